Source: an optimization exercise on an open RTL-to-GDS flow (aim: small area). Production flows keep margins and buffers that such runs may drop. In this exercise RTL edits were held to simulation tests only and were not proved equivalent to the original. The runs stand in the order in which they began. Some may have run side by side, so a run need not build on the results above it, and the first need not be the original design. Some runs may be left out. An edit can pass the tests and still lose a function that they never use.

[flow/config.mk]
export PLATFORM = sky130hd
export DESIGN_NAME = algorithm_top
export DESIGN_NICKNAME = algorithm_top
export VERILOG_FILES = /design/flow/design.v
export SDC_FILE = /design/flow/constraint.sdc
export NUM_CORES = 4
export LEC_CHECK = 0
export CAP_MARGIN = 20
export CORE_MARGIN = 2
export CORE_UTILIZATION = 40
export SLEW_MARGIN = 20
[flow/constraint.sdc]
create_clock -name core_clock -period 11.0 [get_ports {clk}]
set_input_delay 2.2000 -clock core_clock [delete_from_list [all_inputs] [get_ports {clk}]]
set_output_delay 2.2000 -clock core_clock [all_outputs]
set_load 0.01 [all_outputs]
[flow/design.v]
parameter int COEFF_WIDTH      = 16;  
parameter int COEFF_FRAC      = 13;  
parameter int DATA_WIDTH       = 16;  
parameter int DATA_FRAC       = 12;  
parameter int OUTPUT_WIDTH    = 18;  
parameter int OUTPUT_FRAC     = 14;  
parameter int ACC_WIDTH       = 32;  
parameter int PIPELINE_DEPTH  = 16;  
parameter int COEFF_COUNT = 8;  
typedef logic                    logic_t;
typedef logic [DATA_WIDTH-1:0]  data_t;
typedef logic [COEFF_WIDTH-1:0] coeff_t;
typedef logic [OUTPUT_WIDTH-1:0] out_t;
typedef struct packed {
  coeff_t re;
  coeff_t im;
} coeff_complex_t;
localparam logic [COEFF_COUNT*2*COEFF_WIDTH-1:0] TWIDDLE_ROM = {
  16'sd8173, -16'sd604,    
  16'sd8182, -16'sd402,    
  16'sd8190, -16'sd202,    
  16'sd8192, 16'sd0,    
  16'sd8173, -16'sd604,    
  16'sd8182, -16'sd402,    
  16'sd8190, -16'sd202,    
  16'sd8192, 16'sd0    
};
`timescale 1ns/1ps
module algorithm_core (
  input  logic            clk,
  input  logic            rst_n,
  input  logic            in_valid,
  output logic            in_ready,
  input  logic signed [DATA_WIDTH*2-1:0] in_data,  
  output logic            out_valid,
  input  logic            out_ready,
  output logic signed [OUTPUT_WIDTH*2-1:0] out_data
);
  localparam int DEPTH = PIPELINE_DEPTH;
  localparam int PTR_BITS = $clog2(DEPTH);
  logic [PTR_BITS-1:0] wr_ptr, rd_ptr;
  logic [PTR_BITS:0]   count;  
  logic signed [OUTPUT_WIDTH-1:0] fifo_real [0:DEPTH-1];
  logic signed [OUTPUT_WIDTH-1:0] fifo_imag [0:DEPTH-1];
  logic [PTR_BITS-1:0] sample_counter;
  logic signed [DATA_WIDTH-1:0] in_real_s, in_imag_s;
  assign in_real_s = in_data[DATA_WIDTH*2-1 -: DATA_WIDTH];
  assign in_imag_s = in_data[DATA_WIDTH-1 -: DATA_WIDTH];
  coeff_complex_t current_twiddle;
  always_comb begin
    current_twiddle = TWIDDLE_ROM[(sample_counter % COEFF_COUNT)*2*COEFF_WIDTH +: 2*COEFF_WIDTH];
  end
  logic signed [ACC_WIDTH-1:0] mul_ar;  
  logic signed [ACC_WIDTH-1:0] mul_bi;  
  logic signed [ACC_WIDTH-1:0] mul_ai;  
  logic signed [ACC_WIDTH-1:0] mul_br;  
  logic signed [ACC_WIDTH-1:0] prod_real_aligned;
  logic signed [ACC_WIDTH-1:0] prod_imag_aligned;
  always_comb begin
    mul_ar = $signed(in_real_s) * $signed(current_twiddle.re);
    mul_bi = $signed(in_imag_s) * $signed(current_twiddle.im);
    mul_ai = $signed(in_real_s) * $signed(current_twiddle.im);
    mul_br = $signed(in_imag_s) * $signed(current_twiddle.re);
    prod_real_aligned = (mul_ar - mul_bi) >>> COEFF_FRAC;
    prod_imag_aligned = (mul_ai + mul_br) >>> COEFF_FRAC;
  end
  localparam int FRAC_DIFF = OUTPUT_FRAC - DATA_FRAC;
  logic signed [ACC_WIDTH-1:0] prod_real_out_scaled;
  logic signed [ACC_WIDTH-1:0] prod_imag_out_scaled;
  always_comb begin
    if (FRAC_DIFF >= 0) begin
      prod_real_out_scaled = prod_real_aligned <<< FRAC_DIFF;
      prod_imag_out_scaled = prod_imag_aligned <<< FRAC_DIFF;
    end else begin
      prod_real_out_scaled = prod_real_aligned >>> (-FRAC_DIFF);
      prod_imag_out_scaled = prod_imag_aligned >>> (-FRAC_DIFF);
    end
  end
  function automatic logic signed [OUTPUT_WIDTH-1:0] saturate_out(input logic signed [ACC_WIDTH-1:0] val);
    logic signed [OUTPUT_WIDTH-1:0] max_v;
    logic signed [OUTPUT_WIDTH-1:0] min_v;
    max_v = $signed({1'b0, {(OUTPUT_WIDTH-1){1'b1}}});
    min_v = $signed({1'b1, {(OUTPUT_WIDTH-1){1'b0}}});
    if (val > $signed({{(ACC_WIDTH-OUTPUT_WIDTH){max_v[OUTPUT_WIDTH-1]}}, max_v}))
      saturate_out = max_v;
    else if (val < $signed({{(ACC_WIDTH-OUTPUT_WIDTH){min_v[OUTPUT_WIDTH-1]}}, min_v}))
      saturate_out = min_v;
    else
      saturate_out = val[OUTPUT_WIDTH-1:0];
  endfunction
  logic push, pop;
  assign push = in_valid && in_ready;
  assign pop  = out_valid && out_ready;
  assign in_ready  = (count < DEPTH);
  assign out_valid = (count > 0);
  always_comb begin
    if (count > 0) begin
      out_data = { fifo_real[rd_ptr], fifo_imag[rd_ptr] };
    end else begin
      out_data = '0;
    end
  end
  integer i;
  always_ff @(posedge clk or negedge rst_n) begin
    if (!rst_n) begin
      wr_ptr <= '0;
      rd_ptr <= '0;
      count  <= '0;
      sample_counter <= '0;
      for (i=0;i<DEPTH;i=i+1) begin
        fifo_real[i] <= '0;
        fifo_imag[i] <= '0;
      end
    end else begin
      if (push) begin
        sample_counter <= sample_counter + 1;
      end
      if (push && (count < DEPTH)) begin
        fifo_real[wr_ptr] <= saturate_out(prod_real_out_scaled);
        fifo_imag[wr_ptr] <= saturate_out(prod_imag_out_scaled);
        wr_ptr <= wr_ptr + 1;
      end
      if (pop && (count > 0)) begin
        rd_ptr <= rd_ptr + 1;
      end
      if ((push && (count < DEPTH)) && !(pop && (count > 0)))
        count <= count + 1;
      else if (!(push && (count < DEPTH)) && (pop && (count > 0)))
        count <= count - 1;
    end
  end
endmodule
`timescale 1ns/1ps
module algorithm_top (
  input  logic            clk,
  input  logic            rst_n,
  input  logic            s_axis_valid,
  output logic            s_axis_ready,
  input  logic signed [DATA_WIDTH*2-1:0] s_axis_data,  
  output logic            m_axis_valid,
  input  logic            m_axis_ready,
  output logic signed [OUTPUT_WIDTH*2-1:0] m_axis_data
);
  algorithm_core core_i (
    .clk      (clk),
    .rst_n    (rst_n),
    .in_valid (s_axis_valid),
    .in_ready (s_axis_ready),
    .in_data  (s_axis_data),
    .out_valid(m_axis_valid),
    .out_ready(m_axis_ready),
    .out_data (m_axis_data)
  );
endmodule
[flow/run.sh]
#!/bin/bash
# synth_recipe.tcl (not shown) runs the flow's synth.tcl, then flattens the netlist and writes it again
# the make line also repeats each setting of config.mk as NAME=value (left out here)
make -C /OpenROAD-flow-scripts/flow DESIGN_CONFIG=/design/flow/config.mk WORK_HOME=/design/flow/orfs CLKGATE_MAP_FILE= SYNTH_SCRIPT=/design/flow/synth_recipe.tcl finish
==> results of run 1 <==
[final timing paths]
kind,startpoint,to,slack [ns],cells after the start
setup reg to reg,core_i.sample_counter[0]$_DFFE_PN0P_,core_i.fifo_imag[15][16]$_DFFE_PN0P_,1.03,30
max in group asynchronous,rst_n,core_i.fifo_real[14][2]$_DFFE_PN0P_,7.17,3
min in group asynchronous,rst_n,core_i.rd_ptr[1]$_DFFE_PN0P_,1.61,1
setup / recovery,s_axis_data[11],core_i.fifo_imag[15][16]$_DFFE_PN0P_,0.37,27
hold reg to reg,core_i.fifo_imag[0][1]$_DFFE_PN0P_,core_i.fifo_imag[0][1]$_DFFE_PN0P_,0.48,2
hold / removal,core_i.fifo_imag[0][1]$_DFFE_PN0P_,core_i.fifo_imag[0][1]$_DFFE_PN0P_,0.48,2
[per-stage QoR]
step	setup slack (ns)	instance area (µm²)
CTS	0.363	61300
finish	0.374	61300
global placement	-0.251	59300
global route	0.0178	61300
detailed placement	-0.266	59300
floorplan	0.668	55300
[layout make-up]
class | count | area [µm²]
clock buffer | 92 | 1720
fill | 13200 | 76000
tap | 1794 | 2240
clock inverter | 13 | 198
inverter | 1208 | 4530
multi-input combinational | 3711 | 35700
timing repair buffer | 301 | 2890
sequential | 560 | 14000
[critical path: stages]
cell and delay (ns):
clkdlybuf4s50_1 0.68, nand2_1 0.38, inv_1 0.28, fa_1 0.58, inv_1 0.07, fa_1 0.54, inv_1 0.05, fa_1 0.49
fa_1 0.59, fa_1 0.46, fa_1 0.47, fa_1 0.50, inv_1 0.05, fa_1 0.48, inv_1 0.05, ha_1 0.35
and4_1 0.22, and2_1 0.17, a221o_1 0.45, nor3_1 0.29, o21ai_1 0.16, a2111oi_0 0.67, o21ai_2 0.15, buf_12 0.19
a21oi_1 0.16, buf_4 0.30, a21oi_1 0.12
[state kept, by name, summed over array words and instances, names as in the netlist]
name,count
core_i.count,5
core_i.fifo_imag,272
core_i.fifo_real,272
core_i.rd_ptr,4
core_i.sample_counter,3
core_i.wr_ptr,4
[routing by layer]
metal / up-vias / routed length [µm] / global-route usage
met1: 21300 / 75400 / 0.354
met3: 483 / 15700 / 0.0506
li1: 18200 / - / -
met5: - / 60 / 0
met2: 1824 / 85900 / 0.432
met4: 8 / 8880 / 0.109
[Yosys cell counts (all sizes together) (2+ instances only)]
master	n	area, µm²
a22oi	185	1390
o21ai	211	1100
nor2b	18	113
nand3	37	185
xnor2	91	797
ha	368	4600
o21bai	11	82.6
or3	4	25.0
xor2	30	263
nand4	55	344
nand2	300	1130
nor3	20	110
a31oi	4	25.0
or2	9	56.3
and3b	3	26.3
mux2	2	22.5
buf	77	392
a221o	2	20.0
a21o	33	248
inv	1208	4530
clkbuf	210	788
fa	898	18000
nor4	2	18.8
dfrtp	560	14000
o2111ai	6	52.6
a31o	3	26.3
and3	7	43.8
a221oi	29	260
o211ai	4	30.0
and4	4	35.0
a2111oi	3	45.1
mux2i	4	40.0
a211oi	8	60.1
nand2b	4	25.0
a21boi	5	37.5
nor3b	3	22.5
a22o	27	236
o21a	13	97.6
a21oi	583	2960
nor2	591	2220
and2	121	757
[cell usage in the layout (no fill, tap or decap), drive strengths merged, types with 13 or more instances in the layout]
cell type,Yosys,layout
a22oi,185,185
fa,898,898
a21o,33,33
inv,1208,1210
dfrtp,560,560
nor2b,18,18
nand2,300,300
a21oi,583,583
a22o,27,27
clkdlybuf4s50,0,72
clkbuf,210,92
nand3,37,37
o21a,13,13
a221oi,29,29
nor3,20,20
and2,121,121
o21ai,211,211
xor2,30,30
xnor2,91,91
nor2,591,591
ha,368,368
nand4,55,55
buf,77,229
[logic make-up (layout without fill, tap and decap cells)]
kind of cell	count (synthesis)	after routing	share of synthesized area
buf+inv	1495	1614	0.103
fa+ha+maj	1266	1266	0.408
simple gates	1181	1181	0.0928
flops	560	560	0.253
xor+xnor	121	121	0.0192
mux	6	6	0.00113
compound gates	1137	1137	0.122
[what timing repair did]
action / CTS / global route
hold buffers: 0 / 0
endpoints found under the hold margin: 0 / 0
setup endpoints to repair: 0 / 16
resized for setup: 0 / 1
==> impl_results.md, run 1 <==
- Status: complete, no violations
- Post-synth ARST share: 1.00
- Layout cells sized above 1: 0.0659
- Core area: 137000 µm²
- Synth Cell Area: 55300 µm²
- Max frequency: 94.1 MHz
- Post-synth cell types: 67
- CTS clk-pin slew, worst paths: 0.06 ns
- Non-filler cells, final: 7679
- Final Skew: 0.0278 ns
- Endpoints failing setup: 0
- Syn Inst Count: 5766
- CP Max Fanout: 17
- First-pass detailed-route iteration total: 6
- Via-per-instance ratio: 5.44
- EDFF count, synth: 0
- Die width: 376 µm
- Minimum clock period after layout: 10.63 ns
- Pins Over Slew Limit: 0
- Die Ht: 376 µm
- First-pass GRT wire length: 282000 µm
- Drt total wl: 186000 µm
- Ant diodes: 0
- Starting Density: 0.403
- CTS Buf Count: 57
- Synth Register Bits: 560
- # DRC: 0
- Initial drt markers: 3945
- Largest net degree at the start of global routing: 102
- Root Buffer: clkbuf_16
- Placer congestion estimate: 0.964
- Slew margin rel.: 0.256
- Via Count: 41800
- Final hold violation count: 0
- GRT Resource Usage Total: 0.267
- Min Hold Slack: 0.477 ns
- Mean area per synthesized cell: 9.60 µm²
- Layout area overhead: 10.7%
- CP endpoint kind: register
- Sequential fraction of the synthesis area: 0.253
- Syn nets: 7068
- Gr ovfl total: 0
- Vias in the first global route: 44400
- # nets final: 7141
- Crit path launch type: input pin
- Dominant synthesized flop cell: dfrtp_1
- Routed WL per cell: 24.2 µm
- Total setup buffers inserted after CTS: 0
- Placed Cells: 7574
- Layout Utilization: 0.446
- Final ANT Viol Nets: 0
- Critical path class: input pin to register
- Max clock buf depth: 3
- Port Buf Inserts: 73
- Row cnt: 136
- Clk sink count: 560
- Worst Tran Pin Value: 1.12 ns
- CP arrival: 11.13 ns
- CTS H-tree depth: 2
- Post-DP HPWL: 137000 µm
- Max-cap violations: 0
- # IOs: 74
- RSZ-0062 raised after global routing: no
- Synth warn: 3
- CTS tree: built
- Initial antenna violation count: 4
- Die area: 141000 µm²
- Hold Crit Class: register to register
- Post-route clock period utilization: 0.966
- CP required: 11.50 ns
- Sum of negative setup slack: 0 ns
- Worst-Skew Late Latency: 0.65 ns
Power of run 1 is not shown: default switching activity piles up to over one toggle a cycle in this logic, so the estimate is an artifact.
==> inputs of run 2 (changes only) <==
==> flow/design.v (replaced) <==
parameter int DATA_WIDTH     = 16;  
parameter int OUTPUT_WIDTH   = 18;  
parameter int PIPELINE_DEPTH = 16;  
`timescale 1ns/1ps
module algorithm_core (
  input  logic            clk,
  input  logic            rst_n,
  input  logic            in_valid,
  output logic            in_ready,
  input  logic signed [DATA_WIDTH*2-1:0] in_data,  
  output logic            out_valid,
  input  logic            out_ready,
  output logic signed [OUTPUT_WIDTH*2-1:0] out_data
);
  localparam int DEPTH = PIPELINE_DEPTH;
  localparam int PTR_BITS = $clog2(DEPTH);
  logic [PTR_BITS:0] wr_ptr, rd_ptr;
  logic [DATA_WIDTH*2-1:0] mem [0:DEPTH-1];
  logic empty, full, push, pop;
  assign empty = (wr_ptr == rd_ptr);
  assign full  = (wr_ptr[PTR_BITS] != rd_ptr[PTR_BITS]) &&
                 (wr_ptr[PTR_BITS-1:0] == rd_ptr[PTR_BITS-1:0]);
  assign in_ready  = !full;
  assign out_valid = !empty;
  assign push = in_valid && !full;
  assign pop  = out_ready && !empty;
  always_ff @(posedge clk or negedge rst_n) begin
    if (!rst_n) begin
      wr_ptr <= '0;
      rd_ptr <= '0;
    end else begin
      if (push) wr_ptr <= wr_ptr + 1'b1;
      if (pop)  rd_ptr <= rd_ptr + 1'b1;
    end
  end
  always_ff @(posedge clk) begin
    if (push) mem[wr_ptr[PTR_BITS-1:0]] <= in_data;
  end
  logic [DATA_WIDTH*2-1:0] head;
  logic [1:0] k;
  assign head = mem[rd_ptr[PTR_BITS-1:0]];
  assign k = rd_ptr[1:0];
  logic signed [DATA_WIDTH-1:0] a, b;
  assign a = head[DATA_WIDTH*2-1 -: DATA_WIDTH];
  assign b = head[DATA_WIDTH-1 -: DATA_WIDTH];
  function automatic logic signed [29:0] dd_mul(input logic signed [15:0] x, input logic [1:0] kk);
    logic signed [29:0] r1, r2, r3, r4, xs;
    xs = 30'(x);
    case (kk)
      2'd1: begin r1 = xs <<< 8; r2 = -(xs <<< 6); r3 = xs <<< 3;    r4 = xs <<< 1; end
      2'd2: begin r1 = xs <<< 9; r2 = -(xs <<< 7); r3 = xs <<< 4;    r4 = xs <<< 1; end
      2'd3: begin r1 = xs <<< 9; r2 = xs <<< 7;    r3 = -(xs <<< 5); r4 = -(xs <<< 2); end
      default: begin r1 = '0; r2 = '0; r3 = '0; r4 = '0; end
    endcase
    dd_mul = r1 + r2 + r3 + r4;
  endfunction
  function automatic logic signed [29:0] dc_mul(input logic signed [15:0] x, input logic [1:0] kk);
    logic signed [29:0] r1, r2, r3, xs;
    xs = 30'(x);
    case (kk)
      2'd1: begin r1 = xs <<< 1; r2 = '0;       r3 = '0; end
      2'd2: begin r1 = xs <<< 3; r2 = xs <<< 1; r3 = '0; end
      2'd3: begin r1 = xs <<< 4; r2 = xs <<< 1; r3 = xs; end
      default: begin r1 = '0; r2 = '0; r3 = '0; end
    endcase
    dc_mul = r1 + r2 + r3;
  endfunction
  logic signed [29:0] re, im;
  assign re = (30'(a) <<< 13) + dd_mul(b, k) - dc_mul(a, k);
  assign im = (30'(b) <<< 13) - dd_mul(a, k) - dc_mul(b, k);
  function automatic logic [OUTPUT_WIDTH-1:0] scale_sat(input logic signed [29:0] x);
    logic [16:0] q;
    q = x[29:13];
    if (!q[16] && q[15])      scale_sat = 18'h1ffff;
    else if (q[16] && !q[15]) scale_sat = 18'h20000;
    else                      scale_sat = {q[15:0], 2'b00};
  endfunction
  assign out_data = {scale_sat(re), scale_sat(im)};
endmodule
`timescale 1ns/1ps
module algorithm_top (
  input  logic            clk,
  input  logic            rst_n,
  input  logic            s_axis_valid,
  output logic            s_axis_ready,
  input  logic signed [DATA_WIDTH*2-1:0] s_axis_data,  
  output logic            m_axis_valid,
  input  logic            m_axis_ready,
  output logic signed [OUTPUT_WIDTH*2-1:0] m_axis_data
);
  algorithm_core core_i (
    .clk      (clk),
    .rst_n    (rst_n),
    .in_valid (s_axis_valid),
    .in_ready (s_axis_ready),
    .in_data  (s_axis_data),
    .out_valid(m_axis_valid),
    .out_ready(m_axis_ready),
    .out_data (m_axis_data)
  );
endmodule
==> impl_results.md, run 2 <==
- Via-per-instance ratio: 5.55 (was 5.44)
- CP Max Fanout: 4 (was 17)
- # DRC: 0 (unchanged)
- Most frequent cells in the layout: edfxtp_1, inv_1, nand2_1 (was inv_1, fa_1, nor2_1)
- GRT Resource Usage Total: 0.232 (was 0.267)
- Design area: 39200 µm² (was 61300 µm²)
- Crit path launch type: register (was input pin)
- Post-DP HPWL: 71100 µm (was 137000 µm)
- Min-delay src: core_i.rd_ptr[4]$_DFFE_PN0P_ (was core_i.fifo_imag[0][1]$_DFFE_PN0P_)
- Initial antenna violation count: 3 (was 4)
- Final ANT Viol Nets: 0 (unchanged)
- Synth Register Bits: 522 (was 560)
- EDFF count, synth: 512 (was 0)
- CTS Buf Count: 43 (was 57)
- R2R setup slack: 7.58 ns (was 1.03 ns)
- Post-synth top cells: edfxtp_1, inv_1, nand2_1, fa_1, mux4_2 (was inv_1, fa_1, nor2_1, a21oi_1, dfrtp_1)
- Most frequent cell on the critical path: buf_4 (was fa_1)
- CTS tree: built (unchanged)
- Sequential fraction of the synthesis area: 0.471 (was 0.253)
- CP max stage delay: 0.56 ns (was 0.68 ns)
- Initial drt markers: 1886 (was 3945)
- Largest net degree at the start of global routing: 66 (was 102)
- Endpoints failing setup: 0 (unchanged)
- Post-synth ARST share: 0.0192 (was 1.00)
- Routed WL per cell: 24.8 µm (was 24.2 µm)
- Most common cell in the netlist: edfxtp_1 (was inv_1)
- Dominant synthesized flop cell: edfxtp_1 (was dfrtp_1)
- Minimum clock period after layout: 10.72 ns (was 10.63 ns)
- CP arrival: 8.52 ns (was 11.13 ns)
- Reg2Reg Depth: 9 (was 30)
- Post-synth cell types: 82 (was 67)
- Worst-Skew Late Latency: 0.57 ns (was 0.65 ns)
- First-pass detailed-route iteration total: 6 (unchanged)
- Hold Crit Class: register to register (unchanged)
- Post-route clock period utilization: 0.975 (was 0.966)
- Worst Tran Pin Value: 0.875 ns (was 1.12 ns)
- Die Ht: 292 µm (was 376 µm)
- Syn Inst Count: 2599 (was 5766)
- Synth Cell Area: 33200 µm² (was 55300 µm²)
- Hold Path Stages: 1 (was 2)
- Min-Delay Endpoint: core_i.rd_ptr[4]$_DFFE_PN0P_ (was core_i.fifo_imag[0][1]$_DFFE_PN0P_)
- R2r startpoint: core_i.rd_ptr[3]$_DFFE_PN0P_ (was core_i.sample_counter[0]$_DFFE_PN0P_)
- Max-cap violations: 0 (unchanged)
- Row cnt: 105 (was 136)
- Yosys top cell by area: edfxtp_1 (was fa_1)
- Gr ovfl total: 0 (unchanged)
- First-pass GRT wire length: 147000 µm (was 282000 µm)
- Via Count: 22100 (was 41800)
- Cell family with most CP delay: adder cells (unchanged)
- Mean area per synthesized cell: 12.8 µm² (was 9.60 µm²)
- Synth warn: 1 (was 3)
- Clk sink count: 522 (was 560)
- Slowest-stage cell, CP: fa_1 (was clkdlybuf4s50_1)
- Share of the synthesized area in the top cell type: 0.464 (was 0.325)
- Die width: 292 µm (was 376 µm)
- Starting Density: 0.404 (was 0.403)
- Port Buf Inserts: 73 (unchanged)
- Dpl cell area: 36600 µm² (was 59300 µm²)
- CTS clk-pin slew, worst paths: 0.07 ns (was 0.06 ns)
- Max frequency: 93.3 MHz (was 94.1 MHz)
- Placed Cells: 3850 (was 7574)
- Vias in the first global route: 23500 (was 44400)
- Die area: 85200 µm² (was 141000 µm²)
- Cts hold-fix bufs: 0 (unchanged)
- Final Skew: 0.0210 ns (was 0.0278 ns)
- RR Endpoint: core_i.mem[8][22]$_DFFE_PP_ (was core_i.fifo_imag[15][16]$_DFFE_PN0P_)
- CP Buf/Inv Count: 10 (was 8)
- Largest register FFs: 512
- Final hold violation count: 0 (unchanged)
- Critical path class: register to output port (was input pin to register)
- Slew margin rel.: 0.414 (was 0.256)
- Status: complete, no violations (unchanged)
- # nets final: 3280 (was 7141)
- Commonest non-fill, non-tap cell in the layout: edfxtp_1 (was inv_1)
- Root Buffer: clkbuf_16 (unchanged)
- Syn nets: 3003 (was 7068)
- # IOs: 74 (unchanged)
- Non-filler cells, final: 3982 (was 7679)
- Max clock buf depth: 3 (unchanged)
- Core area: 82100 µm² (was 137000 µm²)
- Synth area leaders: edfxtp_1, fa_1, mux4_2 (was fa_1, dfrtp_1, ha_1)
- Placer congestion estimate: 1.02 (was 0.964)
- Crit path depth: 35 (was 27)
- CP required: 8.80 ns (was 11.50 ns)
- CP endpoint kind: output port (was register)
- Layout cells sized above 1: 0.231 (was 0.0659)
- Drt total wl: 98900 µm (was 186000 µm)
- Pins Over Slew Limit: 0 (unchanged)
- Layout area overhead: 18.2% (was 10.7%)
- CTS H-tree depth: 2 (unchanged)
## run 2: what timing repair did
action                                  in CTS  in global routing
cloned                                       5                  2
pin swaps                                   21                 87
setup buffers                               27                 19
resized for setup                          114                169
endpoints found under the setup margin      36                 36
## run 2: area by class of cell
| type | instances | area [µm²] |
|---|---|---|
| diodes | 1 | 2.50 |
| fillers | 7225 | 42900 |
| clock buffers | 56 | 1190 |
| repair buffers | 343 | 2980 |
| clock inverters | 24 | 224 |
| flip-flops and latches | 522 | 15600 |
| inverters | 397 | 1490 |
| well taps | 1070 | 1340 |
| multi-input cells | 1569 | 16300 |
## run 2: worst max path at each step
| stage | slack (ns) | endpoint | from |
|---|---|---|---|
| 6_report | 0.28 | m_axis_data[16] | core_i.rd_ptr[2]$_DFFE_PN0P_ |
| 5_1_grt | -0.07 | m_axis_data[5] | core_i.rd_ptr[2]$_DFFE_PN0P_ |
| 4_1_cts | -0.03 | m_axis_data[18] | core_i.rd_ptr[1]$_DFFE_PN0P_ |
| 3_5_place_dp | -0.54 | m_axis_data[32] | core_i.rd_ptr[1]$_DFFE_PN0P_ |
| 3_3_place_gp | -0.43 | m_axis_data[18] | core_i.rd_ptr[1]$_DFFE_PN0P_ |
| 2_1_floorplan | 0.64 | m_axis_data[10] | core_i.rd_ptr[1]$_DFFE_PN0P_ |
## run 2: cell families after synthesis
logic type	share of synthesized area
AO/OA/AOI/OAI	0.0691
XOR/XNOR	0.0234
adder cells (fa/ha/maj)	0.199
buffers and inverters	0.0616
flip-flops	0.471
multiplexers	0.0937
AND/OR/NAND/NOR	0.0821
## run 2: metal layers
metal	global-route usage	vias up	wire length [µm]
met4	0.0925	6	4170
li1	-	9654	-
met3	0.0283	183	6210
met5	0	-	38
met1	0.302	11400	40000
met2	0.395	875	48500
## run 2: per-stage QoR
step / util / setup WS [ns] / hold slack [ns] / setup TNS (ns)
2_1_floorplan: - / 0.635 / 0.462 / 0
3_3_place_gp: 0.446 / -0.430 / 0.476 / -7.53
3_5_place_dp: 0.446 / -0.543 / 0.487 / -11.09
4_1_cts: 0.471 / -0.0326 / 0.500 / -0.0632
5_1_grt: 0.477 / -0.0741 / 0.515 / -0.519
6_report: 0.477 / 0.277 / 0.501 / 0
## run 2: worst register-to-register path, cell delays in order (launching register included)
cell      delay, ns
dfrtp_1        0.41
buf_4          0.24
buf_6          0.26
xor2_1         0.17
nor4_1         0.10
nand2b_1       0.10
and2_1         0.31
nand2_1        0.29
nor2_4         0.65
buf_4          0.51
Power of run 2 is left out for the same reason.
==> inputs of run 3 (changes only) <==
==> flow/design.v (replaced) <==
parameter int DATA_WIDTH     = 16;  
parameter int OUTPUT_WIDTH   = 18;  
parameter int PIPELINE_DEPTH = 16;  
`timescale 1ns/1ps
module algorithm_core (
  input  logic            clk,
  input  logic            rst_n,
  input  logic            in_valid,
  output logic            in_ready,
  input  logic signed [DATA_WIDTH*2-1:0] in_data,  
  output logic            out_valid,
  input  logic            out_ready,
  output logic signed [OUTPUT_WIDTH*2-1:0] out_data
);
  localparam int DEPTH = PIPELINE_DEPTH;
  localparam int PTR_BITS = $clog2(DEPTH);
  logic [PTR_BITS:0] wr_ptr, rd_ptr;
  logic [DATA_WIDTH*2-1:0] mem [0:DEPTH-1];
  logic empty, full, push, pop;
  assign empty = (wr_ptr == rd_ptr);
  assign full  = (wr_ptr[PTR_BITS] != rd_ptr[PTR_BITS]) &&
                 (wr_ptr[PTR_BITS-1:0] == rd_ptr[PTR_BITS-1:0]);
  assign in_ready  = !full;
  assign out_valid = !empty;
  assign push = in_valid && !full;
  assign pop  = out_ready && !empty;
  always_ff @(posedge clk or negedge rst_n) begin
    if (!rst_n) begin
      wr_ptr <= '0;
      rd_ptr <= '0;
    end else begin
      if (push) wr_ptr <= wr_ptr + 1'b1;
      if (pop)  rd_ptr <= rd_ptr + 1'b1;
    end
  end
  always_ff @(posedge clk) begin
    if (push) mem[wr_ptr[PTR_BITS-1:0]] <= in_data;
  end
  logic [DATA_WIDTH*2-1:0] head;
  logic [1:0] k;
  assign head = mem[rd_ptr[PTR_BITS-1:0]];
  assign k = rd_ptr[1:0];
  logic [DATA_WIDTH-1:0] a, b;
  assign a = head[DATA_WIDTH*2-1 -: DATA_WIDTH];
  assign b = head[DATA_WIDTH-1 -: DATA_WIDTH];
  logic [16:0] q_r, q_i;
  wire r_0 = (k == 2'd0) ? 1'b0 : (k == 2'd1) ? b[0] : (k == 2'd2) ? 1'b0 : 1'b0;
  wire r_1 = (k == 2'd0) ? 1'b0 : (k == 2'd1) ? b[1] : (k == 2'd2) ? b[0] : 1'b0;
  wire r_2 = (k == 2'd0) ? 1'b0 : (k == 2'd1) ? b[2] : (k == 2'd2) ? b[1] : b[0];
  wire r_3 = (k == 2'd0) ? 1'b0 : (k == 2'd1) ? b[3] : (k == 2'd2) ? b[2] : b[1];
  wire r_4 = (k == 2'd0) ? 1'b0 : (k == 2'd1) ? b[4] : (k == 2'd2) ? b[3] : b[2];
  wire r_5 = (k == 2'd0) ? 1'b0 : (k == 2'd1) ? b[5] : (k == 2'd2) ? b[4] : b[3];
  wire r_6 = (k == 2'd0) ? 1'b0 : (k == 2'd1) ? b[6] : (k == 2'd2) ? b[5] : b[4];
  wire r_7 = (k == 2'd0) ? 1'b0 : (k == 2'd1) ? b[7] : (k == 2'd2) ? b[6] : b[5];
  wire r_8 = (k == 2'd0) ? 1'b0 : (k == 2'd1) ? b[8] : (k == 2'd2) ? b[7] : b[6];
  wire r_9 = (k == 2'd0) ? 1'b0 : (k == 2'd1) ? b[9] : (k == 2'd2) ? b[8] : b[7];
  wire r_10 = (k == 2'd0) ? 1'b0 : (k == 2'd1) ? b[10] : (k == 2'd2) ? b[9] : b[8];
  wire r_11 = (k == 2'd0) ? 1'b0 : (k == 2'd1) ? b[11] : (k == 2'd2) ? b[10] : b[9];
  wire r_12 = (k == 2'd0) ? 1'b0 : (k == 2'd1) ? b[12] : (k == 2'd2) ? b[11] : b[10];
  wire r_13 = (k == 2'd0) ? 1'b0 : (k == 2'd1) ? b[13] : (k == 2'd2) ? b[12] : b[11];
  wire r_14 = (k == 2'd0) ? 1'b0 : (k == 2'd1) ? b[14] : (k == 2'd2) ? b[13] : b[12];
  wire r_15 = (k == 2'd0) ? 1'b0 : (k == 2'd1) ? b[15] : (k == 2'd2) ? b[14] : b[13];
  wire r_16 = (k == 2'd0) ? 1'b0 : (k == 2'd1) ? b[15] : (k == 2'd2) ? b[15] : b[14];
  wire r_17 = (k == 2'd0) ? 1'b1 : (k == 2'd1) ? ~b[15] : (k == 2'd2) ? ~b[15] : ~b[15];
  wire r_18 = (k == 2'd0) ? 1'b0 : (k == 2'd1) ? b[0] : (k == 2'd2) ? 1'b0 : b[0];
  wire r_19 = (k == 2'd0) ? 1'b0 : (k == 2'd1) ? b[1] : (k == 2'd2) ? b[0] : b[1];
  wire r_20 = (k == 2'd0) ? 1'b0 : (k == 2'd1) ? b[2] : (k == 2'd2) ? b[1] : b[2];
  wire r_21 = (k == 2'd0) ? 1'b0 : (k == 2'd1) ? b[3] : (k == 2'd2) ? b[2] : b[3];
  wire r_22 = (k == 2'd0) ? 1'b0 : (k == 2'd1) ? b[4] : (k == 2'd2) ? b[3] : b[4];
  wire r_23 = (k == 2'd0) ? 1'b0 : (k == 2'd1) ? b[5] : (k == 2'd2) ? b[4] : b[5];
  wire r_24 = (k == 2'd0) ? 1'b0 : (k == 2'd1) ? b[6] : (k == 2'd2) ? b[5] : b[6];
  wire r_25 = (k == 2'd0) ? 1'b0 : (k == 2'd1) ? b[7] : (k == 2'd2) ? b[6] : b[7];
  wire r_26 = (k == 2'd0) ? 1'b0 : (k == 2'd1) ? b[8] : (k == 2'd2) ? b[7] : b[8];
  wire r_27 = (k == 2'd0) ? 1'b0 : (k == 2'd1) ? b[9] : (k == 2'd2) ? b[8] : b[9];
  wire r_28 = (k == 2'd0) ? 1'b0 : (k == 2'd1) ? b[10] : (k == 2'd2) ? b[9] : b[10];
  wire r_29 = (k == 2'd0) ? 1'b0 : (k == 2'd1) ? b[11] : (k == 2'd2) ? b[10] : b[11];
  wire r_30 = (k == 2'd0) ? 1'b0 : (k == 2'd1) ? b[12] : (k == 2'd2) ? b[11] : b[12];
  wire r_31 = (k == 2'd0) ? 1'b0 : (k == 2'd1) ? b[13] : (k == 2'd2) ? b[12] : b[13];
  wire r_32 = (k == 2'd0) ? 1'b0 : (k == 2'd1) ? b[14] : (k == 2'd2) ? b[13] : b[14];
  wire r_33 = (k == 2'd0) ? 1'b0 : (k == 2'd1) ? b[15] : (k == 2'd2) ? b[14] : b[15];
  wire r_34 = (k == 2'd0) ? 1'b1 : (k == 2'd1) ? ~b[15] : (k == 2'd2) ? ~b[15] : ~b[15];
  wire r_35 = (k == 2'd0) ? 1'b0 : (k == 2'd1) ? b[0] : (k == 2'd2) ? 1'b0 : 1'b0;
  wire r_36 = (k == 2'd0) ? 1'b0 : (k == 2'd1) ? b[1] : (k == 2'd2) ? b[0] : 1'b0;
  wire r_37 = (k == 2'd0) ? 1'b0 : (k == 2'd1) ? b[2] : (k == 2'd2) ? b[1] : b[0];
  wire r_38 = (k == 2'd0) ? 1'b0 : (k == 2'd1) ? b[3] : (k == 2'd2) ? b[2] : b[1];
  wire r_39 = (k == 2'd0) ? 1'b0 : (k == 2'd1) ? b[4] : (k == 2'd2) ? b[3] : b[2];
  wire r_40 = (k == 2'd0) ? 1'b0 : (k == 2'd1) ? b[5] : (k == 2'd2) ? b[4] : b[3];
  wire r_41 = (k == 2'd0) ? 1'b0 : (k == 2'd1) ? b[6] : (k == 2'd2) ? b[5] : b[4];
  wire r_42 = (k == 2'd0) ? 1'b0 : (k == 2'd1) ? b[7] : (k == 2'd2) ? b[6] : b[5];
  wire r_43 = (k == 2'd0) ? 1'b0 : (k == 2'd1) ? b[8] : (k == 2'd2) ? b[7] : b[6];
  wire r_44 = (k == 2'd0) ? 1'b0 : (k == 2'd1) ? b[9] : (k == 2'd2) ? b[8] : b[7];
  wire r_45 = (k == 2'd0) ? 1'b0 : (k == 2'd1) ? b[10] : (k == 2'd2) ? b[9] : b[8];
  wire r_46 = (k == 2'd0) ? 1'b0 : (k == 2'd1) ? b[11] : (k == 2'd2) ? b[10] : b[9];
  wire r_47 = (k == 2'd0) ? 1'b0 : (k == 2'd1) ? b[12] : (k == 2'd2) ? b[11] : b[10];
  wire r_48 = (k == 2'd0) ? 1'b0 : (k == 2'd1) ? b[13] : (k == 2'd2) ? b[12] : b[11];
  wire r_49 = (k == 2'd0) ? 1'b0 : (k == 2'd1) ? b[14] : (k == 2'd2) ? b[13] : b[12];
  wire r_50 = (k == 2'd0) ? 1'b0 : (k == 2'd1) ? b[15] : (k == 2'd2) ? b[14] : b[13];
  wire r_51 = (k == 2'd0) ? 1'b0 : (k == 2'd1) ? b[15] : (k == 2'd2) ? b[15] : b[14];
  wire r_52 = (k == 2'd0) ? 1'b1 : (k == 2'd1) ? ~b[15] : (k == 2'd2) ? ~b[15] : ~b[15];
  wire r_53 = (k == 2'd0) ? 1'b0 : (k == 2'd1) ? b[0] : (k == 2'd2) ? b[0] : 1'b0;
  wire r_54 = (k == 2'd0) ? 1'b0 : (k == 2'd1) ? b[1] : (k == 2'd2) ? b[1] : ~b[0];
  wire r_55 = (k == 2'd0) ? 1'b0 : (k == 2'd1) ? b[2] : (k == 2'd2) ? b[2] : ~b[1];
  wire r_56 = (k == 2'd0) ? 1'b0 : (k == 2'd1) ? b[3] : (k == 2'd2) ? b[3] : ~b[2];
  wire r_57 = (k == 2'd0) ? 1'b0 : (k == 2'd1) ? b[4] : (k == 2'd2) ? b[4] : ~b[3];
  wire r_58 = (k == 2'd0) ? 1'b0 : (k == 2'd1) ? b[5] : (k == 2'd2) ? b[5] : ~b[4];
  wire r_59 = (k == 2'd0) ? 1'b0 : (k == 2'd1) ? b[6] : (k == 2'd2) ? b[6] : ~b[5];
  wire r_60 = (k == 2'd0) ? 1'b0 : (k == 2'd1) ? b[7] : (k == 2'd2) ? b[7] : ~b[6];
  wire r_61 = (k == 2'd0) ? 1'b0 : (k == 2'd1) ? b[8] : (k == 2'd2) ? b[8] : ~b[7];
  wire r_62 = (k == 2'd0) ? 1'b0 : (k == 2'd1) ? b[9] : (k == 2'd2) ? b[9] : ~b[8];
  wire r_63 = (k == 2'd0) ? 1'b0 : (k == 2'd1) ? b[10] : (k == 2'd2) ? b[10] : ~b[9];
  wire r_64 = (k == 2'd0) ? 1'b0 : (k == 2'd1) ? b[11] : (k == 2'd2) ? b[11] : ~b[10];
  wire r_65 = (k == 2'd0) ? 1'b0 : (k == 2'd1) ? b[12] : (k == 2'd2) ? b[12] : ~b[11];
  wire r_66 = (k == 2'd0) ? 1'b0 : (k == 2'd1) ? b[13] : (k == 2'd2) ? b[13] : ~b[12];
  wire r_67 = (k == 2'd0) ? 1'b0 : (k == 2'd1) ? b[14] : (k == 2'd2) ? b[14] : ~b[13];
  wire r_68 = (k == 2'd0) ? 1'b0 : (k == 2'd1) ? b[15] : (k == 2'd2) ? b[15] : ~b[14];
  wire r_69 = (k == 2'd0) ? 1'b1 : (k == 2'd1) ? ~b[15] : (k == 2'd2) ? ~b[15] : b[15];
  wire r_70 = (k == 2'd0) ? 1'b0 : (k == 2'd1) ? ~a[0] : (k == 2'd2) ? 1'b0 : 1'b0;
  wire r_71 = (k == 2'd0) ? 1'b0 : (k == 2'd1) ? ~a[1] : (k == 2'd2) ? 1'b0 : 1'b0;
  wire r_72 = (k == 2'd0) ? 1'b0 : (k == 2'd1) ? ~a[2] : (k == 2'd2) ? ~a[0] : 1'b0;
  wire r_73 = (k == 2'd0) ? 1'b0 : (k == 2'd1) ? ~a[3] : (k == 2'd2) ? ~a[1] : ~a[0];
  wire r_74 = (k == 2'd0) ? 1'b0 : (k == 2'd1) ? ~a[4] : (k == 2'd2) ? ~a[2] : ~a[1];
  wire r_75 = (k == 2'd0) ? 1'b0 : (k == 2'd1) ? ~a[5] : (k == 2'd2) ? ~a[3] : ~a[2];
  wire r_76 = (k == 2'd0) ? 1'b0 : (k == 2'd1) ? ~a[6] : (k == 2'd2) ? ~a[4] : ~a[3];
  wire r_77 = (k == 2'd0) ? 1'b0 : (k == 2'd1) ? ~a[7] : (k == 2'd2) ? ~a[5] : ~a[4];
  wire r_78 = (k == 2'd0) ? 1'b0 : (k == 2'd1) ? ~a[8] : (k == 2'd2) ? ~a[6] : ~a[5];
  wire r_79 = (k == 2'd0) ? 1'b0 : (k == 2'd1) ? ~a[9] : (k == 2'd2) ? ~a[7] : ~a[6];
  wire r_80 = (k == 2'd0) ? 1'b0 : (k == 2'd1) ? ~a[10] : (k == 2'd2) ? ~a[8] : ~a[7];
  wire r_81 = (k == 2'd0) ? 1'b0 : (k == 2'd1) ? ~a[11] : (k == 2'd2) ? ~a[9] : ~a[8];
  wire r_82 = (k == 2'd0) ? 1'b0 : (k == 2'd1) ? ~a[12] : (k == 2'd2) ? ~a[10] : ~a[9];
  wire r_83 = (k == 2'd0) ? 1'b0 : (k == 2'd1) ? ~a[13] : (k == 2'd2) ? ~a[11] : ~a[10];
  wire r_84 = (k == 2'd0) ? 1'b0 : (k == 2'd1) ? ~a[14] : (k == 2'd2) ? ~a[12] : ~a[11];
  wire r_85 = (k == 2'd0) ? 1'b0 : (k == 2'd1) ? ~a[15] : (k == 2'd2) ? ~a[13] : ~a[12];
  wire r_86 = (k == 2'd0) ? 1'b0 : (k == 2'd1) ? ~a[15] : (k == 2'd2) ? ~a[14] : ~a[13];
  wire r_87 = (k == 2'd0) ? 1'b0 : (k == 2'd1) ? ~a[15] : (k == 2'd2) ? ~a[15] : ~a[14];
  wire r_88 = (k == 2'd0) ? 1'b1 : (k == 2'd1) ? a[15] : (k == 2'd2) ? a[15] : a[15];
  wire r_89 = (k == 2'd0) ? 1'b0 : (k == 2'd1) ? 1'b0 : (k == 2'd2) ? ~a[0] : ~a[0];
  wire r_90 = (k == 2'd0) ? 1'b0 : (k == 2'd1) ? 1'b0 : (k == 2'd2) ? ~a[1] : ~a[1];
  wire r_91 = (k == 2'd0) ? 1'b0 : (k == 2'd1) ? 1'b0 : (k == 2'd2) ? ~a[2] : ~a[2];
  wire r_92 = (k == 2'd0) ? 1'b0 : (k == 2'd1) ? 1'b0 : (k == 2'd2) ? ~a[3] : ~a[3];
  wire r_93 = (k == 2'd0) ? 1'b0 : (k == 2'd1) ? 1'b0 : (k == 2'd2) ? ~a[4] : ~a[4];
  wire r_94 = (k == 2'd0) ? 1'b0 : (k == 2'd1) ? 1'b0 : (k == 2'd2) ? ~a[5] : ~a[5];
  wire r_95 = (k == 2'd0) ? 1'b0 : (k == 2'd1) ? 1'b0 : (k == 2'd2) ? ~a[6] : ~a[6];
  wire r_96 = (k == 2'd0) ? 1'b0 : (k == 2'd1) ? 1'b0 : (k == 2'd2) ? ~a[7] : ~a[7];
  wire r_97 = (k == 2'd0) ? 1'b0 : (k == 2'd1) ? 1'b0 : (k == 2'd2) ? ~a[8] : ~a[8];
  wire r_98 = (k == 2'd0) ? 1'b0 : (k == 2'd1) ? 1'b0 : (k == 2'd2) ? ~a[9] : ~a[9];
  wire r_99 = (k == 2'd0) ? 1'b0 : (k == 2'd1) ? 1'b0 : (k == 2'd2) ? ~a[10] : ~a[10];
  wire r_100 = (k == 2'd0) ? 1'b0 : (k == 2'd1) ? 1'b0 : (k == 2'd2) ? ~a[11] : ~a[11];
  wire r_101 = (k == 2'd0) ? 1'b0 : (k == 2'd1) ? 1'b0 : (k == 2'd2) ? ~a[12] : ~a[12];
  wire r_102 = (k == 2'd0) ? 1'b0 : (k == 2'd1) ? 1'b0 : (k == 2'd2) ? ~a[13] : ~a[13];
  wire r_103 = (k == 2'd0) ? 1'b0 : (k == 2'd1) ? 1'b0 : (k == 2'd2) ? ~a[14] : ~a[14];
  wire r_104 = (k == 2'd0) ? 1'b1 : (k == 2'd1) ? 1'b1 : (k == 2'd2) ? a[15] : a[15];
  wire r_105 = (k == 2'd0) ? 1'b0 : (k == 2'd1) ? 1'b0 : (k == 2'd2) ? 1'b0 : ~a[0];
  wire r_106 = (k == 2'd0) ? 1'b0 : (k == 2'd1) ? 1'b0 : (k == 2'd2) ? 1'b0 : ~a[1];
  wire r_107 = (k == 2'd0) ? 1'b0 : (k == 2'd1) ? 1'b0 : (k == 2'd2) ? 1'b0 : ~a[2];
  wire r_108 = (k == 2'd0) ? 1'b0 : (k == 2'd1) ? 1'b0 : (k == 2'd2) ? 1'b0 : ~a[3];
  wire r_109 = (k == 2'd0) ? 1'b0 : (k == 2'd1) ? 1'b0 : (k == 2'd2) ? 1'b0 : ~a[4];
  wire r_110 = (k == 2'd0) ? 1'b0 : (k == 2'd1) ? 1'b0 : (k == 2'd2) ? 1'b0 : ~a[5];
  wire r_111 = (k == 2'd0) ? 1'b0 : (k == 2'd1) ? 1'b0 : (k == 2'd2) ? 1'b0 : ~a[6];
  wire r_112 = (k == 2'd0) ? 1'b0 : (k == 2'd1) ? 1'b0 : (k == 2'd2) ? 1'b0 : ~a[7];
  wire r_113 = (k == 2'd0) ? 1'b0 : (k == 2'd1) ? 1'b0 : (k == 2'd2) ? 1'b0 : ~a[8];
  wire r_114 = (k == 2'd0) ? 1'b0 : (k == 2'd1) ? 1'b0 : (k == 2'd2) ? 1'b0 : ~a[9];
  wire r_115 = (k == 2'd0) ? 1'b0 : (k == 2'd1) ? 1'b0 : (k == 2'd2) ? 1'b0 : ~a[10];
  wire r_116 = (k == 2'd0) ? 1'b0 : (k == 2'd1) ? 1'b0 : (k == 2'd2) ? 1'b0 : ~a[11];
  wire r_117 = (k == 2'd0) ? 1'b0 : (k == 2'd1) ? 1'b0 : (k == 2'd2) ? 1'b0 : ~a[12];
  wire r_118 = (k == 2'd0) ? 1'b0 : (k == 2'd1) ? 1'b0 : (k == 2'd2) ? 1'b0 : ~a[13];
  wire r_119 = (k == 2'd0) ? 1'b0 : (k == 2'd1) ? 1'b0 : (k == 2'd2) ? 1'b0 : ~a[14];
  wire r_120 = (k == 2'd0) ? 1'b1 : (k == 2'd1) ? 1'b1 : (k == 2'd2) ? 1'b1 : a[15];
  wire r_121 = (k == 2'd3);
  wire r_122 = (k == 2'd1) | (k == 2'd2) | (k == 2'd3);
  wire r_123 = (k == 2'd3);
  wire r_124 = (k == 2'd2);
  wire r_125 = (k == 2'd3);
  wire r_126, r_127;
  assign {r_127, r_126} = r_112 + r_95;
  wire r_128, r_129;
  assign {r_129, r_128} = r_113 + r_96 + r_77;
  wire r_130, r_131;
  assign {r_131, r_130} = r_114 + r_97 + r_78;
  wire r_132, r_133;
  assign {r_133, r_132} = r_115 + r_98 + r_79;
  wire r_134, r_135;
  assign {r_135, r_134} = r_116 + r_99 + r_80;
  wire r_136, r_137;
  assign {r_137, r_136} = r_117 + r_100 + r_81;
  wire r_138, r_139;
  assign {r_139, r_138} = r_118 + r_101 + r_82;
  wire r_140, r_141;
  assign {r_141, r_140} = r_65 + r_45;
  wire r_142, r_143;
  assign {r_143, r_142} = r_119 + r_102 + r_83;
  wire r_144, r_145;
  assign {r_145, r_144} = r_66 + r_46 + r_26;
  wire r_146, r_147;
  assign {r_147, r_146} = 1'b1 + r_120 + r_103;
  wire r_148, r_149;
  assign {r_149, r_148} = r_84 + r_67 + r_47;
  wire r_150, r_151;
  assign {r_151, r_150} = r_27 + r_8;
  wire r_152, r_153;
  assign {r_153, r_152} = r_104 + r_85 + r_68;
  wire r_154, r_155;
  assign {r_155, r_154} = r_48 + r_28 + r_9;
  wire r_156, r_157;
  assign {r_157, r_156} = r_86 + r_69 + r_49;
  wire r_158, r_159;
  assign {r_159, r_158} = 1'b1 + r_87;
  wire r_160, r_161;
  assign {r_161, r_160} = r_122 + r_106;
  wire r_162, r_163;
  assign {r_163, r_162} = r_123 + r_107 + r_90;
  wire r_164, r_165;
  assign {r_165, r_164} = r_124 + r_108 + r_91;
  wire r_166, r_167;
  assign {r_167, r_166} = r_72 + r_55;
  wire r_168, r_169;
  assign {r_169, r_168} = r_125 + r_109 + r_92;
  wire r_170, r_171;
  assign {r_171, r_170} = r_73 + r_56 + r_36;
  wire r_172, r_173;
  assign {r_173, r_172} = r_110 + r_93 + r_74;
  wire r_174, r_175;
  assign {r_175, r_174} = r_57 + r_37;
  wire r_176, r_177;
  assign {r_177, r_176} = r_111 + r_94 + r_75;
  wire r_178, r_179;
  assign {r_179, r_178} = r_58 + r_38 + r_18;
  wire r_180, r_181;
  assign {r_181, r_180} = r_76 + r_59 + r_39;
  wire r_182, r_183;
  assign {r_183, r_182} = r_19 + r_0 + r_126;
  wire r_184, r_185;
  assign {r_185, r_184} = r_60 + r_40 + r_20;
  wire r_186, r_187;
  assign {r_187, r_186} = r_1 + r_128 + r_127;
  wire r_188, r_189;
  assign {r_189, r_188} = r_61 + r_41 + r_21;
  wire r_190, r_191;
  assign {r_191, r_190} = r_2 + r_130 + r_129;
  wire r_192, r_193;
  assign {r_193, r_192} = r_62 + r_42 + r_22;
  wire r_194, r_195;
  assign {r_195, r_194} = r_3 + r_132 + r_131;
  wire r_196, r_197;
  assign {r_197, r_196} = r_63 + r_43 + r_23;
  wire r_198, r_199;
  assign {r_199, r_198} = r_4 + r_134 + r_133;
  wire r_200, r_201;
  assign {r_201, r_200} = r_64 + r_44 + r_24;
  wire r_202, r_203;
  assign {r_203, r_202} = r_5 + r_136 + r_135;
  wire r_204, r_205;
  assign {r_205, r_204} = r_25 + r_6 + a[0];
  wire r_206, r_207;
  assign {r_207, r_206} = r_140 + r_138 + r_137;
  wire r_208, r_209;
  assign {r_209, r_208} = r_7 + a[1] + r_144;
  wire r_210, r_211;
  assign {r_211, r_210} = r_142 + r_141 + r_139;
  wire r_212, r_213;
  assign {r_213, r_212} = a[2] + r_150 + r_148;
  wire r_214, r_215;
  assign {r_215, r_214} = r_146 + r_145 + r_143;
  wire r_216, r_217;
  assign {r_217, r_216} = a[3] + r_154 + r_152;
  wire r_218, r_219;
  assign {r_219, r_218} = r_151 + r_149 + r_147;
  wire r_220, r_221;
  assign {r_221, r_220} = r_29 + r_10 + a[4];
  wire r_222, r_223;
  assign {r_223, r_222} = r_156 + r_155 + r_153;
  wire r_224, r_225;
  assign {r_225, r_224} = r_50 + r_30 + r_11;
  wire r_226, r_227;
  assign {r_227, r_226} = a[5] + r_158 + r_157;
  wire r_228, r_229;
  assign {r_229, r_228} = r_88 + r_51 + r_31;
  wire r_230, r_231;
  assign {r_231, r_230} = r_12 + a[6] + r_159;
  wire r_232, r_233;
  assign {r_233, r_232} = r_52 + r_32 + r_13;
  wire r_234, r_235;
  assign {r_235, r_234} = 1'b1 + r_33;
  wire r_236, r_237;
  assign {r_237, r_236} = r_89 + r_70;
  wire r_238, r_239;
  assign {r_239, r_238} = r_71 + r_54 + r_162;
  wire r_240, r_241;
  assign {r_241, r_240} = r_35 + r_166 + r_164;
  wire r_242, r_243;
  assign {r_243, r_242} = r_170 + r_168 + r_167;
  wire r_244, r_245;
  assign {r_245, r_244} = r_174 + r_172 + r_171;
  wire r_246, r_247;
  assign {r_247, r_246} = r_178 + r_176 + r_175;
  wire r_248, r_249;
  assign {r_249, r_248} = r_182 + r_180 + r_179;
  wire r_250, r_251;
  assign {r_251, r_250} = r_186 + r_184 + r_183;
  wire r_252, r_253;
  assign {r_253, r_252} = r_190 + r_188 + r_187;
  wire r_254, r_255;
  assign {r_255, r_254} = r_194 + r_192 + r_191;
  wire r_256, r_257;
  assign {r_257, r_256} = r_198 + r_196 + r_195;
  wire r_258, r_259;
  assign {r_259, r_258} = r_202 + r_200 + r_199;
  wire r_260, r_261;
  assign {r_261, r_260} = r_206 + r_204 + r_203;
  wire r_262, r_263;
  assign {r_263, r_262} = r_210 + r_208 + r_207;
  wire r_264, r_265;
  assign {r_265, r_264} = r_214 + r_212 + r_211;
  wire r_266, r_267;
  assign {r_267, r_266} = r_218 + r_216 + r_215;
  wire r_268, r_269;
  assign {r_269, r_268} = r_222 + r_220 + r_219;
  wire r_270, r_271;
  assign {r_271, r_270} = r_226 + r_224 + r_223;
  wire r_272, r_273;
  assign {r_273, r_272} = r_230 + r_228 + r_227;
  wire r_274, r_275;
  assign {r_275, r_274} = a[7] + r_232 + r_231;
  wire r_276, r_277;
  assign {r_277, r_276} = r_14 + a[8] + r_234;
  wire r_278, r_279;
  assign {r_279, r_278} = r_34 + r_15 + a[9];
  wire r_280, r_281;
  assign {r_281, r_280} = 1'b1 + r_16;
  wire r_282, r_283;
  assign {r_283, r_282} = r_53 + r_160;
  wire r_284, r_285;
  assign {r_285, r_284} = r_161 + r_238 + r_237;
  wire r_286, r_287;
  assign {r_287, r_286} = r_163 + r_240 + r_239;
  wire r_288, r_289;
  assign {r_289, r_288} = r_165 + r_242 + r_241;
  wire r_290, r_291;
  assign {r_291, r_290} = r_169 + r_244 + r_243;
  wire r_292, r_293;
  assign {r_293, r_292} = r_173 + r_246 + r_245;
  wire r_294, r_295;
  assign {r_295, r_294} = r_177 + r_248 + r_247;
  wire r_296, r_297;
  assign {r_297, r_296} = r_181 + r_250 + r_249;
  wire r_298, r_299;
  assign {r_299, r_298} = r_185 + r_252 + r_251;
  wire r_300, r_301;
  assign {r_301, r_300} = r_189 + r_254 + r_253;
  wire r_302, r_303;
  assign {r_303, r_302} = r_193 + r_256 + r_255;
  wire r_304, r_305;
  assign {r_305, r_304} = r_197 + r_258 + r_257;
  wire r_306, r_307;
  assign {r_307, r_306} = r_201 + r_260 + r_259;
  wire r_308, r_309;
  assign {r_309, r_308} = r_205 + r_262 + r_261;
  wire r_310, r_311;
  assign {r_311, r_310} = r_209 + r_264 + r_263;
  wire r_312, r_313;
  assign {r_313, r_312} = r_213 + r_266 + r_265;
  wire r_314, r_315;
  assign {r_315, r_314} = r_217 + r_268 + r_267;
  wire r_316, r_317;
  assign {r_317, r_316} = r_221 + r_270 + r_269;
  wire r_318, r_319;
  assign {r_319, r_318} = r_225 + r_272 + r_271;
  wire r_320, r_321;
  assign {r_321, r_320} = r_229 + r_274 + r_273;
  wire r_322, r_323;
  assign {r_323, r_322} = r_233 + r_276 + r_275;
  wire r_324, r_325;
  assign {r_325, r_324} = r_235 + r_278 + r_277;
  wire r_326, r_327;
  assign {r_327, r_326} = a[10] + r_280 + r_279;
  wire r_328, r_329;
  assign {r_329, r_328} = r_17 + a[11] + r_281;
  wire r_330, r_331;
  assign {r_331, r_330} = 1'b1 + a[12];
  wire r_332, r_333;
  assign {r_333, r_332} = 1'b1 + a[13];
  wire r_334, r_335;
  assign {r_335, r_334} = 1'b1 + a[14];
  wire [29:0] r_x = {1'b1, r_335, r_333, r_331, r_329, r_327, r_325, r_323, r_321, r_319, r_317, r_315, r_313, r_311, r_309, r_307, r_305, r_303, r_301, r_299, r_297, r_295, r_293, r_291, r_289, r_287, r_285, r_283, r_282, r_105};
  wire [29:0] r_y = {1'b0, ~a[15], r_334, r_332, r_330, r_328, r_326, r_324, r_322, r_320, r_318, r_316, r_314, r_312, r_310, r_308, r_306, r_304, r_302, r_300, r_298, r_296, r_294, r_292, r_290, r_288, r_286, r_284, r_236, r_121};
  wire [29:0] r_v = r_x + r_y;
  assign q_r = r_v[29:13];
  wire i_0 = (k == 2'd0) ? 1'b0 : (k == 2'd1) ? ~a[0] : (k == 2'd2) ? 1'b0 : 1'b0;
  wire i_1 = (k == 2'd0) ? 1'b0 : (k == 2'd1) ? ~a[1] : (k == 2'd2) ? ~a[0] : 1'b0;
  wire i_2 = (k == 2'd0) ? 1'b0 : (k == 2'd1) ? ~a[2] : (k == 2'd2) ? ~a[1] : ~a[0];
  wire i_3 = (k == 2'd0) ? 1'b0 : (k == 2'd1) ? ~a[3] : (k == 2'd2) ? ~a[2] : ~a[1];
  wire i_4 = (k == 2'd0) ? 1'b0 : (k == 2'd1) ? ~a[4] : (k == 2'd2) ? ~a[3] : ~a[2];
  wire i_5 = (k == 2'd0) ? 1'b0 : (k == 2'd1) ? ~a[5] : (k == 2'd2) ? ~a[4] : ~a[3];
  wire i_6 = (k == 2'd0) ? 1'b0 : (k == 2'd1) ? ~a[6] : (k == 2'd2) ? ~a[5] : ~a[4];
  wire i_7 = (k == 2'd0) ? 1'b0 : (k == 2'd1) ? ~a[7] : (k == 2'd2) ? ~a[6] : ~a[5];
  wire i_8 = (k == 2'd0) ? 1'b0 : (k == 2'd1) ? ~a[8] : (k == 2'd2) ? ~a[7] : ~a[6];
  wire i_9 = (k == 2'd0) ? 1'b0 : (k == 2'd1) ? ~a[9] : (k == 2'd2) ? ~a[8] : ~a[7];
  wire i_10 = (k == 2'd0) ? 1'b0 : (k == 2'd1) ? ~a[10] : (k == 2'd2) ? ~a[9] : ~a[8];
  wire i_11 = (k == 2'd0) ? 1'b0 : (k == 2'd1) ? ~a[11] : (k == 2'd2) ? ~a[10] : ~a[9];
  wire i_12 = (k == 2'd0) ? 1'b0 : (k == 2'd1) ? ~a[12] : (k == 2'd2) ? ~a[11] : ~a[10];
  wire i_13 = (k == 2'd0) ? 1'b0 : (k == 2'd1) ? ~a[13] : (k == 2'd2) ? ~a[12] : ~a[11];
  wire i_14 = (k == 2'd0) ? 1'b0 : (k == 2'd1) ? ~a[14] : (k == 2'd2) ? ~a[13] : ~a[12];
  wire i_15 = (k == 2'd0) ? 1'b0 : (k == 2'd1) ? ~a[15] : (k == 2'd2) ? ~a[14] : ~a[13];
  wire i_16 = (k == 2'd0) ? 1'b0 : (k == 2'd1) ? ~a[15] : (k == 2'd2) ? ~a[15] : ~a[14];
  wire i_17 = (k == 2'd0) ? 1'b1 : (k == 2'd1) ? a[15] : (k == 2'd2) ? a[15] : a[15];
  wire i_18 = (k == 2'd0) ? 1'b0 : (k == 2'd1) ? ~a[0] : (k == 2'd2) ? 1'b0 : ~a[0];
  wire i_19 = (k == 2'd0) ? 1'b0 : (k == 2'd1) ? ~a[1] : (k == 2'd2) ? ~a[0] : ~a[1];
  wire i_20 = (k == 2'd0) ? 1'b0 : (k == 2'd1) ? ~a[2] : (k == 2'd2) ? ~a[1] : ~a[2];
  wire i_21 = (k == 2'd0) ? 1'b0 : (k == 2'd1) ? ~a[3] : (k == 2'd2) ? ~a[2] : ~a[3];
  wire i_22 = (k == 2'd0) ? 1'b0 : (k == 2'd1) ? ~a[4] : (k == 2'd2) ? ~a[3] : ~a[4];
  wire i_23 = (k == 2'd0) ? 1'b0 : (k == 2'd1) ? ~a[5] : (k == 2'd2) ? ~a[4] : ~a[5];
  wire i_24 = (k == 2'd0) ? 1'b0 : (k == 2'd1) ? ~a[6] : (k == 2'd2) ? ~a[5] : ~a[6];
  wire i_25 = (k == 2'd0) ? 1'b0 : (k == 2'd1) ? ~a[7] : (k == 2'd2) ? ~a[6] : ~a[7];
  wire i_26 = (k == 2'd0) ? 1'b0 : (k == 2'd1) ? ~a[8] : (k == 2'd2) ? ~a[7] : ~a[8];
  wire i_27 = (k == 2'd0) ? 1'b0 : (k == 2'd1) ? ~a[9] : (k == 2'd2) ? ~a[8] : ~a[9];
  wire i_28 = (k == 2'd0) ? 1'b0 : (k == 2'd1) ? ~a[10] : (k == 2'd2) ? ~a[9] : ~a[10];
  wire i_29 = (k == 2'd0) ? 1'b0 : (k == 2'd1) ? ~a[11] : (k == 2'd2) ? ~a[10] : ~a[11];
  wire i_30 = (k == 2'd0) ? 1'b0 : (k == 2'd1) ? ~a[12] : (k == 2'd2) ? ~a[11] : ~a[12];
  wire i_31 = (k == 2'd0) ? 1'b0 : (k == 2'd1) ? ~a[13] : (k == 2'd2) ? ~a[12] : ~a[13];
  wire i_32 = (k == 2'd0) ? 1'b0 : (k == 2'd1) ? ~a[14] : (k == 2'd2) ? ~a[13] : ~a[14];
  wire i_33 = (k == 2'd0) ? 1'b0 : (k == 2'd1) ? ~a[15] : (k == 2'd2) ? ~a[14] : ~a[15];
  wire i_34 = (k == 2'd0) ? 1'b1 : (k == 2'd1) ? a[15] : (k == 2'd2) ? a[15] : a[15];
  wire i_35 = (k == 2'd0) ? 1'b0 : (k == 2'd1) ? ~a[0] : (k == 2'd2) ? 1'b0 : 1'b0;
  wire i_36 = (k == 2'd0) ? 1'b0 : (k == 2'd1) ? ~a[1] : (k == 2'd2) ? ~a[0] : 1'b0;
  wire i_37 = (k == 2'd0) ? 1'b0 : (k == 2'd1) ? ~a[2] : (k == 2'd2) ? ~a[1] : ~a[0];
  wire i_38 = (k == 2'd0) ? 1'b0 : (k == 2'd1) ? ~a[3] : (k == 2'd2) ? ~a[2] : ~a[1];
  wire i_39 = (k == 2'd0) ? 1'b0 : (k == 2'd1) ? ~a[4] : (k == 2'd2) ? ~a[3] : ~a[2];
  wire i_40 = (k == 2'd0) ? 1'b0 : (k == 2'd1) ? ~a[5] : (k == 2'd2) ? ~a[4] : ~a[3];
  wire i_41 = (k == 2'd0) ? 1'b0 : (k == 2'd1) ? ~a[6] : (k == 2'd2) ? ~a[5] : ~a[4];
  wire i_42 = (k == 2'd0) ? 1'b0 : (k == 2'd1) ? ~a[7] : (k == 2'd2) ? ~a[6] : ~a[5];
  wire i_43 = (k == 2'd0) ? 1'b0 : (k == 2'd1) ? ~a[8] : (k == 2'd2) ? ~a[7] : ~a[6];
  wire i_44 = (k == 2'd0) ? 1'b0 : (k == 2'd1) ? ~a[9] : (k == 2'd2) ? ~a[8] : ~a[7];
  wire i_45 = (k == 2'd0) ? 1'b0 : (k == 2'd1) ? ~a[10] : (k == 2'd2) ? ~a[9] : ~a[8];
  wire i_46 = (k == 2'd0) ? 1'b0 : (k == 2'd1) ? ~a[11] : (k == 2'd2) ? ~a[10] : ~a[9];
  wire i_47 = (k == 2'd0) ? 1'b0 : (k == 2'd1) ? ~a[12] : (k == 2'd2) ? ~a[11] : ~a[10];
  wire i_48 = (k == 2'd0) ? 1'b0 : (k == 2'd1) ? ~a[13] : (k == 2'd2) ? ~a[12] : ~a[11];
  wire i_49 = (k == 2'd0) ? 1'b0 : (k == 2'd1) ? ~a[14] : (k == 2'd2) ? ~a[13] : ~a[12];
  wire i_50 = (k == 2'd0) ? 1'b0 : (k == 2'd1) ? ~a[15] : (k == 2'd2) ? ~a[14] : ~a[13];
  wire i_51 = (k == 2'd0) ? 1'b0 : (k == 2'd1) ? ~a[15] : (k == 2'd2) ? ~a[15] : ~a[14];
  wire i_52 = (k == 2'd0) ? 1'b1 : (k == 2'd1) ? a[15] : (k == 2'd2) ? a[15] : a[15];
  wire i_53 = (k == 2'd0) ? 1'b0 : (k == 2'd1) ? ~a[0] : (k == 2'd2) ? ~a[0] : 1'b0;
  wire i_54 = (k == 2'd0) ? 1'b0 : (k == 2'd1) ? ~a[1] : (k == 2'd2) ? ~a[1] : a[0];
  wire i_55 = (k == 2'd0) ? 1'b0 : (k == 2'd1) ? ~a[2] : (k == 2'd2) ? ~a[2] : a[1];
  wire i_56 = (k == 2'd0) ? 1'b0 : (k == 2'd1) ? ~a[3] : (k == 2'd2) ? ~a[3] : a[2];
  wire i_57 = (k == 2'd0) ? 1'b0 : (k == 2'd1) ? ~a[4] : (k == 2'd2) ? ~a[4] : a[3];
  wire i_58 = (k == 2'd0) ? 1'b0 : (k == 2'd1) ? ~a[5] : (k == 2'd2) ? ~a[5] : a[4];
  wire i_59 = (k == 2'd0) ? 1'b0 : (k == 2'd1) ? ~a[6] : (k == 2'd2) ? ~a[6] : a[5];
  wire i_60 = (k == 2'd0) ? 1'b0 : (k == 2'd1) ? ~a[7] : (k == 2'd2) ? ~a[7] : a[6];
  wire i_61 = (k == 2'd0) ? 1'b0 : (k == 2'd1) ? ~a[8] : (k == 2'd2) ? ~a[8] : a[7];
  wire i_62 = (k == 2'd0) ? 1'b0 : (k == 2'd1) ? ~a[9] : (k == 2'd2) ? ~a[9] : a[8];
  wire i_63 = (k == 2'd0) ? 1'b0 : (k == 2'd1) ? ~a[10] : (k == 2'd2) ? ~a[10] : a[9];
  wire i_64 = (k == 2'd0) ? 1'b0 : (k == 2'd1) ? ~a[11] : (k == 2'd2) ? ~a[11] : a[10];
  wire i_65 = (k == 2'd0) ? 1'b0 : (k == 2'd1) ? ~a[12] : (k == 2'd2) ? ~a[12] : a[11];
  wire i_66 = (k == 2'd0) ? 1'b0 : (k == 2'd1) ? ~a[13] : (k == 2'd2) ? ~a[13] : a[12];
  wire i_67 = (k == 2'd0) ? 1'b0 : (k == 2'd1) ? ~a[14] : (k == 2'd2) ? ~a[14] : a[13];
  wire i_68 = (k == 2'd0) ? 1'b0 : (k == 2'd1) ? ~a[15] : (k == 2'd2) ? ~a[15] : a[14];
  wire i_69 = (k == 2'd0) ? 1'b1 : (k == 2'd1) ? a[15] : (k == 2'd2) ? a[15] : ~a[15];
  wire i_70 = (k == 2'd0) ? 1'b0 : (k == 2'd1) ? ~b[0] : (k == 2'd2) ? 1'b0 : 1'b0;
  wire i_71 = (k == 2'd0) ? 1'b0 : (k == 2'd1) ? ~b[1] : (k == 2'd2) ? 1'b0 : 1'b0;
  wire i_72 = (k == 2'd0) ? 1'b0 : (k == 2'd1) ? ~b[2] : (k == 2'd2) ? ~b[0] : 1'b0;
  wire i_73 = (k == 2'd0) ? 1'b0 : (k == 2'd1) ? ~b[3] : (k == 2'd2) ? ~b[1] : ~b[0];
  wire i_74 = (k == 2'd0) ? 1'b0 : (k == 2'd1) ? ~b[4] : (k == 2'd2) ? ~b[2] : ~b[1];
  wire i_75 = (k == 2'd0) ? 1'b0 : (k == 2'd1) ? ~b[5] : (k == 2'd2) ? ~b[3] : ~b[2];
  wire i_76 = (k == 2'd0) ? 1'b0 : (k == 2'd1) ? ~b[6] : (k == 2'd2) ? ~b[4] : ~b[3];
  wire i_77 = (k == 2'd0) ? 1'b0 : (k == 2'd1) ? ~b[7] : (k == 2'd2) ? ~b[5] : ~b[4];
  wire i_78 = (k == 2'd0) ? 1'b0 : (k == 2'd1) ? ~b[8] : (k == 2'd2) ? ~b[6] : ~b[5];
  wire i_79 = (k == 2'd0) ? 1'b0 : (k == 2'd1) ? ~b[9] : (k == 2'd2) ? ~b[7] : ~b[6];
  wire i_80 = (k == 2'd0) ? 1'b0 : (k == 2'd1) ? ~b[10] : (k == 2'd2) ? ~b[8] : ~b[7];
  wire i_81 = (k == 2'd0) ? 1'b0 : (k == 2'd1) ? ~b[11] : (k == 2'd2) ? ~b[9] : ~b[8];
  wire i_82 = (k == 2'd0) ? 1'b0 : (k == 2'd1) ? ~b[12] : (k == 2'd2) ? ~b[10] : ~b[9];
  wire i_83 = (k == 2'd0) ? 1'b0 : (k == 2'd1) ? ~b[13] : (k == 2'd2) ? ~b[11] : ~b[10];
  wire i_84 = (k == 2'd0) ? 1'b0 : (k == 2'd1) ? ~b[14] : (k == 2'd2) ? ~b[12] : ~b[11];
  wire i_85 = (k == 2'd0) ? 1'b0 : (k == 2'd1) ? ~b[15] : (k == 2'd2) ? ~b[13] : ~b[12];
  wire i_86 = (k == 2'd0) ? 1'b0 : (k == 2'd1) ? ~b[15] : (k == 2'd2) ? ~b[14] : ~b[13];
  wire i_87 = (k == 2'd0) ? 1'b0 : (k == 2'd1) ? ~b[15] : (k == 2'd2) ? ~b[15] : ~b[14];
  wire i_88 = (k == 2'd0) ? 1'b1 : (k == 2'd1) ? b[15] : (k == 2'd2) ? b[15] : b[15];
  wire i_89 = (k == 2'd0) ? 1'b0 : (k == 2'd1) ? 1'b0 : (k == 2'd2) ? ~b[0] : ~b[0];
  wire i_90 = (k == 2'd0) ? 1'b0 : (k == 2'd1) ? 1'b0 : (k == 2'd2) ? ~b[1] : ~b[1];
  wire i_91 = (k == 2'd0) ? 1'b0 : (k == 2'd1) ? 1'b0 : (k == 2'd2) ? ~b[2] : ~b[2];
  wire i_92 = (k == 2'd0) ? 1'b0 : (k == 2'd1) ? 1'b0 : (k == 2'd2) ? ~b[3] : ~b[3];
  wire i_93 = (k == 2'd0) ? 1'b0 : (k == 2'd1) ? 1'b0 : (k == 2'd2) ? ~b[4] : ~b[4];
  wire i_94 = (k == 2'd0) ? 1'b0 : (k == 2'd1) ? 1'b0 : (k == 2'd2) ? ~b[5] : ~b[5];
  wire i_95 = (k == 2'd0) ? 1'b0 : (k == 2'd1) ? 1'b0 : (k == 2'd2) ? ~b[6] : ~b[6];
  wire i_96 = (k == 2'd0) ? 1'b0 : (k == 2'd1) ? 1'b0 : (k == 2'd2) ? ~b[7] : ~b[7];
  wire i_97 = (k == 2'd0) ? 1'b0 : (k == 2'd1) ? 1'b0 : (k == 2'd2) ? ~b[8] : ~b[8];
  wire i_98 = (k == 2'd0) ? 1'b0 : (k == 2'd1) ? 1'b0 : (k == 2'd2) ? ~b[9] : ~b[9];
  wire i_99 = (k == 2'd0) ? 1'b0 : (k == 2'd1) ? 1'b0 : (k == 2'd2) ? ~b[10] : ~b[10];
  wire i_100 = (k == 2'd0) ? 1'b0 : (k == 2'd1) ? 1'b0 : (k == 2'd2) ? ~b[11] : ~b[11];
  wire i_101 = (k == 2'd0) ? 1'b0 : (k == 2'd1) ? 1'b0 : (k == 2'd2) ? ~b[12] : ~b[12];
  wire i_102 = (k == 2'd0) ? 1'b0 : (k == 2'd1) ? 1'b0 : (k == 2'd2) ? ~b[13] : ~b[13];
  wire i_103 = (k == 2'd0) ? 1'b0 : (k == 2'd1) ? 1'b0 : (k == 2'd2) ? ~b[14] : ~b[14];
  wire i_104 = (k == 2'd0) ? 1'b1 : (k == 2'd1) ? 1'b1 : (k == 2'd2) ? b[15] : b[15];
  wire i_105 = (k == 2'd0) ? 1'b0 : (k == 2'd1) ? 1'b0 : (k == 2'd2) ? 1'b0 : ~b[0];
  wire i_106 = (k == 2'd0) ? 1'b0 : (k == 2'd1) ? 1'b0 : (k == 2'd2) ? 1'b0 : ~b[1];
  wire i_107 = (k == 2'd0) ? 1'b0 : (k == 2'd1) ? 1'b0 : (k == 2'd2) ? 1'b0 : ~b[2];
  wire i_108 = (k == 2'd0) ? 1'b0 : (k == 2'd1) ? 1'b0 : (k == 2'd2) ? 1'b0 : ~b[3];
  wire i_109 = (k == 2'd0) ? 1'b0 : (k == 2'd1) ? 1'b0 : (k == 2'd2) ? 1'b0 : ~b[4];
  wire i_110 = (k == 2'd0) ? 1'b0 : (k == 2'd1) ? 1'b0 : (k == 2'd2) ? 1'b0 : ~b[5];
  wire i_111 = (k == 2'd0) ? 1'b0 : (k == 2'd1) ? 1'b0 : (k == 2'd2) ? 1'b0 : ~b[6];
  wire i_112 = (k == 2'd0) ? 1'b0 : (k == 2'd1) ? 1'b0 : (k == 2'd2) ? 1'b0 : ~b[7];
  wire i_113 = (k == 2'd0) ? 1'b0 : (k == 2'd1) ? 1'b0 : (k == 2'd2) ? 1'b0 : ~b[8];
  wire i_114 = (k == 2'd0) ? 1'b0 : (k == 2'd1) ? 1'b0 : (k == 2'd2) ? 1'b0 : ~b[9];
  wire i_115 = (k == 2'd0) ? 1'b0 : (k == 2'd1) ? 1'b0 : (k == 2'd2) ? 1'b0 : ~b[10];
  wire i_116 = (k == 2'd0) ? 1'b0 : (k == 2'd1) ? 1'b0 : (k == 2'd2) ? 1'b0 : ~b[11];
  wire i_117 = (k == 2'd0) ? 1'b0 : (k == 2'd1) ? 1'b0 : (k == 2'd2) ? 1'b0 : ~b[12];
  wire i_118 = (k == 2'd0) ? 1'b0 : (k == 2'd1) ? 1'b0 : (k == 2'd2) ? 1'b0 : ~b[13];
  wire i_119 = (k == 2'd0) ? 1'b0 : (k == 2'd1) ? 1'b0 : (k == 2'd2) ? 1'b0 : ~b[14];
  wire i_120 = (k == 2'd0) ? 1'b1 : (k == 2'd1) ? 1'b1 : (k == 2'd2) ? 1'b1 : b[15];
  wire i_121 = (k == 2'd3);
  wire i_122 = (k == 2'd3);
  wire i_123 = (k == 2'd1) | (k == 2'd2);
  wire i_124 = (k == 2'd1) | (k == 2'd2);
  wire i_125 = (k == 2'd2) | (k == 2'd3);
  wire i_126 = (k == 2'd3);
  wire i_127 = (k == 2'd1) | (k == 2'd3);
  wire i_128 = (k == 2'd1) | (k == 2'd2);
  wire i_129 = (k == 2'd2);
  wire i_130 = (k == 2'd3);
  wire i_131, i_132;
  assign {i_132, i_131} = i_127 + i_111;
  wire i_133, i_134;
  assign {i_134, i_133} = i_128 + i_112 + i_95;
  wire i_135, i_136;
  assign {i_136, i_135} = i_76 + i_59;
  wire i_137, i_138;
  assign {i_138, i_137} = i_129 + i_113 + i_96;
  wire i_139, i_140;
  assign {i_140, i_139} = i_77 + i_60 + i_40;
  wire i_141, i_142;
  assign {i_142, i_141} = i_130 + i_114 + i_97;
  wire i_143, i_144;
  assign {i_144, i_143} = i_78 + i_61 + i_41;
  wire i_145, i_146;
  assign {i_146, i_145} = i_115 + i_98 + i_79;
  wire i_147, i_148;
  assign {i_148, i_147} = i_62 + i_42;
  wire i_149, i_150;
  assign {i_150, i_149} = i_116 + i_99 + i_80;
  wire i_151, i_152;
  assign {i_152, i_151} = i_63 + i_43;
  wire i_153, i_154;
  assign {i_154, i_153} = i_117 + i_100 + i_81;
  wire i_155, i_156;
  assign {i_156, i_155} = i_64 + i_44;
  wire i_157, i_158;
  assign {i_158, i_157} = i_118 + i_101 + i_82;
  wire i_159, i_160;
  assign {i_160, i_159} = i_65 + i_45 + i_25;
  wire i_161, i_162;
  assign {i_162, i_161} = i_119 + i_102 + i_83;
  wire i_163, i_164;
  assign {i_164, i_163} = i_66 + i_46 + i_26;
  wire i_165, i_166;
  assign {i_166, i_165} = 1'b1 + i_120 + i_103;
  wire i_167, i_168;
  assign {i_168, i_167} = i_84 + i_67 + i_47;
  wire i_169, i_170;
  assign {i_170, i_169} = i_27 + i_8;
  wire i_171, i_172;
  assign {i_172, i_171} = i_104 + i_85 + i_68;
  wire i_173, i_174;
  assign {i_174, i_173} = i_48 + i_28 + i_9;
  wire i_175, i_176;
  assign {i_176, i_175} = i_86 + i_69 + i_49;
  wire i_177, i_178;
  assign {i_178, i_177} = 1'b1 + i_87;
  wire i_179, i_180;
  assign {i_180, i_179} = i_122 + i_106;
  wire i_181, i_182;
  assign {i_182, i_181} = i_123 + i_107 + i_90;
  wire i_183, i_184;
  assign {i_184, i_183} = i_124 + i_108 + i_91;
  wire i_185, i_186;
  assign {i_186, i_185} = i_72 + i_55;
  wire i_187, i_188;
  assign {i_188, i_187} = i_125 + i_109 + i_92;
  wire i_189, i_190;
  assign {i_190, i_189} = i_73 + i_56 + i_36;
  wire i_191, i_192;
  assign {i_192, i_191} = i_126 + i_110 + i_93;
  wire i_193, i_194;
  assign {i_194, i_193} = i_74 + i_57 + i_37;
  wire i_195, i_196;
  assign {i_196, i_195} = i_94 + i_75 + i_58;
  wire i_197, i_198;
  assign {i_198, i_197} = i_38 + i_18 + i_131;
  wire i_199, i_200;
  assign {i_200, i_199} = i_39 + i_19 + i_0;
  wire i_201, i_202;
  assign {i_202, i_201} = i_135 + i_133 + i_132;
  wire i_203, i_204;
  assign {i_204, i_203} = i_20 + i_1 + i_139;
  wire i_205, i_206;
  assign {i_206, i_205} = i_137 + i_136 + i_134;
  wire i_207, i_208;
  assign {i_208, i_207} = i_21 + i_2 + i_143;
  wire i_209, i_210;
  assign {i_210, i_209} = i_141 + i_140 + i_138;
  wire i_211, i_212;
  assign {i_212, i_211} = i_22 + i_3 + i_147;
  wire i_213, i_214;
  assign {i_214, i_213} = i_145 + i_144 + i_142;
  wire i_215, i_216;
  assign {i_216, i_215} = i_23 + i_4 + i_151;
  wire i_217, i_218;
  assign {i_218, i_217} = i_149 + i_148 + i_146;
  wire i_219, i_220;
  assign {i_220, i_219} = i_24 + i_5 + i_155;
  wire i_221, i_222;
  assign {i_222, i_221} = i_153 + i_152 + i_150;
  wire i_223, i_224;
  assign {i_224, i_223} = i_6 + b[0] + i_159;
  wire i_225, i_226;
  assign {i_226, i_225} = i_157 + i_156 + i_154;
  wire i_227, i_228;
  assign {i_228, i_227} = i_7 + b[1] + i_163;
  wire i_229, i_230;
  assign {i_230, i_229} = i_161 + i_160 + i_158;
  wire i_231, i_232;
  assign {i_232, i_231} = b[2] + i_169 + i_167;
  wire i_233, i_234;
  assign {i_234, i_233} = i_165 + i_164 + i_162;
  wire i_235, i_236;
  assign {i_236, i_235} = b[3] + i_173 + i_171;
  wire i_237, i_238;
  assign {i_238, i_237} = i_170 + i_168 + i_166;
  wire i_239, i_240;
  assign {i_240, i_239} = i_29 + i_10 + b[4];
  wire i_241, i_242;
  assign {i_242, i_241} = i_175 + i_174 + i_172;
  wire i_243, i_244;
  assign {i_244, i_243} = i_50 + i_30 + i_11;
  wire i_245, i_246;
  assign {i_246, i_245} = b[5] + i_177 + i_176;
  wire i_247, i_248;
  assign {i_248, i_247} = i_88 + i_51 + i_31;
  wire i_249, i_250;
  assign {i_250, i_249} = i_12 + b[6] + i_178;
  wire i_251, i_252;
  assign {i_252, i_251} = i_52 + i_32 + i_13;
  wire i_253, i_254;
  assign {i_254, i_253} = 1'b1 + i_33;
  wire i_255, i_256;
  assign {i_256, i_255} = i_89 + i_70;
  wire i_257, i_258;
  assign {i_258, i_257} = i_71 + i_54 + i_181;
  wire i_259, i_260;
  assign {i_260, i_259} = i_35 + i_185 + i_183;
  wire i_261, i_262;
  assign {i_262, i_261} = i_189 + i_187 + i_186;
  wire i_263, i_264;
  assign {i_264, i_263} = i_193 + i_191 + i_190;
  wire i_265, i_266;
  assign {i_266, i_265} = i_197 + i_195 + i_194;
  wire i_267, i_268;
  assign {i_268, i_267} = i_201 + i_199 + i_198;
  wire i_269, i_270;
  assign {i_270, i_269} = i_205 + i_203 + i_202;
  wire i_271, i_272;
  assign {i_272, i_271} = i_209 + i_207 + i_206;
  wire i_273, i_274;
  assign {i_274, i_273} = i_213 + i_211 + i_210;
  wire i_275, i_276;
  assign {i_276, i_275} = i_217 + i_215 + i_214;
  wire i_277, i_278;
  assign {i_278, i_277} = i_221 + i_219 + i_218;
  wire i_279, i_280;
  assign {i_280, i_279} = i_225 + i_223 + i_222;
  wire i_281, i_282;
  assign {i_282, i_281} = i_229 + i_227 + i_226;
  wire i_283, i_284;
  assign {i_284, i_283} = i_233 + i_231 + i_230;
  wire i_285, i_286;
  assign {i_286, i_285} = i_237 + i_235 + i_234;
  wire i_287, i_288;
  assign {i_288, i_287} = i_241 + i_239 + i_238;
  wire i_289, i_290;
  assign {i_290, i_289} = i_245 + i_243 + i_242;
  wire i_291, i_292;
  assign {i_292, i_291} = i_249 + i_247 + i_246;
  wire i_293, i_294;
  assign {i_294, i_293} = b[7] + i_251 + i_250;
  wire i_295, i_296;
  assign {i_296, i_295} = i_14 + b[8] + i_253;
  wire i_297, i_298;
  assign {i_298, i_297} = i_34 + i_15 + b[9];
  wire i_299, i_300;
  assign {i_300, i_299} = 1'b1 + i_16;
  wire i_301, i_302;
  assign {i_302, i_301} = i_53 + i_179;
  wire i_303, i_304;
  assign {i_304, i_303} = i_180 + i_257 + i_256;
  wire i_305, i_306;
  assign {i_306, i_305} = i_182 + i_259 + i_258;
  wire i_307, i_308;
  assign {i_308, i_307} = i_184 + i_261 + i_260;
  wire i_309, i_310;
  assign {i_310, i_309} = i_188 + i_263 + i_262;
  wire i_311, i_312;
  assign {i_312, i_311} = i_192 + i_265 + i_264;
  wire i_313, i_314;
  assign {i_314, i_313} = i_196 + i_267 + i_266;
  wire i_315, i_316;
  assign {i_316, i_315} = i_200 + i_269 + i_268;
  wire i_317, i_318;
  assign {i_318, i_317} = i_204 + i_271 + i_270;
  wire i_319, i_320;
  assign {i_320, i_319} = i_208 + i_273 + i_272;
  wire i_321, i_322;
  assign {i_322, i_321} = i_212 + i_275 + i_274;
  wire i_323, i_324;
  assign {i_324, i_323} = i_216 + i_277 + i_276;
  wire i_325, i_326;
  assign {i_326, i_325} = i_220 + i_279 + i_278;
  wire i_327, i_328;
  assign {i_328, i_327} = i_224 + i_281 + i_280;
  wire i_329, i_330;
  assign {i_330, i_329} = i_228 + i_283 + i_282;
  wire i_331, i_332;
  assign {i_332, i_331} = i_232 + i_285 + i_284;
  wire i_333, i_334;
  assign {i_334, i_333} = i_236 + i_287 + i_286;
  wire i_335, i_336;
  assign {i_336, i_335} = i_240 + i_289 + i_288;
  wire i_337, i_338;
  assign {i_338, i_337} = i_244 + i_291 + i_290;
  wire i_339, i_340;
  assign {i_340, i_339} = i_248 + i_293 + i_292;
  wire i_341, i_342;
  assign {i_342, i_341} = i_252 + i_295 + i_294;
  wire i_343, i_344;
  assign {i_344, i_343} = i_254 + i_297 + i_296;
  wire i_345, i_346;
  assign {i_346, i_345} = b[10] + i_299 + i_298;
  wire i_347, i_348;
  assign {i_348, i_347} = i_17 + b[11] + i_300;
  wire i_349, i_350;
  assign {i_350, i_349} = 1'b1 + b[12];
  wire i_351, i_352;
  assign {i_352, i_351} = 1'b1 + b[13];
  wire i_353, i_354;
  assign {i_354, i_353} = 1'b1 + b[14];
  wire [29:0] i_x = {1'b1, i_354, i_352, i_350, i_348, i_346, i_344, i_342, i_340, i_338, i_336, i_334, i_332, i_330, i_328, i_326, i_324, i_322, i_320, i_318, i_316, i_314, i_312, i_310, i_308, i_306, i_304, i_302, i_301, i_105};
  wire [29:0] i_y = {1'b0, ~b[15], i_353, i_351, i_349, i_347, i_345, i_343, i_341, i_339, i_337, i_335, i_333, i_331, i_329, i_327, i_325, i_323, i_321, i_319, i_317, i_315, i_313, i_311, i_309, i_307, i_305, i_303, i_255, i_121};
  wire [29:0] i_v = i_x + i_y;
  assign q_i = i_v[29:13];
  function automatic logic [OUTPUT_WIDTH-1:0] scale_sat(input logic [16:0] q);
    if (!q[16] && q[15])      scale_sat = 18'h1ffff;
    else if (q[16] && !q[15]) scale_sat = 18'h20000;
    else                      scale_sat = {q[15:0], 2'b00};
  endfunction
  assign out_data = {scale_sat(q_r), scale_sat(q_i)};
endmodule
`timescale 1ns/1ps
module algorithm_top (
  input  logic            clk,
  input  logic            rst_n,
  input  logic            s_axis_valid,
  output logic            s_axis_ready,
  input  logic signed [DATA_WIDTH*2-1:0] s_axis_data,  
  output logic            m_axis_valid,
  input  logic            m_axis_ready,
  output logic signed [OUTPUT_WIDTH*2-1:0] m_axis_data
);
  algorithm_core core_i (
    .clk      (clk),
    .rst_n    (rst_n),
    .in_valid (s_axis_valid),
    .in_ready (s_axis_ready),
    .in_data  (s_axis_data),
    .out_valid(m_axis_valid),
    .out_ready(m_axis_ready),
    .out_data (m_axis_data)
  );
endmodule
==> impl_results.md, run 3 <==
- Syn nets: 2479 (was 3003)
- Root Buffer: clkbuf_16 (unchanged)
- EDFF count, synth: 512 (unchanged)
- Worst-Skew Late Latency: 0.56 ns (was 0.57 ns)
- Gr ovfl total: 0 (unchanged)
- # DRC: 0 (unchanged)
- Starting Density: 0.404 (about the same)
- Most frequent cells in the layout: edfxtp_1, inv_1, fa_1 (was edfxtp_1, inv_1, nand2_1)
- Slew margin rel.: 0.361 (was 0.414)
- GRT Resource Usage Total: 0.200 (was 0.232)
- Slowest-stage cell, CP: mux4_2 (was fa_1)
- Largest net degree at the start of global routing: 47 (was 66)
- Mean area per synthesized cell: 13.8 µm² (was 12.8 µm²)
- Die Ht: 278 µm (was 292 µm)
- Die width: 278 µm (was 292 µm)
- Synth area leaders: edfxtp_1, fa_1, mux4_2 (unchanged)
- Pins Over Slew Limit: 0 (unchanged)
- First-pass detailed-route iteration total: 6 (unchanged)
- Initial drt markers: 1610 (was 1886)
- Critical path class: register to output port (unchanged)
- First-pass GRT wire length: 117000 µm (was 147000 µm)
- Initial antenna violation count: 7 (was 3)
- Layout area overhead: 11.9% (was 18.2%)
- Row cnt: 100 (was 105)
- Placed Cells: 3151 (was 3850)
- CP required: 8.80 ns (about the same)
- Layout Utilization: 0.452 (was 0.477)
- Layout cells sized above 1: 0.142 (was 0.231)
- CTS Buf Count: 46 (was 43)
- # IOs: 74 (unchanged)
- Max-cap violations: 0 (unchanged)
- Die area: 77400 µm² (was 85200 µm²)
- Synth warn: 1 (unchanged)
- Synth Register Bits: 522 (unchanged)
- Vias in the first global route: 19100 (was 23500)
- Most frequent cell on the critical path: fa_1 (was buf_4)
- Clk sink count: 522 (unchanged)
- Minimum clock period after layout: 10.64 ns (was 10.72 ns)
- Ant diodes: 0 (was 1)
- Sequential fraction of the synthesis area: 0.520 (was 0.471)
- Final ANT Viol Nets: 0 (unchanged)
- Syn Inst Count: 2172 (was 2599)
- Dominant synthesized flop cell: edfxtp_1 (unchanged)
- Min Hold Slack: 0.500 ns (was 0.501 ns)
- Cell family with most CP delay: adder cells (unchanged)
- CP arrival: 8.44 ns (was 8.52 ns)
- CTS tree: built (unchanged)
- Endpoints failing setup: 0 (unchanged)
- Non-filler cells, final: 3241 (was 3982)
- Hold Crit Class: register to register (unchanged)
- CP Max Fanout: 30 (was 4)
- Commonest non-fill, non-tap cell in the layout: edfxtp_1 (unchanged)
- CP endpoint kind: output port (unchanged)
- Post-synth cell types: 63 (was 82)
- Worst Tran Pin Value: 0.958 ns (was 0.875 ns)
- Via-per-instance ratio: 5.58 (was 5.55)
- CP max stage delay: 0.68 ns (was 0.56 ns)
- Final hold violation count: 0 (unchanged)
- R2R setup slack: 7.62 ns (was 7.58 ns)
- # nets final: 2544 (was 3280)
- Max frequency: 94.0 MHz (was 93.3 MHz)
- Post-synth top cells: edfxtp_1, inv_1, fa_1, nand2_1, mux4_2 (was edfxtp_1, inv_1, nand2_1, fa_1, mux4_2)
- CTS H-tree depth: 2 (unchanged)
- Post-route clock period utilization: 0.967 (was 0.975)
- Placer congestion estimate: 0.914 (was 1.02)
- Port Buf Inserts: 73 (unchanged)
- Via Count: 18100 (was 22100)
- Routed WL per cell: 23.6 µm (was 24.8 µm)
- Yosys top cell by area: edfxtp_1 (unchanged)
- Crit path launch type: register (unchanged)
- Final Skew: 0.0221 ns (was 0.0210 ns)
- Largest register FFs: 512 (unchanged)
- Drt total wl: 76600 µm (was 98900 µm)
- Synth Cell Area: 30100 µm² (was 33200 µm²)
- Core area: 74400 µm² (was 82100 µm²)
- CP Buf/Inv Count: 4 (was 10)
- CTS clk-pin slew, worst paths: 0.06 ns (was 0.07 ns)
- Post-DP HPWL: 51700 µm (was 71100 µm)
- Post-synth ARST share: 0.0192 (unchanged)
- Max clock buf depth: 3 (unchanged)
- Most common cell in the netlist: edfxtp_1 (unchanged)
- Share of the synthesized area in the top cell type: 0.511 (was 0.464)
- Status: complete, no violations (unchanged)
- CP Cell Sequence: buf_12, mux4_2, mux4_2, nor2_1, a21oi_1, mux2i_1, nor2b_1, fa_1, inv_1, fa_1, fa_1, fa_1, inv_1, ha_1, a21o_1, a21o_1, a21oi_1, o221ai_1, a21o_1, a41oi_2, nor2_2, o22ai_2, a2bb2oi_1, clkdlybuf4s50_1
run 3: cell types whose count changed after synthesis, moves of 30 or more:
cell	change
nand2_1	-167
nor2_1	+55
a211oi_1	+30
a22oi_1	-33
inv_1	-117
fa_1	-80
xnor2_1	-34
nand3_1	-39
run 3: per-layer routing:
metal / part of all wire / routed length [µm] / vias up / track usage
met3: 0.057 / 4350 / 120 / 0.0228
li1: - / - / 7925 / -
met5: 0.00078 / 60 / - / 0
met1: 0.42 / 32000 / 9441 / 0.268
met2: 0.50 / 38600 / 595 / 0.347
met4: 0.021 / 1600 / 10 / 0.0500
run 3: area by class of cell:
type                       instances  area (µm²)
multi-input combinational       1257       13100
clock buffer                      64        1250
fill                            6564       40800
tap                              969        1210
timing repair buffer             131        1310
sequential                       522       15600
clock inverter                    19        90.1
inverter                         279        1050
run 3: worst paths after layout:
check,to,cells past startpoint,from
setup / recovery,m_axis_data[26],24,core_i.rd_ptr[0]$_DFFE_PN0P_
hold / removal,core_i.wr_ptr[4]$_DFFE_PN0P_,1,core_i.wr_ptr[4]$_DFFE_PN0P_
setup reg to reg,core_i.mem[7][22]$_DFFE_PP_,8,core_i.rd_ptr[1]$_DFFE_PN0P_
hold reg to reg,core_i.wr_ptr[4]$_DFFE_PN0P_,1,core_i.wr_ptr[4]$_DFFE_PN0P_
max in group asynchronous,core_i.rd_ptr[1]$_DFFE_PN0P_,1,rst_n
min in group asynchronous,core_i.wr_ptr[4]$_DFFE_PN0P_,1,rst_n
run 3: worst reg2reg max path: cells and delay by family (launching register included):
family                 cells  cell delay [ns]
buffers and inverters      2             0.81
XOR/XNOR                   1             0.21
flip-flops                 1             0.61
AND/OR/NAND/NOR            5             1.36
run 3: logic make-up after synthesis:
kind of cell,synth area share
AND/OR/NAND/NOR,0.0695
AO/OA/AOI/OAI,0.0682
XOR/XNOR,0.0119
multiplexers,0.121
flip-flops,0.520
adder cells (fa/ha/maj),0.159
buffers and inverters,0.0509
run 3: what timing repair did:
| item | CTS | global route |
|---|---|---|
| gates resized for setup | 0 | 20 |
| hold endpoints to repair | 0 | 0 |
| setup endpoints to repair | 0 | 35 |
| buffers inserted | 0 | 6 |
| hold buffers | 0 | 0 |
run 3: metrics by stage:
| stage | instance area (µm²) | setup WS, ns | setup TNS [ns] |
|---|---|---|---|
| finish | 33700 | 0.360 | 0 |
| global route | 33700 | -0.000433 | -0.000433 |
| CTS | 33500 | 0.0206 | 0 |
| detailed placement | 32100 | 0.649 | 0 |
| global placement | 32100 | 0.673 | 0 |
| floorplan | 30100 | 1.49 | 0 |
Power of run 3 is left out for the same reason.
==> inputs of run 4 (changes only) <==
--- a/flow/design.v
+++ b/flow/design.v
@@ -38,7 +38,14 @@
   end
   logic [DATA_WIDTH*2-1:0] head;
   logic [1:0] k;
-  assign head = mem[rd_ptr[PTR_BITS-1:0]];
+  logic [DEPTH-1:0] rd_sel;
+  always_comb begin
+    head = '0;
+    for (int j = 0; j < DEPTH; j++) begin
+      rd_sel[j] = (rd_ptr[PTR_BITS-1:0] == j);
+      head = head | ({(DATA_WIDTH*2){rd_sel[j]}} & mem[j]);
+    end
+  end
   assign k = rd_ptr[1:0];
   logic [DATA_WIDTH-1:0] a, b;
   assign a = head[DATA_WIDTH*2-1 -: DATA_WIDTH];
--- a/flow/config.mk
+++ b/flow/config.mk
@@ -8,4 +8,5 @@
 export CAP_MARGIN = 20
 export CORE_MARGIN = 2
 export CORE_UTILIZATION = 40
+export CTS_BUF_LIST = sky130_fd_sc_hd__clkbuf_4 sky130_fd_sc_hd__clkbuf_8
 export SLEW_MARGIN = 20
==> impl_results.md, run 4 <==
- R2r startpoint: core_i.rd_ptr[2]$_DFFE_PN0P_ (was core_i.rd_ptr[1]$_DFFE_PN0P_)
- Placer congestion estimate: 0.946 (was 0.914)
- Worst setup path start: core_i.rd_ptr[0]$_DFFE_PN0P_ (unchanged)
- Layout area overhead: 14.7% (was 11.9%)
- Max clock buf depth: 3 (unchanged)
- First-pass detailed-route iteration total: 8 (was 6)
- GRT Resource Usage Total: 0.242 (was 0.200)
- Min-delay src: core_i.wr_ptr[4]$_DFFE_PN0P_ (unchanged)
- CP endpoint kind: output port (unchanged)
- Synth area leaders: edfxtp_1, fa_1, a22oi_1 (was edfxtp_1, fa_1, mux4_2)
- # DRC: 0 (unchanged)
- Endpoints failing setup: 0 (unchanged)
- Crit path launch type: register (unchanged)
- Gr ovfl total: 0 (unchanged)
- Post-synth ARST share: 0.0192 (unchanged)
- Synth Register Bits: 522 (unchanged)
- Cts hold-fix bufs: 0 (unchanged)
- CTS clk-pin slew, worst paths: 0.06 ns (about the same)
- CP max stage delay: 0.56 ns (was 0.68 ns)
- Final Skew: 0.0300 ns (was 0.0221 ns)
- Slowest-stage cell, CP: clkdlybuf4s50_1 (was mux4_2)
- Final ANT Viol Nets: 0 (unchanged)
- Max frequency: 93.6 MHz (was 94.0 MHz)
- Post-synth cell types: 74 (was 63)
- Slew margin rel.: 0.404 (was 0.361)
- CP Max Fanout: 21 (was 30)
- CTS Buf Count: 74 (was 46)
- Port Buf Inserts: 73 (unchanged)
- Hold Crit Class: register to register (unchanged)
- Ant diodes: 0 (unchanged)
- Commonest non-fill, non-tap cell in the layout: edfxtp_1 (unchanged)
- Post-route clock period utilization: 0.971 (was 0.967)
- Cell family with most CP delay: adder cells (unchanged)
- Layout Utilization: 0.466 (was 0.452)
- Core area: 71700 µm² (was 74400 µm²)
- Starting Density: 0.406 (was 0.404)
- Synth warn: 1 (unchanged)
- CP Buf/Inv Count: 7 (was 4)
- Die Ht: 274 µm (was 278 µm)
- Via-per-instance ratio: 5.83 (was 5.58)
- Syn nets: 2655 (was 2479)
- Most frequent cells in the layout: edfxtp_1, inv_1, nand2_1 (was edfxtp_1, inv_1, fa_1)
- Row cnt: 98 (was 100)
- Root Buffer: clkbuf_8 (was clkbuf_16)
- CTS tree: built (unchanged)
- Mean area per synthesized cell: 12.4 µm² (was 13.8 µm²)
- Max-cap violations: 0 (unchanged)
- Critical path class: register to output port (unchanged)
- Status: complete, no violations (unchanged)
- Largest net degree at the start of global routing: 61 (was 47)
- Dominant synthesized flop cell: edfxtp_1 (unchanged)
- Sum of negative setup slack: 0 ns (unchanged)
- First-pass GRT wire length: 135000 µm (was 117000 µm)
- Vias in the first global route: 21100 (was 19100)
- Initial antenna violation count: 2 (was 7)
- Die width: 274 µm (was 278 µm)
- Min Hold Slack: 0.487 ns (was 0.500 ns)
- Clk sink count: 522 (unchanged)
- Worst Tran Pin Value: 0.883 ns (was 0.958 ns)
- Via Count: 20500 (was 18100)
- Post-synth top cells: edfxtp_1, inv_1, nand2_1, fa_1, a22oi_1 (was edfxtp_1, inv_1, fa_1, nand2_1, mux4_2)
- Routed WL per cell: 25.6 µm (was 23.6 µm)
- Drt total wl: 90300 µm (was 76600 µm)
- RSZ-0062 raised after global routing: no
- CTS H-tree depth: 3 (was 2)
- Final hold violation count: 0 (unchanged)
- Most frequent cell on the critical path: fa_1 (unchanged)
- Share of the synthesized area in the top cell type: 0.528 (was 0.511)
- Minimum clock period after layout: 10.68 ns (was 10.64 ns)
- Die area: 75000 µm² (was 77400 µm²)
- # IOs: 74 (unchanged)
- Pins Over Slew Limit: 0 (unchanged)
- Largest register FFs: 512 (unchanged)
- Syn Inst Count: 2349 (was 2172)
- Layout cells sized above 1: 0.140 (was 0.142)
- EDFF count, synth: 512 (unchanged)
- # nets final: 2830 (was 2544)
- CP arrival: 8.48 ns (was 8.44 ns)
- Synth Cell Area: 29100 µm² (was 30100 µm²)
- Most common cell in the netlist: edfxtp_1 (unchanged)
- CP required: 8.80 ns (about the same)
- Yosys top cell by area: edfxtp_1 (unchanged)
- Post-DP HPWL: 60100 µm (was 51700 µm)
- Sequential fraction of the synthesis area: 0.536 (was 0.520)
- Initial drt markers: 2302 (was 1610)
- Worst-Skew Late Latency: 0.63 ns (was 0.56 ns)
## run 4: per-stage QoR
stage               area, µm²  setup WS (ns)  cells
floorplan               29100           1.72   2349
global placement        31600          0.282   3374
detailed placement      31600          0.311   3375
CTS                     33100         0.0161   3498
global route            33400        0.00274   3520
finish                  33400          0.321   3520
## run 4: kinds of logic after synthesis
family	after synthesis	share of synthesized area
compound gates	574	0.139
xor+xnor	41	0.0123
fa+ha+maj	270	0.163
buf+inv	380	0.0535
flops	522	0.536
mux	7	0.00258
simple gates	555	0.0926
## run 4: what timing repair did
item                                    4_1_cts  5_1_grt
endpoints found under the setup margin       34       34
setup buffers                                 1       22
gates resized for setup                      21       52
pin swaps                                     2       15
## run 4: routing by layer
layer,up-vias,routed length (µm),track usage
met2,971,44000,0.408
met3,205,6850,0.0320
li1,8916,-,-
met4,4,3620,0.0975
met1,10400,35800,0.316
met5,-,27,0
## run 4: layout make-up
class                   instances  area [µm²]
well taps                     950        1190
clock buffers                 105        1270
clock inverters                17        93.8
fillers                      6396       38300
repair buffers                225        2050
inverters                     254         958
flip-flops and latches        522       15600
multi-input cells            1447       12200
## run 4: path summary, 6_finish.rpt
path,depth (start not counted),to,slack [ns]
max,28,m_axis_data[29],0.32
min,1,core_i.wr_ptr[4]$_DFFE_PN0P_,0.49
max reg2reg,8,core_i.mem[15][20]$_DFFE_PP_,8.02
min reg2reg,1,core_i.wr_ptr[4]$_DFFE_PN0P_,0.49
max in group asynchronous,1,core_i.rd_ptr[3]$_DFFE_PN0P_,8.73
min in group asynchronous,1,core_i.rd_ptr[2]$_DFFE_PN0P_,1.90
Power of run 4 is left out for the same reason.
==> inputs of run 5 (changes only) <==
--- a/flow/config.mk
+++ b/flow/config.mk
@@ -5,8 +5,8 @@
 export SDC_FILE = /design/flow/constraint.sdc
 export NUM_CORES = 4
 export LEC_CHECK = 0
-export CAP_MARGIN = 20
+export CAP_MARGIN = 10
 export CORE_MARGIN = 2
-export CORE_UTILIZATION = 40
+export CORE_UTILIZATION = 65
 export CTS_BUF_LIST = sky130_fd_sc_hd__clkbuf_4 sky130_fd_sc_hd__clkbuf_8
-export SLEW_MARGIN = 20
+export SLEW_MARGIN = 10
==> impl_results.md, run 5 <==
- Drt total wl: 85800 µm (was 90300 µm)
- Final setup margin: 0.209 ns (was 0.321 ns)
- Most frequent cell on the critical path: fa_1 (unchanged)
- First-pass GRT wire length: 127000 µm (was 135000 µm)
- Layout cells sized above 1: 0.138 (was 0.140)
- Placer congestion estimate: 0.993 (was 0.946)
- Max clock buf depth: 3 (unchanged)
- Cell family with most CP delay: adder cells (unchanged)
- Worst Tran Pin Value: 1.13 ns (was 0.883 ns)
- Yosys top cell by area: edfxtp_1 (unchanged)
- Most common cell in the netlist: edfxtp_1 (unchanged)
- R2r startpoint: core_i.rd_ptr[3]$_DFFE_PN0P_ (was core_i.rd_ptr[2]$_DFFE_PN0P_)
- CTS clk-pin slew, worst paths: 0.08 ns (was 0.06 ns)
- Hold Path Stages: 1 (unchanged)
- Die Ht: 216 µm (was 274 µm)
- Minimum clock period after layout: 10.79 ns (was 10.68 ns)
- DP Worst Slack: 0.229 ns (was 0.311 ns)
- # nets final: 2816 (was 2830)
- Synth area leaders: edfxtp_1, fa_1, a22oi_1 (unchanged)
- Commonest non-fill, non-tap cell in the layout: edfxtp_1 (unchanged)
- Pins Over Slew Limit: 0 (unchanged)
- Final Skew: 0.0321 ns (was 0.0300 ns)
- Min-delay src: core_i.wr_ptr[4]$_DFFE_PN0P_ (unchanged)
- CTS tree: built (unchanged)
- GRT Resource Usage Total: 0.371 (was 0.242)
- First-pass detailed-route iteration total: 8 (unchanged)
- Syn nets: 2655 (unchanged)
- Critical path class: register to output port (unchanged)
- Via Count: 20900 (was 20500)
- Gr ovfl total: 0 (unchanged)
- CTS Buf Count: 75 (was 74)
- Worst-Skew Late Latency: 0.63 ns (about the same)
- Status: complete, no violations (unchanged)
- Endpoints failing setup: 0 (unchanged)
- Initial drt markers: 2213 (was 2302)
- R2R setup slack: 7.91 ns (was 8.02 ns)
- Port Buf Inserts: 73 (unchanged)
- Post-route clock period utilization: 0.981 (was 0.971)
- CP max stage delay: 0.56 ns (about the same)
- Synth Cell Area: 29100 µm² (unchanged)
- # DRC: 0 (unchanged)
- Layout area overhead: 13.0% (was 14.7%)
- Die width: 216 µm (was 274 µm)
- Largest net degree at the start of global routing: 65 (was 61)
- Slew margin rel.: 0.248 (was 0.404)
- Cts hold-fix bufs: 0 (unchanged)
- Syn Inst Count: 2349 (unchanged)
- CP arrival: 8.59 ns (was 8.48 ns)
- Root Buffer: clkbuf_8 (unchanged)
- Post-DP HPWL: 56100 µm (was 60100 µm)
- Reg2Reg Depth: 8 (unchanged)
- Dominant synthesized flop cell: edfxtp_1 (unchanged)
- Mean area per synthesized cell: 12.4 µm² (unchanged)
- Initial antenna violation count: 2 (unchanged)
- Largest register FFs: 512 (unchanged)
- Die area: 46500 µm² (was 75000 µm²)
- CTS H-tree depth: 3 (unchanged)
- Final ANT Viol Nets: 0 (unchanged)
- Final hold violation count: 0 (unchanged)
- Starting Density: 0.659 (was 0.406)
- Sequential fraction of the synthesis area: 0.536 (unchanged)
- Hold Crit Class: register to register (unchanged)
- Core area: 44200 µm² (was 71700 µm²)
- Min-Delay Endpoint: core_i.wr_ptr[4]$_DFFE_PN0P_ (unchanged)
- CP endpoint kind: output port (unchanged)
- RR Endpoint: core_i.mem[15][17]$_DFFE_PP_ (was core_i.mem[15][20]$_DFFE_PP_)
- Via-per-instance ratio: 6.62 (was 5.83)
- Row cnt: 77 (was 98)
- Crit path launch type: register (unchanged)
- Max frequency: 92.7 MHz (was 93.6 MHz)
- Share of the synthesized area in the top cell type: 0.528 (unchanged)
- Fill cells: 2886 (was 6396)
- Post-synth top cells: edfxtp_1, inv_1, nand2_1, fa_1, a22oi_1 (unchanged)
- Clk sink count: 522 (unchanged)
- Synth warn: 1 (unchanged)
- Most frequent cells in the layout: edfxtp_1, inv_1, nand2_1 (unchanged)
- EDFF count, synth: 512 (unchanged)
- CP required: 8.80 ns (about the same)
- # IOs: 74 (unchanged)
- Routed WL per cell: 27.1 µm (was 25.6 µm)
- CP Buf/Inv Count: 9 (was 7)
- Slowest-stage cell, CP: fa_1 (was clkdlybuf4s50_1)
- Vias in the first global route: 20800 (was 21100)
- Post-synth ARST share: 0.0192 (unchanged)
- Max-cap violations: 0 (unchanged)
- Post-synth cell types: 74 (unchanged)
- CP Max Fanout: 13 (was 21)
- Synth Register Bits: 522 (unchanged)
## run 5: cell types whose count changed in the layout (fill, tap and decap cells not counted), sizes merged, moves of 2 or more
cell	delta
buf	-17
clkbuf	-12
clkdlybuf4s50	+11
clkinv	+23
clkinvlp	+5
diode	+2
dlymetal6s2s	-11
inv	-4
## run 5: kinds of logic (layout without fill, tap and decap cells)
family	Yosys count	count (layout)	synth area share
other	0	2	0
multiplexers	7	7	0.00258
buffers and inverters	380	597	0.0535
adder cells (fa/ha/maj)	270	270	0.163
AO/OA/AOI/OAI	574	574	0.139
XOR/XNOR	41	41	0.0123
AND/OR/NAND/NOR	555	556	0.0926
flip-flops	522	522	0.536
## run 5: area by class of cell
| class | count | area, µm² | share of cell area |
|---|---|---|---|
| sequential | 522 | 15600 | 0.475 |
| multi-input combinational | 1448 | 12300 | 0.372 |
| timing repair buffer | 209 | 1910 | 0.0582 |
| clock buffer | 92 | 1160 | 0.0352 |
| inverter | 254 | 971 | 0.0295 |
| tap | 592 | 741 | 0.0225 |
| clock inverter | 42 | 238 | 0.00722 |
| antenna | 2 | 5.00 | 0.000152 |
## run 5: layer usage
layer / vias to the layer above / part of all wire / global-route usage
li1: 8915 / - / -
met1: 10400 / 0.36 / 0.479
met2: 1389 / 0.49 / 0.608
met3: 283 / 0.11 / 0.0698
met4: 0 / 0.052 / 0.185
met5: - / 0 / 0
## run 5: through the flow
| step | utilization | setup TNS, ns | instance area (µm²) | instances | hold slack (ns) |
|---|---|---|---|---|---|
| CTS | 0.734 | 0 | 32400 | 3129 | 0.502 |
| finish | 0.744 | 0 | 32900 | 3161 | 0.499 |
| global route | 0.744 | -0.239 | 32900 | 3160 | 0.521 |
| global placement | 0.701 | 0 | 31000 | 2994 | 0.475 |
| floorplan | - | 0 | 29100 | 2349 | 0.462 |
| detailed placement | 0.701 | 0 | 31000 | 2994 | 0.483 |
## run 5: how the worst max path moves through the flow
| stage | startpoint | depth (start not counted) | slack (ns) | to |
|---|---|---|---|---|
| final | core_i.rd_ptr[0]$_DFFE_PN0P_ | 30 | 0.21 | m_axis_data[15] |
| after global routing | core_i.rd_ptr[1]$_DFFE_PN0P_ | 30 | -0.03 | m_axis_data[5] |
| after CTS | core_i.rd_ptr[1]$_DFFE_PN0P_ | 30 | 0.01 | m_axis_data[5] |
| after detailed placement | core_i.rd_ptr[0]$_DFFE_PN0P_ | 28 | 0.23 | m_axis_data[5] |
| after global placement | core_i.rd_ptr[0]$_DFFE_PN0P_ | 28 | 0.33 | m_axis_data[2] |
| after floorplan | core_i.rd_ptr[0]$_DFFE_PN0P_ | 31 | 1.72 | m_axis_data[19] |
## run 5: what timing repair did
action / 4_1_cts / 5_1_grt
endpoints found under the hold margin: 0 / 0
gates cloned: 0 / 1
pin swaps: 1 / 15
resized for setup: 17 / 58
setup buffers: 1 / 29
setup endpoints to repair: 34 / 35
Power of run 5 is left out for the same reason.
==> inputs of run 6 (changes only) <==
==> flow/design.v (replaced) <==
parameter int DATA_WIDTH     = 16;  
parameter int OUTPUT_WIDTH   = 18;  
parameter int PIPELINE_DEPTH = 16;  
`timescale 1ns/1ps
module algorithm_core (
  input  logic            clk,
  input  logic            rst_n,
  input  logic            in_valid,
  output logic            in_ready,
  input  logic signed [DATA_WIDTH*2-1:0] in_data,  
  output logic            out_valid,
  input  logic            out_ready,
  output logic signed [OUTPUT_WIDTH*2-1:0] out_data
);
  localparam int DEPTH = PIPELINE_DEPTH;
  localparam int PTR_BITS = $clog2(DEPTH);
  logic [PTR_BITS:0] wr_ptr, rd_ptr;
  logic [DATA_WIDTH*2-1:0] mem [0:DEPTH-1];
  logic empty, full, push, pop;
  assign empty = (wr_ptr == rd_ptr);
  assign full  = (wr_ptr[PTR_BITS] != rd_ptr[PTR_BITS]) &&
                 (wr_ptr[PTR_BITS-1:0] == rd_ptr[PTR_BITS-1:0]);
  assign in_ready  = !full;
  assign out_valid = !empty;
  assign push = in_valid && !full;
  assign pop  = out_ready && !empty;
  always_ff @(posedge clk or negedge rst_n) begin
    if (!rst_n) begin
      wr_ptr <= '0;
      rd_ptr <= '0;
    end else begin
      if (push) wr_ptr <= wr_ptr + 1'b1;
      if (pop)  rd_ptr <= rd_ptr + 1'b1;
    end
  end
  always_ff @(posedge clk) begin
    if (push) mem[wr_ptr[PTR_BITS-1:0]] <= in_data;
  end
  logic [DATA_WIDTH*2-1:0] head;
  logic [1:0] k;
  logic [DEPTH-1:0] rd_sel;
  always_comb begin
    head = '0;
    for (int j = 0; j < DEPTH; j++) begin
      rd_sel[j] = (rd_ptr[PTR_BITS-1:0] == j);
      head = head | ({(DATA_WIDTH*2){rd_sel[j]}} & mem[j]);
    end
  end
  assign k = rd_ptr[1:0];
  logic [DATA_WIDTH-1:0] a, b;
  assign a = head[DATA_WIDTH*2-1 -: DATA_WIDTH];
  assign b = head[DATA_WIDTH-1 -: DATA_WIDTH];
  logic [16:0] q_r, q_i;
  wire r_0 = (k == 2'd0) ? 1'b0 : (k == 2'd1) ? b[0] : (k == 2'd2) ? 1'b0 : 1'b0;
  wire r_1 = (k == 2'd0) ? 1'b0 : (k == 2'd1) ? b[1] : (k == 2'd2) ? b[0] : 1'b0;
  wire r_2 = (k == 2'd0) ? 1'b0 : (k == 2'd1) ? b[2] : (k == 2'd2) ? b[1] : b[0];
  wire r_3 = (k == 2'd0) ? 1'b0 : (k == 2'd1) ? b[3] : (k == 2'd2) ? b[2] : b[1];
  wire r_4 = (k == 2'd0) ? 1'b0 : (k == 2'd1) ? b[4] : (k == 2'd2) ? b[3] : b[2];
  wire r_5 = (k == 2'd0) ? 1'b0 : (k == 2'd1) ? b[5] : (k == 2'd2) ? b[4] : b[3];
  wire r_6 = (k == 2'd0) ? 1'b0 : (k == 2'd1) ? b[6] : (k == 2'd2) ? b[5] : b[4];
  wire r_7 = (k == 2'd0) ? 1'b0 : (k == 2'd1) ? b[7] : (k == 2'd2) ? b[6] : b[5];
  wire r_8 = (k == 2'd0) ? 1'b1 : (k == 2'd1) ? b[8] : (k == 2'd2) ? b[7] : b[6];
  wire r_9 = (k == 2'd0) ? 1'b0 : (k == 2'd1) ? b[9] : (k == 2'd2) ? b[8] : b[7];
  wire r_10 = (k == 2'd0) ? 1'b0 : (k == 2'd1) ? b[10] : (k == 2'd2) ? b[9] : b[8];
  wire r_11 = (k == 2'd0) ? 1'b1 : (k == 2'd1) ? b[11] : (k == 2'd2) ? b[10] : b[9];
  wire r_12 = (k == 2'd0) ? 1'b0 : (k == 2'd1) ? b[12] : (k == 2'd2) ? b[11] : b[10];
  wire r_13 = (k == 2'd0) ? 1'b0 : (k == 2'd1) ? b[13] : (k == 2'd2) ? b[12] : b[11];
  wire r_14 = (k == 2'd0) ? 1'b1 : (k == 2'd1) ? b[14] : (k == 2'd2) ? b[13] : b[12];
  wire r_15 = (k == 2'd0) ? 1'b0 : (k == 2'd1) ? b[15] : (k == 2'd2) ? b[14] : b[13];
  wire r_16 = (k == 2'd0) ? 1'b1 : (k == 2'd1) ? b[15] : (k == 2'd2) ? b[15] : b[14];
  wire r_17 = (k == 2'd0) ? 1'b1 : (k == 2'd1) ? ~b[15] : (k == 2'd2) ? ~b[15] : ~b[15];
  wire r_18 = (k == 2'd0) ? 1'b0 : (k == 2'd1) ? b[0] : (k == 2'd2) ? 1'b0 : b[0];
  wire r_19 = (k == 2'd0) ? 1'b0 : (k == 2'd1) ? b[1] : (k == 2'd2) ? b[0] : b[1];
  wire r_20 = (k == 2'd0) ? 1'b0 : (k == 2'd1) ? b[2] : (k == 2'd2) ? b[1] : b[2];
  wire r_21 = (k == 2'd0) ? 1'b0 : (k == 2'd1) ? b[3] : (k == 2'd2) ? b[2] : b[3];
  wire r_22 = (k == 2'd0) ? 1'b0 : (k == 2'd1) ? b[4] : (k == 2'd2) ? b[3] : b[4];
  wire r_23 = (k == 2'd0) ? 1'b0 : (k == 2'd1) ? b[5] : (k == 2'd2) ? b[4] : b[5];
  wire r_24 = (k == 2'd0) ? 1'b0 : (k == 2'd1) ? b[6] : (k == 2'd2) ? b[5] : b[6];
  wire r_25 = (k == 2'd0) ? 1'b0 : (k == 2'd1) ? b[7] : (k == 2'd2) ? b[6] : b[7];
  wire r_26 = (k == 2'd0) ? 1'b0 : (k == 2'd1) ? b[8] : (k == 2'd2) ? b[7] : b[8];
  wire r_27 = (k == 2'd0) ? 1'b0 : (k == 2'd1) ? b[9] : (k == 2'd2) ? b[8] : b[9];
  wire r_28 = (k == 2'd0) ? 1'b0 : (k == 2'd1) ? b[10] : (k == 2'd2) ? b[9] : b[10];
  wire r_29 = (k == 2'd0) ? 1'b0 : (k == 2'd1) ? b[11] : (k == 2'd2) ? b[10] : b[11];
  wire r_30 = (k == 2'd0) ? 1'b0 : (k == 2'd1) ? b[12] : (k == 2'd2) ? b[11] : b[12];
  wire r_31 = (k == 2'd0) ? 1'b0 : (k == 2'd1) ? b[13] : (k == 2'd2) ? b[12] : b[13];
  wire r_32 = (k == 2'd0) ? 1'b0 : (k == 2'd1) ? b[14] : (k == 2'd2) ? b[13] : b[14];
  wire r_33 = (k == 2'd0) ? 1'b0 : (k == 2'd1) ? b[15] : (k == 2'd2) ? b[14] : b[15];
  wire r_34 = (k == 2'd0) ? 1'b1 : (k == 2'd1) ? ~b[15] : (k == 2'd2) ? ~b[15] : ~b[15];
  wire r_35 = (k == 2'd0) ? 1'b0 : (k == 2'd1) ? b[0] : (k == 2'd2) ? 1'b1 : 1'b0;
  wire r_36 = (k == 2'd0) ? 1'b0 : (k == 2'd1) ? b[1] : (k == 2'd2) ? b[0] : 1'b1;
  wire r_37 = (k == 2'd0) ? 1'b0 : (k == 2'd1) ? b[2] : (k == 2'd2) ? b[1] : b[0];
  wire r_38 = (k == 2'd0) ? 1'b0 : (k == 2'd1) ? b[3] : (k == 2'd2) ? b[2] : b[1];
  wire r_39 = (k == 2'd0) ? 1'b0 : (k == 2'd1) ? b[4] : (k == 2'd2) ? b[3] : b[2];
  wire r_40 = (k == 2'd0) ? 1'b0 : (k == 2'd1) ? b[5] : (k == 2'd2) ? b[4] : b[3];
  wire r_41 = (k == 2'd0) ? 1'b0 : (k == 2'd1) ? b[6] : (k == 2'd2) ? b[5] : b[4];
  wire r_42 = (k == 2'd0) ? 1'b0 : (k == 2'd1) ? b[7] : (k == 2'd2) ? b[6] : b[5];
  wire r_43 = (k == 2'd0) ? 1'b0 : (k == 2'd1) ? b[8] : (k == 2'd2) ? b[7] : b[6];
  wire r_44 = (k == 2'd0) ? 1'b0 : (k == 2'd1) ? b[9] : (k == 2'd2) ? b[8] : b[7];
  wire r_45 = (k == 2'd0) ? 1'b0 : (k == 2'd1) ? b[10] : (k == 2'd2) ? b[9] : b[8];
  wire r_46 = (k == 2'd0) ? 1'b0 : (k == 2'd1) ? b[11] : (k == 2'd2) ? b[10] : b[9];
  wire r_47 = (k == 2'd0) ? 1'b0 : (k == 2'd1) ? b[12] : (k == 2'd2) ? b[11] : b[10];
  wire r_48 = (k == 2'd0) ? 1'b0 : (k == 2'd1) ? b[13] : (k == 2'd2) ? b[12] : b[11];
  wire r_49 = (k == 2'd0) ? 1'b0 : (k == 2'd1) ? b[14] : (k == 2'd2) ? b[13] : b[12];
  wire r_50 = (k == 2'd0) ? 1'b0 : (k == 2'd1) ? b[15] : (k == 2'd2) ? b[14] : b[13];
  wire r_51 = (k == 2'd0) ? 1'b0 : (k == 2'd1) ? b[15] : (k == 2'd2) ? b[15] : b[14];
  wire r_52 = (k == 2'd0) ? 1'b1 : (k == 2'd1) ? ~b[15] : (k == 2'd2) ? ~b[15] : ~b[15];
  wire r_53 = (k == 2'd0) ? 1'b0 : (k == 2'd1) ? b[0] : (k == 2'd2) ? b[0] : 1'b1;
  wire r_54 = (k == 2'd0) ? 1'b0 : (k == 2'd1) ? b[1] : (k == 2'd2) ? b[1] : ~b[0];
  wire r_55 = (k == 2'd0) ? 1'b0 : (k == 2'd1) ? b[2] : (k == 2'd2) ? b[2] : ~b[1];
  wire r_56 = (k == 2'd0) ? 1'b0 : (k == 2'd1) ? b[3] : (k == 2'd2) ? b[3] : ~b[2];
  wire r_57 = (k == 2'd0) ? 1'b0 : (k == 2'd1) ? b[4] : (k == 2'd2) ? b[4] : ~b[3];
  wire r_58 = (k == 2'd0) ? 1'b0 : (k == 2'd1) ? b[5] : (k == 2'd2) ? b[5] : ~b[4];
  wire r_59 = (k == 2'd0) ? 1'b0 : (k == 2'd1) ? b[6] : (k == 2'd2) ? b[6] : ~b[5];
  wire r_60 = (k == 2'd0) ? 1'b0 : (k == 2'd1) ? b[7] : (k == 2'd2) ? b[7] : ~b[6];
  wire r_61 = (k == 2'd0) ? 1'b0 : (k == 2'd1) ? b[8] : (k == 2'd2) ? b[8] : ~b[7];
  wire r_62 = (k == 2'd0) ? 1'b0 : (k == 2'd1) ? b[9] : (k == 2'd2) ? b[9] : ~b[8];
  wire r_63 = (k == 2'd0) ? 1'b0 : (k == 2'd1) ? b[10] : (k == 2'd2) ? b[10] : ~b[9];
  wire r_64 = (k == 2'd0) ? 1'b0 : (k == 2'd1) ? b[11] : (k == 2'd2) ? b[11] : ~b[10];
  wire r_65 = (k == 2'd0) ? 1'b0 : (k == 2'd1) ? b[12] : (k == 2'd2) ? b[12] : ~b[11];
  wire r_66 = (k == 2'd0) ? 1'b0 : (k == 2'd1) ? b[13] : (k == 2'd2) ? b[13] : ~b[12];
  wire r_67 = (k == 2'd0) ? 1'b0 : (k == 2'd1) ? b[14] : (k == 2'd2) ? b[14] : ~b[13];
  wire r_68 = (k == 2'd0) ? 1'b0 : (k == 2'd1) ? b[15] : (k == 2'd2) ? b[15] : ~b[14];
  wire r_69 = (k == 2'd0) ? 1'b1 : (k == 2'd1) ? ~b[15] : (k == 2'd2) ? ~b[15] : b[15];
  wire r_70 = (k == 2'd0) ? 1'b0 : (k == 2'd1) ? ~a[0] : (k == 2'd2) ? 1'b1 : 1'b0;
  wire r_71 = (k == 2'd0) ? 1'b0 : (k == 2'd1) ? ~a[1] : (k == 2'd2) ? 1'b0 : 1'b1;
  wire r_72 = (k == 2'd0) ? 1'b0 : (k == 2'd1) ? ~a[2] : (k == 2'd2) ? ~a[0] : 1'b0;
  wire r_73 = (k == 2'd0) ? 1'b0 : (k == 2'd1) ? ~a[3] : (k == 2'd2) ? ~a[1] : ~a[0];
  wire r_74 = (k == 2'd0) ? 1'b0 : (k == 2'd1) ? ~a[4] : (k == 2'd2) ? ~a[2] : ~a[1];
  wire r_75 = (k == 2'd0) ? 1'b0 : (k == 2'd1) ? ~a[5] : (k == 2'd2) ? ~a[3] : ~a[2];
  wire r_76 = (k == 2'd0) ? 1'b0 : (k == 2'd1) ? ~a[6] : (k == 2'd2) ? ~a[4] : ~a[3];
  wire r_77 = (k == 2'd0) ? 1'b0 : (k == 2'd1) ? ~a[7] : (k == 2'd2) ? ~a[5] : ~a[4];
  wire r_78 = (k == 2'd0) ? 1'b0 : (k == 2'd1) ? ~a[8] : (k == 2'd2) ? ~a[6] : ~a[5];
  wire r_79 = (k == 2'd0) ? 1'b0 : (k == 2'd1) ? ~a[9] : (k == 2'd2) ? ~a[7] : ~a[6];
  wire r_80 = (k == 2'd0) ? 1'b0 : (k == 2'd1) ? ~a[10] : (k == 2'd2) ? ~a[8] : ~a[7];
  wire r_81 = (k == 2'd0) ? 1'b0 : (k == 2'd1) ? ~a[11] : (k == 2'd2) ? ~a[9] : ~a[8];
  wire r_82 = (k == 2'd0) ? 1'b0 : (k == 2'd1) ? ~a[12] : (k == 2'd2) ? ~a[10] : ~a[9];
  wire r_83 = (k == 2'd0) ? 1'b0 : (k == 2'd1) ? ~a[13] : (k == 2'd2) ? ~a[11] : ~a[10];
  wire r_84 = (k == 2'd0) ? 1'b0 : (k == 2'd1) ? ~a[14] : (k == 2'd2) ? ~a[12] : ~a[11];
  wire r_85 = (k == 2'd0) ? 1'b0 : (k == 2'd1) ? ~a[15] : (k == 2'd2) ? ~a[13] : ~a[12];
  wire r_86 = (k == 2'd0) ? 1'b0 : (k == 2'd1) ? ~a[15] : (k == 2'd2) ? ~a[14] : ~a[13];
  wire r_87 = (k == 2'd0) ? 1'b0 : (k == 2'd1) ? ~a[15] : (k == 2'd2) ? ~a[15] : ~a[14];
  wire r_88 = (k == 2'd0) ? 1'b1 : (k == 2'd1) ? a[15] : (k == 2'd2) ? a[15] : a[15];
  wire r_89 = (k == 2'd0) ? 1'b0 : (k == 2'd1) ? 1'b1 : (k == 2'd2) ? ~a[0] : ~a[0];
  wire r_90 = (k == 2'd0) ? 1'b0 : (k == 2'd1) ? 1'b0 : (k == 2'd2) ? ~a[1] : ~a[1];
  wire r_91 = (k == 2'd0) ? 1'b0 : (k == 2'd1) ? 1'b0 : (k == 2'd2) ? ~a[2] : ~a[2];
  wire r_92 = (k == 2'd0) ? 1'b0 : (k == 2'd1) ? 1'b0 : (k == 2'd2) ? ~a[3] : ~a[3];
  wire r_93 = (k == 2'd0) ? 1'b0 : (k == 2'd1) ? 1'b0 : (k == 2'd2) ? ~a[4] : ~a[4];
  wire r_94 = (k == 2'd0) ? 1'b0 : (k == 2'd1) ? 1'b0 : (k == 2'd2) ? ~a[5] : ~a[5];
  wire r_95 = (k == 2'd0) ? 1'b0 : (k == 2'd1) ? 1'b0 : (k == 2'd2) ? ~a[6] : ~a[6];
  wire r_96 = (k == 2'd0) ? 1'b0 : (k == 2'd1) ? 1'b0 : (k == 2'd2) ? ~a[7] : ~a[7];
  wire r_97 = (k == 2'd0) ? 1'b0 : (k == 2'd1) ? 1'b0 : (k == 2'd2) ? ~a[8] : ~a[8];
  wire r_98 = (k == 2'd0) ? 1'b0 : (k == 2'd1) ? 1'b0 : (k == 2'd2) ? ~a[9] : ~a[9];
  wire r_99 = (k == 2'd0) ? 1'b0 : (k == 2'd1) ? 1'b0 : (k == 2'd2) ? ~a[10] : ~a[10];
  wire r_100 = (k == 2'd0) ? 1'b0 : (k == 2'd1) ? 1'b0 : (k == 2'd2) ? ~a[11] : ~a[11];
  wire r_101 = (k == 2'd0) ? 1'b0 : (k == 2'd1) ? 1'b0 : (k == 2'd2) ? ~a[12] : ~a[12];
  wire r_102 = (k == 2'd0) ? 1'b0 : (k == 2'd1) ? 1'b0 : (k == 2'd2) ? ~a[13] : ~a[13];
  wire r_103 = (k == 2'd0) ? 1'b0 : (k == 2'd1) ? 1'b1 : (k == 2'd2) ? ~a[14] : ~a[14];
  wire r_104 = (k == 2'd0) ? 1'b1 : (k == 2'd1) ? 1'b1 : (k == 2'd2) ? a[15] : a[15];
  wire r_105 = (k == 2'd0) ? 1'b0 : (k == 2'd1) ? 1'b0 : (k == 2'd2) ? 1'b0 : ~a[0];
  wire r_106 = (k == 2'd0) ? 1'b0 : (k == 2'd1) ? 1'b0 : (k == 2'd2) ? 1'b0 : ~a[1];
  wire r_107 = (k == 2'd0) ? 1'b0 : (k == 2'd1) ? 1'b0 : (k == 2'd2) ? 1'b0 : ~a[2];
  wire r_108 = (k == 2'd0) ? 1'b0 : (k == 2'd1) ? 1'b0 : (k == 2'd2) ? 1'b0 : ~a[3];
  wire r_109 = (k == 2'd0) ? 1'b0 : (k == 2'd1) ? 1'b0 : (k == 2'd2) ? 1'b0 : ~a[4];
  wire r_110 = (k == 2'd0) ? 1'b0 : (k == 2'd1) ? 1'b0 : (k == 2'd2) ? 1'b0 : ~a[5];
  wire r_111 = (k == 2'd0) ? 1'b0 : (k == 2'd1) ? 1'b0 : (k == 2'd2) ? 1'b0 : ~a[6];
  wire r_112 = (k == 2'd0) ? 1'b0 : (k == 2'd1) ? 1'b0 : (k == 2'd2) ? 1'b0 : ~a[7];
  wire r_113 = (k == 2'd0) ? 1'b0 : (k == 2'd1) ? 1'b0 : (k == 2'd2) ? 1'b0 : ~a[8];
  wire r_114 = (k == 2'd0) ? 1'b0 : (k == 2'd1) ? 1'b0 : (k == 2'd2) ? 1'b0 : ~a[9];
  wire r_115 = (k == 2'd0) ? 1'b0 : (k == 2'd1) ? 1'b0 : (k == 2'd2) ? 1'b0 : ~a[10];
  wire r_116 = (k == 2'd0) ? 1'b0 : (k == 2'd1) ? 1'b0 : (k == 2'd2) ? 1'b0 : ~a[11];
  wire r_117 = (k == 2'd0) ? 1'b0 : (k == 2'd1) ? 1'b0 : (k == 2'd2) ? 1'b0 : ~a[12];
  wire r_118 = (k == 2'd0) ? 1'b0 : (k == 2'd1) ? 1'b0 : (k == 2'd2) ? 1'b0 : ~a[13];
  wire r_119 = (k == 2'd0) ? 1'b0 : (k == 2'd1) ? 1'b0 : (k == 2'd2) ? 1'b0 : ~a[14];
  wire r_120 = (k == 2'd0) ? 1'b1 : (k == 2'd1) ? 1'b1 : (k == 2'd2) ? 1'b1 : a[15];
  wire r_121 = (k == 2'd3);
  wire r_122 = (k == 2'd2) | (k == 2'd3);
  wire r_123 = (k == 2'd1) | (k == 2'd2) | (k == 2'd3);
  wire r_124 = (k == 2'd1) | (k == 2'd2) | (k == 2'd3);
  wire r_125 = (k == 2'd1) | (k == 2'd2) | (k == 2'd3);
  wire r_126, r_127;
  assign {r_127, r_126} = r_112 + r_95;
  wire r_128, r_129;
  assign {r_129, r_128} = r_113 + r_96 + r_77;
  wire r_130, r_131;
  assign {r_131, r_130} = r_114 + r_97 + r_78;
  wire r_132, r_133;
  assign {r_133, r_132} = r_115 + r_98 + r_79;
  wire r_134, r_135;
  assign {r_135, r_134} = r_116 + r_99 + r_80;
  wire r_136, r_137;
  assign {r_137, r_136} = r_117 + r_100 + r_81;
  wire r_138, r_139;
  assign {r_139, r_138} = r_118 + r_101 + r_82;
  wire r_140, r_141;
  assign {r_141, r_140} = r_65 + r_45;
  wire r_142, r_143;
  assign {r_143, r_142} = r_119 + r_102 + r_83;
  wire r_144, r_145;
  assign {r_145, r_144} = r_66 + r_46 + r_26;
  wire r_146, r_147;
  assign {r_147, r_146} = r_122 + r_120 + r_103;
  wire r_148, r_149;
  assign {r_149, r_148} = r_84 + r_67 + r_47;
  wire r_150, r_151;
  assign {r_151, r_150} = r_27 + r_8;
  wire r_152, r_153;
  assign {r_153, r_152} = r_104 + r_85 + r_68;
  wire r_154, r_155;
  assign {r_155, r_154} = r_48 + r_28 + r_9;
  wire r_156, r_157;
  assign {r_157, r_156} = r_86 + r_69 + r_49;
  wire r_158, r_159;
  assign {r_159, r_158} = r_123 + r_87;
  wire r_160, r_161;
  assign {r_161, r_160} = r_108 + r_91;
  wire r_162, r_163;
  assign {r_163, r_162} = r_109 + r_92 + r_73;
  wire r_164, r_165;
  assign {r_165, r_164} = r_110 + r_93 + r_74;
  wire r_166, r_167;
  assign {r_167, r_166} = r_111 + r_94 + r_75;
  wire r_168, r_169;
  assign {r_169, r_168} = r_58 + r_38;
  wire r_170, r_171;
  assign {r_171, r_170} = r_76 + r_59 + r_39;
  wire r_172, r_173;
  assign {r_173, r_172} = r_19 + r_0 + r_126;
  wire r_174, r_175;
  assign {r_175, r_174} = r_60 + r_40 + r_20;
  wire r_176, r_177;
  assign {r_177, r_176} = r_1 + r_128 + r_127;
  wire r_178, r_179;
  assign {r_179, r_178} = r_61 + r_41 + r_21;
  wire r_180, r_181;
  assign {r_181, r_180} = r_2 + r_130 + r_129;
  wire r_182, r_183;
  assign {r_183, r_182} = r_62 + r_42 + r_22;
  wire r_184, r_185;
  assign {r_185, r_184} = r_3 + r_132 + r_131;
  wire r_186, r_187;
  assign {r_187, r_186} = r_63 + r_43 + r_23;
  wire r_188, r_189;
  assign {r_189, r_188} = r_4 + r_134 + r_133;
  wire r_190, r_191;
  assign {r_191, r_190} = r_64 + r_44 + r_24;
  wire r_192, r_193;
  assign {r_193, r_192} = r_5 + r_136 + r_135;
  wire r_194, r_195;
  assign {r_195, r_194} = r_25 + r_6 + a[0];
  wire r_196, r_197;
  assign {r_197, r_196} = r_140 + r_138 + r_137;
  wire r_198, r_199;
  assign {r_199, r_198} = r_7 + a[1] + r_144;
  wire r_200, r_201;
  assign {r_201, r_200} = r_142 + r_141 + r_139;
  wire r_202, r_203;
  assign {r_203, r_202} = a[2] + r_150 + r_148;
  wire r_204, r_205;
  assign {r_205, r_204} = r_146 + r_145 + r_143;
  wire r_206, r_207;
  assign {r_207, r_206} = a[3] + r_154 + r_152;
  wire r_208, r_209;
  assign {r_209, r_208} = r_151 + r_149 + r_147;
  wire r_210, r_211;
  assign {r_211, r_210} = r_29 + r_10 + a[4];
  wire r_212, r_213;
  assign {r_213, r_212} = r_156 + r_155 + r_153;
  wire r_214, r_215;
  assign {r_215, r_214} = r_50 + r_30 + r_11;
  wire r_216, r_217;
  assign {r_217, r_216} = a[5] + r_158 + r_157;
  wire r_218, r_219;
  assign {r_219, r_218} = r_88 + r_51 + r_31;
  wire r_220, r_221;
  assign {r_221, r_220} = r_12 + a[6] + r_159;
  wire r_222, r_223;
  assign {r_223, r_222} = r_52 + r_32 + r_13;
  wire r_224, r_225;
  assign {r_225, r_224} = r_124 + r_33;
  wire r_226, r_227;
  assign {r_227, r_226} = r_106 + r_89;
  wire r_228, r_229;
  assign {r_229, r_228} = r_107 + r_90 + r_71;
  wire r_230, r_231;
  assign {r_231, r_230} = r_72 + r_55 + r_35;
  wire r_232, r_233;
  assign {r_233, r_232} = r_56 + r_36 + r_162;
  wire r_234, r_235;
  assign {r_235, r_234} = r_57 + r_37 + r_164;
  wire r_236, r_237;
  assign {r_237, r_236} = r_18 + r_168 + r_166;
  wire r_238, r_239;
  assign {r_239, r_238} = r_172 + r_170 + r_169;
  wire r_240, r_241;
  assign {r_241, r_240} = r_176 + r_174 + r_173;
  wire r_242, r_243;
  assign {r_243, r_242} = r_180 + r_178 + r_177;
  wire r_244, r_245;
  assign {r_245, r_244} = r_184 + r_182 + r_181;
  wire r_246, r_247;
  assign {r_247, r_246} = r_188 + r_186 + r_185;
  wire r_248, r_249;
  assign {r_249, r_248} = r_192 + r_190 + r_189;
  wire r_250, r_251;
  assign {r_251, r_250} = r_196 + r_194 + r_193;
  wire r_252, r_253;
  assign {r_253, r_252} = r_200 + r_198 + r_197;
  wire r_254, r_255;
  assign {r_255, r_254} = r_204 + r_202 + r_201;
  wire r_256, r_257;
  assign {r_257, r_256} = r_208 + r_206 + r_205;
  wire r_258, r_259;
  assign {r_259, r_258} = r_212 + r_210 + r_209;
  wire r_260, r_261;
  assign {r_261, r_260} = r_216 + r_214 + r_213;
  wire r_262, r_263;
  assign {r_263, r_262} = r_220 + r_218 + r_217;
  wire r_264, r_265;
  assign {r_265, r_264} = a[7] + r_222 + r_221;
  wire r_266, r_267;
  assign {r_267, r_266} = r_14 + a[8] + r_224;
  wire r_268, r_269;
  assign {r_269, r_268} = r_34 + r_15 + a[9];
  wire r_270, r_271;
  assign {r_271, r_270} = r_125 + r_16;
  wire r_272, r_273;
  assign {r_273, r_272} = r_70 + r_53;
  wire r_274, r_275;
  assign {r_275, r_274} = r_54 + r_228 + r_227;
  wire r_276, r_277;
  assign {r_277, r_276} = r_160 + r_230 + r_229;
  wire r_278, r_279;
  assign {r_279, r_278} = r_161 + r_232 + r_231;
  wire r_280, r_281;
  assign {r_281, r_280} = r_163 + r_234 + r_233;
  wire r_282, r_283;
  assign {r_283, r_282} = r_165 + r_236 + r_235;
  wire r_284, r_285;
  assign {r_285, r_284} = r_167 + r_238 + r_237;
  wire r_286, r_287;
  assign {r_287, r_286} = r_171 + r_240 + r_239;
  wire r_288, r_289;
  assign {r_289, r_288} = r_175 + r_242 + r_241;
  wire r_290, r_291;
  assign {r_291, r_290} = r_179 + r_244 + r_243;
  wire r_292, r_293;
  assign {r_293, r_292} = r_183 + r_246 + r_245;
  wire r_294, r_295;
  assign {r_295, r_294} = r_187 + r_248 + r_247;
  wire r_296, r_297;
  assign {r_297, r_296} = r_191 + r_250 + r_249;
  wire r_298, r_299;
  assign {r_299, r_298} = r_195 + r_252 + r_251;
  wire r_300, r_301;
  assign {r_301, r_300} = r_199 + r_254 + r_253;
  wire r_302, r_303;
  assign {r_303, r_302} = r_203 + r_256 + r_255;
  wire r_304, r_305;
  assign {r_305, r_304} = r_207 + r_258 + r_257;
  wire r_306, r_307;
  assign {r_307, r_306} = r_211 + r_260 + r_259;
  wire r_308, r_309;
  assign {r_309, r_308} = r_215 + r_262 + r_261;
  wire r_310, r_311;
  assign {r_311, r_310} = r_219 + r_264 + r_263;
  wire r_312, r_313;
  assign {r_313, r_312} = r_223 + r_266 + r_265;
  wire r_314, r_315;
  assign {r_315, r_314} = r_225 + r_268 + r_267;
  wire r_316, r_317;
  assign {r_317, r_316} = a[10] + r_270 + r_269;
  wire r_318, r_319;
  assign {r_319, r_318} = r_17 + a[11] + r_271;
  wire r_320, r_321;
  assign {r_321, r_320} = 1'b1 + a[12];
  wire r_322, r_323;
  assign {r_323, r_322} = 1'b1 + a[13];
  wire r_324, r_325;
  assign {r_325, r_324} = 1'b1 + a[14];
  wire [29:0] r_x = {1'b1, r_325, r_323, r_321, r_319, r_317, r_315, r_313, r_311, r_309, r_307, r_305, r_303, r_301, r_299, r_297, r_295, r_293, r_291, r_289, r_287, r_285, r_283, r_281, r_279, r_277, r_275, r_273, r_272, r_105};
  wire [29:0] r_y = {1'b0, ~a[15], r_324, r_322, r_320, r_318, r_316, r_314, r_312, r_310, r_308, r_306, r_304, r_302, r_300, r_298, r_296, r_294, r_292, r_290, r_288, r_286, r_284, r_282, r_280, r_278, r_276, r_274, r_226, r_121};
  wire r_326 = r_105 ^ r_121;
  wire r_327 = r_272 ^ r_226;
  wire r_328 = r_273 ^ r_274;
  wire r_329 = r_275 ^ r_276;
  wire r_330 = r_277 ^ r_278;
  wire r_331 = r_279 ^ r_280;
  wire r_332 = r_281 ^ r_282;
  wire r_333 = r_283 ^ r_284;
  wire r_334 = r_285 ^ r_286;
  wire r_335 = r_287 ^ r_288;
  wire r_336 = r_289 ^ r_290;
  wire r_337 = r_291 ^ r_292;
  wire r_338 = r_293 ^ r_294;
  wire r_339 = r_295 ^ r_296;
  wire r_340 = r_297 ^ r_298;
  wire r_341 = r_299 ^ r_300;
  wire r_342 = r_301 ^ r_302;
  wire r_343 = r_303 ^ r_304;
  wire r_344 = r_305 ^ r_306;
  wire r_345 = r_307 ^ r_308;
  wire r_346 = r_309 ^ r_310;
  wire r_347 = r_311 ^ r_312;
  wire r_348 = r_313 ^ r_314;
  wire r_349 = r_315 ^ r_316;
  wire r_350 = r_317 ^ r_318;
  wire r_351 = r_319 ^ r_320;
  wire r_352 = r_321 ^ r_322;
  wire r_353 = r_323 ^ r_324;
  wire r_354 = r_325 ^ ~a[15];
  wire r_355 = 1'b1 ^ 1'b0;
  wire r_356 = r_105 & r_121;
  wire r_357 = r_272 & r_226;
  wire r_358 = r_273 & r_274;
  wire r_359 = r_275 & r_276;
  wire r_360 = r_277 & r_278;
  wire r_361 = r_279 & r_280;
  wire r_362 = r_281 & r_282;
  wire r_363 = r_283 & r_284;
  wire r_364 = r_285 & r_286;
  wire r_365 = r_287 & r_288;
  wire r_366 = r_289 & r_290;
  wire r_367 = r_291 & r_292;
  wire r_368 = r_293 & r_294;
  wire r_369 = r_295 & r_296;
  wire r_370 = r_297 & r_298;
  wire r_371 = r_299 & r_300;
  wire r_372 = r_301 & r_302;
  wire r_373 = r_303 & r_304;
  wire r_374 = r_305 & r_306;
  wire r_375 = r_307 & r_308;
  wire r_376 = r_309 & r_310;
  wire r_377 = r_311 & r_312;
  wire r_378 = r_313 & r_314;
  wire r_379 = r_315 & r_316;
  wire r_380 = r_317 & r_318;
  wire r_381 = r_319 & r_320;
  wire r_382 = r_321 & r_322;
  wire r_383 = r_323 & r_324;
  wire r_384 = r_325 & ~a[15];
  wire r_385 = 1'b1 & 1'b0;
  wire r_386 = r_357 | (r_327 & r_356);
  wire r_387 = r_327 & r_326;
  wire r_388 = r_359 | (r_329 & r_358);
  wire r_389 = r_329 & r_328;
  wire r_390 = r_361 | (r_331 & r_360);
  wire r_391 = r_331 & r_330;
  wire r_392 = r_363 | (r_333 & r_362);
  wire r_393 = r_333 & r_332;
  wire r_394 = r_365 | (r_335 & r_364);
  wire r_395 = r_335 & r_334;
  wire r_396 = r_367 | (r_337 & r_366);
  wire r_397 = r_337 & r_336;
  wire r_398 = r_369 | (r_339 & r_368);
  wire r_399 = r_339 & r_338;
  wire r_400 = r_371 | (r_341 & r_370);
  wire r_401 = r_341 & r_340;
  wire r_402 = r_373 | (r_343 & r_372);
  wire r_403 = r_343 & r_342;
  wire r_404 = r_375 | (r_345 & r_374);
  wire r_405 = r_345 & r_344;
  wire r_406 = r_377 | (r_347 & r_376);
  wire r_407 = r_347 & r_346;
  wire r_408 = r_379 | (r_349 & r_378);
  wire r_409 = r_349 & r_348;
  wire r_410 = r_381 | (r_351 & r_380);
  wire r_411 = r_351 & r_350;
  wire r_412 = r_383 | (r_353 & r_382);
  wire r_413 = r_353 & r_352;
  wire r_414 = r_385 | (r_355 & r_384);
  wire r_415 = r_355 & r_354;
  wire r_416 = r_388 | (r_389 & r_386);
  wire r_417 = r_389 & r_387;
  wire r_418 = r_392 | (r_393 & r_390);
  wire r_419 = r_393 & r_391;
  wire r_420 = r_396 | (r_397 & r_394);
  wire r_421 = r_397 & r_395;
  wire r_422 = r_400 | (r_401 & r_398);
  wire r_423 = r_401 & r_399;
  wire r_424 = r_404 | (r_405 & r_402);
  wire r_425 = r_405 & r_403;
  wire r_426 = r_408 | (r_409 & r_406);
  wire r_427 = r_409 & r_407;
  wire r_428 = r_412 | (r_413 & r_410);
  wire r_429 = r_413 & r_411;
  wire r_430 = r_418 | (r_419 & r_416);
  wire r_431 = r_419 & r_417;
  wire r_432 = r_422 | (r_423 & r_420);
  wire r_433 = r_423 & r_421;
  wire r_434 = r_426 | (r_427 & r_424);
  wire r_435 = r_427 & r_425;
  wire r_436 = r_432 | (r_433 & r_430);
  wire r_437 = r_433 & r_431;
  wire r_438 = r_434 | (r_435 & r_436);
  wire r_439 = r_435 & r_437;
  wire r_440 = r_420 | (r_421 & r_430);
  wire r_441 = r_421 & r_431;
  wire r_442 = r_424 | (r_425 & r_436);
  wire r_443 = r_425 & r_437;
  wire r_444 = r_428 | (r_429 & r_438);
  wire r_445 = r_429 & r_439;
  wire r_446 = r_390 | (r_391 & r_416);
  wire r_447 = r_391 & r_417;
  wire r_448 = r_394 | (r_395 & r_430);
  wire r_449 = r_395 & r_431;
  wire r_450 = r_398 | (r_399 & r_440);
  wire r_451 = r_399 & r_441;
  wire r_452 = r_402 | (r_403 & r_436);
  wire r_453 = r_403 & r_437;
  wire r_454 = r_406 | (r_407 & r_442);
  wire r_455 = r_407 & r_443;
  wire r_456 = r_410 | (r_411 & r_438);
  wire r_457 = r_411 & r_439;
  wire r_458 = r_414 | (r_415 & r_444);
  wire r_459 = r_415 & r_445;
  wire r_460 = r_358 | (r_328 & r_386);
  wire r_461 = r_328 & r_387;
  wire r_462 = r_360 | (r_330 & r_416);
  wire r_463 = r_330 & r_417;
  wire r_464 = r_362 | (r_332 & r_446);
  wire r_465 = r_332 & r_447;
  wire r_466 = r_364 | (r_334 & r_430);
  wire r_467 = r_334 & r_431;
  wire r_468 = r_366 | (r_336 & r_448);
  wire r_469 = r_336 & r_449;
  wire r_470 = r_368 | (r_338 & r_440);
  wire r_471 = r_338 & r_441;
  wire r_472 = r_370 | (r_340 & r_450);
  wire r_473 = r_340 & r_451;
  wire r_474 = r_372 | (r_342 & r_436);
  wire r_475 = r_342 & r_437;
  wire r_476 = r_374 | (r_344 & r_452);
  wire r_477 = r_344 & r_453;
  wire r_478 = r_376 | (r_346 & r_442);
  wire r_479 = r_346 & r_443;
  wire r_480 = r_378 | (r_348 & r_454);
  wire r_481 = r_348 & r_455;
  wire r_482 = r_380 | (r_350 & r_438);
  wire r_483 = r_350 & r_439;
  wire r_484 = r_382 | (r_352 & r_456);
  wire r_485 = r_352 & r_457;
  wire r_486 = r_384 | (r_354 & r_444);
  wire r_487 = r_354 & r_445;
  wire r_488 = r_339 ^ r_470;
  wire r_489 = r_340 ^ r_450;
  wire r_490 = r_341 ^ r_472;
  wire r_491 = r_342 ^ r_436;
  wire r_492 = r_343 ^ r_474;
  wire r_493 = r_344 ^ r_452;
  wire r_494 = r_345 ^ r_476;
  wire r_495 = r_346 ^ r_442;
  wire r_496 = r_347 ^ r_478;
  wire r_497 = r_348 ^ r_454;
  wire r_498 = r_349 ^ r_480;
  wire r_499 = r_350 ^ r_438;
  wire r_500 = r_351 ^ r_482;
  wire r_501 = r_352 ^ r_456;
  wire r_502 = r_353 ^ r_484;
  wire r_503 = r_354 ^ r_444;
  wire r_504 = r_355 ^ r_486;
  assign q_r = {r_504, r_503, r_502, r_501, r_500, r_499, r_498, r_497, r_496, r_495, r_494, r_493, r_492, r_491, r_490, r_489, r_488};
  wire i_0 = (k == 2'd0) ? 1'b0 : (k == 2'd1) ? ~a[0] : (k == 2'd2) ? 1'b1 : 1'b0;
  wire i_1 = (k == 2'd0) ? 1'b0 : (k == 2'd1) ? ~a[1] : (k == 2'd2) ? ~a[0] : 1'b0;
  wire i_2 = (k == 2'd0) ? 1'b0 : (k == 2'd1) ? ~a[2] : (k == 2'd2) ? ~a[1] : ~a[0];
  wire i_3 = (k == 2'd0) ? 1'b0 : (k == 2'd1) ? ~a[3] : (k == 2'd2) ? ~a[2] : ~a[1];
  wire i_4 = (k == 2'd0) ? 1'b0 : (k == 2'd1) ? ~a[4] : (k == 2'd2) ? ~a[3] : ~a[2];
  wire i_5 = (k == 2'd0) ? 1'b0 : (k == 2'd1) ? ~a[5] : (k == 2'd2) ? ~a[4] : ~a[3];
  wire i_6 = (k == 2'd0) ? 1'b0 : (k == 2'd1) ? ~a[6] : (k == 2'd2) ? ~a[5] : ~a[4];
  wire i_7 = (k == 2'd0) ? 1'b0 : (k == 2'd1) ? ~a[7] : (k == 2'd2) ? ~a[6] : ~a[5];
  wire i_8 = (k == 2'd0) ? 1'b1 : (k == 2'd1) ? ~a[8] : (k == 2'd2) ? ~a[7] : ~a[6];
  wire i_9 = (k == 2'd0) ? 1'b0 : (k == 2'd1) ? ~a[9] : (k == 2'd2) ? ~a[8] : ~a[7];
  wire i_10 = (k == 2'd0) ? 1'b0 : (k == 2'd1) ? ~a[10] : (k == 2'd2) ? ~a[9] : ~a[8];
  wire i_11 = (k == 2'd0) ? 1'b1 : (k == 2'd1) ? ~a[11] : (k == 2'd2) ? ~a[10] : ~a[9];
  wire i_12 = (k == 2'd0) ? 1'b0 : (k == 2'd1) ? ~a[12] : (k == 2'd2) ? ~a[11] : ~a[10];
  wire i_13 = (k == 2'd0) ? 1'b0 : (k == 2'd1) ? ~a[13] : (k == 2'd2) ? ~a[12] : ~a[11];
  wire i_14 = (k == 2'd0) ? 1'b1 : (k == 2'd1) ? ~a[14] : (k == 2'd2) ? ~a[13] : ~a[12];
  wire i_15 = (k == 2'd0) ? 1'b0 : (k == 2'd1) ? ~a[15] : (k == 2'd2) ? ~a[14] : ~a[13];
  wire i_16 = (k == 2'd0) ? 1'b1 : (k == 2'd1) ? ~a[15] : (k == 2'd2) ? ~a[15] : ~a[14];
  wire i_17 = (k == 2'd0) ? 1'b1 : (k == 2'd1) ? a[15] : (k == 2'd2) ? a[15] : a[15];
  wire i_18 = (k == 2'd0) ? 1'b0 : (k == 2'd1) ? ~a[0] : (k == 2'd2) ? 1'b0 : ~a[0];
  wire i_19 = (k == 2'd0) ? 1'b0 : (k == 2'd1) ? ~a[1] : (k == 2'd2) ? ~a[0] : ~a[1];
  wire i_20 = (k == 2'd0) ? 1'b0 : (k == 2'd1) ? ~a[2] : (k == 2'd2) ? ~a[1] : ~a[2];
  wire i_21 = (k == 2'd0) ? 1'b0 : (k == 2'd1) ? ~a[3] : (k == 2'd2) ? ~a[2] : ~a[3];
  wire i_22 = (k == 2'd0) ? 1'b0 : (k == 2'd1) ? ~a[4] : (k == 2'd2) ? ~a[3] : ~a[4];
  wire i_23 = (k == 2'd0) ? 1'b0 : (k == 2'd1) ? ~a[5] : (k == 2'd2) ? ~a[4] : ~a[5];
  wire i_24 = (k == 2'd0) ? 1'b0 : (k == 2'd1) ? ~a[6] : (k == 2'd2) ? ~a[5] : ~a[6];
  wire i_25 = (k == 2'd0) ? 1'b0 : (k == 2'd1) ? ~a[7] : (k == 2'd2) ? ~a[6] : ~a[7];
  wire i_26 = (k == 2'd0) ? 1'b0 : (k == 2'd1) ? ~a[8] : (k == 2'd2) ? ~a[7] : ~a[8];
  wire i_27 = (k == 2'd0) ? 1'b0 : (k == 2'd1) ? ~a[9] : (k == 2'd2) ? ~a[8] : ~a[9];
  wire i_28 = (k == 2'd0) ? 1'b0 : (k == 2'd1) ? ~a[10] : (k == 2'd2) ? ~a[9] : ~a[10];
  wire i_29 = (k == 2'd0) ? 1'b0 : (k == 2'd1) ? ~a[11] : (k == 2'd2) ? ~a[10] : ~a[11];
  wire i_30 = (k == 2'd0) ? 1'b0 : (k == 2'd1) ? ~a[12] : (k == 2'd2) ? ~a[11] : ~a[12];
  wire i_31 = (k == 2'd0) ? 1'b0 : (k == 2'd1) ? ~a[13] : (k == 2'd2) ? ~a[12] : ~a[13];
  wire i_32 = (k == 2'd0) ? 1'b0 : (k == 2'd1) ? ~a[14] : (k == 2'd2) ? ~a[13] : ~a[14];
  wire i_33 = (k == 2'd0) ? 1'b0 : (k == 2'd1) ? ~a[15] : (k == 2'd2) ? ~a[14] : ~a[15];
  wire i_34 = (k == 2'd0) ? 1'b1 : (k == 2'd1) ? a[15] : (k == 2'd2) ? a[15] : a[15];
  wire i_35 = (k == 2'd0) ? 1'b0 : (k == 2'd1) ? ~a[0] : (k == 2'd2) ? 1'b1 : 1'b0;
  wire i_36 = (k == 2'd0) ? 1'b0 : (k == 2'd1) ? ~a[1] : (k == 2'd2) ? ~a[0] : 1'b1;
  wire i_37 = (k == 2'd0) ? 1'b0 : (k == 2'd1) ? ~a[2] : (k == 2'd2) ? ~a[1] : ~a[0];
  wire i_38 = (k == 2'd0) ? 1'b0 : (k == 2'd1) ? ~a[3] : (k == 2'd2) ? ~a[2] : ~a[1];
  wire i_39 = (k == 2'd0) ? 1'b0 : (k == 2'd1) ? ~a[4] : (k == 2'd2) ? ~a[3] : ~a[2];
  wire i_40 = (k == 2'd0) ? 1'b0 : (k == 2'd1) ? ~a[5] : (k == 2'd2) ? ~a[4] : ~a[3];
  wire i_41 = (k == 2'd0) ? 1'b0 : (k == 2'd1) ? ~a[6] : (k == 2'd2) ? ~a[5] : ~a[4];
  wire i_42 = (k == 2'd0) ? 1'b0 : (k == 2'd1) ? ~a[7] : (k == 2'd2) ? ~a[6] : ~a[5];
  wire i_43 = (k == 2'd0) ? 1'b0 : (k == 2'd1) ? ~a[8] : (k == 2'd2) ? ~a[7] : ~a[6];
  wire i_44 = (k == 2'd0) ? 1'b0 : (k == 2'd1) ? ~a[9] : (k == 2'd2) ? ~a[8] : ~a[7];
  wire i_45 = (k == 2'd0) ? 1'b0 : (k == 2'd1) ? ~a[10] : (k == 2'd2) ? ~a[9] : ~a[8];
  wire i_46 = (k == 2'd0) ? 1'b0 : (k == 2'd1) ? ~a[11] : (k == 2'd2) ? ~a[10] : ~a[9];
  wire i_47 = (k == 2'd0) ? 1'b0 : (k == 2'd1) ? ~a[12] : (k == 2'd2) ? ~a[11] : ~a[10];
  wire i_48 = (k == 2'd0) ? 1'b0 : (k == 2'd1) ? ~a[13] : (k == 2'd2) ? ~a[12] : ~a[11];
  wire i_49 = (k == 2'd0) ? 1'b0 : (k == 2'd1) ? ~a[14] : (k == 2'd2) ? ~a[13] : ~a[12];
  wire i_50 = (k == 2'd0) ? 1'b0 : (k == 2'd1) ? ~a[15] : (k == 2'd2) ? ~a[14] : ~a[13];
  wire i_51 = (k == 2'd0) ? 1'b0 : (k == 2'd1) ? ~a[15] : (k == 2'd2) ? ~a[15] : ~a[14];
  wire i_52 = (k == 2'd0) ? 1'b1 : (k == 2'd1) ? a[15] : (k == 2'd2) ? a[15] : a[15];
  wire i_53 = (k == 2'd0) ? 1'b0 : (k == 2'd1) ? ~a[0] : (k == 2'd2) ? ~a[0] : 1'b1;
  wire i_54 = (k == 2'd0) ? 1'b0 : (k == 2'd1) ? ~a[1] : (k == 2'd2) ? ~a[1] : a[0];
  wire i_55 = (k == 2'd0) ? 1'b0 : (k == 2'd1) ? ~a[2] : (k == 2'd2) ? ~a[2] : a[1];
  wire i_56 = (k == 2'd0) ? 1'b0 : (k == 2'd1) ? ~a[3] : (k == 2'd2) ? ~a[3] : a[2];
  wire i_57 = (k == 2'd0) ? 1'b0 : (k == 2'd1) ? ~a[4] : (k == 2'd2) ? ~a[4] : a[3];
  wire i_58 = (k == 2'd0) ? 1'b0 : (k == 2'd1) ? ~a[5] : (k == 2'd2) ? ~a[5] : a[4];
  wire i_59 = (k == 2'd0) ? 1'b0 : (k == 2'd1) ? ~a[6] : (k == 2'd2) ? ~a[6] : a[5];
  wire i_60 = (k == 2'd0) ? 1'b0 : (k == 2'd1) ? ~a[7] : (k == 2'd2) ? ~a[7] : a[6];
  wire i_61 = (k == 2'd0) ? 1'b0 : (k == 2'd1) ? ~a[8] : (k == 2'd2) ? ~a[8] : a[7];
  wire i_62 = (k == 2'd0) ? 1'b0 : (k == 2'd1) ? ~a[9] : (k == 2'd2) ? ~a[9] : a[8];
  wire i_63 = (k == 2'd0) ? 1'b0 : (k == 2'd1) ? ~a[10] : (k == 2'd2) ? ~a[10] : a[9];
  wire i_64 = (k == 2'd0) ? 1'b0 : (k == 2'd1) ? ~a[11] : (k == 2'd2) ? ~a[11] : a[10];
  wire i_65 = (k == 2'd0) ? 1'b0 : (k == 2'd1) ? ~a[12] : (k == 2'd2) ? ~a[12] : a[11];
  wire i_66 = (k == 2'd0) ? 1'b0 : (k == 2'd1) ? ~a[13] : (k == 2'd2) ? ~a[13] : a[12];
  wire i_67 = (k == 2'd0) ? 1'b0 : (k == 2'd1) ? ~a[14] : (k == 2'd2) ? ~a[14] : a[13];
  wire i_68 = (k == 2'd0) ? 1'b0 : (k == 2'd1) ? ~a[15] : (k == 2'd2) ? ~a[15] : a[14];
  wire i_69 = (k == 2'd0) ? 1'b1 : (k == 2'd1) ? a[15] : (k == 2'd2) ? a[15] : ~a[15];
  wire i_70 = (k == 2'd0) ? 1'b0 : (k == 2'd1) ? ~b[0] : (k == 2'd2) ? 1'b0 : 1'b0;
  wire i_71 = (k == 2'd0) ? 1'b0 : (k == 2'd1) ? ~b[1] : (k == 2'd2) ? 1'b1 : 1'b0;
  wire i_72 = (k == 2'd0) ? 1'b0 : (k == 2'd1) ? ~b[2] : (k == 2'd2) ? ~b[0] : 1'b0;
  wire i_73 = (k == 2'd0) ? 1'b0 : (k == 2'd1) ? ~b[3] : (k == 2'd2) ? ~b[1] : ~b[0];
  wire i_74 = (k == 2'd0) ? 1'b0 : (k == 2'd1) ? ~b[4] : (k == 2'd2) ? ~b[2] : ~b[1];
  wire i_75 = (k == 2'd0) ? 1'b0 : (k == 2'd1) ? ~b[5] : (k == 2'd2) ? ~b[3] : ~b[2];
  wire i_76 = (k == 2'd0) ? 1'b0 : (k == 2'd1) ? ~b[6] : (k == 2'd2) ? ~b[4] : ~b[3];
  wire i_77 = (k == 2'd0) ? 1'b0 : (k == 2'd1) ? ~b[7] : (k == 2'd2) ? ~b[5] : ~b[4];
  wire i_78 = (k == 2'd0) ? 1'b0 : (k == 2'd1) ? ~b[8] : (k == 2'd2) ? ~b[6] : ~b[5];
  wire i_79 = (k == 2'd0) ? 1'b0 : (k == 2'd1) ? ~b[9] : (k == 2'd2) ? ~b[7] : ~b[6];
  wire i_80 = (k == 2'd0) ? 1'b0 : (k == 2'd1) ? ~b[10] : (k == 2'd2) ? ~b[8] : ~b[7];
  wire i_81 = (k == 2'd0) ? 1'b0 : (k == 2'd1) ? ~b[11] : (k == 2'd2) ? ~b[9] : ~b[8];
  wire i_82 = (k == 2'd0) ? 1'b0 : (k == 2'd1) ? ~b[12] : (k == 2'd2) ? ~b[10] : ~b[9];
  wire i_83 = (k == 2'd0) ? 1'b0 : (k == 2'd1) ? ~b[13] : (k == 2'd2) ? ~b[11] : ~b[10];
  wire i_84 = (k == 2'd0) ? 1'b0 : (k == 2'd1) ? ~b[14] : (k == 2'd2) ? ~b[12] : ~b[11];
  wire i_85 = (k == 2'd0) ? 1'b0 : (k == 2'd1) ? ~b[15] : (k == 2'd2) ? ~b[13] : ~b[12];
  wire i_86 = (k == 2'd0) ? 1'b0 : (k == 2'd1) ? ~b[15] : (k == 2'd2) ? ~b[14] : ~b[13];
  wire i_87 = (k == 2'd0) ? 1'b0 : (k == 2'd1) ? ~b[15] : (k == 2'd2) ? ~b[15] : ~b[14];
  wire i_88 = (k == 2'd0) ? 1'b1 : (k == 2'd1) ? b[15] : (k == 2'd2) ? b[15] : b[15];
  wire i_89 = (k == 2'd0) ? 1'b0 : (k == 2'd1) ? 1'b0 : (k == 2'd2) ? ~b[0] : ~b[0];
  wire i_90 = (k == 2'd0) ? 1'b0 : (k == 2'd1) ? 1'b1 : (k == 2'd2) ? ~b[1] : ~b[1];
  wire i_91 = (k == 2'd0) ? 1'b0 : (k == 2'd1) ? 1'b1 : (k == 2'd2) ? ~b[2] : ~b[2];
  wire i_92 = (k == 2'd0) ? 1'b0 : (k == 2'd1) ? 1'b0 : (k == 2'd2) ? ~b[3] : ~b[3];
  wire i_93 = (k == 2'd0) ? 1'b0 : (k == 2'd1) ? 1'b0 : (k == 2'd2) ? ~b[4] : ~b[4];
  wire i_94 = (k == 2'd0) ? 1'b0 : (k == 2'd1) ? 1'b1 : (k == 2'd2) ? ~b[5] : ~b[5];
  wire i_95 = (k == 2'd0) ? 1'b0 : (k == 2'd1) ? 1'b1 : (k == 2'd2) ? ~b[6] : ~b[6];
  wire i_96 = (k == 2'd0) ? 1'b0 : (k == 2'd1) ? 1'b0 : (k == 2'd2) ? ~b[7] : ~b[7];
  wire i_97 = (k == 2'd0) ? 1'b0 : (k == 2'd1) ? 1'b0 : (k == 2'd2) ? ~b[8] : ~b[8];
  wire i_98 = (k == 2'd0) ? 1'b0 : (k == 2'd1) ? 1'b0 : (k == 2'd2) ? ~b[9] : ~b[9];
  wire i_99 = (k == 2'd0) ? 1'b0 : (k == 2'd1) ? 1'b0 : (k == 2'd2) ? ~b[10] : ~b[10];
  wire i_100 = (k == 2'd0) ? 1'b0 : (k == 2'd1) ? 1'b0 : (k == 2'd2) ? ~b[11] : ~b[11];
  wire i_101 = (k == 2'd0) ? 1'b0 : (k == 2'd1) ? 1'b0 : (k == 2'd2) ? ~b[12] : ~b[12];
  wire i_102 = (k == 2'd0) ? 1'b0 : (k == 2'd1) ? 1'b0 : (k == 2'd2) ? ~b[13] : ~b[13];
  wire i_103 = (k == 2'd0) ? 1'b0 : (k == 2'd1) ? 1'b1 : (k == 2'd2) ? ~b[14] : ~b[14];
  wire i_104 = (k == 2'd0) ? 1'b1 : (k == 2'd1) ? 1'b1 : (k == 2'd2) ? b[15] : b[15];
  wire i_105 = (k == 2'd0) ? 1'b0 : (k == 2'd1) ? 1'b0 : (k == 2'd2) ? 1'b0 : ~b[0];
  wire i_106 = (k == 2'd0) ? 1'b0 : (k == 2'd1) ? 1'b0 : (k == 2'd2) ? 1'b0 : ~b[1];
  wire i_107 = (k == 2'd0) ? 1'b0 : (k == 2'd1) ? 1'b0 : (k == 2'd2) ? 1'b0 : ~b[2];
  wire i_108 = (k == 2'd0) ? 1'b0 : (k == 2'd1) ? 1'b0 : (k == 2'd2) ? 1'b0 : ~b[3];
  wire i_109 = (k == 2'd0) ? 1'b0 : (k == 2'd1) ? 1'b0 : (k == 2'd2) ? 1'b1 : ~b[4];
  wire i_110 = (k == 2'd0) ? 1'b0 : (k == 2'd1) ? 1'b0 : (k == 2'd2) ? 1'b0 : ~b[5];
  wire i_111 = (k == 2'd0) ? 1'b0 : (k == 2'd1) ? 1'b0 : (k == 2'd2) ? 1'b0 : ~b[6];
  wire i_112 = (k == 2'd0) ? 1'b0 : (k == 2'd1) ? 1'b0 : (k == 2'd2) ? 1'b0 : ~b[7];
  wire i_113 = (k == 2'd0) ? 1'b0 : (k == 2'd1) ? 1'b0 : (k == 2'd2) ? 1'b1 : ~b[8];
  wire i_114 = (k == 2'd0) ? 1'b0 : (k == 2'd1) ? 1'b0 : (k == 2'd2) ? 1'b0 : ~b[9];
  wire i_115 = (k == 2'd0) ? 1'b0 : (k == 2'd1) ? 1'b0 : (k == 2'd2) ? 1'b0 : ~b[10];
  wire i_116 = (k == 2'd0) ? 1'b0 : (k == 2'd1) ? 1'b0 : (k == 2'd2) ? 1'b0 : ~b[11];
  wire i_117 = (k == 2'd0) ? 1'b0 : (k == 2'd1) ? 1'b0 : (k == 2'd2) ? 1'b0 : ~b[12];
  wire i_118 = (k == 2'd0) ? 1'b0 : (k == 2'd1) ? 1'b0 : (k == 2'd2) ? 1'b0 : ~b[13];
  wire i_119 = (k == 2'd0) ? 1'b0 : (k == 2'd1) ? 1'b0 : (k == 2'd2) ? 1'b0 : ~b[14];
  wire i_120 = (k == 2'd0) ? 1'b1 : (k == 2'd1) ? 1'b1 : (k == 2'd2) ? 1'b1 : b[15];
  wire i_121 = (k == 2'd3);
  wire i_122 = (k == 2'd3);
  wire i_123 = (k == 2'd3);
  wire i_124 = (k == 2'd3);
  wire i_125 = (k == 2'd2) | (k == 2'd3);
  wire i_126 = (k == 2'd1) | (k == 2'd2) | (k == 2'd3);
  wire i_127 = (k == 2'd1) | (k == 2'd2) | (k == 2'd3);
  wire i_128 = (k == 2'd1) | (k == 2'd2) | (k == 2'd3);
  wire i_129, i_130;
  assign {i_130, i_129} = i_123 + i_111;
  wire i_131, i_132;
  assign {i_132, i_131} = i_112 + i_95 + i_76;
  wire i_133, i_134;
  assign {i_134, i_133} = i_113 + i_96 + i_77;
  wire i_135, i_136;
  assign {i_136, i_135} = i_124 + i_114 + i_97;
  wire i_137, i_138;
  assign {i_138, i_137} = i_78 + i_61;
  wire i_139, i_140;
  assign {i_140, i_139} = i_115 + i_98 + i_79;
  wire i_141, i_142;
  assign {i_142, i_141} = i_62 + i_42;
  wire i_143, i_144;
  assign {i_144, i_143} = i_116 + i_99 + i_80;
  wire i_145, i_146;
  assign {i_146, i_145} = i_63 + i_43;
  wire i_147, i_148;
  assign {i_148, i_147} = i_117 + i_100 + i_81;
  wire i_149, i_150;
  assign {i_150, i_149} = i_64 + i_44;
  wire i_151, i_152;
  assign {i_152, i_151} = i_118 + i_101 + i_82;
  wire i_153, i_154;
  assign {i_154, i_153} = i_65 + i_45 + i_25;
  wire i_155, i_156;
  assign {i_156, i_155} = i_119 + i_102 + i_83;
  wire i_157, i_158;
  assign {i_158, i_157} = i_66 + i_46 + i_26;
  wire i_159, i_160;
  assign {i_160, i_159} = i_125 + i_120 + i_103;
  wire i_161, i_162;
  assign {i_162, i_161} = i_84 + i_67 + i_47;
  wire i_163, i_164;
  assign {i_164, i_163} = i_27 + i_8;
  wire i_165, i_166;
  assign {i_166, i_165} = i_104 + i_85 + i_68;
  wire i_167, i_168;
  assign {i_168, i_167} = i_48 + i_28 + i_9;
  wire i_169, i_170;
  assign {i_170, i_169} = i_86 + i_69 + i_49;
  wire i_171, i_172;
  assign {i_172, i_171} = i_126 + i_87;
  wire i_173, i_174;
  assign {i_174, i_173} = i_108 + i_91;
  wire i_175, i_176;
  assign {i_176, i_175} = i_109 + i_92 + i_73;
  wire i_177, i_178;
  assign {i_178, i_177} = i_122 + i_110 + i_93;
  wire i_179, i_180;
  assign {i_180, i_179} = i_74 + i_57;
  wire i_181, i_182;
  assign {i_182, i_181} = i_94 + i_75 + i_58;
  wire i_183, i_184;
  assign {i_184, i_183} = i_38 + i_18 + i_129;
  wire i_185, i_186;
  assign {i_186, i_185} = i_59 + i_39 + i_19;
  wire i_187, i_188;
  assign {i_188, i_187} = i_0 + i_131 + i_130;
  wire i_189, i_190;
  assign {i_190, i_189} = i_60 + i_40 + i_20;
  wire i_191, i_192;
  assign {i_192, i_191} = i_1 + i_133 + i_132;
  wire i_193, i_194;
  assign {i_194, i_193} = i_41 + i_21 + i_2;
  wire i_195, i_196;
  assign {i_196, i_195} = i_137 + i_135 + i_134;
  wire i_197, i_198;
  assign {i_198, i_197} = i_22 + i_3 + i_141;
  wire i_199, i_200;
  assign {i_200, i_199} = i_139 + i_138 + i_136;
  wire i_201, i_202;
  assign {i_202, i_201} = i_23 + i_4 + i_145;
  wire i_203, i_204;
  assign {i_204, i_203} = i_143 + i_142 + i_140;
  wire i_205, i_206;
  assign {i_206, i_205} = i_24 + i_5 + i_149;
  wire i_207, i_208;
  assign {i_208, i_207} = i_147 + i_146 + i_144;
  wire i_209, i_210;
  assign {i_210, i_209} = i_6 + b[0] + i_153;
  wire i_211, i_212;
  assign {i_212, i_211} = i_151 + i_150 + i_148;
  wire i_213, i_214;
  assign {i_214, i_213} = i_7 + b[1] + i_157;
  wire i_215, i_216;
  assign {i_216, i_215} = i_155 + i_154 + i_152;
  wire i_217, i_218;
  assign {i_218, i_217} = b[2] + i_163 + i_161;
  wire i_219, i_220;
  assign {i_220, i_219} = i_159 + i_158 + i_156;
  wire i_221, i_222;
  assign {i_222, i_221} = b[3] + i_167 + i_165;
  wire i_223, i_224;
  assign {i_224, i_223} = i_164 + i_162 + i_160;
  wire i_225, i_226;
  assign {i_226, i_225} = i_29 + i_10 + b[4];
  wire i_227, i_228;
  assign {i_228, i_227} = i_169 + i_168 + i_166;
  wire i_229, i_230;
  assign {i_230, i_229} = i_50 + i_30 + i_11;
  wire i_231, i_232;
  assign {i_232, i_231} = b[5] + i_171 + i_170;
  wire i_233, i_234;
  assign {i_234, i_233} = i_88 + i_51 + i_31;
  wire i_235, i_236;
  assign {i_236, i_235} = i_12 + b[6] + i_172;
  wire i_237, i_238;
  assign {i_238, i_237} = i_52 + i_32 + i_13;
  wire i_239, i_240;
  assign {i_240, i_239} = i_127 + i_33;
  wire i_241, i_242;
  assign {i_242, i_241} = i_106 + i_89;
  wire i_243, i_244;
  assign {i_244, i_243} = i_107 + i_90 + i_71;
  wire i_245, i_246;
  assign {i_246, i_245} = i_72 + i_55 + i_35;
  wire i_247, i_248;
  assign {i_248, i_247} = i_56 + i_36 + i_175;
  wire i_249, i_250;
  assign {i_250, i_249} = i_37 + i_179 + i_177;
  wire i_251, i_252;
  assign {i_252, i_251} = i_183 + i_181 + i_180;
  wire i_253, i_254;
  assign {i_254, i_253} = i_187 + i_185 + i_184;
  wire i_255, i_256;
  assign {i_256, i_255} = i_191 + i_189 + i_188;
  wire i_257, i_258;
  assign {i_258, i_257} = i_195 + i_193 + i_192;
  wire i_259, i_260;
  assign {i_260, i_259} = i_199 + i_197 + i_196;
  wire i_261, i_262;
  assign {i_262, i_261} = i_203 + i_201 + i_200;
  wire i_263, i_264;
  assign {i_264, i_263} = i_207 + i_205 + i_204;
  wire i_265, i_266;
  assign {i_266, i_265} = i_211 + i_209 + i_208;
  wire i_267, i_268;
  assign {i_268, i_267} = i_215 + i_213 + i_212;
  wire i_269, i_270;
  assign {i_270, i_269} = i_219 + i_217 + i_216;
  wire i_271, i_272;
  assign {i_272, i_271} = i_223 + i_221 + i_220;
  wire i_273, i_274;
  assign {i_274, i_273} = i_227 + i_225 + i_224;
  wire i_275, i_276;
  assign {i_276, i_275} = i_231 + i_229 + i_228;
  wire i_277, i_278;
  assign {i_278, i_277} = i_235 + i_233 + i_232;
  wire i_279, i_280;
  assign {i_280, i_279} = b[7] + i_237 + i_236;
  wire i_281, i_282;
  assign {i_282, i_281} = i_14 + b[8] + i_239;
  wire i_283, i_284;
  assign {i_284, i_283} = i_34 + i_15 + b[9];
  wire i_285, i_286;
  assign {i_286, i_285} = i_128 + i_16;
  wire i_287, i_288;
  assign {i_288, i_287} = i_70 + i_53;
  wire i_289, i_290;
  assign {i_290, i_289} = i_54 + i_243 + i_242;
  wire i_291, i_292;
  assign {i_292, i_291} = i_173 + i_245 + i_244;
  wire i_293, i_294;
  assign {i_294, i_293} = i_174 + i_247 + i_246;
  wire i_295, i_296;
  assign {i_296, i_295} = i_176 + i_249 + i_248;
  wire i_297, i_298;
  assign {i_298, i_297} = i_178 + i_251 + i_250;
  wire i_299, i_300;
  assign {i_300, i_299} = i_182 + i_253 + i_252;
  wire i_301, i_302;
  assign {i_302, i_301} = i_186 + i_255 + i_254;
  wire i_303, i_304;
  assign {i_304, i_303} = i_190 + i_257 + i_256;
  wire i_305, i_306;
  assign {i_306, i_305} = i_194 + i_259 + i_258;
  wire i_307, i_308;
  assign {i_308, i_307} = i_198 + i_261 + i_260;
  wire i_309, i_310;
  assign {i_310, i_309} = i_202 + i_263 + i_262;
  wire i_311, i_312;
  assign {i_312, i_311} = i_206 + i_265 + i_264;
  wire i_313, i_314;
  assign {i_314, i_313} = i_210 + i_267 + i_266;
  wire i_315, i_316;
  assign {i_316, i_315} = i_214 + i_269 + i_268;
  wire i_317, i_318;
  assign {i_318, i_317} = i_218 + i_271 + i_270;
  wire i_319, i_320;
  assign {i_320, i_319} = i_222 + i_273 + i_272;
  wire i_321, i_322;
  assign {i_322, i_321} = i_226 + i_275 + i_274;
  wire i_323, i_324;
  assign {i_324, i_323} = i_230 + i_277 + i_276;
  wire i_325, i_326;
  assign {i_326, i_325} = i_234 + i_279 + i_278;
  wire i_327, i_328;
  assign {i_328, i_327} = i_238 + i_281 + i_280;
  wire i_329, i_330;
  assign {i_330, i_329} = i_240 + i_283 + i_282;
  wire i_331, i_332;
  assign {i_332, i_331} = b[10] + i_285 + i_284;
  wire i_333, i_334;
  assign {i_334, i_333} = i_17 + b[11] + i_286;
  wire i_335, i_336;
  assign {i_336, i_335} = 1'b1 + b[12];
  wire i_337, i_338;
  assign {i_338, i_337} = 1'b1 + b[13];
  wire i_339, i_340;
  assign {i_340, i_339} = 1'b1 + b[14];
  wire [29:0] i_x = {1'b1, i_340, i_338, i_336, i_334, i_332, i_330, i_328, i_326, i_324, i_322, i_320, i_318, i_316, i_314, i_312, i_310, i_308, i_306, i_304, i_302, i_300, i_298, i_296, i_294, i_292, i_290, i_288, i_287, i_105};
  wire [29:0] i_y = {1'b0, ~b[15], i_339, i_337, i_335, i_333, i_331, i_329, i_327, i_325, i_323, i_321, i_319, i_317, i_315, i_313, i_311, i_309, i_307, i_305, i_303, i_301, i_299, i_297, i_295, i_293, i_291, i_289, i_241, i_121};
  wire i_341 = i_105 ^ i_121;
  wire i_342 = i_287 ^ i_241;
  wire i_343 = i_288 ^ i_289;
  wire i_344 = i_290 ^ i_291;
  wire i_345 = i_292 ^ i_293;
  wire i_346 = i_294 ^ i_295;
  wire i_347 = i_296 ^ i_297;
  wire i_348 = i_298 ^ i_299;
  wire i_349 = i_300 ^ i_301;
  wire i_350 = i_302 ^ i_303;
  wire i_351 = i_304 ^ i_305;
  wire i_352 = i_306 ^ i_307;
  wire i_353 = i_308 ^ i_309;
  wire i_354 = i_310 ^ i_311;
  wire i_355 = i_312 ^ i_313;
  wire i_356 = i_314 ^ i_315;
  wire i_357 = i_316 ^ i_317;
  wire i_358 = i_318 ^ i_319;
  wire i_359 = i_320 ^ i_321;
  wire i_360 = i_322 ^ i_323;
  wire i_361 = i_324 ^ i_325;
  wire i_362 = i_326 ^ i_327;
  wire i_363 = i_328 ^ i_329;
  wire i_364 = i_330 ^ i_331;
  wire i_365 = i_332 ^ i_333;
  wire i_366 = i_334 ^ i_335;
  wire i_367 = i_336 ^ i_337;
  wire i_368 = i_338 ^ i_339;
  wire i_369 = i_340 ^ ~b[15];
  wire i_370 = 1'b1 ^ 1'b0;
  wire i_371 = i_105 & i_121;
  wire i_372 = i_287 & i_241;
  wire i_373 = i_288 & i_289;
  wire i_374 = i_290 & i_291;
  wire i_375 = i_292 & i_293;
  wire i_376 = i_294 & i_295;
  wire i_377 = i_296 & i_297;
  wire i_378 = i_298 & i_299;
  wire i_379 = i_300 & i_301;
  wire i_380 = i_302 & i_303;
  wire i_381 = i_304 & i_305;
  wire i_382 = i_306 & i_307;
  wire i_383 = i_308 & i_309;
  wire i_384 = i_310 & i_311;
  wire i_385 = i_312 & i_313;
  wire i_386 = i_314 & i_315;
  wire i_387 = i_316 & i_317;
  wire i_388 = i_318 & i_319;
  wire i_389 = i_320 & i_321;
  wire i_390 = i_322 & i_323;
  wire i_391 = i_324 & i_325;
  wire i_392 = i_326 & i_327;
  wire i_393 = i_328 & i_329;
  wire i_394 = i_330 & i_331;
  wire i_395 = i_332 & i_333;
  wire i_396 = i_334 & i_335;
  wire i_397 = i_336 & i_337;
  wire i_398 = i_338 & i_339;
  wire i_399 = i_340 & ~b[15];
  wire i_400 = 1'b1 & 1'b0;
  wire i_401 = i_372 | (i_342 & i_371);
  wire i_402 = i_342 & i_341;
  wire i_403 = i_374 | (i_344 & i_373);
  wire i_404 = i_344 & i_343;
  wire i_405 = i_376 | (i_346 & i_375);
  wire i_406 = i_346 & i_345;
  wire i_407 = i_378 | (i_348 & i_377);
  wire i_408 = i_348 & i_347;
  wire i_409 = i_380 | (i_350 & i_379);
  wire i_410 = i_350 & i_349;
  wire i_411 = i_382 | (i_352 & i_381);
  wire i_412 = i_352 & i_351;
  wire i_413 = i_384 | (i_354 & i_383);
  wire i_414 = i_354 & i_353;
  wire i_415 = i_386 | (i_356 & i_385);
  wire i_416 = i_356 & i_355;
  wire i_417 = i_388 | (i_358 & i_387);
  wire i_418 = i_358 & i_357;
  wire i_419 = i_390 | (i_360 & i_389);
  wire i_420 = i_360 & i_359;
  wire i_421 = i_392 | (i_362 & i_391);
  wire i_422 = i_362 & i_361;
  wire i_423 = i_394 | (i_364 & i_393);
  wire i_424 = i_364 & i_363;
  wire i_425 = i_396 | (i_366 & i_395);
  wire i_426 = i_366 & i_365;
  wire i_427 = i_398 | (i_368 & i_397);
  wire i_428 = i_368 & i_367;
  wire i_429 = i_400 | (i_370 & i_399);
  wire i_430 = i_370 & i_369;
  wire i_431 = i_403 | (i_404 & i_401);
  wire i_432 = i_404 & i_402;
  wire i_433 = i_407 | (i_408 & i_405);
  wire i_434 = i_408 & i_406;
  wire i_435 = i_411 | (i_412 & i_409);
  wire i_436 = i_412 & i_410;
  wire i_437 = i_415 | (i_416 & i_413);
  wire i_438 = i_416 & i_414;
  wire i_439 = i_419 | (i_420 & i_417);
  wire i_440 = i_420 & i_418;
  wire i_441 = i_423 | (i_424 & i_421);
  wire i_442 = i_424 & i_422;
  wire i_443 = i_427 | (i_428 & i_425);
  wire i_444 = i_428 & i_426;
  wire i_445 = i_433 | (i_434 & i_431);
  wire i_446 = i_434 & i_432;
  wire i_447 = i_437 | (i_438 & i_435);
  wire i_448 = i_438 & i_436;
  wire i_449 = i_441 | (i_442 & i_439);
  wire i_450 = i_442 & i_440;
  wire i_451 = i_447 | (i_448 & i_445);
  wire i_452 = i_448 & i_446;
  wire i_453 = i_449 | (i_450 & i_451);
  wire i_454 = i_450 & i_452;
  wire i_455 = i_435 | (i_436 & i_445);
  wire i_456 = i_436 & i_446;
  wire i_457 = i_439 | (i_440 & i_451);
  wire i_458 = i_440 & i_452;
  wire i_459 = i_443 | (i_444 & i_453);
  wire i_460 = i_444 & i_454;
  wire i_461 = i_405 | (i_406 & i_431);
  wire i_462 = i_406 & i_432;
  wire i_463 = i_409 | (i_410 & i_445);
  wire i_464 = i_410 & i_446;
  wire i_465 = i_413 | (i_414 & i_455);
  wire i_466 = i_414 & i_456;
  wire i_467 = i_417 | (i_418 & i_451);
  wire i_468 = i_418 & i_452;
  wire i_469 = i_421 | (i_422 & i_457);
  wire i_470 = i_422 & i_458;
  wire i_471 = i_425 | (i_426 & i_453);
  wire i_472 = i_426 & i_454;
  wire i_473 = i_429 | (i_430 & i_459);
  wire i_474 = i_430 & i_460;
  wire i_475 = i_373 | (i_343 & i_401);
  wire i_476 = i_343 & i_402;
  wire i_477 = i_375 | (i_345 & i_431);
  wire i_478 = i_345 & i_432;
  wire i_479 = i_377 | (i_347 & i_461);
  wire i_480 = i_347 & i_462;
  wire i_481 = i_379 | (i_349 & i_445);
  wire i_482 = i_349 & i_446;
  wire i_483 = i_381 | (i_351 & i_463);
  wire i_484 = i_351 & i_464;
  wire i_485 = i_383 | (i_353 & i_455);
  wire i_486 = i_353 & i_456;
  wire i_487 = i_385 | (i_355 & i_465);
  wire i_488 = i_355 & i_466;
  wire i_489 = i_387 | (i_357 & i_451);
  wire i_490 = i_357 & i_452;
  wire i_491 = i_389 | (i_359 & i_467);
  wire i_492 = i_359 & i_468;
  wire i_493 = i_391 | (i_361 & i_457);
  wire i_494 = i_361 & i_458;
  wire i_495 = i_393 | (i_363 & i_469);
  wire i_496 = i_363 & i_470;
  wire i_497 = i_395 | (i_365 & i_453);
  wire i_498 = i_365 & i_454;
  wire i_499 = i_397 | (i_367 & i_471);
  wire i_500 = i_367 & i_472;
  wire i_501 = i_399 | (i_369 & i_459);
  wire i_502 = i_369 & i_460;
  wire i_503 = i_354 ^ i_485;
  wire i_504 = i_355 ^ i_465;
  wire i_505 = i_356 ^ i_487;
  wire i_506 = i_357 ^ i_451;
  wire i_507 = i_358 ^ i_489;
  wire i_508 = i_359 ^ i_467;
  wire i_509 = i_360 ^ i_491;
  wire i_510 = i_361 ^ i_457;
  wire i_511 = i_362 ^ i_493;
  wire i_512 = i_363 ^ i_469;
  wire i_513 = i_364 ^ i_495;
  wire i_514 = i_365 ^ i_453;
  wire i_515 = i_366 ^ i_497;
  wire i_516 = i_367 ^ i_471;
  wire i_517 = i_368 ^ i_499;
  wire i_518 = i_369 ^ i_459;
  wire i_519 = i_370 ^ i_501;
  assign q_i = {i_519, i_518, i_517, i_516, i_515, i_514, i_513, i_512, i_511, i_510, i_509, i_508, i_507, i_506, i_505, i_504, i_503};
  function automatic logic [OUTPUT_WIDTH-1:0] scale_sat(input logic [16:0] q);
    if (!q[16] && q[15])      scale_sat = 18'h1ffff;
    else if (q[16] && !q[15]) scale_sat = 18'h20000;
    else                      scale_sat = {q[15:0], 2'b00};
  endfunction
  assign out_data = {scale_sat(q_r), scale_sat(q_i)};
endmodule
`timescale 1ns/1ps
module algorithm_top (
  input  logic            clk,
  input  logic            rst_n,
  input  logic            s_axis_valid,
  output logic            s_axis_ready,
  input  logic signed [DATA_WIDTH*2-1:0] s_axis_data,  
  output logic            m_axis_valid,
  input  logic            m_axis_ready,
  output logic signed [OUTPUT_WIDTH*2-1:0] m_axis_data
);
  algorithm_core core_i (
    .clk      (clk),
    .rst_n    (rst_n),
    .in_valid (s_axis_valid),
    .in_ready (s_axis_ready),
    .in_data  (s_axis_data),
    .out_valid(m_axis_valid),
    .out_ready(m_axis_ready),
    .out_data (m_axis_data)
  );
endmodule
==> flow/flow/run.sh (new file) <==
#!/bin/bash
# Own layout flow: the standard ORFS flow (standard.sh) with a few make settings changed:
#  - SYNTH_ARGS=-noabc: skip the quick ABC pass inside Yosys's synth so that the full-adder
#    extraction sees the adder logic as written (registers are unaffected)
#  - port buffers are buf_1 instead of the default choice
#  - clock tree synthesis without dummy loads, larger sink clusters
set -o pipefail
bash standard.sh \
  SYNTH_ARGS=-noabc \
  BUFFER_PORTS_ARGS="-buffer_cell sky130_fd_sc_hd__buf_1" \
  CTS_ARGS="-sink_clustering_enable -repair_clock_nets -dont_use_dummy_load -sink_clustering_size 25 -sink_clustering_max_diameter 80 -buf_list sky130_fd_sc_hd__clkbuf_16" \
  finish > standard_flow.log 2>&1
==> flow/standard.sh (new file) <==
#!/bin/bash
# synth_recipe.tcl (not shown) runs the flow's synth.tcl, then flattens the netlist and writes it again
# the make line also repeats each setting of config.mk as NAME=value (left out here)
make -C /OpenROAD-flow-scripts/flow DESIGN_CONFIG=/design/flow/config.mk WORK_HOME=/design/flow/orfs CLKGATE_MAP_FILE= SYNTH_SCRIPT=/design/flow/synth_recipe.tcl "${@:-finish}"
==> flow/config.mk (replaced) <==
export PLATFORM = sky130hd
export DESIGN_NAME = algorithm_top
export DESIGN_NICKNAME = algorithm_top
export VERILOG_FILES = /design/flow/design.v
export SDC_FILE = /design/flow/constraint.sdc
export NUM_CORES = 4
export LEC_CHECK = 0
export CAP_MARGIN = 20
export CORE_MARGIN = 2
export CORE_UTILIZATION = 40
export SLEW_MARGIN = 20
removed: flow/run.sh
==> impl_results.md, run 6 <==
- Status: complete, no violations (unchanged)
- Crit path launch type: register (unchanged)
- Placer congestion estimate: 0.933 (was 0.993)
- CP Buf/Inv Count: 7 (was 9)
- Syn nets: 2278 (was 2655)
- EDFF count, synth: 512 (unchanged)
- Pins Over Slew Limit: 0 (unchanged)
- GRT Resource Usage Total: 0.234 (was 0.371)
- # IOs: 74 (unchanged)
- Via Count: 18000 (was 20900)
- Cell family with most CP delay: adder cells (unchanged)
- CTS tree: built (unchanged)
- Post-synth top cells: edfxtp_1, nor2_1, fa_1, a22oi_1, nand2_1 (was edfxtp_1, inv_1, nand2_1, fa_1, a22oi_1)
- Slowest-stage cell, CP: fa_1 (unchanged)
- Share of the synthesized area in the top cell type: 0.558 (was 0.528)
- Largest register FFs: 512 (unchanged)
- Met3 GRT Util: 0.0209 (was 0.0698)
- First-pass detailed-route iteration total: 6 (was 8)
- CTS Buf Count: 24 (was 75)
- # DRC: 0 (unchanged)
- Post-route clock period utilization: 0.975 (was 0.981)
- CP Max Fanout: 20 (was 13)
- Final setup margin: 0.276 ns (was 0.209 ns)
- Final Skew: 0.0153 ns (was 0.0321 ns)
- Max-cap violations: 0 (unchanged)
- Port Buf Inserts: 73 (unchanged)
- Reg2Reg Depth: 8 (unchanged)
- Vias in the first global route: 17900 (was 20800)
- Final ANT Viol Nets: 0 (unchanged)
- Layout area overhead: 12.5% (was 13.0%)
- Critical path class: register to output port (unchanged)
- Synth warn: 1 (unchanged)
- Clk sink count: 522 (unchanged)
- Synth Cell Area: 27500 µm² (was 29100 µm²)
- # nets final: 2422 (was 2816)
- Gr ovfl total: 0 (unchanged)
- Fill cells: 6043 (was 2886)
- Min Hold Slack: 0.491 ns (was 0.499 ns)
- Die width: 266 µm (was 216 µm)
- Mean area per synthesized cell: 14.0 µm² (was 12.4 µm²)
- Yosys top cell by area: edfxtp_1 (unchanged)
- CTS clk-pin slew, worst paths: 0.10 ns (was 0.08 ns)
- Met2 Track Usage GR: 0.395 (was 0.608)
- Synth area leaders: edfxtp_1, fa_1, ha_1 (was edfxtp_1, fa_1, a22oi_1)
- Drt total wl: 84100 µm (was 85800 µm)
- Sequential fraction of the synthesis area: 0.568 (was 0.536)
- Routed WL per cell: 28.1 µm (was 27.1 µm)
- Initial drt markers: 2100 (was 2213)
- Layout cells sized above 1: 0.154 (was 0.138)
- Hold Crit Class: register to register (unchanged)
- Via-per-instance ratio: 6.01 (was 6.62)
- Synth Register Bits: 522 (unchanged)
- Crit path depth: 30 (unchanged)
- Die Ht: 266 µm (was 216 µm)
- Worst Tran Pin Value: 0.821 ns (was 1.13 ns)
- Endpoints failing setup: 0 (unchanged)
- Initial antenna violation count: 2 (unchanged)
- Largest net degree at the start of global routing: 71 (was 65)
- Most frequent cells in the layout: edfxtp_1, fa_1, nor2_1 (was edfxtp_1, inv_1, nand2_1)
- Dominant synthesized flop cell: edfxtp_1 (unchanged)
- Hold Path Stages: 1 (unchanged)
- CP endpoint kind: output port (unchanged)
- Grt met1 use: 0.328 (was 0.479)
- Most common cell in the netlist: edfxtp_1 (unchanged)
- Max frequency: 93.2 MHz (was 92.7 MHz)
- DP Worst Slack: 0.0153 ns (was 0.229 ns)
- CP arrival: 8.52 ns (was 8.59 ns)
- Final hold violation count: 0 (unchanged)
- Row cnt: 96 (was 77)
- Worst-Skew Late Latency: 0.57 ns (was 0.63 ns)
- Slew margin rel.: 0.453 (was 0.248)
- Max clock buf depth: 3 (unchanged)
- Die area: 70900 µm² (was 46500 µm²)
- Starting Density: 0.403 (was 0.659)
- Post-synth cell types: 70 (was 74)
- CP max stage delay: 0.53 ns (was 0.56 ns)
- Busiest layer in global routing: met2 (unchanged)
- Syn Inst Count: 1963 (was 2349)
- Core area: 68300 µm² (was 44200 µm²)
- CP required: 8.80 ns (about the same)
- First-pass GRT wire length: 122000 µm (was 127000 µm)
- Commonest non-fill, non-tap cell in the layout: edfxtp_1 (unchanged)
- Post-DP HPWL: 53300 µm (was 56100 µm)
- Layout Utilization: 0.453 (was 0.744)
- Minimum clock period after layout: 10.72 ns (was 10.79 ns)
- Sum of negative setup slack: 0 ns (unchanged)
- CTS H-tree depth: 1 (was 3)
- Root Buffer: clkbuf_16 (was clkbuf_8)
- Post-synth ARST share: 0.0192 (unchanged)
- Most frequent cell on the critical path: fa_1 (unchanged)
## run 6: cell types whose count changed after synthesis, moves of 26 or more
cell	before	now
a22oi_1	166	115
a21oi_1	106	80
a221oi_1	34	60
nand3_1	56	21
nor2_1	105	195
inv_1	247	36
a22o_1	39	68
nand2_1	210	100
o21ai_0	55	21
## run 6: what timing repair did
action                     CTS  global route
resized for setup           23            70
pin swaps                    7            47
hold endpoints to repair     0             0
buffers inserted             9            38
hold buffers                 0             0
cloned                       0             2
setup endpoints to repair   35            35
## run 6: cell families after synthesis
group	synth area share
buf+inv	0.0266
mux	0.00332
xor+xnor	0.00954
fa+ha+maj	0.188
compound gates	0.124
flops	0.568
simple gates	0.0813
## run 6: metal layers
layer,vias up,routed length (µm)
met5,-,0
met4,0,1840
met3,102,6110
met2,834,41300
met1,9309,34800
li1,7706,-
## run 6: stage by stage
step	instances	area, µm²
floorplan	1963	27500
global placement	2914	29600
detailed placement	2914	29600
CTS	2947	30300
global route	2989	31000
finish	2989	31000
## run 6: path summary, 6_finish.rpt
kind	end	slack, ns	start
worst max-delay path	m_axis_data[21]	0.28	core_i.rd_ptr[0]$_DFFE_PN0P_
worst min-delay path	core_i.rd_ptr[4]$_DFFE_PN0P_	0.49	core_i.rd_ptr[4]$_DFFE_PN0P_
worst max register to register	core_i.mem[15][17]$_DFFE_PP_	7.95	core_i.rd_ptr[3]$_DFFE_PN0P_
worst min register to register	core_i.rd_ptr[4]$_DFFE_PN0P_	0.49	core_i.rd_ptr[4]$_DFFE_PN0P_
max in group asynchronous	core_i.rd_ptr[2]$_DFFE_PN0P_	8.97	rst_n
min in group asynchronous	core_i.wr_ptr[0]$_DFFE_PN0P_	1.61	rst_n
## run 6: final cells by class
type,instances,area [µm²],share of cell area
inverter,45,169,0.00545
tap,882,1100,0.0356
multi-input combinational,1269,11700,0.377
sequential,522,15600,0.505
antenna,2,5.00,0.000162
clock buffer,24,601,0.0194
timing repair buffer,245,1790,0.0577
Power of run 6 is left out for the same reason.
==> inputs of run 7 (changes only) <==
--- a/flow/flow/run.sh
+++ b/flow/flow/run.sh
@@ -8,5 +8,5 @@
 bash standard.sh \
   SYNTH_ARGS=-noabc \
   BUFFER_PORTS_ARGS="-buffer_cell sky130_fd_sc_hd__buf_1" \
-  CTS_ARGS="-sink_clustering_enable -repair_clock_nets -dont_use_dummy_load -sink_clustering_size 25 -sink_clustering_max_diameter 80 -buf_list sky130_fd_sc_hd__clkbuf_16" \
+  CTS_ARGS="-sink_clustering_enable -repair_clock_nets -dont_use_dummy_load -sink_clustering_size 18 -sink_clustering_max_diameter 60 -buf_list sky130_fd_sc_hd__clkbuf_16" \
   finish > standard_flow.log 2>&1
==> impl_results.md, run 7 <==
- Minimum clock period after layout: 10.74 ns (was 10.72 ns)
- CTS clk-pin slew, worst paths: 0.08 ns (was 0.10 ns)
- Fill cells: 6008 (was 6043)
- Initial drt markers: 1965 (was 2100)
- Initial antenna violation count: 3 (was 2)
- CTS H-tree depth: 2 (was 1)
- Non-filler cells, final: 2984 (was 2989)
- Core area: 68300 µm² (unchanged)
- Post-synth top cells: edfxtp_1, nor2_1, fa_1, a22oi_1, nand2_1 (unchanged)
- First-pass GRT wire length: 122000 µm (about the same)
- Share of the synthesized area in the top cell type: 0.558 (unchanged)
- Largest register FFs: 512 (unchanged)
- Routed WL per cell: 28.3 µm (was 28.1 µm)
- Port Buf Inserts: 73 (unchanged)
- Synth warn: 1 (unchanged)
- Layout Utilization: 0.455 (was 0.453)
- Layout cells sized above 1: 0.149 (was 0.154)
- Worst-Skew Late Latency: 0.54 ns (was 0.57 ns)
- Synth Cell Area: 27500 µm² (unchanged)
- Vias in the first global route: 18100 (was 17900)
- Post-route clock period utilization: 0.977 (was 0.975)
- Die area: 70900 µm² (unchanged)
- CP endpoint kind: output port (unchanged)
- Syn Inst Count: 1963 (unchanged)
- Final ANT Viol Nets: 0 (unchanged)
- Post-DP HPWL: 53300 µm (unchanged)
- Most frequent cells in the layout: edfxtp_1, fa_1, nor2_1 (unchanged)
- Gr ovfl total: 0 (unchanged)
- Critical path class: register to output port (unchanged)
- Die width: 266 µm (unchanged)
- Dominant synthesized flop cell: edfxtp_1 (unchanged)
- CP arrival: 8.54 ns (was 8.52 ns)
- Mean area per synthesized cell: 14.0 µm² (unchanged)
- Starting Density: 0.403 (unchanged)
- Crit path launch type: register (unchanged)
- Largest net degree at the start of global routing: 71 (unchanged)
- Die Ht: 266 µm (unchanged)
- Most common cell in the netlist: edfxtp_1 (unchanged)
- Layout area overhead: 12.9% (was 12.5%)
- Via-per-instance ratio: 6.07 (was 6.01)
- CP Max Fanout: 70 (was 20)
- CTS Buf Count: 35 (was 24)
- Post-synth ARST share: 0.0192 (unchanged)
- Via Count: 18100 (was 18000)
- Synth area leaders: edfxtp_1, fa_1, ha_1 (unchanged)
- Synth Register Bits: 522 (unchanged)
- Slew margin rel.: 0.415 (was 0.453)
- Clk sink count: 522 (unchanged)
- Drt total wl: 84600 µm (was 84100 µm)
- Row cnt: 96 (unchanged)
- EDFF count, synth: 512 (unchanged)
- Max clock buf depth: 3 (unchanged)
- # DRC: 0 (unchanged)
- Hold Crit Class: register to register (unchanged)
- # nets final: 2416 (was 2422)
- # IOs: 74 (unchanged)
- Yosys top cell by area: edfxtp_1 (unchanged)
- Placed Cells: 2914 (unchanged)
- Root Buffer: clkbuf_16 (unchanged)
- Syn nets: 2278 (unchanged)
- CP required: 8.80 ns (about the same)
- Sum of negative setup slack: 0 ns (unchanged)
- Commonest non-fill, non-tap cell in the layout: edfxtp_1 (unchanged)
- Worst Tran Pin Value: 0.878 ns (was 0.821 ns)
- Final hold violation count: 0 (unchanged)
- First-pass detailed-route iteration total: 5 (was 6)
- Pins Over Slew Limit: 0 (unchanged)
- Endpoints failing setup: 0 (unchanged)
- Post-synth cell types: 70 (unchanged)
- Sequential fraction of the synthesis area: 0.568 (unchanged)
- GRT Resource Usage Total: 0.236 (was 0.234)
- Final Skew: 0.0281 ns (was 0.0153 ns)
- CTS tree: built (unchanged)
- Status: complete, no violations (unchanged)
- Max-cap violations: 0 (unchanged)
- Placer congestion estimate: 0.933 (unchanged)
- Max frequency: 93.1 MHz (was 93.2 MHz)
-- run 7: cell counts after synthesis --
No cell type changed its count.
-- run 7: kinds of logic after synthesis --
| kind of cell | after synthesis | synth area share |
|---|---|---|
| AO/OA/AOI/OAI | 460 | 0.124 |
| XOR/XNOR | 30 | 0.00954 |
| adder cells (fa/ha/maj) | 302 | 0.188 |
| buffers and inverters | 172 | 0.0266 |
| flip-flops | 522 | 0.568 |
| multiplexers | 9 | 0.00332 |
| AND/OR/NAND/NOR | 468 | 0.0813 |
-- run 7: area by class of cell --
type                       count  area, µm²  share of cell area
sequential                   522      15600               0.503
antenna                        3       7.51            0.000241
clock buffer                  35        876              0.0282
timing repair buffer         228       1660              0.0532
multi-input combinational   1269      11700               0.375
tap                          882       1100              0.0355
inverter                      45        169             0.00543
-- run 7: worst max-delay path, cell delays in order, from the launching register on --
cell      delay [ns]
dfrtp_2         0.44
inv_1           0.16
ha_4            0.19
buf_4           0.52
buf_4           0.77
nor2_1          0.31
nand2b_1        0.25
fa_1            0.45
inv_1           0.09
fa_1            0.46
fa_1            0.52
fa_1            0.50
ha_1            0.32
a21o_1          0.16
a21oi_1         0.24
o22ai_1         0.25
nor3b_4         0.24
o21ai_2         0.08
a211o_1         0.28
a21o_1          0.21
a21oi_4         0.16
o21ai_2         0.08
fa_2            0.59
buf_4           0.16
nor2_1          0.04
buf_4           0.16
nor2_1          0.10
buf_1           0.16
-- run 7: path summary, 6_finish.rpt --
path / slack, ns / to / depth (start not counted) / from
max in group asynchronous: 8.94 / core_i.rd_ptr[2]$_DFFE_PN0P_ / 1 / rst_n
max reg2reg: 7.86 / core_i.mem[6][29]$_DFFE_PP_ / 8 / core_i.rd_ptr[3]$_DFFE_PN0P_
min in group asynchronous: 1.63 / core_i.rd_ptr[4]$_DFFE_PN0P_ / 1 / rst_n
max: 0.26 / m_axis_data[5] / 27 / core_i.rd_ptr[0]$_DFFE_PN0P_
min: 0.49 / core_i.rd_ptr[4]$_DFFE_PN0P_ / 1 / core_i.rd_ptr[4]$_DFFE_PN0P_
min reg2reg: 0.49 / core_i.rd_ptr[4]$_DFFE_PN0P_ / 1 / core_i.rd_ptr[4]$_DFFE_PN0P_
-- run 7: routing by layer --
| layer | share of wire | GRT usage |
|---|---|---|
| met4 | 0.028 | 0.0679 |
| met2 | 0.49 | 0.394 |
| met1 | 0.41 | 0.327 |
| met5 | 0 | 0 |
| met3 | 0.077 | 0.0258 |
-- run 7: what timing repair did --
item | CTS | global route
buffers inserted | 8 | 22
pin swaps | 6 | 39
cloned | 0 | 2
hold buffers | 0 | 0
setup endpoints to repair | 35 | 35
resized for setup | 20 | 63
-- run 7: stage by stage --
stage / setup slack, ns / hold WS, ns / cell area, µm²
floorplan: 0.694 / 0.462 / 27500
global placement: 0.0904 / 0.480 / 29600
detailed placement: 0.0153 / 0.487 / 29600
CTS: -0.0162 / 0.497 / 30600
global route: -0.0236 / 0.513 / 31100
finish: 0.256 / 0.489 / 31100
Power of run 7 is left out for the same reason.
==> inputs of run 8 (changes only) <==
--- a/flow/design.v
+++ b/flow/design.v
@@ -13,40 +13,44 @@
   output logic signed [OUTPUT_WIDTH*2-1:0] out_data
 );
   localparam int DEPTH = PIPELINE_DEPTH;
-  localparam int PTR_BITS = $clog2(DEPTH);
-  logic [PTR_BITS:0] wr_ptr, rd_ptr;
+  localparam int CNT_BITS = $clog2(DEPTH) + 1;
+  logic [CNT_BITS-1:0] count;    
+  logic [1:0] rd_k;              
   logic [DATA_WIDTH*2-1:0] mem [0:DEPTH-1];
   logic empty, full, push, pop;
-  assign empty = (wr_ptr == rd_ptr);
-  assign full  = (wr_ptr[PTR_BITS] != rd_ptr[PTR_BITS]) &&
-                 (wr_ptr[PTR_BITS-1:0] == rd_ptr[PTR_BITS-1:0]);
+  assign empty = (count == 0);
+  assign full  = (count == DEPTH);
   assign in_ready  = !full;
   assign out_valid = !empty;
   assign push = in_valid && !full;
   assign pop  = out_ready && !empty;
   always_ff @(posedge clk or negedge rst_n) begin
     if (!rst_n) begin
-      wr_ptr <= '0;
-      rd_ptr <= '0;
+      count <= '0;
+      rd_k  <= '0;
     end else begin
-      if (push) wr_ptr <= wr_ptr + 1'b1;
-      if (pop)  rd_ptr <= rd_ptr + 1'b1;
+      if (push && !pop) count <= count + 1'b1;
+      else if (pop && !push) count <= count - 1'b1;
+      if (pop) rd_k <= rd_k + 1'b1;
     end
   end
   always_ff @(posedge clk) begin
-    if (push) mem[wr_ptr[PTR_BITS-1:0]] <= in_data;
+    if (push) begin
+      mem[0] <= in_data;
+      for (int j = 1; j < DEPTH; j++) mem[j] <= mem[j-1];
+    end
   end
   logic [DATA_WIDTH*2-1:0] head;
   logic [1:0] k;
+  assign k = rd_k;
   logic [DEPTH-1:0] rd_sel;
   always_comb begin
     head = '0;
     for (int j = 0; j < DEPTH; j++) begin
-      rd_sel[j] = (rd_ptr[PTR_BITS-1:0] == j);
+      rd_sel[j] = (count == j + 1);
       head = head | ({(DATA_WIDTH*2){rd_sel[j]}} & mem[j]);
     end
   end
-  assign k = rd_ptr[1:0];
   logic [DATA_WIDTH-1:0] a, b;
   assign a = head[DATA_WIDTH*2-1 -: DATA_WIDTH];
   assign b = head[DATA_WIDTH-1 -: DATA_WIDTH];
==> flow/flow/run.sh (replaced) <==
#!/bin/bash
# Own layout flow: the standard ORFS flow (standard.sh) with a few make settings changed:
#  - SYNTH_ARGS=-noabc: skip the quick ABC pass inside Yosys's synth so that the full-adder
#    extraction sees the adder logic as written (registers are unaffected)
#  - port buffers are buf_1 instead of the default choice
#  - clock tree synthesis without dummy loads, with larger sink clusters of clkbuf_16
set -o pipefail
bash standard.sh \
  SYNTH_ARGS=-noabc \
  BUFFER_PORTS_ARGS="-buffer_cell sky130_fd_sc_hd__buf_1" \
  CTS_ARGS="-sink_clustering_enable -repair_clock_nets -dont_use_dummy_load -sink_clustering_size 25 -sink_clustering_max_diameter 80 -buf_list sky130_fd_sc_hd__clkbuf_16" \
   finish > standard_flow.log 2>&1
==> impl_results.md, run 8 <==
- Initial drt markers: 1924 (was 1965)
- Worst-Skew Late Latency: 0.57 ns (was 0.54 ns)
- Sequential fraction of the synthesis area: 0.558 (was 0.568)
- Design area: 31400 µm² (was 31100 µm²)
- Non-filler cells, final: 3015 (was 2984)
- CP endpoint kind: output port (unchanged)
- CTS H-tree depth: 1 (was 2)
- Drt total wl: 78600 µm (was 84600 µm)
- Post-route clock period utilization: 0.979 (was 0.977)
- Row cnt: 96 (unchanged)
- Synth Cell Area: 27900 µm² (was 27500 µm²)
- CP Max Fanout: 16 (was 70)
- Grt met1 use: 0.311 (was 0.327)
- Largest net degree at the start of global routing: 215 (was 71)
- Vias in the first global route: 18100 (about the same)
- CP max stage delay: 0.56 ns (was 0.77 ns)
- Cts hold-fix bufs: 0 (unchanged)
- Met2 Track Usage GR: 0.355 (was 0.394)
- Dominant synthesized flop cell: edfxtp_1 (unchanged)
- Busiest layer in global routing: met2 (unchanged)
- CTS tree: built (unchanged)
- Commonest non-fill, non-tap cell in the layout: edfxtp_1 (unchanged)
- Pins Over Slew Limit: 0 (unchanged)
- Post-DP HPWL: 53900 µm (was 53300 µm)
- Share of the synthesized area in the top cell type: 0.552 (was 0.558)
- Max frequency: 92.8 MHz (was 93.1 MHz)
- Die width: 268 µm (was 266 µm)
- Final Skew: 0.0351 ns (was 0.0281 ns)
- CTS Buf Count: 24 (was 35)
- Placer congestion estimate: 0.987 (was 0.933)
- Worst setup path start: core_i.count[0]$_DFFE_PN0P_ (was core_i.rd_ptr[0]$_DFFE_PN0P_)
- Placed Cells: 2923 (was 2914)
- Syn Inst Count: 1947 (was 1963)
- CP Buf/Inv Count: 7 (unchanged)
- Synth Register Bits: 519 (was 522)
- Gr ovfl total: 0 (unchanged)
- Final hold violation count: 0 (unchanged)
- Synth warn: 2 (was 1)
- R2r startpoint: core_i.count[1]$_DFFE_PN0P_ (was core_i.rd_ptr[3]$_DFFE_PN0P_)
- Layout area overhead: 12.6% (was 12.9%)
- CTS clk-pin slew, worst paths: 0.11 ns (was 0.08 ns)
- Most frequent cell on the critical path: fa_1
- Critical path class: register to output port (unchanged)
- Fill cells: 6100 (was 6008)
- Die Ht: 268 µm (was 266 µm)
- Dpl cell area: 29700 µm² (was 29600 µm²)
- Hold Path Stages: 0 (was 1)
- GRT Resource Usage Total: 0.217 (was 0.236)
- Mean area per synthesized cell: 14.3 µm² (was 14.0 µm²)
- Status: complete, no violations (unchanged)
- Reg2Reg Depth: 8 (unchanged)
- First-pass detailed-route iteration total: 6 (was 5)
- Post-synth cell types: 91 (was 70)
- R2R setup slack: 7.19 ns (was 7.86 ns)
- Core area: 68800 µm² (was 68300 µm²)
- Max-cap violations: 0 (unchanged)
- Slew margin rel.: 0.341 (was 0.415)
- # nets final: 2403 (was 2416)
- Syn nets: 2264 (was 2278)
- Port Buf Inserts: 73 (unchanged)
- Min Hold Slack: 0.439 ns (was 0.489 ns)
- Synth area leaders: edfxtp_1, fa_1, ha_1 (unchanged)
- Die area: 71800 µm² (was 70900 µm²)
- Max clock buf depth: 3 (unchanged)
- Routed WL per cell: 26.1 µm (was 28.3 µm)
- Post-synth top cells: edfxtp_1, fa_1, nor2_1, a22oi_1, nand2_1 (was edfxtp_1, nor2_1, fa_1, a22oi_1, nand2_1)
- Slowest-stage cell, CP: fa_2 (was buf_4)
- Post-synth ARST share: 0.0135 (was 0.0192)
- Most frequent cells in the layout: edfxtp_1, fa_1, nor2_1 (unchanged)
- # DRC: 0 (unchanged)
- Crit path launch type: register (unchanged)
- Layout cells sized above 1: 0.171 (was 0.149)
- Cell family with most CP delay: adder cells (unchanged)
- Ant diodes: 0 (was 3)
- Minimum clock period after layout: 10.77 ns (was 10.74 ns)
- Initial antenna violation count: 0 (was 3)
- CP arrival: 8.57 ns (was 8.54 ns)
- Crit path depth: 28 (was 27)
- Sum of negative setup slack: 0 ns (unchanged)
- First-pass GRT wire length: 117000 µm (was 122000 µm)
- Endpoints failing setup: 0 (unchanged)
- # IOs: 74 (unchanged)
- Root Buffer: clkbuf_16 (unchanged)
- Largest register FFs: 512 (unchanged)
- Via Count: 17900 (was 18100)
- CP required: 8.80 ns (about the same)
- EDFF count, synth: 512 (unchanged)
- Yosys top cell by area: edfxtp_1 (unchanged)
- Starting Density: 0.405 (was 0.403)
- Worst Tran Pin Value: 0.989 ns (was 0.878 ns)
- Via-per-instance ratio: 5.92 (was 6.07)
- RR Endpoint: core_i.mem[0][18]$_DFFE_PP_ (was core_i.mem[6][29]$_DFFE_PP_)
- Most common cell in the netlist: edfxtp_1 (unchanged)
- CP endpoint: m_axis_data[3] (was m_axis_data[5])
- Met3 GRT Util: 0.0196 (was 0.0258)
- Final ANT Viol Nets: 0 (unchanged)
- Hold Crit Class: register to register (unchanged)
- Clk sink count: 519 (was 522)
[run 8: through the flow]
stage / setup slack, ns / utilization
global route: -0.0186 / 0.456
detailed placement: -0.636 / 0.431
global placement: -0.601 / 0.431
floorplan: -0.189 / -
finish: 0.229 / 0.456
CTS: 0.00679 / 0.446
[run 8: logic make-up after synthesis]
logic type	synth area share
and+or+nand+nor	0.0851
AOI/OAI and AO/OA	0.117
muxes	0.0174
xor gates and xnor gates	0.00691
adders and majority gates	0.188
buffers and inverters	0.0277
DFF	0.558
[run 8: final cells by class]
cell class	instances	area, µm²	share of cell area
clock buffers	24	601	0.0191
inverters	37	141	0.00451
multi-input cells	1262	12100	0.384
flip-flops and latches	519	15600	0.496
well taps	931	1160	0.0371
repair buffers	242	1840	0.0587
[run 8: how the worst min path moves through the flow]
stage | startpoint | endpoint | slack, ns
2_1_floorplan | core_i.mem[11][0]$_DFFE_PP_ | core_i.mem[12][0]$_DFFE_PP_ | 0.42
4_1_cts | core_i.mem[13][6]$_DFFE_PP_ | core_i.mem[14][6]$_DFFE_PP_ | 0.44
5_1_grt | core_i.mem[13][6]$_DFFE_PP_ | core_i.mem[14][6]$_DFFE_PP_ | 0.45
3_5_place_dp | core_i.mem[10][12]$_DFFE_PP_ | core_i.mem[11][12]$_DFFE_PP_ | 0.43
3_3_place_gp | core_i.mem[11][7]$_DFFE_PP_ | core_i.mem[12][7]$_DFFE_PP_ | 0.42
6_report | core_i.mem[13][6]$_DFFE_PP_ | core_i.mem[14][6]$_DFFE_PP_ | 0.44
[run 8: layer usage]
metal  part of all wire  routed length (µm)
met1               0.43               33900
met2               0.47               37200
met3              0.067                5230
met4              0.029                2290
met5                  0                   0
[run 8: timing repair]
item / CTS / global route
setup endpoints to repair: 35 / 34
cloned: 1 / 2
resized for setup: 48 / 81
hold endpoints to repair: 0 / 0
pin swaps: 18 / 46
setup buffers: 27 / 38
Power of run 8 is left out for the same reason.
==> inputs of run 9 (changes only) <==
--- a/flow/config.mk
+++ b/flow/config.mk
@@ -5,7 +5,8 @@
 export SDC_FILE = /design/flow/constraint.sdc
 export NUM_CORES = 4
 export LEC_CHECK = 0
-export CAP_MARGIN = 20
+export CAP_MARGIN = 5
 export CORE_MARGIN = 2
 export CORE_UTILIZATION = 40
-export SLEW_MARGIN = 20
+export GPL_TIMING_DRIVEN = 0
+export SLEW_MARGIN = 5
==> impl_results.md, run 9 <==
- Synth Register Bits: 519 (unchanged)
- Slowest-stage cell, CP: fa_1 (was fa_2)
- Drt total wl: 86900 µm (was 78600 µm)
- First-pass detailed-route iteration total: 6 (unchanged)
- Max frequency: 93.3 MHz (was 92.8 MHz)
- Ant diodes: 0 (unchanged)
- CP endpoint kind: output port (unchanged)
- Yosys top cell by area: edfxtp_1 (unchanged)
- Critical path class: register to output port (unchanged)
- Initial antenna violation count: 1 (was 0)
- Initial drt markers: 2271 (was 1924)
- Post-synth cell types: 91 (unchanged)
- Via Count: 18600 (was 17900)
- Via-per-instance ratio: 6.01 (was 5.92)
- Hold Crit Class: register to register (unchanged)
- Routed WL per cell: 28.1 µm (was 26.1 µm)
- Placer congestion estimate: 0.982 (was 0.987)
- Worst setup path start: core_i.count[3]$_DFFE_PN0P_ (was core_i.count[0]$_DFFE_PN0P_)
- CTS H-tree depth: 1 (unchanged)
- Die Ht: 268 µm (unchanged)
- Minimum clock period after layout: 10.71 ns (was 10.77 ns)
- Post-route clock period utilization: 0.974 (was 0.979)
- Sum of negative setup slack: 0 ns (unchanged)
- Worst-Skew Late Latency: 0.59 ns (was 0.57 ns)
- Row cnt: 96 (unchanged)
- Non-filler cells, final: 3089 (was 3015)
- Worst Tran Pin Value: 1.05 ns (was 0.989 ns)
- Cell family with most CP delay: adder cells (unchanged)
- Largest register FFs: 512 (unchanged)
- Die width: 268 µm (unchanged)
- # IOs: 74 (unchanged)
- Clk sink count: 519 (unchanged)
- Max clock buf depth: 3 (unchanged)
- Dpl cell area: 29700 µm² (about the same)
- Mean area per synthesized cell: 14.3 µm² (unchanged)
- CP Buf/Inv Count: 8 (was 7)
- CP required: 8.80 ns (about the same)
- Post-synth ARST share: 0.0135 (unchanged)
- Min-delay src: core_i.mem[14][12]$_DFFE_PP_ (was core_i.mem[13][6]$_DFFE_PP_)
- Syn Inst Count: 1947 (unchanged)
- Core area: 68800 µm² (unchanged)
- CP max stage delay: 0.58 ns (was 0.56 ns)
- Final ANT Viol Nets: 0 (unchanged)
- Dominant synthesized flop cell: edfxtp_1 (unchanged)
- R2r startpoint: core_i.count[0]$_DFFE_PN0P_ (was core_i.count[1]$_DFFE_PN0P_)
- Design area: 32200 µm² (was 31400 µm²)
- Final hold violation count: 0 (unchanged)
- First-pass GRT wire length: 126000 µm (was 117000 µm)
- Post-DP HPWL: 61300 µm (was 53900 µm)
- Synth warn: 2 (unchanged)
- Port Buf Inserts: 73 (unchanged)
- CTS clk-pin slew, worst paths: 0.10 ns (was 0.11 ns)
- Root Buffer: clkbuf_16 (unchanged)
- # DRC: 0 (unchanged)
- Gr ovfl total: 0 (unchanged)
- CP Max Fanout: 10 (was 16)
- Starting Density: 0.405 (unchanged)
- EDFF count, synth: 512 (unchanged)
- Endpoints failing setup: 0 (unchanged)
- Most common cell in the netlist: edfxtp_1 (unchanged)
- Commonest non-fill, non-tap cell in the layout: edfxtp_1 (unchanged)
- Final Skew: 0.0475 ns (was 0.0351 ns)
- Crit path launch type: register (unchanged)
- Die area: 71800 µm² (unchanged)
- Synth Cell Area: 27900 µm² (unchanged)
- Layout cells sized above 1: 0.192 (was 0.171)
- Synth area leaders: edfxtp_1, fa_1, ha_1 (unchanged)
- Syn nets: 2264 (unchanged)
- Share of the synthesized area in the top cell type: 0.552 (unchanged)
- Placed Cells: 2969 (was 2923)
- Layout area overhead: 15.7% (was 12.6%)
- # nets final: 2477 (was 2403)
- CTS Buf Count: 24 (unchanged)
- Largest net degree at the start of global routing: 36 (was 215)
- Status: complete, no violations (unchanged)
- Sequential fraction of the synthesis area: 0.558 (unchanged)
- Post-synth top cells: edfxtp_1, fa_1, nor2_1, a22oi_1, nand2_1 (unchanged)
- Vias in the first global route: 18600 (was 18100)
- Max-cap violations: 0 (unchanged)
- Cts hold-fix bufs: 0 (unchanged)
- Most frequent cells in the layout: edfxtp_1, fa_1, nor2_1 (unchanged)
- CP arrival: 8.51 ns (was 8.57 ns)
- Slew margin rel.: 0.298 (was 0.341)
- Pins Over Slew Limit: 0 (unchanged)
- CTS tree: built (unchanged)
- GRT Resource Usage Total: 0.241 (was 0.217)
run 9: cell counts after synthesis:
Identical to the previous run, type by type.
run 9: timing repair:
item                                    CTS  global route
endpoints found under the setup margin   36            36
resized for setup                       180           120
gates cloned                              0             3
buffers inserted                         51            52
hold endpoints to repair                  0             0
pin swaps                                36            59
run 9: per-layer routing:
metal	wire length, µm	GRT usage
met5	0	0
met4	2880	0.0740
met3	6810	0.0286
met2	41100	0.391
met1	36100	0.340
run 9: logic make-up after synthesis:
logic type	Yosys count	share of synthesized area
compound gates	439	0.117
xor+xnor	22	0.00691
fa+ha+maj	308	0.188
buf+inv	167	0.0277
flops	519	0.558
mux	44	0.0174
simple gates	448	0.0851
run 9: layout make-up:
class                           instances  area, µm²
Fill cell                            6066      36600
Sequential cell                       519      15600
Multi-Input combinational cell       1261      12200
Timing Repair Buffer                  197       1570
Tap cell                              931       1160
Buffer                                120        975
Clock buffer                           24        601
Inverter                               37        143
run 9: per-stage QoR:
step                hold WS, ns  worst slack, ns   util
finish                    0.437            0.286  0.468
CTS                       0.424          -0.0203  0.456
global route              0.426          -0.0222  0.468
floorplan                 0.419           -0.189      -
global placement          0.425            -2.98  0.426
detailed placement        0.434            -2.12  0.432
run 9: worst paths after layout:
check	to	slack, ns	cells after the start
worst max-delay path	m_axis_data[27]	0.29	28
worst min-delay path	core_i.mem[15][12]$_DFFE_PP_	0.44	0
worst max register to register	core_i.count[4]$_DFFE_PN0P_	6.80	16
worst min register to register	core_i.mem[15][12]$_DFFE_PP_	0.44	0
max in group asynchronous	core_i.count[0]$_DFFE_PN0P_	9.14	1
min in group asynchronous	core_i.count[4]$_DFFE_PN0P_	1.51	1
Power of run 9 is left out for the same reason.
==> inputs of run 10 (changes only) <==
==> flow/design.v (replaced) <==
parameter int DATA_WIDTH     = 16;  
parameter int OUTPUT_WIDTH   = 18;  
parameter int PIPELINE_DEPTH = 16;  
`timescale 1ns/1ps
module algorithm_core (
  input  logic            clk,
  input  logic            rst_n,
  input  logic            in_valid,
  output logic            in_ready,
  input  logic signed [DATA_WIDTH*2-1:0] in_data,  
  output logic            out_valid,
  input  logic            out_ready,
  output logic signed [OUTPUT_WIDTH*2-1:0] out_data
);
  localparam int DEPTH = PIPELINE_DEPTH;
  localparam int CNT_BITS = $clog2(DEPTH) + 1;
  logic [CNT_BITS-1:0] count;    
  logic [1:0] rd_k;              
  logic [DATA_WIDTH*2-1:0] mem [0:DEPTH-1];
  logic empty, full, push, pop;
  assign empty = (count == 0);
  assign full  = (count == DEPTH);
  assign in_ready  = !full;
  assign out_valid = !empty;
  assign push = in_valid && !full;
  assign pop  = out_ready && !empty;
  always_ff @(posedge clk or negedge rst_n) begin
    if (!rst_n) begin
      count <= '0;
      rd_k  <= '0;
    end else begin
      if (push && !pop) count <= count + 1'b1;
      else if (pop && !push) count <= count - 1'b1;
      if (pop) rd_k <= rd_k + 1'b1;
    end
  end
  always_ff @(posedge clk) begin
    if (push) begin
      mem[0] <= in_data;
      for (int j = 1; j < DEPTH; j++) mem[j] <= mem[j-1];
    end
  end
  logic [DATA_WIDTH*2-1:0] head;
  logic [1:0] k;
  assign k = rd_k;
  logic [DEPTH-1:0] rd_sel;
  always_comb begin
    head = '0;
    for (int j = 0; j < DEPTH; j++) begin
      rd_sel[j] = (count == j + 1);
      head = head | ({(DATA_WIDTH*2){rd_sel[j]}} & mem[j]);
    end
  end
  logic [DATA_WIDTH-1:0] a, b;
  assign a = head[DATA_WIDTH*2-1 -: DATA_WIDTH];
  assign b = head[DATA_WIDTH-1 -: DATA_WIDTH];
  logic [16:0] q_r, q_i;
  wire r_0 = (k == 2'd0) ? 1'b0 : (k == 2'd1) ? b[0] : (k == 2'd2) ? 1'b0 : 1'b0;
  wire r_1 = (k == 2'd0) ? 1'b0 : (k == 2'd1) ? b[1] : (k == 2'd2) ? b[0] : 1'b0;
  wire r_2 = (k == 2'd0) ? 1'b0 : (k == 2'd1) ? b[2] : (k == 2'd2) ? b[1] : b[0];
  wire r_3 = (k == 2'd0) ? 1'b0 : (k == 2'd1) ? b[3] : (k == 2'd2) ? b[2] : b[1];
  wire r_4 = (k == 2'd0) ? 1'b0 : (k == 2'd1) ? b[4] : (k == 2'd2) ? b[3] : b[2];
  wire r_5 = (k == 2'd0) ? 1'b0 : (k == 2'd1) ? b[5] : (k == 2'd2) ? b[4] : b[3];
  wire r_6 = (k == 2'd0) ? 1'b0 : (k == 2'd1) ? b[6] : (k == 2'd2) ? b[5] : b[4];
  wire r_7 = (k == 2'd0) ? 1'b0 : (k == 2'd1) ? b[7] : (k == 2'd2) ? b[6] : b[5];
  wire r_8 = (k == 2'd0) ? 1'b0 : (k == 2'd1) ? b[8] : (k == 2'd2) ? b[7] : b[6];
  wire r_9 = (k == 2'd0) ? 1'b0 : (k == 2'd1) ? b[9] : (k == 2'd2) ? b[8] : b[7];
  wire r_10 = (k == 2'd0) ? 1'b0 : (k == 2'd1) ? b[10] : (k == 2'd2) ? b[9] : b[8];
  wire r_11 = (k == 2'd0) ? 1'b0 : (k == 2'd1) ? b[11] : (k == 2'd2) ? b[10] : b[9];
  wire r_12 = (k == 2'd0) ? 1'b0 : (k == 2'd1) ? b[12] : (k == 2'd2) ? b[11] : b[10];
  wire r_13 = (k == 2'd0) ? 1'b0 : (k == 2'd1) ? b[13] : (k == 2'd2) ? b[12] : b[11];
  wire r_14 = (k == 2'd0) ? 1'b0 : (k == 2'd1) ? b[14] : (k == 2'd2) ? b[13] : b[12];
  wire r_15 = (k == 2'd0) ? 1'b0 : (k == 2'd1) ? b[15] : (k == 2'd2) ? b[14] : b[13];
  wire r_16 = (k == 2'd0) ? 1'b0 : (k == 2'd1) ? b[15] : (k == 2'd2) ? b[15] : b[14];
  wire r_17 = (k == 2'd0) ? 1'b1 : (k == 2'd1) ? ~b[15] : (k == 2'd2) ? ~b[15] : ~b[15];
  wire r_18 = (k == 2'd0) ? 1'b0 : (k == 2'd1) ? b[0] : (k == 2'd2) ? 1'b0 : b[0];
  wire r_19 = (k == 2'd0) ? 1'b0 : (k == 2'd1) ? b[1] : (k == 2'd2) ? b[0] : b[1];
  wire r_20 = (k == 2'd0) ? 1'b0 : (k == 2'd1) ? b[2] : (k == 2'd2) ? b[1] : b[2];
  wire r_21 = (k == 2'd0) ? 1'b0 : (k == 2'd1) ? b[3] : (k == 2'd2) ? b[2] : b[3];
  wire r_22 = (k == 2'd0) ? 1'b0 : (k == 2'd1) ? b[4] : (k == 2'd2) ? b[3] : b[4];
  wire r_23 = (k == 2'd0) ? 1'b0 : (k == 2'd1) ? b[5] : (k == 2'd2) ? b[4] : b[5];
  wire r_24 = (k == 2'd0) ? 1'b0 : (k == 2'd1) ? b[6] : (k == 2'd2) ? b[5] : b[6];
  wire r_25 = (k == 2'd0) ? 1'b0 : (k == 2'd1) ? b[7] : (k == 2'd2) ? b[6] : b[7];
  wire r_26 = (k == 2'd0) ? 1'b0 : (k == 2'd1) ? b[8] : (k == 2'd2) ? b[7] : b[8];
  wire r_27 = (k == 2'd0) ? 1'b0 : (k == 2'd1) ? b[9] : (k == 2'd2) ? b[8] : b[9];
  wire r_28 = (k == 2'd0) ? 1'b0 : (k == 2'd1) ? b[10] : (k == 2'd2) ? b[9] : b[10];
  wire r_29 = (k == 2'd0) ? 1'b0 : (k == 2'd1) ? b[11] : (k == 2'd2) ? b[10] : b[11];
  wire r_30 = (k == 2'd0) ? 1'b0 : (k == 2'd1) ? b[12] : (k == 2'd2) ? b[11] : b[12];
  wire r_31 = (k == 2'd0) ? 1'b0 : (k == 2'd1) ? b[13] : (k == 2'd2) ? b[12] : b[13];
  wire r_32 = (k == 2'd0) ? 1'b0 : (k == 2'd1) ? b[14] : (k == 2'd2) ? b[13] : b[14];
  wire r_33 = (k == 2'd0) ? 1'b0 : (k == 2'd1) ? b[15] : (k == 2'd2) ? b[14] : b[15];
  wire r_34 = (k == 2'd0) ? 1'b1 : (k == 2'd1) ? ~b[15] : (k == 2'd2) ? ~b[15] : ~b[15];
  wire r_35 = (k == 2'd0) ? 1'b0 : (k == 2'd1) ? b[0] : (k == 2'd2) ? 1'b0 : 1'b0;
  wire r_36 = (k == 2'd0) ? 1'b0 : (k == 2'd1) ? b[1] : (k == 2'd2) ? b[0] : 1'b0;
  wire r_37 = (k == 2'd0) ? 1'b0 : (k == 2'd1) ? b[2] : (k == 2'd2) ? b[1] : b[0];
  wire r_38 = (k == 2'd0) ? 1'b0 : (k == 2'd1) ? b[3] : (k == 2'd2) ? b[2] : b[1];
  wire r_39 = (k == 2'd0) ? 1'b0 : (k == 2'd1) ? b[4] : (k == 2'd2) ? b[3] : b[2];
  wire r_40 = (k == 2'd0) ? 1'b0 : (k == 2'd1) ? b[5] : (k == 2'd2) ? b[4] : b[3];
  wire r_41 = (k == 2'd0) ? 1'b0 : (k == 2'd1) ? b[6] : (k == 2'd2) ? b[5] : b[4];
  wire r_42 = (k == 2'd0) ? 1'b0 : (k == 2'd1) ? b[7] : (k == 2'd2) ? b[6] : b[5];
  wire r_43 = (k == 2'd0) ? 1'b0 : (k == 2'd1) ? b[8] : (k == 2'd2) ? b[7] : b[6];
  wire r_44 = (k == 2'd0) ? 1'b0 : (k == 2'd1) ? b[9] : (k == 2'd2) ? b[8] : b[7];
  wire r_45 = (k == 2'd0) ? 1'b0 : (k == 2'd1) ? b[10] : (k == 2'd2) ? b[9] : b[8];
  wire r_46 = (k == 2'd0) ? 1'b0 : (k == 2'd1) ? b[11] : (k == 2'd2) ? b[10] : b[9];
  wire r_47 = (k == 2'd0) ? 1'b0 : (k == 2'd1) ? b[12] : (k == 2'd2) ? b[11] : b[10];
  wire r_48 = (k == 2'd0) ? 1'b0 : (k == 2'd1) ? b[13] : (k == 2'd2) ? b[12] : b[11];
  wire r_49 = (k == 2'd0) ? 1'b0 : (k == 2'd1) ? b[14] : (k == 2'd2) ? b[13] : b[12];
  wire r_50 = (k == 2'd0) ? 1'b0 : (k == 2'd1) ? b[15] : (k == 2'd2) ? b[14] : b[13];
  wire r_51 = (k == 2'd0) ? 1'b0 : (k == 2'd1) ? b[15] : (k == 2'd2) ? b[15] : b[14];
  wire r_52 = (k == 2'd0) ? 1'b1 : (k == 2'd1) ? ~b[15] : (k == 2'd2) ? ~b[15] : ~b[15];
  wire r_53 = (k == 2'd0) ? 1'b0 : (k == 2'd1) ? b[0] : (k == 2'd2) ? b[0] : 1'b0;
  wire r_54 = (k == 2'd0) ? 1'b0 : (k == 2'd1) ? b[1] : (k == 2'd2) ? b[1] : ~b[0];
  wire r_55 = (k == 2'd0) ? 1'b0 : (k == 2'd1) ? b[2] : (k == 2'd2) ? b[2] : ~b[1];
  wire r_56 = (k == 2'd0) ? 1'b0 : (k == 2'd1) ? b[3] : (k == 2'd2) ? b[3] : ~b[2];
  wire r_57 = (k == 2'd0) ? 1'b0 : (k == 2'd1) ? b[4] : (k == 2'd2) ? b[4] : ~b[3];
  wire r_58 = (k == 2'd0) ? 1'b0 : (k == 2'd1) ? b[5] : (k == 2'd2) ? b[5] : ~b[4];
  wire r_59 = (k == 2'd0) ? 1'b0 : (k == 2'd1) ? b[6] : (k == 2'd2) ? b[6] : ~b[5];
  wire r_60 = (k == 2'd0) ? 1'b0 : (k == 2'd1) ? b[7] : (k == 2'd2) ? b[7] : ~b[6];
  wire r_61 = (k == 2'd0) ? 1'b0 : (k == 2'd1) ? b[8] : (k == 2'd2) ? b[8] : ~b[7];
  wire r_62 = (k == 2'd0) ? 1'b0 : (k == 2'd1) ? b[9] : (k == 2'd2) ? b[9] : ~b[8];
  wire r_63 = (k == 2'd0) ? 1'b0 : (k == 2'd1) ? b[10] : (k == 2'd2) ? b[10] : ~b[9];
  wire r_64 = (k == 2'd0) ? 1'b0 : (k == 2'd1) ? b[11] : (k == 2'd2) ? b[11] : ~b[10];
  wire r_65 = (k == 2'd0) ? 1'b0 : (k == 2'd1) ? b[12] : (k == 2'd2) ? b[12] : ~b[11];
  wire r_66 = (k == 2'd0) ? 1'b0 : (k == 2'd1) ? b[13] : (k == 2'd2) ? b[13] : ~b[12];
  wire r_67 = (k == 2'd0) ? 1'b0 : (k == 2'd1) ? b[14] : (k == 2'd2) ? b[14] : ~b[13];
  wire r_68 = (k == 2'd0) ? 1'b0 : (k == 2'd1) ? b[15] : (k == 2'd2) ? b[15] : ~b[14];
  wire r_69 = (k == 2'd0) ? 1'b1 : (k == 2'd1) ? ~b[15] : (k == 2'd2) ? ~b[15] : b[15];
  wire r_70 = (k == 2'd0) ? 1'b0 : (k == 2'd1) ? ~a[0] : (k == 2'd2) ? 1'b0 : 1'b0;
  wire r_71 = (k == 2'd0) ? 1'b0 : (k == 2'd1) ? ~a[1] : (k == 2'd2) ? 1'b0 : 1'b0;
  wire r_72 = (k == 2'd0) ? 1'b0 : (k == 2'd1) ? ~a[2] : (k == 2'd2) ? ~a[0] : 1'b0;
  wire r_73 = (k == 2'd0) ? 1'b0 : (k == 2'd1) ? ~a[3] : (k == 2'd2) ? ~a[1] : ~a[0];
  wire r_74 = (k == 2'd0) ? 1'b0 : (k == 2'd1) ? ~a[4] : (k == 2'd2) ? ~a[2] : ~a[1];
  wire r_75 = (k == 2'd0) ? 1'b0 : (k == 2'd1) ? ~a[5] : (k == 2'd2) ? ~a[3] : ~a[2];
  wire r_76 = (k == 2'd0) ? 1'b0 : (k == 2'd1) ? ~a[6] : (k == 2'd2) ? ~a[4] : ~a[3];
  wire r_77 = (k == 2'd0) ? 1'b0 : (k == 2'd1) ? ~a[7] : (k == 2'd2) ? ~a[5] : ~a[4];
  wire r_78 = (k == 2'd0) ? 1'b0 : (k == 2'd1) ? ~a[8] : (k == 2'd2) ? ~a[6] : ~a[5];
  wire r_79 = (k == 2'd0) ? 1'b0 : (k == 2'd1) ? ~a[9] : (k == 2'd2) ? ~a[7] : ~a[6];
  wire r_80 = (k == 2'd0) ? 1'b0 : (k == 2'd1) ? ~a[10] : (k == 2'd2) ? ~a[8] : ~a[7];
  wire r_81 = (k == 2'd0) ? 1'b0 : (k == 2'd1) ? ~a[11] : (k == 2'd2) ? ~a[9] : ~a[8];
  wire r_82 = (k == 2'd0) ? 1'b0 : (k == 2'd1) ? ~a[12] : (k == 2'd2) ? ~a[10] : ~a[9];
  wire r_83 = (k == 2'd0) ? 1'b0 : (k == 2'd1) ? ~a[13] : (k == 2'd2) ? ~a[11] : ~a[10];
  wire r_84 = (k == 2'd0) ? 1'b0 : (k == 2'd1) ? ~a[14] : (k == 2'd2) ? ~a[12] : ~a[11];
  wire r_85 = (k == 2'd0) ? 1'b0 : (k == 2'd1) ? ~a[15] : (k == 2'd2) ? ~a[13] : ~a[12];
  wire r_86 = (k == 2'd0) ? 1'b0 : (k == 2'd1) ? ~a[15] : (k == 2'd2) ? ~a[14] : ~a[13];
  wire r_87 = (k == 2'd0) ? 1'b0 : (k == 2'd1) ? ~a[15] : (k == 2'd2) ? ~a[15] : ~a[14];
  wire r_88 = (k == 2'd0) ? 1'b1 : (k == 2'd1) ? a[15] : (k == 2'd2) ? a[15] : a[15];
  wire r_89 = (k == 2'd0) ? 1'b0 : (k == 2'd1) ? 1'b0 : (k == 2'd2) ? ~a[0] : ~a[0];
  wire r_90 = (k == 2'd0) ? 1'b0 : (k == 2'd1) ? 1'b0 : (k == 2'd2) ? ~a[1] : ~a[1];
  wire r_91 = (k == 2'd0) ? 1'b0 : (k == 2'd1) ? 1'b0 : (k == 2'd2) ? ~a[2] : ~a[2];
  wire r_92 = (k == 2'd0) ? 1'b0 : (k == 2'd1) ? 1'b0 : (k == 2'd2) ? ~a[3] : ~a[3];
  wire r_93 = (k == 2'd0) ? 1'b0 : (k == 2'd1) ? 1'b0 : (k == 2'd2) ? ~a[4] : ~a[4];
  wire r_94 = (k == 2'd0) ? 1'b0 : (k == 2'd1) ? 1'b0 : (k == 2'd2) ? ~a[5] : ~a[5];
  wire r_95 = (k == 2'd0) ? 1'b0 : (k == 2'd1) ? 1'b0 : (k == 2'd2) ? ~a[6] : ~a[6];
  wire r_96 = (k == 2'd0) ? 1'b0 : (k == 2'd1) ? 1'b0 : (k == 2'd2) ? ~a[7] : ~a[7];
  wire r_97 = (k == 2'd0) ? 1'b0 : (k == 2'd1) ? 1'b0 : (k == 2'd2) ? ~a[8] : ~a[8];
  wire r_98 = (k == 2'd0) ? 1'b0 : (k == 2'd1) ? 1'b0 : (k == 2'd2) ? ~a[9] : ~a[9];
  wire r_99 = (k == 2'd0) ? 1'b0 : (k == 2'd1) ? 1'b0 : (k == 2'd2) ? ~a[10] : ~a[10];
  wire r_100 = (k == 2'd0) ? 1'b0 : (k == 2'd1) ? 1'b0 : (k == 2'd2) ? ~a[11] : ~a[11];
  wire r_101 = (k == 2'd0) ? 1'b0 : (k == 2'd1) ? 1'b0 : (k == 2'd2) ? ~a[12] : ~a[12];
  wire r_102 = (k == 2'd0) ? 1'b0 : (k == 2'd1) ? 1'b0 : (k == 2'd2) ? ~a[13] : ~a[13];
  wire r_103 = (k == 2'd0) ? 1'b0 : (k == 2'd1) ? 1'b0 : (k == 2'd2) ? ~a[14] : ~a[14];
  wire r_104 = (k == 2'd0) ? 1'b1 : (k == 2'd1) ? 1'b1 : (k == 2'd2) ? a[15] : a[15];
  wire r_105 = (k == 2'd0) ? 1'b0 : (k == 2'd1) ? 1'b0 : (k == 2'd2) ? 1'b0 : ~a[0];
  wire r_106 = (k == 2'd0) ? 1'b0 : (k == 2'd1) ? 1'b0 : (k == 2'd2) ? 1'b0 : ~a[1];
  wire r_107 = (k == 2'd0) ? 1'b0 : (k == 2'd1) ? 1'b0 : (k == 2'd2) ? 1'b0 : ~a[2];
  wire r_108 = (k == 2'd0) ? 1'b0 : (k == 2'd1) ? 1'b0 : (k == 2'd2) ? 1'b0 : ~a[3];
  wire r_109 = (k == 2'd0) ? 1'b0 : (k == 2'd1) ? 1'b0 : (k == 2'd2) ? 1'b0 : ~a[4];
  wire r_110 = (k == 2'd0) ? 1'b0 : (k == 2'd1) ? 1'b0 : (k == 2'd2) ? 1'b0 : ~a[5];
  wire r_111 = (k == 2'd0) ? 1'b0 : (k == 2'd1) ? 1'b0 : (k == 2'd2) ? 1'b0 : ~a[6];
  wire r_112 = (k == 2'd0) ? 1'b0 : (k == 2'd1) ? 1'b0 : (k == 2'd2) ? 1'b0 : ~a[7];
  wire r_113 = (k == 2'd0) ? 1'b0 : (k == 2'd1) ? 1'b0 : (k == 2'd2) ? 1'b0 : ~a[8];
  wire r_114 = (k == 2'd0) ? 1'b0 : (k == 2'd1) ? 1'b0 : (k == 2'd2) ? 1'b0 : ~a[9];
  wire r_115 = (k == 2'd0) ? 1'b0 : (k == 2'd1) ? 1'b0 : (k == 2'd2) ? 1'b0 : ~a[10];
  wire r_116 = (k == 2'd0) ? 1'b0 : (k == 2'd1) ? 1'b0 : (k == 2'd2) ? 1'b0 : ~a[11];
  wire r_117 = (k == 2'd0) ? 1'b0 : (k == 2'd1) ? 1'b0 : (k == 2'd2) ? 1'b0 : ~a[12];
  wire r_118 = (k == 2'd0) ? 1'b0 : (k == 2'd1) ? 1'b0 : (k == 2'd2) ? 1'b0 : ~a[13];
  wire r_119 = (k == 2'd0) ? 1'b0 : (k == 2'd1) ? 1'b0 : (k == 2'd2) ? 1'b0 : ~a[14];
  wire r_120 = (k == 2'd0) ? 1'b1 : (k == 2'd1) ? 1'b1 : (k == 2'd2) ? 1'b1 : a[15];
  wire r_121 = (k == 2'd3);
  wire r_122 = (k == 2'd1) | (k == 2'd2) | (k == 2'd3);
  wire r_123 = (k == 2'd3);
  wire r_124 = (k == 2'd2);
  wire r_125 = (k == 2'd3);
  wire r_126, r_127;
  assign {r_127, r_126} = r_112 + r_95;
  wire r_128, r_129;
  assign {r_129, r_128} = r_113 + r_96 + r_77;
  wire r_130, r_131;
  assign {r_131, r_130} = r_114 + r_97 + r_78;
  wire r_132, r_133;
  assign {r_133, r_132} = r_115 + r_98 + r_79;
  wire r_134, r_135;
  assign {r_135, r_134} = r_116 + r_99 + r_80;
  wire r_136, r_137;
  assign {r_137, r_136} = r_117 + r_100 + r_81;
  wire r_138, r_139;
  assign {r_139, r_138} = r_118 + r_101 + r_82;
  wire r_140, r_141;
  assign {r_141, r_140} = r_65 + r_45;
  wire r_142, r_143;
  assign {r_143, r_142} = r_119 + r_102 + r_83;
  wire r_144, r_145;
  assign {r_145, r_144} = r_66 + r_46 + r_26;
  wire r_146, r_147;
  assign {r_147, r_146} = 1'b1 + r_120 + r_103;
  wire r_148, r_149;
  assign {r_149, r_148} = r_84 + r_67 + r_47;
  wire r_150, r_151;
  assign {r_151, r_150} = r_27 + r_8;
  wire r_152, r_153;
  assign {r_153, r_152} = r_104 + r_85 + r_68;
  wire r_154, r_155;
  assign {r_155, r_154} = r_48 + r_28 + r_9;
  wire r_156, r_157;
  assign {r_157, r_156} = r_86 + r_69 + r_49;
  wire r_158, r_159;
  assign {r_159, r_158} = 1'b1 + r_87;
  wire r_160, r_161;
  assign {r_161, r_160} = r_122 + r_106;
  wire r_162, r_163;
  assign {r_163, r_162} = r_123 + r_107 + r_90;
  wire r_164, r_165;
  assign {r_165, r_164} = r_124 + r_108 + r_91;
  wire r_166, r_167;
  assign {r_167, r_166} = r_72 + r_55;
  wire r_168, r_169;
  assign {r_169, r_168} = r_125 + r_109 + r_92;
  wire r_170, r_171;
  assign {r_171, r_170} = r_73 + r_56 + r_36;
  wire r_172, r_173;
  assign {r_173, r_172} = r_110 + r_93 + r_74;
  wire r_174, r_175;
  assign {r_175, r_174} = r_57 + r_37;
  wire r_176, r_177;
  assign {r_177, r_176} = r_111 + r_94 + r_75;
  wire r_178, r_179;
  assign {r_179, r_178} = r_58 + r_38 + r_18;
  wire r_180, r_181;
  assign {r_181, r_180} = r_76 + r_59 + r_39;
  wire r_182, r_183;
  assign {r_183, r_182} = r_19 + r_0 + r_126;
  wire r_184, r_185;
  assign {r_185, r_184} = r_60 + r_40 + r_20;
  wire r_186, r_187;
  assign {r_187, r_186} = r_1 + r_128 + r_127;
  wire r_188, r_189;
  assign {r_189, r_188} = r_61 + r_41 + r_21;
  wire r_190, r_191;
  assign {r_191, r_190} = r_2 + r_130 + r_129;
  wire r_192, r_193;
  assign {r_193, r_192} = r_62 + r_42 + r_22;
  wire r_194, r_195;
  assign {r_195, r_194} = r_3 + r_132 + r_131;
  wire r_196, r_197;
  assign {r_197, r_196} = r_63 + r_43 + r_23;
  wire r_198, r_199;
  assign {r_199, r_198} = r_4 + r_134 + r_133;
  wire r_200, r_201;
  assign {r_201, r_200} = r_64 + r_44 + r_24;
  wire r_202, r_203;
  assign {r_203, r_202} = r_5 + r_136 + r_135;
  wire r_204, r_205;
  assign {r_205, r_204} = r_25 + r_6 + a[0];
  wire r_206, r_207;
  assign {r_207, r_206} = r_140 + r_138 + r_137;
  wire r_208, r_209;
  assign {r_209, r_208} = r_7 + a[1] + r_144;
  wire r_210, r_211;
  assign {r_211, r_210} = r_142 + r_141 + r_139;
  wire r_212, r_213;
  assign {r_213, r_212} = a[2] + r_150 + r_148;
  wire r_214, r_215;
  assign {r_215, r_214} = r_146 + r_145 + r_143;
  wire r_216, r_217;
  assign {r_217, r_216} = a[3] + r_154 + r_152;
  wire r_218, r_219;
  assign {r_219, r_218} = r_151 + r_149 + r_147;
  wire r_220, r_221;
  assign {r_221, r_220} = r_29 + r_10 + a[4];
  wire r_222, r_223;
  assign {r_223, r_222} = r_156 + r_155 + r_153;
  wire r_224, r_225;
  assign {r_225, r_224} = r_50 + r_30 + r_11;
  wire r_226, r_227;
  assign {r_227, r_226} = a[5] + r_158 + r_157;
  wire r_228, r_229;
  assign {r_229, r_228} = r_88 + r_51 + r_31;
  wire r_230, r_231;
  assign {r_231, r_230} = r_12 + a[6] + r_159;
  wire r_232, r_233;
  assign {r_233, r_232} = r_52 + r_32 + r_13;
  wire r_234, r_235;
  assign {r_235, r_234} = 1'b1 + r_33;
  wire r_236, r_237;
  assign {r_237, r_236} = r_89 + r_70;
  wire r_238, r_239;
  assign {r_239, r_238} = r_71 + r_54 + r_162;
  wire r_240, r_241;
  assign {r_241, r_240} = r_35 + r_166 + r_164;
  wire r_242, r_243;
  assign {r_243, r_242} = r_170 + r_168 + r_167;
  wire r_244, r_245;
  assign {r_245, r_244} = r_174 + r_172 + r_171;
  wire r_246, r_247;
  assign {r_247, r_246} = r_178 + r_176 + r_175;
  wire r_248, r_249;
  assign {r_249, r_248} = r_182 + r_180 + r_179;
  wire r_250, r_251;
  assign {r_251, r_250} = r_186 + r_184 + r_183;
  wire r_252, r_253;
  assign {r_253, r_252} = r_190 + r_188 + r_187;
  wire r_254, r_255;
  assign {r_255, r_254} = r_194 + r_192 + r_191;
  wire r_256, r_257;
  assign {r_257, r_256} = r_198 + r_196 + r_195;
  wire r_258, r_259;
  assign {r_259, r_258} = r_202 + r_200 + r_199;
  wire r_260, r_261;
  assign {r_261, r_260} = r_206 + r_204 + r_203;
  wire r_262, r_263;
  assign {r_263, r_262} = r_210 + r_208 + r_207;
  wire r_264, r_265;
  assign {r_265, r_264} = r_214 + r_212 + r_211;
  wire r_266, r_267;
  assign {r_267, r_266} = r_218 + r_216 + r_215;
  wire r_268, r_269;
  assign {r_269, r_268} = r_222 + r_220 + r_219;
  wire r_270, r_271;
  assign {r_271, r_270} = r_226 + r_224 + r_223;
  wire r_272, r_273;
  assign {r_273, r_272} = r_230 + r_228 + r_227;
  wire r_274, r_275;
  assign {r_275, r_274} = a[7] + r_232 + r_231;
  wire r_276, r_277;
  assign {r_277, r_276} = r_14 + a[8] + r_234;
  wire r_278, r_279;
  assign {r_279, r_278} = r_34 + r_15 + a[9];
  wire r_280, r_281;
  assign {r_281, r_280} = 1'b1 + r_16;
  wire r_282, r_283;
  assign {r_283, r_282} = r_53 + r_160;
  wire r_284, r_285;
  assign {r_285, r_284} = r_161 + r_238 + r_237;
  wire r_286, r_287;
  assign {r_287, r_286} = r_163 + r_240 + r_239;
  wire r_288, r_289;
  assign {r_289, r_288} = r_165 + r_242 + r_241;
  wire r_290, r_291;
  assign {r_291, r_290} = r_169 + r_244 + r_243;
  wire r_292, r_293;
  assign {r_293, r_292} = r_173 + r_246 + r_245;
  wire r_294, r_295;
  assign {r_295, r_294} = r_177 + r_248 + r_247;
  wire r_296, r_297;
  assign {r_297, r_296} = r_181 + r_250 + r_249;
  wire r_298, r_299;
  assign {r_299, r_298} = r_185 + r_252 + r_251;
  wire r_300, r_301;
  assign {r_301, r_300} = r_189 + r_254 + r_253;
  wire r_302, r_303;
  assign {r_303, r_302} = r_193 + r_256 + r_255;
  wire r_304, r_305;
  assign {r_305, r_304} = r_197 + r_258 + r_257;
  wire r_306, r_307;
  assign {r_307, r_306} = r_201 + r_260 + r_259;
  wire r_308, r_309;
  assign {r_309, r_308} = r_205 + r_262 + r_261;
  wire r_310, r_311;
  assign {r_311, r_310} = r_209 + r_264 + r_263;
  wire r_312, r_313;
  assign {r_313, r_312} = r_213 + r_266 + r_265;
  wire r_314, r_315;
  assign {r_315, r_314} = r_217 + r_268 + r_267;
  wire r_316, r_317;
  assign {r_317, r_316} = r_221 + r_270 + r_269;
  wire r_318, r_319;
  assign {r_319, r_318} = r_225 + r_272 + r_271;
  wire r_320, r_321;
  assign {r_321, r_320} = r_229 + r_274 + r_273;
  wire r_322, r_323;
  assign {r_323, r_322} = r_233 + r_276 + r_275;
  wire r_324, r_325;
  assign {r_325, r_324} = r_235 + r_278 + r_277;
  wire r_326, r_327;
  assign {r_327, r_326} = a[10] + r_280 + r_279;
  wire r_328, r_329;
  assign {r_329, r_328} = r_17 + a[11] + r_281;
  wire r_330, r_331;
  assign {r_331, r_330} = 1'b1 + a[12];
  wire r_332, r_333;
  assign {r_333, r_332} = 1'b1 + a[13];
  wire r_334, r_335;
  assign {r_335, r_334} = 1'b1 + a[14];
  wire [29:0] r_x = {1'b1, r_335, r_333, r_331, r_329, r_327, r_325, r_323, r_321, r_319, r_317, r_315, r_313, r_311, r_309, r_307, r_305, r_303, r_301, r_299, r_297, r_295, r_293, r_291, r_289, r_287, r_285, r_283, r_282, r_105};
  wire [29:0] r_y = {1'b0, ~a[15], r_334, r_332, r_330, r_328, r_326, r_324, r_322, r_320, r_318, r_316, r_314, r_312, r_310, r_308, r_306, r_304, r_302, r_300, r_298, r_296, r_294, r_292, r_290, r_288, r_286, r_284, r_236, r_121};
  wire r_336 = r_105 ^ r_121;
  wire r_337 = r_282 ^ r_236;
  wire r_338 = r_283 ^ r_284;
  wire r_339 = r_285 ^ r_286;
  wire r_340 = r_287 ^ r_288;
  wire r_341 = r_289 ^ r_290;
  wire r_342 = r_291 ^ r_292;
  wire r_343 = r_293 ^ r_294;
  wire r_344 = r_295 ^ r_296;
  wire r_345 = r_297 ^ r_298;
  wire r_346 = r_299 ^ r_300;
  wire r_347 = r_301 ^ r_302;
  wire r_348 = r_303 ^ r_304;
  wire r_349 = r_305 ^ r_306;
  wire r_350 = r_307 ^ r_308;
  wire r_351 = r_309 ^ r_310;
  wire r_352 = r_311 ^ r_312;
  wire r_353 = r_313 ^ r_314;
  wire r_354 = r_315 ^ r_316;
  wire r_355 = r_317 ^ r_318;
  wire r_356 = r_319 ^ r_320;
  wire r_357 = r_321 ^ r_322;
  wire r_358 = r_323 ^ r_324;
  wire r_359 = r_325 ^ r_326;
  wire r_360 = r_327 ^ r_328;
  wire r_361 = r_329 ^ r_330;
  wire r_362 = r_331 ^ r_332;
  wire r_363 = r_333 ^ r_334;
  wire r_364 = r_335 ^ ~a[15];
  wire r_365 = 1'b1 ^ 1'b0;
  wire r_366 = r_105 & r_121;
  wire r_367 = r_282 & r_236;
  wire r_368 = r_283 & r_284;
  wire r_369 = r_285 & r_286;
  wire r_370 = r_287 & r_288;
  wire r_371 = r_289 & r_290;
  wire r_372 = r_291 & r_292;
  wire r_373 = r_293 & r_294;
  wire r_374 = r_295 & r_296;
  wire r_375 = r_297 & r_298;
  wire r_376 = r_299 & r_300;
  wire r_377 = r_301 & r_302;
  wire r_378 = r_303 & r_304;
  wire r_379 = r_305 & r_306;
  wire r_380 = r_307 & r_308;
  wire r_381 = r_309 & r_310;
  wire r_382 = r_311 & r_312;
  wire r_383 = r_313 & r_314;
  wire r_384 = r_315 & r_316;
  wire r_385 = r_317 & r_318;
  wire r_386 = r_319 & r_320;
  wire r_387 = r_321 & r_322;
  wire r_388 = r_323 & r_324;
  wire r_389 = r_325 & r_326;
  wire r_390 = r_327 & r_328;
  wire r_391 = r_329 & r_330;
  wire r_392 = r_331 & r_332;
  wire r_393 = r_333 & r_334;
  wire r_394 = r_335 & ~a[15];
  wire r_395 = 1'b1 & 1'b0;
  wire r_396 = r_367 | (r_337 & r_366);
  wire r_397 = r_337 & r_336;
  wire r_398 = r_369 | (r_339 & r_368);
  wire r_399 = r_339 & r_338;
  wire r_400 = r_371 | (r_341 & r_370);
  wire r_401 = r_341 & r_340;
  wire r_402 = r_373 | (r_343 & r_372);
  wire r_403 = r_343 & r_342;
  wire r_404 = r_375 | (r_345 & r_374);
  wire r_405 = r_345 & r_344;
  wire r_406 = r_377 | (r_347 & r_376);
  wire r_407 = r_347 & r_346;
  wire r_408 = r_379 | (r_349 & r_378);
  wire r_409 = r_349 & r_348;
  wire r_410 = r_381 | (r_351 & r_380);
  wire r_411 = r_351 & r_350;
  wire r_412 = r_383 | (r_353 & r_382);
  wire r_413 = r_353 & r_352;
  wire r_414 = r_385 | (r_355 & r_384);
  wire r_415 = r_355 & r_354;
  wire r_416 = r_387 | (r_357 & r_386);
  wire r_417 = r_357 & r_356;
  wire r_418 = r_389 | (r_359 & r_388);
  wire r_419 = r_359 & r_358;
  wire r_420 = r_391 | (r_361 & r_390);
  wire r_421 = r_361 & r_360;
  wire r_422 = r_393 | (r_363 & r_392);
  wire r_423 = r_363 & r_362;
  wire r_424 = r_395 | (r_365 & r_394);
  wire r_425 = r_365 & r_364;
  wire r_426 = r_398 | (r_399 & r_396);
  wire r_427 = r_399 & r_397;
  wire r_428 = r_402 | (r_403 & r_400);
  wire r_429 = r_403 & r_401;
  wire r_430 = r_406 | (r_407 & r_404);
  wire r_431 = r_407 & r_405;
  wire r_432 = r_410 | (r_411 & r_408);
  wire r_433 = r_411 & r_409;
  wire r_434 = r_414 | (r_415 & r_412);
  wire r_435 = r_415 & r_413;
  wire r_436 = r_418 | (r_419 & r_416);
  wire r_437 = r_419 & r_417;
  wire r_438 = r_422 | (r_423 & r_420);
  wire r_439 = r_423 & r_421;
  wire r_440 = r_428 | (r_429 & r_426);
  wire r_441 = r_429 & r_427;
  wire r_442 = r_432 | (r_433 & r_430);
  wire r_443 = r_433 & r_431;
  wire r_444 = r_436 | (r_437 & r_434);
  wire r_445 = r_437 & r_435;
  wire r_446 = r_442 | (r_443 & r_440);
  wire r_447 = r_443 & r_441;
  wire r_448 = r_444 | (r_445 & r_446);
  wire r_449 = r_445 & r_447;
  wire r_450 = r_430 | (r_431 & r_440);
  wire r_451 = r_431 & r_441;
  wire r_452 = r_434 | (r_435 & r_446);
  wire r_453 = r_435 & r_447;
  wire r_454 = r_438 | (r_439 & r_448);
  wire r_455 = r_439 & r_449;
  wire r_456 = r_400 | (r_401 & r_426);
  wire r_457 = r_401 & r_427;
  wire r_458 = r_404 | (r_405 & r_440);
  wire r_459 = r_405 & r_441;
  wire r_460 = r_408 | (r_409 & r_450);
  wire r_461 = r_409 & r_451;
  wire r_462 = r_412 | (r_413 & r_446);
  wire r_463 = r_413 & r_447;
  wire r_464 = r_416 | (r_417 & r_452);
  wire r_465 = r_417 & r_453;
  wire r_466 = r_420 | (r_421 & r_448);
  wire r_467 = r_421 & r_449;
  wire r_468 = r_424 | (r_425 & r_454);
  wire r_469 = r_425 & r_455;
  wire r_470 = r_368 | (r_338 & r_396);
  wire r_471 = r_338 & r_397;
  wire r_472 = r_370 | (r_340 & r_426);
  wire r_473 = r_340 & r_427;
  wire r_474 = r_372 | (r_342 & r_456);
  wire r_475 = r_342 & r_457;
  wire r_476 = r_374 | (r_344 & r_440);
  wire r_477 = r_344 & r_441;
  wire r_478 = r_376 | (r_346 & r_458);
  wire r_479 = r_346 & r_459;
  wire r_480 = r_378 | (r_348 & r_450);
  wire r_481 = r_348 & r_451;
  wire r_482 = r_380 | (r_350 & r_460);
  wire r_483 = r_350 & r_461;
  wire r_484 = r_382 | (r_352 & r_446);
  wire r_485 = r_352 & r_447;
  wire r_486 = r_384 | (r_354 & r_462);
  wire r_487 = r_354 & r_463;
  wire r_488 = r_386 | (r_356 & r_452);
  wire r_489 = r_356 & r_453;
  wire r_490 = r_388 | (r_358 & r_464);
  wire r_491 = r_358 & r_465;
  wire r_492 = r_390 | (r_360 & r_448);
  wire r_493 = r_360 & r_449;
  wire r_494 = r_392 | (r_362 & r_466);
  wire r_495 = r_362 & r_467;
  wire r_496 = r_394 | (r_364 & r_454);
  wire r_497 = r_364 & r_455;
  wire r_498 = r_349 ^ r_480;
  wire r_499 = r_350 ^ r_460;
  wire r_500 = r_351 ^ r_482;
  wire r_501 = r_352 ^ r_446;
  wire r_502 = r_353 ^ r_484;
  wire r_503 = r_354 ^ r_462;
  wire r_504 = r_355 ^ r_486;
  wire r_505 = r_356 ^ r_452;
  wire r_506 = r_357 ^ r_488;
  wire r_507 = r_358 ^ r_464;
  wire r_508 = r_359 ^ r_490;
  wire r_509 = r_360 ^ r_448;
  wire r_510 = r_361 ^ r_492;
  wire r_511 = r_362 ^ r_466;
  wire r_512 = r_363 ^ r_494;
  wire r_513 = r_364 ^ r_454;
  wire r_514 = r_365 ^ r_496;
  assign q_r = {r_514, r_513, r_512, r_511, r_510, r_509, r_508, r_507, r_506, r_505, r_504, r_503, r_502, r_501, r_500, r_499, r_498};
  wire i_0 = (k == 2'd0) ? 1'b0 : (k == 2'd1) ? ~a[0] : (k == 2'd2) ? 1'b0 : 1'b0;
  wire i_1 = (k == 2'd0) ? 1'b0 : (k == 2'd1) ? ~a[1] : (k == 2'd2) ? ~a[0] : 1'b0;
  wire i_2 = (k == 2'd0) ? 1'b0 : (k == 2'd1) ? ~a[2] : (k == 2'd2) ? ~a[1] : ~a[0];
  wire i_3 = (k == 2'd0) ? 1'b0 : (k == 2'd1) ? ~a[3] : (k == 2'd2) ? ~a[2] : ~a[1];
  wire i_4 = (k == 2'd0) ? 1'b0 : (k == 2'd1) ? ~a[4] : (k == 2'd2) ? ~a[3] : ~a[2];
  wire i_5 = (k == 2'd0) ? 1'b0 : (k == 2'd1) ? ~a[5] : (k == 2'd2) ? ~a[4] : ~a[3];
  wire i_6 = (k == 2'd0) ? 1'b0 : (k == 2'd1) ? ~a[6] : (k == 2'd2) ? ~a[5] : ~a[4];
  wire i_7 = (k == 2'd0) ? 1'b0 : (k == 2'd1) ? ~a[7] : (k == 2'd2) ? ~a[6] : ~a[5];
  wire i_8 = (k == 2'd0) ? 1'b0 : (k == 2'd1) ? ~a[8] : (k == 2'd2) ? ~a[7] : ~a[6];
  wire i_9 = (k == 2'd0) ? 1'b0 : (k == 2'd1) ? ~a[9] : (k == 2'd2) ? ~a[8] : ~a[7];
  wire i_10 = (k == 2'd0) ? 1'b0 : (k == 2'd1) ? ~a[10] : (k == 2'd2) ? ~a[9] : ~a[8];
  wire i_11 = (k == 2'd0) ? 1'b0 : (k == 2'd1) ? ~a[11] : (k == 2'd2) ? ~a[10] : ~a[9];
  wire i_12 = (k == 2'd0) ? 1'b0 : (k == 2'd1) ? ~a[12] : (k == 2'd2) ? ~a[11] : ~a[10];
  wire i_13 = (k == 2'd0) ? 1'b0 : (k == 2'd1) ? ~a[13] : (k == 2'd2) ? ~a[12] : ~a[11];
  wire i_14 = (k == 2'd0) ? 1'b0 : (k == 2'd1) ? ~a[14] : (k == 2'd2) ? ~a[13] : ~a[12];
  wire i_15 = (k == 2'd0) ? 1'b0 : (k == 2'd1) ? ~a[15] : (k == 2'd2) ? ~a[14] : ~a[13];
  wire i_16 = (k == 2'd0) ? 1'b0 : (k == 2'd1) ? ~a[15] : (k == 2'd2) ? ~a[15] : ~a[14];
  wire i_17 = (k == 2'd0) ? 1'b1 : (k == 2'd1) ? a[15] : (k == 2'd2) ? a[15] : a[15];
  wire i_18 = (k == 2'd0) ? 1'b0 : (k == 2'd1) ? ~a[0] : (k == 2'd2) ? 1'b0 : ~a[0];
  wire i_19 = (k == 2'd0) ? 1'b0 : (k == 2'd1) ? ~a[1] : (k == 2'd2) ? ~a[0] : ~a[1];
  wire i_20 = (k == 2'd0) ? 1'b0 : (k == 2'd1) ? ~a[2] : (k == 2'd2) ? ~a[1] : ~a[2];
  wire i_21 = (k == 2'd0) ? 1'b0 : (k == 2'd1) ? ~a[3] : (k == 2'd2) ? ~a[2] : ~a[3];
  wire i_22 = (k == 2'd0) ? 1'b0 : (k == 2'd1) ? ~a[4] : (k == 2'd2) ? ~a[3] : ~a[4];
  wire i_23 = (k == 2'd0) ? 1'b0 : (k == 2'd1) ? ~a[5] : (k == 2'd2) ? ~a[4] : ~a[5];
  wire i_24 = (k == 2'd0) ? 1'b0 : (k == 2'd1) ? ~a[6] : (k == 2'd2) ? ~a[5] : ~a[6];
  wire i_25 = (k == 2'd0) ? 1'b0 : (k == 2'd1) ? ~a[7] : (k == 2'd2) ? ~a[6] : ~a[7];
  wire i_26 = (k == 2'd0) ? 1'b0 : (k == 2'd1) ? ~a[8] : (k == 2'd2) ? ~a[7] : ~a[8];
  wire i_27 = (k == 2'd0) ? 1'b0 : (k == 2'd1) ? ~a[9] : (k == 2'd2) ? ~a[8] : ~a[9];
  wire i_28 = (k == 2'd0) ? 1'b0 : (k == 2'd1) ? ~a[10] : (k == 2'd2) ? ~a[9] : ~a[10];
  wire i_29 = (k == 2'd0) ? 1'b0 : (k == 2'd1) ? ~a[11] : (k == 2'd2) ? ~a[10] : ~a[11];
  wire i_30 = (k == 2'd0) ? 1'b0 : (k == 2'd1) ? ~a[12] : (k == 2'd2) ? ~a[11] : ~a[12];
  wire i_31 = (k == 2'd0) ? 1'b0 : (k == 2'd1) ? ~a[13] : (k == 2'd2) ? ~a[12] : ~a[13];
  wire i_32 = (k == 2'd0) ? 1'b0 : (k == 2'd1) ? ~a[14] : (k == 2'd2) ? ~a[13] : ~a[14];
  wire i_33 = (k == 2'd0) ? 1'b0 : (k == 2'd1) ? ~a[15] : (k == 2'd2) ? ~a[14] : ~a[15];
  wire i_34 = (k == 2'd0) ? 1'b1 : (k == 2'd1) ? a[15] : (k == 2'd2) ? a[15] : a[15];
  wire i_35 = (k == 2'd0) ? 1'b0 : (k == 2'd1) ? ~a[0] : (k == 2'd2) ? 1'b0 : 1'b0;
  wire i_36 = (k == 2'd0) ? 1'b0 : (k == 2'd1) ? ~a[1] : (k == 2'd2) ? ~a[0] : 1'b0;
  wire i_37 = (k == 2'd0) ? 1'b0 : (k == 2'd1) ? ~a[2] : (k == 2'd2) ? ~a[1] : ~a[0];
  wire i_38 = (k == 2'd0) ? 1'b0 : (k == 2'd1) ? ~a[3] : (k == 2'd2) ? ~a[2] : ~a[1];
  wire i_39 = (k == 2'd0) ? 1'b0 : (k == 2'd1) ? ~a[4] : (k == 2'd2) ? ~a[3] : ~a[2];
  wire i_40 = (k == 2'd0) ? 1'b0 : (k == 2'd1) ? ~a[5] : (k == 2'd2) ? ~a[4] : ~a[3];
  wire i_41 = (k == 2'd0) ? 1'b0 : (k == 2'd1) ? ~a[6] : (k == 2'd2) ? ~a[5] : ~a[4];
  wire i_42 = (k == 2'd0) ? 1'b0 : (k == 2'd1) ? ~a[7] : (k == 2'd2) ? ~a[6] : ~a[5];
  wire i_43 = (k == 2'd0) ? 1'b0 : (k == 2'd1) ? ~a[8] : (k == 2'd2) ? ~a[7] : ~a[6];
  wire i_44 = (k == 2'd0) ? 1'b0 : (k == 2'd1) ? ~a[9] : (k == 2'd2) ? ~a[8] : ~a[7];
  wire i_45 = (k == 2'd0) ? 1'b0 : (k == 2'd1) ? ~a[10] : (k == 2'd2) ? ~a[9] : ~a[8];
  wire i_46 = (k == 2'd0) ? 1'b0 : (k == 2'd1) ? ~a[11] : (k == 2'd2) ? ~a[10] : ~a[9];
  wire i_47 = (k == 2'd0) ? 1'b0 : (k == 2'd1) ? ~a[12] : (k == 2'd2) ? ~a[11] : ~a[10];
  wire i_48 = (k == 2'd0) ? 1'b0 : (k == 2'd1) ? ~a[13] : (k == 2'd2) ? ~a[12] : ~a[11];
  wire i_49 = (k == 2'd0) ? 1'b0 : (k == 2'd1) ? ~a[14] : (k == 2'd2) ? ~a[13] : ~a[12];
  wire i_50 = (k == 2'd0) ? 1'b0 : (k == 2'd1) ? ~a[15] : (k == 2'd2) ? ~a[14] : ~a[13];
  wire i_51 = (k == 2'd0) ? 1'b0 : (k == 2'd1) ? ~a[15] : (k == 2'd2) ? ~a[15] : ~a[14];
  wire i_52 = (k == 2'd0) ? 1'b1 : (k == 2'd1) ? a[15] : (k == 2'd2) ? a[15] : a[15];
  wire i_53 = (k == 2'd0) ? 1'b0 : (k == 2'd1) ? ~a[0] : (k == 2'd2) ? ~a[0] : 1'b0;
  wire i_54 = (k == 2'd0) ? 1'b0 : (k == 2'd1) ? ~a[1] : (k == 2'd2) ? ~a[1] : a[0];
  wire i_55 = (k == 2'd0) ? 1'b0 : (k == 2'd1) ? ~a[2] : (k == 2'd2) ? ~a[2] : a[1];
  wire i_56 = (k == 2'd0) ? 1'b0 : (k == 2'd1) ? ~a[3] : (k == 2'd2) ? ~a[3] : a[2];
  wire i_57 = (k == 2'd0) ? 1'b0 : (k == 2'd1) ? ~a[4] : (k == 2'd2) ? ~a[4] : a[3];
  wire i_58 = (k == 2'd0) ? 1'b0 : (k == 2'd1) ? ~a[5] : (k == 2'd2) ? ~a[5] : a[4];
  wire i_59 = (k == 2'd0) ? 1'b0 : (k == 2'd1) ? ~a[6] : (k == 2'd2) ? ~a[6] : a[5];
  wire i_60 = (k == 2'd0) ? 1'b0 : (k == 2'd1) ? ~a[7] : (k == 2'd2) ? ~a[7] : a[6];
  wire i_61 = (k == 2'd0) ? 1'b0 : (k == 2'd1) ? ~a[8] : (k == 2'd2) ? ~a[8] : a[7];
  wire i_62 = (k == 2'd0) ? 1'b0 : (k == 2'd1) ? ~a[9] : (k == 2'd2) ? ~a[9] : a[8];
  wire i_63 = (k == 2'd0) ? 1'b0 : (k == 2'd1) ? ~a[10] : (k == 2'd2) ? ~a[10] : a[9];
  wire i_64 = (k == 2'd0) ? 1'b0 : (k == 2'd1) ? ~a[11] : (k == 2'd2) ? ~a[11] : a[10];
  wire i_65 = (k == 2'd0) ? 1'b0 : (k == 2'd1) ? ~a[12] : (k == 2'd2) ? ~a[12] : a[11];
  wire i_66 = (k == 2'd0) ? 1'b0 : (k == 2'd1) ? ~a[13] : (k == 2'd2) ? ~a[13] : a[12];
  wire i_67 = (k == 2'd0) ? 1'b0 : (k == 2'd1) ? ~a[14] : (k == 2'd2) ? ~a[14] : a[13];
  wire i_68 = (k == 2'd0) ? 1'b0 : (k == 2'd1) ? ~a[15] : (k == 2'd2) ? ~a[15] : a[14];
  wire i_69 = (k == 2'd0) ? 1'b1 : (k == 2'd1) ? a[15] : (k == 2'd2) ? a[15] : ~a[15];
  wire i_70 = (k == 2'd0) ? 1'b0 : (k == 2'd1) ? ~b[0] : (k == 2'd2) ? 1'b0 : 1'b0;
  wire i_71 = (k == 2'd0) ? 1'b0 : (k == 2'd1) ? ~b[1] : (k == 2'd2) ? 1'b0 : 1'b0;
  wire i_72 = (k == 2'd0) ? 1'b0 : (k == 2'd1) ? ~b[2] : (k == 2'd2) ? ~b[0] : 1'b0;
  wire i_73 = (k == 2'd0) ? 1'b0 : (k == 2'd1) ? ~b[3] : (k == 2'd2) ? ~b[1] : ~b[0];
  wire i_74 = (k == 2'd0) ? 1'b0 : (k == 2'd1) ? ~b[4] : (k == 2'd2) ? ~b[2] : ~b[1];
  wire i_75 = (k == 2'd0) ? 1'b0 : (k == 2'd1) ? ~b[5] : (k == 2'd2) ? ~b[3] : ~b[2];
  wire i_76 = (k == 2'd0) ? 1'b0 : (k == 2'd1) ? ~b[6] : (k == 2'd2) ? ~b[4] : ~b[3];
  wire i_77 = (k == 2'd0) ? 1'b0 : (k == 2'd1) ? ~b[7] : (k == 2'd2) ? ~b[5] : ~b[4];
  wire i_78 = (k == 2'd0) ? 1'b0 : (k == 2'd1) ? ~b[8] : (k == 2'd2) ? ~b[6] : ~b[5];
  wire i_79 = (k == 2'd0) ? 1'b0 : (k == 2'd1) ? ~b[9] : (k == 2'd2) ? ~b[7] : ~b[6];
  wire i_80 = (k == 2'd0) ? 1'b0 : (k == 2'd1) ? ~b[10] : (k == 2'd2) ? ~b[8] : ~b[7];
  wire i_81 = (k == 2'd0) ? 1'b0 : (k == 2'd1) ? ~b[11] : (k == 2'd2) ? ~b[9] : ~b[8];
  wire i_82 = (k == 2'd0) ? 1'b0 : (k == 2'd1) ? ~b[12] : (k == 2'd2) ? ~b[10] : ~b[9];
  wire i_83 = (k == 2'd0) ? 1'b0 : (k == 2'd1) ? ~b[13] : (k == 2'd2) ? ~b[11] : ~b[10];
  wire i_84 = (k == 2'd0) ? 1'b0 : (k == 2'd1) ? ~b[14] : (k == 2'd2) ? ~b[12] : ~b[11];
  wire i_85 = (k == 2'd0) ? 1'b0 : (k == 2'd1) ? ~b[15] : (k == 2'd2) ? ~b[13] : ~b[12];
  wire i_86 = (k == 2'd0) ? 1'b0 : (k == 2'd1) ? ~b[15] : (k == 2'd2) ? ~b[14] : ~b[13];
  wire i_87 = (k == 2'd0) ? 1'b0 : (k == 2'd1) ? ~b[15] : (k == 2'd2) ? ~b[15] : ~b[14];
  wire i_88 = (k == 2'd0) ? 1'b1 : (k == 2'd1) ? b[15] : (k == 2'd2) ? b[15] : b[15];
  wire i_89 = (k == 2'd0) ? 1'b0 : (k == 2'd1) ? 1'b0 : (k == 2'd2) ? ~b[0] : ~b[0];
  wire i_90 = (k == 2'd0) ? 1'b0 : (k == 2'd1) ? 1'b0 : (k == 2'd2) ? ~b[1] : ~b[1];
  wire i_91 = (k == 2'd0) ? 1'b0 : (k == 2'd1) ? 1'b0 : (k == 2'd2) ? ~b[2] : ~b[2];
  wire i_92 = (k == 2'd0) ? 1'b0 : (k == 2'd1) ? 1'b0 : (k == 2'd2) ? ~b[3] : ~b[3];
  wire i_93 = (k == 2'd0) ? 1'b0 : (k == 2'd1) ? 1'b0 : (k == 2'd2) ? ~b[4] : ~b[4];
  wire i_94 = (k == 2'd0) ? 1'b0 : (k == 2'd1) ? 1'b0 : (k == 2'd2) ? ~b[5] : ~b[5];
  wire i_95 = (k == 2'd0) ? 1'b0 : (k == 2'd1) ? 1'b0 : (k == 2'd2) ? ~b[6] : ~b[6];
  wire i_96 = (k == 2'd0) ? 1'b0 : (k == 2'd1) ? 1'b0 : (k == 2'd2) ? ~b[7] : ~b[7];
  wire i_97 = (k == 2'd0) ? 1'b0 : (k == 2'd1) ? 1'b0 : (k == 2'd2) ? ~b[8] : ~b[8];
  wire i_98 = (k == 2'd0) ? 1'b0 : (k == 2'd1) ? 1'b0 : (k == 2'd2) ? ~b[9] : ~b[9];
  wire i_99 = (k == 2'd0) ? 1'b0 : (k == 2'd1) ? 1'b0 : (k == 2'd2) ? ~b[10] : ~b[10];
  wire i_100 = (k == 2'd0) ? 1'b0 : (k == 2'd1) ? 1'b0 : (k == 2'd2) ? ~b[11] : ~b[11];
  wire i_101 = (k == 2'd0) ? 1'b0 : (k == 2'd1) ? 1'b0 : (k == 2'd2) ? ~b[12] : ~b[12];
  wire i_102 = (k == 2'd0) ? 1'b0 : (k == 2'd1) ? 1'b0 : (k == 2'd2) ? ~b[13] : ~b[13];
  wire i_103 = (k == 2'd0) ? 1'b0 : (k == 2'd1) ? 1'b0 : (k == 2'd2) ? ~b[14] : ~b[14];
  wire i_104 = (k == 2'd0) ? 1'b1 : (k == 2'd1) ? 1'b1 : (k == 2'd2) ? b[15] : b[15];
  wire i_105 = (k == 2'd0) ? 1'b0 : (k == 2'd1) ? 1'b0 : (k == 2'd2) ? 1'b0 : ~b[0];
  wire i_106 = (k == 2'd0) ? 1'b0 : (k == 2'd1) ? 1'b0 : (k == 2'd2) ? 1'b0 : ~b[1];
  wire i_107 = (k == 2'd0) ? 1'b0 : (k == 2'd1) ? 1'b0 : (k == 2'd2) ? 1'b0 : ~b[2];
  wire i_108 = (k == 2'd0) ? 1'b0 : (k == 2'd1) ? 1'b0 : (k == 2'd2) ? 1'b0 : ~b[3];
  wire i_109 = (k == 2'd0) ? 1'b0 : (k == 2'd1) ? 1'b0 : (k == 2'd2) ? 1'b0 : ~b[4];
  wire i_110 = (k == 2'd0) ? 1'b0 : (k == 2'd1) ? 1'b0 : (k == 2'd2) ? 1'b0 : ~b[5];
  wire i_111 = (k == 2'd0) ? 1'b0 : (k == 2'd1) ? 1'b0 : (k == 2'd2) ? 1'b0 : ~b[6];
  wire i_112 = (k == 2'd0) ? 1'b0 : (k == 2'd1) ? 1'b0 : (k == 2'd2) ? 1'b0 : ~b[7];
  wire i_113 = (k == 2'd0) ? 1'b0 : (k == 2'd1) ? 1'b0 : (k == 2'd2) ? 1'b0 : ~b[8];
  wire i_114 = (k == 2'd0) ? 1'b0 : (k == 2'd1) ? 1'b0 : (k == 2'd2) ? 1'b0 : ~b[9];
  wire i_115 = (k == 2'd0) ? 1'b0 : (k == 2'd1) ? 1'b0 : (k == 2'd2) ? 1'b0 : ~b[10];
  wire i_116 = (k == 2'd0) ? 1'b0 : (k == 2'd1) ? 1'b0 : (k == 2'd2) ? 1'b0 : ~b[11];
  wire i_117 = (k == 2'd0) ? 1'b0 : (k == 2'd1) ? 1'b0 : (k == 2'd2) ? 1'b0 : ~b[12];
  wire i_118 = (k == 2'd0) ? 1'b0 : (k == 2'd1) ? 1'b0 : (k == 2'd2) ? 1'b0 : ~b[13];
  wire i_119 = (k == 2'd0) ? 1'b0 : (k == 2'd1) ? 1'b0 : (k == 2'd2) ? 1'b0 : ~b[14];
  wire i_120 = (k == 2'd0) ? 1'b1 : (k == 2'd1) ? 1'b1 : (k == 2'd2) ? 1'b1 : b[15];
  wire i_121 = (k == 2'd3);
  wire i_122 = (k == 2'd3);
  wire i_123 = (k == 2'd1) | (k == 2'd2);
  wire i_124 = (k == 2'd1) | (k == 2'd2);
  wire i_125 = (k == 2'd2) | (k == 2'd3);
  wire i_126 = (k == 2'd3);
  wire i_127 = (k == 2'd1) | (k == 2'd3);
  wire i_128 = (k == 2'd1) | (k == 2'd2);
  wire i_129 = (k == 2'd2);
  wire i_130 = (k == 2'd3);
  wire i_131, i_132;
  assign {i_132, i_131} = i_127 + i_111;
  wire i_133, i_134;
  assign {i_134, i_133} = i_128 + i_112 + i_95;
  wire i_135, i_136;
  assign {i_136, i_135} = i_76 + i_59;
  wire i_137, i_138;
  assign {i_138, i_137} = i_129 + i_113 + i_96;
  wire i_139, i_140;
  assign {i_140, i_139} = i_77 + i_60 + i_40;
  wire i_141, i_142;
  assign {i_142, i_141} = i_130 + i_114 + i_97;
  wire i_143, i_144;
  assign {i_144, i_143} = i_78 + i_61 + i_41;
  wire i_145, i_146;
  assign {i_146, i_145} = i_115 + i_98 + i_79;
  wire i_147, i_148;
  assign {i_148, i_147} = i_62 + i_42;
  wire i_149, i_150;
  assign {i_150, i_149} = i_116 + i_99 + i_80;
  wire i_151, i_152;
  assign {i_152, i_151} = i_63 + i_43;
  wire i_153, i_154;
  assign {i_154, i_153} = i_117 + i_100 + i_81;
  wire i_155, i_156;
  assign {i_156, i_155} = i_64 + i_44;
  wire i_157, i_158;
  assign {i_158, i_157} = i_118 + i_101 + i_82;
  wire i_159, i_160;
  assign {i_160, i_159} = i_65 + i_45 + i_25;
  wire i_161, i_162;
  assign {i_162, i_161} = i_119 + i_102 + i_83;
  wire i_163, i_164;
  assign {i_164, i_163} = i_66 + i_46 + i_26;
  wire i_165, i_166;
  assign {i_166, i_165} = 1'b1 + i_120 + i_103;
  wire i_167, i_168;
  assign {i_168, i_167} = i_84 + i_67 + i_47;
  wire i_169, i_170;
  assign {i_170, i_169} = i_27 + i_8;
  wire i_171, i_172;
  assign {i_172, i_171} = i_104 + i_85 + i_68;
  wire i_173, i_174;
  assign {i_174, i_173} = i_48 + i_28 + i_9;
  wire i_175, i_176;
  assign {i_176, i_175} = i_86 + i_69 + i_49;
  wire i_177, i_178;
  assign {i_178, i_177} = 1'b1 + i_87;
  wire i_179, i_180;
  assign {i_180, i_179} = i_122 + i_106;
  wire i_181, i_182;
  assign {i_182, i_181} = i_123 + i_107 + i_90;
  wire i_183, i_184;
  assign {i_184, i_183} = i_124 + i_108 + i_91;
  wire i_185, i_186;
  assign {i_186, i_185} = i_72 + i_55;
  wire i_187, i_188;
  assign {i_188, i_187} = i_125 + i_109 + i_92;
  wire i_189, i_190;
  assign {i_190, i_189} = i_73 + i_56 + i_36;
  wire i_191, i_192;
  assign {i_192, i_191} = i_126 + i_110 + i_93;
  wire i_193, i_194;
  assign {i_194, i_193} = i_74 + i_57 + i_37;
  wire i_195, i_196;
  assign {i_196, i_195} = i_94 + i_75 + i_58;
  wire i_197, i_198;
  assign {i_198, i_197} = i_38 + i_18 + i_131;
  wire i_199, i_200;
  assign {i_200, i_199} = i_39 + i_19 + i_0;
  wire i_201, i_202;
  assign {i_202, i_201} = i_135 + i_133 + i_132;
  wire i_203, i_204;
  assign {i_204, i_203} = i_20 + i_1 + i_139;
  wire i_205, i_206;
  assign {i_206, i_205} = i_137 + i_136 + i_134;
  wire i_207, i_208;
  assign {i_208, i_207} = i_21 + i_2 + i_143;
  wire i_209, i_210;
  assign {i_210, i_209} = i_141 + i_140 + i_138;
  wire i_211, i_212;
  assign {i_212, i_211} = i_22 + i_3 + i_147;
  wire i_213, i_214;
  assign {i_214, i_213} = i_145 + i_144 + i_142;
  wire i_215, i_216;
  assign {i_216, i_215} = i_23 + i_4 + i_151;
  wire i_217, i_218;
  assign {i_218, i_217} = i_149 + i_148 + i_146;
  wire i_219, i_220;
  assign {i_220, i_219} = i_24 + i_5 + i_155;
  wire i_221, i_222;
  assign {i_222, i_221} = i_153 + i_152 + i_150;
  wire i_223, i_224;
  assign {i_224, i_223} = i_6 + b[0] + i_159;
  wire i_225, i_226;
  assign {i_226, i_225} = i_157 + i_156 + i_154;
  wire i_227, i_228;
  assign {i_228, i_227} = i_7 + b[1] + i_163;
  wire i_229, i_230;
  assign {i_230, i_229} = i_161 + i_160 + i_158;
  wire i_231, i_232;
  assign {i_232, i_231} = b[2] + i_169 + i_167;
  wire i_233, i_234;
  assign {i_234, i_233} = i_165 + i_164 + i_162;
  wire i_235, i_236;
  assign {i_236, i_235} = b[3] + i_173 + i_171;
  wire i_237, i_238;
  assign {i_238, i_237} = i_170 + i_168 + i_166;
  wire i_239, i_240;
  assign {i_240, i_239} = i_29 + i_10 + b[4];
  wire i_241, i_242;
  assign {i_242, i_241} = i_175 + i_174 + i_172;
  wire i_243, i_244;
  assign {i_244, i_243} = i_50 + i_30 + i_11;
  wire i_245, i_246;
  assign {i_246, i_245} = b[5] + i_177 + i_176;
  wire i_247, i_248;
  assign {i_248, i_247} = i_88 + i_51 + i_31;
  wire i_249, i_250;
  assign {i_250, i_249} = i_12 + b[6] + i_178;
  wire i_251, i_252;
  assign {i_252, i_251} = i_52 + i_32 + i_13;
  wire i_253, i_254;
  assign {i_254, i_253} = 1'b1 + i_33;
  wire i_255, i_256;
  assign {i_256, i_255} = i_89 + i_70;
  wire i_257, i_258;
  assign {i_258, i_257} = i_71 + i_54 + i_181;
  wire i_259, i_260;
  assign {i_260, i_259} = i_35 + i_185 + i_183;
  wire i_261, i_262;
  assign {i_262, i_261} = i_189 + i_187 + i_186;
  wire i_263, i_264;
  assign {i_264, i_263} = i_193 + i_191 + i_190;
  wire i_265, i_266;
  assign {i_266, i_265} = i_197 + i_195 + i_194;
  wire i_267, i_268;
  assign {i_268, i_267} = i_201 + i_199 + i_198;
  wire i_269, i_270;
  assign {i_270, i_269} = i_205 + i_203 + i_202;
  wire i_271, i_272;
  assign {i_272, i_271} = i_209 + i_207 + i_206;
  wire i_273, i_274;
  assign {i_274, i_273} = i_213 + i_211 + i_210;
  wire i_275, i_276;
  assign {i_276, i_275} = i_217 + i_215 + i_214;
  wire i_277, i_278;
  assign {i_278, i_277} = i_221 + i_219 + i_218;
  wire i_279, i_280;
  assign {i_280, i_279} = i_225 + i_223 + i_222;
  wire i_281, i_282;
  assign {i_282, i_281} = i_229 + i_227 + i_226;
  wire i_283, i_284;
  assign {i_284, i_283} = i_233 + i_231 + i_230;
  wire i_285, i_286;
  assign {i_286, i_285} = i_237 + i_235 + i_234;
  wire i_287, i_288;
  assign {i_288, i_287} = i_241 + i_239 + i_238;
  wire i_289, i_290;
  assign {i_290, i_289} = i_245 + i_243 + i_242;
  wire i_291, i_292;
  assign {i_292, i_291} = i_249 + i_247 + i_246;
  wire i_293, i_294;
  assign {i_294, i_293} = b[7] + i_251 + i_250;
  wire i_295, i_296;
  assign {i_296, i_295} = i_14 + b[8] + i_253;
  wire i_297, i_298;
  assign {i_298, i_297} = i_34 + i_15 + b[9];
  wire i_299, i_300;
  assign {i_300, i_299} = 1'b1 + i_16;
  wire i_301, i_302;
  assign {i_302, i_301} = i_53 + i_179;
  wire i_303, i_304;
  assign {i_304, i_303} = i_180 + i_257 + i_256;
  wire i_305, i_306;
  assign {i_306, i_305} = i_182 + i_259 + i_258;
  wire i_307, i_308;
  assign {i_308, i_307} = i_184 + i_261 + i_260;
  wire i_309, i_310;
  assign {i_310, i_309} = i_188 + i_263 + i_262;
  wire i_311, i_312;
  assign {i_312, i_311} = i_192 + i_265 + i_264;
  wire i_313, i_314;
  assign {i_314, i_313} = i_196 + i_267 + i_266;
  wire i_315, i_316;
  assign {i_316, i_315} = i_200 + i_269 + i_268;
  wire i_317, i_318;
  assign {i_318, i_317} = i_204 + i_271 + i_270;
  wire i_319, i_320;
  assign {i_320, i_319} = i_208 + i_273 + i_272;
  wire i_321, i_322;
  assign {i_322, i_321} = i_212 + i_275 + i_274;
  wire i_323, i_324;
  assign {i_324, i_323} = i_216 + i_277 + i_276;
  wire i_325, i_326;
  assign {i_326, i_325} = i_220 + i_279 + i_278;
  wire i_327, i_328;
  assign {i_328, i_327} = i_224 + i_281 + i_280;
  wire i_329, i_330;
  assign {i_330, i_329} = i_228 + i_283 + i_282;
  wire i_331, i_332;
  assign {i_332, i_331} = i_232 + i_285 + i_284;
  wire i_333, i_334;
  assign {i_334, i_333} = i_236 + i_287 + i_286;
  wire i_335, i_336;
  assign {i_336, i_335} = i_240 + i_289 + i_288;
  wire i_337, i_338;
  assign {i_338, i_337} = i_244 + i_291 + i_290;
  wire i_339, i_340;
  assign {i_340, i_339} = i_248 + i_293 + i_292;
  wire i_341, i_342;
  assign {i_342, i_341} = i_252 + i_295 + i_294;
  wire i_343, i_344;
  assign {i_344, i_343} = i_254 + i_297 + i_296;
  wire i_345, i_346;
  assign {i_346, i_345} = b[10] + i_299 + i_298;
  wire i_347, i_348;
  assign {i_348, i_347} = i_17 + b[11] + i_300;
  wire i_349, i_350;
  assign {i_350, i_349} = 1'b1 + b[12];
  wire i_351, i_352;
  assign {i_352, i_351} = 1'b1 + b[13];
  wire i_353, i_354;
  assign {i_354, i_353} = 1'b1 + b[14];
  wire [29:0] i_x = {1'b1, i_354, i_352, i_350, i_348, i_346, i_344, i_342, i_340, i_338, i_336, i_334, i_332, i_330, i_328, i_326, i_324, i_322, i_320, i_318, i_316, i_314, i_312, i_310, i_308, i_306, i_304, i_302, i_301, i_105};
  wire [29:0] i_y = {1'b0, ~b[15], i_353, i_351, i_349, i_347, i_345, i_343, i_341, i_339, i_337, i_335, i_333, i_331, i_329, i_327, i_325, i_323, i_321, i_319, i_317, i_315, i_313, i_311, i_309, i_307, i_305, i_303, i_255, i_121};
  wire i_355 = i_105 ^ i_121;
  wire i_356 = i_301 ^ i_255;
  wire i_357 = i_302 ^ i_303;
  wire i_358 = i_304 ^ i_305;
  wire i_359 = i_306 ^ i_307;
  wire i_360 = i_308 ^ i_309;
  wire i_361 = i_310 ^ i_311;
  wire i_362 = i_312 ^ i_313;
  wire i_363 = i_314 ^ i_315;
  wire i_364 = i_316 ^ i_317;
  wire i_365 = i_318 ^ i_319;
  wire i_366 = i_320 ^ i_321;
  wire i_367 = i_322 ^ i_323;
  wire i_368 = i_324 ^ i_325;
  wire i_369 = i_326 ^ i_327;
  wire i_370 = i_328 ^ i_329;
  wire i_371 = i_330 ^ i_331;
  wire i_372 = i_332 ^ i_333;
  wire i_373 = i_334 ^ i_335;
  wire i_374 = i_336 ^ i_337;
  wire i_375 = i_338 ^ i_339;
  wire i_376 = i_340 ^ i_341;
  wire i_377 = i_342 ^ i_343;
  wire i_378 = i_344 ^ i_345;
  wire i_379 = i_346 ^ i_347;
  wire i_380 = i_348 ^ i_349;
  wire i_381 = i_350 ^ i_351;
  wire i_382 = i_352 ^ i_353;
  wire i_383 = i_354 ^ ~b[15];
  wire i_384 = 1'b1 ^ 1'b0;
  wire i_385 = i_105 & i_121;
  wire i_386 = i_301 & i_255;
  wire i_387 = i_302 & i_303;
  wire i_388 = i_304 & i_305;
  wire i_389 = i_306 & i_307;
  wire i_390 = i_308 & i_309;
  wire i_391 = i_310 & i_311;
  wire i_392 = i_312 & i_313;
  wire i_393 = i_314 & i_315;
  wire i_394 = i_316 & i_317;
  wire i_395 = i_318 & i_319;
  wire i_396 = i_320 & i_321;
  wire i_397 = i_322 & i_323;
  wire i_398 = i_324 & i_325;
  wire i_399 = i_326 & i_327;
  wire i_400 = i_328 & i_329;
  wire i_401 = i_330 & i_331;
  wire i_402 = i_332 & i_333;
  wire i_403 = i_334 & i_335;
  wire i_404 = i_336 & i_337;
  wire i_405 = i_338 & i_339;
  wire i_406 = i_340 & i_341;
  wire i_407 = i_342 & i_343;
  wire i_408 = i_344 & i_345;
  wire i_409 = i_346 & i_347;
  wire i_410 = i_348 & i_349;
  wire i_411 = i_350 & i_351;
  wire i_412 = i_352 & i_353;
  wire i_413 = i_354 & ~b[15];
  wire i_414 = 1'b1 & 1'b0;
  wire i_415 = i_386 | (i_356 & i_385);
  wire i_416 = i_356 & i_355;
  wire i_417 = i_388 | (i_358 & i_387);
  wire i_418 = i_358 & i_357;
  wire i_419 = i_390 | (i_360 & i_389);
  wire i_420 = i_360 & i_359;
  wire i_421 = i_392 | (i_362 & i_391);
  wire i_422 = i_362 & i_361;
  wire i_423 = i_394 | (i_364 & i_393);
  wire i_424 = i_364 & i_363;
  wire i_425 = i_396 | (i_366 & i_395);
  wire i_426 = i_366 & i_365;
  wire i_427 = i_398 | (i_368 & i_397);
  wire i_428 = i_368 & i_367;
  wire i_429 = i_400 | (i_370 & i_399);
  wire i_430 = i_370 & i_369;
  wire i_431 = i_402 | (i_372 & i_401);
  wire i_432 = i_372 & i_371;
  wire i_433 = i_404 | (i_374 & i_403);
  wire i_434 = i_374 & i_373;
  wire i_435 = i_406 | (i_376 & i_405);
  wire i_436 = i_376 & i_375;
  wire i_437 = i_408 | (i_378 & i_407);
  wire i_438 = i_378 & i_377;
  wire i_439 = i_410 | (i_380 & i_409);
  wire i_440 = i_380 & i_379;
  wire i_441 = i_412 | (i_382 & i_411);
  wire i_442 = i_382 & i_381;
  wire i_443 = i_414 | (i_384 & i_413);
  wire i_444 = i_384 & i_383;
  wire i_445 = i_417 | (i_418 & i_415);
  wire i_446 = i_418 & i_416;
  wire i_447 = i_421 | (i_422 & i_419);
  wire i_448 = i_422 & i_420;
  wire i_449 = i_425 | (i_426 & i_423);
  wire i_450 = i_426 & i_424;
  wire i_451 = i_429 | (i_430 & i_427);
  wire i_452 = i_430 & i_428;
  wire i_453 = i_433 | (i_434 & i_431);
  wire i_454 = i_434 & i_432;
  wire i_455 = i_437 | (i_438 & i_435);
  wire i_456 = i_438 & i_436;
  wire i_457 = i_441 | (i_442 & i_439);
  wire i_458 = i_442 & i_440;
  wire i_459 = i_447 | (i_448 & i_445);
  wire i_460 = i_448 & i_446;
  wire i_461 = i_451 | (i_452 & i_449);
  wire i_462 = i_452 & i_450;
  wire i_463 = i_455 | (i_456 & i_453);
  wire i_464 = i_456 & i_454;
  wire i_465 = i_461 | (i_462 & i_459);
  wire i_466 = i_462 & i_460;
  wire i_467 = i_463 | (i_464 & i_465);
  wire i_468 = i_464 & i_466;
  wire i_469 = i_449 | (i_450 & i_459);
  wire i_470 = i_450 & i_460;
  wire i_471 = i_453 | (i_454 & i_465);
  wire i_472 = i_454 & i_466;
  wire i_473 = i_457 | (i_458 & i_467);
  wire i_474 = i_458 & i_468;
  wire i_475 = i_419 | (i_420 & i_445);
  wire i_476 = i_420 & i_446;
  wire i_477 = i_423 | (i_424 & i_459);
  wire i_478 = i_424 & i_460;
  wire i_479 = i_427 | (i_428 & i_469);
  wire i_480 = i_428 & i_470;
  wire i_481 = i_431 | (i_432 & i_465);
  wire i_482 = i_432 & i_466;
  wire i_483 = i_435 | (i_436 & i_471);
  wire i_484 = i_436 & i_472;
  wire i_485 = i_439 | (i_440 & i_467);
  wire i_486 = i_440 & i_468;
  wire i_487 = i_443 | (i_444 & i_473);
  wire i_488 = i_444 & i_474;
  wire i_489 = i_387 | (i_357 & i_415);
  wire i_490 = i_357 & i_416;
  wire i_491 = i_389 | (i_359 & i_445);
  wire i_492 = i_359 & i_446;
  wire i_493 = i_391 | (i_361 & i_475);
  wire i_494 = i_361 & i_476;
  wire i_495 = i_393 | (i_363 & i_459);
  wire i_496 = i_363 & i_460;
  wire i_497 = i_395 | (i_365 & i_477);
  wire i_498 = i_365 & i_478;
  wire i_499 = i_397 | (i_367 & i_469);
  wire i_500 = i_367 & i_470;
  wire i_501 = i_399 | (i_369 & i_479);
  wire i_502 = i_369 & i_480;
  wire i_503 = i_401 | (i_371 & i_465);
  wire i_504 = i_371 & i_466;
  wire i_505 = i_403 | (i_373 & i_481);
  wire i_506 = i_373 & i_482;
  wire i_507 = i_405 | (i_375 & i_471);
  wire i_508 = i_375 & i_472;
  wire i_509 = i_407 | (i_377 & i_483);
  wire i_510 = i_377 & i_484;
  wire i_511 = i_409 | (i_379 & i_467);
  wire i_512 = i_379 & i_468;
  wire i_513 = i_411 | (i_381 & i_485);
  wire i_514 = i_381 & i_486;
  wire i_515 = i_413 | (i_383 & i_473);
  wire i_516 = i_383 & i_474;
  wire i_517 = i_368 ^ i_499;
  wire i_518 = i_369 ^ i_479;
  wire i_519 = i_370 ^ i_501;
  wire i_520 = i_371 ^ i_465;
  wire i_521 = i_372 ^ i_503;
  wire i_522 = i_373 ^ i_481;
  wire i_523 = i_374 ^ i_505;
  wire i_524 = i_375 ^ i_471;
  wire i_525 = i_376 ^ i_507;
  wire i_526 = i_377 ^ i_483;
  wire i_527 = i_378 ^ i_509;
  wire i_528 = i_379 ^ i_467;
  wire i_529 = i_380 ^ i_511;
  wire i_530 = i_381 ^ i_485;
  wire i_531 = i_382 ^ i_513;
  wire i_532 = i_383 ^ i_473;
  wire i_533 = i_384 ^ i_515;
  assign q_i = {i_533, i_532, i_531, i_530, i_529, i_528, i_527, i_526, i_525, i_524, i_523, i_522, i_521, i_520, i_519, i_518, i_517};
  function automatic logic [OUTPUT_WIDTH-1:0] scale_sat(input logic [16:0] q);
    if (!q[16] && q[15])      scale_sat = 18'h1ffff;
    else if (q[16] && !q[15]) scale_sat = 18'h20000;
    else                      scale_sat = {q[15:0], 2'b00};
  endfunction
  assign out_data = {scale_sat(q_r), scale_sat(q_i)};
endmodule
`timescale 1ns/1ps
module algorithm_top (
  input  logic            clk,
  input  logic            rst_n,
  input  logic            s_axis_valid,
  output logic            s_axis_ready,
  input  logic signed [DATA_WIDTH*2-1:0] s_axis_data,  
  output logic            m_axis_valid,
  input  logic            m_axis_ready,
  output logic signed [OUTPUT_WIDTH*2-1:0] m_axis_data
);
  algorithm_core core_i (
    .clk      (clk),
    .rst_n    (rst_n),
    .in_valid (s_axis_valid),
    .in_ready (s_axis_ready),
    .in_data  (s_axis_data),
    .out_valid(m_axis_valid),
    .out_ready(m_axis_ready),
    .out_data (m_axis_data)
  );
endmodule
--- a/flow/config.mk
+++ b/flow/config.mk
@@ -5,8 +5,7 @@
 export SDC_FILE = /design/flow/constraint.sdc
 export NUM_CORES = 4
 export LEC_CHECK = 0
-export CAP_MARGIN = 5
+export CAP_MARGIN = 20
 export CORE_MARGIN = 2
 export CORE_UTILIZATION = 40
-export GPL_TIMING_DRIVEN = 0
-export SLEW_MARGIN = 5
+export SLEW_MARGIN = 20
==> impl_results.md, run 10 <==
- Via-per-instance ratio: 5.93 (was 6.01)
- Initial drt markers: 2069 (was 2271)
- Syn Inst Count: 1948 (was 1947)
- Layout Utilization: 0.451 (was 0.468)
- Final ANT Viol Nets: 0 (unchanged)
- Post-synthesis mux area share: 0.00674 (was 0.0174)
- Final hold violation count: 0 (unchanged)
- Clk sink count: 519 (unchanged)
- CP required: 8.80 ns (about the same)
- Share of the synthesized area in the top cell type: 0.560 (was 0.552)
- Post-DP HPWL: 54700 µm (was 61300 µm)
- Non-filler cells, final: 2967 (was 3089)
- Most frequent cells in the layout: edfxtp_1, fa_1, nor2_1 (unchanged)
- Die width: 266 µm (was 268 µm)
- # DRC: 0 (unchanged)
- Max clock buf depth: 3 (unchanged)
- Ant diodes: 0 (unchanged)
- Final Skew: 0.0236 ns (was 0.0475 ns)
- CP max stage delay: 0.58 ns (about the same)
- Vias in the first global route: 17800 (was 18600)
- Placer congestion estimate: 0.934 (was 0.982)
- Synth Register Bits: 519 (unchanged)
- Worst Tran Pin Value: 1.07 ns (was 1.05 ns)
- Post-synth top cells: edfxtp_1, fa_1, nor2_1, a22oi_1, nand2_1 (unchanged)
- Largest net degree at the start of global routing: 152 (was 36)
- Placed Cells: 2894 (was 2969)
- Most frequent cell on the critical path: fa_1
- Dominant synthesized flop cell: edfxtp_1 (unchanged)
- Complex-gate fraction of the synthesized area: 0.118 (was 0.117)
- Commonest non-fill, non-tap cell in the layout: edfxtp_1 (unchanged)
- Root Buffer: clkbuf_16 (unchanged)
- Hold Crit Class: register to register (unchanged)
- Critical path class: register to output port (unchanged)
- Initial antenna violation count: 0 (was 1)
- First-pass GRT wire length: 116000 µm (was 126000 µm)
- Hold Path Stages: 0 (unchanged)
- CP Max Fanout: 16 (was 10)
- R2r startpoint: core_i.count[0]$_DFFE_PN0P_ (unchanged)
- CP endpoint kind: output port (unchanged)
- Post-synth cell types: 72 (was 91)
- Post-synth ARST share: 0.0135 (unchanged)
- Row cnt: 96 (unchanged)
- Adder-cell share of the synthesized area: 0.196 (was 0.188)
- Pins Over Slew Limit: 0 (unchanged)
- Worst setup path start: core_i.count[1]$_DFFE_PN0P_ (was core_i.count[3]$_DFFE_PN0P_)
- Starting Density: 0.402 (was 0.405)
- Reg2Reg Depth: 8 (was 16)
- Port Buf Inserts: 73 (unchanged)
- Worst-Skew Late Latency: 0.56 ns (was 0.59 ns)
- Final setup margin: 0.290 ns (was 0.286 ns)
- CTS Buf Count: 24 (unchanged)
- Post-Synth XOR/XNOR Area: 0.00733 (was 0.00691)
- EDFF count, synth: 512 (unchanged)
- Max frequency: 93.4 MHz (was 93.3 MHz)
- Drt total wl: 77900 µm (was 86900 µm)
- CTS clk-pin slew, worst paths: 0.10 ns (about the same)
- Most common cell in the netlist: edfxtp_1 (unchanged)
- CTS tree: built (unchanged)
- Slew margin rel.: 0.290 (was 0.298)
- Syn nets: 2270 (was 2264)
- Layout area overhead: 12.2% (was 15.7%)
- Max-cap violations: 0 (unchanged)
- Die area: 70800 µm² (was 71800 µm²)
- # IOs: 74 (unchanged)
- DP Worst Slack: 0.0473 ns (was -2.12 ns)
- Synth Cell Area: 27500 µm² (was 27900 µm²)
- Slowest-stage cell, CP: fa_1 (unchanged)
- Gr ovfl total: 0 (unchanged)
- Minimum clock period after layout: 10.71 ns (about the same)
- Status: complete, no violations (unchanged)
- Yosys top cell by area: edfxtp_1 (unchanged)
- CTS H-tree depth: 1 (unchanged)
- Largest family of logic cells by synthesized area: adder cells (unchanged)
- Mean area per synthesized cell: 14.1 µm² (was 14.3 µm²)
- Endpoints failing setup: 0 (unchanged)
- Layout cells sized above 1: 0.144 (was 0.192)
- Post-route clock period utilization: 0.974 (about the same)
- Synth warn: 2 (unchanged)
- Sequential fraction of the synthesis area: 0.566 (was 0.558)
- Die Ht: 266 µm (was 268 µm)
- Core area: 68300 µm² (was 68800 µm²)
- Simple-gate share of the synthesized area: 0.0762 (was 0.0851)
- Synth area leaders: edfxtp_1, fa_1, ha_1 (unchanged)
- Min-delay src: core_i.mem[6][2]$_DFFE_PP_ (was core_i.mem[14][12]$_DFFE_PP_)
- Crit path launch type: register (unchanged)
- CP arrival: 8.51 ns (about the same)
- # nets final: 2409 (was 2477)
- Largest register FFs: 512 (unchanged)
- Routed WL per cell: 26.2 µm (was 28.1 µm)
- GRT Resource Usage Total: 0.218 (was 0.241)
- First-pass detailed-route iteration total: 7 (was 6)
- Via Count: 17600 (was 18600)
==> run 10: cell count changes after synthesis, moves of 8 or more <==
cell	previous run	this run
a211oi_1	36	46
a21oi_1	79	57
clkbuf_1	68	78
fa_1	193	201
inv_1	32	64
mux2_2	26	8
mux2i_1	17	8
nand4_1	29	21
nor2_1	149	198
o211ai_1	12	3
o21a_1	16	6
o21ai_0	21	29
o22ai_1	3	12
==> run 10: final timing paths <==
check	slack (ns)	to
worst max-delay path	0.29	m_axis_data[33]
worst min-delay path	0.44	core_i.mem[7][2]$_DFFE_PP_
worst max register to register	7.05	core_i.mem[13][3]$_DFFE_PP_
worst min register to register	0.44	core_i.mem[7][2]$_DFFE_PP_
max in group asynchronous	9.02	core_i.count[3]$_DFFE_PN0P_
min in group asynchronous	1.58	core_i.count[4]$_DFFE_PN0P_
==> run 10: cell families after synthesis <==
| logic type | count (synthesis) |
|---|---|
| xor gates and xnor gates | 23 |
| buffers and inverters | 196 |
| AOI/OAI and AO/OA | 433 |
| adders and majority gates | 315 |
| and+or+nand+nor | 445 |
| muxes | 17 |
| DFF | 519 |
==> run 10: layout make-up <==
class	count	area, µm²
Multi-Input combinational cell	1233	11500
Sequential cell	519	15600
Clock buffer	24	601
Inverter	67	251
Tap cell	882	1100
Timing Repair Buffer	242	1760
Fill cell	6097	37500
==> run 10: per-layer routing <==
metal  up-vias  track usage  share of wire
met1      9045        0.312           0.42
met2       847        0.351           0.47
met4         0       0.0627          0.027
met5         -            0              0
met3       117       0.0254          0.081
li1       7599            -              -
==> run 10: stage by stage <==
stage / hold slack, ns / cell area [µm²] / setup TNS, ns
global route: 0.450 / 30800 / -0.0524
floorplan: 0.420 / 27500 / -0.543
CTS: 0.439 / 30200 / 0
global placement: 0.426 / 29400 / 0
finish: 0.439 / 30800 / 0
detailed placement: 0.430 / 29400 / 0
==> run 10: repair_timing <==
action                                  4_1_cts  5_1_grt
gates resized for setup                      40       71
pin swaps                                     4       33
endpoints found under the setup margin       36       35
setup buffers                                 6       41
hold buffers                                  0        0
cloned                                        0        2
==> run 10: worst max-delay path, delay by kind of cell, from the launching register on <==
family | cells | cell delay (ns)
buffers and inverters | 6 | 1.02
adders and majority gates | 7 | 3.20
DFF | 1 | 0.45
AOI/OAI and AO/OA | 12 | 1.93
and+or+nand+nor | 5 | 1.32
Power of run 10 is left out for the same reason.
==> inputs of run 11 (changes only) <==
==> flow/design.v: back to that of run 6 <==
--- a/flow/config.mk
+++ b/flow/config.mk
@@ -7,5 +7,5 @@
 export LEC_CHECK = 0
 export CAP_MARGIN = 20
 export CORE_MARGIN = 2
-export CORE_UTILIZATION = 40
+export CORE_UTILIZATION = 65
 export SLEW_MARGIN = 20
==> impl_results.md, run 11 <==
- Most frequent cell on the critical path: buf_4 (was fa_1)
- Post-Synth XOR/XNOR Area: 0.00954 (was 0.00733)
- Routed WL per cell: 30.9 µm (was 26.2 µm)
- Synth Register Bits: 522 (was 519)
- Die area: 44000 µm² (was 70800 µm²)
- Slew margin rel.: 0.359 (was 0.290)
- Largest net degree at the start of global routing: 84 (was 152)
- Post-synth top cells: edfxtp_1, nor2_1, fa_1, a22oi_1, nand2_1 (was edfxtp_1, fa_1, nor2_1, a22oi_1, nand2_1)
- Min-delay src: core_i.wr_ptr[4]$_DFFE_PN0P_ (was core_i.mem[6][2]$_DFFE_PP_)
- Max-cap violations: 0 (unchanged)
- Drt total wl: 81000 µm (was 77900 µm)
- GRT Resource Usage Total: 0.370 (was 0.218)
- Port Buf Inserts: 73 (unchanged)
- CTS clk-pin slew, worst paths: 0.09 ns (was 0.10 ns)
- Post-route clock period utilization: 0.980 (was 0.974)
- Largest register FFs: 512 (unchanged)
- Die width: 210 µm (was 266 µm)
- CP endpoint kind: output port (unchanged)
- Complex-gate fraction of the synthesized area: 0.124 (was 0.118)
- Layout cells sized above 1: 0.146 (was 0.144)
- # nets final: 2397 (was 2409)
- Vias in the first global route: 18200 (was 17800)
- Simple-gate share of the synthesized area: 0.0813 (was 0.0762)
- Multi-input gate area: 11700 µm² (was 11500 µm²)
- Adder-cell share of the synthesized area: 0.188 (was 0.196)
- Via-per-instance ratio: 6.98 (was 5.93)
- Core area: 41900 µm² (was 68300 µm²)
- First-pass GRT wire length: 118000 µm (was 116000 µm)
- R2R setup slack: 7.51 ns (was 7.05 ns)
- Fill cells: 2779 (was 6097)
- Layout area overhead: 10.1% (was 12.2%)
- Syn nets: 2278 (was 2270)
- Synth warn: 1 (was 2)
- CTS tree: built (unchanged)
- Die Ht: 210 µm (was 266 µm)
- Post-synthesis mux area share: 0.00332 (was 0.00674)
- Synth area leaders: edfxtp_1, fa_1, ha_1 (unchanged)
- Minimum clock period after layout: 10.78 ns (was 10.71 ns)
- Gr ovfl total: 0 (unchanged)
- Worst Tran Pin Value: 0.957 ns (was 1.07 ns)
- CTS H-tree depth: 1 (unchanged)
- Crit path launch type: register (unchanged)
- Mean area per synthesized cell: 14.0 µm² (was 14.1 µm²)
- Register area: 15600 µm² (about the same)
- Initial antenna violation count: 3 (was 0)
- Post-synth ARST share: 0.0192 (was 0.0135)
- # IOs: 74 (unchanged)
- EDFF count, synth: 512 (unchanged)
- Post-synth cell types: 70 (was 72)
- CP required: 8.80 ns (about the same)
- Sequential fraction of the synthesis area: 0.568 (was 0.566)
- Final ANT Viol Nets: 0 (unchanged)
- Final Skew: 0.0175 ns (was 0.0236 ns)
- Share of the synthesized area in the top cell type: 0.558 (was 0.560)
- Slowest-stage cell, CP: fa_2 (was fa_1)
- First-pass detailed-route iteration total: 6 (was 7)
- Commonest non-fill, non-tap cell in the layout: edfxtp_1 (unchanged)
- Initial drt markers: 2106 (was 2069)
- Most common cell in the netlist: edfxtp_1 (unchanged)
- Root Buffer: clkbuf_16 (unchanged)
- Synth Cell Area: 27500 µm² (about the same)
- Pins Over Slew Limit: 0 (unchanged)
- RSZ-0062 raised after global routing: yes
- Post-DP HPWL: 51200 µm (was 54700 µm)
- Yosys top cell by area: edfxtp_1 (unchanged)
- # DRC: 0 (unchanged)
- R2r startpoint: core_i.wr_ptr[2]$_DFFE_PN0P_ (was core_i.count[0]$_DFFE_PN0P_)
- CP max stage delay: 0.63 ns (was 0.58 ns)
- Max clock buf depth: 3 (unchanged)
- Min Hold Slack: 0.492 ns (was 0.439 ns)
- Hold Crit Class: register to register (unchanged)
- Starting Density: 0.658 (was 0.402)
- CP arrival: 8.58 ns (was 8.51 ns)
- Final hold violation count: 0 (unchanged)
- CTS Buf Count: 24 (unchanged)
- Worst-Skew Late Latency: 0.55 ns (was 0.56 ns)
- Syn Inst Count: 1963 (was 1948)
- Endpoints failing setup: 0 (unchanged)
- Dominant synthesized flop cell: edfxtp_1 (unchanged)
- Via Count: 18300 (was 17600)
- Clk sink count: 522 (was 519)
- Placer congestion estimate: 0.956 (was 0.934)
- Row cnt: 75 (was 96)
- Cts hold-fix bufs: 0 (unchanged)
- Status: complete, no violations (unchanged)
- Worst setup path start: core_i.rd_ptr[1]$_DFFE_PN0P_ (was core_i.count[1]$_DFFE_PN0P_)
- Critical path class: register to output port (unchanged)
- Largest family of logic cells by synthesized area: adder cells (unchanged)
- Max frequency: 92.8 MHz (was 93.4 MHz)
- Most frequent cells in the layout: edfxtp_1, fa_1, nor2_1 (unchanged)
- CP Max Fanout: 8 (was 16)
==> run 11: logic make-up after synthesis <==
group	after synthesis
compound gates	460
simple gates	468
mux	9
fa+ha+maj	302
flops	522
xor+xnor	30
buf+inv	172
==> run 11: metrics by stage <==
stage | area (µm²) | setup TNS (ns) | utilization | std cells | setup slack (ns)
3_3_place_gp | 29000 | -5.45 | 0.693 | 2562 | -0.342
3_5_place_dp | 29000 | -4.95 | 0.693 | 2562 | -0.323
2_1_floorplan | 27500 | 0 | - | 1963 | 0.694
5_1_grt | 30300 | -1.10 | 0.724 | 2620 | -0.0646
4_1_cts | 29700 | 0 | 0.711 | 2592 | 0.00853
6_report | 30300 | 0 | 0.724 | 2621 | 0.219
==> run 11: timing repair <==
item                                    4_1_cts  5_1_grt
endpoints found under the setup margin       35       35
gates cloned                                  0        3
setup buffers                                 6       24
pin swaps                                     6       42
resized for setup                            20       82
==> run 11: worst max-delay path: cells and delay by family (launching register included) <==
| kind | cells | cell delay [ns] |
|---|---|---|
| AO/OA/AOI/OAI | 11 | 2.30 |
| adder cells (fa/ha/maj) | 7 | 3.15 |
| buffers and inverters | 6 | 0.99 |
| flip-flops | 1 | 0.46 |
| AND/OR/NAND/NOR | 6 | 1.12 |
==> run 11: area by class of cell <==
class	instances	area share
well taps	539	0.0222
repair buffers	219	0.0503
clock buffers	24	0.0198
multi-input cells	1270	0.386
inverters	45	0.00582
flip-flops and latches	522	0.515
diodes	2	0.000165
==> run 11: final timing paths <==
kind                                                 to  cells past startpoint
min reg2reg                core_i.wr_ptr[4]$_DFFE_PN0P_                      1
min in group asynchronous  core_i.wr_ptr[4]$_DFFE_PN0P_                      1
max in group asynchronous  core_i.rd_ptr[2]$_DFFE_PN0P_                      1
max                                      m_axis_data[7]                     30
min                        core_i.wr_ptr[4]$_DFFE_PN0P_                      1
max reg2reg                  core_i.mem[2][7]$_DFFE_PP_                      7
==> run 11: metal layers <==
| layer | up-vias | routed length (µm) | part of all wire | track usage |
|---|---|---|---|---|
| met5 | - | 11 | 0.00014 | 0 |
| met4 | 2 | 4000 | 0.049 | 0.162 |
| met3 | 228 | 8010 | 0.099 | 0.0504 |
| met2 | 1120 | 39100 | 0.48 | 0.608 |
| met1 | 9295 | 29800 | 0.37 | 0.503 |
| li1 | 7662 | - | - | - |
Power of run 11 is left out for the same reason.
==> inputs of run 12 (changes only) <==
--- a/flow/flow/run.sh
+++ b/flow/flow/run.sh
@@ -4,9 +4,10 @@
 #    extraction sees the adder logic as written (registers are unaffected)
 #  - port buffers are buf_1 instead of the default choice
 #  - clock tree synthesis without dummy loads, with larger sink clusters of clkbuf_16
+#  - RECOVER_POWER=100: after global routing, downsize gates on paths with positive slack
 set -o pipefail
 bash standard.sh \
   SYNTH_ARGS=-noabc \
   BUFFER_PORTS_ARGS="-buffer_cell sky130_fd_sc_hd__buf_1" \
   CTS_ARGS="-sink_clustering_enable -repair_clock_nets -dont_use_dummy_load -sink_clustering_size 25 -sink_clustering_max_diameter 80 -buf_list sky130_fd_sc_hd__clkbuf_16" \
-   finish > standard_flow.log 2>&1
+  RECOVER_POWER=100 finish > standard_flow.log 2>&1
==> impl_results.md, run 12 <==
- Status: complete, but fails checks (was complete, no violations)
- Violated checks: max-capacitance violations, max-slew violations
- # nets final: 2397 (unchanged)
- Syn Inst Count: 1963 (unchanged)
- CTS clk-pin slew, worst paths: 0.09 ns (about the same)
- Critical path class: register to output port (unchanged)
- Die area: 44000 µm² (unchanged)
- CP endpoint kind: output port (unchanged)
- Max-cap violations: 18 (was 0)
- Sequential fraction of the synthesis area: 0.568 (unchanged)
- Largest family of logic cells by synthesized area: adder cells (unchanged)
- Post-synth top cells: edfxtp_1, nor2_1, fa_1, a22oi_1, nand2_1 (unchanged)
- Reg2Reg Depth: 8 (was 7)
- Dominant synthesized flop cell: edfxtp_1 (unchanged)
- Fill cells: 2803 (was 2779)
- CTS Buf Count: 24 (unchanged)
- Complex-gate fraction of the synthesized area: 0.124 (unchanged)
- Commonest non-fill, non-tap cell in the layout: edfxtp_1 (unchanged)
- GRT Resource Usage Total: 0.370 (unchanged)
- Via-per-instance ratio: 6.94 (was 6.98)
- Largest net degree at the start of global routing: 84 (unchanged)
- Most frequent cells in the layout: edfxtp_1, fa_1, nor2_1 (unchanged)
- Port Buf Inserts: 73 (unchanged)
- Synth area leaders: edfxtp_1, fa_1, ha_1 (unchanged)
- Layout cells sized above 1: 0.135 (was 0.146)
- Simple-gate share of the synthesized area: 0.0813 (unchanged)
- Yosys top cell by area: edfxtp_1 (unchanged)
- Non-filler cells, final: 2622 (was 2621)
- Synth Cell Area: 27500 µm² (unchanged)
- Min Hold Slack: 0.492 ns (about the same)
- Final Skew: 0.0180 ns (was 0.0175 ns)
- Routed WL per cell: 30.9 µm (about the same)
- Largest register FFs: 512 (unchanged)
- Mean area per synthesized cell: 14.0 µm² (unchanged)
- # IOs: 74 (unchanged)
- Starting Density: 0.658 (unchanged)
- Post-synth ARST share: 0.0192 (unchanged)
- First-pass detailed-route iteration total: 5 (was 6)
- Post-synth cell types: 70 (unchanged)
- Post-route clock period utilization: 0.979 (was 0.980)
- Die Ht: 210 µm (unchanged)
- CP Max Fanout: 16 (was 8)
- Final ANT Viol Nets: 0 (unchanged)
- Core area: 41900 µm² (unchanged)
- Hold Crit Class: register to register (unchanged)
- Root Buffer: clkbuf_16 (unchanged)
- Multi-input gate area: 11700 µm² (about the same)
- Worst Tran Pin Value: 3.24 ns (was 0.957 ns)
- CP arrival: 8.57 ns (was 8.58 ns)
- Crit path launch type: register (unchanged)
- EDFF count, synth: 512 (unchanged)
- Register area: 15600 µm² (unchanged)
- Vias in the first global route: 18200 (unchanged)
- CTS H-tree depth: 1 (unchanged)
- Placed Cells: 2562 (unchanged)
- Slew margin rel.: -1.16 (was 0.359)
- Layout area overhead: 9.78% (was 10.1%)
- Most frequent cell on the critical path: fa_1 (was buf_4)
- CP max stage delay: 0.65 ns (was 0.63 ns)
- Initial antenna violation count: 3 (unchanged)
- Placer congestion estimate: 0.956 (unchanged)
- Hold Path Stages: 1 (unchanged)
- Slowest-stage cell, CP: fa_2 (unchanged)
- Post-synthesis mux area share: 0.00332 (unchanged)
- Synth warn: 1 (unchanged)
- Endpoints failing setup: 0 (unchanged)
- Max clock buf depth: 3 (unchanged)
- Synth Register Bits: 522 (unchanged)
- Pins Over Slew Limit: 531 (was 0)
- Adder-cell share of the synthesized area: 0.188 (unchanged)
- R2R setup slack: 5.63 ns (was 7.51 ns)
- # DRC: 0 (unchanged)
- Worst-Skew Late Latency: 0.56 ns (was 0.55 ns)
- RSZ-0062 raised after global routing: yes (unchanged)
- CP required: 8.80 ns (about the same)
- Final hold violation count: 0 (unchanged)
- First-pass GRT wire length: 118000 µm (unchanged)
- Row cnt: 75 (unchanged)
- Syn nets: 2278 (unchanged)
- Clk sink count: 522 (unchanged)
- Gr ovfl total: 0 (unchanged)
- Post-Synth XOR/XNOR Area: 0.00954 (unchanged)
- Most common cell in the netlist: edfxtp_1 (unchanged)
- Minimum clock period after layout: 10.77 ns (was 10.78 ns)
- CTS tree: built (unchanged)
- Via Count: 18200 (was 18300)
- Post-DP HPWL: 51200 µm (unchanged)
- Share of the synthesized area in the top cell type: 0.558 (unchanged)
- Die width: 210 µm (unchanged)
- Drt total wl: 81100 µm (was 81000 µm)
- Max frequency: 92.9 MHz (was 92.8 MHz)
- Initial drt markers: 2053 (was 2106)
- Cts hold-fix bufs: 0 (unchanged)
run 12: cell counts after synthesis:
Identical to the previous run, type by type.
run 12: cells by family (layout without fill, tap and decap cells):
family | after synthesis | count (layout)
flip-flops | 522 | 522
multiplexers | 9 | 9
other | 0 | 3
buffers and inverters | 172 | 288
AND/OR/NAND/NOR | 468 | 469
AO/OA/AOI/OAI | 460 | 460
XOR/XNOR | 30 | 30
adder cells (fa/ha/maj) | 302 | 302
run 12: worst paths after layout:
| path | start | to |
|---|---|---|
| min reg2reg | core_i.wr_ptr[4]$_DFFE_PN0P_ | core_i.wr_ptr[4]$_DFFE_PN0P_ |
| min in group asynchronous | rst_n | core_i.wr_ptr[0]$_DFFE_PN0P_ |
| min | core_i.wr_ptr[4]$_DFFE_PN0P_ | core_i.wr_ptr[4]$_DFFE_PN0P_ |
| max reg2reg | core_i.rd_ptr[3]$_DFFE_PN0P_ | core_i.mem[2][7]$_DFFE_PP_ |
| max | core_i.rd_ptr[0]$_DFFE_PN0P_ | m_axis_data[29] |
| max in group asynchronous | rst_n | core_i.rd_ptr[0]$_DFFE_PN0P_ |
run 12: stage by stage:
| step | setup slack (ns) | setup TNS, ns | util | cell area (µm²) |
|---|---|---|---|---|
| after floorplan | 0.694 | 0 | - | 27500 |
| after global placement | -0.342 | -5.45 | 0.693 | 29000 |
| after detailed placement | -0.323 | -4.95 | 0.693 | 29000 |
| after CTS | 0.00853 | 0 | 0.711 | 29700 |
| after global routing | -0.0646 | -1.10 | 0.722 | 30200 |
| final | 0.233 | 0 | 0.722 | 30200 |
run 12: area by class of cell:
class	count	share of cell area
Sequential cell	522	0.517
Multi-Input combinational cell	1270	0.386
Timing Repair Buffer	219	0.0484
Tap cell	539	0.0223
Clock buffer	24	0.0199
Inverter	45	0.00584
Antenna cell	3	0.000248
run 12: layer usage:
metal | wire, µm | GRT usage | share of wire | vias to the layer above
met5 | 11 | 0 | 0.00014 | -
met4 | 4020 | 0.162 | 0.050 | 2
met3 | 8600 | 0.0504 | 0.11 | 222
met2 | 39200 | 0.608 | 0.48 | 1191
met1 | 29300 | 0.503 | 0.36 | 9127
li1 | - | - | - | 7660
run 12: critical path: cells and delay by family (launching register included):
kind,cells,cell delay [ns]
and+or+nand+nor,5,1.05
buffers and inverters,6,1.11
adders and majority gates,8,3.57
AOI/OAI and AO/OA,9,1.80
DFF,1,0.45
run 12: repair_timing:
item | 4_1_cts | 5_1_grt
setup endpoints to repair | 35 | 35
pin swaps | 6 | 42
buffers inserted | 6 | 24
gates cloned | 0 | 3
resized for setup | 20 | 82
Power of run 12 is left out for the same reason.
==> inputs of run 13 (changes only) <==
--- a/flow/config.mk
+++ b/flow/config.mk
@@ -7,5 +7,5 @@
 export LEC_CHECK = 0
 export CAP_MARGIN = 20
 export CORE_MARGIN = 2
-export CORE_UTILIZATION = 65
+export CORE_UTILIZATION = 40
 export SLEW_MARGIN = 20
==> impl_results.md, run 13 <==
- Status: complete, but fails checks (unchanged)
- Violated checks: max-capacitance violations, max-slew violations (unchanged)
- Synth Register Bits: 522 (unchanged)
- RR Endpoint: core_i.mem[15][17]$_DFFE_PP_ (was core_i.mem[2][7]$_DFFE_PP_)
- CTS Buf Count: 24 (unchanged)
- CTS tree: built (unchanged)
- Layout area overhead: 12.1% (was 9.78%)
- Endpoints failing setup: 0 (unchanged)
- Dominant synthesized flop cell: edfxtp_1 (unchanged)
- Share of the synthesized area in the top cell type: 0.558 (unchanged)
- Placer congestion estimate: 0.933 (was 0.956)
- Sequential fraction of the synthesis area: 0.568 (unchanged)
- CTS H-tree depth: 1 (unchanged)
- Critical path class: register to output port (unchanged)
- Routed WL per cell: 28.1 µm (was 30.9 µm)
- Most frequent cells in the layout: edfxtp_1, fa_1, nor2_1 (unchanged)
- Syn nets: 2278 (unchanged)
- Most frequent cell on the critical path: fa_1 (unchanged)
- Drt total wl: 84100 µm (was 81100 µm)
- Final hold violation count: 0 (unchanged)
- Mean area per synthesized cell: 14.0 µm² (unchanged)
- Core area: 68300 µm² (was 41900 µm²)
- Minimum clock period after layout: 10.74 ns (was 10.77 ns)
- Pins Over Slew Limit: 506 (was 531)
- Synth warn: 1 (unchanged)
- CP endpoint kind: output port (unchanged)
- Crit path launch type: register (unchanged)
- CP max stage delay: 0.54 ns (was 0.65 ns)
- Starting Density: 0.403 (was 0.658)
- Yosys top cell by area: edfxtp_1 (unchanged)
- Synth Cell Area: 27500 µm² (unchanged)
- Post-route clock period utilization: 0.976 (was 0.979)
- CTS clk-pin slew, worst paths: 0.10 ns (was 0.09 ns)
- Final Skew: 0.0194 ns (was 0.0180 ns)
- Cts hold-fix bufs: 0 (unchanged)
- Slew margin rel.: -1.10 (was -1.16)
- Gr ovfl total: 0 (unchanged)
- Syn Inst Count: 1963 (unchanged)
- Via-per-instance ratio: 5.99 (was 6.94)
- Largest register FFs: 512 (unchanged)
- First-pass detailed-route iteration total: 5 (unchanged)
- Design area: 30900 µm² (was 30200 µm²)
- Port Buf Inserts: 73 (unchanged)
- Post-synth ARST share: 0.0192 (unchanged)
- Layout cells sized above 1: 0.142 (was 0.135)
- Root Buffer: clkbuf_16 (unchanged)
- Most common cell in the netlist: edfxtp_1 (unchanged)
- Cell family with most CP delay: adder cells (unchanged)
- CP Buf/Inv Count: 7 (was 6)
- Via Count: 17900 (was 18200)
- Max frequency: 93.1 MHz (was 92.9 MHz)
- Post-synth cell types: 70 (unchanged)
- Die width: 266 µm (was 210 µm)
- First-pass GRT wire length: 122000 µm (was 118000 µm)
- Die Ht: 266 µm (was 210 µm)
- CP required: 8.80 ns (about the same)
- Clk sink count: 522 (unchanged)
- Worst Tran Pin Value: 3.15 ns (was 3.24 ns)
- CP arrival: 8.54 ns (was 8.57 ns)
- Min-delay src: core_i.rd_ptr[4]$_DFFE_PN0P_ (was core_i.wr_ptr[4]$_DFFE_PN0P_)
- Largest net degree at the start of global routing: 71 (was 84)
- # DRC: 0 (unchanged)
- Slowest-stage cell, CP: fa_1 (was fa_2)
- # nets final: 2422 (was 2397)
- Reg2Reg Depth: 8 (unchanged)
- Hold Path Stages: 1 (unchanged)
- Initial drt markers: 2082 (was 2053)
- # IOs: 74 (unchanged)
- Synth area leaders: edfxtp_1, fa_1, ha_1 (unchanged)
- Commonest non-fill, non-tap cell in the layout: edfxtp_1 (unchanged)
- EDFF count, synth: 512 (unchanged)
- Max-cap violations: 16 (was 18)
- R2r startpoint: core_i.rd_ptr[3]$_DFFE_PN0P_ (unchanged)
- Row cnt: 96 (was 75)
- GRT Resource Usage Total: 0.234 (was 0.370)
- Hold Crit Class: register to register (unchanged)
- Initial antenna violation count: 2 (was 3)
- Max clock buf depth: 3 (unchanged)
- Post-synth top cells: edfxtp_1, nor2_1, fa_1, a22oi_1, nand2_1 (unchanged)
- Final ANT Viol Nets: 0 (unchanged)
- Dpl cell area: 29600 µm² (was 29000 µm²)
- Die area: 70900 µm² (was 44000 µm²)
- Min-Delay Endpoint: core_i.rd_ptr[4]$_DFFE_PN0P_ (was core_i.wr_ptr[4]$_DFFE_PN0P_)
- R2R setup slack: 5.84 ns (was 5.63 ns)
- CP Max Fanout: 20 (was 16)
- Worst-Skew Late Latency: 0.57 ns (was 0.56 ns)
- Post-DP HPWL: 53300 µm (was 51200 µm)
- Vias in the first global route: 17900 (was 18200)
==> run 13: changes by cell type in the layout (fill, tap and decap cells not counted), sizes merged <==
| cell | previous run | this run |
|---|---|---|
| inv | 43 | 45 |
| and3 | 17 | 16 |
| diode | 3 | 2 |
| clkinvlp | 2 | 0 |
| clkbuf | 77 | 79 |
| buf | 166 | 190 |
==> run 13: kinds of logic (layout without fill, tap and decap cells) <==
family          count (synthesis)  after routing  share of synthesized area
other cells                     0              2                          0
fa+ha+maj                     302            302                      0.188
xor+xnor                       30             30                    0.00954
buf+inv                       172            314                     0.0266
mux                             9              9                    0.00332
flops                         522            522                      0.568
compound gates                460            460                      0.124
simple gates                  468            468                     0.0813
==> run 13: final cells by class <==
type                       instances  area, µm²
antenna                            2       5.00
clock buffer                      24        601
fill                            6075      37500
inverter                          45        169
multi-input combinational       1269      11600
sequential                       522      15600
tap                              882       1100
timing repair buffer             245       1720
==> run 13: through the flow <==
| step | instances | hold slack (ns) | setup slack [ns] | setup TNS, ns | util |
|---|---|---|---|---|---|
| 6_report | 2989 | 0.491 | 0.264 | 0 | 0.451 |
| 5_1_grt | 2989 | 0.517 | -0.0277 | -0.138 | 0.451 |
| 4_1_cts | 2947 | 0.499 | 0.0106 | 0 | 0.444 |
| 3_5_place_dp | 2914 | 0.487 | 0.0153 | 0 | 0.433 |
| 3_3_place_gp | 2914 | 0.480 | 0.0904 | 0 | 0.433 |
| 2_1_floorplan | 1963 | 0.462 | 0.694 | 0 | - |
==> run 13: how the worst max path moves through the flow <==
stage | startpoint | endpoint | cells after the start
6_report | core_i.rd_ptr[0]$_DFFE_PN0P_ | m_axis_data[21] | 30
3_3_place_gp | core_i.rd_ptr[3]$_DFFE_PN0P_ | m_axis_data[21] | 28
5_1_grt | core_i.rd_ptr[0]$_DFFE_PN0P_ | m_axis_data[21] | 31
3_5_place_dp | core_i.rd_ptr[3]$_DFFE_PN0P_ | m_axis_data[21] | 28
2_1_floorplan | core_i.rd_ptr[0]$_DFFE_PN0P_ | m_axis_data[19] | 30
4_1_cts | core_i.rd_ptr[0]$_DFFE_PN0P_ | m_axis_data[25] | 30
==> run 13: what timing repair did <==
action	CTS	global route
endpoints found under the setup margin	35	35
resized for setup	23	70
pin swaps	7	47
setup buffers	9	38
gates cloned	0	2
==> run 13: routing by layer <==
metal	vias up	part of all wire	GRT usage
li1	7707	-	-
met1	9277	0.41	0.328
met2	809	0.49	0.395
met3	104	0.073	0.0209
met4	0	0.023	0.0582
met5	-	0	0
Power of run 13 is left out for the same reason.
==> inputs of run 14 (changes only) <==
==> flow/design.v: back to that of run 10 <==
==> flow/flow/run.sh (replaced) <==
#!/bin/bash
# Own layout flow: the standard ORFS flow (standard.sh) with a few make settings changed:
#  - SYNTH_ARGS=-noabc: skip the quick ABC pass inside Yosys's synth so that the full-adder
#    extraction sees the adder logic as written (registers are unaffected)
#  - port buffers are buf_1 instead of the default choice
#  - clock tree synthesis without dummy loads, with larger sink clusters of clkbuf_16
set -o pipefail
bash standard.sh \
  SYNTH_ARGS=-noabc \
  BUFFER_PORTS_ARGS="-buffer_cell sky130_fd_sc_hd__buf_1" \
  CTS_ARGS="-sink_clustering_enable -repair_clock_nets -dont_use_dummy_load -sink_clustering_size 25 -sink_clustering_max_diameter 80 -buf_list sky130_fd_sc_hd__clkbuf_16" \
   finish > standard_flow.log 2>&1
--- a/flow/config.mk
+++ b/flow/config.mk
@@ -7,5 +7,5 @@
 export LEC_CHECK = 0
 export CAP_MARGIN = 20
 export CORE_MARGIN = 2
-export CORE_UTILIZATION = 40
+export CORE_UTILIZATION = 65
 export SLEW_MARGIN = 20
==> impl_results.md, run 14 <==
- Final Skew: 0.0287 ns (was 0.0194 ns)
- Hold Crit Class: register to register (unchanged)
- Initial antenna violation count: 1 (was 2)
- RR Endpoint: core_i.mem[1][10]$_DFFE_PP_ (was core_i.mem[15][17]$_DFFE_PP_)
- Most common cell in the netlist: edfxtp_1 (unchanged)
- Sequential fraction of the synthesis area: 0.566 (was 0.568)
- Row cnt: 75 (was 96)
- Layout Utilization: 0.726 (was 0.451)
- Mean area per synthesized cell: 14.1 µm² (was 14.0 µm²)
- Final ANT Viol Nets: 0 (unchanged)
- CP arrival: 8.53 ns (was 8.54 ns)
- CP max stage delay: 0.60 ns (was 0.54 ns)
- Max-cap violations: 0 (was 16)
- Initial drt markers: 2161 (was 2082)
- Vias in the first global route: 18000 (was 17900)
- CTS clk-pin slew, worst paths: 0.10 ns (about the same)
- Gr ovfl total: 0 (unchanged)
- Die Ht: 210 µm (was 266 µm)
- Cts hold-fix bufs: 0 (unchanged)
- CP required: 8.80 ns (about the same)
- Post-synth ARST share: 0.0135 (was 0.0192)
- Synth Cell Area: 27500 µm² (about the same)
- Slew margin rel.: 0.287 (was -1.10)
- Starting Density: 0.656 (was 0.403)
- Share of the synthesized area in the top cell type: 0.560 (was 0.558)
- Root Buffer: clkbuf_16 (unchanged)
- Post-synth top cells: edfxtp_1, fa_1, nor2_1, a22oi_1, nand2_1 (was edfxtp_1, nor2_1, fa_1, a22oi_1, nand2_1)
- First-pass GRT wire length: 111000 µm (was 122000 µm)
- Core area: 41900 µm² (was 68300 µm²)
- Endpoints failing setup: 0 (unchanged)
- EDFF count, synth: 512 (unchanged)
- Crit path launch type: register (unchanged)
- CP Max Fanout: 21 (was 20)
- Min-delay src: core_i.mem[2][20]$_DFFE_PP_ (was core_i.rd_ptr[4]$_DFFE_PN0P_)
- Largest register FFs: 512 (unchanged)
- Syn Inst Count: 1948 (was 1963)
- Commonest non-fill, non-tap cell in the layout: edfxtp_1 (unchanged)
- Reg2Reg Depth: 8 (unchanged)
- First-pass detailed-route iteration total: 8 (was 5)
- Layout area overhead: 10.6% (was 12.1%)
- Most frequent cell on the critical path: fa_1 (unchanged)
- Routed WL per cell: 28.2 µm (was 28.1 µm)
- # nets final: 2410 (was 2422)
- CTS Buf Count: 25 (was 24)
- Layout cells sized above 1: 0.140 (was 0.142)
- Post-synth cell types: 72 (was 70)
- CTS H-tree depth: 1 (unchanged)
- CP Buf/Inv Count: 6 (was 7)
- Cell family with most CP delay: adder cells (unchanged)
- Port Buf Inserts: 73 (unchanged)
- Drt total wl: 74100 µm (was 84100 µm)
- R2r startpoint: core_i.count[0]$_DFFE_PN0P_ (was core_i.rd_ptr[3]$_DFFE_PN0P_)
- Min-Delay Endpoint: core_i.mem[3][20]$_DFFE_PP_ (was core_i.rd_ptr[4]$_DFFE_PN0P_)
- Yosys top cell by area: edfxtp_1 (unchanged)
- CP endpoint kind: output port (unchanged)
- Syn nets: 2270 (was 2278)
- Max frequency: 93.2 MHz (was 93.1 MHz)
- Worst-Skew Late Latency: 0.57 ns (about the same)
- Final hold violation count: 0 (unchanged)
- Dominant synthesized flop cell: edfxtp_1 (unchanged)
- Synth area leaders: edfxtp_1, fa_1, ha_1 (unchanged)
- # IOs: 74 (unchanged)
- Most frequent cells in the layout: edfxtp_1, fa_1, nor2_1 (unchanged)
- Ant diodes: 0 (was 2)
- Worst Tran Pin Value: 1.07 ns (was 3.15 ns)
- Status: complete, no violations (was complete, but fails checks)
- Synth warn: 2 (was 1)
- Via Count: 17900 (about the same)
- Slowest-stage cell, CP: or4_4 (was fa_1)
- Min Hold Slack: 0.444 ns (was 0.491 ns)
- Minimum clock period after layout: 10.73 ns (was 10.74 ns)
- Via-per-instance ratio: 6.83 (was 5.99)
- Clk sink count: 519 (was 522)
- Placer congestion estimate: 0.985 (was 0.933)
- CTS tree: built (unchanged)
- Hold Path Stages: 0 (was 1)
- R2R setup slack: 6.65 ns (was 5.84 ns)
- Post-DP HPWL: 52300 µm (was 53300 µm)
- Largest net degree at the start of global routing: 171 (was 71)
- Post-route clock period utilization: 0.975 (was 0.976)
- Pins Over Slew Limit: 0 (was 506)
- Critical path class: register to output port (unchanged)
- Synth Register Bits: 519 (was 522)
- Max clock buf depth: 3 (unchanged)
- GRT Resource Usage Total: 0.345 (was 0.234)
- Die area: 43900 µm² (was 70900 µm²)
- Die width: 210 µm (was 266 µm)
- # DRC: 0 (unchanged)
run 14: cell families (layout without fill, tap and decap cells):
| family | Yosys count | after routing | synth area share |
|---|---|---|---|
| buf+inv | 196 | 334 | 0.0302 |
| xor+xnor | 23 | 23 | 0.00733 |
| mux | 17 | 17 | 0.00674 |
| compound gates | 433 | 433 | 0.118 |
| fa+ha+maj | 315 | 315 | 0.196 |
| flops | 519 | 519 | 0.566 |
| simple gates | 445 | 445 | 0.0762 |
run 14: final cells by class:
cell class | count | area, µm²
Multi-Input combinational cell | 1233 | 11500
Sequential cell | 519 | 15600
Timing Repair Buffer | 242 | 1780
Fill cell | 2791 | 11500
Inverter | 67 | 251
Clock buffer | 25 | 626
Tap cell | 539 | 674
run 14: metrics by stage:
stage                     setup TNS (ns)  worst slack [ns]  cell area (µm²)  std cells
after global placement                 0             0.205            29100       2566
after global routing              -0.346           -0.0301            30400       2625
final                                  0             0.270            30400       2625
after detailed placement               0            0.0547            29100       2566
after CTS                              0         0.0000862            30000       2607
after floorplan                   -0.543            -0.186            27500       1948
run 14: routing by layer:
| layer | up-vias | global-route usage | routed length (µm) |
|---|---|---|---|
| met5 | - | 0 | 0 |
| met4 | 0 | 0.125 | 3010 |
| met3 | 193 | 0.0631 | 8510 |
| met2 | 1209 | 0.522 | 33400 |
| met1 | 8919 | 0.510 | 29100 |
| li1 | 7615 | - | - |
run 14: worst max path at each step:
stage	start	to	slack, ns	cells after the start
after detailed placement	core_i.count[0]$_DFFE_PN0P_	m_axis_data[11]	0.05	25
after floorplan	s_axis_valid	core_i.count[2]$_DFFE_PN0P_	-0.19	5
after global placement	core_i.count[3]$_DFFE_PN0P_	m_axis_data[31]	0.21	26
final	core_i.count[0]$_DFFE_PN0P_	m_axis_data[29]	0.27	28
after global routing	core_i.count[0]$_DFFE_PN0P_	m_axis_data[21]	-0.03	27
after CTS	core_i.count[0]$_DFFE_PN0P_	m_axis_data[2]	0.00009	28
run 14: repair_timing:
action                                 4_1_cts  5_1_grt
endpoints found under the hold margin        0        0
resized for setup                           29       52
cloned                                       1        0
pin swaps                                   10       21
setup endpoints to repair                   35       34
setup buffers                               15       18
Power of run 14 is left out for the same reason.

-- separate check: timing with driven ports --
How much do the figures lean on ideal ports? The routed layouts below were timed once more, with nothing changed but the port constraints.
Step 1: set_driving_cell puts a clkbuf_16 on clk and a buf_2 on each other input, an assumption about the parent block.
Step 2 times the ports against the registers' clock, not the clock port: input delays grow and output delays shrink by t, the midpoint of the rising clock arrivals with the driver on.
Three values: ideal ports, drivers, drivers and shift; two values: the first two.
| run | t (ns) | slack for setup (ns) | worst hold slack (ns) | worst data-port slew with drivers (ns) | cell pins on the clock port's net |
|---|---|---|---|---|---|
| run 1 | 0.692 | 0.374 / 0.349 / -0.343 | 0.477 / 0.477 / 0.477 | 0.08 | 1 |
| run 2 | 0.611 | 0.277 / 0.221 / 0.832 | 0.501 / 0.501 / 0.501 | 0.10 | 1 |
| run 3 | 0.602 | 0.360 / 0.308 / 0.910 | 0.500 / 0.500 / 0.500 | 0.10 | 1 |
| run 4 | 0.668 | 0.321 / 0.272 / 0.940 | 0.487 / 0.487 / 0.487 | 0.09 | 1 |
| run 5 | 0.665 | 0.209 / 0.158 / 0.823 | 0.499 / 0.499 / 0.499 | 0.06 | 1 |
| run 6 | 0.613 | 0.276 / 0.223 / 0.835 | 0.491 / 0.491 / 0.491 | 0.12 | 1 |
| run 7 | 0.580 | 0.256 / 0.202 / 0.782 | 0.489 / 0.489 / 0.489 | 0.13 | 1 |
| run 8 | 0.612 | 0.229 / 0.176 / 0.788 | 0.439 / 0.439 / 0.439 | 0.07 | 1 |
| run 9 | 0.618 | 0.286 / 0.231 / 0.849 | 0.437 / 0.437 / 0.437 | 0.06 | 1 |
| run 10 | 0.609 | 0.290 / 0.235 / 0.844 | 0.439 / 0.439 / 0.439 | 0.05 | 1 |
| run 11 | 0.601 | 0.219 / 0.168 / 0.769 | 0.492 / 0.492 / 0.492 | 0.10 | 1 |
| run 12 | 0.602 | 0.233 / 0.180 / 0.782 | 0.492 / 0.492 / 0.492 | 0.09 | 1 |
| run 13 | 0.611 | 0.264 / 0.211 / 0.822 | 0.491 / 0.491 / 0.491 | 0.12 | 1 |
| run 14 | 0.619 | 0.270 / 0.213 / 0.832 | 0.444 / 0.444 / 0.444 | 0.07 | 1 |
With both steps, setup timing fails in run 1, where it was met with ideal ports. The setup slack of run 1, which loses most, moves by -0.025 ns with the drivers and by -0.717 ns with both steps.
